Context: an optimization exercise on an open-source flow, tuned for small area, a short achievable clock period and few clock cycles. The choices shown serve that exercise and are no tape-out recipe. RTL that was checked went through simulation tests only; none was proved equivalent to the original. Runs are listed by start time; runs that overlapped did not see each other's results, and the first one shown may already differ from the original design. The series may have gaps, and a smaller design here may also do less where the tests do not look. Function not checked in runs 2, 7, 9 and 10: the RTL went through the layout flow alone. Power is estimated from default activity; no workload was simulated.

--- config.mk ---
export PLATFORM = sky130hd
export DESIGN_NAME = hsid_main
export DESIGN_NICKNAME = hsid_main
export VERILOG_FILES = /design/flow/design.v
export SDC_FILE = /design/flow/constraint.sdc
export NUM_CORES = 4
export LEC_CHECK = 0
export CAP_MARGIN = 20
export CORE_MARGIN = 2
export CORE_UTILIZATION = 40
export SLEW_MARGIN = 20
--- constraint.sdc ---
create_clock -name core_clock -period 10.0 [get_ports {clk}]
set_input_delay 2.0000 -clock core_clock [delete_from_list [all_inputs] [get_ports {clk}]]
set_output_delay 2.0000 -clock core_clock [all_outputs]
set_load 0.01 [all_outputs]
--- design.v ---
`timescale 1ns / 1ps
package hsid_pkg;
  localparam int HSID_WORD_WIDTH = 32;  
  localparam int HSID_DATA_WIDTH = 16;  
  localparam int HSID_DATA_WIDTH_MUL = 32;  
  localparam int HSID_DATA_WIDTH_ACC = 40;  
  localparam int HSID_HSP_BANDS_WIDTH = 7;  
  localparam int HSID_HSP_LIBRARY_WIDTH = 6;  
  localparam int HSID_FIFO_ADDR_WIDTH = 2;  
  localparam int HSID_MEM_ACCESS_WIDTH = HSID_HSP_BANDS_WIDTH + HSID_HSP_LIBRARY_WIDTH;  
  typedef enum logic [3:0] {
    HM_IDLE, HM_CLEAR, HM_CONFIG, HM_ERROR, HM_READ_HSP_CAPTURED,
    HM_COMPUTE_MSE, HM_WAIT_MSE, HM_COMPARE_MSE, HM_DONE
  } hsid_main_state_t;
  typedef enum logic [3:0] {
    HXT_IDLE, HXT_CLEAR, HXT_CONFIG, HXT_START_READ_CAPTURED, HXT_READ_CAPTURED, HXT_START_READ_LIBRARY, HXT_READ_LIBRARY
  } hsid_x_top_t;
  typedef enum logic [2:0] {
    HXOM_IDLE, HXOM_INIT, HXOM_READING, HXOM_DONE, HXOM_CLEAR
  } hsid_x_obi_mem_state_t;
  typedef enum logic [2:0] {
    HID_IDLE, HID_COMPUTE, HID_CHECK, HID_DONE, HID_CLEAR
  } hsid_ite_div_state_t;
endpackage
`timescale 1ns/1ps
import hsid_pkg::*;
module hsid_fifo #(
    parameter WORD_WIDTH = HSID_WORD_WIDTH,
    parameter FIFO_ADDR_WIDTH = HSID_FIFO_ADDR_WIDTH
  ) (
    input logic clk,
    input logic rst_n,
    input logic loop_en,
    input logic wr_en,
    input logic rd_en,
    input logic [WORD_WIDTH-1:0] data_in,
    input logic [FIFO_ADDR_WIDTH:0] almost_full_threshold,
    output logic [WORD_WIDTH-1:0] data_out,
    output logic full,
    output logic almost_full,
    output logic empty,
    input logic clear
  );
  localparam FIFO_DEPTH = 2 ** FIFO_ADDR_WIDTH;  
  logic [WORD_WIDTH-1:0] fifo_mem[0:FIFO_DEPTH-1];
  logic [FIFO_ADDR_WIDTH-1:0] wr_ptr;
  logic [FIFO_ADDR_WIDTH-1:0] rd_ptr;
  logic [FIFO_ADDR_WIDTH:0] fifo_count;  
  logic [1:0] fifo_request;
  assign full  = (fifo_count == FIFO_DEPTH);  
  assign empty = (fifo_count == 0);
  assign almost_full = (fifo_count >= almost_full_threshold);  
  assign fifo_request = {rd_en && !empty, wr_en && !full};  
  always @(posedge clk or negedge rst_n) begin
    if (!rst_n) begin
      clear_fifo();
    end else begin
      if (clear) begin
        clear_fifo();
      end else if (loop_en && !empty) begin
        loop_fifo();   
      end else if (!loop_en) begin
        casez (fifo_request)
          2'b10:   read_fifo();    
          2'b01:   write_input();    
          2'b11:   read_and_write();    
          default: ;   
        endcase
      end
    end
  end
  task loop_fifo();
    data_out <= fifo_mem[rd_ptr];
    fifo_mem[wr_ptr] <= fifo_mem[rd_ptr];
    rd_ptr <= rd_ptr + 1;
    wr_ptr <= wr_ptr + 1;
  endtask
  task read_fifo();
    data_out <= fifo_mem[rd_ptr];
    rd_ptr   <= rd_ptr + 1;
    fifo_count <= fifo_count - 1;
  endtask
  task write_input();
    fifo_mem[wr_ptr] <= data_in;
    wr_ptr <= wr_ptr + 1;
    fifo_count <= fifo_count + 1;
  endtask
  task read_and_write();
    data_out <= fifo_mem[rd_ptr];
    fifo_mem[wr_ptr] <= data_in;
    rd_ptr <= rd_ptr + 1;
    wr_ptr <= wr_ptr + 1;
    fifo_count <= fifo_count;  
  endtask
  task clear_fifo();
    wr_ptr <= 0;
    rd_ptr <= 0;
    fifo_count <= 0;
    for (int i = 0; i < FIFO_DEPTH; i++) begin : fifo_mem_rst
      fifo_mem[i] <= '0;
    end
    data_out <= '0;
  endtask
endmodule
`timescale 1ns / 1ps
import hsid_pkg::*;
module hsid_sq_df_acc #(
    parameter DATA_WIDTH = HSID_DATA_WIDTH,   
    parameter DATA_WIDTH_MUL = HSID_DATA_WIDTH_MUL,  
    parameter DATA_WIDTH_ACC = HSID_DATA_WIDTH_ACC  
  ) (
    input logic clk,
    input logic rst_n,
    input logic clear,
    input logic initial_acc_en,  
    input logic [DATA_WIDTH_ACC-1:0] initial_acc,  
    input logic data_in_valid,  
    input logic [DATA_WIDTH-1:0] data_in_a,  
    input logic [DATA_WIDTH-1:0] data_in_b,  
    input logic data_in_last,
    output logic acc_valid,  
    output logic [DATA_WIDTH_ACC-1:0] acc_value,  
    output logic acc_last,  
    output logic acc_of  
  );
  logic stage_1_en, stage_2_en;  
  logic acc_1_en, acc_2_en;  
  logic [DATA_WIDTH_ACC-1:0] acc_1, acc_2;  
  logic last_1, last_2;  
  logic signed [DATA_WIDTH:0] diff;  
  logic [DATA_WIDTH_MUL-1:0] mult;  
  logic [DATA_WIDTH_ACC:0] acc_w_of;  
  logic acc_reg_of;  
  assign acc_of = acc_reg_of || acc_w_of[DATA_WIDTH_ACC];  
  assign acc_value = acc_w_of[DATA_WIDTH_ACC-1:0];  
  always @(posedge clk or negedge rst_n) begin
    if (!rst_n) begin
      reset_values();
    end else begin
      if (clear) begin
        reset_values();
      end else begin
        if (data_in_valid) begin : diff_stage
          stage_1_en <= 1;
          acc_1_en <= initial_acc_en;  
          acc_1 <= initial_acc;  
          last_1 <= data_in_last;  
          diff <= data_in_a - data_in_b;  
        end else begin
          stage_1_en <= 0;  
        end
        if (stage_1_en) begin : square_diff_stage
          stage_2_en <= 1;
          acc_2_en <= acc_1_en;  
          acc_2 <= acc_1;  
          last_2 <= last_1;  
          mult <= diff * diff;  
        end else begin
          stage_2_en <= 0;  
        end
        if (stage_2_en) begin : accumulate_stage
          acc_valid <= 1;  
          acc_last <= last_2;  
          if(acc_2_en) begin
            acc_reg_of <= 0;
            acc_w_of <= acc_2 + mult;  
          end else begin
            if (acc_w_of[DATA_WIDTH_ACC]) begin
              acc_reg_of <= 1;  
            end
            acc_w_of <= acc_w_of + mult;  
          end
        end else begin
          acc_valid <= 0;  
          acc_last <= 0;  
        end
      end
    end
  end
  task reset_values();
    diff <= 0;  
    mult <= 0;  
    stage_1_en <= 0;  
    stage_2_en <= 0;  
    acc_1 <= 0;  
    acc_2 <= 0;  
    acc_1_en <= 0;  
    acc_2_en <= 0;  
    last_1 <= 0;  
    last_2 <= 0;  
    acc_w_of <= 0;  
    acc_reg_of <= 0;  
    acc_last <= 0;  
    acc_valid <= 0;  
  endtask
endmodule
`timescale 1ns / 1ps
import hsid_pkg::*;
module hsid_divider #(
    parameter HSP_LIBRARY_WIDTH = HSID_HSP_LIBRARY_WIDTH,
    parameter K = 32,  
    localparam DK = 2*K  
  ) (
    input logic clk,
    input logic rst_n,
    input logic clear,
    input logic start,
    input logic [DK-1:0] dividend,
    input logic [K-1:0] divisor,
    input logic of_in,  
    input logic [HSP_LIBRARY_WIDTH-1:0] hsp_ref_in,
    output logic idle,
    output logic done,
    output logic ready,
    output logic [K-1:0] quotient,
    output logic [K-1:0] remainder,
    output logic overflow,
    output logic [HSP_LIBRARY_WIDTH-1:0] hsp_ref_out
  );
  localparam STEP_COUNT_WIDTH = $clog2(K);
  hsid_pkg::hsid_ite_div_state_t state;
  hsid_pkg::hsid_ite_div_state_t next_state;
  logic [K:0] divisor_ext;
  logic [K:0] rem_reg;  
  logic [K-1:0] q_reg;  
  logic qbit_next;
  logic [K:0] rem_shift, rem_next, rem_final;
  logic [STEP_COUNT_WIDTH-1:0] step;  
  assign rem_shift = {rem_reg[K-1:0], q_reg[K-1]};  
  assign rem_next = rem_reg[K] ? (rem_shift + divisor_ext) : (rem_shift - divisor_ext);  
  assign qbit_next = ~rem_next[K];  
  assign rem_final = (state == HID_CHECK) ? (rem_reg[K] ? (rem_reg + divisor_ext) : rem_reg) : '0;
  always @(posedge clk or negedge rst_n) begin
    if (!rst_n) begin
      state <= HID_IDLE;
      reset_dut();
    end else begin
      state <= next_state;
      case (state)
        HID_CLEAR: begin
          reset_dut();
        end
        HID_IDLE: begin
          if (clear) begin
            reset_dut();
          end else if (start) begin
            divisor_ext <= {1'b0, divisor};  
            rem_reg <= {1'b0, dividend[DK-1:K]};  
            q_reg <= dividend[K-1:0];             
            step <= K - 1;
            overflow <= of_in || (dividend >= {{K{1'b0}}, divisor} << K);  
            hsp_ref_out <= hsp_ref_in;  
          end
        end
        HID_COMPUTE: begin
          rem_reg <= rem_next;  
          q_reg <= {q_reg[K-2:0], qbit_next};  
          step <= step - 1;  
        end
        HID_CHECK: begin
          quotient <= q_reg;
          remainder <= rem_final[K-1:0];
        end
      endcase
    end
  end
  always_comb begin
    case (state)
      HID_IDLE: begin
        idle = 1; ready = 1; done = 0;
        next_state = start && !clear ? HID_COMPUTE : HID_IDLE;
      end
      HID_COMPUTE: begin
        idle = 0; ready = 0; done = 0;
        next_state = clear ? HID_CLEAR : (overflow ? HID_DONE : (step == 0 ? HID_CHECK : HID_COMPUTE));
      end
      HID_CHECK: begin
        idle = 0; ready = 0; done = 0;
        next_state = clear ? HID_CLEAR : HID_DONE;
      end
      HID_DONE: begin
        idle = 0; ready = 0; done = 1;
        next_state = HID_IDLE;
      end
      HID_CLEAR: begin
        idle = 0; ready = 0; done = 0;
        next_state = HID_IDLE;
      end
      default: begin
        idle = 1; ready = 0; done = 0;
        next_state = HID_IDLE;
      end
    endcase
  end
  task reset_dut();
    divisor_ext <= 0;
    q_reg <= 0;
    rem_reg <= 0;
    step <= 0;
    overflow <= 0;
    quotient <= 0;
    remainder <= 0;
    hsp_ref_out <= 0;
  endtask
endmodule
`timescale 1ns / 1ps
import hsid_pkg::*;
module hsid_mse #(
    parameter WORD_WIDTH = HSID_WORD_WIDTH,   
    parameter DATA_WIDTH = HSID_DATA_WIDTH,   
    parameter DATA_WIDTH_MUL = HSID_DATA_WIDTH_MUL,   
    parameter DATA_WIDTH_ACC = HSID_DATA_WIDTH_ACC,   
    parameter HSP_BANDS_WIDTH = HSID_HSP_BANDS_WIDTH,   
    parameter HSP_LIBRARY_WIDTH = HSID_HSP_LIBRARY_WIDTH   
  ) (
    input logic clk,
    input logic rst_n,
    input logic clear,
    input logic band_pack_start,
    input logic band_pack_last,
    input logic [HSP_LIBRARY_WIDTH-1:0] hsp_ref,
    input logic [WORD_WIDTH-1:0] band_pack_a,  
    input logic [WORD_WIDTH-1:0] band_pack_b,  
    input logic band_pack_valid,   
    input logic [HSP_BANDS_WIDTH-1:0] hsp_bands,   
    output logic [WORD_WIDTH-1:0] mse_value,   
    output logic [HSP_LIBRARY_WIDTH-1:0] mse_ref,   
    output logic mse_valid,   
    output logic acc_of
  );
  localparam HALF_WORD_WIDTH = WORD_WIDTH / 2;  
  localparam K = WORD_WIDTH;
  localparam DK = 2*K;
  localparam DIVIDEND_ZERO_FILL = {(DK - DATA_WIDTH_ACC){1'b0}};  
  localparam DIVISOR_ZERO_FILL = {(K - HSP_BANDS_WIDTH){1'b0}};  
  logic channel_1_acc_valid, channel_2_acc_valid;
  logic [DATA_WIDTH_ACC-1:0] channel_1_acc_value, channel_2_acc_value;
  logic channel_1_acc_last, channel_2_acc_last;
  logic channel_1_acc_of, channel_2_acc_of;   
  logic compute_acc_sum_en;   
  assign compute_acc_sum_en = channel_1_acc_valid && channel_2_acc_valid
    && (channel_1_acc_last == channel_2_acc_last)
    && (channel_1_acc_last);
  logic compute_mse_en;
  logic [DATA_WIDTH_ACC:0] acc_value;   
  logic [HSP_LIBRARY_WIDTH-1:0] acc_ref;   
  logic [HSP_BANDS_WIDTH-1:0] acc_hsp_bands;  
  logic acc_channel_of;
  always @(posedge clk or negedge rst_n) begin
    if (!rst_n) begin
      reset_values();
    end else begin
      if (clear) begin
        reset_values();
      end else begin
        if (band_pack_valid && band_pack_last) begin: last_band_pack
          acc_ref <= hsp_ref;  
          acc_hsp_bands <= hsp_bands;  
        end
        if (compute_acc_sum_en) begin: compute_acc_sum
          compute_mse_en <= 1;   
          acc_channel_of <= channel_1_acc_of || channel_2_acc_of;   
          acc_value <= channel_1_acc_value + channel_2_acc_value;   
        end else begin
          compute_mse_en <= 0;   
        end
      end
    end
  end
  hsid_sq_df_acc #(
    .DATA_WIDTH(DATA_WIDTH),
    .DATA_WIDTH_MUL(DATA_WIDTH_MUL),
    .DATA_WIDTH_ACC(DATA_WIDTH_ACC)
  ) channel_1 (
    .clk(clk),
    .rst_n(rst_n),
    .data_in_valid(band_pack_valid),   
    .initial_acc_en(band_pack_valid && band_pack_start),   
    .initial_acc('0),
    .data_in_a(band_pack_a[HALF_WORD_WIDTH-1:0]),   
    .data_in_b(band_pack_b[HALF_WORD_WIDTH-1:0]),   
    .data_in_last(band_pack_last),
    .acc_valid(channel_1_acc_valid),
    .acc_value(channel_1_acc_value),
    .acc_last(channel_1_acc_last),
    .clear(clear),   
    .acc_of(channel_1_acc_of)   
  );
  hsid_sq_df_acc #(
    .DATA_WIDTH(DATA_WIDTH),
    .DATA_WIDTH_MUL(DATA_WIDTH_MUL),
    .DATA_WIDTH_ACC(DATA_WIDTH_ACC)
  ) channel_2 (
    .clk(clk),
    .rst_n(rst_n),
    .data_in_valid(band_pack_valid),   
    .initial_acc_en(band_pack_valid && band_pack_start),
    .initial_acc('0),
    .data_in_a(band_pack_a[WORD_WIDTH-1:HALF_WORD_WIDTH]),   
    .data_in_b(band_pack_b[WORD_WIDTH-1:HALF_WORD_WIDTH]),   
    .data_in_last(band_pack_last),
    .acc_valid(channel_2_acc_valid),
    .acc_value(channel_2_acc_value),
    .acc_last(channel_2_acc_last),
    .clear(clear),   
    .acc_of(channel_2_acc_of)   
  );
  hsid_divider #(
    .HSP_LIBRARY_WIDTH(HSP_LIBRARY_WIDTH),
    .K(WORD_WIDTH)
  ) divider (
    .clk(clk),
    .rst_n(rst_n),
    .dividend({DIVIDEND_ZERO_FILL, acc_value}),   
    .divisor({DIVISOR_ZERO_FILL, acc_hsp_bands}),
    .quotient(mse_value),
    .remainder(),
    .of_in(acc_value[DATA_WIDTH_ACC] || acc_channel_of),  
    .hsp_ref_in(acc_ref),
    .overflow(acc_of),
    .start(compute_mse_en),
    .clear(clear),
    .ready(),
    .done(mse_valid),
    .hsp_ref_out(mse_ref),
    .idle()
  );
  task reset_values();
    begin
      acc_channel_of <= 0;   
      acc_hsp_bands <= 0;  
      compute_mse_en <= 0;   
      acc_value <= 0;   
      acc_ref <= 0;   
    end
  endtask
endmodule
`timescale 1ns / 1ps
import hsid_pkg::*;
module hsid_mse_comp #(
    parameter WORD_WIDTH = HSID_WORD_WIDTH,   
    parameter HSP_LIBRARY_WIDTH = HSID_HSP_LIBRARY_WIDTH   
  ) (
    input logic clk,
    input logic rst_n,
    input logic clear,
    input logic mse_in_valid,   
    input logic mse_in_of,
    input logic [WORD_WIDTH-1:0] mse_in_value,   
    input logic [HSP_LIBRARY_WIDTH-1:0] mse_in_ref,
    output logic mse_out_valid,   
    output logic [WORD_WIDTH-1:0] mse_min_value,
    output logic [HSP_LIBRARY_WIDTH-1:0] mse_min_ref,
    output logic mse_min_changed,
    output logic [WORD_WIDTH-1:0] mse_max_value,
    output logic [HSP_LIBRARY_WIDTH-1:0] mse_max_ref,
    output logic mse_max_changed
  );
  always @(posedge clk or negedge rst_n) begin
    if (!rst_n) begin
      mse_clear();   
    end else begin
      if (clear) begin
        mse_clear();   
      end else begin
        if (mse_in_valid) begin
          mse_out_valid <= 1;
          if (!mse_in_of) begin
            if (mse_in_value <= mse_min_value) begin
              mse_min_changed <= 1;   
              mse_min_ref <= mse_in_ref;   
              mse_min_value <= mse_in_value;   
            end else begin
              mse_min_changed <= 0;   
            end
            if (mse_in_value >= mse_max_value) begin
              mse_max_changed <= 1;   
              mse_max_ref <= mse_in_ref;   
              mse_max_value <= mse_in_value;   
            end else begin
              mse_max_changed <= 0;   
            end
          end else begin
            mse_min_changed <= 0;
            mse_max_changed <= 0;
          end
        end else begin
          mse_out_valid <= 0;   
          mse_min_changed <= 0;
          mse_max_changed <= 0;
        end
      end
    end
  end
  task mse_clear();
    begin
      mse_min_value <= 32'hFFFFFFFF;   
      mse_max_value <= '0;   
      mse_out_valid <= 0;   
      mse_min_ref <= '0;   
      mse_max_ref <= '0;   
      mse_min_changed <= 0;   
      mse_max_changed <= 0;   
    end
  endtask
endmodule
`timescale 1ns / 1ps
import hsid_pkg::*;   
module hsid_main_fsm #(
    parameter WORD_WIDTH = HSID_WORD_WIDTH,   
    parameter HSP_BANDS_WIDTH = HSID_HSP_BANDS_WIDTH,   
    parameter HSP_LIBRARY_WIDTH = HSID_HSP_LIBRARY_WIDTH   
  ) (
    input logic clk,
    input logic rst_n,
    input logic clear,
    input logic band_data_in_valid,   
    input logic [WORD_WIDTH-1:0] band_data_in,  
    input logic [HSP_BANDS_WIDTH-1:0] hsp_bands,   
    input logic [HSP_LIBRARY_WIDTH-1:0] hsp_library_size,   
    output logic [HSP_BANDS_WIDTH-1:0] cfg_band_pack_threshold,   
    output logic [HSP_BANDS_WIDTH-1:0] cfg_hsp_bands,   
    input logic fifo_captured_complete,   
    input logic fifo_captured_empty,   
    input logic fifo_ref_empty,   
    input logic fifo_ref_full,   
    output logic [WORD_WIDTH-1:0] fifo_captured_data_in,
    output logic fifo_captured_write_en,
    output logic fifo_ref_write_en,
    input logic mse_valid,
    input logic [HSP_LIBRARY_WIDTH-1:0] mse_ref,
    input logic mse_comparison_valid,
    output logic [HSP_LIBRARY_WIDTH-1:0] hsp_ref_count,
    output logic band_pack_start,   
    output logic band_pack_last,   
    output logic band_pack_valid,   
    output logic fifo_both_read_en,
    output logic initialize,
    input logic start,
    output logic done,
    output logic idle,
    output logic ready,
    output logic error,
    output logic cancelled
  );
  hsid_pkg::hsid_main_state_t current_state;
  hsid_pkg::hsid_main_state_t next_state;
  logic [HSP_LIBRARY_WIDTH-1:0] cfg_hsp_library_size;
  logic cfg_fail;   
  logic [HSP_BANDS_WIDTH-1:0] ref_band_pack_count;
  logic hsp_ref_last;
  assign fifo_both_read_en = (current_state == HM_COMPUTE_MSE && next_state == HM_COMPUTE_MSE && !fifo_ref_empty && !fifo_captured_empty);
  assign hsp_ref_last = (current_state == HM_COMPUTE_MSE && hsp_ref_count == cfg_hsp_library_size - 1);
  assign band_pack_start = (current_state == HM_COMPUTE_MSE && band_pack_valid && ref_band_pack_count == 0);
  assign band_pack_last = (current_state == HM_COMPUTE_MSE && band_pack_valid && ref_band_pack_count == cfg_band_pack_threshold - 1);
  assign cfg_fail = (current_state == HM_CONFIG && hsp_bands < 7 || hsp_library_size == 0);
  assign fifo_captured_write_en = (current_state == HM_READ_HSP_CAPTURED && next_state == HM_READ_HSP_CAPTURED && band_data_in_valid);  
  assign fifo_captured_data_in = current_state == HM_READ_HSP_CAPTURED ? band_data_in : '0;  
  assign fifo_ref_write_en = (current_state == HM_COMPUTE_MSE && next_state == HM_COMPUTE_MSE && band_data_in_valid);
  assign initialize = (current_state == HM_DONE || current_state == HM_ERROR);
  always @(posedge clk or negedge rst_n) begin
    if (!rst_n) begin
      current_state <= HM_IDLE;   
      reset_values();
    end else begin
      current_state <= next_state;   
      if (current_state == HM_CLEAR || current_state == HM_DONE || current_state == HM_ERROR) begin
        reset_values();
      end else if (current_state == HM_CONFIG) begin
        cfg_hsp_bands <= hsp_bands;   
        cfg_hsp_library_size <= hsp_library_size;   
        cfg_band_pack_threshold <= (hsp_bands + 1) / 2;
      end else begin
        band_pack_valid <= fifo_both_read_en;  
        if (band_pack_valid) begin
          if (ref_band_pack_count == cfg_band_pack_threshold - 1) begin
            ref_band_pack_count <= 0;   
          end else begin
            ref_band_pack_count <= ref_band_pack_count + 1;
          end
          if (band_pack_last) begin
            hsp_ref_count <= hsp_ref_count + 1;
          end
        end
      end
    end
  end
  always_comb begin
    case (current_state)
      HM_IDLE: begin
        idle = 1; ready = 0; done = 0; error = 0; cancelled = 0;
        next_state = !clear && start ? HM_CONFIG : HM_IDLE;  
      end
      HM_CLEAR: begin
        idle = 0; ready = 0; done = 0; error = 0; cancelled = 1;
        next_state = HM_IDLE;   
      end
      HM_CONFIG: begin
        idle = 0; ready = 0; done = 0; error = 0; cancelled = 0;
        next_state = clear ? HM_CLEAR : (cfg_fail ? HM_ERROR : HM_READ_HSP_CAPTURED);
      end
      HM_ERROR: begin
        idle = 0; ready = 0; done = 0; error = 1; cancelled = 0;   
        next_state = HM_IDLE;   
      end
      HM_READ_HSP_CAPTURED: begin
        idle = 0; ready = !fifo_captured_complete; done = 0; error = 0; cancelled = 0;
        next_state = clear ? HM_CLEAR : (fifo_captured_complete ? HM_COMPUTE_MSE : HM_READ_HSP_CAPTURED);
      end
      HM_COMPUTE_MSE: begin
        idle = 0; ready = !fifo_ref_full; done = 0; error = 0; cancelled = 0;
        next_state = clear ? HM_CLEAR : (hsp_ref_last & band_pack_last ? HM_WAIT_MSE : HM_COMPUTE_MSE);
      end
      HM_WAIT_MSE: begin
        idle = 0; ready = 0; done = 0; error = 0; cancelled = 0;
        next_state = clear ? HM_CLEAR : (mse_valid && mse_ref == cfg_hsp_library_size - 1 ? HM_COMPARE_MSE : HM_WAIT_MSE);
      end
      HM_COMPARE_MSE: begin
        idle = 0; ready = 0; done = 0; error = 0; cancelled = 0;
        next_state = clear ? HM_CLEAR : (mse_comparison_valid ? HM_DONE : HM_COMPARE_MSE);
      end
      HM_DONE: begin
        idle = 0; ready = 0; done = 1; error = 0; cancelled = 0;
        next_state = HM_IDLE;
      end
      default: begin
        idle = 1; ready = 0; done = 0; error = 0; cancelled = 0;
        next_state = HM_IDLE;
      end
    endcase
  end
  task reset_values();
    begin
      ref_band_pack_count <= 0;
      hsp_ref_count <= 0;
      band_pack_valid <= 0;
      cfg_band_pack_threshold <= {{HSP_BANDS_WIDTH{1'b1}}};   
      cfg_hsp_library_size <= {{HSP_LIBRARY_WIDTH{1'b1}}};  
      cfg_hsp_bands <= {{HSP_BANDS_WIDTH{1'b1}}};  
    end
  endtask
endmodule
`timescale 1ns / 1ps
import hsid_pkg::*;   
module hsid_main #(
    parameter WORD_WIDTH = HSID_WORD_WIDTH,   
    parameter DATA_WIDTH = HSID_DATA_WIDTH,   
    parameter DATA_WIDTH_MUL = HSID_DATA_WIDTH_MUL,   
    parameter DATA_WIDTH_ACC = HSID_DATA_WIDTH_ACC,   
    parameter BUFFER_WIDTH = HSID_FIFO_ADDR_WIDTH,   
    parameter HSP_BANDS_WIDTH = HSID_HSP_BANDS_WIDTH,   
    parameter HSP_LIBRARY_WIDTH = HSID_HSP_LIBRARY_WIDTH   
  ) (
    input logic clk,
    input logic rst_n,
    input logic clear,
    input logic band_data_in_valid,   
    input logic [WORD_WIDTH-1:0] band_data_in,  
    input logic [HSP_LIBRARY_WIDTH-1:0] hsp_library_size_in,   
    input logic [HSP_BANDS_WIDTH-1:0] hsp_bands_in,   
    output logic [HSP_LIBRARY_WIDTH-1:0] mse_min_ref,
    output logic [HSP_LIBRARY_WIDTH-1:0] mse_max_ref,
    output logic [WORD_WIDTH-1:0] mse_min_value,   
    output logic [WORD_WIDTH-1:0] mse_max_value,   
    input logic start,
    output logic done,
    output logic idle,
    output logic ready,
    output logic error,
    output logic cancelled
  );
  wire fifo_captured_complete, fifo_captured_empty;
  wire fifo_ref_full, fifo_ref_empty;
  wire [WORD_WIDTH-1:0] fifo_captured_data_in;
  wire fifo_captured_write_en, fifo_ref_write_en;
  wire fifo_both_read_en;
  wire [WORD_WIDTH-1:0] fifo_captured_data_out, fifo_ref_data_out;
  wire mse_valid;   
  wire acc_of;   
  wire mse_comparison_valid;   
  wire band_pack_start;   
  wire band_pack_last;   
  wire band_pack_valid;  
  wire [HSP_LIBRARY_WIDTH-1:0] hsp_ref;   
  wire [WORD_WIDTH-1:0] mse_out;   
  wire [HSP_LIBRARY_WIDTH-1:0] mse_ref;   
  wire initialize;
  wire [HSP_BANDS_WIDTH-1:0] cfg_band_pack_threshold;
  wire [HSP_BANDS_WIDTH-1:0] cfg_hsp_bands;
  hsid_main_fsm #(
    .HSP_BANDS_WIDTH(HSP_BANDS_WIDTH),
    .HSP_LIBRARY_WIDTH(HSP_LIBRARY_WIDTH)
  ) fsm (
    .clk(clk),
    .rst_n(rst_n),
    .clear(clear),
    .band_data_in_valid(band_data_in_valid),
    .band_data_in(band_data_in),
    .hsp_bands(hsp_bands_in),
    .hsp_library_size(hsp_library_size_in),
    .fifo_captured_complete(fifo_captured_complete),
    .fifo_captured_empty(fifo_captured_empty),
    .fifo_ref_empty(fifo_ref_empty),
    .fifo_ref_full(fifo_ref_full),
    .fifo_captured_data_in(fifo_captured_data_in),
    .fifo_captured_write_en(fifo_captured_write_en),
    .fifo_ref_write_en(fifo_ref_write_en),
    .mse_valid(mse_valid),
    .mse_comparison_valid(mse_comparison_valid),
    .mse_ref(mse_ref),
    .cfg_band_pack_threshold(cfg_band_pack_threshold),
    .cfg_hsp_bands(cfg_hsp_bands),
    .hsp_ref_count(hsp_ref),
    .band_pack_start(band_pack_start),   
    .band_pack_last(band_pack_last),
    .band_pack_valid(band_pack_valid),
    .fifo_both_read_en(fifo_both_read_en),   
    .initialize(initialize),   
    .start(start),
    .done(done),
    .idle(idle),
    .ready(ready),
    .error(error),
    .cancelled(cancelled)
  );
  hsid_mse #(
    .WORD_WIDTH(WORD_WIDTH),
    .DATA_WIDTH(DATA_WIDTH),
    .HSP_BANDS_WIDTH(HSP_BANDS_WIDTH),
    .HSP_LIBRARY_WIDTH(HSP_LIBRARY_WIDTH),
    .DATA_WIDTH_ACC(DATA_WIDTH_ACC),
    .DATA_WIDTH_MUL(DATA_WIDTH_MUL)
  ) mse (
    .clk(clk),
    .rst_n(rst_n),
    .clear(clear || initialize),
    .band_pack_start(band_pack_start),
    .band_pack_last(band_pack_last),
    .hsp_ref(hsp_ref),
    .band_pack_a(fifo_captured_data_out),
    .band_pack_b(fifo_ref_data_out),
    .band_pack_valid(band_pack_valid),
    .hsp_bands(cfg_hsp_bands),
    .mse_value(mse_out),
    .mse_ref(mse_ref),
    .mse_valid(mse_valid),
    .acc_of(acc_of)
  );
  hsid_mse_comp #(
    .WORD_WIDTH(WORD_WIDTH),
    .HSP_LIBRARY_WIDTH(HSP_LIBRARY_WIDTH)
  ) mse_comp (
    .clk(clk),
    .rst_n(rst_n),
    .mse_in_valid(mse_valid),   
    .mse_in_of(acc_of),
    .mse_in_value(mse_out),
    .mse_in_ref(mse_ref),
    .clear(clear || initialize),
    .mse_min_value(mse_min_value),
    .mse_min_ref(mse_min_ref),
    .mse_min_changed(),
    .mse_max_value(mse_max_value),
    .mse_max_ref(mse_max_ref),
    .mse_max_changed(),
    .mse_out_valid(mse_comparison_valid)
  );
  hsid_fifo #(
    .WORD_WIDTH(WORD_WIDTH),
    .FIFO_ADDR_WIDTH(HSP_BANDS_WIDTH - 1)   
  ) fifo_captured (
    .clk(clk),
    .rst_n(rst_n),
    .loop_en(fifo_both_read_en),
    .wr_en(fifo_captured_write_en),
    .rd_en(fifo_both_read_en),
    .data_in(fifo_captured_data_in),
    .almost_full_threshold(cfg_band_pack_threshold),   
    .data_out(fifo_captured_data_out),
    .full(),
    .almost_full(fifo_captured_complete),
    .empty(fifo_captured_empty),
    .clear(clear || initialize)
  );
  hsid_fifo #(
    .WORD_WIDTH(WORD_WIDTH),
    .FIFO_ADDR_WIDTH(BUFFER_WIDTH)   
  ) fifo_ref (
    .clk(clk),
    .rst_n(rst_n),
    .loop_en('0),   
    .wr_en(fifo_ref_write_en),
    .rd_en(fifo_both_read_en),
    .data_in(band_data_in),
    .almost_full_threshold({BUFFER_WIDTH,{1'b1}}),   
    .data_out(fifo_ref_data_out),
    .full(fifo_ref_full),
    .almost_full(),
    .empty(fifo_ref_empty),
    .clear(clear || initialize)
  );
endmodule
--- run.sh ---
#!/bin/bash
# synth_recipe.tcl (not shown) runs the flow's synth.tcl, then flattens the netlist and writes it again
# the make line also repeats each setting of config.mk as NAME=value (left out here)
make -C /OpenROAD-flow-scripts/flow DESIGN_CONFIG=/design/flow/config.mk WORK_HOME=/design/flow/orfs CLKGATE_MAP_FILE= SYNTH_SCRIPT=/design/flow/synth_recipe.tcl finish
==> results of run 1 <==
[metrics by stage]
| stage | util [%] | hold slack [ps] | std cells | area, µm² | total power, mW |
|---|---|---|---|---|---|
| global placement | 42.0 | 459 | 19397 | 151000 | 15.7 |
| global route | 44.9 | 493 | 19959 | 161000 | 28.3 |
| finish | 44.9 | 477 | 19974 | 161000 | 27.5 |
| floorplan | - | 446 | 15299 | 144000 | 14.3 |
| detailed placement | 42.0 | 468 | 19399 | 151000 | 15.8 |
| CTS | 44.9 | 483 | 19950 | 161000 | 27.5 |
[final cells by class]
type / instances / area (µm²) / area share, %
timing repair buffer: 460 / 4220 / 2.62
clock buffer: 430 / 8850 / 5.50
multi-input combinational: 10565 / 68500 / 42.5
antenna: 22 / 55.1 / 0.0342
inverter: 859 / 3220 / 2.00
sequential: 2744 / 68700 / 42.7
tap: 4773 / 5970 / 3.71
clock inverter: 121 / 1520 / 0.944
[kinds of logic after synthesis]
family                   Yosys count  synth area share, %
multiplexers                     146                 1.02
XOR/XNOR                         282                 1.73
buffers and inverters           1990                 5.62
AND/OR/NAND/NOR                 4609                 13.7
adder cells (fa/ha/maj)          964                 11.1
flip-flops                      2744                 47.8
AO/OA/AOI/OAI                   4564                 19.1
[cells in the mapped netlist (42+ instances only)]
cell type,instances
sky130_fd_sc_hd__a21oi_1,524
sky130_fd_sc_hd__mux2i_1,143
sky130_fd_sc_hd__dfstp_2,52
sky130_fd_sc_hd__ha_1,443
sky130_fd_sc_hd__xnor2_1,191
sky130_fd_sc_hd__a222oi_1,60
sky130_fd_sc_hd__a22o_1,61
sky130_fd_sc_hd__buf_1,43
sky130_fd_sc_hd__clkbuf_1,861
sky130_fd_sc_hd__nand2_1,2924
sky130_fd_sc_hd__nand2b_1,59
sky130_fd_sc_hd__nor3_1,146
sky130_fd_sc_hd__nand4_1,154
sky130_fd_sc_hd__o21a_1,42
sky130_fd_sc_hd__and2_1,189
sky130_fd_sc_hd__nand3_1,275
sky130_fd_sc_hd__o21ai_1,225
sky130_fd_sc_hd__a31oi_1,42
sky130_fd_sc_hd__nor2_1,603
sky130_fd_sc_hd__o21ai_0,2179
sky130_fd_sc_hd__nor4_1,54
sky130_fd_sc_hd__inv_1,854
sky130_fd_sc_hd__a21o_1,100
sky130_fd_sc_hd__fa_1,521
sky130_fd_sc_hd__a22oi_1,990
sky130_fd_sc_hd__dfrtp_1,2692
sky130_fd_sc_hd__buf_2,143
sky130_fd_sc_hd__o211ai_1,46
sky130_fd_sc_hd__a211oi_1,84
sky130_fd_sc_hd__xor2_1,89
[how the worst max path moves through the flow]
stage	start	end
6_report	mse.channel_1.diff[12]$_DFFE_PN0P_	mse.channel_1.mult[29]$_DFFE_PN0P_
5_1_grt	mse.channel_1.diff[10]$_DFFE_PN0P_	mse.channel_1.mult[29]$_DFFE_PN0P_
4_1_cts	mse.channel_1.diff[11]$_DFFE_PN0P_	mse.channel_1.mult[29]$_DFFE_PN0P_
3_5_place_dp	mse.channel_1.diff[12]$_DFFE_PN0P_	mse.channel_1.mult[29]$_DFFE_PN0P_
3_3_place_gp	mse.channel_1.diff[12]$_DFFE_PN0P_	mse.channel_1.mult[29]$_DFFE_PN0P_
2_1_floorplan	mse.channel_2.diff[4]$_DFFE_PN0P_	mse.channel_2.mult[31]$_DFFE_PN0P_
[report_power, final]
part | total (mW) | internal (mW) | switching (mW)
clock | 11.9 | 6.92 | 4.94
sequential | 12.8 | 12.2 | 0.638
combinational | 2.82 | 0.639 | 2.18
total | 27.5 | 19.8 | 7.76
[layer usage]
layer | GRT usage, % | wire length, µm | vias up
met4 | 12.7 | 28600 | 26
li1 | - | - | 51735
met1 | 42.5 | 229000 | 58480
met2 | 43.5 | 232000 | 6305
met5 | 0 | 171 | -
met3 | 8.47 | 68300 | 1467
[worst max-delay path, delay by kind of cell (launching register included)]
kind,cells,cell delay [ps]
flip-flops,1,860
AO/OA/AOI/OAI,7,2390
adder cells (fa/ha/maj),7,3390
buffers and inverters,5,520
XOR/XNOR,1,250
AND/OR/NAND/NOR,1,260
==> reports/qor.csv, run 1 <==
metric,value,unit
drt-total-wl,558000,µm
fin_nets,15951,
netlist_top_cells_area,"sky130_fd_sc_hd__dfrtp_1 (47%), sky130_fd_sc_hd__nand2_1 (7.6%), sky130_fd_sc_hd__o21ai_0 (7.6%)",
finalWeightedCongestion,0.912,
synth_async_sr_flop_share,100,%
outcome,finished clean,
yosys_most_used_dff,sky130_fd_sc_hd__dfrtp_1,
grt.overflow.total,0,
worstSetupStartpointType,flip-flop,
syn_area,0.144,mm²
synth_top_cell_area_share,46.9,%
largest_register_ffs,2048,
synthCells,15299,
grt_antenna_before_repair,46,
via_count_of_the_first_global_routing_pass,111246,
worst_min_path_start,fifo_captured.fifo_mem[38][13]$_DFFE_PN0P_,
path_max_fanout,17,
gr-usage-all-layers,30.2,%
yosys_register_bits,2744,
biggestRegsByFlops,"fifo_captured.fifo_mem (2048), fifo_ref.fifo_mem (128)",
ys.warnings.count,10,
cts_setup_buffers,0,
path_clk_slew,60,ps
r2r_cells,21,
drive_gt1_share,7.40,%
detail_route.wl_per_cell,27.9,µm
power_density,171,mW/mm²
detailedRoute.firstIterationViolations,15346,
timing.setup.critical_path_class,reg -> reg,
crit_path_cell_trace,"inv_1, nor2_1, fa_1, fa_1, inv_1, fa_1, inv_1, fa_1, fa_1, inv_1, fa_1, inv_1, ha_1, a21o_1, a2111oi_0, o31ai_1, a21oi_1, o21ai_0, o31ai_1, xor2_1, o22ai_1",
cts_tree,done,
nFillCells,34453,
crit_end_element,flip-flop,
crit_path_max_incr_delay,860,ps
grt_pass1_wl,806000,µm
drt_pass1_iterations,6,
worstHoldEndpoint,fifo_captured.fifo_mem[38][13]$_DFFE_PN0P_,
holdCritPathClass,reg -> reg,
cts_max_path_buffers,4,
top_register,fifo_captured.fifo_mem,
dieArea,0.364,mm²
cts_buffers,307,
final_min_period_over_clock_period,78.0,%
layout_common_cells,"sky130_fd_sc_hd__nand2_1 (2923), sky130_fd_sc_hd__dfrtp_1 (2688), sky130_fd_sc_hd__o21ai_0 (2178)",
r2r-end,mse.channel_1.mult[29]$_DFFE_PN0P_,
post_synthesis_net_count,16313,
achievable-frequency,128,MHz
worst_clock_skew,142,ps
core,0.358,mm²
layout_setup_ws,2200,ps
mostFrequentLayoutCell,sky130_fd_sc_hd__nand2_1,
route.detailed.vias_per_inst,5.91,
timing_hold_violations_final,0,
ant_nets,0,
post_cts_sizing,0,
initial_utilization,40.1,%
timing.final.crit_period,7800,ps
data_required_critical_path,10700,ps
synth_top_area_cell,sky130_fd_sc_hd__dfrtp_1,
cts.hold.buffers_added,0,
die_h,604,µm
timing.final.max_slew_violations,0,
placement_rows,220,
power.leakage,73.8,nW
portBuffers,130,
clock_insertion_delay_worst_skew,970,ps
cp.arrival,8500,ps
route.detailed.drc,0,
max_slew.worst_pin.slew,1340,ps
cts.sinks,2744,
yosysUniqueCellTypes,91,
min_path_cells,2,
finalSetupViolCount,0,
area_growth_syn_to_layout,12.0,%
clock-root-buffer,sky130_fd_sc_hd__clkbuf_16,
grt_max_degree,237,
post_synth_edffs,0,
dr_total_vias,118013,
avgSynthCellArea,9.40,µm²
pin_count,131,
die_w,604,µm
crit-reg2reg-launch,mse.channel_1.diff[12]$_DFFE_PN0P_,
critPathSlowestCell,sky130_fd_sc_hd__dfrtp_1,
grt_setup_unrepaired,false,
ir_worst_vdd,0.151,mV
max-slew-margin-rel,10.9,%
critical_path.most_common_cell,sky130_fd_sc_hd__fa_1,
hpwl,347000,µm
tns,0,ps
cts.htree.levels,5,
number_of_max_cap_violations,0,
yosysSeqAreaShare,47.8,%
pre_cts_ws,2300,ps
ff2ff_setup_slack,2200,ps
Testbench counts, summed over its fixed seeds: cycles 87,093.
==> run 2: changes to the inputs <==
==> design.v (replaced) <==
`timescale 1ns / 1ps
module hsid_main #(
    parameter WORD_WIDTH = 32,
    parameter DATA_WIDTH = 16,
    parameter DATA_WIDTH_MUL = 32,
    parameter DATA_WIDTH_ACC = 40,
    parameter BUFFER_WIDTH = 2,
    parameter HSP_BANDS_WIDTH = 7,
    parameter HSP_LIBRARY_WIDTH = 6
  ) (
    input logic clk,
    input logic rst_n,
    input logic clear,
    input logic band_data_in_valid,
    input logic [WORD_WIDTH-1:0] band_data_in,
    input logic [HSP_LIBRARY_WIDTH-1:0] hsp_library_size_in,
    input logic [HSP_BANDS_WIDTH-1:0] hsp_bands_in,
    output logic [HSP_LIBRARY_WIDTH-1:0] mse_min_ref,
    output logic [HSP_LIBRARY_WIDTH-1:0] mse_max_ref,
    output logic [WORD_WIDTH-1:0] mse_min_value,
    output logic [WORD_WIDTH-1:0] mse_max_value,
    input logic start,
    output logic done,
    output logic idle,
    output logic ready,
    output logic error,
    output logic cancelled
  );
  localparam logic [1:0] F_IDLE = 2'd0, F_DATA = 2'd1, F_ERRW = 2'd2;
  logic [1:0] fr, fr_n;
  logic [6:0] cfg_b;         
  logic [5:0] cfg_l;         
  logic [5:0] pm1;           
  logic [5:0] idx, idx_n;    
  logic [5:0] pix, pix_n;    
  logic [5:0] phn, phn_n;    
  logic [4:0] bcnt, bcnt_n;  
  logic back_busy, back_busy_n;
  logic pc, pc_n;            
  logic ready_n, idle_n, done_n, err_n, canc_n;
  logic start_take, bad_cfg, taken;
  logic idx_last, pix_last, pix_ref;
  logic [5:0] idx_inc, phn_inc;
  logic [1:0] tot;
  assign start_take = start && idle && !clear;
  assign bad_cfg = (hsp_bands_in < 7) || (hsp_library_size_in == 0);
  assign taken = band_data_in_valid && ready && !clear;
  assign idx_last = (idx == pm1);
  assign pix_last = (pix == cfg_l);
  assign pix_ref = (pix != 0);
  assign idx_inc = idx_last ? 6'd0 : idx + 6'd1;
  assign phn_inc = (phn == pm1) ? 6'd0 : phn + 6'd1;
  logic cv;                  
  logic d_jl;                
  always_comb begin
    fr_n = fr;
    idx_n = idx;
    pix_n = pix;
    phn_n = phn_inc;
    err_n = 1'b0;
    done_n = cv && d_jl && !clear;
    back_busy_n = back_busy && !done_n;
    bcnt_n = (bcnt != 0) ? bcnt - 5'd1 : 5'd0;
    if (taken) begin
      idx_n = idx_inc;
      if (idx_last) pix_n = pix + 6'd1;
      if (idx_last && pix_ref) bcnt_n = 5'd22;
      if (idx_last && pix_last) begin
        fr_n = F_IDLE;
        back_busy_n = 1'b1;
      end
    end
    case (fr)
      F_IDLE: if (start_take) begin
        fr_n = bad_cfg ? F_ERRW : F_DATA;
        idx_n = 6'd0;
        pix_n = 6'd0;
        phn_n = 6'd0;
      end
      F_ERRW: if (!back_busy && !clear) begin
        err_n = 1'b1;
        fr_n = F_IDLE;
      end
      default: ;
    endcase
    if (clear) begin
      fr_n = F_IDLE;
      back_busy_n = 1'b0;
      bcnt_n = 5'd0;
    end
    tot = {1'b0, pc} + (clear ? ({1'b0, back_busy} + {1'b0, fr != F_IDLE}) : 2'd0);
    canc_n = (tot != 0);
    pc_n = (tot == 2'd2);
    idle_n = (fr_n == F_IDLE) && !pc_n;
    if (fr_n != F_DATA) ready_n = 1'b0;
    else if (fr == F_IDLE) ready_n = 1'b1;
    else if (taken) ready_n = (phn == idx) && !((idx_inc == pm1) && (pix_ref || idx_last) && (bcnt > 5'd1));
    else ready_n = (phn_inc == idx) && !(idx_last && pix_ref && (bcnt > 5'd1));
  end
  always_ff @(posedge clk or negedge rst_n) begin
    if (!rst_n) begin
      fr <= F_IDLE;
      idx <= '0;
      pix <= '0;
      phn <= '0;
      bcnt <= '0;
      back_busy <= 1'b0;
      pc <= 1'b0;
      ready <= 1'b0;
      idle <= 1'b1;
      done <= 1'b0;
      error <= 1'b0;
      cancelled <= 1'b0;
      cfg_b <= 7'd127;
      cfg_l <= 6'd63;
      pm1 <= 6'd63;
    end else begin
      fr <= fr_n;
      idx <= idx_n;
      pix <= pix_n;
      phn <= phn_n;
      bcnt <= bcnt_n;
      back_busy <= back_busy_n;
      pc <= pc_n;
      ready <= ready_n;
      idle <= idle_n;
      done <= done_n;
      error <= err_n;
      cancelled <= canc_n;
      if (start_take && !bad_cfg) begin
        cfg_b <= hsp_bands_in;
        cfg_l <= hsp_library_size_in;
      end
      pm1 <= cfg_b[6:1] - {5'd0, !cfg_b[0]};
    end
  end
  logic [31:0] in_d;
  logic in_v, in_cap, in_f, in_l, in_jf, in_jl;
  always_ff @(posedge clk) in_d <= band_data_in;
  always_ff @(posedge clk or negedge rst_n) begin
    if (!rst_n) begin
      in_v <= 1'b0;
      in_cap <= 1'b0;
      in_f <= 1'b0;
      in_l <= 1'b0;
      in_jf <= 1'b0;
      in_jl <= 1'b0;
    end else begin
      in_v <= taken;
      in_cap <= !pix_ref;
      in_f <= (idx == 0);
      in_l <= idx_last;
      in_jf <= (pix == 6'd1);
      in_jl <= pix_last;
    end
  end
  logic [31:0] ring_out, feed;
  logic [31:0][31:0] seg5;
  logic [15:0][31:0] seg4;
  logic [7:0][31:0] seg3;
  logic [3:0][31:0] seg2;
  logic [1:0][31:0] seg1;
  logic [31:0] seg0;
  logic [31:0] m5, m4, m3, m2, m1, m0;
  assign feed = (in_v && in_cap) ? in_d : ring_out;
  assign m5 = pm1[5] ? seg5[31] : feed;
  assign m4 = pm1[4] ? seg4[15] : m5;
  assign m3 = pm1[3] ? seg3[7] : m4;
  assign m2 = pm1[2] ? seg2[3] : m3;
  assign m1 = pm1[1] ? seg1[1] : m2;
  assign m0 = pm1[0] ? seg0 : m1;
  always_ff @(posedge clk) begin
    seg5 <= {seg5[30:0], feed};
    seg4 <= {seg4[14:0], m5};
    seg3 <= {seg3[6:0], m4};
    seg2 <= {seg2[2:0], m3};
    seg1 <= {seg1[0], m2};
    seg0 <= m1;
    ring_out <= m0;
  end
  logic [15:0] d0, d1;
  logic s1_v, s1_f, s1_l, s1_jf, s1_jl;
  logic [16:0] df0, df1;
  assign df0 = {1'b0, in_d[15:0]} - {1'b0, ring_out[15:0]};
  assign df1 = {1'b0, in_d[31:16]} - {1'b0, ring_out[31:16]};
  always_ff @(posedge clk) begin
    d0 <= df0[16] ? ring_out[15:0] - in_d[15:0] : df0[15:0];
    d1 <= df1[16] ? ring_out[31:16] - in_d[31:16] : df1[15:0];
    s1_f <= in_f;
    s1_l <= in_l;
    s1_jf <= in_jf;
    s1_jl <= in_jl;
  end
  logic [32:0] sq;
  logic s2_v, s2_f, s2_l, s2_jf, s2_jl;
  always_ff @(posedge clk) begin
    sq <= 33'(d0 * d0) + 33'(d1 * d1);
    s2_f <= s1_f;
    s2_l <= s1_l;
    s2_jf <= s1_jf;
    s2_jl <= s1_jl;
  end
  logic [39:0] acc;
  logic s3_v, s3_jf, s3_jl;
  always_ff @(posedge clk) begin
    if (s2_v) acc <= s2_f ? {7'd0, sq} : acc + {7'd0, sq};
    s3_jf <= s2_jf;
    s3_jl <= s2_jl;
  end
  always_ff @(posedge clk or negedge rst_n) begin
    if (!rst_n) begin
      s1_v <= 1'b0;
      s2_v <= 1'b0;
      s3_v <= 1'b0;
    end else begin
      s1_v <= in_v && !in_cap && !clear;
      s2_v <= s1_v && !clear;
      s3_v <= s2_v && s2_l && !clear;
    end
  end
  logic [6:0] bk_b;           
  logic [6:0] dv_b;
  logic [8:0] dv_b3;
  logic [31:0] dq;
  logic [6:0] drem;
  logic [3:0] dcnt;
  logic dbusy, d_ovf, d_jf;
  logic [6:0] ld_b;
  logic [8:0] t;
  logic [9:0] r1, r2, r3;
  logic [1:0] qd;
  logic [6:0] rem_n;
  assign ld_b = s3_jl ? bk_b : cfg_b;
  assign t = {drem, dq[31:30]};
  assign r1 = {1'b0, t} - {3'd0, dv_b};
  assign r2 = {1'b0, t} - {2'd0, dv_b, 1'b0};
  assign r3 = {1'b0, t} - {1'b0, dv_b3};
  always_comb begin
    if (!r3[9]) begin qd = 2'd3; rem_n = r3[6:0]; end
    else if (!r2[9]) begin qd = 2'd2; rem_n = r2[6:0]; end
    else if (!r1[9]) begin qd = 2'd1; rem_n = r1[6:0]; end
    else begin qd = 2'd0; rem_n = t[6:0]; end
  end
  always_ff @(posedge clk) begin
    if (taken && idx_last && pix_last) bk_b <= cfg_b;
    if (s3_v) begin
      dv_b <= ld_b;
      dv_b3 <= {2'd0, ld_b} + {1'b0, ld_b, 1'b0};
      d_ovf <= (acc[39:32] >= {1'b0, ld_b});
      drem <= acc[38:32];
      dq <= acc[31:0];
      d_jf <= s3_jf;
      d_jl <= s3_jl;
    end else if (dbusy) begin
      dq <= {dq[29:0], qd};
      drem <= rem_n;
    end
  end
  always_ff @(posedge clk or negedge rst_n) begin
    if (!rst_n) begin
      dbusy <= 1'b0;
      dcnt <= '0;
      cv <= 1'b0;
    end else begin
      cv <= dbusy && (dcnt == 0) && !clear;
      if (clear) begin
        dbusy <= 1'b0;
      end else if (s3_v) begin
        dbusy <= 1'b1;
        dcnt <= 4'd15;
      end else if (dbusy) begin
        dcnt <= dcnt - 4'd1;
        if (dcnt == 0) dbusy <= 1'b0;
      end
    end
  end
  logic [5:0] rcnt, cur_r;
  assign cur_r = d_jf ? 6'd0 : rcnt + 6'd1;
  always_ff @(posedge clk) begin
    if (cv) begin
      rcnt <= cur_r;
      if (d_jf) begin
        mse_min_value <= d_ovf ? 32'hFFFF_FFFF : dq;
        mse_max_value <= d_ovf ? 32'h0 : dq;
        mse_min_ref <= 6'd0;
        mse_max_ref <= 6'd0;
      end else if (!d_ovf) begin
        if (dq <= mse_min_value) begin
          mse_min_value <= dq;
          mse_min_ref <= cur_r;
        end
        if (dq >= mse_max_value) begin
          mse_max_value <= dq;
          mse_max_ref <= cur_r;
        end
      end
    end
  end
endmodule
--- a/config.mk
+++ b/config.mk
@@ -6,6 +6,8 @@
 export NUM_CORES = 4
 export LEC_CHECK = 0
+export ABC_CLOCK_PERIOD_IN_PS = 3000
 export CAP_MARGIN = 20
 export CORE_MARGIN = 2
-export CORE_UTILIZATION = 40
+export CORE_UTILIZATION = 55
+export SETUP_SLACK_MARGIN = 5
 export SLEW_MARGIN = 20
==> run 2 against run 1 <==
Worst hold slack lost 220 ps. Flip-flop and latch count is 337 lower. Cell area shrank 43%. Sequential share of layout area rose by 12 points. Global-route usage decreased by 11 points. Critical path depth is 1 higher. Fmax rose by 14%. Register-to-register slack better by 930 ps. Worst setup slack gained 930 ps. Synthesized area shrank 45%. Clock skew down 48 ps. Synthesized cell count shrank 62%. Largest cell class unchanged.
==> reports/qor.csv, run 2 <==
metric,value,unit
outcome,finished clean,
top_register,seg5,
final_min_period_over_clock_period,68.7,%
achievable-frequency,146,MHz
number_of_diodes,0,
dr_total_vias,39957,
dpl-instance-area,0.0830,mm²
timing.final.max_slew_violations,0,
nFillCells,10965,
hpwl,93400,µm
layout_setup_ws,3130,ps
drt-total-wl,137000,µm
path_clk_slew,60,ps
holdCritPathClass,reg -> reg,
pin_count,131,
grt.overflow.total,0,
synth_async_sr_flop_share,2.74,%
drive_gt1_share,15.3,%
mostFrequentLayoutCell,sky130_fd_sc_hd__dfxtp_1,
max-slew-margin-rel,22.6,%
grt_pass1_wl,222000,µm
area_growth_syn_to_layout,16.2,%
biggestRegsByFlops,"seg5 (1024), seg4 (512), seg3 (256)",
grt_antenna_before_repair,1,
finalWeightedCongestion,0.891,
gr-usage-all-layers,19.1,%
netlist_top_cells_area,"sky130_fd_sc_hd__dfxtp_1 (54%), sky130_fd_sc_hd__fa_1 (9.9%), sky130_fd_sc_hd__edfxtp_1 (7.0%)",
synth.most_common_cell,sky130_fd_sc_hd__dfxtp_1,
clock_insertion_delay_worst_skew,850,ps
cts.sinks,2407,
finalSetupViolCount,0,
timing_hold_violations_final,0,
path_max_fanout,6,
die_h,384,µm
data_required_critical_path,10690,ps
design_area,0.0921,mm²
synth_common_cells,"sky130_fd_sc_hd__dfxtp_1 (2155), sky130_fd_sc_hd__inv_1 (716), sky130_fd_sc_hd__ha_1 (410), sky130_fd_sc_hd__fa_1 (393), sky130_fd_sc_hd__nand2_1 (232)",
ant_nets,0,
portBuffers,130,
cts_max_path_buffers,3,
dieArea,0.147,mm²
ys.warnings.count,1,
synth_top_area_cell,sky130_fd_sc_hd__dfxtp_1,
post_synthesis_net_count,6743,
core,0.143,mm²
placement_rows,139,
die_w,384,µm
syn_area,0.0792,mm²
yosys_register_bits,2407,
timing.final.crit_period,6870,ps
largest_register_ffs,1024,
synthCells,5890,
yosys_most_used_dff,sky130_fd_sc_hd__dfxtp_1,
number_of_max_cap_violations,0,
layout_common_cells,"sky130_fd_sc_hd__dfxtp_1 (2122), sky130_fd_sc_hd__inv_1 (686), sky130_fd_sc_hd__ha_1 (391)",
cts.htree.levels,4,
route.detailed.vias_per_inst,4.79,
detailedRoute.firstIterationViolations,1746,
yosysUniqueCellTypes,78,
grt_max_degree,73,
cts_buffers,215,
cts_tree,done,
worstSetupStartpointType,flip-flop,
timing.setup.critical_path_class,reg -> reg,
yosysSeqAreaShare,63.6,%
tns,0,ps
synth_top_cell_area_share,54.4,%
worst_clock_skew,93.5,ps
via_count_of_the_first_global_routing_pass,41446,
fin_nets,7106,
fin_util,64.2,%
grt_setup_unrepaired,true,
max_slew.worst_pin.slew,1150,ps
detail_route.wl_per_cell,16.5,µm
pre_cts_ws,2570,ps
route.detailed.drc,0,
cp.arrival,7560,ps
clock-root-buffer,sky130_fd_sc_hd__clkbuf_16,
initial_utilization,55.3,%
drt_pass1_iterations,5,
crit_end_element,flip-flop,
post_synth_edffs,186,
avgSynthCellArea,13.5,µm²
## run 2: changes by cell type in the layout (fill, tap and decap cells not counted), sizes merged, moves of 433 or more
cell	before	now
nand2	2929	233
dfrtp	2692	46
o21ai	2436	127
dfxtp	0	2155
a22oi	990	4
nor2	603	170
## run 2: timing repair
action / in CTS / in global routing
pin swaps: 37 / 35
endpoints found under the setup margin: 27 / 27
hold endpoints to repair: 0 / 0
resized for setup: 85 / 75
setup buffers: 87 / 31
hold buffers: 0 / 0
## run 2: final timing paths
kind                            depth (start not counted)                to        startpoint  slack, ps
worst min register to register                          0  seg2[43]$_DFF_P_  seg2[11]$_DFF_P_        260
worst max register to register                         22    sq[30]$_DFF_P_     d0[5]$_DFF_P_       3130
max in group asynchronous                               2    s3_v$_DFF_PN0_             rst_n       7960
worst max-delay path                                   22    sq[30]$_DFF_P_     d0[5]$_DFF_P_       3130
worst min-delay path                                    0  seg2[43]$_DFF_P_  seg2[11]$_DFF_P_        260
min in group asynchronous                               2   in_jl$_DFF_PN0_             rst_n       1350
## run 2: per-layer routing
layer	wire length [µm]	vias up	GRT usage (%)
li1	-	19704	-
met1	65200	19338	26.5
met2	62400	658	30.3
met3	5860	257	3.68
met4	3790	0	6.16
met5	0	-	0
## run 2: cell type report
class	count	area [µm²]	share of cell area (%)
repair buffers	266	2440	2.65
well taps	1903	2380	2.59
multi-input cells	2645	26400	28.7
flip-flops and latches	2407	50500	54.9
clock inverters	97	1380	1.50
clock buffers	300	6180	6.72
inverters	718	2720	2.96
## run 2: logic make-up (layout without fill, tap and decap cells)
family / after synthesis / after routing / synth area share, %
DFF: 2407 / 2407 / 63.6
xor gates and xnor gates: 157 / 157 / 1.74
and+or+nand+nor: 860 / 860 / 5.50
buffers and inverters: 838 / 1381 / 4.03
adders and majority gates: 803 / 803 / 16.4
AOI/OAI and AO/OA: 509 / 509 / 4.10
muxes: 316 / 316 / 4.63
## run 2: metrics by stage
| step | hold WS (ps) | instances |
|---|---|---|
| finish | 261 | 8336 |
| global route | 257 | 8336 |
| CTS | 258 | 8305 |
| detailed placement | 312 | 7821 |
| global placement | 310 | 7821 |
| floorplan | 310 | 5890 |
## run 2: worst max-delay path, stage by stage, from the launching register on
cell                       delay, ps
sky130_fd_sc_hd__dfxtp_4         370
sky130_fd_sc_hd__buf_6           140
sky130_fd_sc_hd__buf_6           110
sky130_fd_sc_hd__and2_4          130
sky130_fd_sc_hd__fa_2            390
sky130_fd_sc_hd__fa_1            550
sky130_fd_sc_hd__inv_2            40
sky130_fd_sc_hd__fa_1            520
sky130_fd_sc_hd__fa_1            440
sky130_fd_sc_hd__fa_1            500
sky130_fd_sc_hd__inv_1            60
sky130_fd_sc_hd__fa_1            500
sky130_fd_sc_hd__fa_1            540
sky130_fd_sc_hd__fa_1            450
sky130_fd_sc_hd__ha_4            290
sky130_fd_sc_hd__a211oi_4        250
sky130_fd_sc_hd__o21a_1          230
sky130_fd_sc_hd__o21ai_2         120
sky130_fd_sc_hd__a31o_4          270
sky130_fd_sc_hd__or3_4           360
sky130_fd_sc_hd__a31o_4          260
sky130_fd_sc_hd__a21oi_2         120
sky130_fd_sc_hd__xnor2_1         120
Power of run 2 is left out: the tool's default activity adds up to more than one toggle a clock period on the data nets, which glitch-free logic cannot reach.
==> run 3: changes to the inputs <==
--- a/design.v
+++ b/design.v
@@ -1,3 +1,1169 @@
 `timescale 1ns / 1ps
+module hsid_sqsum (
+    input logic [15:0] m0,
+    input logic [15:0] m1,
+    input logic s0,
+    input logic s1,
+    output logic [98:0] rows
+  );
+  wire w1 = m0[0] & m0[2];
+  wire w2 = m0[0] & m0[3];
+  wire w3 = m0[0] & m0[4];
+  wire w4 = m0[0] & m0[5];
+  wire w5 = m0[0] & m0[6];
+  wire w6 = m0[0] & m0[7];
+  wire w7 = m0[0] & m0[8];
+  wire w8 = m0[0] & m0[9];
+  wire w9 = m0[0] & m0[10];
+  wire w10 = m0[0] & m0[11];
+  wire w11 = m0[0] & m0[12];
+  wire w12 = m0[0] & m0[13];
+  wire w13 = m0[0] & m0[14];
+  wire w14 = m0[0] & m0[15];
+  wire w15 = m0[1] & m0[3];
+  wire w16 = m0[1] & m0[4];
+  wire w17 = m0[1] & m0[5];
+  wire w18 = m0[1] & m0[6];
+  wire w19 = m0[1] & m0[7];
+  wire w20 = m0[1] & m0[8];
+  wire w21 = m0[1] & m0[9];
+  wire w22 = m0[1] & m0[10];
+  wire w23 = m0[1] & m0[11];
+  wire w24 = m0[1] & m0[12];
+  wire w25 = m0[1] & m0[13];
+  wire w26 = m0[1] & m0[14];
+  wire w27 = m0[1] & m0[15];
+  wire w28 = m0[2] & m0[4];
+  wire w29 = m0[2] & m0[5];
+  wire w30 = m0[2] & m0[6];
+  wire w31 = m0[2] & m0[7];
+  wire w32 = m0[2] & m0[8];
+  wire w33 = m0[2] & m0[9];
+  wire w34 = m0[2] & m0[10];
+  wire w35 = m0[2] & m0[11];
+  wire w36 = m0[2] & m0[12];
+  wire w37 = m0[2] & m0[13];
+  wire w38 = m0[2] & m0[14];
+  wire w39 = m0[2] & m0[15];
+  wire w40 = m0[3] & m0[5];
+  wire w41 = m0[3] & m0[6];
+  wire w42 = m0[3] & m0[7];
+  wire w43 = m0[3] & m0[8];
+  wire w44 = m0[3] & m0[9];
+  wire w45 = m0[3] & m0[10];
+  wire w46 = m0[3] & m0[11];
+  wire w47 = m0[3] & m0[12];
+  wire w48 = m0[3] & m0[13];
+  wire w49 = m0[3] & m0[14];
+  wire w50 = m0[3] & m0[15];
+  wire w51 = m0[4] & m0[6];
+  wire w52 = m0[4] & m0[7];
+  wire w53 = m0[4] & m0[8];
+  wire w54 = m0[4] & m0[9];
+  wire w55 = m0[4] & m0[10];
+  wire w56 = m0[4] & m0[11];
+  wire w57 = m0[4] & m0[12];
+  wire w58 = m0[4] & m0[13];
+  wire w59 = m0[4] & m0[14];
+  wire w60 = m0[4] & m0[15];
+  wire w61 = m0[5] & m0[7];
+  wire w62 = m0[5] & m0[8];
+  wire w63 = m0[5] & m0[9];
+  wire w64 = m0[5] & m0[10];
+  wire w65 = m0[5] & m0[11];
+  wire w66 = m0[5] & m0[12];
+  wire w67 = m0[5] & m0[13];
+  wire w68 = m0[5] & m0[14];
+  wire w69 = m0[5] & m0[15];
+  wire w70 = m0[6] & m0[8];
+  wire w71 = m0[6] & m0[9];
+  wire w72 = m0[6] & m0[10];
+  wire w73 = m0[6] & m0[11];
+  wire w74 = m0[6] & m0[12];
+  wire w75 = m0[6] & m0[13];
+  wire w76 = m0[6] & m0[14];
+  wire w77 = m0[6] & m0[15];
+  wire w78 = m0[7] & m0[9];
+  wire w79 = m0[7] & m0[10];
+  wire w80 = m0[7] & m0[11];
+  wire w81 = m0[7] & m0[12];
+  wire w82 = m0[7] & m0[13];
+  wire w83 = m0[7] & m0[14];
+  wire w84 = m0[7] & m0[15];
+  wire w85 = m0[8] & m0[10];
+  wire w86 = m0[8] & m0[11];
+  wire w87 = m0[8] & m0[12];
+  wire w88 = m0[8] & m0[13];
+  wire w89 = m0[8] & m0[14];
+  wire w90 = m0[8] & m0[15];
+  wire w91 = m0[9] & m0[11];
+  wire w92 = m0[9] & m0[12];
+  wire w93 = m0[9] & m0[13];
+  wire w94 = m0[9] & m0[14];
+  wire w95 = m0[9] & m0[15];
+  wire w96 = m0[10] & m0[12];
+  wire w97 = m0[10] & m0[13];
+  wire w98 = m0[10] & m0[14];
+  wire w99 = m0[10] & m0[15];
+  wire w100 = m0[11] & m0[13];
+  wire w101 = m0[11] & m0[14];
+  wire w102 = m0[11] & m0[15];
+  wire w103 = m0[12] & m0[14];
+  wire w104 = m0[12] & m0[15];
+  wire w105 = m0[13] & m0[15];
+  wire w106 = m0[1] & ~m0[0];
+  wire w107 = m0[1] & m0[0];
+  wire w108 = m0[2] & ~m0[1];
+  wire w109 = m0[2] & m0[1];
+  wire w110 = m0[3] & ~m0[2];
+  wire w111 = m0[3] & m0[2];
+  wire w112 = m0[4] & ~m0[3];
+  wire w113 = m0[4] & m0[3];
+  wire w114 = m0[5] & ~m0[4];
+  wire w115 = m0[5] & m0[4];
+  wire w116 = m0[6] & ~m0[5];
+  wire w117 = m0[6] & m0[5];
+  wire w118 = m0[7] & ~m0[6];
+  wire w119 = m0[7] & m0[6];
+  wire w120 = m0[8] & ~m0[7];
+  wire w121 = m0[8] & m0[7];
+  wire w122 = m0[9] & ~m0[8];
+  wire w123 = m0[9] & m0[8];
+  wire w124 = m0[10] & ~m0[9];
+  wire w125 = m0[10] & m0[9];
+  wire w126 = m0[11] & ~m0[10];
+  wire w127 = m0[11] & m0[10];
+  wire w128 = m0[12] & ~m0[11];
+  wire w129 = m0[12] & m0[11];
+  wire w130 = m0[13] & ~m0[12];
+  wire w131 = m0[13] & m0[12];
+  wire w132 = m0[14] & ~m0[13];
+  wire w133 = m0[14] & m0[13];
+  wire w134 = m0[15] & ~m0[14];
+  wire w135 = m0[15] & m0[14];
+  wire w136 = s0 & m0[0];
+  wire w137 = s0 & m0[1];
+  wire w138 = s0 & m0[2];
+  wire w139 = s0 & m0[3];
+  wire w140 = s0 & m0[4];
+  wire w141 = s0 & m0[5];
+  wire w142 = s0 & m0[6];
+  wire w143 = s0 & m0[7];
+  wire w144 = s0 & m0[8];
+  wire w145 = s0 & m0[9];
+  wire w146 = s0 & m0[10];
+  wire w147 = s0 & m0[11];
+  wire w148 = s0 & m0[12];
+  wire w149 = s0 & m0[13];
+  wire w150 = s0 & m0[14];
+  wire w151 = s0 & m0[15];
+  wire w152 = m1[0] & m1[2];
+  wire w153 = m1[0] & m1[3];
+  wire w154 = m1[0] & m1[4];
+  wire w155 = m1[0] & m1[5];
+  wire w156 = m1[0] & m1[6];
+  wire w157 = m1[0] & m1[7];
+  wire w158 = m1[0] & m1[8];
+  wire w159 = m1[0] & m1[9];
+  wire w160 = m1[0] & m1[10];
+  wire w161 = m1[0] & m1[11];
+  wire w162 = m1[0] & m1[12];
+  wire w163 = m1[0] & m1[13];
+  wire w164 = m1[0] & m1[14];
+  wire w165 = m1[0] & m1[15];
+  wire w166 = m1[1] & m1[3];
+  wire w167 = m1[1] & m1[4];
+  wire w168 = m1[1] & m1[5];
+  wire w169 = m1[1] & m1[6];
+  wire w170 = m1[1] & m1[7];
+  wire w171 = m1[1] & m1[8];
+  wire w172 = m1[1] & m1[9];
+  wire w173 = m1[1] & m1[10];
+  wire w174 = m1[1] & m1[11];
+  wire w175 = m1[1] & m1[12];
+  wire w176 = m1[1] & m1[13];
+  wire w177 = m1[1] & m1[14];
+  wire w178 = m1[1] & m1[15];
+  wire w179 = m1[2] & m1[4];
+  wire w180 = m1[2] & m1[5];
+  wire w181 = m1[2] & m1[6];
+  wire w182 = m1[2] & m1[7];
+  wire w183 = m1[2] & m1[8];
+  wire w184 = m1[2] & m1[9];
+  wire w185 = m1[2] & m1[10];
+  wire w186 = m1[2] & m1[11];
+  wire w187 = m1[2] & m1[12];
+  wire w188 = m1[2] & m1[13];
+  wire w189 = m1[2] & m1[14];
+  wire w190 = m1[2] & m1[15];
+  wire w191 = m1[3] & m1[5];
+  wire w192 = m1[3] & m1[6];
+  wire w193 = m1[3] & m1[7];
+  wire w194 = m1[3] & m1[8];
+  wire w195 = m1[3] & m1[9];
+  wire w196 = m1[3] & m1[10];
+  wire w197 = m1[3] & m1[11];
+  wire w198 = m1[3] & m1[12];
+  wire w199 = m1[3] & m1[13];
+  wire w200 = m1[3] & m1[14];
+  wire w201 = m1[3] & m1[15];
+  wire w202 = m1[4] & m1[6];
+  wire w203 = m1[4] & m1[7];
+  wire w204 = m1[4] & m1[8];
+  wire w205 = m1[4] & m1[9];
+  wire w206 = m1[4] & m1[10];
+  wire w207 = m1[4] & m1[11];
+  wire w208 = m1[4] & m1[12];
+  wire w209 = m1[4] & m1[13];
+  wire w210 = m1[4] & m1[14];
+  wire w211 = m1[4] & m1[15];
+  wire w212 = m1[5] & m1[7];
+  wire w213 = m1[5] & m1[8];
+  wire w214 = m1[5] & m1[9];
+  wire w215 = m1[5] & m1[10];
+  wire w216 = m1[5] & m1[11];
+  wire w217 = m1[5] & m1[12];
+  wire w218 = m1[5] & m1[13];
+  wire w219 = m1[5] & m1[14];
+  wire w220 = m1[5] & m1[15];
+  wire w221 = m1[6] & m1[8];
+  wire w222 = m1[6] & m1[9];
+  wire w223 = m1[6] & m1[10];
+  wire w224 = m1[6] & m1[11];
+  wire w225 = m1[6] & m1[12];
+  wire w226 = m1[6] & m1[13];
+  wire w227 = m1[6] & m1[14];
+  wire w228 = m1[6] & m1[15];
+  wire w229 = m1[7] & m1[9];
+  wire w230 = m1[7] & m1[10];
+  wire w231 = m1[7] & m1[11];
+  wire w232 = m1[7] & m1[12];
+  wire w233 = m1[7] & m1[13];
+  wire w234 = m1[7] & m1[14];
+  wire w235 = m1[7] & m1[15];
+  wire w236 = m1[8] & m1[10];
+  wire w237 = m1[8] & m1[11];
+  wire w238 = m1[8] & m1[12];
+  wire w239 = m1[8] & m1[13];
+  wire w240 = m1[8] & m1[14];
+  wire w241 = m1[8] & m1[15];
+  wire w242 = m1[9] & m1[11];
+  wire w243 = m1[9] & m1[12];
+  wire w244 = m1[9] & m1[13];
+  wire w245 = m1[9] & m1[14];
+  wire w246 = m1[9] & m1[15];
+  wire w247 = m1[10] & m1[12];
+  wire w248 = m1[10] & m1[13];
+  wire w249 = m1[10] & m1[14];
+  wire w250 = m1[10] & m1[15];
+  wire w251 = m1[11] & m1[13];
+  wire w252 = m1[11] & m1[14];
+  wire w253 = m1[11] & m1[15];
+  wire w254 = m1[12] & m1[14];
+  wire w255 = m1[12] & m1[15];
+  wire w256 = m1[13] & m1[15];
+  wire w257 = m1[1] & ~m1[0];
+  wire w258 = m1[1] & m1[0];
+  wire w259 = m1[2] & ~m1[1];
+  wire w260 = m1[2] & m1[1];
+  wire w261 = m1[3] & ~m1[2];
+  wire w262 = m1[3] & m1[2];
+  wire w263 = m1[4] & ~m1[3];
+  wire w264 = m1[4] & m1[3];
+  wire w265 = m1[5] & ~m1[4];
+  wire w266 = m1[5] & m1[4];
+  wire w267 = m1[6] & ~m1[5];
+  wire w268 = m1[6] & m1[5];
+  wire w269 = m1[7] & ~m1[6];
+  wire w270 = m1[7] & m1[6];
+  wire w271 = m1[8] & ~m1[7];
+  wire w272 = m1[8] & m1[7];
+  wire w273 = m1[9] & ~m1[8];
+  wire w274 = m1[9] & m1[8];
+  wire w275 = m1[10] & ~m1[9];
+  wire w276 = m1[10] & m1[9];
+  wire w277 = m1[11] & ~m1[10];
+  wire w278 = m1[11] & m1[10];
+  wire w279 = m1[12] & ~m1[11];
+  wire w280 = m1[12] & m1[11];
+  wire w281 = m1[13] & ~m1[12];
+  wire w282 = m1[13] & m1[12];
+  wire w283 = m1[14] & ~m1[13];
+  wire w284 = m1[14] & m1[13];
+  wire w285 = m1[15] & ~m1[14];
+  wire w286 = m1[15] & m1[14];
+  wire w287 = s1 & m1[0];
+  wire w288 = s1 & m1[1];
+  wire w289 = s1 & m1[2];
+  wire w290 = s1 & m1[3];
+  wire w291 = s1 & m1[4];
+  wire w292 = s1 & m1[5];
+  wire w293 = s1 & m1[6];
+  wire w294 = s1 & m1[7];
+  wire w295 = s1 & m1[8];
+  wire w296 = s1 & m1[9];
+  wire w297 = s1 & m1[10];
+  wire w298 = s1 & m1[11];
+  wire w299 = s1 & m1[12];
+  wire w300 = s1 & m1[13];
+  wire w301 = s1 & m1[14];
+  wire w302 = s1 & m1[15];
+  wire w303 = w9 ^ w21;
+  wire w304 = w9 & w21;
+  wire w305 = w10 ^ w22 ^ w33;
+  wire w306 = (w10 & w22) | (w10 & w33) | (w22 & w33);
+  wire w307 = w11 ^ w23 ^ w34;
+  wire w308 = (w11 & w23) | (w11 & w34) | (w23 & w34);
+  wire w309 = w44 ^ w53 ^ w61;
+  wire w310 = (w44 & w53) | (w44 & w61) | (w53 & w61);
+  wire w311 = w12 ^ w24 ^ w35;
+  wire w312 = (w12 & w24) | (w12 & w35) | (w24 & w35);
+  wire w313 = w45 ^ w54 ^ w62;
+  wire w314 = (w45 & w54) | (w45 & w62) | (w54 & w62);
+  wire w315 = w118 ^ w149;
+  wire w316 = w118 & w149;
+  wire w317 = w13 ^ w25 ^ w36;
+  wire w318 = (w13 & w25) | (w13 & w36) | (w25 & w36);
+  wire w319 = w46 ^ w55 ^ w63;
+  wire w320 = (w46 & w55) | (w46 & w63) | (w55 & w63);
+  wire w321 = w70 ^ w119 ^ w150;
+  wire w322 = (w70 & w119) | (w70 & w150) | (w119 & w150);
+  wire w323 = w164 ^ w176 ^ w187;
+  wire w324 = (w164 & w176) | (w164 & w187) | (w176 & w187);
+  wire w325 = w14 ^ w26 ^ w37;
+  wire w326 = (w14 & w26) | (w14 & w37) | (w26 & w37);
+  wire w327 = w47 ^ w56 ^ w64;
+  wire w328 = (w47 & w56) | (w47 & w64) | (w56 & w64);
+  wire w329 = w71 ^ w120 ^ w151;
+  wire w330 = (w71 & w120) | (w71 & w151) | (w120 & w151);
+  wire w331 = w165 ^ w177 ^ w188;
+  wire w332 = (w165 & w177) | (w165 & w188) | (w177 & w188);
+  wire w333 = w198 ^ w207;
+  wire w334 = w198 & w207;
+  wire w335 = w27 ^ w38 ^ w48;
+  wire w336 = (w27 & w38) | (w27 & w48) | (w38 & w48);
+  wire w337 = w57 ^ w65 ^ w72;
+  wire w338 = (w57 & w65) | (w57 & w72) | (w65 & w72);
+  wire w339 = w78 ^ w121 ^ w178;
+  wire w340 = (w78 & w121) | (w78 & w178) | (w121 & w178);
+  wire w341 = w189 ^ w199 ^ w208;
+  wire w342 = (w189 & w199) | (w189 & w208) | (w199 & w208);
+  wire w343 = w39 ^ w49 ^ w58;
+  wire w344 = (w39 & w49) | (w39 & w58) | (w49 & w58);
+  wire w345 = w66 ^ w73 ^ w79;
+  wire w346 = (w66 & w73) | (w66 & w79) | (w73 & w79);
+  wire w347 = w122 ^ w190;
+  wire w348 = w122 & w190;
+  wire w349 = w50 ^ w59 ^ w67;
+  wire w350 = (w50 & w59) | (w50 & w67) | (w59 & w67);
+  wire w351 = w74 ^ w80 ^ w85;
+  wire w352 = (w74 & w80) | (w74 & w85) | (w80 & w85);
+  wire w353 = w60 ^ w68;
+  wire w354 = w60 & w68;
+  wire w355 = w5 ^ w17;
+  wire w356 = w5 & w17;
+  wire w357 = w6 ^ w18 ^ w29;
+  wire w358 = (w6 & w18) | (w6 & w29) | (w18 & w29);
+  wire w359 = w7 ^ w19 ^ w30;
+  wire w360 = (w7 & w19) | (w7 & w30) | (w19 & w30);
+  wire w361 = w40 ^ w113 ^ w144;
+  wire w362 = (w40 & w113) | (w40 & w144) | (w113 & w144);
+  wire w363 = w8 ^ w20 ^ w31;
+  wire w364 = (w8 & w20) | (w8 & w31) | (w20 & w31);
+  wire w365 = w41 ^ w114 ^ w145;
+  wire w366 = (w41 & w114) | (w41 & w145) | (w114 & w145);
+  wire w367 = w159 ^ w171;
+  wire w368 = w159 & w171;
+  wire w369 = w32 ^ w42 ^ w51;
+  wire w370 = (w32 & w42) | (w32 & w51) | (w42 & w51);
+  wire w371 = w115 ^ w146 ^ w160;
+  wire w372 = (w115 & w146) | (w115 & w160) | (w146 & w160);
+  wire w373 = w172 ^ w183 ^ w193;
+  wire w374 = (w172 & w183) | (w172 & w193) | (w183 & w193);
+  wire w375 = w202 ^ w266;
+  wire w376 = w202 & w266;
+  wire w377 = w43 ^ w52 ^ w116;
+  wire w378 = (w43 & w52) | (w43 & w116) | (w52 & w116);
+  wire w379 = w147 ^ w161 ^ w173;
+  wire w380 = (w147 & w161) | (w147 & w173) | (w161 & w173);
+  wire w381 = w184 ^ w194 ^ w203;
+  wire w382 = (w184 & w194) | (w184 & w203) | (w194 & w203);
+  wire w383 = w267 ^ w298 ^ w305;
+  wire w384 = (w267 & w298) | (w267 & w305) | (w298 & w305);
+  wire w385 = w117 ^ w148 ^ w162;
+  wire w386 = (w117 & w148) | (w117 & w162) | (w148 & w162);
+  wire w387 = w174 ^ w185 ^ w195;
+  wire w388 = (w174 & w185) | (w174 & w195) | (w185 & w195);
+  wire w389 = w204 ^ w212 ^ w268;
+  wire w390 = (w204 & w212) | (w204 & w268) | (w212 & w268);
+  wire w391 = w299 ^ w307 ^ w309;
+  wire w392 = (w299 & w307) | (w299 & w309) | (w307 & w309);
+  wire w393 = w163 ^ w175 ^ w186;
+  wire w394 = (w163 & w175) | (w163 & w186) | (w175 & w186);
+  wire w395 = w196 ^ w205 ^ w213;
+  wire w396 = (w196 & w205) | (w196 & w213) | (w205 & w213);
+  wire w397 = w269 ^ w300 ^ w311;
+  wire w398 = (w269 & w300) | (w269 & w311) | (w300 & w311);
+  wire w399 = w313 ^ w315 ^ w308;
+  wire w400 = (w313 & w315) | (w313 & w308) | (w315 & w308);
+  wire w401 = w197 ^ w206 ^ w214;
+  wire w402 = (w197 & w206) | (w197 & w214) | (w206 & w214);
+  wire w403 = w221 ^ w270 ^ w301;
+  wire w404 = (w221 & w270) | (w221 & w301) | (w270 & w301);
+  wire w405 = w317 ^ w319 ^ w321;
+  wire w406 = (w317 & w319) | (w317 & w321) | (w319 & w321);
+  wire w407 = w323 ^ w312 ^ w314;
+  wire w408 = (w323 & w312) | (w323 & w314) | (w312 & w314);
+  wire w409 = w215 ^ w222 ^ w271;
+  wire w410 = (w215 & w222) | (w215 & w271) | (w222 & w271);
+  wire w411 = w302 ^ w325 ^ w327;
+  wire w412 = (w302 & w325) | (w302 & w327) | (w325 & w327);
+  wire w413 = w329 ^ w331 ^ w333;
+  wire w414 = (w329 & w331) | (w329 & w333) | (w331 & w333);
+  wire w415 = w318 ^ w320 ^ w322;
+  wire w416 = (w318 & w320) | (w318 & w322) | (w320 & w322);
+  wire w417 = w216 ^ w223 ^ w229;
+  wire w418 = (w216 & w223) | (w216 & w229) | (w223 & w229);
+  wire w419 = w272 ^ w335 ^ w337;
+  wire w420 = (w272 & w335) | (w272 & w337) | (w335 & w337);
+  wire w421 = w339 ^ w341 ^ w326;
+  wire w422 = (w339 & w341) | (w339 & w326) | (w341 & w326);
+  wire w423 = w328 ^ w330 ^ w332;
+  wire w424 = (w328 & w330) | (w328 & w332) | (w330 & w332);
+  wire w425 = w200 ^ w209 ^ w217;
+  wire w426 = (w200 & w209) | (w200 & w217) | (w209 & w217);
+  wire w427 = w224 ^ w230 ^ w273;
+  wire w428 = (w224 & w230) | (w224 & w273) | (w230 & w273);
+  wire w429 = w343 ^ w345 ^ w347;
+  wire w430 = (w343 & w345) | (w343 & w347) | (w345 & w347);
+  wire w431 = w336 ^ w338 ^ w340;
+  wire w432 = (w336 & w338) | (w336 & w340) | (w338 & w340);
+  wire w433 = w123 ^ w201 ^ w210;
+  wire w434 = (w123 & w201) | (w123 & w210) | (w201 & w210);
+  wire w435 = w218 ^ w225 ^ w231;
+  wire w436 = (w218 & w225) | (w218 & w231) | (w225 & w231);
+  wire w437 = w236 ^ w274 ^ w349;
+  wire w438 = (w236 & w274) | (w236 & w349) | (w274 & w349);
+  wire w439 = w351 ^ w344 ^ w346;
+  wire w440 = (w351 & w344) | (w351 & w346) | (w344 & w346);
+  wire w441 = w75 ^ w81 ^ w86;
+  wire w442 = (w75 & w81) | (w75 & w86) | (w81 & w86);
+  wire w443 = w124 ^ w211 ^ w219;
+  wire w444 = (w124 & w211) | (w124 & w219) | (w211 & w219);
+  wire w445 = w226 ^ w232 ^ w237;
+  wire w446 = (w226 & w232) | (w226 & w237) | (w232 & w237);
+  wire w447 = w275 ^ w353 ^ w350;
+  wire w448 = (w275 & w353) | (w275 & w350) | (w353 & w350);
+  wire w449 = w69 ^ w76 ^ w82;
+  wire w450 = (w69 & w76) | (w69 & w82) | (w76 & w82);
+  wire w451 = w87 ^ w91 ^ w125;
+  wire w452 = (w87 & w91) | (w87 & w125) | (w91 & w125);
+  wire w453 = w220 ^ w227 ^ w233;
+  wire w454 = (w220 & w227) | (w220 & w233) | (w227 & w233);
+  wire w455 = w238 ^ w242 ^ w276;
+  wire w456 = (w238 & w242) | (w238 & w276) | (w242 & w276);
+  wire w457 = w77 ^ w83 ^ w88;
+  wire w458 = (w77 & w83) | (w77 & w88) | (w83 & w88);
+  wire w459 = w92 ^ w126 ^ w228;
+  wire w460 = (w92 & w126) | (w92 & w228) | (w126 & w228);
+  wire w461 = w234 ^ w239;
+  wire w462 = w234 & w239;
+  wire w463 = w84 ^ w89 ^ w93;
+  wire w464 = (w84 & w89) | (w84 & w93) | (w89 & w93);
+  wire w465 = w96 ^ w127 ^ w235;
+  wire w466 = (w96 & w127) | (w96 & w235) | (w127 & w235);
+  wire w467 = w90 ^ w94;
+  wire w468 = w90 & w94;
+  wire w469 = w3 ^ w15 ^ w109;
+  wire w470 = (w3 & w15) | (w3 & w109) | (w15 & w109);
+  wire w471 = w4 ^ w16 ^ w110;
+  wire w472 = (w4 & w16) | (w4 & w110) | (w16 & w110);
+  wire w473 = w141 ^ w155;
+  wire w474 = w141 & w155;
+  wire w475 = w28 ^ w111 ^ w142;
+  wire w476 = (w28 & w111) | (w28 & w142) | (w111 & w142);
+  wire w477 = w156 ^ w168 ^ w179;
+  wire w478 = (w156 & w168) | (w156 & w179) | (w168 & w179);
+  wire w479 = w262 ^ w293;
+  wire w480 = w262 & w293;
+  wire w481 = w112 ^ w143 ^ w157;
+  wire w482 = (w112 & w143) | (w112 & w157) | (w143 & w157);
+  wire w483 = w169 ^ w180 ^ w263;
+  wire w484 = (w169 & w180) | (w169 & w263) | (w180 & w263);
+  wire w485 = w294 ^ w357 ^ w356;
+  wire w486 = (w294 & w357) | (w294 & w356) | (w357 & w356);
+  wire w487 = w158 ^ w170 ^ w181;
+  wire w488 = (w158 & w170) | (w158 & w181) | (w170 & w181);
+  wire w489 = w191 ^ w264 ^ w295;
+  wire w490 = (w191 & w264) | (w191 & w295) | (w264 & w295);
+  wire w491 = w359 ^ w361 ^ w358;
+  wire w492 = (w359 & w361) | (w359 & w358) | (w361 & w358);
+  wire w493 = w182 ^ w192 ^ w265;
+  wire w494 = (w182 & w192) | (w182 & w265) | (w192 & w265);
+  wire w495 = w296 ^ w363 ^ w365;
+  wire w496 = (w296 & w363) | (w296 & w365) | (w363 & w365);
+  wire w497 = w367 ^ w360 ^ w362;
+  wire w498 = (w367 & w360) | (w367 & w362) | (w360 & w362);
+  wire w499 = w297 ^ w303 ^ w369;
+  wire w500 = (w297 & w303) | (w297 & w369) | (w303 & w369);
+  wire w501 = w371 ^ w373 ^ w375;
+  wire w502 = (w371 & w373) | (w371 & w375) | (w373 & w375);
+  wire w503 = w364 ^ w366 ^ w368;
+  wire w504 = (w364 & w366) | (w364 & w368) | (w366 & w368);
+  wire w505 = w304 ^ w377 ^ w379;
+  wire w506 = (w304 & w377) | (w304 & w379) | (w377 & w379);
+  wire w507 = w381 ^ w383 ^ w370;
+  wire w508 = (w381 & w383) | (w381 & w370) | (w383 & w370);
+  wire w509 = w372 ^ w374 ^ w376;
+  wire w510 = (w372 & w374) | (w372 & w376) | (w374 & w376);
+  wire w511 = w306 ^ w385 ^ w387;
+  wire w512 = (w306 & w385) | (w306 & w387) | (w385 & w387);
+  wire w513 = w389 ^ w391 ^ w378;
+  wire w514 = (w389 & w391) | (w389 & w378) | (w391 & w378);
+  wire w515 = w380 ^ w382 ^ w384;
+  wire w516 = (w380 & w382) | (w380 & w384) | (w382 & w384);
+  wire w517 = w310 ^ w393 ^ w395;
+  wire w518 = (w310 & w393) | (w310 & w395) | (w393 & w395);
+  wire w519 = w397 ^ w399 ^ w386;
+  wire w520 = (w397 & w399) | (w397 & w386) | (w399 & w386);
+  wire w521 = w388 ^ w390 ^ w392;
+  wire w522 = (w388 & w390) | (w388 & w392) | (w390 & w392);
+  wire w523 = w316 ^ w401 ^ w403;
+  wire w524 = (w316 & w401) | (w316 & w403) | (w401 & w403);
+  wire w525 = w405 ^ w407 ^ w394;
+  wire w526 = (w405 & w407) | (w405 & w394) | (w407 & w394);
+  wire w527 = w396 ^ w398 ^ w400;
+  wire w528 = (w396 & w398) | (w396 & w400) | (w398 & w400);
+  wire w529 = w324 ^ w409 ^ w411;
+  wire w530 = (w324 & w409) | (w324 & w411) | (w409 & w411);
+  wire w531 = w413 ^ w415 ^ w402;
+  wire w532 = (w413 & w415) | (w413 & w402) | (w415 & w402);
+  wire w533 = w404 ^ w406 ^ w408;
+  wire w534 = (w404 & w406) | (w404 & w408) | (w406 & w408);
+  wire w535 = w334 ^ w417 ^ w419;
+  wire w536 = (w334 & w417) | (w334 & w419) | (w417 & w419);
+  wire w537 = w421 ^ w423 ^ w410;
+  wire w538 = (w421 & w423) | (w421 & w410) | (w423 & w410);
+  wire w539 = w412 ^ w414 ^ w416;
+  wire w540 = (w412 & w414) | (w412 & w416) | (w414 & w416);
+  wire w541 = w342 ^ w425 ^ w427;
+  wire w542 = (w342 & w425) | (w342 & w427) | (w425 & w427);
+  wire w543 = w429 ^ w431 ^ w418;
+  wire w544 = (w429 & w431) | (w429 & w418) | (w431 & w418);
+  wire w545 = w420 ^ w422 ^ w424;
+  wire w546 = (w420 & w422) | (w420 & w424) | (w422 & w424);
+  wire w547 = w348 ^ w433 ^ w435;
+  wire w548 = (w348 & w433) | (w348 & w435) | (w433 & w435);
+  wire w549 = w437 ^ w439 ^ w426;
+  wire w550 = (w437 & w439) | (w437 & w426) | (w439 & w426);
+  wire w551 = w428 ^ w430 ^ w432;
+  wire w552 = (w428 & w430) | (w428 & w432) | (w430 & w432);
+  wire w553 = w352 ^ w441 ^ w443;
+  wire w554 = (w352 & w441) | (w352 & w443) | (w441 & w443);
+  wire w555 = w445 ^ w447 ^ w434;
+  wire w556 = (w445 & w447) | (w445 & w434) | (w447 & w434);
+  wire w557 = w436 ^ w438 ^ w440;
+  wire w558 = (w436 & w438) | (w436 & w440) | (w438 & w440);
+  wire w559 = w354 ^ w449 ^ w451;
+  wire w560 = (w354 & w449) | (w354 & w451) | (w449 & w451);
+  wire w561 = w453 ^ w455 ^ w442;
+  wire w562 = (w453 & w455) | (w453 & w442) | (w455 & w442);
+  wire w563 = w444 ^ w446 ^ w448;
+  wire w564 = (w444 & w446) | (w444 & w448) | (w446 & w448);
+  wire w565 = w243 ^ w277 ^ w457;
+  wire w566 = (w243 & w277) | (w243 & w457) | (w277 & w457);
+  wire w567 = w459 ^ w461 ^ w450;
+  wire w568 = (w459 & w461) | (w459 & w450) | (w461 & w450);
+  wire w569 = w452 ^ w454 ^ w456;
+  wire w570 = (w452 & w454) | (w452 & w456) | (w454 & w456);
+  wire w571 = w240 ^ w244 ^ w247;
+  wire w572 = (w240 & w244) | (w240 & w247) | (w244 & w247);
+  wire w573 = w278 ^ w463 ^ w465;
+  wire w574 = (w278 & w463) | (w278 & w465) | (w463 & w465);
+  wire w575 = w458 ^ w460 ^ w462;
+  wire w576 = (w458 & w460) | (w458 & w462) | (w460 & w462);
+  wire w577 = w97 ^ w128 ^ w241;
+  wire w578 = (w97 & w128) | (w97 & w241) | (w128 & w241);
+  wire w579 = w245 ^ w248 ^ w279;
+  wire w580 = (w245 & w248) | (w245 & w279) | (w248 & w279);
+  wire w581 = w467 ^ w464 ^ w466;
+  wire w582 = (w467 & w464) | (w467 & w466) | (w464 & w466);
+  wire w583 = w95 ^ w98 ^ w100;
+  wire w584 = (w95 & w98) | (w95 & w100) | (w98 & w100);
+  wire w585 = w129 ^ w246 ^ w249;
+  wire w586 = (w129 & w246) | (w129 & w249) | (w246 & w249);
+  wire w587 = w251 ^ w280 ^ w468;
+  wire w588 = (w251 & w280) | (w251 & w468) | (w280 & w468);
+  wire w589 = w99 ^ w101 ^ w130;
+  wire w590 = (w99 & w101) | (w99 & w130) | (w101 & w130);
+  wire w591 = w250 ^ w252;
+  wire w592 = w250 & w252;
+  wire w593 = w102 ^ w103 ^ w131;
+  wire w594 = (w102 & w103) | (w102 & w131) | (w103 & w131);
+  wire w595 = w1 ^ w107 ^ w138;
+  wire w596 = (w1 & w107) | (w1 & w138) | (w107 & w138);
+  wire w597 = w2 ^ w108 ^ w139;
+  wire w598 = (w2 & w108) | (w2 & w139) | (w108 & w139);
+  wire w599 = w153 ^ w259;
+  wire w600 = w153 & w259;
+  wire w601 = w140 ^ w154 ^ w166;
+  wire w602 = (w140 & w154) | (w140 & w166) | (w154 & w166);
+  wire w603 = w260 ^ w291 ^ w469;
+  wire w604 = (w260 & w291) | (w260 & w469) | (w291 & w469);
+  wire w605 = w167 ^ w261 ^ w292;
+  wire w606 = (w167 & w261) | (w167 & w292) | (w261 & w292);
+  wire w607 = w471 ^ w473 ^ w470;
+  wire w608 = (w471 & w473) | (w471 & w470) | (w473 & w470);
+  wire w609 = w355 ^ w475 ^ w477;
+  wire w610 = (w355 & w475) | (w355 & w477) | (w475 & w477);
+  wire w611 = w479 ^ w472 ^ w474;
+  wire w612 = (w479 & w472) | (w479 & w474) | (w472 & w474);
+  wire w613 = w481 ^ w483 ^ w485;
+  wire w614 = (w481 & w483) | (w481 & w485) | (w483 & w485);
+  wire w615 = w476 ^ w478 ^ w480;
+  wire w616 = (w476 & w478) | (w476 & w480) | (w478 & w480);
+  wire w617 = w487 ^ w489 ^ w491;
+  wire w618 = (w487 & w489) | (w487 & w491) | (w489 & w491);
+  wire w619 = w482 ^ w484 ^ w486;
+  wire w620 = (w482 & w484) | (w482 & w486) | (w484 & w486);
+  wire w621 = w493 ^ w495 ^ w497;
+  wire w622 = (w493 & w495) | (w493 & w497) | (w495 & w497);
+  wire w623 = w488 ^ w490 ^ w492;
+  wire w624 = (w488 & w490) | (w488 & w492) | (w490 & w492);
+  wire w625 = w499 ^ w501 ^ w503;
+  wire w626 = (w499 & w501) | (w499 & w503) | (w501 & w503);
+  wire w627 = w494 ^ w496 ^ w498;
+  wire w628 = (w494 & w496) | (w494 & w498) | (w496 & w498);
+  wire w629 = w505 ^ w507 ^ w509;
+  wire w630 = (w505 & w507) | (w505 & w509) | (w507 & w509);
+  wire w631 = w500 ^ w502 ^ w504;
+  wire w632 = (w500 & w502) | (w500 & w504) | (w502 & w504);
+  wire w633 = w511 ^ w513 ^ w515;
+  wire w634 = (w511 & w513) | (w511 & w515) | (w513 & w515);
+  wire w635 = w506 ^ w508 ^ w510;
+  wire w636 = (w506 & w508) | (w506 & w510) | (w508 & w510);
+  wire w637 = w517 ^ w519 ^ w521;
+  wire w638 = (w517 & w519) | (w517 & w521) | (w519 & w521);
+  wire w639 = w512 ^ w514 ^ w516;
+  wire w640 = (w512 & w514) | (w512 & w516) | (w514 & w516);
+  wire w641 = w523 ^ w525 ^ w527;
+  wire w642 = (w523 & w525) | (w523 & w527) | (w525 & w527);
+  wire w643 = w518 ^ w520 ^ w522;
+  wire w644 = (w518 & w520) | (w518 & w522) | (w520 & w522);
+  wire w645 = w529 ^ w531 ^ w533;
+  wire w646 = (w529 & w531) | (w529 & w533) | (w531 & w533);
+  wire w647 = w524 ^ w526 ^ w528;
+  wire w648 = (w524 & w526) | (w524 & w528) | (w526 & w528);
+  wire w649 = w535 ^ w537 ^ w539;
+  wire w650 = (w535 & w537) | (w535 & w539) | (w537 & w539);
+  wire w651 = w530 ^ w532 ^ w534;
+  wire w652 = (w530 & w532) | (w530 & w534) | (w532 & w534);
+  wire w653 = w541 ^ w543 ^ w545;
+  wire w654 = (w541 & w543) | (w541 & w545) | (w543 & w545);
+  wire w655 = w536 ^ w538 ^ w540;
+  wire w656 = (w536 & w538) | (w536 & w540) | (w538 & w540);
+  wire w657 = w547 ^ w549 ^ w551;
+  wire w658 = (w547 & w549) | (w547 & w551) | (w549 & w551);
+  wire w659 = w542 ^ w544 ^ w546;
+  wire w660 = (w542 & w544) | (w542 & w546) | (w544 & w546);
+  wire w661 = w553 ^ w555 ^ w557;
+  wire w662 = (w553 & w555) | (w553 & w557) | (w555 & w557);
+  wire w663 = w548 ^ w550 ^ w552;
+  wire w664 = (w548 & w550) | (w548 & w552) | (w550 & w552);
+  wire w665 = w559 ^ w561 ^ w563;
+  wire w666 = (w559 & w561) | (w559 & w563) | (w561 & w563);
+  wire w667 = w554 ^ w556 ^ w558;
+  wire w668 = (w554 & w556) | (w554 & w558) | (w556 & w558);
+  wire w669 = w565 ^ w567 ^ w569;
+  wire w670 = (w565 & w567) | (w565 & w569) | (w567 & w569);
+  wire w671 = w560 ^ w562 ^ w564;
+  wire w672 = (w560 & w562) | (w560 & w564) | (w562 & w564);
+  wire w673 = w571 ^ w573 ^ w575;
+  wire w674 = (w571 & w573) | (w571 & w575) | (w573 & w575);
+  wire w675 = w566 ^ w568 ^ w570;
+  wire w676 = (w566 & w568) | (w566 & w570) | (w568 & w570);
+  wire w677 = w577 ^ w579 ^ w581;
+  wire w678 = (w577 & w579) | (w577 & w581) | (w579 & w581);
+  wire w679 = w572 ^ w574 ^ w576;
+  wire w680 = (w572 & w574) | (w572 & w576) | (w574 & w576);
+  wire w681 = w583 ^ w585 ^ w587;
+  wire w682 = (w583 & w585) | (w583 & w587) | (w585 & w587);
+  wire w683 = w578 ^ w580 ^ w582;
+  wire w684 = (w578 & w580) | (w578 & w582) | (w580 & w582);
+  wire w685 = w281 ^ w589 ^ w591;
+  wire w686 = (w281 & w589) | (w281 & w591) | (w589 & w591);
+  wire w687 = w584 ^ w586 ^ w588;
+  wire w688 = (w584 & w586) | (w584 & w588) | (w586 & w588);
+  wire w689 = w253 ^ w254 ^ w282;
+  wire w690 = (w253 & w254) | (w253 & w282) | (w254 & w282);
+  wire w691 = w593 ^ w590 ^ w592;
+  wire w692 = (w593 & w590) | (w593 & w592) | (w590 & w592);
+  wire w693 = w104 ^ w132 ^ w255;
+  wire w694 = (w104 & w132) | (w104 & w255) | (w132 & w255);
+  wire w695 = w283 ^ w594;
+  wire w696 = w283 & w594;
+  wire w697 = w105 ^ w133 ^ w256;
+  wire w698 = (w105 & w133) | (w105 & w256) | (w133 & w256);
+  wire w699 = m0[0] ^ s0;
+  wire w700 = m0[0] & s0;
+  wire w701 = w106 ^ w137;
+  wire w702 = w106 & w137;
+  wire w703 = w152 ^ w258 ^ w289;
+  wire w704 = (w152 & w258) | (w152 & w289) | (w258 & w289);
+  wire w705 = w290 ^ w597 ^ w599;
+  wire w706 = (w290 & w597) | (w290 & w599) | (w597 & w599);
+  wire w707 = w601 ^ w603 ^ w598;
+  wire w708 = (w601 & w603) | (w601 & w598) | (w603 & w598);
+  wire w709 = w605 ^ w607 ^ w602;
+  wire w710 = (w605 & w607) | (w605 & w602) | (w607 & w602);
+  wire w711 = w609 ^ w611 ^ w606;
+  wire w712 = (w609 & w611) | (w609 & w606) | (w611 & w606);
+  wire w713 = w613 ^ w615 ^ w610;
+  wire w714 = (w613 & w615) | (w613 & w610) | (w615 & w610);
+  wire w715 = w617 ^ w619 ^ w614;
+  wire w716 = (w617 & w619) | (w617 & w614) | (w619 & w614);
+  wire w717 = w621 ^ w623 ^ w618;
+  wire w718 = (w621 & w623) | (w621 & w618) | (w623 & w618);
+  wire w719 = w625 ^ w627 ^ w622;
+  wire w720 = (w625 & w627) | (w625 & w622) | (w627 & w622);
+  wire w721 = w629 ^ w631 ^ w626;
+  wire w722 = (w629 & w631) | (w629 & w626) | (w631 & w626);
+  wire w723 = w633 ^ w635 ^ w630;
+  wire w724 = (w633 & w635) | (w633 & w630) | (w635 & w630);
+  wire w725 = w637 ^ w639 ^ w634;
+  wire w726 = (w637 & w639) | (w637 & w634) | (w639 & w634);
+  wire w727 = w641 ^ w643 ^ w638;
+  wire w728 = (w641 & w643) | (w641 & w638) | (w643 & w638);
+  wire w729 = w645 ^ w647 ^ w642;
+  wire w730 = (w645 & w647) | (w645 & w642) | (w647 & w642);
+  wire w731 = w649 ^ w651 ^ w646;
+  wire w732 = (w649 & w651) | (w649 & w646) | (w651 & w646);
+  wire w733 = w653 ^ w655 ^ w650;
+  wire w734 = (w653 & w655) | (w653 & w650) | (w655 & w650);
+  wire w735 = w657 ^ w659 ^ w654;
+  wire w736 = (w657 & w659) | (w657 & w654) | (w659 & w654);
+  wire w737 = w661 ^ w663 ^ w658;
+  wire w738 = (w661 & w663) | (w661 & w658) | (w663 & w658);
+  wire w739 = w665 ^ w667 ^ w662;
+  wire w740 = (w665 & w667) | (w665 & w662) | (w667 & w662);
+  wire w741 = w669 ^ w671 ^ w666;
+  wire w742 = (w669 & w671) | (w669 & w666) | (w671 & w666);
+  wire w743 = w673 ^ w675 ^ w670;
+  wire w744 = (w673 & w675) | (w673 & w670) | (w675 & w670);
+  wire w745 = w677 ^ w679 ^ w674;
+  wire w746 = (w677 & w679) | (w677 & w674) | (w679 & w674);
+  wire w747 = w681 ^ w683 ^ w678;
+  wire w748 = (w681 & w683) | (w681 & w678) | (w683 & w678);
+  wire w749 = w685 ^ w687 ^ w682;
+  wire w750 = (w685 & w687) | (w685 & w682) | (w687 & w682);
+  wire w751 = w689 ^ w691 ^ w686;
+  wire w752 = (w689 & w691) | (w689 & w686) | (w691 & w686);
+  wire w753 = w693 ^ w695 ^ w690;
+  wire w754 = (w693 & w695) | (w693 & w690) | (w695 & w690);
+  wire w755 = w284 ^ w697 ^ w694;
+  wire w756 = (w284 & w697) | (w284 & w694) | (w697 & w694);
+  wire w757 = w134 ^ w285;
+  wire w758 = w134 & w285;
+  assign rows[0] = m1[0];
+  assign rows[1] = w136;
+  assign rows[2] = w257;
+  assign rows[3] = w595;
+  assign rows[4] = w596;
+  assign rows[5] = w600;
+  assign rows[6] = w604;
+  assign rows[7] = w608;
+  assign rows[8] = w612;
+  assign rows[9] = w616;
+  assign rows[10] = w620;
+  assign rows[11] = w624;
+  assign rows[12] = w628;
+  assign rows[13] = w632;
+  assign rows[14] = w636;
+  assign rows[15] = w640;
+  assign rows[16] = w644;
+  assign rows[17] = w648;
+  assign rows[18] = w652;
+  assign rows[19] = w656;
+  assign rows[20] = w660;
+  assign rows[21] = w664;
+  assign rows[22] = w668;
+  assign rows[23] = w672;
+  assign rows[24] = w676;
+  assign rows[25] = w680;
+  assign rows[26] = w684;
+  assign rows[27] = w688;
+  assign rows[28] = w692;
+  assign rows[29] = w696;
+  assign rows[30] = w698;
+  assign rows[31] = w135;
+  assign rows[32] = 1'b0;
+  assign rows[33] = s1;
+  assign rows[34] = w287;
+  assign rows[35] = w288;
+  assign rows[36] = w703;
+  assign rows[37] = w705;
+  assign rows[38] = w707;
+  assign rows[39] = w709;
+  assign rows[40] = w711;
+  assign rows[41] = w713;
+  assign rows[42] = w715;
+  assign rows[43] = w717;
+  assign rows[44] = w719;
+  assign rows[45] = w721;
+  assign rows[46] = w723;
+  assign rows[47] = w725;
+  assign rows[48] = w727;
+  assign rows[49] = w729;
+  assign rows[50] = w731;
+  assign rows[51] = w733;
+  assign rows[52] = w735;
+  assign rows[53] = w737;
+  assign rows[54] = w739;
+  assign rows[55] = w741;
+  assign rows[56] = w743;
+  assign rows[57] = w745;
+  assign rows[58] = w747;
+  assign rows[59] = w749;
+  assign rows[60] = w751;
+  assign rows[61] = w753;
+  assign rows[62] = w755;
+  assign rows[63] = w757;
+  assign rows[64] = w286;
+  assign rows[65] = 1'b0;
+  assign rows[66] = w699;
+  assign rows[67] = w700;
+  assign rows[68] = w701;
+  assign rows[69] = w702;
+  assign rows[70] = w704;
+  assign rows[71] = w706;
+  assign rows[72] = w708;
+  assign rows[73] = w710;
+  assign rows[74] = w712;
+  assign rows[75] = w714;
+  assign rows[76] = w716;
+  assign rows[77] = w718;
+  assign rows[78] = w720;
+  assign rows[79] = w722;
+  assign rows[80] = w724;
+  assign rows[81] = w726;
+  assign rows[82] = w728;
+  assign rows[83] = w730;
+  assign rows[84] = w732;
+  assign rows[85] = w734;
+  assign rows[86] = w736;
+  assign rows[87] = w738;
+  assign rows[88] = w740;
+  assign rows[89] = w742;
+  assign rows[90] = w744;
+  assign rows[91] = w746;
+  assign rows[92] = w748;
+  assign rows[93] = w750;
+  assign rows[94] = w752;
+  assign rows[95] = w754;
+  assign rows[96] = w756;
+  assign rows[97] = w758;
+  assign rows[98] = 1'b0;
+endmodule
+module hsid_accsum (
+    input logic [98:0] rows,
+    input logic [39:0] acc_s,
+    input logic [39:0] acc_c,
+    output logic [79:0] sum
+  );
+  wire w1 = rows[0] ^ rows[33];
+  wire w2 = rows[0] & rows[33];
+  wire w3 = rows[1] ^ rows[34] ^ rows[67];
+  wire w4 = (rows[1] & rows[34]) | (rows[1] & rows[67]) | (rows[34] & rows[67]);
+  wire w5 = rows[2] ^ rows[35] ^ rows[68];
+  wire w6 = (rows[2] & rows[35]) | (rows[2] & rows[68]) | (rows[35] & rows[68]);
+  wire w7 = rows[3] ^ rows[36] ^ rows[69];
+  wire w8 = (rows[3] & rows[36]) | (rows[3] & rows[69]) | (rows[36] & rows[69]);
+  wire w9 = rows[4] ^ rows[37] ^ rows[70];
+  wire w10 = (rows[4] & rows[37]) | (rows[4] & rows[70]) | (rows[37] & rows[70]);
+  wire w11 = rows[5] ^ rows[38] ^ rows[71];
+  wire w12 = (rows[5] & rows[38]) | (rows[5] & rows[71]) | (rows[38] & rows[71]);
+  wire w13 = rows[6] ^ rows[39] ^ rows[72];
+  wire w14 = (rows[6] & rows[39]) | (rows[6] & rows[72]) | (rows[39] & rows[72]);
+  wire w15 = rows[7] ^ rows[40] ^ rows[73];
+  wire w16 = (rows[7] & rows[40]) | (rows[7] & rows[73]) | (rows[40] & rows[73]);
+  wire w17 = rows[8] ^ rows[41] ^ rows[74];
+  wire w18 = (rows[8] & rows[41]) | (rows[8] & rows[74]) | (rows[41] & rows[74]);
+  wire w19 = rows[9] ^ rows[42] ^ rows[75];
+  wire w20 = (rows[9] & rows[42]) | (rows[9] & rows[75]) | (rows[42] & rows[75]);
+  wire w21 = rows[10] ^ rows[43] ^ rows[76];
+  wire w22 = (rows[10] & rows[43]) | (rows[10] & rows[76]) | (rows[43] & rows[76]);
+  wire w23 = rows[11] ^ rows[44] ^ rows[77];
+  wire w24 = (rows[11] & rows[44]) | (rows[11] & rows[77]) | (rows[44] & rows[77]);
+  wire w25 = rows[12] ^ rows[45] ^ rows[78];
+  wire w26 = (rows[12] & rows[45]) | (rows[12] & rows[78]) | (rows[45] & rows[78]);
+  wire w27 = rows[13] ^ rows[46] ^ rows[79];
+  wire w28 = (rows[13] & rows[46]) | (rows[13] & rows[79]) | (rows[46] & rows[79]);
+  wire w29 = rows[14] ^ rows[47] ^ rows[80];
+  wire w30 = (rows[14] & rows[47]) | (rows[14] & rows[80]) | (rows[47] & rows[80]);
+  wire w31 = rows[15] ^ rows[48] ^ rows[81];
+  wire w32 = (rows[15] & rows[48]) | (rows[15] & rows[81]) | (rows[48] & rows[81]);
+  wire w33 = rows[16] ^ rows[49] ^ rows[82];
+  wire w34 = (rows[16] & rows[49]) | (rows[16] & rows[82]) | (rows[49] & rows[82]);
+  wire w35 = rows[17] ^ rows[50] ^ rows[83];
+  wire w36 = (rows[17] & rows[50]) | (rows[17] & rows[83]) | (rows[50] & rows[83]);
+  wire w37 = rows[18] ^ rows[51] ^ rows[84];
+  wire w38 = (rows[18] & rows[51]) | (rows[18] & rows[84]) | (rows[51] & rows[84]);
+  wire w39 = rows[19] ^ rows[52] ^ rows[85];
+  wire w40 = (rows[19] & rows[52]) | (rows[19] & rows[85]) | (rows[52] & rows[85]);
+  wire w41 = rows[20] ^ rows[53] ^ rows[86];
+  wire w42 = (rows[20] & rows[53]) | (rows[20] & rows[86]) | (rows[53] & rows[86]);
+  wire w43 = rows[21] ^ rows[54] ^ rows[87];
+  wire w44 = (rows[21] & rows[54]) | (rows[21] & rows[87]) | (rows[54] & rows[87]);
+  wire w45 = rows[22] ^ rows[55] ^ rows[88];
+  wire w46 = (rows[22] & rows[55]) | (rows[22] & rows[88]) | (rows[55] & rows[88]);
+  wire w47 = rows[23] ^ rows[56] ^ rows[89];
+  wire w48 = (rows[23] & rows[56]) | (rows[23] & rows[89]) | (rows[56] & rows[89]);
+  wire w49 = rows[24] ^ rows[57] ^ rows[90];
+  wire w50 = (rows[24] & rows[57]) | (rows[24] & rows[90]) | (rows[57] & rows[90]);
+  wire w51 = rows[25] ^ rows[58] ^ rows[91];
+  wire w52 = (rows[25] & rows[58]) | (rows[25] & rows[91]) | (rows[58] & rows[91]);
+  wire w53 = rows[26] ^ rows[59] ^ rows[92];
+  wire w54 = (rows[26] & rows[59]) | (rows[26] & rows[92]) | (rows[59] & rows[92]);
+  wire w55 = rows[27] ^ rows[60] ^ rows[93];
+  wire w56 = (rows[27] & rows[60]) | (rows[27] & rows[93]) | (rows[60] & rows[93]);
+  wire w57 = rows[28] ^ rows[61] ^ rows[94];
+  wire w58 = (rows[28] & rows[61]) | (rows[28] & rows[94]) | (rows[61] & rows[94]);
+  wire w59 = rows[29] ^ rows[62] ^ rows[95];
+  wire w60 = (rows[29] & rows[62]) | (rows[29] & rows[95]) | (rows[62] & rows[95]);
+  wire w61 = rows[30] ^ rows[63] ^ rows[96];
+  wire w62 = (rows[30] & rows[63]) | (rows[30] & rows[96]) | (rows[63] & rows[96]);
+  wire w63 = rows[31] ^ rows[64] ^ rows[97];
+  wire w64 = (rows[31] & rows[64]) | (rows[31] & rows[97]) | (rows[64] & rows[97]);
+  wire w65 = rows[32] ^ rows[65] ^ rows[98];
+  wire w66 = (rows[32] & rows[65]) | (rows[32] & rows[98]) | (rows[65] & rows[98]);
+  wire w67 = rows[66] ^ acc_s[0];
+  wire w68 = rows[66] & acc_s[0];
+  wire w69 = acc_s[1] ^ acc_c[1] ^ w3;
+  wire w70 = (acc_s[1] & acc_c[1]) | (acc_s[1] & w3) | (acc_c[1] & w3);
+  wire w71 = acc_s[2] ^ acc_c[2] ^ w5;
+  wire w72 = (acc_s[2] & acc_c[2]) | (acc_s[2] & w5) | (acc_c[2] & w5);
+  wire w73 = acc_s[3] ^ acc_c[3] ^ w7;
+  wire w74 = (acc_s[3] & acc_c[3]) | (acc_s[3] & w7) | (acc_c[3] & w7);
+  wire w75 = acc_s[4] ^ acc_c[4] ^ w9;
+  wire w76 = (acc_s[4] & acc_c[4]) | (acc_s[4] & w9) | (acc_c[4] & w9);
+  wire w77 = acc_s[5] ^ acc_c[5] ^ w11;
+  wire w78 = (acc_s[5] & acc_c[5]) | (acc_s[5] & w11) | (acc_c[5] & w11);
+  wire w79 = acc_s[6] ^ acc_c[6] ^ w13;
+  wire w80 = (acc_s[6] & acc_c[6]) | (acc_s[6] & w13) | (acc_c[6] & w13);
+  wire w81 = acc_s[7] ^ acc_c[7] ^ w15;
+  wire w82 = (acc_s[7] & acc_c[7]) | (acc_s[7] & w15) | (acc_c[7] & w15);
+  wire w83 = acc_s[8] ^ acc_c[8] ^ w17;
+  wire w84 = (acc_s[8] & acc_c[8]) | (acc_s[8] & w17) | (acc_c[8] & w17);
+  wire w85 = acc_s[9] ^ acc_c[9] ^ w19;
+  wire w86 = (acc_s[9] & acc_c[9]) | (acc_s[9] & w19) | (acc_c[9] & w19);
+  wire w87 = acc_s[10] ^ acc_c[10] ^ w21;
+  wire w88 = (acc_s[10] & acc_c[10]) | (acc_s[10] & w21) | (acc_c[10] & w21);
+  wire w89 = acc_s[11] ^ acc_c[11] ^ w23;
+  wire w90 = (acc_s[11] & acc_c[11]) | (acc_s[11] & w23) | (acc_c[11] & w23);
+  wire w91 = acc_s[12] ^ acc_c[12] ^ w25;
+  wire w92 = (acc_s[12] & acc_c[12]) | (acc_s[12] & w25) | (acc_c[12] & w25);
+  wire w93 = acc_s[13] ^ acc_c[13] ^ w27;
+  wire w94 = (acc_s[13] & acc_c[13]) | (acc_s[13] & w27) | (acc_c[13] & w27);
+  wire w95 = acc_s[14] ^ acc_c[14] ^ w29;
+  wire w96 = (acc_s[14] & acc_c[14]) | (acc_s[14] & w29) | (acc_c[14] & w29);
+  wire w97 = acc_s[15] ^ acc_c[15] ^ w31;
+  wire w98 = (acc_s[15] & acc_c[15]) | (acc_s[15] & w31) | (acc_c[15] & w31);
+  wire w99 = acc_s[16] ^ acc_c[16] ^ w33;
+  wire w100 = (acc_s[16] & acc_c[16]) | (acc_s[16] & w33) | (acc_c[16] & w33);
+  wire w101 = acc_s[17] ^ acc_c[17] ^ w35;
+  wire w102 = (acc_s[17] & acc_c[17]) | (acc_s[17] & w35) | (acc_c[17] & w35);
+  wire w103 = acc_s[18] ^ acc_c[18] ^ w37;
+  wire w104 = (acc_s[18] & acc_c[18]) | (acc_s[18] & w37) | (acc_c[18] & w37);
+  wire w105 = acc_s[19] ^ acc_c[19] ^ w39;
+  wire w106 = (acc_s[19] & acc_c[19]) | (acc_s[19] & w39) | (acc_c[19] & w39);
+  wire w107 = acc_s[20] ^ acc_c[20] ^ w41;
+  wire w108 = (acc_s[20] & acc_c[20]) | (acc_s[20] & w41) | (acc_c[20] & w41);
+  wire w109 = acc_s[21] ^ acc_c[21] ^ w43;
+  wire w110 = (acc_s[21] & acc_c[21]) | (acc_s[21] & w43) | (acc_c[21] & w43);
+  wire w111 = acc_s[22] ^ acc_c[22] ^ w45;
+  wire w112 = (acc_s[22] & acc_c[22]) | (acc_s[22] & w45) | (acc_c[22] & w45);
+  wire w113 = acc_s[23] ^ acc_c[23] ^ w47;
+  wire w114 = (acc_s[23] & acc_c[23]) | (acc_s[23] & w47) | (acc_c[23] & w47);
+  wire w115 = acc_s[24] ^ acc_c[24] ^ w49;
+  wire w116 = (acc_s[24] & acc_c[24]) | (acc_s[24] & w49) | (acc_c[24] & w49);
+  wire w117 = acc_s[25] ^ acc_c[25] ^ w51;
+  wire w118 = (acc_s[25] & acc_c[25]) | (acc_s[25] & w51) | (acc_c[25] & w51);
+  wire w119 = acc_s[26] ^ acc_c[26] ^ w53;
+  wire w120 = (acc_s[26] & acc_c[26]) | (acc_s[26] & w53) | (acc_c[26] & w53);
+  wire w121 = acc_s[27] ^ acc_c[27] ^ w55;
+  wire w122 = (acc_s[27] & acc_c[27]) | (acc_s[27] & w55) | (acc_c[27] & w55);
+  wire w123 = acc_s[28] ^ acc_c[28] ^ w57;
+  wire w124 = (acc_s[28] & acc_c[28]) | (acc_s[28] & w57) | (acc_c[28] & w57);
+  wire w125 = acc_s[29] ^ acc_c[29] ^ w59;
+  wire w126 = (acc_s[29] & acc_c[29]) | (acc_s[29] & w59) | (acc_c[29] & w59);
+  wire w127 = acc_s[30] ^ acc_c[30] ^ w61;
+  wire w128 = (acc_s[30] & acc_c[30]) | (acc_s[30] & w61) | (acc_c[30] & w61);
+  wire w129 = acc_s[31] ^ acc_c[31] ^ w63;
+  wire w130 = (acc_s[31] & acc_c[31]) | (acc_s[31] & w63) | (acc_c[31] & w63);
+  wire w131 = acc_s[32] ^ acc_c[32] ^ w65;
+  wire w132 = (acc_s[32] & acc_c[32]) | (acc_s[32] & w65) | (acc_c[32] & w65);
+  wire w133 = acc_s[33] ^ acc_c[33];
+  wire w134 = acc_s[33] & acc_c[33];
+  wire w135 = acc_c[0] ^ w1;
+  wire w136 = acc_c[0] & w1;
+  wire w137 = w2 ^ w69 ^ w68;
+  wire w138 = (w2 & w69) | (w2 & w68) | (w69 & w68);
+  wire w139 = w4 ^ w71 ^ w70;
+  wire w140 = (w4 & w71) | (w4 & w70) | (w71 & w70);
+  wire w141 = w6 ^ w73 ^ w72;
+  wire w142 = (w6 & w73) | (w6 & w72) | (w73 & w72);
+  wire w143 = w8 ^ w75 ^ w74;
+  wire w144 = (w8 & w75) | (w8 & w74) | (w75 & w74);
+  wire w145 = w10 ^ w77 ^ w76;
+  wire w146 = (w10 & w77) | (w10 & w76) | (w77 & w76);
+  wire w147 = w12 ^ w79 ^ w78;
+  wire w148 = (w12 & w79) | (w12 & w78) | (w79 & w78);
+  wire w149 = w14 ^ w81 ^ w80;
+  wire w150 = (w14 & w81) | (w14 & w80) | (w81 & w80);
+  wire w151 = w16 ^ w83 ^ w82;
+  wire w152 = (w16 & w83) | (w16 & w82) | (w83 & w82);
+  wire w153 = w18 ^ w85 ^ w84;
+  wire w154 = (w18 & w85) | (w18 & w84) | (w85 & w84);
+  wire w155 = w20 ^ w87 ^ w86;
+  wire w156 = (w20 & w87) | (w20 & w86) | (w87 & w86);
+  wire w157 = w22 ^ w89 ^ w88;
+  wire w158 = (w22 & w89) | (w22 & w88) | (w89 & w88);
+  wire w159 = w24 ^ w91 ^ w90;
+  wire w160 = (w24 & w91) | (w24 & w90) | (w91 & w90);
+  wire w161 = w26 ^ w93 ^ w92;
+  wire w162 = (w26 & w93) | (w26 & w92) | (w93 & w92);
+  wire w163 = w28 ^ w95 ^ w94;
+  wire w164 = (w28 & w95) | (w28 & w94) | (w95 & w94);
+  wire w165 = w30 ^ w97 ^ w96;
+  wire w166 = (w30 & w97) | (w30 & w96) | (w97 & w96);
+  wire w167 = w32 ^ w99 ^ w98;
+  wire w168 = (w32 & w99) | (w32 & w98) | (w99 & w98);
+  wire w169 = w34 ^ w101 ^ w100;
+  wire w170 = (w34 & w101) | (w34 & w100) | (w101 & w100);
+  wire w171 = w36 ^ w103 ^ w102;
+  wire w172 = (w36 & w103) | (w36 & w102) | (w103 & w102);
+  wire w173 = w38 ^ w105 ^ w104;
+  wire w174 = (w38 & w105) | (w38 & w104) | (w105 & w104);
+  wire w175 = w40 ^ w107 ^ w106;
+  wire w176 = (w40 & w107) | (w40 & w106) | (w107 & w106);
+  wire w177 = w42 ^ w109 ^ w108;
+  wire w178 = (w42 & w109) | (w42 & w108) | (w109 & w108);
+  wire w179 = w44 ^ w111 ^ w110;
+  wire w180 = (w44 & w111) | (w44 & w110) | (w111 & w110);
+  wire w181 = w46 ^ w113 ^ w112;
+  wire w182 = (w46 & w113) | (w46 & w112) | (w113 & w112);
+  wire w183 = w48 ^ w115 ^ w114;
+  wire w184 = (w48 & w115) | (w48 & w114) | (w115 & w114);
+  wire w185 = w50 ^ w117 ^ w116;
+  wire w186 = (w50 & w117) | (w50 & w116) | (w117 & w116);
+  wire w187 = w52 ^ w119 ^ w118;
+  wire w188 = (w52 & w119) | (w52 & w118) | (w119 & w118);
+  wire w189 = w54 ^ w121 ^ w120;
+  wire w190 = (w54 & w121) | (w54 & w120) | (w121 & w120);
+  wire w191 = w56 ^ w123 ^ w122;
+  wire w192 = (w56 & w123) | (w56 & w122) | (w123 & w122);
+  wire w193 = w58 ^ w125 ^ w124;
+  wire w194 = (w58 & w125) | (w58 & w124) | (w125 & w124);
+  wire w195 = w60 ^ w127 ^ w126;
+  wire w196 = (w60 & w127) | (w60 & w126) | (w127 & w126);
+  wire w197 = w62 ^ w129 ^ w128;
+  wire w198 = (w62 & w129) | (w62 & w128) | (w129 & w128);
+  wire w199 = w64 ^ w131 ^ w130;
+  wire w200 = (w64 & w131) | (w64 & w130) | (w131 & w130);
+  wire w201 = w66 ^ w133 ^ w132;
+  wire w202 = (w66 & w133) | (w66 & w132) | (w133 & w132);
+  wire w203 = acc_s[34] ^ acc_c[34] ^ w134;
+  wire w204 = (acc_s[34] & acc_c[34]) | (acc_s[34] & w134) | (acc_c[34] & w134);
+  wire w205 = acc_s[35] ^ acc_c[35];
+  wire w206 = acc_s[35] & acc_c[35];
+  wire w207 = acc_s[36] ^ acc_c[36];
+  wire w208 = acc_s[36] & acc_c[36];
+  wire w209 = acc_s[37] ^ acc_c[37];
+  wire w210 = acc_s[37] & acc_c[37];
+  wire w211 = acc_s[38] ^ acc_c[38];
+  wire w212 = acc_s[38] & acc_c[38];
+  wire w213 = acc_s[39] ^ acc_c[39];
+  assign sum[0] = w67;
+  assign sum[1] = w137;
+  assign sum[2] = w139;
+  assign sum[3] = w141;
+  assign sum[4] = w143;
+  assign sum[5] = w145;
+  assign sum[6] = w147;
+  assign sum[7] = w149;
+  assign sum[8] = w151;
+  assign sum[9] = w153;
+  assign sum[10] = w155;
+  assign sum[11] = w157;
+  assign sum[12] = w159;
+  assign sum[13] = w161;
+  assign sum[14] = w163;
+  assign sum[15] = w165;
+  assign sum[16] = w167;
+  assign sum[17] = w169;
+  assign sum[18] = w171;
+  assign sum[19] = w173;
+  assign sum[20] = w175;
+  assign sum[21] = w177;
+  assign sum[22] = w179;
+  assign sum[23] = w181;
+  assign sum[24] = w183;
+  assign sum[25] = w185;
+  assign sum[26] = w187;
+  assign sum[27] = w189;
+  assign sum[28] = w191;
+  assign sum[29] = w193;
+  assign sum[30] = w195;
+  assign sum[31] = w197;
+  assign sum[32] = w199;
+  assign sum[33] = w201;
+  assign sum[34] = w203;
+  assign sum[35] = w205;
+  assign sum[36] = w207;
+  assign sum[37] = w209;
+  assign sum[38] = w211;
+  assign sum[39] = w213;
+  assign sum[40] = w135;
+  assign sum[41] = w136;
+  assign sum[42] = w138;
+  assign sum[43] = w140;
+  assign sum[44] = w142;
+  assign sum[45] = w144;
+  assign sum[46] = w146;
+  assign sum[47] = w148;
+  assign sum[48] = w150;
+  assign sum[49] = w152;
+  assign sum[50] = w154;
+  assign sum[51] = w156;
+  assign sum[52] = w158;
+  assign sum[53] = w160;
+  assign sum[54] = w162;
+  assign sum[55] = w164;
+  assign sum[56] = w166;
+  assign sum[57] = w168;
+  assign sum[58] = w170;
+  assign sum[59] = w172;
+  assign sum[60] = w174;
+  assign sum[61] = w176;
+  assign sum[62] = w178;
+  assign sum[63] = w180;
+  assign sum[64] = w182;
+  assign sum[65] = w184;
+  assign sum[66] = w186;
+  assign sum[67] = w188;
+  assign sum[68] = w190;
+  assign sum[69] = w192;
+  assign sum[70] = w194;
+  assign sum[71] = w196;
+  assign sum[72] = w198;
+  assign sum[73] = w200;
+  assign sum[74] = w202;
+  assign sum[75] = w204;
+  assign sum[76] = w206;
+  assign sum[77] = w208;
+  assign sum[78] = w210;
+  assign sum[79] = w212;
+endmodule
+`timescale 1ns / 1ps
 module hsid_main #(
     parameter WORD_WIDTH = 32,
@@ -162,38 +1328,45 @@
   logic [1:0][31:0] seg1;
   logic [31:0] seg0;
-  logic [31:0] m5, m4, m3, m2, m1, m0;
+  logic [31:0] rm5, rm4, rm3, rm2, rm1, rm0;
   assign feed = (in_v && in_cap) ? in_d : ring_out;
-  assign m5 = pm1[5] ? seg5[31] : feed;
-  assign m4 = pm1[4] ? seg4[15] : m5;
-  assign m3 = pm1[3] ? seg3[7] : m4;
-  assign m2 = pm1[2] ? seg2[3] : m3;
-  assign m1 = pm1[1] ? seg1[1] : m2;
-  assign m0 = pm1[0] ? seg0 : m1;
+  assign rm5 = pm1[5] ? seg5[31] : feed;
+  assign rm4 = pm1[4] ? seg4[15] : rm5;
+  assign rm3 = pm1[3] ? seg3[7] : rm4;
+  assign rm2 = pm1[2] ? seg2[3] : rm3;
+  assign rm1 = pm1[1] ? seg1[1] : rm2;
+  assign rm0 = pm1[0] ? seg0 : rm1;
   always_ff @(posedge clk) begin
     seg5 <= {seg5[30:0], feed};
-    seg4 <= {seg4[14:0], m5};
-    seg3 <= {seg3[6:0], m4};
-    seg2 <= {seg2[2:0], m3};
-    seg1 <= {seg1[0], m2};
-    seg0 <= m1;
-    ring_out <= m0;
+    seg4 <= {seg4[14:0], rm5};
+    seg3 <= {seg3[6:0], rm4};
+    seg2 <= {seg2[2:0], rm3};
+    seg1 <= {seg1[0], rm2};
+    seg0 <= rm1;
+    ring_out <= rm0;
   end
-  logic [15:0] d0, d1;
+  logic [15:0] m0, m1;
+  logic sg0, sg1;
   logic s1_v, s1_f, s1_l, s1_jf, s1_jl;
   logic [16:0] df0, df1;
   assign df0 = {1'b0, in_d[15:0]} - {1'b0, ring_out[15:0]};
   assign df1 = {1'b0, in_d[31:16]} - {1'b0, ring_out[31:16]};
+  logic v1;
+  assign v1 = in_v && !in_cap;
   always_ff @(posedge clk) begin
-    d0 <= df0[16] ? ring_out[15:0] - in_d[15:0] : df0[15:0];
-    d1 <= df1[16] ? ring_out[31:16] - in_d[31:16] : df1[15:0];
-    s1_f <= in_f;
+    m0 <= v1 ? df0[15:0] ^ {16{df0[16]}} : 16'd0;
+    m1 <= v1 ? df1[15:0] ^ {16{df1[16]}} : 16'd0;
+    sg0 <= v1 && df0[16];
+    sg1 <= v1 && df1[16];
+    s1_f <= in_f && v1;
     s1_l <= in_l;
     s1_jf <= in_jf;
     s1_jl <= in_jl;
   end
-  logic [32:0] sq;
+  localparam int SQ_ROWS = 3;
+  logic [SQ_ROWS*33-1:0] sq_rows_w, sq_rows;
   logic s2_v, s2_f, s2_l, s2_jf, s2_jl;
+  hsid_sqsum sqsum (.m0(m0), .m1(m1), .s0(sg0), .s1(sg1), .rows(sq_rows_w));
   always_ff @(posedge clk) begin
-    sq <= 33'(d0 * d0) + 33'(d1 * d1);
+    sq_rows <= sq_rows_w;
     s2_f <= s1_f;
     s2_l <= s1_l;
@@ -201,8 +1374,16 @@
     s2_jl <= s1_jl;
   end
-  logic [39:0] acc;
+  logic [39:0] acc_s, acc_c;
+  logic [79:0] acc_w;
   logic s3_v, s3_jf, s3_jl;
+  hsid_accsum accsum (
+    .rows(sq_rows),
+    .acc_s(s2_f ? 40'd0 : acc_s),
+    .acc_c(s2_f ? 40'd0 : acc_c),
+    .sum(acc_w)
+  );
   always_ff @(posedge clk) begin
-    if (s2_v) acc <= s2_f ? {7'd0, sq} : acc + {7'd0, sq};
+    acc_s <= acc_w[39:0];
+    acc_c <= acc_w[79:40];
     s3_jf <= s2_jf;
     s3_jl <= s2_jl;
@@ -220,16 +1401,20 @@
   end
   logic [6:0] bk_b;           
-  logic [6:0] dv_b;
-  logic [8:0] dv_b3;
+  logic [8:0] cfg_b3, bk_b3;  
+  logic [39:0] ssum;
   logic [31:0] dq;
   logic [6:0] drem;
   logic [3:0] dcnt;
   logic dbusy, d_ovf, d_jf;
-  logic [6:0] ld_b;
+  logic [6:0] ld_b, dv_b;
+  logic [8:0] dv_b3;
   logic [8:0] t;
   logic [9:0] r1, r2, r3;
   logic [1:0] qd;
   logic [6:0] rem_n;
+  assign ssum = acc_s + acc_c;
   assign ld_b = s3_jl ? bk_b : cfg_b;
+  assign dv_b = d_jl ? bk_b : cfg_b;
+  assign dv_b3 = d_jl ? bk_b3 : cfg_b3;
   assign t = {drem, dq[31:30]};
   assign r1 = {1'b0, t} - {3'd0, dv_b};
@@ -244,15 +1429,17 @@
   always_ff @(posedge clk) begin
     if (taken && idx_last && pix_last) bk_b <= cfg_b;
+    cfg_b3 <= {2'd0, cfg_b} + {1'b0, cfg_b, 1'b0};
+    bk_b3 <= {2'd0, bk_b} + {1'b0, bk_b, 1'b0};
     if (s3_v) begin
-      dv_b <= ld_b;
-      dv_b3 <= {2'd0, ld_b} + {1'b0, ld_b, 1'b0};
-      d_ovf <= (acc[39:32] >= {1'b0, ld_b});
-      drem <= acc[38:32];
-      dq <= acc[31:0];
+      d_ovf <= (ssum[39:32] >= {1'b0, ld_b});
       d_jf <= s3_jf;
       d_jl <= s3_jl;
-    end else if (dbusy) begin
-      dq <= {dq[29:0], qd};
+    end
+    if (s3_v) begin
+      drem <= ssum[38:32];
+      dq <= ssum[31:0];
+    end else begin
       drem <= rem_n;
+      dq <= {dq[29:0], qd};
     end
   end
--- a/config.mk
+++ b/config.mk
@@ -6,8 +6,9 @@
 export NUM_CORES = 4
 export LEC_CHECK = 0
-export ABC_CLOCK_PERIOD_IN_PS = 3000
+export ABC_CLOCK_PERIOD_IN_PS = 2500
 export CAP_MARGIN = 20
 export CORE_MARGIN = 2
-export CORE_UTILIZATION = 55
+export CORE_UTILIZATION = 60
+export CTS_BUF_LIST = sky130_fd_sc_hd__clkbuf_4 sky130_fd_sc_hd__clkbuf_8
 export SETUP_SLACK_MARGIN = 5
 export SLEW_MARGIN = 20
==> run 3 against run 2 <==
Still clean on timing, DRC and antenna. Routed wire length fell by 9.6%. Sequential share of layout area rose by 5.2 points. Clock skew fell by 0.59 ps. Final cell count fell by 7.3%. Fmax rose by 51%. Worst setup slack improved by 2300 ps. Non-clock buffer count fell by 116.
==> reports/qor.csv, run 3 <==
metric,value,unit
grt_pass1_wl,202000,µm
hpwl,78900,µm
worst_clock_skew,92.9,ps
min_path_cells,0,
synth_common_cells,"sky130_fd_sc_hd__dfxtp_1 (2356), sky130_fd_sc_hd__inv_1 (550), sky130_fd_sc_hd__fa_1 (312), sky130_fd_sc_hd__mux2_2 (236), sky130_fd_sc_hd__ha_1 (227)",
avgSynthCellArea,13.8,µm²
timing.final.crit_period,4540,ps
drt-total-wl,124000,µm
synth_top_cell_area_share,63.0,%
outcome,finished clean,
holdCritPathClass,reg -> reg,
synth.most_common_cell,sky130_fd_sc_hd__dfxtp_1,
nFillCells,8724,
drt_pass1_iterations,19,
biggestRegsByFlops,"seg5 (1024), seg4 (512), seg3 (256)",
cts_tree,done,
yosys_most_used_dff,sky130_fd_sc_hd__dfxtp_1,
cp.arrival,5220,ps
route.detailed.vias_per_inst,4.77,
cts.htree.levels,5,
initial_utilization,60.5,%
yosysUniqueCellTypes,76,
path_clk_slew,60,ps
pre_cts_ws,5260,ps
grt_max_degree,80,
grt.overflow.total,0,
post_cts_sizing,0,
timing.final.max_slew_violations,0,
stdcell_count,7729,
fin_nets,6405,
post_synth_edffs,92,
detail_route.wl_per_cell,16.0,µm
power.leakage,37.0,nW
core,0.124,mm²
route.detailed.drc,0,
clock_insertion_delay_worst_skew,970,ps
r2r_cells,19,
yosysSeqAreaShare,68.9,%
ant_nets,0,
path_max_fanout,7,
layout_common_cells,"sky130_fd_sc_hd__dfxtp_1 (2355), sky130_fd_sc_hd__inv_1 (550), sky130_fd_sc_hd__clkbuf_8 (465)",
final_min_period_over_clock_period,45.4,%
timing_hold_violations_final,0,
cts_setup_buffers,0,
crit_end_element,flip-flop,
ys.warnings.count,1,
mostFrequentLayoutCell,sky130_fd_sc_hd__dfxtp_1,
dr_total_vias,36844,
via_count_of_the_first_global_routing_pass,38713,
data_required_critical_path,10680,ps
cts.sinks,2514,
synth_async_sr_flop_share,2.63,%
timing.setup.critical_path_class,reg -> reg,
placed_cells_incl_taps,7077,
synthCells,5408,
layout_setup_ws,5460,ps
post_synthesis_net_count,5997,
number_of_max_cap_violations,0,
drive_gt1_share,15.8,%
clock-root-buffer,sky130_fd_sc_hd__clkbuf_8,
max-slew-margin-rel,34.2,%
top_register,seg5,
largest_register_ffs,1024,
yosys_register_bits,2514,
grt_antenna_before_repair,3,
pin_count,131,
finalWeightedCongestion,0.874,
finalSetupViolCount,0,
cts.hold.buffers_added,0,
synth_top_area_cell,sky130_fd_sc_hd__dfxtp_1,
achievable-frequency,220,MHz
power_density,254,mW/mm²
netlist_top_cells_area,"sky130_fd_sc_hd__dfxtp_1 (63%), sky130_fd_sc_hd__fa_1 (8.3%), sky130_fd_sc_hd__ha_1 (3.8%)",
detailedRoute.firstIterationViolations,1650,
placement_rows,129,
fin_util,69.3,%
worstSetupStartpointType,flip-flop,
cts_buffers,374,
cts_max_path_buffers,4,
tns,0,ps
multiInputGateArea,0.0207,mm²
layout.area.seq,0.0516,mm²
gr-usage-all-layers,20.0,%
ir_worst_vdd,0.197,mV
die_h,357,µm
syn_area,0.0749,mm²
die_w,357,µm
dieArea,0.128,mm²
max_slew.worst_pin.slew,987,ps
area_growth_syn_to_layout,14.7,%
portBuffers,130,
grt_setup_unrepaired,false,
==> run 3: cell types whose count changed after synthesis, moves of 49 or more <==
cell and delta:
sky130_fd_sc_hd__dfxtp_1 +201, sky130_fd_sc_hd__ha_1 -183, sky130_fd_sc_hd__inv_1 -166, sky130_fd_sc_hd__edfxtp_1 -94, sky130_fd_sc_hd__fa_1 -81, sky130_fd_sc_hd__nand2b_1 +56, sky130_fd_sc_hd__mux2i_1 -50, sky130_fd_sc_hd__mux2_2 +49
==> run 3: layer usage <==
| metal | global-route usage [%] | routed length, µm | vias to the layer above |
|---|---|---|---|
| met1 | 27.7 | 59900 | 17836 |
| met2 | 31.5 | 56400 | 694 |
| met4 | 7.38 | 3010 | 0 |
| met3 | 3.97 | 4770 | 273 |
| met5 | 0 | 0 | - |
| li1 | - | - | 18041 |
==> run 3: area by class of cell <==
type                    instances  share of cell area (%)
flip-flops and latches       2514                    60.1
well taps                    1637                    2.39
clock inverters                62                   0.707
multi-input cells            2225                    24.2
diodes                          6                  0.0175
repair buffers                150                    1.69
clock buffers                 584                    8.50
inverters                     551                    2.41
==> run 3: kinds of logic after synthesis <==
logic type,Yosys count,share of synthesized area [%]
AOI/OAI and AO/OA,349,3.01
xor gates and xnor gates,162,1.90
adders and majority gates,539,12.1
buffers and inverters,669,3.39
DFF,2514,68.9
muxes,282,4.31
and+or+nand+nor,893,6.31
==> run 3: final timing paths <==
path | from | end | slack, ps
setup / recovery | acc_s[1]$_DFF_P_ | d_ovf$_DFFE_PP_ | 5460
hold / removal | seg3[98]$_DFF_P_ | seg3[130]$_DFF_P_ | 300
setup reg to reg | acc_s[1]$_DFF_P_ | d_ovf$_DFFE_PP_ | 5460
hold reg to reg | seg3[98]$_DFF_P_ | seg3[130]$_DFF_P_ | 300
max in group asynchronous | rst_n | phn[0]$_DFF_PN0_ | 8200
min in group asynchronous | rst_n | cancelled$_DFF_PN0_ | 1240
==> run 3: power by group <==
part           internal, mW  leakage (nW)  switching [mW]
Combinational         0.877          12.0            1.03
Sequential             11.0          20.7           0.403
Clock                  4.90          4.22            3.56
Total                  16.8          37.0            4.99
==> run 3: critical path: stages, from the launching register on <==
cell and delay (ps):
sky130_fd_sc_hd__dfxtp_1 340, sky130_fd_sc_hd__ha_1 300, sky130_fd_sc_hd__a21o_1 200, sky130_fd_sc_hd__and4_1 210, sky130_fd_sc_hd__o211ai_1 210, sky130_fd_sc_hd__a31oi_1 280
sky130_fd_sc_hd__a31oi_1 340, sky130_fd_sc_hd__o21ai_1 190, sky130_fd_sc_hd__a311oi_2 610, sky130_fd_sc_hd__o21ai_0 220, sky130_fd_sc_hd__xor2_1 180, sky130_fd_sc_hd__ha_1 310
sky130_fd_sc_hd__a21o_1 160, sky130_fd_sc_hd__a21o_1 170, sky130_fd_sc_hd__a21oi_1 130, sky130_fd_sc_hd__nor2b_1 50, sky130_fd_sc_hd__o21ai_0 150, sky130_fd_sc_hd__nand2b_1 70
sky130_fd_sc_hd__a21oi_1 140, sky130_fd_sc_hd__nand2_1 60
==> run 3: stage by stage <==
stage	instance area (µm²)	power (mW)	hold slack, ps
finish	85800	21.8	298
detailed placement	77900	13.5	312
global route	85800	22.8	299
floorplan	74900	12.8	310
CTS	85800	22.1	294
global placement	77900	13.5	310
Testbench counts for the RTL of run 3, summed over its fixed seeds: cycles 85,157.
==> run 4: changes to the inputs <==
--- a/config.mk
+++ b/config.mk
@@ -10,5 +10,4 @@
 export CORE_MARGIN = 2
 export CORE_UTILIZATION = 60
-export CTS_BUF_LIST = sky130_fd_sc_hd__clkbuf_4 sky130_fd_sc_hd__clkbuf_8
 export SETUP_SLACK_MARGIN = 5
 export SLEW_MARGIN = 20
==> run 4 against run 3 <==
Count of clock-buffer cells in the layout fell by 270. Critical path depth did not move. Critical endpoint unchanged. First-iteration DRC count rose by 6.6%. Cell area fell by 0.25%. Synthesized area did not move. Flip-flop and latch count did not move. Routed wire length fell by 0.13%. Sequential power barely moved.
==> reports/qor.csv, run 4 <==
metric,value,unit
post_synth_edffs,92,
mostFrequentLayoutCell,sky130_fd_sc_hd__dfxtp_1,
drt-total-wl,124000,µm
grt_pass1_wl,200000,µm
avgSynthCellArea,13.8,µm²
crit_end_element,flip-flop,
globalRouteMet2Util,32.0,%
number_of_diodes,0,
cts_tree,done,
max_slew.worst_pin.slew,973,ps
tns,0,ps
finalSetupViolCount,0,
cts_setup_buffers,0,
finalWeightedCongestion,0.874,
timing.final.max_slew_violations,0,
dpl-instance-area,0.0779,mm²
timing.setup.critical_path_class,reg -> reg,
synth_top_family_by_area,adder cells,
largest_register_ffs,1024,
drt_pass1_iterations,19,
placed_cells_incl_taps,7077,
biggestRegsByFlops,"seg5 (1024), seg4 (512), seg3 (256)",
fin_util,69.2,%
route.detailed.vias_per_inst,4.80,
synth-compound-area-share,3.01,%
portBuffers,130,
clock_insertion_delay_worst_skew,850,ps
met1_layer_usage_reported_by_global_route,28.1,%
fin_nets,6251,
layout_common_cells,"sky130_fd_sc_hd__dfxtp_1 (2355), sky130_fd_sc_hd__inv_1 (550), sky130_fd_sc_hd__fa_1 (312)",
dr_total_vias,35978,
synth-simple-area-share,6.31,%
layout_setup_ws,5540,ps
holdCritPathClass,reg -> reg,
yosysSeqAreaShare,68.9,%
route.detailed.drc,0,
final_min_period_over_clock_period,44.6,%
hpwl,78900,µm
grt_antenna_before_repair,0,
dieArea,0.128,mm²
crit_path_max_incr_delay,530,ps
timing_hold_violations_final,0,
worst_clock_skew,60.4,ps
yosys_register_bits,2514,
pre_cts_ws,5260,ps
worst_min_path_start,seg3[11]$_DFF_P_,
cp.arrival,5010,ps
critical_path.n_buffers_inverters,0,
critPathSlowestCell,sky130_fd_sc_hd__nor4_1,
detail_route.wl_per_cell,16.5,µm
synth_common_cells,"sky130_fd_sc_hd__dfxtp_1 (2356), sky130_fd_sc_hd__inv_1 (550), sky130_fd_sc_hd__fa_1 (312), sky130_fd_sc_hd__mux2_2 (236), sky130_fd_sc_hd__ha_1 (227)",
detailedRoute.firstIterationViolations,1759,
clock-root-buffer,sky130_fd_sc_hd__clkbuf_16,
drive_gt1_share,11.7,%
ant_nets,0,
area_growth_syn_to_layout,14.4,%
via_count_of_the_first_global_routing_pass,37506,
synth_top_cell_area_share,63.0,%
post_cts_sizing,0,
stdcell_count,7488,
cts.htree.levels,4,
path_clk_slew,70,ps
synth_xor_area_share,1.90,%
outcome,finished clean,
number_of_max_cap_violations,0,
die_w,357,µm
timing.final.crit_period,4460,ps
grt.overflow.total,0,
max-slew-margin-rel,35.1,%
placement_rows,129,
initial_utilization,60.5,%
design_area,0.0856,mm²
synth_fa_ha_area_share,12.1,%
core,0.124,mm²
top_register,seg5,
achievable-frequency,224,MHz
power.leakage,36.5,nW
ys.warnings.count,1,
syn_area,0.0749,mm²
path_max_fanout,8,
die_h,357,µm
synth.most_common_cell,sky130_fd_sc_hd__dfxtp_1,
synth_async_sr_flop_share,2.63,%
cts.hold.buffers_added,0,
power_density,256,mW/mm²
yosysUniqueCellTypes,76,
ir_worst_vdd,0.214,mV
grt_max_degree,80,
startpoint,acc_s[19]$_DFF_P_,
grt_use_met3,3.57,%
crit-reg2reg-launch,acc_s[19]$_DFF_P_,
pin_count,131,
synthCells,5408,
yosys_most_used_dff,sky130_fd_sc_hd__dfxtp_1,
post_synthesis_net_count,5997,
data_required_critical_path,10540,ps
cts_buffers,219,
critical_path.top_delay_family,simple AND/OR/NAND/NOR gates,
cts_max_path_buffers,3,
synth_top_area_cell,sky130_fd_sc_hd__dfxtp_1,
gr-usage-all-layers,20.0,%
grt_setup_unrepaired,false,
crit_path_cell_trace,"ha_1, nand4_1, nor4_1, nand4_1, a211oi_1, a311oi_1, and2_1, o21ai_0, xnor2_1, ha_1, nand2b_1, a21o_1, a21o_1, a21oi_1, nor2b_1, o21ai_0, nand2b_1, a21oi_1, nand2_1",
synth.area.mux_share,4.31,%
grt.busiest_layer,met2,
worstSetupStartpointType,flip-flop,
cts.sinks,2514,
netlist_top_cells_area,"sky130_fd_sc_hd__dfxtp_1 (63%), sky130_fd_sc_hd__fa_1 (8.3%), sky130_fd_sc_hd__ha_1 (3.8%)",
## run 4: cell counts after synthesis
No cell type changed its count.
## run 4: worst reg2reg max path, cell delays in order (launching register included)
cell,delay [ps]
sky130_fd_sc_hd__dfxtp_1,310
sky130_fd_sc_hd__ha_1,430
sky130_fd_sc_hd__nand4_1,250
sky130_fd_sc_hd__nor4_1,530
sky130_fd_sc_hd__nand4_1,310
sky130_fd_sc_hd__a211oi_1,340
sky130_fd_sc_hd__a311oi_1,120
sky130_fd_sc_hd__and2_1,220
sky130_fd_sc_hd__o21ai_0,200
sky130_fd_sc_hd__xnor2_1,180
sky130_fd_sc_hd__ha_1,260
sky130_fd_sc_hd__nand2b_1,140
sky130_fd_sc_hd__a21o_1,170
sky130_fd_sc_hd__a21o_1,170
sky130_fd_sc_hd__a21oi_1,130
sky130_fd_sc_hd__nor2b_1,50
sky130_fd_sc_hd__o21ai_0,160
sky130_fd_sc_hd__nand2b_1,70
sky130_fd_sc_hd__a21oi_1,140
sky130_fd_sc_hd__nand2_1,60
## run 4: worst paths after layout
check,endpoint,slack (ps),cells after the start
setup reg to reg,d_ovf$_DFFE_PP_,5540,19
hold reg to reg,seg3[43]$_DFF_P_,270,0
min in group asynchronous,dcnt[0]$_DFFE_PN0P_,1370,2
hold / removal,seg3[43]$_DFF_P_,270,0
setup / recovery,d_ovf$_DFFE_PP_,5540,19
max in group asynchronous,phn[4]$_DFF_PN0_,8020,2
## run 4: kinds of logic (layout without fill, tap and decap cells)
kind of cell | Yosys count | in the layout
flip-flops | 2514 | 2514
AND/OR/NAND/NOR | 893 | 893
buffers and inverters | 669 | 1112
adder cells (fa/ha/maj) | 539 | 539
AO/OA/AOI/OAI | 349 | 349
multiplexers | 282 | 282
XOR/XNOR | 162 | 162
## run 4: area by class of cell
class                      instances  area (µm²)
timing repair buffer             151        1450
clock inverter                    96        1390
sequential                      2514       51600
tap                             1637        2050
fill                            8643       38200
inverter                         551        2070
multi-input combinational       2225       20700
clock buffer                     314        6310
## run 4: metal layers
metal,vias up,share of wire [%],wire length [µm]
met5,-,0,0
met4,0,2.0,2470
met1,17516,48,59900
met2,591,46,56700
met3,215,3.9,4830
li1,17656,-,-
## run 4: power breakdown
part | switching, mW | internal [mW] | total (mW)
registers | 0.408 | 11.0 | 11.4
clock network | 3.65 | 4.98 | 8.64
logic | 1.02 | 0.877 | 1.90
## run 4: stage by stage
stage / hold WS, ps / total power, mW
global route: 270 / 22.9
finish: 268 / 22.0
CTS: 267 / 22.2
global placement: 310 / 13.5
floorplan: 310 / 12.8
detailed placement: 312 / 13.5
==> run 5: changes to the inputs <==
==> flow/run.sh (new file) <==
#!/bin/bash
# The standard layout, with timing repair aimed at a shorter period than the
# 10 ns constraint (setup margin), faster port buffers, and free gate sizing.
set -o pipefail
bash standard.sh SETUP_SLACK_MARGIN=6.5 MATCH_CELL_FOOTPRINT=0 \
  "BUFFER_PORTS_ARGS=-buffer_cell sky130_fd_sc_hd__buf_4" finish > flow.log 2>&1
==> standard.sh (new file) <==
#!/bin/bash
# synth_recipe.tcl (not shown) runs the flow's synth.tcl, then flattens the netlist and writes it again
# the make line also repeats each setting of config.mk as NAME=value (left out here)
make -C /OpenROAD-flow-scripts/flow DESIGN_CONFIG=/design/flow/config.mk WORK_HOME=/design/flow/orfs CLKGATE_MAP_FILE= SYNTH_SCRIPT=/design/flow/synth_recipe.tcl "${@:-finish}"
--- a/config.mk
+++ b/config.mk
@@ -10,4 +10,3 @@
 export CORE_MARGIN = 2
 export CORE_UTILIZATION = 60
-export SETUP_SLACK_MARGIN = 5
 export SLEW_MARGIN = 20
removed: run.sh
==> run 5 against run 4 <==
Critical path depth increased by 2. Combinational power decreased by 4%. Non-clock buffer count increased by 62. Worst setup slack improved by 550 ps. Critical path type unchanged. Count of clock-buffer cells in the layout increased by 1. Sequential share of layout area decreased by 0.18 points. Power decreased by 0.33%.
==> reports/qor.csv, run 5 <==
metric,value,unit
outcome,finished clean,
max-slew-margin-rel,38.1,%
synth_top_area_cell,sky130_fd_sc_hd__dfxtp_1,
timing.setup.critical_path_class,reg -> reg,
post_synthesis_net_count,5997,
ys.warnings.count,1,
cp.arrival,4450,ps
cts_buffers,218,
final_min_period_over_clock_period,39.1,%
largest_register_ffs,1024,
synth_common_cells,"sky130_fd_sc_hd__dfxtp_1 (2356), sky130_fd_sc_hd__inv_1 (550), sky130_fd_sc_hd__fa_1 (312), sky130_fd_sc_hd__mux2_2 (236), sky130_fd_sc_hd__ha_1 (227)",
yosysSeqAreaShare,68.9,%
die_h,357,µm
drt_pass1_iterations,27,
grt_max_degree,80,
data_required_critical_path,10530,ps
ant_nets,0,
core,0.124,mm²
dieArea,0.128,mm²
die_w,357,µm
timing.final.max_slew_violations,0,
path_clk_slew,60,ps
gr-usage-all-layers,20.2,%
layout_setup_ws,6090,ps
finalWeightedCongestion,0.857,
crit_end_element,flip-flop,
portBuffers,130,
fin_util,69.5,%
critPathSlowestCell,sky130_fd_sc_hd__a221o_1,
route.detailed.vias_per_inst,4.80,
syn_area,0.0749,mm²
critical_path.n_buffers_inverters,1,
grt_setup_unrepaired,true,
holdCritPathClass,reg -> reg,
critical_path.top_delay_family,compound AO/OA/AOI/OAI gates,
yosys_register_bits,2514,
worst_clock_skew,79.9,ps
nFillCells,8622,
crit_path_cell_trace,"ha_4, fa_2, a21o_1, a221o_1, nand4_1, a211oi_2, a311oi_2, buf_4, and2_4, o21ai_1, xnor2_1, ha_1, nand2b_4, a21o_1, a21o_1, a21oi_2, nor2b_1, o21ai_1, nand2b_1, a21oi_2, nand2_1",
grt.overflow.total,0,
post_synth_edffs,92,
layout.area.seq,0.0517,mm²
ff2ff_setup_slack,6090,ps
detailedRoute.firstIterationViolations,1844,
route.detailed.drc,0,
area_growth_syn_to_layout,14.9,%
achievable-frequency,256,MHz
critical_path.most_common_cell,sky130_fd_sc_hd__a21o_1,
netlist_top_cells_area,"sky130_fd_sc_hd__dfxtp_1 (63%), sky130_fd_sc_hd__fa_1 (8.3%), sky130_fd_sc_hd__ha_1 (3.8%)",
finalSetupViolCount,0,
power.leakage,36.9,nW
crit_path_max_incr_delay,370,ps
path_max_fanout,2,
pin_count,131,
mostFrequentLayoutCell,sky130_fd_sc_hd__dfxtp_1,
design_area,0.0860,mm²
timing_hold_violations_final,0,
max_slew.worst_pin.slew,928,ps
placement_rows,129,
dpl-instance-area,0.0776,mm²
number_of_max_cap_violations,0,
tns,0,ps
pre_cts_ws,5670,ps
hpwl,81300,µm
initial_utilization,60.5,%
yosysUniqueCellTypes,76,
cts_tree,done,
grt_antenna_before_repair,7,
avgSynthCellArea,13.8,µm²
synth.most_common_cell,sky130_fd_sc_hd__dfxtp_1,
cts.htree.levels,4,
clock_insertion_delay_worst_skew,840,ps
ir_worst_vdd,0.220,mV
synth_async_sr_flop_share,2.63,%
via_count_of_the_first_global_routing_pass,36810,
synthCells,5408,
dr_total_vias,36145,
cts.hold.buffers_added,0,
power_density,254,mW/mm²
layout_common_cells,"sky130_fd_sc_hd__dfxtp_1 (2324), sky130_fd_sc_hd__inv_1 (550), sky130_fd_sc_hd__fa_1 (311)",
drive_gt1_share,15.5,%
timing.final.crit_period,3910,ps
clock-root-buffer,sky130_fd_sc_hd__clkbuf_16,
cts.sinks,2514,
yosys_most_used_dff,sky130_fd_sc_hd__dfxtp_1,
drt-total-wl,126000,µm
biggestRegsByFlops,"seg5 (1024), seg4 (512), seg3 (256)",
worstSetupStartpointType,flip-flop,
detail_route.wl_per_cell,16.7,µm
synth_top_cell_area_share,63.0,%
cts_max_path_buffers,3,
top_register,seg5,
multiInputGateArea,0.0210,mm²
grt_pass1_wl,201000,µm
holdWs,296,ps
fin_nets,6312,
## run 5: final timing paths
path / from / endpoint / cells past startpoint
worst max-delay path: acc_s[0]$_DFF_P_ / d_ovf$_DFFE_PP_ / 21
worst min-delay path: seg5[239]$_DFF_P_ / seg5[271]$_DFF_P_ / 0
worst max register to register: acc_s[0]$_DFF_P_ / d_ovf$_DFFE_PP_ / 21
worst min register to register: seg5[239]$_DFF_P_ / seg5[271]$_DFF_P_ / 0
max in group asynchronous: rst_n / s1_v$_DFF_PN0_ / 1
min in group asynchronous: rst_n / phn[4]$_DFF_PN0_ / 1
## run 5: layout make-up
| cell class | instances | area share (%) |
|---|---|---|
| antenna | 2 | 0.00582 |
| clock buffer | 315 | 7.40 |
| clock inverter | 80 | 1.42 |
| inverter | 551 | 2.40 |
| multi-input combinational | 2225 | 24.4 |
| sequential | 2514 | 60.1 |
| tap | 1637 | 2.38 |
| timing repair buffer | 213 | 1.91 |
## run 5: per-layer routing
| layer | wire length (µm) | vias up | track usage (%) |
|---|---|---|---|
| met4 | 2780 | 0 | 5.90 |
| met5 | 0 | - | 0 |
| met3 | 5400 | 220 | 3.68 |
| li1 | - | 17789 | - |
| met2 | 55500 | 646 | 31.2 |
| met1 | 62000 | 17490 | 29.4 |
## run 5: cell families after synthesis
group | Yosys count | share of synthesized area [%]
AO/OA/AOI/OAI | 349 | 3.01
XOR/XNOR | 162 | 1.90
adder cells (fa/ha/maj) | 539 | 12.1
buffers and inverters | 669 | 3.39
flip-flops | 2514 | 68.9
multiplexers | 282 | 4.31
AND/OR/NAND/NOR | 893 | 6.31
## run 5: power by group
group          switching, mW  internal, mW  total (mW)
clock                   3.58          4.99        8.58
combinational          0.939         0.882        1.82
sequential             0.478          11.0        11.5
total                   5.00          16.9        21.9
## run 5: repair_timing
action,4_1_cts,5_1_grt
cloned,0,0
buffers inserted,17,54
resized for setup,58,41
pin swaps,12,26
setup endpoints to repair,77,108
## run 5: worst register-to-register path, stage by stage (launching register included)
cell and delay, ps:
sky130_fd_sc_hd__dfxtp_2 330, sky130_fd_sc_hd__ha_4 160, sky130_fd_sc_hd__fa_2 330, sky130_fd_sc_hd__a21o_1 180, sky130_fd_sc_hd__a221o_1 370, sky130_fd_sc_hd__nand4_1 160, sky130_fd_sc_hd__a211oi_2 100, sky130_fd_sc_hd__a311oi_2 190
sky130_fd_sc_hd__buf_4 160, sky130_fd_sc_hd__and2_4 140, sky130_fd_sc_hd__o21ai_1 60, sky130_fd_sc_hd__xnor2_1 220, sky130_fd_sc_hd__ha_1 270, sky130_fd_sc_hd__nand2b_4 140, sky130_fd_sc_hd__a21o_1 150, sky130_fd_sc_hd__a21o_1 160
sky130_fd_sc_hd__a21oi_2 110, sky130_fd_sc_hd__nor2b_1 50, sky130_fd_sc_hd__o21ai_1 120, sky130_fd_sc_hd__nand2b_1 90, sky130_fd_sc_hd__a21oi_2 130, sky130_fd_sc_hd__nand2_1 60
## run 5: stage by stage
stage	cells	power (mW)
detailed placement	7069	13.5
global route	7535	22.8
global placement	7069	13.4
CTS	7481	22.1
finish	7537	21.9
floorplan	5408	12.8
==> run 6: changes to the inputs <==
==> flow/run.sh (replaced) <==
#!/bin/bash
# The standard layout, with timing repair aimed at a shorter period than the
# 10 ns constraint (setup margin), faster port buffers, and free gate sizing.
set -o pipefail
bash standard.sh SETUP_SLACK_MARGIN=6.0 MATCH_CELL_FOOTPRINT=0 \
  "BUFFER_PORTS_ARGS=-buffer_cell sky130_fd_sc_hd__buf_4" finish > flow.log 2>&1
==> run 6 against run 5 <==
Clock skew down 23 ps. Count of clock-buffer cells in the layout decreased by 11. Routed wire length is 3.1% lower. Worst hold slack worse by 5.6 ps. Cell area down 0.74%. Worst setup slack got worse by 13 ps. Flip-flop and latch count is the same. Fmax is 0.34% lower. Global-route usage is 0.40 points lower. Clock power fell by 1%. Via count decreased by 1.1%. Combinational power is essentially flat. Largest power group unchanged.
==> reports/qor.csv, run 6 <==
metric,value,unit
outcome,finished clean,
layout.area.seq,0.0516,mm²
dr_total_vias,35761,
top_register,seg5,
layout_common_cells,"sky130_fd_sc_hd__dfxtp_1 (2350), sky130_fd_sc_hd__inv_1 (550), sky130_fd_sc_hd__fa_1 (311)",
final_min_period_over_clock_period,39.3,%
power_density,255,mW/mm²
clock-root-buffer,sky130_fd_sc_hd__clkbuf_16,
placement_rows,129,
holdCritPathClass,reg -> reg,
syn_area,0.0749,mm²
finalWeightedCongestion,0.863,
ys.warnings.count,1,
path_clk_slew,60,ps
dieArea,0.128,mm²
post_synth_edffs,92,
timing.final.max_slew_violations,0,
combPwrFrac,8.5,%
timing.final.crit_period,3930,ps
grt_setup_unrepaired,true,
data_required_critical_path,10540,ps
globalRouteMet2Util,30.9,%
ant_nets,0,
max_slew.worst_pin.slew,942,ps
p_clk_share,39.0,%
route.detailed.vias_per_inst,4.77,
synthCells,5408,
achievable-frequency,255,MHz
p_int,16.8,mW
path_max_fanout,4,
worstSetupStartpointType,flip-flop,
route.detailed.drc,0,
multiInputGateArea,0.0209,mm²
yosys_most_used_dff,sky130_fd_sc_hd__dfxtp_1,
synth.most_common_cell,sky130_fd_sc_hd__dfxtp_1,
critPathSlowestCell,sky130_fd_sc_hd__dfxtp_2,
number_of_diodes,0,
drive_gt1_share,14.4,%
detailedRoute.firstIterationViolations,1894,
pwr-share-seq,52.5,%
critical_path.n_buffers_inverters,0,
number_of_max_cap_violations,0,
portBuffers,130,
cts_buffers,219,
cts.htree.levels,4,
avgSynthCellArea,13.8,µm²
grt_antenna_before_repair,2,
grt_pass1_wl,198000,µm
synth_top_cell_area_share,63.0,%
yosys_register_bits,2514,
hpwl,78700,µm
min_path_cells,0,
grt.overflow.total,0,
worst_min_path_start,seg1[13]$_DFF_P_,
critical_path.most_common_cell,sky130_fd_sc_hd__a21o_1,
gr-usage-all-layers,19.8,%
swShare,22.8,%
die_h,357,µm
crit-reg2reg-launch,acc_s[1]$_DFF_P_,
initial_utilization,60.5,%
worstHoldEndpoint,seg1[45]$_DFF_P_,
area_growth_syn_to_layout,14.1,%
timing_hold_violations_final,0,
post_synthesis_net_count,5997,
cts_tree,done,
fin_nets,6268,
netlist_top_cells_area,"sky130_fd_sc_hd__dfxtp_1 (63%), sky130_fd_sc_hd__fa_1 (8.3%), sky130_fd_sc_hd__ha_1 (3.8%)",
synth_common_cells,"sky130_fd_sc_hd__dfxtp_1 (2356), sky130_fd_sc_hd__inv_1 (550), sky130_fd_sc_hd__fa_1 (312), sky130_fd_sc_hd__mux2_2 (236), sky130_fd_sc_hd__ha_1 (227)",
design_area,0.0854,mm²
cts_max_path_buffers,3,
r2r-end,d_ovf$_DFFE_PP_,
cts.sinks,2514,
mostFrequentLayoutCell,sky130_fd_sc_hd__dfxtp_1,
crit_path_max_incr_delay,340,ps
p_switching,4.96,mW
clock_insertion_delay_worst_skew,810,ps
met1_layer_usage_reported_by_global_route,28.5,%
cp.arrival,4470,ps
ir_worst_vdd,0.225,mV
biggestRegsByFlops,"seg5 (1024), seg4 (512), seg3 (256)",
crit_path_cell_trace,"ha_1, a21o_1, and4_1, o211ai_1, a31oi_4, a31oi_4, o21ai_2, a311oi_4, o21ai_0, xor2_1, ha_1, a21o_1, a21o_1, a21oi_2, nor2b_1, o21ai_1, nand2b_1, a21oi_1, nand2_1",
pin_count,131,
cts.hold.buffers_added,0,
synth_async_sr_flop_share,2.63,%
grt_max_degree,80,
timing.setup.critical_path_class,reg -> reg,
crit_end_element,flip-flop,
nFillCells,8733,
worst_clock_skew,57.0,ps
critical_path.top_delay_family,compound AO/OA/AOI/OAI gates,
ff2ff_setup_slack,6070,ps
max-slew-margin-rel,36.5,%
dpl-instance-area,0.0776,mm²
yosysSeqAreaShare,68.9,%
die_w,357,µm
tns,0,ps
drt_pass1_iterations,23,
drt-total-wl,122000,µm
r2r_cells,19,
grt.busiest_layer,met2,
synth_top_area_cell,sky130_fd_sc_hd__dfxtp_1,
via_count_of_the_first_global_routing_pass,37144,
power.leakage,36.7,nW
core,0.124,mm²
yosysUniqueCellTypes,76,
detail_route.wl_per_cell,16.3,µm
largest_register_ffs,1024,
grt_use_met3,3.56,%
finalSetupViolCount,0,
run 6: cell count changes in the layout (fill, tap and decap cells not counted), moves of 7 or more:
| cell | previous run | this run |
|---|---|---|
| sky130_fd_sc_hd__buf_4 | 202 | 167 |
| sky130_fd_sc_hd__dfxtp_1 | 2324 | 2350 |
| sky130_fd_sc_hd__dfxtp_4 | 25 | 0 |
| sky130_fd_sc_hd__clkinv_2 | 27 | 41 |
| sky130_fd_sc_hd__buf_6 | 7 | 0 |
| sky130_fd_sc_hd__clkbuf_1 | 48 | 41 |
run 6: final cells by class:
| cell class | count | area share, % |
|---|---|---|
| multi-input cells | 2225 | 24.5 |
| well taps | 1637 | 2.40 |
| clock inverters | 92 | 1.42 |
| clock buffers | 304 | 7.38 |
| flip-flops and latches | 2514 | 60.4 |
| repair buffers | 168 | 1.49 |
| inverters | 551 | 2.42 |
run 6: metrics by stage:
| stage | utilization (%) | hold slack [ps] | worst slack, ps | total power [mW] | std cells |
|---|---|---|---|---|---|
| 6_report | 69.0 | 291 | 6070 | 21.8 | 7491 |
| 4_1_cts | 68.9 | 288 | 5980 | 22.0 | 7482 |
| 2_1_floorplan | - | 310 | 6100 | 12.8 | 5408 |
| 3_3_place_gp | 62.7 | 310 | 5590 | 13.5 | 7075 |
| 5_1_grt | 69.0 | 288 | 5910 | 22.7 | 7491 |
| 3_5_place_dp | 62.7 | 312 | 5580 | 13.5 | 7075 |
run 6: logic make-up after synthesis:
kind of cell	after synthesis	synth area share [%]
xor gates and xnor gates	162	1.90
DFF	2514	68.9
muxes	282	4.31
AOI/OAI and AO/OA	349	3.01
adders and majority gates	539	12.1
and+or+nand+nor	893	6.31
buffers and inverters	669	3.39
run 6: worst register-to-register path, stage by stage (launching register included):
cell,delay [ps]
sky130_fd_sc_hd__dfxtp_2,340
sky130_fd_sc_hd__ha_1,290
sky130_fd_sc_hd__a21o_1,200
sky130_fd_sc_hd__and4_1,210
sky130_fd_sc_hd__o211ai_1,300
sky130_fd_sc_hd__a31oi_4,200
sky130_fd_sc_hd__a31oi_4,260
sky130_fd_sc_hd__o21ai_2,120
sky130_fd_sc_hd__a311oi_4,290
sky130_fd_sc_hd__o21ai_0,160
sky130_fd_sc_hd__xor2_1,180
sky130_fd_sc_hd__ha_1,300
sky130_fd_sc_hd__a21o_1,150
sky130_fd_sc_hd__a21o_1,150
sky130_fd_sc_hd__a21oi_2,120
sky130_fd_sc_hd__nor2b_1,50
sky130_fd_sc_hd__o21ai_1,120
sky130_fd_sc_hd__nand2b_1,70
sky130_fd_sc_hd__a21oi_1,130
sky130_fd_sc_hd__nand2_1,60
run 6: worst max-delay path by stage:
stage,from,to,depth (start not counted)
final,acc_s[1]$_DFF_P_,d_ovf$_DFFE_PP_,19
after global routing,acc_c[0]$_DFF_P_,d_ovf$_DFFE_PP_,20
after CTS,acc_c[0]$_DFF_P_,d_ovf$_DFFE_PP_,20
after detailed placement,acc_s[1]$_DFF_P_,d_ovf$_DFFE_PP_,19
after global placement,acc_s[0]$_DFF_P_,d_ovf$_DFFE_PP_,20
after floorplan,acc_s[1]$_DFF_P_,d_ovf$_DFFE_PP_,19
run 6: routing by layer:
metal,up-vias,wire [µm]
li1,17673,-
met1,17362,60100
met2,544,54700
met3,182,4560
met4,0,2510
met5,-,0
run 6: power by group through the flow:
stage,Combinational (mW),Sequential [mW],Clock [mW]
4_1_cts,1.87,11.4,8.70
3_3_place_gp,1.84,11.6,0
5_1_grt,2.07,11.5,9.12
2_1_floorplan,1.42,11.4,0
6_report,1.85,11.4,8.48
3_5_place_dp,1.86,11.6,0
run 6: timing repair:
| item | CTS | global route |
|---|---|---|
| pin swaps | 18 | 6 |
| setup buffers | 11 | 9 |
| setup endpoints to repair | 2 | 7 |
| gates resized for setup | 16 | 16 |
==> run 7: changes to the inputs <==
--- a/design.v
+++ b/design.v
@@ -5,5 +5,5 @@
     input logic s0,
     input logic s1,
-    output logic [98:0] rows
+    output logic [131:0] rows
   );
   wire w1 = m0[0] & m0[2];
@@ -705,463 +705,500 @@
   wire w697 = w105 ^ w133 ^ w256;
   wire w698 = (w105 & w133) | (w105 & w256) | (w133 & w256);
-  wire w699 = m0[0] ^ s0;
-  wire w700 = m0[0] & s0;
-  wire w701 = w106 ^ w137;
-  wire w702 = w106 & w137;
-  wire w703 = w152 ^ w258 ^ w289;
-  wire w704 = (w152 & w258) | (w152 & w289) | (w258 & w289);
-  wire w705 = w290 ^ w597 ^ w599;
-  wire w706 = (w290 & w597) | (w290 & w599) | (w597 & w599);
-  wire w707 = w601 ^ w603 ^ w598;
-  wire w708 = (w601 & w603) | (w601 & w598) | (w603 & w598);
-  wire w709 = w605 ^ w607 ^ w602;
-  wire w710 = (w605 & w607) | (w605 & w602) | (w607 & w602);
-  wire w711 = w609 ^ w611 ^ w606;
-  wire w712 = (w609 & w611) | (w609 & w606) | (w611 & w606);
-  wire w713 = w613 ^ w615 ^ w610;
-  wire w714 = (w613 & w615) | (w613 & w610) | (w615 & w610);
-  wire w715 = w617 ^ w619 ^ w614;
-  wire w716 = (w617 & w619) | (w617 & w614) | (w619 & w614);
-  wire w717 = w621 ^ w623 ^ w618;
-  wire w718 = (w621 & w623) | (w621 & w618) | (w623 & w618);
-  wire w719 = w625 ^ w627 ^ w622;
-  wire w720 = (w625 & w627) | (w625 & w622) | (w627 & w622);
-  wire w721 = w629 ^ w631 ^ w626;
-  wire w722 = (w629 & w631) | (w629 & w626) | (w631 & w626);
-  wire w723 = w633 ^ w635 ^ w630;
-  wire w724 = (w633 & w635) | (w633 & w630) | (w635 & w630);
-  wire w725 = w637 ^ w639 ^ w634;
-  wire w726 = (w637 & w639) | (w637 & w634) | (w639 & w634);
-  wire w727 = w641 ^ w643 ^ w638;
-  wire w728 = (w641 & w643) | (w641 & w638) | (w643 & w638);
-  wire w729 = w645 ^ w647 ^ w642;
-  wire w730 = (w645 & w647) | (w645 & w642) | (w647 & w642);
-  wire w731 = w649 ^ w651 ^ w646;
-  wire w732 = (w649 & w651) | (w649 & w646) | (w651 & w646);
-  wire w733 = w653 ^ w655 ^ w650;
-  wire w734 = (w653 & w655) | (w653 & w650) | (w655 & w650);
-  wire w735 = w657 ^ w659 ^ w654;
-  wire w736 = (w657 & w659) | (w657 & w654) | (w659 & w654);
-  wire w737 = w661 ^ w663 ^ w658;
-  wire w738 = (w661 & w663) | (w661 & w658) | (w663 & w658);
-  wire w739 = w665 ^ w667 ^ w662;
-  wire w740 = (w665 & w667) | (w665 & w662) | (w667 & w662);
-  wire w741 = w669 ^ w671 ^ w666;
-  wire w742 = (w669 & w671) | (w669 & w666) | (w671 & w666);
-  wire w743 = w673 ^ w675 ^ w670;
-  wire w744 = (w673 & w675) | (w673 & w670) | (w675 & w670);
-  wire w745 = w677 ^ w679 ^ w674;
-  wire w746 = (w677 & w679) | (w677 & w674) | (w679 & w674);
-  wire w747 = w681 ^ w683 ^ w678;
-  wire w748 = (w681 & w683) | (w681 & w678) | (w683 & w678);
-  wire w749 = w685 ^ w687 ^ w682;
-  wire w750 = (w685 & w687) | (w685 & w682) | (w687 & w682);
-  wire w751 = w689 ^ w691 ^ w686;
-  wire w752 = (w689 & w691) | (w689 & w686) | (w691 & w686);
-  wire w753 = w693 ^ w695 ^ w690;
-  wire w754 = (w693 & w695) | (w693 & w690) | (w695 & w690);
-  wire w755 = w284 ^ w697 ^ w694;
-  wire w756 = (w284 & w697) | (w284 & w694) | (w697 & w694);
-  wire w757 = w134 ^ w285;
-  wire w758 = w134 & w285;
-  assign rows[0] = m1[0];
+  assign rows[0] = m0[0];
   assign rows[1] = w136;
-  assign rows[2] = w257;
-  assign rows[3] = w595;
-  assign rows[4] = w596;
-  assign rows[5] = w600;
-  assign rows[6] = w604;
-  assign rows[7] = w608;
-  assign rows[8] = w612;
-  assign rows[9] = w616;
-  assign rows[10] = w620;
-  assign rows[11] = w624;
-  assign rows[12] = w628;
-  assign rows[13] = w632;
-  assign rows[14] = w636;
-  assign rows[15] = w640;
-  assign rows[16] = w644;
-  assign rows[17] = w648;
-  assign rows[18] = w652;
-  assign rows[19] = w656;
-  assign rows[20] = w660;
-  assign rows[21] = w664;
-  assign rows[22] = w668;
-  assign rows[23] = w672;
-  assign rows[24] = w676;
-  assign rows[25] = w680;
-  assign rows[26] = w684;
-  assign rows[27] = w688;
-  assign rows[28] = w692;
-  assign rows[29] = w696;
-  assign rows[30] = w698;
+  assign rows[2] = w106;
+  assign rows[3] = w152;
+  assign rows[4] = w290;
+  assign rows[5] = w601;
+  assign rows[6] = w605;
+  assign rows[7] = w609;
+  assign rows[8] = w613;
+  assign rows[9] = w617;
+  assign rows[10] = w621;
+  assign rows[11] = w625;
+  assign rows[12] = w629;
+  assign rows[13] = w633;
+  assign rows[14] = w637;
+  assign rows[15] = w641;
+  assign rows[16] = w645;
+  assign rows[17] = w649;
+  assign rows[18] = w653;
+  assign rows[19] = w657;
+  assign rows[20] = w661;
+  assign rows[21] = w665;
+  assign rows[22] = w669;
+  assign rows[23] = w673;
+  assign rows[24] = w677;
+  assign rows[25] = w681;
+  assign rows[26] = w685;
+  assign rows[27] = w689;
+  assign rows[28] = w693;
+  assign rows[29] = w284;
+  assign rows[30] = w134;
   assign rows[31] = w135;
   assign rows[32] = 1'b0;
-  assign rows[33] = s1;
+  assign rows[33] = s0;
   assign rows[34] = w287;
-  assign rows[35] = w288;
-  assign rows[36] = w703;
-  assign rows[37] = w705;
-  assign rows[38] = w707;
-  assign rows[39] = w709;
-  assign rows[40] = w711;
-  assign rows[41] = w713;
-  assign rows[42] = w715;
-  assign rows[43] = w717;
-  assign rows[44] = w719;
-  assign rows[45] = w721;
-  assign rows[46] = w723;
-  assign rows[47] = w725;
-  assign rows[48] = w727;
-  assign rows[49] = w729;
-  assign rows[50] = w731;
-  assign rows[51] = w733;
-  assign rows[52] = w735;
-  assign rows[53] = w737;
-  assign rows[54] = w739;
-  assign rows[55] = w741;
-  assign rows[56] = w743;
-  assign rows[57] = w745;
-  assign rows[58] = w747;
-  assign rows[59] = w749;
-  assign rows[60] = w751;
-  assign rows[61] = w753;
-  assign rows[62] = w755;
-  assign rows[63] = w757;
+  assign rows[35] = w137;
+  assign rows[36] = w258;
+  assign rows[37] = w597;
+  assign rows[38] = w603;
+  assign rows[39] = w607;
+  assign rows[40] = w611;
+  assign rows[41] = w615;
+  assign rows[42] = w619;
+  assign rows[43] = w623;
+  assign rows[44] = w627;
+  assign rows[45] = w631;
+  assign rows[46] = w635;
+  assign rows[47] = w639;
+  assign rows[48] = w643;
+  assign rows[49] = w647;
+  assign rows[50] = w651;
+  assign rows[51] = w655;
+  assign rows[52] = w659;
+  assign rows[53] = w663;
+  assign rows[54] = w667;
+  assign rows[55] = w671;
+  assign rows[56] = w675;
+  assign rows[57] = w679;
+  assign rows[58] = w683;
+  assign rows[59] = w687;
+  assign rows[60] = w691;
+  assign rows[61] = w695;
+  assign rows[62] = w697;
+  assign rows[63] = w285;
   assign rows[64] = w286;
   assign rows[65] = 1'b0;
-  assign rows[66] = w699;
-  assign rows[67] = w700;
-  assign rows[68] = w701;
-  assign rows[69] = w702;
-  assign rows[70] = w704;
-  assign rows[71] = w706;
-  assign rows[72] = w708;
-  assign rows[73] = w710;
-  assign rows[74] = w712;
-  assign rows[75] = w714;
-  assign rows[76] = w716;
-  assign rows[77] = w718;
-  assign rows[78] = w720;
-  assign rows[79] = w722;
-  assign rows[80] = w724;
-  assign rows[81] = w726;
-  assign rows[82] = w728;
-  assign rows[83] = w730;
-  assign rows[84] = w732;
-  assign rows[85] = w734;
-  assign rows[86] = w736;
-  assign rows[87] = w738;
-  assign rows[88] = w740;
-  assign rows[89] = w742;
-  assign rows[90] = w744;
-  assign rows[91] = w746;
-  assign rows[92] = w748;
-  assign rows[93] = w750;
-  assign rows[94] = w752;
-  assign rows[95] = w754;
-  assign rows[96] = w756;
-  assign rows[97] = w758;
+  assign rows[66] = m1[0];
+  assign rows[67] = 1'b0;
+  assign rows[68] = w257;
+  assign rows[69] = w289;
+  assign rows[70] = w599;
+  assign rows[71] = w598;
+  assign rows[72] = w602;
+  assign rows[73] = w606;
+  assign rows[74] = w610;
+  assign rows[75] = w614;
+  assign rows[76] = w618;
+  assign rows[77] = w622;
+  assign rows[78] = w626;
+  assign rows[79] = w630;
+  assign rows[80] = w634;
+  assign rows[81] = w638;
+  assign rows[82] = w642;
+  assign rows[83] = w646;
+  assign rows[84] = w650;
+  assign rows[85] = w654;
+  assign rows[86] = w658;
+  assign rows[87] = w662;
+  assign rows[88] = w666;
+  assign rows[89] = w670;
+  assign rows[90] = w674;
+  assign rows[91] = w678;
+  assign rows[92] = w682;
+  assign rows[93] = w686;
+  assign rows[94] = w690;
+  assign rows[95] = w694;
+  assign rows[96] = w698;
+  assign rows[97] = 1'b0;
   assign rows[98] = 1'b0;
+  assign rows[99] = s1;
+  assign rows[100] = 1'b0;
+  assign rows[101] = w288;
+  assign rows[102] = w595;
+  assign rows[103] = w596;
+  assign rows[104] = w600;
+  assign rows[105] = w604;
+  assign rows[106] = w608;
+  assign rows[107] = w612;
+  assign rows[108] = w616;
+  assign rows[109] = w620;
+  assign rows[110] = w624;
+  assign rows[111] = w628;
+  assign rows[112] = w632;
+  assign rows[113] = w636;
+  assign rows[114] = w640;
+  assign rows[115] = w644;
+  assign rows[116] = w648;
+  assign rows[117] = w652;
+  assign rows[118] = w656;
+  assign rows[119] = w660;
+  assign rows[120] = w664;
+  assign rows[121] = w668;
+  assign rows[122] = w672;
+  assign rows[123] = w676;
+  assign rows[124] = w680;
+  assign rows[125] = w684;
+  assign rows[126] = w688;
+  assign rows[127] = w692;
+  assign rows[128] = w696;
+  assign rows[129] = 1'b0;
+  assign rows[130] = 1'b0;
+  assign rows[131] = 1'b0;
 endmodule
 module hsid_accsum (
-    input logic [98:0] rows,
+    input logic [131:0] rows,
     input logic [39:0] acc_s,
     input logic [39:0] acc_c,
     output logic [79:0] sum
   );
-  wire w1 = rows[0] ^ rows[33];
-  wire w2 = rows[0] & rows[33];
+  wire w1 = rows[0] ^ rows[33] ^ rows[66];
+  wire w2 = (rows[0] & rows[33]) | (rows[0] & rows[66]) | (rows[33] & rows[66]);
   wire w3 = rows[1] ^ rows[34] ^ rows[67];
   wire w4 = (rows[1] & rows[34]) | (rows[1] & rows[67]) | (rows[34] & rows[67]);
-  wire w5 = rows[2] ^ rows[35] ^ rows[68];
-  wire w6 = (rows[2] & rows[35]) | (rows[2] & rows[68]) | (rows[35] & rows[68]);
-  wire w7 = rows[3] ^ rows[36] ^ rows[69];
-  wire w8 = (rows[3] & rows[36]) | (rows[3] & rows[69]) | (rows[36] & rows[69]);
-  wire w9 = rows[4] ^ rows[37] ^ rows[70];
-  wire w10 = (rows[4] & rows[37]) | (rows[4] & rows[70]) | (rows[37] & rows[70]);
-  wire w11 = rows[5] ^ rows[38] ^ rows[71];
-  wire w12 = (rows[5] & rows[38]) | (rows[5] & rows[71]) | (rows[38] & rows[71]);
-  wire w13 = rows[6] ^ rows[39] ^ rows[72];
-  wire w14 = (rows[6] & rows[39]) | (rows[6] & rows[72]) | (rows[39] & rows[72]);
-  wire w15 = rows[7] ^ rows[40] ^ rows[73];
-  wire w16 = (rows[7] & rows[40]) | (rows[7] & rows[73]) | (rows[40] & rows[73]);
-  wire w17 = rows[8] ^ rows[41] ^ rows[74];
-  wire w18 = (rows[8] & rows[41]) | (rows[8] & rows[74]) | (rows[41] & rows[74]);
-  wire w19 = rows[9] ^ rows[42] ^ rows[75];
-  wire w20 = (rows[9] & rows[42]) | (rows[9] & rows[75]) | (rows[42] & rows[75]);
-  wire w21 = rows[10] ^ rows[43] ^ rows[76];
-  wire w22 = (rows[10] & rows[43]) | (rows[10] & rows[76]) | (rows[43] & rows[76]);
-  wire w23 = rows[11] ^ rows[44] ^ rows[77];
-  wire w24 = (rows[11] & rows[44]) | (rows[11] & rows[77]) | (rows[44] & rows[77]);
-  wire w25 = rows[12] ^ rows[45] ^ rows[78];
-  wire w26 = (rows[12] & rows[45]) | (rows[12] & rows[78]) | (rows[45] & rows[78]);
-  wire w27 = rows[13] ^ rows[46] ^ rows[79];
-  wire w28 = (rows[13] & rows[46]) | (rows[13] & rows[79]) | (rows[46] & rows[79]);
-  wire w29 = rows[14] ^ rows[47] ^ rows[80];
-  wire w30 = (rows[14] & rows[47]) | (rows[14] & rows[80]) | (rows[47] & rows[80]);
-  wire w31 = rows[15] ^ rows[48] ^ rows[81];
-  wire w32 = (rows[15] & rows[48]) | (rows[15] & rows[81]) | (rows[48] & rows[81]);
-  wire w33 = rows[16] ^ rows[49] ^ rows[82];
-  wire w34 = (rows[16] & rows[49]) | (rows[16] & rows[82]) | (rows[49] & rows[82]);
-  wire w35 = rows[17] ^ rows[50] ^ rows[83];
-  wire w36 = (rows[17] & rows[50]) | (rows[17] & rows[83]) | (rows[50] & rows[83]);
-  wire w37 = rows[18] ^ rows[51] ^ rows[84];
-  wire w38 = (rows[18] & rows[51]) | (rows[18] & rows[84]) | (rows[51] & rows[84]);
-  wire w39 = rows[19] ^ rows[52] ^ rows[85];
-  wire w40 = (rows[19] & rows[52]) | (rows[19] & rows[85]) | (rows[52] & rows[85]);
-  wire w41 = rows[20] ^ rows[53] ^ rows[86];
-  wire w42 = (rows[20] & rows[53]) | (rows[20] & rows[86]) | (rows[53] & rows[86]);
-  wire w43 = rows[21] ^ rows[54] ^ rows[87];
-  wire w44 = (rows[21] & rows[54]) | (rows[21] & rows[87]) | (rows[54] & rows[87]);
-  wire w45 = rows[22] ^ rows[55] ^ rows[88];
-  wire w46 = (rows[22] & rows[55]) | (rows[22] & rows[88]) | (rows[55] & rows[88]);
-  wire w47 = rows[23] ^ rows[56] ^ rows[89];
-  wire w48 = (rows[23] & rows[56]) | (rows[23] & rows[89]) | (rows[56] & rows[89]);
-  wire w49 = rows[24] ^ rows[57] ^ rows[90];
-  wire w50 = (rows[24] & rows[57]) | (rows[24] & rows[90]) | (rows[57] & rows[90]);
-  wire w51 = rows[25] ^ rows[58] ^ rows[91];
-  wire w52 = (rows[25] & rows[58]) | (rows[25] & rows[91]) | (rows[58] & rows[91]);
-  wire w53 = rows[26] ^ rows[59] ^ rows[92];
-  wire w54 = (rows[26] & rows[59]) | (rows[26] & rows[92]) | (rows[59] & rows[92]);
-  wire w55 = rows[27] ^ rows[60] ^ rows[93];
-  wire w56 = (rows[27] & rows[60]) | (rows[27] & rows[93]) | (rows[60] & rows[93]);
-  wire w57 = rows[28] ^ rows[61] ^ rows[94];
-  wire w58 = (rows[28] & rows[61]) | (rows[28] & rows[94]) | (rows[61] & rows[94]);
-  wire w59 = rows[29] ^ rows[62] ^ rows[95];
-  wire w60 = (rows[29] & rows[62]) | (rows[29] & rows[95]) | (rows[62] & rows[95]);
-  wire w61 = rows[30] ^ rows[63] ^ rows[96];
-  wire w62 = (rows[30] & rows[63]) | (rows[30] & rows[96]) | (rows[63] & rows[96]);
-  wire w63 = rows[31] ^ rows[64] ^ rows[97];
-  wire w64 = (rows[31] & rows[64]) | (rows[31] & rows[97]) | (rows[64] & rows[97]);
-  wire w65 = rows[32] ^ rows[65] ^ rows[98];
-  wire w66 = (rows[32] & rows[65]) | (rows[32] & rows[98]) | (rows[65] & rows[98]);
-  wire w67 = rows[66] ^ acc_s[0];
-  wire w68 = rows[66] & acc_s[0];
-  wire w69 = acc_s[1] ^ acc_c[1] ^ w3;
-  wire w70 = (acc_s[1] & acc_c[1]) | (acc_s[1] & w3) | (acc_c[1] & w3);
-  wire w71 = acc_s[2] ^ acc_c[2] ^ w5;
-  wire w72 = (acc_s[2] & acc_c[2]) | (acc_s[2] & w5) | (acc_c[2] & w5);
-  wire w73 = acc_s[3] ^ acc_c[3] ^ w7;
-  wire w74 = (acc_s[3] & acc_c[3]) | (acc_s[3] & w7) | (acc_c[3] & w7);
-  wire w75 = acc_s[4] ^ acc_c[4] ^ w9;
-  wire w76 = (acc_s[4] & acc_c[4]) | (acc_s[4] & w9) | (acc_c[4] & w9);
-  wire w77 = acc_s[5] ^ acc_c[5] ^ w11;
-  wire w78 = (acc_s[5] & acc_c[5]) | (acc_s[5] & w11) | (acc_c[5] & w11);
-  wire w79 = acc_s[6] ^ acc_c[6] ^ w13;
-  wire w80 = (acc_s[6] & acc_c[6]) | (acc_s[6] & w13) | (acc_c[6] & w13);
-  wire w81 = acc_s[7] ^ acc_c[7] ^ w15;
-  wire w82 = (acc_s[7] & acc_c[7]) | (acc_s[7] & w15) | (acc_c[7] & w15);
-  wire w83 = acc_s[8] ^ acc_c[8] ^ w17;
-  wire w84 = (acc_s[8] & acc_c[8]) | (acc_s[8] & w17) | (acc_c[8] & w17);
-  wire w85 = acc_s[9] ^ acc_c[9] ^ w19;
-  wire w86 = (acc_s[9] & acc_c[9]) | (acc_s[9] & w19) | (acc_c[9] & w19);
-  wire w87 = acc_s[10] ^ acc_c[10] ^ w21;
-  wire w88 = (acc_s[10] & acc_c[10]) | (acc_s[10] & w21) | (acc_c[10] & w21);
-  wire w89 = acc_s[11] ^ acc_c[11] ^ w23;
-  wire w90 = (acc_s[11] & acc_c[11]) | (acc_s[11] & w23) | (acc_c[11] & w23);
-  wire w91 = acc_s[12] ^ acc_c[12] ^ w25;
-  wire w92 = (acc_s[12] & acc_c[12]) | (acc_s[12] & w25) | (acc_c[12] & w25);
-  wire w93 = acc_s[13] ^ acc_c[13] ^ w27;
-  wire w94 = (acc_s[13] & acc_c[13]) | (acc_s[13] & w27) | (acc_c[13] & w27);
-  wire w95 = acc_s[14] ^ acc_c[14] ^ w29;
-  wire w96 = (acc_s[14] & acc_c[14]) | (acc_s[14] & w29) | (acc_c[14] & w29);
-  wire w97 = acc_s[15] ^ acc_c[15] ^ w31;
-  wire w98 = (acc_s[15] & acc_c[15]) | (acc_s[15] & w31) | (acc_c[15] & w31);
-  wire w99 = acc_s[16] ^ acc_c[16] ^ w33;
-  wire w100 = (acc_s[16] & acc_c[16]) | (acc_s[16] & w33) | (acc_c[16] & w33);
-  wire w101 = acc_s[17] ^ acc_c[17] ^ w35;
-  wire w102 = (acc_s[17] & acc_c[17]) | (acc_s[17] & w35) | (acc_c[17] & w35);
-  wire w103 = acc_s[18] ^ acc_c[18] ^ w37;
-  wire w104 = (acc_s[18] & acc_c[18]) | (acc_s[18] & w37) | (acc_c[18] & w37);
-  wire w105 = acc_s[19] ^ acc_c[19] ^ w39;
-  wire w106 = (acc_s[19] & acc_c[19]) | (acc_s[19] & w39) | (acc_c[19] & w39);
-  wire w107 = acc_s[20] ^ acc_c[20] ^ w41;
-  wire w108 = (acc_s[20] & acc_c[20]) | (acc_s[20] & w41) | (acc_c[20] & w41);
-  wire w109 = acc_s[21] ^ acc_c[21] ^ w43;
-  wire w110 = (acc_s[21] & acc_c[21]) | (acc_s[21] & w43) | (acc_c[21] & w43);
-  wire w111 = acc_s[22] ^ acc_c[22] ^ w45;
-  wire w112 = (acc_s[22] & acc_c[22]) | (acc_s[22] & w45) | (acc_c[22] & w45);
-  wire w113 = acc_s[23] ^ acc_c[23] ^ w47;
-  wire w114 = (acc_s[23] & acc_c[23]) | (acc_s[23] & w47) | (acc_c[23] & w47);
-  wire w115 = acc_s[24] ^ acc_c[24] ^ w49;
-  wire w116 = (acc_s[24] & acc_c[24]) | (acc_s[24] & w49) | (acc_c[24] & w49);
-  wire w117 = acc_s[25] ^ acc_c[25] ^ w51;
-  wire w118 = (acc_s[25] & acc_c[25]) | (acc_s[25] & w51) | (acc_c[25] & w51);
-  wire w119 = acc_s[26] ^ acc_c[26] ^ w53;
-  wire w120 = (acc_s[26] & acc_c[26]) | (acc_s[26] & w53) | (acc_c[26] & w53);
-  wire w121 = acc_s[27] ^ acc_c[27] ^ w55;
-  wire w122 = (acc_s[27] & acc_c[27]) | (acc_s[27] & w55) | (acc_c[27] & w55);
-  wire w123 = acc_s[28] ^ acc_c[28] ^ w57;
-  wire w124 = (acc_s[28] & acc_c[28]) | (acc_s[28] & w57) | (acc_c[28] & w57);
-  wire w125 = acc_s[29] ^ acc_c[29] ^ w59;
-  wire w126 = (acc_s[29] & acc_c[29]) | (acc_s[29] & w59) | (acc_c[29] & w59);
-  wire w127 = acc_s[30] ^ acc_c[30] ^ w61;
-  wire w128 = (acc_s[30] & acc_c[30]) | (acc_s[30] & w61) | (acc_c[30] & w61);
-  wire w129 = acc_s[31] ^ acc_c[31] ^ w63;
-  wire w130 = (acc_s[31] & acc_c[31]) | (acc_s[31] & w63) | (acc_c[31] & w63);
-  wire w131 = acc_s[32] ^ acc_c[32] ^ w65;
-  wire w132 = (acc_s[32] & acc_c[32]) | (acc_s[32] & w65) | (acc_c[32] & w65);
-  wire w133 = acc_s[33] ^ acc_c[33];
-  wire w134 = acc_s[33] & acc_c[33];
-  wire w135 = acc_c[0] ^ w1;
-  wire w136 = acc_c[0] & w1;
-  wire w137 = w2 ^ w69 ^ w68;
-  wire w138 = (w2 & w69) | (w2 & w68) | (w69 & w68);
-  wire w139 = w4 ^ w71 ^ w70;
-  wire w140 = (w4 & w71) | (w4 & w70) | (w71 & w70);
-  wire w141 = w6 ^ w73 ^ w72;
-  wire w142 = (w6 & w73) | (w6 & w72) | (w73 & w72);
-  wire w143 = w8 ^ w75 ^ w74;
-  wire w144 = (w8 & w75) | (w8 & w74) | (w75 & w74);
-  wire w145 = w10 ^ w77 ^ w76;
-  wire w146 = (w10 & w77) | (w10 & w76) | (w77 & w76);
-  wire w147 = w12 ^ w79 ^ w78;
-  wire w148 = (w12 & w79) | (w12 & w78) | (w79 & w78);
-  wire w149 = w14 ^ w81 ^ w80;
-  wire w150 = (w14 & w81) | (w14 & w80) | (w81 & w80);
-  wire w151 = w16 ^ w83 ^ w82;
-  wire w152 = (w16 & w83) | (w16 & w82) | (w83 & w82);
-  wire w153 = w18 ^ w85 ^ w84;
-  wire w154 = (w18 & w85) | (w18 & w84) | (w85 & w84);
-  wire w155 = w20 ^ w87 ^ w86;
-  wire w156 = (w20 & w87) | (w20 & w86) | (w87 & w86);
-  wire w157 = w22 ^ w89 ^ w88;
-  wire w158 = (w22 & w89) | (w22 & w88) | (w89 & w88);
-  wire w159 = w24 ^ w91 ^ w90;
-  wire w160 = (w24 & w91) | (w24 & w90) | (w91 & w90);
-  wire w161 = w26 ^ w93 ^ w92;
-  wire w162 = (w26 & w93) | (w26 & w92) | (w93 & w92);
-  wire w163 = w28 ^ w95 ^ w94;
-  wire w164 = (w28 & w95) | (w28 & w94) | (w95 & w94);
-  wire w165 = w30 ^ w97 ^ w96;
-  wire w166 = (w30 & w97) | (w30 & w96) | (w97 & w96);
-  wire w167 = w32 ^ w99 ^ w98;
-  wire w168 = (w32 & w99) | (w32 & w98) | (w99 & w98);
-  wire w169 = w34 ^ w101 ^ w100;
-  wire w170 = (w34 & w101) | (w34 & w100) | (w101 & w100);
-  wire w171 = w36 ^ w103 ^ w102;
-  wire w172 = (w36 & w103) | (w36 & w102) | (w103 & w102);
-  wire w173 = w38 ^ w105 ^ w104;
-  wire w174 = (w38 & w105) | (w38 & w104) | (w105 & w104);
-  wire w175 = w40 ^ w107 ^ w106;
-  wire w176 = (w40 & w107) | (w40 & w106) | (w107 & w106);
-  wire w177 = w42 ^ w109 ^ w108;
-  wire w178 = (w42 & w109) | (w42 & w108) | (w109 & w108);
-  wire w179 = w44 ^ w111 ^ w110;
-  wire w180 = (w44 & w111) | (w44 & w110) | (w111 & w110);
-  wire w181 = w46 ^ w113 ^ w112;
-  wire w182 = (w46 & w113) | (w46 & w112) | (w113 & w112);
-  wire w183 = w48 ^ w115 ^ w114;
-  wire w184 = (w48 & w115) | (w48 & w114) | (w115 & w114);
-  wire w185 = w50 ^ w117 ^ w116;
-  wire w186 = (w50 & w117) | (w50 & w116) | (w117 & w116);
-  wire w187 = w52 ^ w119 ^ w118;
-  wire w188 = (w52 & w119) | (w52 & w118) | (w119 & w118);
-  wire w189 = w54 ^ w121 ^ w120;
-  wire w190 = (w54 & w121) | (w54 & w120) | (w121 & w120);
-  wire w191 = w56 ^ w123 ^ w122;
-  wire w192 = (w56 & w123) | (w56 & w122) | (w123 & w122);
-  wire w193 = w58 ^ w125 ^ w124;
-  wire w194 = (w58 & w125) | (w58 & w124) | (w125 & w124);
-  wire w195 = w60 ^ w127 ^ w126;
-  wire w196 = (w60 & w127) | (w60 & w126) | (w127 & w126);
-  wire w197 = w62 ^ w129 ^ w128;
-  wire w198 = (w62 & w129) | (w62 & w128) | (w129 & w128);
-  wire w199 = w64 ^ w131 ^ w130;
-  wire w200 = (w64 & w131) | (w64 & w130) | (w131 & w130);
-  wire w201 = w66 ^ w133 ^ w132;
-  wire w202 = (w66 & w133) | (w66 & w132) | (w133 & w132);
-  wire w203 = acc_s[34] ^ acc_c[34] ^ w134;
-  wire w204 = (acc_s[34] & acc_c[34]) | (acc_s[34] & w134) | (acc_c[34] & w134);
-  wire w205 = acc_s[35] ^ acc_c[35];
-  wire w206 = acc_s[35] & acc_c[35];
-  wire w207 = acc_s[36] ^ acc_c[36];
-  wire w208 = acc_s[36] & acc_c[36];
-  wire w209 = acc_s[37] ^ acc_c[37];
-  wire w210 = acc_s[37] & acc_c[37];
-  wire w211 = acc_s[38] ^ acc_c[38];
-  wire w212 = acc_s[38] & acc_c[38];
-  wire w213 = acc_s[39] ^ acc_c[39];
-  assign sum[0] = w67;
-  assign sum[1] = w137;
-  assign sum[2] = w139;
-  assign sum[3] = w141;
-  assign sum[4] = w143;
-  assign sum[5] = w145;
-  assign sum[6] = w147;
-  assign sum[7] = w149;
-  assign sum[8] = w151;
-  assign sum[9] = w153;
-  assign sum[10] = w155;
-  assign sum[11] = w157;
-  assign sum[12] = w159;
-  assign sum[13] = w161;
-  assign sum[14] = w163;
-  assign sum[15] = w165;
-  assign sum[16] = w167;
-  assign sum[17] = w169;
-  assign sum[18] = w171;
-  assign sum[19] = w173;
-  assign sum[20] = w175;
-  assign sum[21] = w177;
-  assign sum[22] = w179;
-  assign sum[23] = w181;
-  assign sum[24] = w183;
-  assign sum[25] = w185;
-  assign sum[26] = w187;
-  assign sum[27] = w189;
-  assign sum[28] = w191;
-  assign sum[29] = w193;
-  assign sum[30] = w195;
-  assign sum[31] = w197;
-  assign sum[32] = w199;
-  assign sum[33] = w201;
-  assign sum[34] = w203;
-  assign sum[35] = w205;
-  assign sum[36] = w207;
-  assign sum[37] = w209;
-  assign sum[38] = w211;
-  assign sum[39] = w213;
-  assign sum[40] = w135;
-  assign sum[41] = w136;
-  assign sum[42] = w138;
-  assign sum[43] = w140;
-  assign sum[44] = w142;
-  assign sum[45] = w144;
-  assign sum[46] = w146;
-  assign sum[47] = w148;
-  assign sum[48] = w150;
-  assign sum[49] = w152;
-  assign sum[50] = w154;
-  assign sum[51] = w156;
-  assign sum[52] = w158;
-  assign sum[53] = w160;
-  assign sum[54] = w162;
-  assign sum[55] = w164;
-  assign sum[56] = w166;
-  assign sum[57] = w168;
-  assign sum[58] = w170;
-  assign sum[59] = w172;
-  assign sum[60] = w174;
-  assign sum[61] = w176;
-  assign sum[62] = w178;
-  assign sum[63] = w180;
-  assign sum[64] = w182;
-  assign sum[65] = w184;
-  assign sum[66] = w186;
-  assign sum[67] = w188;
-  assign sum[68] = w190;
-  assign sum[69] = w192;
-  assign sum[70] = w194;
-  assign sum[71] = w196;
-  assign sum[72] = w198;
-  assign sum[73] = w200;
-  assign sum[74] = w202;
-  assign sum[75] = w204;
-  assign sum[76] = w206;
-  assign sum[77] = w208;
-  assign sum[78] = w210;
-  assign sum[79] = w212;
+  wire w5 = rows[100] ^ acc_s[1];
+  wire w6 = rows[100] & acc_s[1];
+  wire w7 = rows[2] ^ rows[35] ^ rows[68];
+  wire w8 = (rows[2] & rows[35]) | (rows[2] & rows[68]) | (rows[35] & rows[68]);
+  wire w9 = rows[101] ^ acc_s[2] ^ acc_c[2];
+  wire w10 = (rows[101] & acc_s[2]) | (rows[101] & acc_c[2]) | (acc_s[2] & acc_c[2]);
+  wire w11 = rows[3] ^ rows[36] ^ rows[69];
+  wire w12 = (rows[3] & rows[36]) | (rows[3] & rows[69]) | (rows[36] & rows[69]);
+  wire w13 = rows[102] ^ acc_s[3] ^ acc_c[3];
+  wire w14 = (rows[102] & acc_s[3]) | (rows[102] & acc_c[3]) | (acc_s[3] & acc_c[3]);
+  wire w15 = rows[4] ^ rows[37] ^ rows[70];
+  wire w16 = (rows[4] & rows[37]) | (rows[4] & rows[70]) | (rows[37] & rows[70]);
+  wire w17 = rows[103] ^ acc_s[4] ^ acc_c[4];
+  wire w18 = (rows[103] & acc_s[4]) | (rows[103] & acc_c[4]) | (acc_s[4] & acc_c[4]);
+  wire w19 = rows[5] ^ rows[38] ^ rows[71];
+  wire w20 = (rows[5] & rows[38]) | (rows[5] & rows[71]) | (rows[38] & rows[71]);
+  wire w21 = rows[104] ^ acc_s[5] ^ acc_c[5];
+  wire w22 = (rows[104] & acc_s[5]) | (rows[104] & acc_c[5]) | (acc_s[5] & acc_c[5]);
+  wire w23 = rows[6] ^ rows[39] ^ rows[72];
+  wire w24 = (rows[6] & rows[39]) | (rows[6] & rows[72]) | (rows[39] & rows[72]);
+  wire w25 = rows[105] ^ acc_s[6] ^ acc_c[6];
+  wire w26 = (rows[105] & acc_s[6]) | (rows[105] & acc_c[6]) | (acc_s[6] & acc_c[6]);
+  wire w27 = rows[7] ^ rows[40] ^ rows[73];
+  wire w28 = (rows[7] & rows[40]) | (rows[7] & rows[73]) | (rows[40] & rows[73]);
+  wire w29 = rows[106] ^ acc_s[7] ^ acc_c[7];
+  wire w30 = (rows[106] & acc_s[7]) | (rows[106] & acc_c[7]) | (acc_s[7] & acc_c[7]);
+  wire w31 = rows[8] ^ rows[41] ^ rows[74];
+  wire w32 = (rows[8] & rows[41]) | (rows[8] & rows[74]) | (rows[41] & rows[74]);
+  wire w33 = rows[107] ^ acc_s[8] ^ acc_c[8];
+  wire w34 = (rows[107] & acc_s[8]) | (rows[107] & acc_c[8]) | (acc_s[8] & acc_c[8]);
+  wire w35 = rows[9] ^ rows[42] ^ rows[75];
+  wire w36 = (rows[9] & rows[42]) | (rows[9] & rows[75]) | (rows[42] & rows[75]);
+  wire w37 = rows[108] ^ acc_s[9] ^ acc_c[9];
+  wire w38 = (rows[108] & acc_s[9]) | (rows[108] & acc_c[9]) | (acc_s[9] & acc_c[9]);
+  wire w39 = rows[10] ^ rows[43] ^ rows[76];
+  wire w40 = (rows[10] & rows[43]) | (rows[10] & rows[76]) | (rows[43] & rows[76]);
+  wire w41 = rows[109] ^ acc_s[10] ^ acc_c[10];
+  wire w42 = (rows[109] & acc_s[10]) | (rows[109] & acc_c[10]) | (acc_s[10] & acc_c[10]);
+  wire w43 = rows[11] ^ rows[44] ^ rows[77];
+  wire w44 = (rows[11] & rows[44]) | (rows[11] & rows[77]) | (rows[44] & rows[77]);
+  wire w45 = rows[110] ^ acc_s[11] ^ acc_c[11];
+  wire w46 = (rows[110] & acc_s[11]) | (rows[110] & acc_c[11]) | (acc_s[11] & acc_c[11]);
+  wire w47 = rows[12] ^ rows[45] ^ rows[78];
+  wire w48 = (rows[12] & rows[45]) | (rows[12] & rows[78]) | (rows[45] & rows[78]);
+  wire w49 = rows[111] ^ acc_s[12] ^ acc_c[12];
+  wire w50 = (rows[111] & acc_s[12]) | (rows[111] & acc_c[12]) | (acc_s[12] & acc_c[12]);
+  wire w51 = rows[13] ^ rows[46] ^ rows[79];
+  wire w52 = (rows[13] & rows[46]) | (rows[13] & rows[79]) | (rows[46] & rows[79]);
+  wire w53 = rows[112] ^ acc_s[13] ^ acc_c[13];
+  wire w54 = (rows[112] & acc_s[13]) | (rows[112] & acc_c[13]) | (acc_s[13] & acc_c[13]);
+  wire w55 = rows[14] ^ rows[47] ^ rows[80];
+  wire w56 = (rows[14] & rows[47]) | (rows[14] & rows[80]) | (rows[47] & rows[80]);
+  wire w57 = rows[113] ^ acc_s[14] ^ acc_c[14];
+  wire w58 = (rows[113] & acc_s[14]) | (rows[113] & acc_c[14]) | (acc_s[14] & acc_c[14]);
+  wire w59 = rows[15] ^ rows[48] ^ rows[81];
+  wire w60 = (rows[15] & rows[48]) | (rows[15] & rows[81]) | (rows[48] & rows[81]);
+  wire w61 = rows[114] ^ acc_s[15] ^ acc_c[15];
+  wire w62 = (rows[114] & acc_s[15]) | (rows[114] & acc_c[15]) | (acc_s[15] & acc_c[15]);
+  wire w63 = rows[16] ^ rows[49] ^ rows[82];
+  wire w64 = (rows[16] & rows[49]) | (rows[16] & rows[82]) | (rows[49] & rows[82]);
+  wire w65 = rows[115] ^ acc_s[16] ^ acc_c[16];
+  wire w66 = (rows[115] & acc_s[16]) | (rows[115] & acc_c[16]) | (acc_s[16] & acc_c[16]);
+  wire w67 = rows[17] ^ rows[50] ^ rows[83];
+  wire w68 = (rows[17] & rows[50]) | (rows[17] & rows[83]) | (rows[50] & rows[83]);
+  wire w69 = rows[116] ^ acc_s[17] ^ acc_c[17];
+  wire w70 = (rows[116] & acc_s[17]) | (rows[116] & acc_c[17]) | (acc_s[17] & acc_c[17]);
+  wire w71 = rows[18] ^ rows[51] ^ rows[84];
+  wire w72 = (rows[18] & rows[51]) | (rows[18] & rows[84]) | (rows[51] & rows[84]);
+  wire w73 = rows[117] ^ acc_s[18] ^ acc_c[18];
+  wire w74 = (rows[117] & acc_s[18]) | (rows[117] & acc_c[18]) | (acc_s[18] & acc_c[18]);
+  wire w75 = rows[19] ^ rows[52] ^ rows[85];
+  wire w76 = (rows[19] & rows[52]) | (rows[19] & rows[85]) | (rows[52] & rows[85]);
+  wire w77 = rows[118] ^ acc_s[19] ^ acc_c[19];
+  wire w78 = (rows[118] & acc_s[19]) | (rows[118] & acc_c[19]) | (acc_s[19] & acc_c[19]);
+  wire w79 = rows[20] ^ rows[53] ^ rows[86];
+  wire w80 = (rows[20] & rows[53]) | (rows[20] & rows[86]) | (rows[53] & rows[86]);
+  wire w81 = rows[119] ^ acc_s[20] ^ acc_c[20];
+  wire w82 = (rows[119] & acc_s[20]) | (rows[119] & acc_c[20]) | (acc_s[20] & acc_c[20]);
+  wire w83 = rows[21] ^ rows[54] ^ rows[87];
+  wire w84 = (rows[21] & rows[54]) | (rows[21] & rows[87]) | (rows[54] & rows[87]);
+  wire w85 = rows[120] ^ acc_s[21] ^ acc_c[21];
+  wire w86 = (rows[120] & acc_s[21]) | (rows[120] & acc_c[21]) | (acc_s[21] & acc_c[21]);
+  wire w87 = rows[22] ^ rows[55] ^ rows[88];
+  wire w88 = (rows[22] & rows[55]) | (rows[22] & rows[88]) | (rows[55] & rows[88]);
+  wire w89 = rows[121] ^ acc_s[22] ^ acc_c[22];
+  wire w90 = (rows[121] & acc_s[22]) | (rows[121] & acc_c[22]) | (acc_s[22] & acc_c[22]);
+  wire w91 = rows[23] ^ rows[56] ^ rows[89];
+  wire w92 = (rows[23] & rows[56]) | (rows[23] & rows[89]) | (rows[56] & rows[89]);
+  wire w93 = rows[122] ^ acc_s[23] ^ acc_c[23];
+  wire w94 = (rows[122] & acc_s[23]) | (rows[122] & acc_c[23]) | (acc_s[23] & acc_c[23]);
+  wire w95 = rows[24] ^ rows[57] ^ rows[90];
+  wire w96 = (rows[24] & rows[57]) | (rows[24] & rows[90]) | (rows[57] & rows[90]);
+  wire w97 = rows[123] ^ acc_s[24] ^ acc_c[24];
+  wire w98 = (rows[123] & acc_s[24]) | (rows[123] & acc_c[24]) | (acc_s[24] & acc_c[24]);
+  wire w99 = rows[25] ^ rows[58] ^ rows[91];
+  wire w100 = (rows[25] & rows[58]) | (rows[25] & rows[91]) | (rows[58] & rows[91]);
+  wire w101 = rows[124] ^ acc_s[25] ^ acc_c[25];
+  wire w102 = (rows[124] & acc_s[25]) | (rows[124] & acc_c[25]) | (acc_s[25] & acc_c[25]);
+  wire w103 = rows[26] ^ rows[59] ^ rows[92];
+  wire w104 = (rows[26] & rows[59]) | (rows[26] & rows[92]) | (rows[59] & rows[92]);
+  wire w105 = rows[125] ^ acc_s[26] ^ acc_c[26];
+  wire w106 = (rows[125] & acc_s[26]) | (rows[125] & acc_c[26]) | (acc_s[26] & acc_c[26]);
+  wire w107 = rows[27] ^ rows[60] ^ rows[93];
+  wire w108 = (rows[27] & rows[60]) | (rows[27] & rows[93]) | (rows[60] & rows[93]);
+  wire w109 = rows[126] ^ acc_s[27] ^ acc_c[27];
+  wire w110 = (rows[126] & acc_s[27]) | (rows[126] & acc_c[27]) | (acc_s[27] & acc_c[27]);
+  wire w111 = rows[28] ^ rows[61] ^ rows[94];
+  wire w112 = (rows[28] & rows[61]) | (rows[28] & rows[94]) | (rows[61] & rows[94]);
+  wire w113 = rows[127] ^ acc_s[28] ^ acc_c[28];
+  wire w114 = (rows[127] & acc_s[28]) | (rows[127] & acc_c[28]) | (acc_s[28] & acc_c[28]);
+  wire w115 = rows[29] ^ rows[62] ^ rows[95];
+  wire w116 = (rows[29] & rows[62]) | (rows[29] & rows[95]) | (rows[62] & rows[95]);
+  wire w117 = rows[128] ^ acc_s[29] ^ acc_c[29];
+  wire w118 = (rows[128] & acc_s[29]) | (rows[128] & acc_c[29]) | (acc_s[29] & acc_c[29]);
+  wire w119 = rows[30] ^ rows[63] ^ rows[96];
+  wire w120 = (rows[30] & rows[63]) | (rows[30] & rows[96]) | (rows[63] & rows[96]);
+  wire w121 = rows[129] ^ acc_s[30] ^ acc_c[30];
+  wire w122 = (rows[129] & acc_s[30]) | (rows[129] & acc_c[30]) | (acc_s[30] & acc_c[30]);
+  wire w123 = rows[31] ^ rows[64] ^ rows[97];
+  wire w124 = (rows[31] & rows[64]) | (rows[31] & rows[97]) | (rows[64] & rows[97]);
+  wire w125 = rows[130] ^ acc_s[31] ^ acc_c[31];
+  wire w126 = (rows[130] & acc_s[31]) | (rows[130] & acc_c[31]) | (acc_s[31] & acc_c[31]);
+  wire w127 = rows[32] ^ rows[65] ^ rows[98];
+  wire w128 = (rows[32] & rows[65]) | (rows[32] & rows[98]) | (rows[65] & rows[98]);
+  wire w129 = rows[131] ^ acc_s[32] ^ acc_c[32];
+  wire w130 = (rows[131] & acc_s[32]) | (rows[131] & acc_c[32]) | (acc_s[32] & acc_c[32]);
+  wire w131 = rows[99] ^ acc_s[0];
+  wire w132 = rows[99] & acc_s[0];
+  wire w133 = acc_c[1] ^ w3 ^ w5;
+  wire w134 = (acc_c[1] & w3) | (acc_c[1] & w5) | (w3 & w5);
+  wire w135 = w7 ^ w9 ^ w4;
+  wire w136 = (w7 & w9) | (w7 & w4) | (w9 & w4);
+  wire w137 = w11 ^ w13 ^ w8;
+  wire w138 = (w11 & w13) | (w11 & w8) | (w13 & w8);
+  wire w139 = w15 ^ w17 ^ w12;
+  wire w140 = (w15 & w17) | (w15 & w12) | (w17 & w12);
+  wire w141 = w19 ^ w21 ^ w16;
+  wire w142 = (w19 & w21) | (w19 & w16) | (w21 & w16);
+  wire w143 = w23 ^ w25 ^ w20;
+  wire w144 = (w23 & w25) | (w23 & w20) | (w25 & w20);
+  wire w145 = w27 ^ w29 ^ w24;
+  wire w146 = (w27 & w29) | (w27 & w24) | (w29 & w24);
+  wire w147 = w31 ^ w33 ^ w28;
+  wire w148 = (w31 & w33) | (w31 & w28) | (w33 & w28);
+  wire w149 = w35 ^ w37 ^ w32;
+  wire w150 = (w35 & w37) | (w35 & w32) | (w37 & w32);
+  wire w151 = w39 ^ w41 ^ w36;
+  wire w152 = (w39 & w41) | (w39 & w36) | (w41 & w36);
+  wire w153 = w43 ^ w45 ^ w40;
+  wire w154 = (w43 & w45) | (w43 & w40) | (w45 & w40);
+  wire w155 = w47 ^ w49 ^ w44;
+  wire w156 = (w47 & w49) | (w47 & w44) | (w49 & w44);
+  wire w157 = w51 ^ w53 ^ w48;
+  wire w158 = (w51 & w53) | (w51 & w48) | (w53 & w48);
+  wire w159 = w55 ^ w57 ^ w52;
+  wire w160 = (w55 & w57) | (w55 & w52) | (w57 & w52);
+  wire w161 = w59 ^ w61 ^ w56;
+  wire w162 = (w59 & w61) | (w59 & w56) | (w61 & w56);
+  wire w163 = w63 ^ w65 ^ w60;
+  wire w164 = (w63 & w65) | (w63 & w60) | (w65 & w60);
+  wire w165 = w67 ^ w69 ^ w64;
+  wire w166 = (w67 & w69) | (w67 & w64) | (w69 & w64);
+  wire w167 = w71 ^ w73 ^ w68;
+  wire w168 = (w71 & w73) | (w71 & w68) | (w73 & w68);
+  wire w169 = w75 ^ w77 ^ w72;
+  wire w170 = (w75 & w77) | (w75 & w72) | (w77 & w72);
+  wire w171 = w79 ^ w81 ^ w76;
+  wire w172 = (w79 & w81) | (w79 & w76) | (w81 & w76);
+  wire w173 = w83 ^ w85 ^ w80;
+  wire w174 = (w83 & w85) | (w83 & w80) | (w85 & w80);
+  wire w175 = w87 ^ w89 ^ w84;
+  wire w176 = (w87 & w89) | (w87 & w84) | (w89 & w84);
+  wire w177 = w91 ^ w93 ^ w88;
+  wire w178 = (w91 & w93) | (w91 & w88) | (w93 & w88);
+  wire w179 = w95 ^ w97 ^ w92;
+  wire w180 = (w95 & w97) | (w95 & w92) | (w97 & w92);
+  wire w181 = w99 ^ w101 ^ w96;
+  wire w182 = (w99 & w101) | (w99 & w96) | (w101 & w96);
+  wire w183 = w103 ^ w105 ^ w100;
+  wire w184 = (w103 & w105) | (w103 & w100) | (w105 & w100);
+  wire w185 = w107 ^ w109 ^ w104;
+  wire w186 = (w107 & w109) | (w107 & w104) | (w109 & w104);
+  wire w187 = w111 ^ w113 ^ w108;
+  wire w188 = (w111 & w113) | (w111 & w108) | (w113 & w108);
+  wire w189 = w115 ^ w117 ^ w112;
+  wire w190 = (w115 & w117) | (w115 & w112) | (w117 & w112);
+  wire w191 = w119 ^ w121 ^ w116;
+  wire w192 = (w119 & w121) | (w119 & w116) | (w121 & w116);
+  wire w193 = w123 ^ w125 ^ w120;
+  wire w194 = (w123 & w125) | (w123 & w120) | (w125 & w120);
+  wire w195 = w127 ^ w129 ^ w124;
+  wire w196 = (w127 & w129) | (w127 & w124) | (w129 & w124);
+  wire w197 = acc_s[33] ^ acc_c[33] ^ w128;
+  wire w198 = (acc_s[33] & acc_c[33]) | (acc_s[33] & w128) | (acc_c[33] & w128);
+  wire w199 = acc_c[0] ^ w1;
+  wire w200 = acc_c[0] & w1;
+  wire w201 = w2 ^ w133 ^ w132;
+  wire w202 = (w2 & w133) | (w2 & w132) | (w133 & w132);
+  wire w203 = w6 ^ w135 ^ w134;
+  wire w204 = (w6 & w135) | (w6 & w134) | (w135 & w134);
+  wire w205 = w10 ^ w137 ^ w136;
+  wire w206 = (w10 & w137) | (w10 & w136) | (w137 & w136);
+  wire w207 = w14 ^ w139 ^ w138;
+  wire w208 = (w14 & w139) | (w14 & w138) | (w139 & w138);
+  wire w209 = w18 ^ w141 ^ w140;
+  wire w210 = (w18 & w141) | (w18 & w140) | (w141 & w140);
+  wire w211 = w22 ^ w143 ^ w142;
+  wire w212 = (w22 & w143) | (w22 & w142) | (w143 & w142);
+  wire w213 = w26 ^ w145 ^ w144;
+  wire w214 = (w26 & w145) | (w26 & w144) | (w145 & w144);
+  wire w215 = w30 ^ w147 ^ w146;
+  wire w216 = (w30 & w147) | (w30 & w146) | (w147 & w146);
+  wire w217 = w34 ^ w149 ^ w148;
+  wire w218 = (w34 & w149) | (w34 & w148) | (w149 & w148);
+  wire w219 = w38 ^ w151 ^ w150;
+  wire w220 = (w38 & w151) | (w38 & w150) | (w151 & w150);
+  wire w221 = w42 ^ w153 ^ w152;
+  wire w222 = (w42 & w153) | (w42 & w152) | (w153 & w152);
+  wire w223 = w46 ^ w155 ^ w154;
+  wire w224 = (w46 & w155) | (w46 & w154) | (w155 & w154);
+  wire w225 = w50 ^ w157 ^ w156;
+  wire w226 = (w50 & w157) | (w50 & w156) | (w157 & w156);
+  wire w227 = w54 ^ w159 ^ w158;
+  wire w228 = (w54 & w159) | (w54 & w158) | (w159 & w158);
+  wire w229 = w58 ^ w161 ^ w160;
+  wire w230 = (w58 & w161) | (w58 & w160) | (w161 & w160);
+  wire w231 = w62 ^ w163 ^ w162;
+  wire w232 = (w62 & w163) | (w62 & w162) | (w163 & w162);
+  wire w233 = w66 ^ w165 ^ w164;
+  wire w234 = (w66 & w165) | (w66 & w164) | (w165 & w164);
+  wire w235 = w70 ^ w167 ^ w166;
+  wire w236 = (w70 & w167) | (w70 & w166) | (w167 & w166);
+  wire w237 = w74 ^ w169 ^ w168;
+  wire w238 = (w74 & w169) | (w74 & w168) | (w169 & w168);
+  wire w239 = w78 ^ w171 ^ w170;
+  wire w240 = (w78 & w171) | (w78 & w170) | (w171 & w170);
+  wire w241 = w82 ^ w173 ^ w172;
+  wire w242 = (w82 & w173) | (w82 & w172) | (w173 & w172);
+  wire w243 = w86 ^ w175 ^ w174;
+  wire w244 = (w86 & w175) | (w86 & w174) | (w175 & w174);
+  wire w245 = w90 ^ w177 ^ w176;
+  wire w246 = (w90 & w177) | (w90 & w176) | (w177 & w176);
+  wire w247 = w94 ^ w179 ^ w178;
+  wire w248 = (w94 & w179) | (w94 & w178) | (w179 & w178);
+  wire w249 = w98 ^ w181 ^ w180;
+  wire w250 = (w98 & w181) | (w98 & w180) | (w181 & w180);
+  wire w251 = w102 ^ w183 ^ w182;
+  wire w252 = (w102 & w183) | (w102 & w182) | (w183 & w182);
+  wire w253 = w106 ^ w185 ^ w184;
+  wire w254 = (w106 & w185) | (w106 & w184) | (w185 & w184);
+  wire w255 = w110 ^ w187 ^ w186;
+  wire w256 = (w110 & w187) | (w110 & w186) | (w187 & w186);
+  wire w257 = w114 ^ w189 ^ w188;
+  wire w258 = (w114 & w189) | (w114 & w188) | (w189 & w188);
+  wire w259 = w118 ^ w191 ^ w190;
+  wire w260 = (w118 & w191) | (w118 & w190) | (w191 & w190);
+  wire w261 = w122 ^ w193 ^ w192;
+  wire w262 = (w122 & w193) | (w122 & w192) | (w193 & w192);
+  wire w263 = w126 ^ w195 ^ w194;
+  wire w264 = (w126 & w195) | (w126 & w194) | (w195 & w194);
+  wire w265 = w130 ^ w197 ^ w196;
+  wire w266 = (w130 & w197) | (w130 & w196) | (w197 & w196);
+  wire w267 = acc_s[34] ^ acc_c[34] ^ w198;
+  wire w268 = (acc_s[34] & acc_c[34]) | (acc_s[34] & w198) | (acc_c[34] & w198);
+  wire w269 = acc_s[35] ^ acc_c[35];
+  wire w270 = acc_s[35] & acc_c[35];
+  wire w271 = acc_s[36] ^ acc_c[36];
+  wire w272 = acc_s[36] & acc_c[36];
+  wire w273 = acc_s[37] ^ acc_c[37];
+  wire w274 = acc_s[37] & acc_c[37];
+  wire w275 = acc_s[38] ^ acc_c[38];
+  wire w276 = acc_s[38] & acc_c[38];
+  wire w277 = acc_s[39] ^ acc_c[39];
+  assign sum[0] = w131;
+  assign sum[1] = w201;
+  assign sum[2] = w203;
+  assign sum[3] = w205;
+  assign sum[4] = w207;
+  assign sum[5] = w209;
+  assign sum[6] = w211;
+  assign sum[7] = w213;
+  assign sum[8] = w215;
+  assign sum[9] = w217;
+  assign sum[10] = w219;
+  assign sum[11] = w221;
+  assign sum[12] = w223;
+  assign sum[13] = w225;
+  assign sum[14] = w227;
+  assign sum[15] = w229;
+  assign sum[16] = w231;
+  assign sum[17] = w233;
+  assign sum[18] = w235;
+  assign sum[19] = w237;
+  assign sum[20] = w239;
+  assign sum[21] = w241;
+  assign sum[22] = w243;
+  assign sum[23] = w245;
+  assign sum[24] = w247;
+  assign sum[25] = w249;
+  assign sum[26] = w251;
+  assign sum[27] = w253;
+  assign sum[28] = w255;
+  assign sum[29] = w257;
+  assign sum[30] = w259;
+  assign sum[31] = w261;
+  assign sum[32] = w263;
+  assign sum[33] = w265;
+  assign sum[34] = w267;
+  assign sum[35] = w269;
+  assign sum[36] = w271;
+  assign sum[37] = w273;
+  assign sum[38] = w275;
+  assign sum[39] = w277;
+  assign sum[40] = w199;
+  assign sum[41] = w200;
+  assign sum[42] = w202;
+  assign sum[43] = w204;
+  assign sum[44] = w206;
+  assign sum[45] = w208;
+  assign sum[46] = w210;
+  assign sum[47] = w212;
+  assign sum[48] = w214;
+  assign sum[49] = w216;
+  assign sum[50] = w218;
+  assign sum[51] = w220;
+  assign sum[52] = w222;
+  assign sum[53] = w224;
+  assign sum[54] = w226;
+  assign sum[55] = w228;
+  assign sum[56] = w230;
+  assign sum[57] = w232;
+  assign sum[58] = w234;
+  assign sum[59] = w236;
+  assign sum[60] = w238;
+  assign sum[61] = w240;
+  assign sum[62] = w242;
+  assign sum[63] = w244;
+  assign sum[64] = w246;
+  assign sum[65] = w248;
+  assign sum[66] = w250;
+  assign sum[67] = w252;
+  assign sum[68] = w254;
+  assign sum[69] = w256;
+  assign sum[70] = w258;
+  assign sum[71] = w260;
+  assign sum[72] = w262;
+  assign sum[73] = w264;
+  assign sum[74] = w266;
+  assign sum[75] = w268;
+  assign sum[76] = w270;
+  assign sum[77] = w272;
+  assign sum[78] = w274;
+  assign sum[79] = w276;
 endmodule
 `timescale 1ns / 1ps
@@ -1211,5 +1248,5 @@
   assign start_take = start && idle && !clear;
   assign bad_cfg = (hsp_bands_in < 7) || (hsp_library_size_in == 0);
-  assign taken = band_data_in_valid && ready && !clear;
+  assign taken = band_data_in_valid && ready;
   assign idx_last = (idx == pm1);
   assign pix_last = (pix == cfg_l);
@@ -1244,5 +1281,5 @@
         phn_n = 6'd0;
       end
-      F_ERRW: if (!back_busy && !clear) begin
+      F_ERRW: if (!back_busy) begin
         err_n = 1'b1;
         fr_n = F_IDLE;
@@ -1250,8 +1287,13 @@
       default: ;
     endcase
+    if (fr_n != F_DATA) ready_n = 1'b0;
+    else if (fr == F_IDLE) ready_n = 1'b1;
+    else if (taken) ready_n = (phn == idx) && !((idx_inc == pm1) && (pix_ref || idx_last) && (bcnt > 5'd1));
+    else ready_n = (phn_inc == idx) && !(idx_last && pix_ref && (bcnt > 5'd1));
     if (clear) begin
       fr_n = F_IDLE;
       back_busy_n = 1'b0;
-      bcnt_n = 5'd0;
+      err_n = 1'b0;
+      ready_n = 1'b0;
     end
     tot = {1'b0, pc} + (clear ? ({1'b0, back_busy} + {1'b0, fr != F_IDLE}) : 2'd0);
@@ -1259,8 +1301,4 @@
     pc_n = (tot == 2'd2);
     idle_n = (fr_n == F_IDLE) && !pc_n;
-    if (fr_n != F_DATA) ready_n = 1'b0;
-    else if (fr == F_IDLE) ready_n = 1'b1;
-    else if (taken) ready_n = (phn == idx) && !((idx_inc == pm1) && (pix_ref || idx_last) && (bcnt > 5'd1));
-    else ready_n = (phn_inc == idx) && !(idx_last && pix_ref && (bcnt > 5'd1));
   end
   always_ff @(posedge clk or negedge rst_n) begin
@@ -1302,10 +1340,10 @@
   end
   logic [31:0] in_d;
-  logic in_v, in_cap, in_f, in_l, in_jf, in_jl;
+  logic in_capv, in_refv, in_f, in_l, in_jf, in_jl;
   always_ff @(posedge clk) in_d <= band_data_in;
   always_ff @(posedge clk or negedge rst_n) begin
     if (!rst_n) begin
-      in_v <= 1'b0;
-      in_cap <= 1'b0;
+      in_capv <= 1'b0;
+      in_refv <= 1'b0;
       in_f <= 1'b0;
       in_l <= 1'b0;
@@ -1313,6 +1351,6 @@
       in_jl <= 1'b0;
     end else begin
-      in_v <= taken;
-      in_cap <= !pix_ref;
+      in_capv <= taken && !clear && !pix_ref;
+      in_refv <= taken && !clear && pix_ref;
       in_f <= (idx == 0);
       in_l <= idx_last;
@@ -1328,8 +1366,7 @@
   logic [1:0][31:0] seg1;
   logic [31:0] seg0;
-  logic [31:0] rm5, rm4, rm3, rm2, rm1, rm0;
-  assign feed = (in_v && in_cap) ? in_d : ring_out;
-  assign rm5 = pm1[5] ? seg5[31] : feed;
-  assign rm4 = pm1[4] ? seg4[15] : rm5;
+  logic [31:0] rm4, rm3, rm2, rm1, rm0;
+  assign feed = in_capv ? in_d : ring_out;
+  assign rm4 = pm1[4] ? seg4[15] : seg5[31];
   assign rm3 = pm1[3] ? seg3[7] : rm4;
   assign rm2 = pm1[2] ? seg2[3] : rm3;
@@ -1338,5 +1375,5 @@
   always_ff @(posedge clk) begin
     seg5 <= {seg5[30:0], feed};
-    seg4 <= {seg4[14:0], rm5};
+    seg4 <= {seg4[14:0], seg5[31]};
     seg3 <= {seg3[6:0], rm4};
     seg2 <= {seg2[2:0], rm3};
@@ -1352,5 +1389,5 @@
   assign df1 = {1'b0, in_d[31:16]} - {1'b0, ring_out[31:16]};
   logic v1;
-  assign v1 = in_v && !in_cap;
+  assign v1 = in_refv;
   always_ff @(posedge clk) begin
     m0 <= v1 ? df0[15:0] ^ {16{df0[16]}} : 16'd0;
@@ -1363,5 +1400,5 @@
     s1_jl <= in_jl;
   end
-  localparam int SQ_ROWS = 3;
+  localparam int SQ_ROWS = 4;
   logic [SQ_ROWS*33-1:0] sq_rows_w, sq_rows;
   logic s2_v, s2_f, s2_l, s2_jf, s2_jl;
@@ -1395,5 +1432,5 @@
       s3_v <= 1'b0;
     end else begin
-      s1_v <= in_v && !in_cap && !clear;
+      s1_v <= in_refv && !clear;
       s2_v <= s1_v && !clear;
       s3_v <= s2_v && s2_l && !clear;
@@ -1401,8 +1438,8 @@
   end
   logic [6:0] bk_b;           
-  logic [8:0] cfg_b3, bk_b3;  
   logic [39:0] ssum;
   logic [31:0] dq;
   logic [6:0] drem;
+  logic dh7;                  
   logic [3:0] dcnt;
   logic dbusy, d_ovf, d_jf;
@@ -1415,6 +1452,4 @@
   assign ssum = acc_s + acc_c;
   assign ld_b = s3_jl ? bk_b : cfg_b;
-  assign dv_b = d_jl ? bk_b : cfg_b;
-  assign dv_b3 = d_jl ? bk_b3 : cfg_b3;
   assign t = {drem, dq[31:30]};
   assign r1 = {1'b0, t} - {3'd0, dv_b};
@@ -1429,11 +1464,12 @@
   always_ff @(posedge clk) begin
     if (taken && idx_last && pix_last) bk_b <= cfg_b;
-    cfg_b3 <= {2'd0, cfg_b} + {1'b0, cfg_b, 1'b0};
-    bk_b3 <= {2'd0, bk_b} + {1'b0, bk_b, 1'b0};
     if (s3_v) begin
-      d_ovf <= (ssum[39:32] >= {1'b0, ld_b});
+      dv_b <= ld_b;
+      dv_b3 <= {2'd0, ld_b} + {1'b0, ld_b, 1'b0};
+      dh7 <= ssum[39];
       d_jf <= s3_jf;
       d_jl <= s3_jl;
     end
+    if (dbusy && dcnt == 4'd15) d_ovf <= ({dh7, drem} >= {1'b0, dv_b});
     if (s3_v) begin
       drem <= ssum[38:32];
==> run 7 against run 6 <==
Non-clock buffer count down 21. Still clean on timing, DRC and antenna. Synthesized area fell by 0.48%. Critical path type is now in -> reg. Core utilization fell by 0.053 points. First-iteration DRC count grew 3.0%. Largest power group unchanged.
==> reports/qor.csv, run 7 <==
metric,value,unit
power.leakage,36.7,nW
initial_utilization,60.3,%
ant_nets,0,
crit_path_max_incr_delay,710,ps
synth_fa_ha_area_share,12.0,%
drt_pass1_iterations,5,
via_count_of_the_first_global_routing_pass,37220,
grt_antenna_before_repair,6,
cts.htree.levels,4,
cts_buffers,222,
ir_worst_vdd,0.229,mV
clock_insertion_delay_worst_skew,840,ps
synth_async_sr_flop_share,2.60,%
final_min_period_over_clock_period,38.5,%
syn_area,0.0745,mm²
route.detailed.drc,0,
synth_common_cells,"sky130_fd_sc_hd__dfxtp_1 (2366), sky130_fd_sc_hd__inv_1 (498), sky130_fd_sc_hd__fa_1 (312), sky130_fd_sc_hd__and2_1 (245), sky130_fd_sc_hd__ha_1 (216)",
dieArea,0.127,mm²
core,0.123,mm²
dr_total_vias,35711,
synth_xor_area_share,1.62,%
crit_end_element,flip-flop,
mostFrequentLayoutCell,sky130_fd_sc_hd__dfxtp_1,
biggestRegsByFlops,"seg5 (1024), seg4 (512), seg3 (256)",
number_of_max_cap_violations,0,
pre_cts_ws,5260,ps
post_cts_sizing,0,
synth-simple-area-share,6.50,%
layout_setup_ws,6150,ps
timing.final.crit_period,3850,ps
cts_setup_buffers,0,
cts_tree,done,
cts.hold.buffers_added,0,
synth_top_family_by_area,adder cells,
layout.area.seq,0.0523,mm²
data_required_critical_path,10760,ps
detailedRoute.firstIterationViolations,1950,
grt_max_degree,80,
worstSetupStartpointType,primary input,
die_h,356,µm
cts.sinks,2540,
post_synth_edffs,108,
avgSynthCellArea,14.0,µm²
top_register,seg5,
layout_common_cells,"sky130_fd_sc_hd__dfxtp_1 (2365), sky130_fd_sc_hd__inv_1 (498), sky130_fd_sc_hd__fa_1 (312)",
tns,0,ps
max-slew-margin-rel,31.2,%
fin_util,68.9,%
placement_rows,129,
met1_layer_usage_reported_by_global_route,28.7,%
synthCells,5321,
fin_nets,6159,
synth.area.mux_share,3.25,%
max_slew.worst_pin.slew,1030,ps
path_clk_slew,60,ps
synth_top_cell_area_share,63.6,%
outcome,finished clean,
die_w,356,µm
largest_register_ffs,1024,
yosysUniqueCellTypes,84,
power_density,256,mW/mm²
drive_gt1_share,12.6,%
achievable-frequency,259,MHz
timing_hold_violations_final,0,
holdWs,287,ps
worst_clock_skew,67.3,ps
yosys_register_bits,2540,
cp.arrival,4610,ps
yosysSeqAreaShare,70.2,%
synth-compound-area-share,3.35,%
portBuffers,130,
synth_top_area_cell,sky130_fd_sc_hd__dfxtp_1,
clock-root-buffer,sky130_fd_sc_hd__clkbuf_16,
gr-usage-all-layers,20.8,%
multiInputGateArea,0.0199,mm²
grt.busiest_layer,met2,
finalWeightedCongestion,0.832,
grt.overflow.total,0,
netlist_top_cells_area,"sky130_fd_sc_hd__dfxtp_1 (64%), sky130_fd_sc_hd__fa_1 (8.4%), sky130_fd_sc_hd__edfxtp_1 (4.4%)",
grt_use_met3,4.32,%
grt_pass1_wl,205000,µm
area_growth_syn_to_layout,14.3,%
nFillCells,8683,
ys.warnings.count,1,
critPathSlowestCell,sky130_fd_sc_hd__nand2_1,
drt-total-wl,128000,µm
globalRouteMet2Util,32.9,%
timing.setup.critical_path_class,in -> reg,
grt_setup_unrepaired,false,
pin_count,131,
holdCritPathClass,reg -> reg,
cts_max_path_buffers,3,
yosys_most_used_dff,sky130_fd_sc_hd__dfxtp_1,
post_synthesis_net_count,5899,
route.detailed.vias_per_inst,4.82,
path_max_fanout,21,
synth.most_common_cell,sky130_fd_sc_hd__dfxtp_1,
finalSetupViolCount,0,
detail_route.wl_per_cell,17.3,µm
crit_path_cell_trace,"buf_4, nand3b_1, a21oi_1, nand2_1, a32oi_1, nor2_1, nor3_1",
hpwl,81200,µm
timing.final.max_slew_violations,0,
-- run 7: final timing paths --
kind,from,slack (ps),to,cells past startpoint
worst min register to register,seg5[460]$_DFF_P_,290,seg5[492]$_DFF_P_,0
worst max-delay path,clear,6150,idle$_DFF_PN1_,7
worst max register to register,m0[9]$_SDFF_PN0_,6430,accsum.rows[17]$_DFF_P_,8
max in group asynchronous,rst_n,8050,s3_v$_DFF_PN0_,1
worst min-delay path,seg5[460]$_DFF_P_,290,seg5[492]$_DFF_P_,0
min in group asynchronous,rst_n,1270,in_capv$_DFF_PN0_,1
-- run 7: layout make-up --
type | instances | share of cell area [%]
diodes | 1 | 0.00294
clock buffers | 313 | 7.52
clock inverters | 100 | 1.74
inverters | 498 | 2.20
multi-input cells | 2172 | 23.4
flip-flops and latches | 2540 | 61.4
well taps | 1637 | 2.41
repair buffers | 147 | 1.30
-- run 7: logic make-up after synthesis --
| logic type | count (synthesis) |
|---|---|
| AO/OA/AOI/OAI | 386 |
| AND/OR/NAND/NOR | 904 |
| multiplexers | 216 |
| buffers and inverters | 609 |
| flip-flops | 2540 |
| adder cells (fa/ha/maj) | 528 |
| XOR/XNOR | 138 |
-- run 7: stage by stage --
stage                     total power, mW  cell area [µm²]  instances
final                                21.8            85100       7408
after global routing                 22.7            85100       7407
after CTS                            22.1            85100       7407
after detailed placement             13.2            77200       6994
after global placement               13.1            77200       6994
after floorplan                      12.6            74500       5321
-- run 7: power by group --
| part | total (mW) | leakage, nW | switching (mW) | internal, mW |
|---|---|---|---|---|
| combinational | 1.59 | 11.9 | 0.861 | 0.731 |
| sequential | 11.4 | 21.0 | 0.402 | 11.0 |
| clock | 8.86 | 3.83 | 3.71 | 5.15 |
-- run 7: per-layer routing --
layer  share of wire [%]  vias to the layer above  wire (µm)
met5               0.022                        -         28
met4                 2.9                        6       3690
met3                 4.3                      257       5530
met2                  46                      582      59000
met1                  47                    17412      60300
li1                    -                    17454          -
-- run 7: worst max-delay path, delay by kind of cell --
kind	cells	cell delay (ps)
AO/OA/AOI/OAI	2	1090
buffers and inverters	1	190
AND/OR/NAND/NOR	4	1320
==> run 8: changes to the inputs <==
--- a/design.v
+++ b/design.v
@@ -1243,4 +1243,6 @@
   logic ready_n, idle_n, done_n, err_n, canc_n;
   logic start_take, bad_cfg, taken;
+  logic bad_q;               
+  logic fst;                 
   logic idx_last, pix_last, pix_ref;
   logic [5:0] idx_inc, phn_inc;
@@ -1276,9 +1278,10 @@
     case (fr)
       F_IDLE: if (start_take) begin
-        fr_n = bad_cfg ? F_ERRW : F_DATA;
+        fr_n = F_DATA;
         idx_n = 6'd0;
         pix_n = 6'd0;
         phn_n = 6'd0;
       end
+      F_DATA: if (fst && bad_q) fr_n = F_ERRW;
       F_ERRW: if (!back_busy) begin
         err_n = 1'b1;
@@ -1319,4 +1322,6 @@
       cfg_l <= 6'd63;
       pm1 <= 6'd63;
+      bad_q <= 1'b0;
+      fst <= 1'b0;
     end else begin
       fr <= fr_n;
@@ -1332,9 +1337,11 @@
       error <= err_n;
       cancelled <= canc_n;
-      if (start_take && !bad_cfg) begin
+      if (fr == F_IDLE) begin
         cfg_b <= hsp_bands_in;
         cfg_l <= hsp_library_size_in;
+        bad_q <= bad_cfg;
       end
-      pm1 <= cfg_b[6:1] - {5'd0, !cfg_b[0]};
+      fst <= start_take;
+      pm1 <= {1'b1, 5'(cfg_b[6:1] - {5'd0, !cfg_b[0]})};
     end
   end
==> flow/run.sh (replaced) <==
#!/bin/bash
# The standard layout, with timing repair aimed at a shorter period than the
# 10 ns constraint (setup margin), faster port buffers, and free gate sizing.
set -o pipefail
bash standard.sh SETUP_SLACK_MARGIN=6.6 MATCH_CELL_FOOTPRINT=0 \
  "BUFFER_PORTS_ARGS=-buffer_cell sky130_fd_sc_hd__buf_4" finish > flow.log 2>&1
==> run 8 against run 7 <==
Fmax increased by 9.7%. Clock skew decreased by 7.9 ps. Non-clock buffer count increased by 20. Via count decreased by 1.3%. Sequential power about the same. Count of clock-buffer cells in the layout decreased by 1. Routed wire length decreased by 3.2%. Critical path depth decreased by 6. Final cell count decreased by 0.31%. Cell area increased by 0.17%. Critical path type is now reg -> out.
==> reports/qor.csv, run 8 <==
metric,value,unit
outcome,finished clean,
gr-usage-all-layers,20.3,%
portBuffers,130,
design_area,0.0853,mm²
cts_tree,done,
cts_max_path_buffers,3,
layout_common_cells,"sky130_fd_sc_hd__dfxtp_1 (2346), sky130_fd_sc_hd__inv_1 (505), sky130_fd_sc_hd__fa_1 (312)",
ir_worst_vdd,0.221,mV
max-slew-margin-rel,32.3,%
synthCells,5282,
area_growth_syn_to_layout,14.5,%
synth_async_sr_flop_share,2.64,%
netlist_top_cells_area,"sky130_fd_sc_hd__dfxtp_1 (64%), sky130_fd_sc_hd__fa_1 (8.4%), sky130_fd_sc_hd__edfxtp_1 (4.4%)",
drt-total-wl,124000,µm
ff2ff_setup_slack,6730,ps
path_clk_slew,60,ps
placement_rows,129,
critical_path.n_buffers_inverters,1,
holdCritPathClass,reg -> reg,
critical_path.top_delay_family,flip-flops,
placed_cells_incl_taps,6959,
detail_route.wl_per_cell,16.8,µm
cts.sinks,2541,
pre_cts_ws,6400,ps
timing_hold_violations_final,0,
synth_top_cell_area_share,63.6,%
worstHoldEndpoint,seg3[186]$_DFF_P_,
max_slew.worst_pin.slew,1010,ps
drive_gt1_share,13.7,%
clock_insertion_delay_worst_skew,820,ps
avgSynthCellArea,14.1,µm²
route.detailed.vias_per_inst,4.77,
hpwl,79700,µm
core,0.123,mm²
synth.most_common_cell,sky130_fd_sc_hd__dfxtp_1,
via_count_of_the_first_global_routing_pass,36557,
achievable-frequency,285,MHz
layout_setup_ws,6490,ps
post_synthesis_net_count,5860,
pin_count,131,
die_h,356,µm
tns,0,ps
cp.arrival,1510,ps
clock-root-buffer,sky130_fd_sc_hd__clkbuf_16,
power_density,241,mW/mm²
grt_setup_unrepaired,true,
worstSetupStartpointType,flip-flop,
largest_register_ffs,1024,
initial_utilization,60.3,%
synth_common_cells,"sky130_fd_sc_hd__dfxtp_1 (2366), sky130_fd_sc_hd__inv_1 (505), sky130_fd_sc_hd__fa_1 (312), sky130_fd_sc_hd__and2_1 (270), sky130_fd_sc_hd__ha_1 (216)",
grt_pass1_wl,201000,µm
syn_area,0.0745,mm²
yosys_most_used_dff,sky130_fd_sc_hd__dfxtp_1,
critPathSlowestCell,sky130_fd_sc_hd__dfstp_2,
r2r-end,accsum.rows[15]$_DFF_P_,
grt.overflow.total,0,
yosysUniqueCellTypes,90,
power.leakage,36.9,nW
timing.final.max_slew_violations,0,
yosys_register_bits,2541,
route.detailed.drc,0,
crit_end_element,output pin,
dr_total_vias,35248,
worst_min_path_start,seg3[154]$_DFF_P_,
final_min_period_over_clock_period,35.1,%
synth_top_area_cell,sky130_fd_sc_hd__dfxtp_1,
grt_antenna_before_repair,12,
data_required_critical_path,8000,ps
dpl-instance-area,0.0772,mm²
ant_nets,0,
path_max_fanout,2,
post_synth_edffs,108,
die_w,356,µm
worst_clock_skew,59.4,ps
yosysSeqAreaShare,70.3,%
detailedRoute.firstIterationViolations,1971,
dieArea,0.127,mm²
timing.final.crit_period,3510,ps
cts.htree.levels,4,
timing.setup.critical_path_class,reg -> out,
grt_max_degree,80,
fin_nets,6140,
finalSetupViolCount,0,
finalWeightedCongestion,0.801,
top_register,seg5,
crit_path_cell_trace,buf_6,
crit-reg2reg-launch,m0[1]$_SDFF_PN0_,
cts_buffers,219,
crit_path_max_incr_delay,580,ps
ys.warnings.count,1,
number_of_max_cap_violations,0,
r2r_cells,7,
stdcell_count,7385,
biggestRegsByFlops,"seg5 (1024), seg4 (512), seg3 (256)",
min_path_cells,0,
mostFrequentLayoutCell,sky130_fd_sc_hd__dfxtp_1,
drt_pass1_iterations,5,
run 8: changes by cell type after synthesis, sizes merged, moves of 11 or more:
cell	change
nor2	-40
nor3	-15
and2	+26
o21a	-11
a21oi	+18
nor4	-11
nand2	-14
run 8: final cells by class:
class,count,area [µm²]
Timing Repair Buffer,167,1410
Inverter,505,1900
Multi-Input combinational cell,2128,19900
Antenna cell,2,5.00
Tap cell,1637,2050
Clock buffer,312,6460
Clock inverter,93,1270
Sequential cell,2541,52300
Fill cell,8685,38200
run 8: how the worst max path moves through the flow:
| stage | slack [ps] | depth (start not counted) | startpoint | endpoint |
|---|---|---|---|---|
| detailed placement | 6400 | 11 | mse_min_value[1]$_DFFE_PP_ | mse_min_value[12]$_DFFE_PP_ |
| global route | 6410 | 1 | idle$_DFF_PN1_ | idle |
| finish | 6490 | 1 | idle$_DFF_PN1_ | idle |
| CTS | 6410 | 1 | idle$_DFF_PN1_ | idle |
| global placement | 6500 | 11 | mse_min_value[1]$_DFFE_PP_ | mse_min_value[13]$_DFFE_PP_ |
| floorplan | 6740 | 7 | clear | idle$_DFF_PN1_ |
run 8: report_power, final:
group	switching, mW	internal, mW	leakage, nW	total (mW)
Clock	3.65	5.04	3.78	8.69
Combinational	0.488	0.351	12.1	0.839
Sequential	0.191	10.9	21.0	11.1
run 8: repair_timing:
| action | CTS | global route |
|---|---|---|
| pin swaps | 0 | 1 |
| setup endpoints to repair | 97 | 120 |
| gates cloned | 0 | 0 |
| hold buffers | 0 | 0 |
| buffers inserted | 11 | 8 |
| gates resized for setup | 35 | 34 |
run 8: per-stage QoR:
stage                     total power [mW]  hold WS (ps)  util [%]
final                                 20.6           301      69.1
after global placement                12.1           310      62.5
after detailed placement              12.1           312      62.5
after CTS                             20.8           290      68.9
after global routing                  21.4           298      69.1
after floorplan                       11.8           310         -
run 8: cells by family after synthesis:
logic type | Yosys count | share of synthesized area (%)
compound gates | 379 | 3.31
xor+xnor | 144 | 1.69
fa+ha+maj | 528 | 12.0
buf+inv | 613 | 3.14
flops | 2541 | 70.3
mux | 217 | 3.26
simple gates | 860 | 6.32
run 8: routing by layer:
layer / global-route usage, % / vias up / routed length [µm]
li1: - / 17314 / -
met1: 29.0 / 17178 / 60400
met2: 31.5 / 535 / 56300
met3: 4.03 / 215 / 5010
met4: 5.83 / 6 / 2640
met5: 0 / - / 40
Testbench counts for the RTL of run 8, summed over its fixed seeds: cycles 85,157.
==> run 9: changes to the inputs <==
--- a/design.v
+++ b/design.v
@@ -1242,4 +1242,6 @@
   logic pc, pc_n;            
   logic ready_n, idle_n, done_n, err_n, canc_n;
+  logic busy_q;              
+  assign idle = !busy_q;
   logic start_take, bad_cfg, taken;
   logic bad_q;               
@@ -1315,5 +1317,5 @@
       pc <= 1'b0;
       ready <= 1'b0;
-      idle <= 1'b1;
+      busy_q <= 1'b0;
       done <= 1'b0;
       error <= 1'b0;
@@ -1333,5 +1335,5 @@
       pc <= pc_n;
       ready <= ready_n;
-      idle <= idle_n;
+      busy_q <= !idle_n;
       done <= done_n;
       error <= err_n;
@@ -1348,22 +1350,11 @@
   logic [31:0] in_d;
   logic in_capv, in_refv, in_f, in_l, in_jf, in_jl;
-  always_ff @(posedge clk) in_d <= band_data_in;
-  always_ff @(posedge clk or negedge rst_n) begin
-    if (!rst_n) begin
-      in_capv <= 1'b0;
-      in_refv <= 1'b0;
-      in_f <= 1'b0;
-      in_l <= 1'b0;
-      in_jf <= 1'b0;
-      in_jl <= 1'b0;
-    end else begin
-      in_capv <= taken && !clear && !pix_ref;
-      in_refv <= taken && !clear && pix_ref;
-      in_f <= (idx == 0);
-      in_l <= idx_last;
-      in_jf <= (pix == 6'd1);
-      in_jl <= pix_last;
-    end
-  end
+  assign in_d = band_data_in;
+  assign in_capv = taken && !clear && !pix_ref;
+  assign in_refv = taken && !clear && pix_ref;
+  assign in_f = (idx == 0);
+  assign in_l = idx_last;
+  assign in_jf = (pix == 6'd1);
+  assign in_jl = pix_last;
   logic [31:0] ring_out, feed;
   logic [31:0][31:0] seg5;
@@ -1439,5 +1430,5 @@
       s3_v <= 1'b0;
     end else begin
-      s1_v <= in_refv && !clear;
+      s1_v <= in_refv;
       s2_v <= s1_v && !clear;
       s3_v <= s2_v && s2_l && !clear;
==> flow/run.sh (replaced) <==
#!/bin/bash
# The standard layout, with timing repair aimed at a shorter period than the
# 10 ns constraint (setup margin), faster port buffers, and free gate sizing.
set -o pipefail
bash standard.sh SETUP_SLACK_MARGIN=6.8 MATCH_CELL_FOOTPRINT=0 \
  "BUFFER_PORTS_ARGS=-buffer_cell sky130_fd_sc_hd__buf_4" finish > flow.log 2>&1
--- a/config.mk
+++ b/config.mk
@@ -10,3 +10,5 @@
 export CORE_MARGIN = 2
 export CORE_UTILIZATION = 60
+export CTS_CLUSTER_DIAMETER = 100
+export CTS_CLUSTER_SIZE = 24
 export SLEW_MARGIN = 20
==> run 9 against run 8 <==
Still clean on timing, DRC and antenna. Register-to-register slack improved by 100 ps. Flip-flop and latch count decreased by 38. Global-route usage is 0.051 points lower. Die area is 0.99% lower. Clock skew shrank 1.5 ps. Count of clock-buffer cells in the layout shrank 183. Final cell count decreased by 3.7%. Largest cell class unchanged. Critical path depth rose by 14. First-iteration DRC count rose by 1.8%. Synthesized area down 1.0%.
==> reports/qor.csv, run 9 <==
metric,value,unit
outcome,finished clean,
cts.hold.buffers_added,0,
final_min_period_over_clock_period,38.5,%
clock_insertion_delay_worst_skew,770,ps
timing.final.crit_period,3850,ps
path_clk_slew,100,ps
detailedRoute.firstIterationViolations,2007,
timing_hold_violations_final,0,
nFillCells,8969,
r2r_cells,8,
drt-total-wl,125000,µm
max_slew.worst_pin.slew,1120,ps
synth_top_family_by_area,adder cells,
grt_antenna_before_repair,3,
holdCritPathClass,reg -> reg,
clock-root-buffer,sky130_fd_sc_hd__clkbuf_16,
cts_tree,done,
area_growth_syn_to_layout,10.0,%
path_max_fanout,8,
dr_total_vias,34509,
synth_fa_ha_area_share,12.1,%
initial_utilization,60.5,%
die_w,355,µm
route.detailed.vias_per_inst,4.85,
synth_xor_area_share,1.78,%
drive_gt1_share,12.8,%
yosys_register_bits,2503,
core,0.122,mm²
yosysSeqAreaShare,69.9,%
synthCells,5229,
ff2ff_setup_slack,6830,ps
crit_end_element,flip-flop,
ys.warnings.count,1,
drt_pass1_iterations,7,
hpwl,80400,µm
grt_pass1_wl,198000,µm
layout_common_cells,"sky130_fd_sc_hd__dfxtp_1 (2316), sky130_fd_sc_hd__inv_1 (498), sky130_fd_sc_hd__fa_1 (309)",
detail_route.wl_per_cell,17.5,µm
max-slew-margin-rel,25.1,%
gr-usage-all-layers,20.2,%
grt.overflow.total,0,
worstSetupStartpointType,primary input,
synth_top_cell_area_share,63.4,%
fin_nets,6046,
synth.area.mux_share,3.56,%
timing.final.max_slew_violations,0,
top_register,seg5,
portBuffers,130,
synth_common_cells,"sky130_fd_sc_hd__dfxtp_1 (2334), sky130_fd_sc_hd__inv_1 (503), sky130_fd_sc_hd__fa_1 (312), sky130_fd_sc_hd__and2_1 (248), sky130_fd_sc_hd__mux2_2 (224)",
grt_setup_unrepaired,true,
worst_clock_skew,57.9,ps
design_area,0.0811,mm²
dieArea,0.126,mm²
cts.sinks,2503,
pin_count,131,
ant_nets,0,
cts_max_path_buffers,3,
synth-simple-area-share,6.34,%
yosysUniqueCellTypes,84,
timing.setup.critical_path_class,in -> reg,
largest_register_ffs,1024,
netlist_top_cells_area,"sky130_fd_sc_hd__dfxtp_1 (63%), sky130_fd_sc_hd__fa_1 (8.5%), sky130_fd_sc_hd__edfxtp_1 (4.4%)",
power.leakage,34.8,nW
grt_max_degree,81,
avgSynthCellArea,14.1,µm²
data_required_critical_path,10640,ps
cts_buffers,114,
tns,0,ps
synth_top_area_cell,sky130_fd_sc_hd__dfxtp_1,
synth-compound-area-share,3.17,%
die_h,355,µm
number_of_max_cap_violations,0,
power_density,201,mW/mm²
dpl-instance-area,0.0767,mm²
finalWeightedCongestion,0.818,
cp-endpoint,m0[12]$_SDFF_PN0_,
post_synth_edffs,108,
synth_async_sr_flop_share,2.44,%
post_synthesis_net_count,5807,
achievable-frequency,260,MHz
mostFrequentLayoutCell,sky130_fd_sc_hd__dfxtp_1,
cp.arrival,4490,ps
startpoint,band_data_in[0],
route.detailed.drc,0,
via_count_of_the_first_global_routing_pass,35496,
placement_rows,128,
cts.htree.levels,3,
finalSetupViolCount,0,
ir_worst_vdd,0.203,mV
r2r-end,accsum.rows[14]$_DFF_P_,
biggestRegsByFlops,"seg5 (1024), seg4 (512), seg3 (256)",
yosys_most_used_dff,sky130_fd_sc_hd__dfxtp_1,
syn_area,0.0737,mm²
synth.most_common_cell,sky130_fd_sc_hd__dfxtp_1,
crit-reg2reg-launch,m0[4]$_SDFF_PN0_,
[run 9: power by group]
part | switching [mW] | total [mW] | internal (mW)
sequential | 0.245 | 10.6 | 10.4
combinational | 0.325 | 0.649 | 0.324
clock | 2.89 | 4.99 | 2.10
[run 9: per-layer routing]
layer / vias up / GRT usage (%) / routed length [µm]
li1: 16905 / - / -
met1: 16979 / 29.4 / 60600
met2: 440 / 32.0 / 56700
met3: 183 / 3.02 / 4300
met4: 2 / 5.15 / 2890
met5: - / 0 / 12
[run 9: critical path: stages]
cell                        delay (ps)
sky130_fd_sc_hd__buf_8              80
sky130_fd_sc_hd__inv_8              30
sky130_fd_sc_hd__ha_4              170
sky130_fd_sc_hd__fa_2              370
sky130_fd_sc_hd__nor2b_2           120
sky130_fd_sc_hd__o21a_2            190
sky130_fd_sc_hd__o21ai_2            90
sky130_fd_sc_hd__a211oi_2          330
sky130_fd_sc_hd__nor3_2             90
sky130_fd_sc_hd__nor4b_2           280
sky130_fd_sc_hd__a221oi_2           90
sky130_fd_sc_hd__a21oi_4           220
sky130_fd_sc_hd__clkbuf_16         240
sky130_fd_sc_hd__xnor2_2           120
sky130_fd_sc_hd__nor2_1             50
[run 9: logic make-up (layout without fill, tap and decap cells)]
group | after synthesis | after routing
buffers and inverters | 605 | 864
and+or+nand+nor | 865 | 865
xor gates and xnor gates | 150 | 150
AOI/OAI and AO/OA | 344 | 345
adders and majority gates | 528 | 528
DFF | 2503 | 2503
muxes | 234 | 234
other | 0 | 1
[run 9: worst min path at each step]
stage	startpoint	end	slack [ps]	cells after the start
global route	seg5[74]$_DFF_P_	seg5[106]$_DFF_P_	300	0
global placement	seg5[434]$_DFF_P_	seg5[466]$_DFF_P_	310	0
floorplan	s1_f$_DFF_P_	s2_f$_DFF_P_	310	0
CTS	seg5[68]$_DFF_P_	seg5[100]$_DFF_P_	290	0
finish	seg5[74]$_DFF_P_	seg5[106]$_DFF_P_	300	0
detailed placement	seg3[222]$_DFF_P_	seg3[254]$_DFF_P_	310	0
[run 9: cell type report]
class / count / area (µm²) / area share (%)
inverter: 503 / 1910 / 2.35
clock inverter: 8 / 151 / 0.187
antenna: 1 / 2.50 / 0.00309
clock buffer: 129 / 2940 / 3.63
multi-input combinational: 2122 / 20300 / 25.0
sequential: 2503 / 51600 / 63.6
tap: 1625 / 2030 / 2.51
timing repair buffer: 224 / 2170 / 2.68
[run 9: what timing repair did]
action,in CTS,in global routing
cloned,2,1
gates resized for setup,120,45
pin swaps,21,23
setup buffers,38,32
endpoints found under the setup margin,235,194
[run 9: stage by stage]
stage	util, %	hold slack, ps	setup slack [ps]	power [mW]	cells
6_report	66.5	298	6150	16.3	7115
2_1_floorplan	-	310	5720	11.2	5229
5_1_grt	66.5	302	6100	16.9	7114
3_5_place_dp	62.9	312	5000	11.5	6904
4_1_cts	66.1	295	6210	16.4	7081
3_3_place_gp	62.9	310	5040	11.4	6904
==> run 10: changes to the inputs <==
--- a/config.mk
+++ b/config.mk
@@ -11,4 +11,4 @@
 export CORE_UTILIZATION = 60
 export CTS_CLUSTER_DIAMETER = 100
-export CTS_CLUSTER_SIZE = 24
+export CTS_CLUSTER_SIZE = 30
 export SLEW_MARGIN = 20
==> run 10 against run 9 <==
Still clean on timing, DRC and antenna. Largest power group unchanged. Worst setup slack worse by 14 ps. Count of clock-buffer cells in the layout shrank 24. Non-clock buffer count down 15. Clock skew decreased by 18 ps. Flip-flop and latch count unchanged. Synthesized area is the same.
==> reports/qor.csv, run 10 <==
metric,value,unit
route.detailed.drc,0,
worst_clock_skew,39.6,ps
cp.arrival,4510,ps
via_count_of_the_first_global_routing_pass,35192,
avgSynthCellArea,14.1,µm²
clock_insertion_delay_worst_skew,740,ps
timing.setup.critical_path_class,in -> reg,
cts_buffers,94,
grt_max_degree,81,
synth_async_sr_flop_share,2.44,%
power_density,198,mW/mm²
timing_hold_violations_final,0,
drt-total-wl,123000,µm
yosysSeqAreaShare,69.9,%
synth_common_cells,"sky130_fd_sc_hd__dfxtp_1 (2334), sky130_fd_sc_hd__inv_1 (503), sky130_fd_sc_hd__fa_1 (312), sky130_fd_sc_hd__and2_1 (248), sky130_fd_sc_hd__mux2_2 (224)",
die_w,355,µm
outcome,finished clean,
grt.overflow.total,0,
core,0.122,mm²
gr-usage-all-layers,20.0,%
synth_top_area_cell,sky130_fd_sc_hd__dfxtp_1,
timing.final.crit_period,3860,ps
detailedRoute.firstIterationViolations,1899,
crit_end_element,flip-flop,
final_min_period_over_clock_period,38.6,%
post_synthesis_net_count,5807,
placement_rows,128,
cts_max_path_buffers,3,
ant_nets,0,
initial_utilization,60.5,%
top_register,seg5,
synth_top_cell_area_share,63.4,%
worstSetupStartpointType,primary input,
path_max_fanout,5,
grt_antenna_before_repair,3,
synth.most_common_cell,sky130_fd_sc_hd__dfxtp_1,
number_of_max_cap_violations,0,
data_required_critical_path,10650,ps
biggestRegsByFlops,"seg5 (1024), seg4 (512), seg3 (256)",
cts_tree,done,
dr_total_vias,34315,
finalWeightedCongestion,0.818,
yosys_register_bits,2503,
ys.warnings.count,1,
grt_pass1_wl,196000,µm
clock-root-buffer,sky130_fd_sc_hd__clkbuf_16,
post_synth_edffs,108,
cts.sinks,2503,
detail_route.wl_per_cell,17.4,µm
largest_register_ffs,1024,
mostFrequentLayoutCell,sky130_fd_sc_hd__dfxtp_1,
path_clk_slew,100,ps
pin_count,131,
yosysUniqueCellTypes,84,
cts.hold.buffers_added,0,
fin_nets,6012,
drive_gt1_share,12.3,%
syn_area,0.0737,mm²
portBuffers,130,
holdCritPathClass,reg -> reg,
drt_pass1_iterations,5,
layout_common_cells,"sky130_fd_sc_hd__dfxtp_1 (2316), sky130_fd_sc_hd__inv_1 (498), sky130_fd_sc_hd__fa_1 (309)",
netlist_top_cells_area,"sky130_fd_sc_hd__dfxtp_1 (63%), sky130_fd_sc_hd__fa_1 (8.5%), sky130_fd_sc_hd__edfxtp_1 (4.4%)",
power.leakage,34.5,nW
max_slew.worst_pin.slew,1120,ps
route.detailed.vias_per_inst,4.85,
timing.final.max_slew_violations,0,
achievable-frequency,259,MHz
finalPower,15.9,mW
finalSetupViolCount,0,
number_of_diodes,0,
cts.htree.levels,3,
grt_setup_unrepaired,true,
max-slew-margin-rel,25.2,%
hpwl,80400,µm
synthCells,5229,
tns,0,ps
die_h,355,µm
area_growth_syn_to_layout,9.26,%
ir_worst_vdd,0.223,mV
dieArea,0.126,mm²
yosys_most_used_dff,sky130_fd_sc_hd__dfxtp_1,
run 10: changes by cell type in the layout (fill, tap and decap cells not counted), moves of 3 or more:
cell and change:
sky130_fd_sc_hd__clkbuf_16 -19, sky130_fd_sc_hd__buf_4 -11, sky130_fd_sc_hd__xnor2_1 -4, sky130_fd_sc_hd__xnor2_2 +4, sky130_fd_sc_hd__buf_12 -3, sky130_fd_sc_hd__clkbuf_1 -3
run 10: critical path: stages:
cell	delay [ps]
sky130_fd_sc_hd__buf_8	80
sky130_fd_sc_hd__inv_8	30
sky130_fd_sc_hd__ha_4	170
sky130_fd_sc_hd__fa_2	360
sky130_fd_sc_hd__nor2b_2	120
sky130_fd_sc_hd__o21a_2	200
sky130_fd_sc_hd__o21ai_2	90
sky130_fd_sc_hd__a211oi_2	320
sky130_fd_sc_hd__nor3_2	90
sky130_fd_sc_hd__nor4b_2	280
sky130_fd_sc_hd__a221oi_2	90
sky130_fd_sc_hd__a21oi_4	150
sky130_fd_sc_hd__buf_12	140
sky130_fd_sc_hd__buf_12	130
sky130_fd_sc_hd__xnor2_1	110
sky130_fd_sc_hd__and2_1	130
run 10: cell families (layout without fill, tap and decap cells):
kind of cell	Yosys count	count (layout)	share of synthesized area, %
muxes	234	234	3.56
AOI/OAI and AO/OA	344	346	3.17
buffers and inverters	605	828	3.11
and+or+nand+nor	865	865	6.34
xor gates and xnor gates	150	150	1.78
DFF	2503	2503	69.9
adders and majority gates	528	528	12.1
run 10: worst paths after layout:
kind	startpoint	to	slack, ps	depth (start not counted)
setup / recovery	band_data_in[0]	m0[3]$_SDFF_PN0_	6140	16
hold / removal	seg5[662]$_DFF_P_	seg5[694]$_DFF_P_	320	0
setup reg to reg	mse_min_value[9]$_DFFE_PP_	mse_min_value[12]$_DFFE_PP_	6840	13
hold reg to reg	seg5[662]$_DFF_P_	seg5[694]$_DFF_P_	320	0
max in group asynchronous	rst_n	s3_v$_DFF_PN0_	8090	1
min in group asynchronous	rst_n	error$_DFF_PN0_	1350	1
run 10: metal layers:
| metal | up-vias | wire (µm) | global-route usage [%] |
|---|---|---|---|
| met3 | 169 | 4680 | 2.96 |
| li1 | 16843 | - | - |
| met4 | 2 | 2780 | 4.90 |
| met2 | 454 | 55800 | 31.6 |
| met5 | - | 12 | 0 |
| met1 | 16847 | 60200 | 29.3 |
run 10: power by group:
part	switching (mW)	internal [mW]	total, mW
logic	0.328	0.331	0.659
registers	0.245	10.4	10.6
clock network	2.83	1.81	4.63
run 10: metrics by stage:
step | std cells | utilization, % | hold slack (ps) | area [µm²] | worst slack (ps)
after global routing | 7079 | 66.1 | 319 | 80500 | 6080
final | 7079 | 66.1 | 319 | 80500 | 6140
after global placement | 6904 | 62.9 | 310 | 76700 | 5040
after floorplan | 5229 | - | 310 | 73900 | 5720
after detailed placement | 6904 | 62.9 | 312 | 76700 | 5000
after CTS | 7058 | 65.7 | 309 | 80100 | 6210
run 10: final cells by class:
cell class / count / area (µm²)
Sequential cell: 2503 / 51600
Fill cell: 8997 / 41300
Multi-Input combinational cell: 2123 / 20300
Clock buffer: 105 / 2410
Timing Repair Buffer: 209 / 2030
Tap cell: 1625 / 2030
Inverter: 503 / 1910
Clock inverter: 11 / 230
run 10: repair_timing:
action | 4_1_cts | 5_1_grt
endpoints found under the hold margin | 0 | 0
gates cloned | 2 | 3
pin swaps | 22 | 19
setup buffers | 36 | 18
setup endpoints to repair | 235 | 210
resized for setup | 118 | 50
==> run 11: changes to the inputs <==
--- a/design.v
+++ b/design.v
@@ -1242,6 +1242,4 @@
   logic pc, pc_n;            
   logic ready_n, idle_n, done_n, err_n, canc_n;
-  logic busy_q;              
-  assign idle = !busy_q;
   logic start_take, bad_cfg, taken;
   logic bad_q;               
@@ -1317,5 +1315,5 @@
       pc <= 1'b0;
       ready <= 1'b0;
-      busy_q <= 1'b0;
+      idle <= 1'b1;
       done <= 1'b0;
       error <= 1'b0;
@@ -1335,5 +1333,5 @@
       pc <= pc_n;
       ready <= ready_n;
-      busy_q <= !idle_n;
+      idle <= idle_n;
       done <= done_n;
       error <= err_n;
@@ -1350,11 +1348,22 @@
   logic [31:0] in_d;
   logic in_capv, in_refv, in_f, in_l, in_jf, in_jl;
-  assign in_d = band_data_in;
-  assign in_capv = taken && !clear && !pix_ref;
-  assign in_refv = taken && !clear && pix_ref;
-  assign in_f = (idx == 0);
-  assign in_l = idx_last;
-  assign in_jf = (pix == 6'd1);
-  assign in_jl = pix_last;
+  always_ff @(posedge clk) in_d <= band_data_in;
+  always_ff @(posedge clk or negedge rst_n) begin
+    if (!rst_n) begin
+      in_capv <= 1'b0;
+      in_refv <= 1'b0;
+      in_f <= 1'b0;
+      in_l <= 1'b0;
+      in_jf <= 1'b0;
+      in_jl <= 1'b0;
+    end else begin
+      in_capv <= taken && !clear && !pix_ref;
+      in_refv <= taken && !clear && pix_ref;
+      in_f <= (idx == 0);
+      in_l <= idx_last;
+      in_jf <= (pix == 6'd1);
+      in_jl <= pix_last;
+    end
+  end
   logic [31:0] ring_out, feed;
   logic [31:0][31:0] seg5;
@@ -1430,5 +1439,5 @@
       s3_v <= 1'b0;
     end else begin
-      s1_v <= in_refv;
+      s1_v <= in_refv && !clear;
       s2_v <= s1_v && !clear;
       s3_v <= s2_v && s2_l && !clear;
==> flow/run.sh (replaced) <==
#!/bin/bash
# The standard layout, with timing repair aimed at a shorter period than the
# 10 ns constraint (setup margin), faster port buffers, and free gate sizing.
set -o pipefail
bash standard.sh SETUP_SLACK_MARGIN=6.6 MATCH_CELL_FOOTPRINT=0 \
  "BUFFER_PORTS_ARGS=-buffer_cell sky130_fd_sc_hd__buf_4" finish > flow.log 2>&1
==> run 11 against run 10 <==
Clock skew about the same. Critical endpoint is now idle. Worst hold slack about the same. Power rose by 3.6%. Critical path depth decreased by 15. Clock power about the same. Count of clock-buffer cells in the layout fell by 1. Critical path type is now reg -> out.
==> reports/qor.csv, run 11 <==
metric,value,unit
synth_top_area_cell,sky130_fd_sc_hd__dfxtp_1,
nFillCells,9316,
finalWeightedCongestion,0.801,
worst_clock_skew,39.2,ps
placement_rows,129,
layout_common_cells,"sky130_fd_sc_hd__dfxtp_1 (2345), sky130_fd_sc_hd__inv_1 (505), sky130_fd_sc_hd__fa_1 (312)",
post_synth_edffs,108,
crit-reg2reg-launch,m1[12]$_SDFF_PN0_,
die_h,356,µm
biggestRegsByFlops,"seg5 (1024), seg4 (512), seg3 (256)",
r2r-end,accsum.rows[17]$_DFF_P_,
p_switching,3.52,mW
crit_end_element,output pin,
grt_setup_unrepaired,true,
cp.arrival,1440,ps
design_area,0.0800,mm²
tns,0,ps
pin_count,131,
timing.final.max_slew_violations,0,
p_int,13.0,mW
clock-root-buffer,sky130_fd_sc_hd__clkbuf_16,
cts_max_path_buffers,3,
worst_min_path_start,seg3[137]$_DFF_P_,
data_required_critical_path,8000,ps
cts.hold.buffers_added,0,
achievable-frequency,290,MHz
critPathSlowestCell,sky130_fd_sc_hd__dfstp_2,
p_clk_share,28.0,%
cts_tree,done,
grt_max_degree,80,
largest_register_ffs,1024,
detailedRoute.firstIterationViolations,2169,
holdCritPathClass,reg -> reg,
die_w,356,µm
pwr-share-seq,66.9,%
path_max_fanout,2,
crit_path_cell_trace,buf_6,
drt_pass1_iterations,5,
post_synthesis_net_count,5860,
synth_async_sr_flop_share,2.64,%
holdWs,319,ps
final_min_period_over_clock_period,34.4,%
top_register,seg5,
fin_util,64.8,%
critical_path.top_delay_family,flip-flops,
ys.warnings.count,1,
timing_hold_violations_final,0,
placed_cells_incl_taps,6959,
grt_antenna_before_repair,11,
power.leakage,34.3,nW
timing.setup.critical_path_class,reg -> out,
area_growth_syn_to_layout,7.42,%
finalSetupViolCount,0,
ant_nets,0,
max_slew.worst_pin.slew,1030,ps
drive_gt1_share,9.45,%
yosys_most_used_dff,sky130_fd_sc_hd__dfxtp_1,
critical_path.n_buffers_inverters,1,
initial_utilization,60.3,%
dpl-instance-area,0.0772,mm²
yosys_register_bits,2541,
r2r_cells,7,
cts.sinks,2541,
grt.overflow.total,0,
cts.htree.levels,3,
path_clk_slew,110,ps
ff2ff_setup_slack,6690,ps
yosysUniqueCellTypes,90,
gr-usage-all-layers,19.2,%
portBuffers,130,
timing.final.crit_period,3440,ps
synth_common_cells,"sky130_fd_sc_hd__dfxtp_1 (2366), sky130_fd_sc_hd__inv_1 (505), sky130_fd_sc_hd__fa_1 (312), sky130_fd_sc_hd__and2_1 (270), sky130_fd_sc_hd__ha_1 (216)",
route.detailed.vias_per_inst,4.81,
number_of_max_cap_violations,0,
netlist_top_cells_area,"sky130_fd_sc_hd__dfxtp_1 (64%), sky130_fd_sc_hd__fa_1 (8.4%), sky130_fd_sc_hd__edfxtp_1 (4.4%)",
yosysSeqAreaShare,70.3,%
ir_worst_vdd,0.224,mV
grt_pass1_wl,192000,µm
fin_nets,6006,
crit_path_max_incr_delay,600,ps
combPwrFrac,5.1,%
hpwl,79700,µm
worstHoldEndpoint,seg3[169]$_DFF_P_,
dieArea,0.127,mm²
dr_total_vias,34059,
detail_route.wl_per_cell,16.8,µm
synthCells,5282,
power_density,206,mW/mm²
min_path_cells,0,
synth.most_common_cell,sky130_fd_sc_hd__dfxtp_1,
cts_buffers,95,
swShare,21.3,%
mostFrequentLayoutCell,sky130_fd_sc_hd__dfxtp_1,
syn_area,0.0745,mm²
outcome,finished clean,
core,0.123,mm²
via_count_of_the_first_global_routing_pass,34555,
stdcell_count,7085,
synth_top_cell_area_share,63.6,%
route.detailed.drc,0,
avgSynthCellArea,14.1,µm²
clock_insertion_delay_worst_skew,740,ps
worstSetupStartpointType,flip-flop,
drt-total-wl,119000,µm
max-slew-margin-rel,31.1,%
==> run 11: cell types whose count changed after synthesis, sizes merged, moves of 10 or more <==
cell,before,now
nand3,30,20
nand2,150,168
mux2,225,204
and2,249,271
dfxtp,2334,2366
nor2,138,106
o21ai,75,114
o21bai,6,16
==> run 11: worst max path at each step <==
stage,startpoint,to,cells past startpoint
after floorplan,clear,idle$_DFF_PN1_,7
after global placement,mse_min_value[1]$_DFFE_PP_,mse_min_value[13]$_DFFE_PP_,11
after detailed placement,mse_min_value[1]$_DFFE_PP_,mse_min_value[12]$_DFFE_PP_,11
after CTS,idle$_DFF_PN1_,idle,1
after global routing,idle$_DFF_PN1_,idle,1
final,idle$_DFF_PN1_,idle,1
==> run 11: area by class of cell <==
class	instances	area, µm²	share of cell area [%]
Sequential cell	2541	52300	65.4
Tap cell	1637	2050	2.56
Clock inverter	12	171	0.214
Clock buffer	104	2430	3.04
Multi-Input combinational cell	2128	19800	24.8
Inverter	505	1900	2.37
Antenna cell	1	2.50	0.00313
Timing Repair Buffer	157	1250	1.56
==> run 11: kinds of logic (layout without fill, tap and decap cells) <==
| logic type | Yosys count | after routing | share of synthesized area [%] |
|---|---|---|---|
| XOR/XNOR | 144 | 144 | 1.69 |
| AO/OA/AOI/OAI | 379 | 379 | 3.31 |
| adder cells (fa/ha/maj) | 528 | 528 | 12.0 |
| multiplexers | 217 | 217 | 3.26 |
| AND/OR/NAND/NOR | 860 | 860 | 6.32 |
| flip-flops | 2541 | 2541 | 70.3 |
| other | 0 | 1 | 0 |
| buffers and inverters | 613 | 778 | 3.14 |
==> run 11: repair_timing <==
item,4_1_cts,5_1_grt
buffers inserted,4,5
setup endpoints to repair,83,91
resized for setup,23,23
pin swaps,0,2
==> run 11: per-stage QoR <==
stage          total power [mW]  worst slack [ps]
3_3_place_gp               12.1              6500
6_report                   16.5              6560
5_1_grt                    17.2              6490
3_5_place_dp               12.1              6400
4_1_cts                    16.7              6490
2_1_floorplan              11.8              6740
==> run 11: power by group through the flow <==
stage | Combinational [mW] | Sequential (mW) | Clock [mW]
2_1_floorplan | 0.617 | 11.2 | 0
3_3_place_gp | 0.848 | 11.3 | 0
3_5_place_dp | 0.849 | 11.3 | 0
4_1_cts | 0.857 | 11.1 | 4.80
5_1_grt | 0.926 | 11.1 | 5.15
6_report | 0.839 | 11.0 | 4.62
==> run 11: worst register-to-register path: cells and delay by family (launching register included) <==
family / cells / cell delay (ps)
and+or+nand+nor: 1 / 250
adders and majority gates: 4 / 1910
buffers and inverters: 2 / 110
DFF: 1 / 900
==> run 11: metal layers <==
layer | up-vias | track usage, % | routed length [µm]
met4 | 8 | 5.04 | 2520
met2 | 422 | 29.7 | 52800
met1 | 16616 | 28.6 | 59000
met5 | - | 0 | 39
met3 | 150 | 2.89 | 4550
li1 | 16863 | - | -
Testbench counts for the RTL of run 11, summed over its fixed seeds: cycles 85,157.
==> run 12: changes to the inputs <==
--- a/design.v
+++ b/design.v
@@ -1242,4 +1242,6 @@
   logic pc, pc_n;            
   logic ready_n, idle_n, done_n, err_n, canc_n;
+  logic busy_q;              
+  assign idle = !busy_q;
   logic start_take, bad_cfg, taken;
   logic bad_q;               
@@ -1315,12 +1317,8 @@
       pc <= 1'b0;
       ready <= 1'b0;
-      idle <= 1'b1;
+      busy_q <= 1'b0;
       done <= 1'b0;
       error <= 1'b0;
       cancelled <= 1'b0;
-      cfg_b <= 7'd127;
-      cfg_l <= 6'd63;
-      pm1 <= 6'd63;
-      bad_q <= 1'b0;
       fst <= 1'b0;
     end else begin
@@ -1333,17 +1331,19 @@
       pc <= pc_n;
       ready <= ready_n;
-      idle <= idle_n;
+      busy_q <= !idle_n;
       done <= done_n;
       error <= err_n;
       cancelled <= canc_n;
-      if (fr == F_IDLE) begin
-        cfg_b <= hsp_bands_in;
-        cfg_l <= hsp_library_size_in;
-        bad_q <= bad_cfg;
-      end
       fst <= start_take;
-      pm1 <= {1'b1, 5'(cfg_b[6:1] - {5'd0, !cfg_b[0]})};
     end
   end
+  always_ff @(posedge clk) begin
+    if (fr == F_IDLE) begin
+      cfg_b <= hsp_bands_in;
+      cfg_l <= hsp_library_size_in;
+      bad_q <= bad_cfg;
+    end
+    pm1 <= {1'b1, 5'(cfg_b[6:1] - {5'd0, !cfg_b[0]})};
+  end
   logic [31:0] in_d;
   logic in_capv, in_refv, in_f, in_l, in_jf, in_jl;
==> flow/run.sh (replaced) <==
#!/bin/bash
# The standard layout, with timing repair aimed at a shorter period than the
# 10 ns constraint (setup margin), faster port buffers, and free gate sizing.
set -o pipefail
bash standard.sh SETUP_SLACK_MARGIN=6.8 MATCH_CELL_FOOTPRINT=0 \
  "BUFFER_PORTS_ARGS=-buffer_cell sky130_fd_sc_hd__buf_4" finish > flow.log 2>&1
--- a/config.mk
+++ b/config.mk
@@ -11,4 +11,4 @@
 export CORE_UTILIZATION = 60
 export CTS_CLUSTER_DIAMETER = 100
-export CTS_CLUSTER_SIZE = 30
+export CTS_CLUSTER_SIZE = 24
 export SLEW_MARGIN = 20
==> run 12 against run 11 <==
Still clean on timing, DRC and antenna. Clock skew grew 14 ps. Cell area grew 1.7%. Clock power up 11%. Power rose by 8.7%. Worst setup slack better by 52 ps. Register-to-register slack improved by 190 ps. Sequential share of layout area shrank 1.0 points. Die area about the same.
==> reports/qor.csv, run 12 <==
metric,value,unit
outcome,finished clean,
finalWeightedCongestion,0.825,
nFillCells,9142,
clock_insertion_delay_worst_skew,760,ps
post_synthesis_net_count,5931,
via_count_of_the_first_global_routing_pass,35634,
detail_route.wl_per_cell,17.1,µm
placement_rows,129,
power.leakage,34.9,nW
cts.htree.levels,3,
data_required_critical_path,8000,ps
top_register,seg5,
timing.setup.critical_path_class,reg -> out,
hpwl,82600,µm
design_area,0.0813,mm²
gr-usage-all-layers,20.0,%
dpl-instance-area,0.0772,mm²
yosys_register_bits,2541,
worstSetupStartpointType,flip-flop,
yosys_most_used_dff,sky130_fd_sc_hd__dfxtp_1,
ir_worst_vdd,0.218,mV
synth_top_cell_area_share,63.7,%
fin_util,65.9,%
initial_utilization,60.4,%
yosysUniqueCellTypes,77,
synthCells,5353,
post_synth_edffs,122,
holdCritPathClass,reg -> reg,
yosysSeqAreaShare,70.2,%
drive_gt1_share,10.3,%
holdWs,301,ps
grt.overflow.total,0,
crit_path_cell_trace,"inv_1, buf_6",
placed_cells_incl_taps,7016,
biggestRegsByFlops,"seg5 (1024), seg4 (512), seg3 (256)",
grt_max_degree,80,
drt_pass1_iterations,5,
tns,0,ps
die_w,356,µm
grt_pass1_wl,198000,µm
synth_async_sr_flop_share,1.89,%
drt-total-wl,123000,µm
grt_setup_unrepaired,true,
timing.final.max_slew_violations,0,
cts_tree,done,
cp.arrival,1390,ps
synth_common_cells,"sky130_fd_sc_hd__dfxtp_1 (2371), sky130_fd_sc_hd__inv_1 (506), sky130_fd_sc_hd__fa_1 (312), sky130_fd_sc_hd__and2_1 (250), sky130_fd_sc_hd__ha_1 (216)",
pre_cts_ws,6260,ps
cts.hold.buffers_added,0,
detailedRoute.firstIterationViolations,2082,
stdcell_count,7208,
crit_end_element,output pin,
crit_path_max_incr_delay,450,ps
achievable-frequency,295,MHz
path_max_fanout,2,
largest_register_ffs,1024,
worst_clock_skew,53.2,ps
netlist_top_cells_area,"sky130_fd_sc_hd__dfxtp_1 (64%), sky130_fd_sc_hd__fa_1 (8.4%), sky130_fd_sc_hd__edfxtp_1 (4.9%)",
critPathSlowestCell,sky130_fd_sc_hd__dfrtp_1,
portBuffers,130,
core,0.123,mm²
cts.sinks,2541,
layout_setup_ws,6610,ps
number_of_max_cap_violations,0,
clock-root-buffer,sky130_fd_sc_hd__clkbuf_16,
synth_top_area_cell,sky130_fd_sc_hd__dfxtp_1,
die_h,356,µm
area_growth_syn_to_layout,9.13,%
finalPower,17.9,mW
cts_max_path_buffers,3,
route.detailed.vias_per_inst,4.83,
ant_nets,0,
finalSetupViolCount,0,
route.detailed.drc,0,
cts_buffers,117,
ys.warnings.count,1,
dieArea,0.127,mm²
power_density,220,mW/mm²
critical_path.n_buffers_inverters,2,
avgSynthCellArea,13.9,µm²
pin_count,131,
max_slew.worst_pin.slew,1110,ps
synth.most_common_cell,sky130_fd_sc_hd__dfxtp_1,
fin_nets,6121,
timing_hold_violations_final,0,
dr_total_vias,34783,
syn_area,0.0745,mm²
max-slew-margin-rel,26.1,%
timing.final.crit_period,3390,ps
critical_path.top_delay_family,flip-flops,
mostFrequentLayoutCell,sky130_fd_sc_hd__dfxtp_1,
grt_antenna_before_repair,8,
final_min_period_over_clock_period,33.9,%
path_clk_slew,100,ps
layout_common_cells,"sky130_fd_sc_hd__dfxtp_1 (2337), sky130_fd_sc_hd__inv_1 (506), sky130_fd_sc_hd__fa_1 (312)",
## run 12: logic make-up (layout without fill, tap and decap cells)
| family | count (synthesis) | after routing | synth area share (%) |
|---|---|---|---|
| AOI/OAI and AO/OA | 404 | 404 | 3.46 |
| xor gates and xnor gates | 133 | 133 | 1.56 |
| adders and majority gates | 528 | 528 | 12.0 |
| buffers and inverters | 624 | 840 | 3.16 |
| DFF | 2541 | 2541 | 70.2 |
| muxes | 194 | 194 | 2.92 |
| other | 0 | 2 | 0 |
| and+or+nand+nor | 929 | 929 | 6.67 |
## run 12: final cells by class
class | count | area [µm²] | area share, %
Timing Repair Buffer | 189 | 1750 | 2.15
Inverter | 506 | 1900 | 2.34
Multi-Input combinational cell | 2188 | 20000 | 24.6
Clock inverter | 12 | 231 | 0.285
Sequential cell | 2541 | 52400 | 64.4
Tap cell | 1637 | 2050 | 2.52
Antenna cell | 2 | 5.00 | 0.00615
Clock buffer | 133 | 3020 | 3.71
## run 12: where the power goes
group | internal, mW | leakage, nW | total [mW] | switching (mW)
Sequential | 10.9 | 21.1 | 11.2 | 0.312
Combinational | 0.723 | 12.3 | 1.55 | 0.832
Clock | 2.19 | 1.58 | 5.13 | 2.94
Total | 13.8 | 34.9 | 17.9 | 4.08
## run 12: final timing paths
check / start / endpoint / slack (ps) / cells past startpoint
max: busy_q$_DFF_PN0_ / idle / 6610 / 2
min: seg5[234]$_DFF_P_ / seg5[266]$_DFF_P_ / 300 / 0
max reg2reg: ring_out[21]$_DFF_P_ / m1[13]$_SDFF_PN0_ / 6880 / 9
min reg2reg: seg5[234]$_DFF_P_ / seg5[266]$_DFF_P_ / 300 / 0
max in group asynchronous: rst_n / in_capv$_DFF_PN0_ / 8240 / 1
min in group asynchronous: rst_n / in_f$_DFF_PN0_ / 1270 / 1
## run 12: repair_timing
item / in CTS / in global routing
endpoints found under the setup margin: 127 / 182
resized for setup: 102 / 40
pin swaps: 2 / 1
buffers inserted: 25 / 20
## run 12: routing by layer
| layer | routed length (µm) | part of all wire (%) | GRT usage (%) |
|---|---|---|---|
| met5 | 21 | 0.017 | 0 |
| met4 | 2660 | 2.2 | 4.62 |
| met3 | 4390 | 3.6 | 3.24 |
| met2 | 55200 | 45 | 31.0 |
| met1 | 61100 | 50 | 29.8 |
Testbench counts for the RTL of run 12, summed over its fixed seeds: cycles 85,157.
==> run 13: changes to the inputs <==
--- a/flow/run.sh
+++ b/flow/run.sh
@@ -4,3 +4,3 @@
 set -o pipefail
 bash standard.sh SETUP_SLACK_MARGIN=6.8 MATCH_CELL_FOOTPRINT=0 \
-  "BUFFER_PORTS_ARGS=-buffer_cell sky130_fd_sc_hd__buf_4" finish > flow.log 2>&1
+  "BUFFER_PORTS_ARGS=-buffer_cell sky130_fd_sc_hd__buf_2" finish > flow.log 2>&1
--- a/config.mk
+++ b/config.mk
@@ -11,4 +11,4 @@
 export CORE_UTILIZATION = 60
 export CTS_CLUSTER_DIAMETER = 100
-export CTS_CLUSTER_SIZE = 24
+export CTS_CLUSTER_SIZE = 30
 export SLEW_MARGIN = 20
==> run 13 against run 12 <==
Largest cell class unchanged. Critical endpoint unchanged. Non-clock buffer count shrank 3. Synthesized area is the same. Cell area shrank 1.4%. Flip-flop and latch count is the same. Synthesized cell count is the same. Fmax grew 0.27%. Clock power shrank 7.8%. Routed wire length shrank 0.61%. Largest power group unchanged. Highest routed layer unchanged. Sequential share of layout area grew 0.88 points. First-iteration DRC count grew 8.1%. Count of clock-buffer cells in the layout shrank 24.
==> reports/qor.csv, run 13 <==
metric,value,unit
grt_pass1_wl,196000,µm
grt.overflow.total,0,
drive_gt1_share,10.0,%
clock_insertion_delay_worst_skew,740,ps
timing_hold_violations_final,0,
synth_common_cells,"sky130_fd_sc_hd__dfxtp_1 (2371), sky130_fd_sc_hd__inv_1 (506), sky130_fd_sc_hd__fa_1 (312), sky130_fd_sc_hd__and2_1 (250), sky130_fd_sc_hd__ha_1 (216)",
synth-simple-area-share,6.67,%
stdcell_count,7180,
max-slew-margin-rel,34.1,%
dr_total_vias,34778,
fin_nets,6099,
grt_antenna_before_repair,4,
largest_register_ffs,1024,
worstSetupStartpointType,flip-flop,
top_register,seg5,
power_density,219,mW/mm²
synth_fa_ha_area_share,12.0,%
placement_rows,129,
synth.most_common_cell,sky130_fd_sc_hd__dfxtp_1,
via_count_of_the_first_global_routing_pass,35449,
design_area,0.0802,mm²
nFillCells,9302,
ir_worst_vdd,0.212,mV
synthCells,5353,
cp.arrival,1380,ps
max_slew.worst_pin.slew,988,ps
pin_count,131,
synth-compound-area-share,3.46,%
path_clk_slew,110,ps
power.leakage,34.5,nW
clock-root-buffer,sky130_fd_sc_hd__clkbuf_16,
path_max_fanout,2,
yosys_register_bits,2541,
holdWs,306,ps
detailedRoute.firstIterationViolations,2250,
initial_utilization,60.4,%
cts_max_path_buffers,3,
synth.area.mux_share,2.92,%
fin_util,65.0,%
layout_setup_ws,6620,ps
achievable-frequency,296,MHz
core,0.123,mm²
finalPower,17.5,mW
biggestRegsByFlops,"seg5 (1024), seg4 (512), seg3 (256)",
cts.htree.levels,3,
hpwl,82600,µm
ant_nets,0,
route.detailed.vias_per_inst,4.84,
yosysSeqAreaShare,70.2,%
timing.setup.critical_path_class,reg -> out,
avgSynthCellArea,13.9,µm²
die_h,356,µm
number_of_diodes,0,
cts.sinks,2541,
worst_clock_skew,53.8,ps
cts_tree,done,
grt_max_degree,80,
tns,0,ps
finalWeightedCongestion,0.829,
synth_async_sr_flop_share,1.89,%
yosys_most_used_dff,sky130_fd_sc_hd__dfxtp_1,
ys.warnings.count,1,
netlist_top_cells_area,"sky130_fd_sc_hd__dfxtp_1 (64%), sky130_fd_sc_hd__fa_1 (8.4%), sky130_fd_sc_hd__edfxtp_1 (4.9%)",
die_w,356,µm
timing.final.crit_period,3380,ps
syn_area,0.0745,mm²
synth_top_area_cell,sky130_fd_sc_hd__dfxtp_1,
post_synth_edffs,122,
grt_setup_unrepaired,true,
placed_cells_incl_taps,7019,
dieArea,0.127,mm²
cts.hold.buffers_added,0,
gr-usage-all-layers,19.7,%
number_of_max_cap_violations,0,
cts_buffers,97,
synth_top_cell_area_share,63.7,%
drt_pass1_iterations,5,
area_growth_syn_to_layout,7.63,%
post_synthesis_net_count,5931,
detail_route.wl_per_cell,17.1,µm
synth_xor_area_share,1.56,%
yosysUniqueCellTypes,77,
holdCritPathClass,reg -> reg,
timing.final.max_slew_violations,0,
outcome,finished clean,
synth_top_family_by_area,adder cells,
finalSetupViolCount,0,
layout_common_cells,"sky130_fd_sc_hd__dfxtp_1 (2339), sky130_fd_sc_hd__inv_1 (506), sky130_fd_sc_hd__fa_1 (312)",
route.detailed.drc,0,
portBuffers,130,
data_required_critical_path,8000,ps
mostFrequentLayoutCell,sky130_fd_sc_hd__dfxtp_1,
drt-total-wl,123000,µm
crit_end_element,output pin,
dpl-instance-area,0.0769,mm²
pre_cts_ws,6120,ps
final_min_period_over_clock_period,33.8,%
==> run 13: cell counts after synthesis <==
No cell type changed its count.
==> run 13: area by class of cell <==
type	count	area [µm²]	share of cell area, %
sequential	2541	52400	65.3
multi-input combinational	2189	20000	24.9
clock buffer	109	2520	3.15
tap	1637	2050	2.55
inverter	506	1900	2.37
timing repair buffer	186	1180	1.47
clock inverter	12	189	0.236
==> run 13: what timing repair did <==
item	CTS	global route
setup endpoints to repair	126	152
cloned	0	1
pin swaps	2	4
gates resized for setup	52	28
buffers inserted	20	19
==> run 13: kinds of logic (layout without fill, tap and decap cells) <==
group                      Yosys count  count (layout)
DFF                               2541            2541
and+or+nand+nor                    929             929
buffers and inverters              624             813
adders and majority gates          528             528
AOI/OAI and AO/OA                  404             405
muxes                              194             194
xor gates and xnor gates           133             133
==> run 13: where the power goes <==
group	switching [mW]	internal (mW)	total [mW]	leakage (nW)
Sequential	0.302	10.9	11.2	21.1
Combinational	0.845	0.721	1.57	12.1
Clock	2.88	1.84	4.73	1.32
==> run 13: path summary, 6_finish.rpt <==
path                                    from                       to  slack (ps)  cells past startpoint
max                         busy_q$_DFF_PN0_                     idle        6620                      2
max in group asynchronous              rst_n          ready$_DFF_PN0_        8130                      2
min in group asynchronous              rst_n         phn[2]$_DFF_PN0_        1370                      2
max reg2reg                m1[11]$_SDFF_PN0_  accsum.rows[16]$_DFF_P_        6910                      7
min reg2reg                 seg3[13]$_DFF_P_         seg3[45]$_DFF_P_         310                      0
min                         seg3[13]$_DFF_P_         seg3[45]$_DFF_P_         310                      0
==> run 13: metal layers <==
layer	track usage, %	wire, µm
met1	29.6	61700
met5	0	7
met3	2.72	3800
met4	4.10	2300
met2	30.8	54800
==> run 13: critical path, cell delays in order, from the launching register on <==
cell and delay [ps]:
sky130_fd_sc_hd__dfrtp_1 440, sky130_fd_sc_hd__inv_1 80, sky130_fd_sc_hd__buf_2 130
==> run 14: changes to the inputs <==
--- a/config.mk
+++ b/config.mk
@@ -6,4 +6,5 @@
 export NUM_CORES = 4
 export LEC_CHECK = 0
+export ABC_AREA = 1
 export ABC_CLOCK_PERIOD_IN_PS = 2500
 export CAP_MARGIN = 20
==> run 14 against run 13 <==
Final cell count rose by 15%. Routed wire length rose by 12%. Fmax fell by 1.0%. Synthesized cell count rose by 20%. Sequential share of layout area fell by 0.68 points. Critical path type unchanged. Register-to-register slack barely moved. First-iteration DRC count rose by 7.6%. Critical endpoint is now mse_max_value[30]. Still clean. Count of clock-buffer cells in the layout did not move. Global-route usage rose by 1.9 points. Sequential power rose by 34%. Flip-flop and latch count did not move.
==> reports/qor.csv, run 14 <==
metric,value,unit
outcome,finished clean,
stdcell_count,8248,
pre_cts_ws,6420,ps
grt_max_degree,80,
path_clk_slew,110,ps
post_synthesis_net_count,7020,
ant_nets,0,
p_int,16.8,mW
critical_path.n_buffers_inverters,1,
min_path_cells,0,
data_required_critical_path,8000,ps
die_h,359,µm
cts.htree.levels,3,
cts_buffers,97,
largest_register_ffs,1024,
layout_setup_ws,6580,ps
crit_end_element,output pin,
critPathSlowestCell,sky130_fd_sc_hd__edfxtp_1,
path_max_fanout,2,
multiInputGateArea,0.0189,mm²
layout_common_cells,"sky130_fd_sc_hd__dfxtp_1 (2346), sky130_fd_sc_hd__nand2_1 (1112), sky130_fd_sc_hd__inv_1 (975)",
syn_area,0.0756,mm²
cp.arrival,1420,ps
area_growth_syn_to_layout,7.17,%
grt.overflow.total,0,
met1_layer_usage_reported_by_global_route,30.7,%
die_w,359,µm
number_of_max_cap_violations,0,
timing.final.max_slew_violations,0,
ff2ff_setup_slack,6910,ps
yosysUniqueCellTypes,50,
avgSynthCellArea,11.7,µm²
cts.sinks,2541,
biggestRegsByFlops,"seg5 (1024), seg4 (512), seg3 (256)",
mostFrequentLayoutCell,sky130_fd_sc_hd__dfxtp_1,
worstHoldEndpoint,seg3[224]$_DFF_P_,
power.leakage,38.0,nW
clock_insertion_delay_worst_skew,760,ps
holdWs,303,ps
post_synth_edffs,122,
timing.setup.critical_path_class,reg -> out,
gr-usage-all-layers,21.6,%
crit_path_cell_trace,buf_2,
fin_util,64.6,%
pwr-share-seq,66.2,%
grt_pass1_wl,219000,µm
synth_top_area_cell,sky130_fd_sc_hd__dfxtp_1,
design_area,0.0811,mm²
holdCritPathClass,reg -> reg,
drt_pass1_iterations,6,
grt_antenna_before_repair,7,
cts.hold.buffers_added,0,
p_clk_share,20.9,%
pin_count,131,
tns,0,ps
synth.most_common_cell,sky130_fd_sc_hd__dfxtp_1,
placed_cells_incl_taps,8095,
nFillCells,9848,
max_slew.worst_pin.slew,1100,ps
detail_route.wl_per_cell,16.6,µm
detailedRoute.firstIterationViolations,2420,
worstSetupStartpointType,flip-flop,
dieArea,0.129,mm²
finalSetupViolCount,0,
ir_worst_vdd,0.232,mV
r2r_cells,9,
yosysSeqAreaShare,69.2,%
power_density,279,mW/mm²
dpl-instance-area,0.0779,mm²
synth_async_sr_flop_share,1.89,%
netlist_top_cells_area,"sky130_fd_sc_hd__dfxtp_1 (63%), sky130_fd_sc_hd__fa_1 (8.3%), sky130_fd_sc_hd__nand2_1 (5.5%)",
route.detailed.vias_per_inst,4.77,
timing.final.crit_period,3420,ps
finalWeightedCongestion,0.936,
achievable-frequency,293,MHz
route.detailed.drc,0,
portBuffers,130,
grt.busiest_layer,met2,
synth_common_cells,"sky130_fd_sc_hd__dfxtp_1 (2371), sky130_fd_sc_hd__nand2_1 (1112), sky130_fd_sc_hd__inv_1 (979), sky130_fd_sc_hd__nor2_1 (331), sky130_fd_sc_hd__fa_1 (312)",
globalRouteMet2Util,34.7,%
cts_tree,done,
r2r-end,accsum.rows[17]$_DFF_P_,
fin_nets,7147,
hpwl,95800,µm
combPwrFrac,12.9,%
initial_utilization,60.3,%
grt_setup_unrepaired,true,
critical_path.top_delay_family,flip-flops,
synthCells,6442,
swShare,26.0,%
max-slew-margin-rel,26.8,%
worst_clock_skew,63.5,ps
drt-total-wl,137000,µm
top_register,seg5,
yosys_most_used_dff,sky130_fd_sc_hd__dfxtp_1,
drive_gt1_share,5.58,%
synth_top_cell_area_share,62.8,%
dr_total_vias,39311,
worst_min_path_start,seg3[192]$_DFF_P_,
timing_hold_violations_final,0,
ys.warnings.count,1,
final_min_period_over_clock_period,34.2,%
clock-root-buffer,sky130_fd_sc_hd__clkbuf_16,
yosys_register_bits,2541,
crit-reg2reg-launch,m0[9]$_SDFF_PN0_,
placement_rows,130,
via_count_of_the_first_global_routing_pass,39707,
p_switching,5.88,mW
core,0.125,mm²
crit_path_max_incr_delay,480,ps
finalPower,22.6,mW
cts_max_path_buffers,3,
layout.area.seq,0.0524,mm²
grt_use_met3,3.22,%
run 14: cell types whose count changed after synthesis, moves of 40 or more:
| cell | before | now |
|---|---|---|
| sky130_fd_sc_hd__and2_1 | 250 | 0 |
| sky130_fd_sc_hd__nand2b_1 | 117 | 0 |
| sky130_fd_sc_hd__nor2b_1 | 63 | 0 |
| sky130_fd_sc_hd__a21o_1 | 50 | 10 |
| sky130_fd_sc_hd__nor2_1 | 143 | 331 |
| sky130_fd_sc_hd__nand2_1 | 185 | 1112 |
| sky130_fd_sc_hd__nand3_1 | 31 | 119 |
| sky130_fd_sc_hd__inv_1 | 506 | 979 |
| sky130_fd_sc_hd__o21ai_0 | 106 | 170 |
| sky130_fd_sc_hd__xnor2_1 | 79 | 23 |
| sky130_fd_sc_hd__mux2_2 | 187 | 1 |
| sky130_fd_sc_hd__a21oi_1 | 105 | 171 |
| sky130_fd_sc_hd__a31oi_1 | 13 | 82 |
run 14: area by class of cell:
cell class,count,share of cell area [%]
inverters,997,4.62
clock buffers,109,3.12
diodes,6,0.0185
well taps,1650,2.55
repair buffers,180,1.39
multi-input cells,2752,23.4
clock inverters,13,0.315
flip-flops and latches,2541,64.6
run 14: logic make-up (layout without fill, tap and decap cells):
kind of cell	after synthesis	in the layout	synth area share [%]
buf+inv	1149	1299	5.80
compound gates	508	508	3.76
mux	1	1	0.0149
xor+xnor	62	62	0.718
other cells	0	6	0
simple gates	1653	1653	8.69
flops	2541	2541	69.2
fa+ha+maj	528	528	11.8
run 14: timing repair:
item | 4_1_cts | 5_1_grt
gates cloned | 0 | 0
resized for setup | 34 | 28
buffers inserted | 19 | 6
pin swaps | 0 | 1
setup endpoints to repair | 100 | 121
run 14: how the worst max path moves through the flow:
stage,cells after the start,to,from
2_1_floorplan,10,accsum.rows[17]$_DFF_P_,m0[7]$_SDFF_PN0_
6_report,1,mse_max_value[30],mse_max_value[30]$_DFFE_PP_
3_5_place_dp,12,ready$_DFF_PN0_,band_data_in_valid
4_1_cts,1,mse_min_value[30],mse_min_value[30]$_DFFE_PP_
5_1_grt,1,mse_max_value[30],mse_max_value[30]$_DFFE_PP_
3_3_place_gp,12,ready$_DFF_PN0_,band_data_in_valid
run 14: power by group through the flow:
| stage | Sequential, mW | Clock (mW) | Combinational (mW) |
|---|---|---|---|
| 2_1_floorplan | 14.7 | 0 | 2.14 |
| 3_5_place_dp | 15.2 | 0 | 2.92 |
| 3_3_place_gp | 15.1 | 0 | 2.86 |
| 6_report | 15.0 | 4.74 | 2.92 |
| 5_1_grt | 15.4 | 5.24 | 3.35 |
| 4_1_cts | 15.1 | 4.90 | 2.94 |
run 14: layer usage:
metal / wire [µm] / vias to the layer above
li1: - / 19773
met1: 65500 / 18651
met2: 61700 / 691
met3: 5850 / 196
met4: 3900 / 0
met5: 0 / -
==> run 15: changes to the inputs <==
--- a/config.mk
+++ b/config.mk
@@ -6,9 +6,8 @@
 export NUM_CORES = 4
 export LEC_CHECK = 0
-export ABC_AREA = 1
 export ABC_CLOCK_PERIOD_IN_PS = 2500
 export CAP_MARGIN = 20
 export CORE_MARGIN = 2
-export CORE_UTILIZATION = 60
+export CORE_UTILIZATION = 70
 export CTS_CLUSTER_DIAMETER = 100
 export CTS_CLUSTER_SIZE = 30
==> run 15 against run 14 <==
Synthesized cell count shrank 17%. Highest routed layer unchanged. Combinational power shrank 47%. Largest power group unchanged. Worst hold slack lost 5.9 ps. Still clean.
==> reports/qor.csv, run 15 <==
metric,value,unit
top_register,seg5,
pre_cts_ws,6170,ps
via_count_of_the_first_global_routing_pass,36446,
area_growth_syn_to_layout,7.10,%
p_switching,4.00,mW
detail_route.wl_per_cell,18.0,µm
finalSetupViolCount,0,
placement_rows,119,
holdWs,297,ps
post_synth_edffs,122,
worst_min_path_start,seg5[119]$_DFF_P_,
startpoint,busy_q$_DFF_PN0_,
drt-total-wl,125000,µm
grt.overflow.total,0,
cts.htree.levels,3,
timing.final.crit_period,3360,ps
max_slew.worst_pin.slew,985,ps
hpwl,81800,µm
cts_max_path_buffers,3,
grt_pass1_wl,198000,µm
synth.most_common_cell,sky130_fd_sc_hd__dfxtp_1,
yosysUniqueCellTypes,77,
yosys_register_bits,2541,
dr_total_vias,35205,
post_synthesis_net_count,5931,
portBuffers,130,
power_density,219,mW/mm²
achievable-frequency,297,MHz
path_clk_slew,120,ps
ant_nets,0,
final_min_period_over_clock_period,33.6,%
dieArea,0.109,mm²
syn_area,0.0745,mm²
number_of_max_cap_violations,0,
cts.sinks,2541,
grt_setup_unrepaired,true,
finalWeightedCongestion,0.850,
route.detailed.vias_per_inst,5.08,
crit-reg2reg-launch,acc_s[2]$_DFF_P_,
layout.area.seq,0.0524,mm²
route.detailed.drc,0,
drive_gt1_share,9.96,%
grt_max_degree,80,
combPwrFrac,8.8,%
pwr-share-seq,64.5,%
yosys_most_used_dff,sky130_fd_sc_hd__dfxtp_1,
synth_async_sr_flop_share,1.89,%
synth_top_cell_area_share,63.7,%
clock_insertion_delay_worst_skew,720,ps
netlist_top_cells_area,"sky130_fd_sc_hd__dfxtp_1 (64%), sky130_fd_sc_hd__fa_1 (8.4%), sky130_fd_sc_hd__edfxtp_1 (4.9%)",
crit_end_element,output pin,
synth_top_area_cell,sky130_fd_sc_hd__dfxtp_1,
largest_register_ffs,1024,
grt_antenna_before_repair,4,
cts.hold.buffers_added,0,
outcome,finished clean,
ir_worst_vdd,0.253,mV
drt_pass1_iterations,16,
max-slew-margin-rel,33.7,%
layout_common_cells,"sky130_fd_sc_hd__dfxtp_1 (2337), sky130_fd_sc_hd__inv_1 (506), sky130_fd_sc_hd__fa_1 (312)",
swShare,22.9,%
timing_hold_violations_final,0,
tns,0,ps
p_clk_share,26.6,%
path_max_fanout,2,
fin_nets,6099,
power.leakage,34.4,nW
gr-usage-all-layers,23.3,%
initial_utilization,70.7,%
data_required_critical_path,8000,ps
cts_tree,done,
die_h,330,µm
clock-root-buffer,sky130_fd_sc_hd__clkbuf_16,
worst_clock_skew,47.9,ps
die_w,330,µm
multiInputGateArea,0.0200,mm²
biggestRegsByFlops,"seg5 (1024), seg4 (512), seg3 (256)",
pin_count,131,
worstSetupStartpointType,flip-flop,
cts_buffers,95,
cp.arrival,1360,ps
layout_setup_ws,6640,ps
avgSynthCellArea,13.9,µm²
synth_common_cells,"sky130_fd_sc_hd__dfxtp_1 (2371), sky130_fd_sc_hd__inv_1 (506), sky130_fd_sc_hd__fa_1 (312), sky130_fd_sc_hd__and2_1 (250), sky130_fd_sc_hd__ha_1 (216)",
core,0.105,mm²
holdCritPathClass,reg -> reg,
placed_cells_incl_taps,6770,
mostFrequentLayoutCell,sky130_fd_sc_hd__dfxtp_1,
stdcell_count,6935,
ys.warnings.count,1,
synthCells,5353,
detailedRoute.firstIterationViolations,1896,
yosysSeqAreaShare,70.2,%
timing.setup.critical_path_class,reg -> out,
timing.final.max_slew_violations,0,
p_int,13.5,mW
nFillCells,6605,
==> run 15: final timing paths <==
check | to | cells after the start | slack [ps]
min | seg5[151]$_DFF_P_ | 0 | 300
max in group asynchronous | in_capv$_DFF_PN0_ | 2 | 8160
max | idle | 2 | 6640
max reg2reg | dh7$_DFFE_PP_ | 10 | 6920
min reg2reg | seg5[151]$_DFF_P_ | 0 | 300
min in group asynchronous | dbusy$_DFF_PN0_ | 2 | 1380
==> run 15: timing repair <==
| action | 4_1_cts | 5_1_grt |
|---|---|---|
| cloned | 0 | 0 |
| endpoints found under the setup margin | 135 | 177 |
| gates resized for setup | 41 | 39 |
| pin swaps | 2 | 6 |
| setup buffers | 23 | 22 |
==> run 15: metrics by stage <==
step / power, mW / util (%) / instance area, µm²
5_1_grt: 18.2 / 75.7 / 79800
4_1_cts: 17.6 / 75.4 / 79500
6_report: 17.5 / 75.7 / 79800
2_1_floorplan: 12.5 / - / 74600
3_5_place_dp: 13.0 / 72.7 / 76600
3_3_place_gp: 12.9 / 72.7 / 76600
==> run 15: routing by layer <==
layer	up-vias	track usage (%)	wire length, µm
met2	512	38.2	58600
met4	0	6.12	3000
li1	17218	-	-
met1	17282	33.4	58800
met5	-	0	0
met3	193	2.86	4290
==> run 15: cell type report <==
cell class / count / area share (%)
flip-flops and latches: 2541 / 65.6
inverters: 506 / 2.38
clock buffers: 107 / 3.13
clock inverters: 10 / 0.171
multi-input cells: 2188 / 25.0
well taps: 1391 / 2.18
repair buffers: 189 / 1.50
diodes: 3 / 0.00941
==> run 15: logic make-up after synthesis <==
group / share of synthesized area (%)
compound gates: 3.46
buf+inv: 3.16
mux: 2.92
xor+xnor: 1.56
fa+ha+maj: 12.0
simple gates: 6.67
flops: 70.2
==> run 15: power by group through the flow <==
stage               Combinational, mW  Sequential [mW]  Clock, mW
floorplan                        1.17             11.3          0
global placement                 1.46             11.5          0
detailed placement               1.49             11.5          0
CTS                              1.52             11.3       4.77
global route                     1.72             11.3       5.09
finish                           1.54             11.3       4.65
==> run 15: critical path, stage by stage (launching register included) <==
cell	delay, ps
sky130_fd_sc_hd__dfrtp_1	450
sky130_fd_sc_hd__inv_1	80
sky130_fd_sc_hd__buf_2	120
==> run 16: changes to the inputs <==
==> flow/run.sh (replaced) <==
#!/bin/bash
# The standard layout, with timing repair aimed at a shorter period than the
# 10 ns constraint (setup margin), faster port buffers and free gate sizing.
# Between synthesis and floorplan, inverters around full adders are reduced
# (flow/bubble.py); the result is checked for equivalence with Yosys and
# dropped if the check fails.
set -o pipefail
ARGS=(SETUP_SLACK_MARGIN=6.8 MATCH_CELL_FOOTPRINT=0 "BUFFER_PORTS_ARGS=-buffer_cell sky130_fd_sc_hd__buf_2")
bash standard.sh "${ARGS[@]}" synth > synth.log 2>&1 || exit 1
R=orfs/results/sky130hd/hsid_main/base
mkdir -p bub
cp $R/1_synth.odb bub/1_synth_std.odb
( cd bub
  ODB_IN=1_synth_std.odb DUMP_OUT=dump.txt openroad -no_init -exit ../flow/dump.tcl > dump.log 2>&1 &&
  python3 ../flow/bubble.py dump.txt edits.tcl > bubble.log 2>&1 &&
  ODB_IN=1_synth_std.odb EDITS=edits.tcl ODB_OUT=1_synth_bub.odb V_OUT=gate_raw.v \
    openroad -no_init -exit ../flow/apply.tcl > apply.log 2>&1 &&
  ODB_IN=1_synth_std.odb openroad -no_init -exit <(echo 'read_db $::env(ODB_IN); write_verilog gold_raw.v') > gold.log 2>&1 &&
  sed 's/^module hsid_main/module gold/' gold_raw.v > gold.v &&
  sed 's/^module hsid_main/module gate/' gate_raw.v > gate.v &&
  timeout 1200 yosys -q ../flow/eq.ys > eq.log 2>&1 && echo EQUIV_OK >> eq.log
) 
if grep -q EQUIV_OK bub/eq.log 2>/dev/null; then
  cp bub/1_synth_bub.odb $R/1_synth.odb
  echo "bubble: applied" > bub/result.log
else
  echo "bubble: not applied" > bub/result.log
fi
touch $R/1_synth.odb; touch $R/1_synth.sdc
bash standard.sh "${ARGS[@]}" finish > flow.log 2>&1
==> flow/apply.tcl (new file) <==
# Applies bubble.py's edits to an odb and writes it, with its Verilog.
read_db $::env(ODB_IN)
source $::env(EDITS)
write_db $::env(ODB_OUT)
write_verilog $::env(V_OUT)
==> flow/bubble.py (new file) <==
#!/usr/bin/env python3
"""Inverter bubble pushing through full adders.

A full adder is self-dual: FA(~a, ~b, ~c) = ~FA(a, b, c) on both outputs. Yosys's
extract_fa leaves many inverters between full adders. This picks, for every
full adder, whether to use it flipped (inputs and outputs inverted) so that as
few inverters as possible are needed, then rebuilds the inverters: at most one
per signal. The logic function of the netlist is unchanged.

usage: bubble.py dump.txt edits.tcl
dump.txt lines:  I inst master pin iotype net   |   P port iotype net
"""
import sys
from collections import defaultdict

FA = "sky130_fd_sc_hd__fa_1"
INV_PREFIX = ("sky130_fd_sc_hd__inv_", "sky130_fd_sc_hd__clkinv_")
INV = "sky130_fd_sc_hd__inv_1"

master = {}
pins = defaultdict(dict)          # inst -> pin -> net
out_pins = defaultdict(set)
net_drv = {}                      # net -> (inst, pin) or ('PORT', name)
net_loads = defaultdict(list)     # net -> [(inst, pin)] ; ports as ('PORT', name)
port_nets = set()
for line in open(sys.argv[1]):
    f = line.split()
    if f[0] == "I":
        _, inst, m, pin, io, net = f
        master[inst] = m
        pins[inst][pin] = net
        if io == "OUTPUT":
            out_pins[inst].add(pin)
            net_drv[net] = (inst, pin)
        else:
            net_loads[net].append((inst, pin))
    else:
        _, port, io, net = f
        port_nets.add(net)
        if io == "INPUT":
            net_drv[net] = ("PORT", port)
        else:
            net_loads[net].append(("PORT", port))

is_inv = {i for i, m in master.items() if m.startswith(INV_PREFIX)}
# inverters that drive a port net are kept as they are
kept = {i for i in is_inv if pins[i]["Y"] in port_nets}
movable = is_inv - kept


def lit(net):
    """(base net, polarity) of a net, looking back through movable inverters."""
    pol = 0
    seen = 0
    while True:
        d = net_drv.get(net)
        if d and d[0] in movable:
            net = pins[d[0]]["A"]
            pol ^= 1
            seen += 1
            assert seen < 100
        else:
            return net, pol


# every load pin of a non-inverter (or kept inverter) cell and every output port
loads = []   # (base, pol, load_inst or None)
for net, ls in net_loads.items():
    for (inst, pin) in ls:
        if inst != "PORT" and inst in movable:
            continue
        b, p = lit(net)
        loads.append((b, p, inst, pin))

fas = [i for i, m in master.items() if m == FA]
fixed = set()
for f in fas:
    for p in ("SUM", "COUT"):
        n = pins[f].get(p)
        if n is None or n in port_nets:
            fixed.add(f)
phi = {f: 0 for f in fas}

drv_fa = {}
for f in fas:
    for p in ("SUM", "COUT"):
        if p in pins[f]:
            drv_fa[pins[f][p]] = f

by_base = defaultdict(list)       # base -> indices of loads
for k, (b, p, inst, pin) in enumerate(loads):
    by_base[b].append(k)
fa_in_loads = defaultdict(list)   # fa -> load indices of its input pins
for k, (b, p, inst, pin) in enumerate(loads):
    if inst in phi:
        fa_in_loads[inst].append(k)


def phys(k):
    b, p, inst, pin = loads[k]
    v = p
    if inst in phi:
        v ^= phi[inst]
    d = drv_fa.get(b)
    if d is not None:
        v ^= phi[d]
    return v


def need(b):
    return any(phys(k) for k in by_base[b])


def affected(f):
    s = set(loads[k][0] for k in fa_in_loads[f])
    for p in ("SUM", "COUT"):
        if p in pins[f]:
            s.add(pins[f][p])
    return s


def cost():
    return sum(1 for b in by_base if need(b))


c0 = cost()
improved = True
rounds = 0
while improved and rounds < 20:
    improved = False
    rounds += 1
    for f in fas:
        if f in fixed:
            continue
        aff = affected(f)
        before = sum(need(b) for b in aff)
        phi[f] ^= 1
        after = sum(need(b) for b in aff)
        if after < before:
            improved = True
        else:
            phi[f] ^= 1
c1 = cost()
sys.stderr.write(f"inverters: {len(movable)} movable ({len(kept)} kept); "
                 f"cost before {c0}, after {c1}; flipped {sum(phi.values())} of {len(fas)} FAs\n")

# edits
out = ["set block [ord::get_db_block]",
       f"set invm [[ord::get_db] findMaster {INV}]",
       "proc pinof {i p} { return [[[ord::get_db_block] findInst $i] findITerm $p] }",
       "proc netof {n} { return [[ord::get_db_block] findNet $n] }"]
for i in sorted(movable):
    out.append(f"odb::dbInst_destroy [$block findInst {{{i}}}]")
newnet = {}
cnt = 0
for b in sorted(by_base):
    if need(b):
        cnt += 1
        nn = f"bub_n{cnt}"
        newnet[b] = nn
        out.append(f"set n [odb::dbNet_create $block {nn}]")
        out.append(f"set i [odb::dbInst_create $block $invm bub_inv{cnt}]")
        out.append(f"[$i findITerm A] connect [netof {{{b}}}]")
        out.append(f"[$i findITerm Y] connect $n")
for k, (b, p, inst, pin) in enumerate(loads):
    target = newnet[b] if phys(k) else b
    if inst == "PORT":
        # output port: its net must be the signal itself
        assert phys(k) == 0 and b in port_nets or target == b, (b, inst, pin)
        continue
    cur = pins[inst][pin]
    if cur != target:
        out.append(f"set it [pinof {{{inst}}} {pin}]; $it disconnect; $it connect [netof {{{target}}}]")
# remove nets left without any connection
old_nets = set(pins[i]["Y"] for i in movable)
for n in sorted(old_nets):
    out.append(f"set n [netof {{{n}}}]; if {{$n != \"NULL\" && [llength [$n getITerms]] == 0 && [llength [$n getBTerms]] == 0}} {{ odb::dbNet_destroy $n }}")
open(sys.argv[2], "w").write("\n".join(out) + "\n")
==> flow/dump.tcl (new file) <==
# Writes the netlist of an odb as lines "I inst master pin iotype net" and
# "P port iotype net".
read_db $::env(ODB_IN)
set block [ord::get_db_block]
set f [open $::env(DUMP_OUT) w]
foreach inst [$block getInsts] {
  set m [[$inst getMaster] getName]
  foreach it [$inst getITerms] {
    set n [$it getNet]
    if {$n == "NULL"} continue
    set mt [$it getMTerm]
    if {[$mt getSigType] != "SIGNAL"} continue
    puts $f "I [$inst getName] $m [$mt getName] [$mt getIoType] [$n getName]"
  }
}
foreach bt [$block getBTerms] {
  puts $f "P [$bt getName] [$bt getIoType] [[$bt getNet] getName]"
}
close $f
==> flow/eq.ys (new file) <==
# Equivalence of the netlist before (gold.v) and after (gate.v) the edits.
read_liberty -ignore_miss_func /OpenROAD-flow-scripts/flow/platforms/sky130hd/lib/sky130_fd_sc_hd__tt_025C_1v80.lib
read_verilog gold.v
read_verilog gate.v
flatten gold gate
async2sync
rename -hide gate/w:_* gate/w:bub_*
rename -hide gold/w:_*
opt_clean
equiv_make gold gate equiv
hierarchy -top equiv
equiv_simple -seq 2
equiv_induct
equiv_status -assert
==> run 16 against run 15 <==
Still clean on timing, DRC and antenna. Count of clock-buffer cells in the layout is 1 higher. Flip-flop and latch count stayed put. Die area is 1.2% lower. Worst hold slack better by 12 ps. Global-route usage is 0.81 points higher. Via count is 1.6% lower. Largest power group unchanged.
==> reports/qor.csv, run 16 <==
metric,value,unit
outcome,finished clean,
die_h,328,µm
worstSetupStartpointType,flip-flop,
grt.overflow.total,0,
fin_util,75.9,%
timing_hold_violations_final,0,
largest_register_ffs,1024,
cts.htree.levels,3,
data_required_critical_path,8000,ps
dpl-instance-area,0.0757,mm²
dieArea,0.108,mm²
critical_path_cell_count,2,
cts_tree,done,
critPathSlowestCell,sky130_fd_sc_hd__dfrtp_1,
critical_path.top_delay_family,flip-flops,
cts_max_path_buffers,3,
drive_gt1_share,10.3,%
mostFrequentLayoutCell,sky130_fd_sc_hd__dfxtp_1,
ant_nets,0,
initial_utilization,70.9,%
power_density,222,mW/mm²
path_max_fanout,2,
max-slew-margin-rel,27.6,%
grt_antenna_before_repair,14,
grt_max_degree,80,
avgSynthCellArea,14.4,µm²
achievable-frequency,296,MHz
tns,0,ps
finalSetupViolCount,0,
dr_total_vias,34639,
critical_path.n_buffers_inverters,2,
layout_setup_ws,6630,ps
finalWeightedCongestion,0.850,
detail_route.wl_per_cell,19.2,µm
drt-total-wl,128000,µm
pre_cts_ws,6130,ps
finalPower,17.5,mW
placement_rows,118,
worst_clock_skew,45.2,ps
r2r_cells,10,
stdcell_count,6689,
ys.warnings.count,1,
max_slew.worst_pin.slew,1080,ps
post_synthesis_net_count,5700,
grt_setup_unrepaired,true,
clock-root-buffer,sky130_fd_sc_hd__clkbuf_16,
timing.final.crit_period,3370,ps
holdWs,309,ps
number_of_max_cap_violations,0,
top_register,seg5,
hpwl,82600,µm
holdCritPathClass,reg -> reg,
timing.setup.critical_path_class,reg -> out,
clock_insertion_delay_worst_skew,730,ps
ff2ff_setup_slack,6850,ps
layout_common_cells,"sky130_fd_sc_hd__dfxtp_1 (2340), sky130_fd_sc_hd__fa_1 (312), sky130_fd_sc_hd__inv_1 (275)",
route.detailed.drc,0,
cts.sinks,2541,
synthCells,5122,
fin_nets,5865,
design_area,0.0789,mm²
biggestRegsByFlops,"seg5 (1024), seg4 (512), seg3 (256)",
cts_buffers,95,
crit_end_element,output pin,
core,0.104,mm²
startpoint,busy_q$_DFF_PN0_,
drt_pass1_iterations,6,
pin_count,131,
cp-endpoint,idle,
area_growth_syn_to_layout,7.06,%
crit_path_max_incr_delay,450,ps
cp.arrival,1370,ps
syn_area,0.0737,mm²
crit-reg2reg-launch,acc_s[2]$_DFF_P_,
die_w,328,µm
timing.final.max_slew_violations,0,
path_clk_slew,100,ps
crit_path_cell_trace,"inv_1, buf_2",
r2r-end,dh7$_DFFE_PP_,
detailedRoute.firstIterationViolations,1932,
portBuffers,130,
power.leakage,34.6,nW
ir_worst_vdd,0.243,mV
gr-usage-all-layers,24.2,%
final_min_period_over_clock_period,33.7,%
via_count_of_the_first_global_routing_pass,35515,
placed_cells_incl_taps,6529,
grt_pass1_wl,200000,µm
route.detailed.vias_per_inst,5.18,
==> run 16: cell types whose count changed in the layout (fill, tap and decap cells not counted), moves of 3 or more <==
| cell | change |
|---|---|
| sky130_fd_sc_hd__inv_1 | -231 |
| sky130_fd_sc_hd__buf_4 | -3 |
| sky130_fd_sc_hd__clkbuf_1 | +3 |
| sky130_fd_sc_hd__dfxtp_1 | +3 |
| sky130_fd_sc_hd__o21ai_1 | -3 |
==> run 16: timing repair <==
action,CTS,global route
setup endpoints to repair,131,171
resized for setup,34,37
pin swaps,3,2
buffers inserted,22,19
hold buffers,0,0
==> run 16: how the worst min path moves through the flow <==
stage | endpoint | cells past startpoint | from
after floorplan | s2_f$_DFF_P_ | 0 | s1_f$_DFF_P_
after global placement | seg5[981]$_DFF_P_ | 0 | seg5[949]$_DFF_P_
after detailed placement | seg2[52]$_DFF_P_ | 0 | seg2[20]$_DFF_P_
after CTS | seg5[791]$_DFF_P_ | 0 | seg5[759]$_DFF_P_
after global routing | seg5[791]$_DFF_P_ | 0 | seg5[759]$_DFF_P_
final | seg5[114]$_DFF_P_ | 0 | seg5[82]$_DFF_P_
==> run 16: worst register-to-register path, stage by stage (launching register included) <==
cell	delay, ps
sky130_fd_sc_hd__dfxtp_1	340
sky130_fd_sc_hd__ha_1	370
sky130_fd_sc_hd__o21ai_0	370
sky130_fd_sc_hd__o21ai_0	250
sky130_fd_sc_hd__a21oi_2	290
sky130_fd_sc_hd__o211ai_1	140
sky130_fd_sc_hd__buf_4	190
sky130_fd_sc_hd__a31o_2	310
sky130_fd_sc_hd__a2111oi_1	380
sky130_fd_sc_hd__nor3_1	140
sky130_fd_sc_hd__xnor2_1	140
==> run 16: per-layer routing <==
metal  wire length (µm)  share of wire, %  vias to the layer above  track usage, %
met1              58600                46                    17037            34.5
met2              60600                47                      668            39.0
met5                 13             0.010                        -               0
met3               5610               4.4                      190            3.44
li1                   -                 -                    16742               -
met4               3480               2.7                        2            6.85
==> run 16: power breakdown <==
group | switching [mW] | internal (mW)
Sequential | 0.341 | 10.9
Clock | 2.85 | 1.78
Combinational | 0.840 | 0.722
Total | 4.03 | 13.4
==> run 16: final cells by class <==
| type | instances | area, µm² |
|---|---|---|
| Sequential cell | 2541 | 52400 |
| Fill cell | 6315 | 25100 |
| Multi-Input combinational cell | 2188 | 20000 |
| Clock buffer | 108 | 2460 |
| Tap cell | 1380 | 1730 |
| Timing Repair Buffer | 186 | 1160 |
| Inverter | 275 | 1030 |
| Clock inverter | 9 | 138 |
| Antenna cell | 2 | 5.00 |
==> run 17: changes to the inputs <==
--- a/flow/run.sh
+++ b/flow/run.sh
@@ -6,5 +6,5 @@
 # dropped if the check fails.
 set -o pipefail
-ARGS=(SETUP_SLACK_MARGIN=6.8 MATCH_CELL_FOOTPRINT=0 "BUFFER_PORTS_ARGS=-buffer_cell sky130_fd_sc_hd__buf_2")
+ARGS=(SETUP_SLACK_MARGIN=7.0 MATCH_CELL_FOOTPRINT=0 "BUFFER_PORTS_ARGS=-buffer_cell sky130_fd_sc_hd__buf_2")
 bash standard.sh "${ARGS[@]}" synth > synth.log 2>&1 || exit 1
 R=orfs/results/sky130hd/hsid_main/base
==> run 17 against run 16 <==
Still clean. Final cell count barely moved. Critical path depth decreased by 1. Global-route usage is 0.32 points higher. First-iteration DRC count up 2.8%. Non-clock buffer count increased by 4. Routed wire length is 0.49% higher. Register-to-register slack improved by 230 ps. Sequential power barely moved. Synthesized cell count stayed put. Cell area up 0.30%. Clock skew down 11 ps. Sequential share of layout area down 0.12 points. Largest power group unchanged. Highest routed layer unchanged.
==> reports/qor.csv, run 17 <==
metric,value,unit
outcome,finished clean,
route.detailed.drc,0,
die_h,328,µm
drive_gt1_share,10.7,%
grt_max_degree,80,
p_switching,4.04,mW
post_synthesis_net_count,5700,
cts.htree.levels,3,
syn_area,0.0737,mm²
top_register,seg5,
clock-root-buffer,sky130_fd_sc_hd__clkbuf_16,
cp.arrival,1350,ps
holdCritPathClass,reg -> reg,
synthCells,5122,
swShare,23.1,%
timing.final.max_slew_violations,0,
drt-total-wl,129000,µm
power_density,221,mW/mm²
cts_tree,done,
fin_nets,5869,
dieArea,0.108,mm²
detail_route.wl_per_cell,19.3,µm
grt.overflow.total,0,
p_int,13.5,mW
combPwrFrac,9.0,%
path_clk_slew,110,ps
portBuffers,130,
max-slew-margin-rel,33.5,%
area_growth_syn_to_layout,7.38,%
largest_register_ffs,1024,
power.leakage,34.7,nW
avgSynthCellArea,14.4,µm²
hpwl,83000,µm
timing.final.crit_period,3350,ps
timing.setup.critical_path_class,reg -> out,
number_of_max_cap_violations,0,
achievable-frequency,298,MHz
crit_path_max_incr_delay,460,ps
stdcell_count,6693,
crit_path_cell_trace,buf_2,
pwr-share-seq,64.4,%
grt_pass1_wl,203000,µm
route.detailed.vias_per_inst,5.18,
drt_pass1_iterations,5,
grt_antenna_before_repair,8,
initial_utilization,70.9,%
worstSetupStartpointType,flip-flop,
tns,0,ps
cts_buffers,95,
ys.warnings.count,1,
via_count_of_the_first_global_routing_pass,35996,
die_w,328,µm
worst_clock_skew,34.2,ps
core,0.104,mm²
biggestRegsByFlops,"seg5 (1024), seg4 (512), seg3 (256)",
cts_max_path_buffers,3,
finalWeightedCongestion,0.847,
layout.area.seq,0.0524,mm²
timing_hold_violations_final,0,
placed_cells_incl_taps,6529,
grt_setup_unrepaired,true,
path_max_fanout,2,
cts.sinks,2541,
nFillCells,6308,
cts.hold.buffers_added,0,
layout_common_cells,"sky130_fd_sc_hd__dfxtp_1 (2337), sky130_fd_sc_hd__fa_1 (310), sky130_fd_sc_hd__inv_1 (274)",
critical_path.top_delay_family,flip-flops,
final_min_period_over_clock_period,33.5,%
multiInputGateArea,0.0200,mm²
clock_insertion_delay_worst_skew,730,ps
p_clk_share,26.6,%
detailedRoute.firstIterationViolations,1986,
ant_nets,0,
placement_rows,118,
dr_total_vias,34647,
critPathSlowestCell,sky130_fd_sc_hd__edfxtp_1,
ir_worst_vdd,0.234,mV
crit_end_element,output pin,
gr-usage-all-layers,24.5,%
data_required_critical_path,8000,ps
critical_path.n_buffers_inverters,1,
pin_count,131,
finalSetupViolCount,0,
mostFrequentLayoutCell,sky130_fd_sc_hd__dfxtp_1,
finalPower,17.5,mW
max_slew.worst_pin.slew,997,ps
==> run 17: cell type report <==
class / count / share of cell area, %
diodes: 2 / 0.00633
clock buffers: 107 / 3.09
clock inverters: 10 / 0.204
inverters: 275 / 1.31
multi-input cells: 2188 / 25.3
flip-flops and latches: 2541 / 66.3
well taps: 1380 / 2.18
repair buffers: 190 / 1.56
==> run 17: stage by stage <==
step | instance area (µm²) | worst slack (ps) | hold WS (ps) | utilization (%)
global route | 79100 | 6590 | 318 | 76.1
detailed placement | 75700 | 6160 | 312 | 72.9
finish | 79100 | 6650 | 314 | 76.1
CTS | 78700 | 6590 | 309 | 75.7
global placement | 75700 | 6170 | 309 | 72.9
floorplan | 73700 | 6850 | 310 | -
==> run 17: layer usage <==
layer  track usage, %  vias up  share of wire (%)
met1             34.3    17061                 45
met3             4.23      188                4.6
met5                0        -              0.010
li1                 -    16740                  -
met2             40.0      656                 48
met4             6.41        2                2.6
==> run 17: power by group through the flow <==
stage	registers [mW]	clock network (mW)	logic, mW
2_1_floorplan	11.3	0	1.17
3_3_place_gp	11.5	0	1.46
3_5_place_dp	11.5	0	1.51
4_1_cts	11.3	4.77	1.56
5_1_grt	11.3	5.11	1.76
6_report	11.3	4.66	1.57
==> run 17: path summary, 6_finish.rpt <==
| kind | from | to | slack [ps] | cells after the start |
|---|---|---|---|---|
| worst max-delay path | mse_max_value[29]$_DFFE_PP_ | mse_max_value[29] | 6650 | 1 |
| worst min-delay path | seg5[43]$_DFF_P_ | seg5[75]$_DFF_P_ | 310 | 0 |
| worst max register to register | m0[9]$_SDFF_PN0_ | accsum.rows[16]$_DFF_P_ | 7080 | 7 |
| worst min register to register | seg5[43]$_DFF_P_ | seg5[75]$_DFF_P_ | 310 | 0 |
| max in group asynchronous | rst_n | ready$_DFF_PN0_ | 8120 | 2 |
| min in group asynchronous | rst_n | phn[0]$_DFF_PN0_ | 1390 | 2 |
==> run 17: what timing repair did <==
item	in CTS	in global routing
setup buffers	25	20
pin swaps	7	4
resized for setup	56	75
endpoints found under the setup margin	205	167
==> run 18: changes to the inputs <==
--- a/config.mk
+++ b/config.mk
@@ -6,5 +6,5 @@
 export NUM_CORES = 4
 export LEC_CHECK = 0
-export ABC_CLOCK_PERIOD_IN_PS = 2500
+export ABC_CLOCK_PERIOD_IN_PS = 3500
 export CAP_MARGIN = 20
 export CORE_MARGIN = 2
==> run 18 against run 17 <==
Largest cell class unchanged. Fmax unchanged. Via count is the same. Clock power about the same. Final cell count did not move. Power unchanged. Worst setup slack unchanged. Core utilization unchanged. Worst hold slack is the same.
==> reports/qor.csv, run 18 <==
metric,value,unit
placement_rows,118,
dr_total_vias,34647,
met1_layer_usage_reported_by_global_route,34.3,%
number_of_max_cap_violations,0,
largest_register_ffs,1024,
grt.overflow.total,0,
ys.warnings.count,1,
timing.final.max_slew_violations,0,
crit_path_cell_trace,buf_2,
placed_cells_incl_taps,6529,
critical_path.top_delay_family,flip-flops,
pre_cts_ws,6160,ps
detailedRoute.firstIterationViolations,1986,
layout_setup_ws,6650,ps
hpwl,83000,µm
final_min_period_over_clock_period,33.5,%
cts_max_path_buffers,3,
cts.htree.levels,3,
finalSetupViolCount,0,
timing_hold_violations_final,0,
pin_count,131,
crit_path_max_incr_delay,460,ps
path_clk_slew,110,ps
power.leakage,34.7,nW
critical_path.n_buffers_inverters,1,
via_count_of_the_first_global_routing_pass,35996,
critPathSlowestCell,sky130_fd_sc_hd__edfxtp_1,
synthCells,5122,
portBuffers,130,
cp.arrival,1350,ps
ir_worst_vdd,0.234,mV
data_required_critical_path,8000,ps
max-slew-margin-rel,33.5,%
avgSynthCellArea,14.4,µm²
core,0.104,mm²
fin_nets,5869,
detail_route.wl_per_cell,19.3,µm
gr-usage-all-layers,24.5,%
drt_pass1_iterations,5,
drive_gt1_share,10.7,%
mostFrequentLayoutCell,sky130_fd_sc_hd__dfxtp_1,
grt.busiest_layer,met2,
outcome,finished clean,
path_max_fanout,2,
drt-total-wl,129000,µm
globalRouteMet2Util,40.0,%
dieArea,0.108,mm²
route.detailed.vias_per_inst,5.18,
die_h,328,µm
grt_max_degree,80,
nFillCells,6308,
initial_utilization,70.9,%
clock-root-buffer,sky130_fd_sc_hd__clkbuf_16,
layout_common_cells,"sky130_fd_sc_hd__dfxtp_1 (2337), sky130_fd_sc_hd__fa_1 (310), sky130_fd_sc_hd__inv_1 (274)",
grt_pass1_wl,203000,µm
top_register,seg5,
timing.setup.critical_path_class,reg -> out,
tns,0,ps
area_growth_syn_to_layout,7.38,%
worst_clock_skew,34.2,ps
post_synthesis_net_count,5700,
max_slew.worst_pin.slew,997,ps
grt_setup_unrepaired,true,
clock_insertion_delay_worst_skew,730,ps
grt_use_met3,4.23,%
cts_buffers,95,
power_density,221,mW/mm²
worstSetupStartpointType,flip-flop,
syn_area,0.0737,mm²
timing.final.crit_period,3350,ps
ant_nets,0,
cts_tree,done,
stdcell_count,6693,
holdCritPathClass,reg -> reg,
die_w,328,µm
cts.sinks,2541,
crit_end_element,output pin,
grt_antenna_before_repair,8,
finalWeightedCongestion,0.847,
achievable-frequency,298,MHz
finalPower,17.5,mW
biggestRegsByFlops,"seg5 (1024), seg4 (512), seg3 (256)",
route.detailed.drc,0,
[run 18: worst paths after layout]
| path | start | endpoint | slack (ps) | cells after the start |
|---|---|---|---|---|
| worst min-delay path | seg5[43]$_DFF_P_ | seg5[75]$_DFF_P_ | 310 | 0 |
| worst max-delay path | mse_max_value[29]$_DFFE_PP_ | mse_max_value[29] | 6650 | 1 |
| max in group asynchronous | rst_n | ready$_DFF_PN0_ | 8120 | 2 |
| worst max register to register | m0[9]$_SDFF_PN0_ | accsum.rows[16]$_DFF_P_ | 7080 | 7 |
| min in group asynchronous | rst_n | phn[0]$_DFF_PN0_ | 1390 | 2 |
| worst min register to register | seg5[43]$_DFF_P_ | seg5[75]$_DFF_P_ | 310 | 0 |
[run 18: stage by stage]
stage / area (µm²) / hold WS (ps) / util, %
6_report: 79100 / 314 / 76.1
3_3_place_gp: 75700 / 309 / 72.9
4_1_cts: 78700 / 309 / 75.7
3_5_place_dp: 75700 / 312 / 72.9
2_1_floorplan: 73700 / 310 / -
5_1_grt: 79100 / 318 / 76.1
[run 18: final cells by class]
class	instances	area [µm²]	share of cell area (%)
Multi-Input combinational cell	2188	20000	25.3
Timing Repair Buffer	190	1230	1.56
Clock inverter	10	161	0.204
Tap cell	1380	1730	2.18
Sequential cell	2541	52400	66.3
Inverter	275	1040	1.31
Antenna cell	2	5.00	0.00633
Clock buffer	107	2440	3.09
[run 18: where the power goes]
part	internal (mW)	switching (mW)
Combinational	0.729	0.845
Clock	1.80	2.86
Sequential	10.9	0.339
Total	13.5	4.04
[run 18: layer usage]
metal | up-vias | share of wire (%)
met5 | - | 0.010
met4 | 2 | 2.6
met3 | 188 | 4.6
met2 | 656 | 48
met1 | 17061 | 45
li1 | 16740 | -
[run 18: repair_timing]
item,CTS,global route
resized for setup,56,75
setup endpoints to repair,205,167
setup buffers,25,20
pin swaps,7,4
hold buffers,0,0
==> run 19: changes to the inputs <==
--- a/config.mk
+++ b/config.mk
@@ -6,5 +6,5 @@
 export NUM_CORES = 4
 export LEC_CHECK = 0
-export ABC_CLOCK_PERIOD_IN_PS = 3500
+export ABC_CLOCK_PERIOD_IN_PS = 5000
 export CAP_MARGIN = 20
 export CORE_MARGIN = 2
==> run 19 against run 18 <==
Combinational power about the same. Clock skew stayed put. Synthesized area unchanged. Register-to-register slack hardly changed. Flip-flop and latch count unchanged. Critical path type unchanged. Via count unchanged. Critical endpoint unchanged. Clock power about the same. Cell area stayed put. Sequential share of layout area stayed put.
==> reports/qor.csv, run 19 <==
metric,value,unit
cts_max_path_buffers,3,
drive_gt1_share,10.7,%
max_slew.worst_pin.slew,997,ps
syn_area,0.0737,mm²
cts.htree.levels,3,
worst_clock_skew,34.2,ps
portBuffers,130,
critical_path.n_buffers_inverters,1,
biggestRegsByFlops,"seg5 (1024), seg4 (512), seg3 (256)",
startpoint,mse_max_value[29]$_DFFE_PP_,
pin_count,131,
holdCritPathClass,reg -> reg,
detail_route.wl_per_cell,19.3,µm
globalRouteMet2Util,40.0,%
finalPower,17.5,mW
ys.warnings.count,1,
met1_layer_usage_reported_by_global_route,34.3,%
achievable-frequency,298,MHz
route.detailed.vias_per_inst,5.18,
via_count_of_the_first_global_routing_pass,35996,
synthCells,5122,
nFillCells,6308,
grt.busiest_layer,met2,
grt_max_degree,80,
path_clk_slew,110,ps
dr_total_vias,34647,
cts.hold.buffers_added,0,
hpwl,83000,µm
worstSetupStartpointType,flip-flop,
ir_worst_vdd,0.234,mV
path_max_fanout,2,
number_of_max_cap_violations,0,
largest_register_ffs,1024,
clock_insertion_delay_worst_skew,730,ps
crit_path_cell_trace,buf_2,
placed_cells_incl_taps,6529,
grt_antenna_before_repair,8,
cts.sinks,2541,
timing.final.max_slew_violations,0,
fin_nets,5869,
drt_pass1_iterations,5,
tns,0,ps
detailedRoute.firstIterationViolations,1986,
stdcell_count,6693,
core,0.104,mm²
grt_use_met3,4.23,%
layout_common_cells,"sky130_fd_sc_hd__dfxtp_1 (2337), sky130_fd_sc_hd__fa_1 (310), sky130_fd_sc_hd__inv_1 (274)",
timing.final.crit_period,3350,ps
worst_min_path_start,seg5[43]$_DFF_P_,
grt_setup_unrepaired,true,
drt-total-wl,129000,µm
crit-reg2reg-launch,m0[9]$_SDFF_PN0_,
finalWeightedCongestion,0.847,
grt_pass1_wl,203000,µm
cts_tree,done,
route.detailed.drc,0,
cp.arrival,1350,ps
power_density,221,mW/mm²
outcome,finished clean,
top_register,seg5,
cts_buffers,95,
gr-usage-all-layers,24.5,%
power.leakage,34.7,nW
max-slew-margin-rel,33.5,%
final_min_period_over_clock_period,33.5,%
timing_hold_violations_final,0,
critical_path.top_delay_family,flip-flops,
crit_end_element,output pin,
die_h,328,µm
clock-root-buffer,sky130_fd_sc_hd__clkbuf_16,
placement_rows,118,
die_w,328,µm
critPathSlowestCell,sky130_fd_sc_hd__edfxtp_1,
avgSynthCellArea,14.4,µm²
mostFrequentLayoutCell,sky130_fd_sc_hd__dfxtp_1,
dieArea,0.108,mm²
area_growth_syn_to_layout,7.38,%
data_required_critical_path,8000,ps
finalSetupViolCount,0,
post_synthesis_net_count,5700,
initial_utilization,70.9,%
ant_nets,0,
grt.overflow.total,0,
timing.setup.critical_path_class,reg -> out,
crit_path_max_incr_delay,460,ps
## run 19: through the flow
step / worst slack, ps / util [%] / hold WS [ps] / instance area [µm²]
2_1_floorplan: 6850 / - / 310 / 73700
3_3_place_gp: 6170 / 72.9 / 309 / 75700
3_5_place_dp: 6160 / 72.9 / 312 / 75700
4_1_cts: 6590 / 75.7 / 309 / 78700
5_1_grt: 6590 / 76.1 / 318 / 79100
6_report: 6650 / 76.1 / 314 / 79100
## run 19: final cells by class
cell class / count / area [µm²] / area share (%)
inverters: 275 / 1040 / 1.31
multi-input cells: 2188 / 20000 / 25.3
repair buffers: 190 / 1230 / 1.56
well taps: 1380 / 1730 / 2.18
diodes: 2 / 5.00 / 0.00633
clock buffers: 107 / 2440 / 3.09
flip-flops and latches: 2541 / 52400 / 66.3
clock inverters: 10 / 161 / 0.204
## run 19: routing by layer
layer / vias to the layer above / part of all wire [%] / routed length [µm]
met3: 188 / 4.6 / 5890
li1: 16740 / - / -
met4: 2 / 2.6 / 3350
met1: 17061 / 45 / 58400
met2: 656 / 48 / 61400
met5: - / 0.010 / 13
## run 19: worst paths after layout
| kind | endpoint | depth (start not counted) | slack [ps] |
|---|---|---|---|
| min | seg5[75]$_DFF_P_ | 0 | 310 |
| max reg2reg | accsum.rows[16]$_DFF_P_ | 7 | 7080 |
| min reg2reg | seg5[75]$_DFF_P_ | 0 | 310 |
| max in group asynchronous | ready$_DFF_PN0_ | 2 | 8120 |
| min in group asynchronous | phn[0]$_DFF_PN0_ | 2 | 1390 |
| max | mse_max_value[29] | 1 | 6650 |
## run 19: repair_timing
| action | CTS | global route |
|---|---|---|
| setup endpoints to repair | 205 | 167 |
| pin swaps | 7 | 4 |
| resized for setup | 56 | 75 |
| buffers inserted | 25 | 20 |
## run 19: power by group
group          internal [mW]  leakage [nW]  switching (mW)  total (mW)
combinational          0.729          12.3           0.845        1.57
clock                   1.80          1.27            2.86        4.66
sequential              10.9          21.1           0.339        11.3
==> run 20: changes to the inputs <==
--- a/flow/run.sh
+++ b/flow/run.sh
@@ -6,5 +6,5 @@
 # dropped if the check fails.
 set -o pipefail
-ARGS=(SETUP_SLACK_MARGIN=7.0 MATCH_CELL_FOOTPRINT=0 "BUFFER_PORTS_ARGS=-buffer_cell sky130_fd_sc_hd__buf_2")
+ARGS=(SETUP_SLACK_MARGIN=7.3 MATCH_CELL_FOOTPRINT=0 "BUFFER_PORTS_ARGS=-buffer_cell sky130_fd_sc_hd__buf_2")
 bash standard.sh "${ARGS[@]}" synth > synth.log 2>&1 || exit 1
 R=orfs/results/sky130hd/hsid_main/base
--- a/config.mk
+++ b/config.mk
@@ -6,5 +6,5 @@
 export NUM_CORES = 4
 export LEC_CHECK = 0
-export ABC_CLOCK_PERIOD_IN_PS = 5000
+export ABC_CLOCK_PERIOD_IN_PS = 2500
 export CAP_MARGIN = 20
 export CORE_MARGIN = 2
==> run 20 against run 19 <==
Critical path depth is the same. Sequential power about the same. Core utilization is 1.7 points higher. Fmax increased by 0.19%. Global-route usage is 0.53 points higher. Sequential share of layout area down 1.4 points. Largest power group unchanged. Final cell count increased by 1.5%. Highest routed layer is now met4.
==> reports/qor.csv, run 20 <==
metric,value,unit
path_clk_slew,110,ps
power.leakage,35.4,nW
drt-total-wl,133000,µm
power_density,218,mW/mm²
grt_setup_unrepaired,true,
grt_pass1_wl,208000,µm
post_synthesis_net_count,5700,
cts_tree,done,
ir_worst_vdd,0.302,mV
ys.warnings.count,1,
cts_buffers,95,
grt.overflow.total,0,
mostFrequentLayoutCell,sky130_fd_sc_hd__dfxtp_1,
grt_antenna_before_repair,6,
gr-usage-all-layers,25.0,%
tns,0,ps
cts.sinks,2541,
drt_pass1_iterations,5,
final_min_period_over_clock_period,33.5,%
syn_area,0.0737,mm²
cts.hold.buffers_added,0,
finalSetupViolCount,0,
layout_common_cells,"sky130_fd_sc_hd__dfxtp_1 (2312), sky130_fd_sc_hd__fa_1 (285), sky130_fd_sc_hd__inv_1 (261)",
pin_count,131,
critical_path.n_buffers_inverters,1,
clock_insertion_delay_worst_skew,710,ps
critPathSlowestCell,sky130_fd_sc_hd__edfxtp_1,
biggestRegsByFlops,"seg5 (1024), seg4 (512), seg3 (256)",
outcome,finished clean,
max_slew.worst_pin.slew,902,ps
detail_route.wl_per_cell,19.7,µm
crit_path_max_incr_delay,470,ps
detailedRoute.firstIterationViolations,2040,
drive_gt1_share,15.4,%
hpwl,83000,µm
finalWeightedCongestion,0.859,
clock-root-buffer,sky130_fd_sc_hd__clkbuf_16,
crit_path_cell_trace,buf_2,
area_growth_syn_to_layout,9.75,%
critical_path.top_delay_family,flip-flops,
initial_utilization,70.9,%
timing_hold_violations_final,0,
worstSetupStartpointType,flip-flop,
max-slew-margin-rel,39.9,%
cp.arrival,1350,ps
largest_register_ffs,1024,
path_max_fanout,2,
avgSynthCellArea,14.4,µm²
grt_max_degree,80,
holdCritPathClass,reg -> reg,
fin_util,77.8,%
cts.htree.levels,3,
cts_max_path_buffers,3,
via_count_of_the_first_global_routing_pass,36974,
portBuffers,130,
dieArea,0.108,mm²
timing.final.crit_period,3350,ps
route.detailed.vias_per_inst,5.20,
fin_nets,5967,
synthCells,5122,
worst_clock_skew,29.5,ps
ant_nets,0,
dr_total_vias,35336,
timing.final.max_slew_violations,0,
timing.setup.critical_path_class,reg -> out,
crit_end_element,output pin,
die_h,328,µm
placement_rows,118,
data_required_critical_path,8000,ps
route.detailed.drc,0,
achievable-frequency,299,MHz
die_w,328,µm
top_register,seg5,
core,0.104,mm²
number_of_max_cap_violations,0,
-- run 20: cell count changes in the layout (fill, tap and decap cells not counted), sizes merged --
cell      before  now
clkinvlp       2    0
inv          278  276
bufinv         1    2
buf          188  285
clkinv         4    7
diode          2    3
-- run 20: cell type report --
type	count	area, µm²
tap	1380	1730
clock inverter	10	181
antenna	3	7.51
multi-input combinational	2188	20800
inverter	275	1030
fill	6096	23100
timing repair buffer	288	2210
clock buffer	106	2440
sequential	2541	52500
-- run 20: power breakdown --
part	internal, mW	switching, mW	leakage, nW
combinational	0.804	0.897	13.0
sequential	10.9	0.332	21.1
clock	1.82	2.86	1.28
total	13.6	4.09	35.4
-- run 20: repair_timing --
action,CTS,global route
endpoints found under the setup margin,324,270
hold endpoints to repair,0,0
buffers inserted,94,47
gates cloned,0,2
pin swaps,66,67
resized for setup,167,169
-- run 20: worst register-to-register path, cell delays in order (launching register included) --
cell                      delay, ps
sky130_fd_sc_hd__dfxtp_4        480
sky130_fd_sc_hd__buf_8          180
sky130_fd_sc_hd__and2_4         150
sky130_fd_sc_hd__fa_1           430
sky130_fd_sc_hd__fa_2           580
sky130_fd_sc_hd__fa_2           450
sky130_fd_sc_hd__fa_2           540
-- run 20: worst paths after layout --
check	startpoint	to	slack [ps]	cells after the start
worst max-delay path	mse_max_value[24]$_DFFE_PP_	mse_max_value[24]	6650	1
worst min-delay path	s1_f$_DFF_P_	s2_f$_DFF_P_	320	0
worst max register to register	m0[11]$_SDFF_PN0_	accsum.rows[15]$_DFF_P_	7150	6
worst min register to register	s1_f$_DFF_P_	s2_f$_DFF_P_	320	0
max in group asynchronous	rst_n	busy_q$_DFF_PN0_	8140	2
min in group asynchronous	rst_n	in_capv$_DFF_PN0_	1390	2
-- run 20: through the flow --
step	hold WS, ps	worst slack (ps)	std cells	area [µm²]	power [mW]
floorplan	310	6850	5122	73900	12.5
global placement	309	6580	6529	75800	12.9
detailed placement	312	6560	6529	75800	13.0
CTS	314	6600	6739	79800	17.6
global route	325	6600	6789	80800	18.3
finish	317	6650	6791	80800	17.6
-- run 20: metal layers --
layer	track usage (%)	up-vias	part of all wire [%]
met5	0	-	0
met4	6.34	0	2.5
met3	3.44	226	4.1
met2	42.1	713	49
met1	34.6	17449	45
li1	-	16948	-
==> run 21: changes to the inputs <==
--- a/flow/run.sh
+++ b/flow/run.sh
@@ -6,5 +6,5 @@
 # dropped if the check fails.
 set -o pipefail
-ARGS=(SETUP_SLACK_MARGIN=7.3 MATCH_CELL_FOOTPRINT=0 "BUFFER_PORTS_ARGS=-buffer_cell sky130_fd_sc_hd__buf_2")
+ARGS=(SETUP_SLACK_MARGIN=6.9 MATCH_CELL_FOOTPRINT=0 "BUFFER_PORTS_ARGS=-buffer_cell sky130_fd_sc_hd__buf_2")
 bash standard.sh "${ARGS[@]}" synth > synth.log 2>&1 || exit 1
 R=orfs/results/sky130hd/hsid_main/base
==> run 21 against run 20 <==
Still clean on timing, DRC and antenna. Die area is the same. Worst hold slack lost 7.9 ps. Cell area shrank 2.4%. Count of clock-buffer cells in the layout grew 2. Power shrank 0.96%. Final cell count shrank 1.5%. Non-clock buffer count shrank 99. Global-route usage shrank 0.83 points. Via count shrank 2.2%. Synthesized area is the same. First-iteration DRC count shrank 0.98%. Critical endpoint is now idle. Largest cell class unchanged. Largest power group unchanged.
==> reports/qor.csv, run 21 <==
metric,value,unit
final_min_period_over_clock_period,33.8,%
detail_route.wl_per_cell,19.2,µm
gr-usage-all-layers,24.2,%
cts_tree,done,
synthCells,5122,
clock-root-buffer,sky130_fd_sc_hd__clkbuf_16,
layout_common_cells,"sky130_fd_sc_hd__dfxtp_1 (2339), sky130_fd_sc_hd__fa_1 (312), sky130_fd_sc_hd__inv_1 (275)",
top_register,seg5,
grt_setup_unrepaired,true,
achievable-frequency,296,MHz
syn_area,0.0737,mm²
cp.arrival,1380,ps
power_density,221,mW/mm²
power.leakage,34.6,nW
combPwrFrac,8.9,%
largest_register_ffs,1024,
grt_antenna_before_repair,15,
layout.area.seq,0.0524,mm²
fin_util,75.9,%
die_w,328,µm
finalSetupViolCount,0,
cts.hold.buffers_added,0,
via_count_of_the_first_global_routing_pass,35558,
drive_gt1_share,10.4,%
outcome,finished clean,
holdCritPathClass,reg -> reg,
p_int,13.4,mW
worst_clock_skew,44.6,ps
avgSynthCellArea,14.4,µm²
post_synthesis_net_count,5700,
placement_rows,118,
clock_insertion_delay_worst_skew,730,ps
cts.sinks,2541,
cts_buffers,95,
p_clk_share,26.5,%
critical_path.top_delay_family,flip-flops,
nFillCells,6306,
p_switching,4.03,mW
initial_utilization,70.9,%
ant_nets,0,
fin_nets,5868,
critical_path.n_buffers_inverters,2,
pin_count,131,
critPathSlowestCell,sky130_fd_sc_hd__dfrtp_1,
swShare,23.1,%
pwr-share-seq,64.5,%
route.detailed.drc,0,
crit_end_element,output pin,
grt.overflow.total,0,
cts.htree.levels,3,
route.detailed.vias_per_inst,5.16,
cp-endpoint,idle,
finalWeightedCongestion,0.850,
crit-reg2reg-launch,acc_s[0]$_DFF_P_,
hpwl,82600,µm
drt_pass1_iterations,5,
timing.final.crit_period,3380,ps
path_max_fanout,2,
ys.warnings.count,1,
ff2ff_setup_slack,6950,ps
portBuffers,130,
crit_path_cell_trace,"inv_1, buf_2",
cts_max_path_buffers,3,
timing.setup.critical_path_class,reg -> out,
path_clk_slew,100,ps
dr_total_vias,34549,
holdWs,309,ps
area_growth_syn_to_layout,7.15,%
biggestRegsByFlops,"seg5 (1024), seg4 (512), seg3 (256)",
stdcell_count,6692,
number_of_max_cap_violations,0,
grt_pass1_wl,200000,µm
dieArea,0.108,mm²
data_required_critical_path,8000,ps
timing.final.max_slew_violations,0,
worstSetupStartpointType,flip-flop,
startpoint,busy_q$_DFF_PN0_,
tns,0,ps
ir_worst_vdd,0.243,mV
placed_cells_incl_taps,6529,
crit_path_max_incr_delay,450,ps
drt-total-wl,128000,µm
timing_hold_violations_final,0,
mostFrequentLayoutCell,sky130_fd_sc_hd__dfxtp_1,
multiInputGateArea,0.0200,mm²
critical_path_cell_count,2,
core,0.104,mm²
r2r_cells,11,
max_slew.worst_pin.slew,1050,ps
die_h,328,µm
grt_max_degree,80,
detailedRoute.firstIterationViolations,2020,
max-slew-margin-rel,30.2,%
r2r-end,drem[6]$_DFF_P_,
[run 21: cell count changes in the layout (fill, tap and decap cells not counted), moves of 16 or more]
cell and change:
sky130_fd_sc_hd__buf_4 -64, sky130_fd_sc_hd__buf_6 -21, sky130_fd_sc_hd__dfxtp_1 +27, sky130_fd_sc_hd__dfxtp_4 -17, sky130_fd_sc_hd__fa_1 +27, sky130_fd_sc_hd__fa_2 -27
sky130_fd_sc_hd__ha_1 +16, sky130_fd_sc_hd__nand2_1 +17
[run 21: worst min path at each step]
stage,from,endpoint,slack [ps],depth (start not counted)
2_1_floorplan,s1_f$_DFF_P_,s2_f$_DFF_P_,310,0
3_3_place_gp,seg5[949]$_DFF_P_,seg5[981]$_DFF_P_,310,0
3_5_place_dp,seg2[20]$_DFF_P_,seg2[52]$_DFF_P_,310,0
4_1_cts,seg5[759]$_DFF_P_,seg5[791]$_DFF_P_,310,0
5_1_grt,seg5[759]$_DFF_P_,seg5[791]$_DFF_P_,320,0
6_report,seg5[82]$_DFF_P_,seg5[114]$_DFF_P_,310,0
[run 21: worst register-to-register path: cells and delay by family, from the launching register on]
kind,cells,cell delay (ps)
compound gates,8,1640
fa+ha+maj,2,700
flops,1,330
buf+inv,1,210
[run 21: what timing repair did]
| action | 4_1_cts | 5_1_grt |
|---|---|---|
| setup endpoints to repair | 160 | 153 |
| cloned | 0 | 0 |
| pin swaps | 4 | 5 |
| gates resized for setup | 42 | 47 |
| setup buffers | 25 | 19 |
[run 21: power by group through the flow]
stage          clock, mW  combinational (mW)  sequential [mW]
3_3_place_gp           0                1.47             11.5
4_1_cts             4.74                1.55             11.3
2_1_floorplan          0                1.17             11.3
6_report            4.64                1.56             11.3
5_1_grt             5.07                1.74             11.3
3_5_place_dp           0                1.51             11.5
[run 21: final cells by class]
class	instances	area share [%]
clock buffers	108	3.11
inverters	275	1.31
flip-flops and latches	2541	66.4
well taps	1380	2.19
diodes	2	0.00634
clock inverters	9	0.174
multi-input cells	2188	25.3
repair buffers	189	1.51
[run 21: metal layers]
layer | wire (µm) | part of all wire, % | vias to the layer above | global-route usage, %
met3 | 5410 | 4.2 | 203 | 3.46
met5 | 13 | 0.010 | - | 0
li1 | - | - | 16743 | -
met4 | 3620 | 2.8 | 2 | 6.88
met2 | 60500 | 47 | 673 | 39.0
met1 | 58700 | 46 | 16928 | 34.5
[run 21: per-stage QoR]
stage / cell area, µm² / worst slack (ps) / power (mW)
finish: 78900 / 6620 / 17.5
global route: 78900 / 6550 / 18.2
CTS: 78600 / 6570 / 17.6
detailed placement: 75700 / 6130 / 13.0
global placement: 75700 / 6160 / 12.9
floorplan: 73700 / 6850 / 12.5
==> run 22: changes to the inputs <==
--- a/flow/run.sh
+++ b/flow/run.sh
@@ -6,5 +6,5 @@
 # dropped if the check fails.
 set -o pipefail
-ARGS=(SETUP_SLACK_MARGIN=6.9 MATCH_CELL_FOOTPRINT=0 "BUFFER_PORTS_ARGS=-buffer_cell sky130_fd_sc_hd__buf_2")
+ARGS=(SETUP_SLACK_MARGIN=7.0 MATCH_CELL_FOOTPRINT=0 "BUFFER_PORTS_ARGS=-buffer_cell sky130_fd_sc_hd__buf_2")
 bash standard.sh "${ARGS[@]}" synth > synth.log 2>&1 || exit 1
 R=orfs/results/sky130hd/hsid_main/base
--- a/config.mk
+++ b/config.mk
@@ -9,5 +9,5 @@
 export CAP_MARGIN = 20
 export CORE_MARGIN = 2
-export CORE_UTILIZATION = 70
+export CORE_UTILIZATION = 65
 export CTS_CLUSTER_DIAMETER = 100
 export CTS_CLUSTER_SIZE = 30
==> run 22 against run 21 <==
Still clean on timing, DRC and antenna. Worst hold slack better by 10 ps. First-iteration DRC count down 15%. Clock power up 2%. Fmax up 0.24%. Register-to-register slack better by 120 ps. Count of clock-buffer cells in the layout up 2. Critical path type unchanged. Critical endpoint is now ready.
==> reports/qor.csv, run 22 <==
metric,value,unit
outcome,finished clean,
grt_antenna_before_repair,8,
max-slew-margin-rel,37.3,%
grt.overflow.total,0,
dpl-instance-area,0.0759,mm²
cts_buffers,96,
biggestRegsByFlops,"seg5 (1024), seg4 (512), seg3 (256)",
die_w,341,µm
timing.final.crit_period,3370,ps
met1_layer_usage_reported_by_global_route,31.3,%
core,0.112,mm²
cts_tree,done,
worst_clock_skew,44.6,ps
grt_use_met3,3.05,%
portBuffers,130,
worstSetupStartpointType,flip-flop,
power_density,221,mW/mm²
mostFrequentLayoutCell,sky130_fd_sc_hd__dfxtp_1,
globalRouteMet2Util,34.6,%
finalSetupViolCount,0,
critical_path.top_delay_family,flip-flops,
clock-root-buffer,sky130_fd_sc_hd__clkbuf_16,
top_register,seg5,
post_synthesis_net_count,5700,
area_growth_syn_to_layout,8.13,%
grt_max_degree,80,
path_clk_slew,110,ps
ys.warnings.count,1,
die_h,341,µm
final_min_period_over_clock_period,33.7,%
syn_area,0.0737,mm²
gr-usage-all-layers,21.5,%
hpwl,81000,µm
critPathSlowestCell,sky130_fd_sc_hd__dfrtp_2,
largest_register_ffs,1024,
critical_path.n_buffers_inverters,1,
via_count_of_the_first_global_routing_pass,35212,
fin_nets,5895,
cts.sinks,2541,
achievable-frequency,297,MHz
holdCritPathClass,reg -> reg,
grt.busiest_layer,met2,
crit_path_cell_trace,buf_6,
dr_total_vias,34264,
avgSynthCellArea,14.4,µm²
nFillCells,7639,
placement_rows,123,
crit_end_element,output pin,
layout_common_cells,"sky130_fd_sc_hd__dfxtp_1 (2335), sky130_fd_sc_hd__fa_1 (311), sky130_fd_sc_hd__inv_1 (272)",
grt_pass1_wl,195000,µm
finalWeightedCongestion,0.851,
number_of_max_cap_violations,0,
cts_max_path_buffers,3,
pin_count,131,
drt-total-wl,123000,µm
power.leakage,34.9,nW
detail_route.wl_per_cell,18.0,µm
fin_util,70.8,%
ant_nets,0,
route.detailed.drc,0,
drt_pass1_iterations,5,
cts.htree.levels,3,
route.detailed.vias_per_inst,5.01,
data_required_critical_path,8000,ps
drive_gt1_share,11.3,%
tns,0,ps
timing.final.max_slew_violations,0,
grt_setup_unrepaired,true,
ir_worst_vdd,0.214,mV
max_slew.worst_pin.slew,931,ps
cp.arrival,1370,ps
path_max_fanout,3,
design_area,0.0796,mm²
timing.setup.critical_path_class,reg -> out,
initial_utilization,65.5,%
detailedRoute.firstIterationViolations,1726,
synthCells,5122,
clock_insertion_delay_worst_skew,730,ps
dieArea,0.116,mm²
crit_path_max_incr_delay,490,ps
timing_hold_violations_final,0,
==> run 22: repair_timing <==
item                       CTS  global route
gates resized for setup     67            76
gates cloned                 1             0
buffers inserted            33            33
hold buffers                 0             0
setup endpoints to repair  205           204
pin swaps                    7            15
==> run 22: final cells by class <==
type	count	area (µm²)	area share (%)
tap	1500	1880	2.36
clock inverter	9	175	0.220
inverter	275	1040	1.30
multi-input combinational	2189	20100	25.2
clock buffer	110	2560	3.22
sequential	2541	52400	65.8
timing repair buffer	214	1440	1.81
antenna	4	10.0	0.0126
==> run 22: power breakdown <==
| part | internal [mW] | leakage [nW] | switching, mW |
|---|---|---|---|
| logic | 0.748 | 12.5 | 0.826 |
| registers | 10.9 | 21.1 | 0.332 |
| clock network | 1.87 | 1.33 | 2.86 |
==> run 22: worst reg2reg max path: cells and delay by family (launching register included) <==
kind                       cells  cell delay [ps]
and+or+nand+nor                1              130
DFF                            1              520
buffers and inverters          1               60
adders and majority gates      4             2080
==> run 22: path summary, 6_finish.rpt <==
kind / start / to / slack, ps / depth (start not counted)
hold reg to reg: seg5[215]$_DFF_P_ / seg5[247]$_DFF_P_ / 320 / 0
max in group asynchronous: rst_n / s3_v$_DFF_PN0_ / 8120 / 2
min in group asynchronous: rst_n / in_capv$_DFF_PN0_ / 1390 / 2
setup / recovery: ready$_DFF_PN0_ / ready / 6630 / 1
hold / removal: seg5[215]$_DFF_P_ / seg5[247]$_DFF_P_ / 320 / 0
setup reg to reg: m0[6]$_SDFF_PN0_ / accsum.rows[15]$_DFF_P_ / 7070 / 6
==> run 22: per-layer routing <==
layer  up-vias  wire [µm]  part of all wire [%]
li1      16788          -                     -
met1     16790      59400                    48
met2       541      56400                    46
met3       143       4820                   3.9
met4         2       2170                   1.8
met5         -         10                0.0081
==> run 22: stage by stage <==
stage          hold WS, ps  setup WS, ps  power [mW]  instances
3_5_place_dp           312          6160        13.0       6652
5_1_grt                327          6580        18.3       6838
6_report               319          6630        17.6       6842
4_1_cts                306          6550        17.7       6805
3_3_place_gp           309          6170        12.9       6652
2_1_floorplan          310          6850        12.5       5122

re-timing with driven ports:
How much do the figures lean on ideal ports? The routed layouts below were timed once more, with nothing changed but the port constraints. Step 1 (the two cells are an assumption about what drives the block):
set clk [get_ports {clk}]
set_driving_cell -lib_cell sky130_fd_sc_hd__clkbuf_16 $clk
set_driving_cell -lib_cell sky130_fd_sc_hd__buf_2 [delete_from_list [all_inputs] $clk]
Step 2 also shifts input and output timing later by t, the mid clock arrival at the registers, as if the neighbouring blocks saw the same clock. Slacks: no drivers / after step 1 / after step 2; pairs: no drivers / after step 1.
| run | t, ns | setup WS [ns] | slew at the worst register clock pin (ns) |
|---|---|---|---|
| run 1 | 0.995 | 2.197 / 2.197 / 2.197 | 0.07 / 0.07 |
| run 2 | 0.877 | 3.132 / 3.132 / 3.132 | 0.07 / 0.07 |
| run 3 | 1.002 | 5.460 / 5.460 / 5.289 | 0.07 / 0.07 |
| run 4 | 0.883 | 5.535 / 5.535 / 5.241 | 0.07 / 0.07 |
| run 5 | 0.869 | 6.087 / 6.087 / 5.838 | 0.07 / 0.07 |
| run 6 | 0.854 | 6.074 / 6.074 / 5.602 | 0.07 / 0.07 |
| run 7 | 0.877 | 6.145 / 6.186 / 5.310 | 0.07 / 0.07 |
| run 8 | 0.864 | 6.485 / 6.410 / 6.359 | 0.07 / 0.07 |
| run 9 | 0.815 | 6.155 / 6.182 / 5.367 | 0.10 / 0.10 |
| run 10 | 0.802 | 6.140 / 6.171 / 5.368 | 0.12 / 0.12 |
| run 11 | 0.798 | 6.556 / 6.482 / 6.354 | 0.12 / 0.12 |
| run 12 | 0.808 | 6.608 / 6.532 / 6.330 | 0.10 / 0.10 |
| run 13 | 0.793 | 6.617 / 6.544 / 6.167 | 0.12 / 0.12 |
| run 14 | 0.795 | 6.582 / 6.512 / 6.371 | 0.11 / 0.11 |
| run 15 | 0.771 | 6.635 / 6.564 / 6.361 | 0.12 / 0.12 |
| run 16 | 0.778 | 6.626 / 6.550 / 6.339 | 0.12 / 0.12 |
| run 17 | 0.777 | 6.648 / 6.575 / 6.477 | 0.12 / 0.12 |
| run 18 | 0.777 | 6.648 / 6.575 / 6.477 | 0.12 / 0.12 |
| run 19 | 0.777 | 6.648 / 6.575 / 6.477 | 0.12 / 0.12 |
| run 20 | 0.772 | 6.655 / 6.582 / 6.632 | 0.12 / 0.12 |
| run 21 | 0.779 | 6.623 / 6.548 / 6.344 | 0.12 / 0.12 |
| run 22 | 0.786 | 6.632 / 6.556 / 6.388 | 0.12 / 0.12 |
After both steps setup and hold are still met in every run listed. The setup slack of run 7, which loses most, moves by +0.041 ns with the drivers and by -0.835 ns with both steps.
